Context: an optimization exercise on an open-source flow, tuned for small area and a short achievable clock period. The choices shown serve that exercise and are no tape-out recipe. RTL that was checked went through simulation tests only; none was proved equivalent to the original. The runs stand in the order in which they began. Some may have run side by side, so a run need not build on the results above it, and the first need not be the original design. The series may have gaps, and a smaller design here may also do less where the tests do not look. No functional check of the RTL was part of runs 3, 6, 8 to 10 and 18. The clock port is modelled as an ideal driver; clocking choices that lean on that would not hold on a real chip. No activity file was given, so power comes from the tool's default toggle rates.

==> flow/design.v <==
module decoder(
input [1:0]alu_fn,
output reg arith_enable,cmp_enable,logic_enable,shift_enable
);
always @(*) begin
        arith_enable=0;
        logic_enable=0;
        cmp_enable=0;
        shift_enable=0;
    case (alu_fn)
       2'b00: arith_enable=1;
       2'b01: logic_enable=1;
       2'b10: cmp_enable=1;
       2'b11: shift_enable=1;
    endcase
end
endmodule
module arith_unit#(parameter in_data_width=16,out_data_width=32)(
input signed [in_data_width-1:0]A,B,
input clk,rst,arith_enable,
input [1:0]alu_fn,
output  carry_out,
output reg arith_flag,
output reg signed[out_data_width-1:0]arith_out
);
assign carry_out=arith_out[in_data_width];
always @(posedge clk , negedge rst) begin
    if(!rst)begin
        arith_flag<=0;
        arith_out<=0;
    end
    else if(arith_enable) begin
        arith_flag<=1;
    case (alu_fn)
        2'b00: arith_out<=A + B;
        2'b01: arith_out<=A - B;
        2'b10: arith_out<=A * B;
        2'b11: arith_out<=(B == 0) ? 0 : A / B;
    endcase
    end
    else begin
        arith_flag<=0;
        arith_out<=0;
    end
end
endmodule
module logic_unit#(parameter in_data_width=16,out_data_width=16)(
input signed[in_data_width-1:0]  A,B,
input clk,rst,logic_enable,
input [1:0]alu_fn,
output reg logic_flag,
output reg [out_data_width-1:0]logic_out
);
reg logic_flag_next;
reg [out_data_width-1:0]logic_out_next;
always @(posedge clk , negedge rst) begin
    if(!rst)begin
        logic_out<=0;
        logic_flag<=0;
    end
    else begin
        logic_out<=logic_out_next;
        logic_flag<=logic_flag_next;
    end    
end
always @(*) begin
    if(logic_enable) begin
        logic_flag_next=1;
    case (alu_fn)
        2'b00: logic_out_next= A & B;
        2'b01: logic_out_next= A | B;
        2'b10: logic_out_next=~(A & B);
        2'b11: logic_out_next=~(A | B);
    endcase
    end
    else begin
        logic_flag_next=0;
        logic_out_next=0;
    end
end
endmodule
module cmp_unit#(parameter in_data_width=16,out_data_width=16)(
input [in_data_width-1:0]A,B,
input clk,rst,cmp_enable,
input [1:0]alu_fn,
output reg cmp_flag,
output reg [out_data_width-1:0]cmp_out
);
always @(posedge clk , negedge rst) begin
    if(!rst)begin
        cmp_out<=0;
        cmp_flag<=0;
    end
    else if(cmp_enable) begin
        cmp_flag<=1;
    case (alu_fn)
        2'b00: cmp_out<=0;
        2'b01: cmp_out<=(A==B)?1:0;
        2'b10: cmp_out<=(A>B)?2:0;
        2'b11: cmp_out<=(A<B)?3:0;
    endcase
    end
    else begin
        cmp_out<=0;
        cmp_flag<=0;
    end
end
endmodule
module shift_unit#(parameter in_data_width=16,out_data_width=16)(
input [in_data_width-1:0]A,B,
input clk,rst,shift_enable,
input [1:0]alu_fn,
output reg shift_flag,
output reg [out_data_width-1:0]shift_out
);
always @(posedge clk , negedge rst) begin
    if(!rst)begin
        shift_flag<=0;
        shift_out<=0;
    end
    else if(shift_enable) begin
        shift_flag<=1;
    case (alu_fn)
        2'b00: shift_out<=A>>1;
        2'b01: shift_out<=A<<1;
        2'b10: shift_out<=B>>1;
        2'b11: shift_out<=B<<1;
    endcase
    end
    else begin
        shift_flag<=0;
        shift_out<=0;
    end
end
endmodule
module parameterized_signed_alu #(parameter in_data_width=16,out_data_width=16,arith_out_data_width=32)(
input signed [in_data_width-1:0]A,B,
input clk,rst,
input [3:0]alu_fn,
output shift_flag,arith_flag,logic_flag,cmp_flag,carry_out,
output [out_data_width-1:0]shift_out,logic_out,cmp_out,
output signed[arith_out_data_width-1:0] arith_out
);
wire arith_enable,shift_enable,logic_enable,cmp_enable;
arith_unit dut0(
.A(A),
.B(B),
.clk(clk),
.rst(rst),
.arith_enable(arith_enable),
.alu_fn(alu_fn[1:0]),
.carry_out(carry_out),
.arith_flag(arith_flag),
.arith_out(arith_out)
);
logic_unit dut1(
.A(A),
.B(B),
.clk(clk),
.rst(rst),
.logic_enable(logic_enable),
.alu_fn(alu_fn[1:0]),
.logic_flag(logic_flag),
.logic_out(logic_out)
);
cmp_unit   dut2(
.A(A),
.B(B),
.clk(clk),
.rst(rst),
.cmp_enable(cmp_enable),
.alu_fn(alu_fn[1:0]),
.cmp_flag(cmp_flag),
.cmp_out(cmp_out)
);
shift_unit dut3(
.A(A),
.B(B),
.clk(clk),
.rst(rst),
.shift_enable(shift_enable),
.alu_fn(alu_fn[1:0]),
.shift_flag(shift_flag),
.shift_out(shift_out)
);
decoder dut4(
.alu_fn(alu_fn[3:2]),
.arith_enable(arith_enable),
.cmp_enable(cmp_enable),
.logic_enable(logic_enable),
.shift_enable(shift_enable)
);
endmodule
==> flow/run.sh <==
#!/bin/bash
# synth_recipe.tcl (not shown) runs the flow's synth.tcl, then flattens the netlist and writes it again
# the make line also repeats each setting of config.mk as NAME=value (left out here)
make -C /OpenROAD-flow-scripts/flow DESIGN_CONFIG=/design/flow/config.mk WORK_HOME=/design/flow/orfs CLKGATE_MAP_FILE= SYNTH_SCRIPT=/design/flow/synth_recipe.tcl finish
==> flow/config.mk <==
export PLATFORM = sky130hd
export DESIGN_NAME = parameterized_signed_alu
export DESIGN_NICKNAME = parameterized_signed_alu
export VERILOG_FILES = /design/flow/design.v
export SDC_FILE = /design/flow/constraint.sdc
export NUM_CORES = 4
export LEC_CHECK = 0
export CAP_MARGIN = 20
export CORE_MARGIN = 2
export CORE_UTILIZATION = 40
export SLEW_MARGIN = 20
==> flow/constraint.sdc <==
create_clock -name core_clock -period 85.0 [get_ports {clk}]
set_input_delay 17.0000 -clock core_clock [delete_from_list [all_inputs] [get_ports {clk}]]
set_output_delay 17.0000 -clock core_clock [all_outputs]
set_load 0.01 [all_outputs]
==> results of run 1 <==
-- metrics by stage --
step	hold slack, ns	utilization	setup TNS [ns]
floorplan	16.70	-	0
global placement	17.24	0.463	-67.21
detailed placement	17.24	0.463	-96.39
CTS	16.80	0.470	0
global route	16.69	0.484	-6.43
finish	16.63	0.484	0
-- cell families (layout without fill, tap and decap cells) --
family | Yosys count | count (layout) | synth area share
and+or+nand+nor | 1973 | 1973 | 0.212
muxes | 121 | 121 | 0.0341
adders and majority gates | 926 | 926 | 0.313
AOI/OAI and AO/OA | 1618 | 1618 | 0.250
DFF | 70 | 70 | 0.0404
other | 2 | 168 | 0.000173
buffers and inverters | 718 | 1162 | 0.0643
xor gates and xnor gates | 429 | 429 | 0.0866
-- cell type report --
cell class / count / area [sq um] / area share
multi-input cells: 5233 / 41000 / 0.789
repair buffers: 652 / 5310 / 0.102
inverters: 494 / 1850 / 0.0357
well taps: 1403 / 1760 / 0.0338
flip-flops and latches: 70 / 1750 / 0.0337
clock buffers: 9 / 225 / 0.00433
clock inverters: 7 / 86.3 / 0.00166
diodes: 2 / 5.00 / 0.0000962
-- flip-flops by register name, summed over array words and instances, names as in the netlist --
| signal | count |
|---|---|
| dut0.arith_flag | 1 |
| dut2.cmp_out | 2 |
| dut3.shift_flag | 1 |
| dut1.logic_flag | 1 |
| dut0.arith_out | 32 |
| dut3.shift_out | 16 |
| dut2.cmp_flag | 1 |
| dut1.logic_out | 16 |
-- layer usage --
| layer | part of all wire | GRT usage | routed length [um] | up-vias |
|---|---|---|---|---|
| met4 | 0.044 | 0.117 | 7730 | 2 |
| met2 | 0.45 | 0.502 | 79700 | 1925 |
| met5 | 0.000063 | 0 | 11 | - |
| met3 | 0.073 | 0.0348 | 12800 | 375 |
| li1 | - | - | - | 21900 |
| met1 | 0.43 | 0.408 | 75700 | 22300 |
-- final timing paths --
kind | startpoint | to | slack, ns | cells after the start
hold / removal | rst | dut0.arith_out[18] | 16.63 | 1
setup / recovery | B[2] | dut0.arith_out[11] | 3.04 | 315
min in group core_clock | alu_fn[2] | dut2.cmp_flag | 17.28 | 2
max in group asynchronous | rst | dut0.arith_out[2] | 67.78 | 1
-- worst max-delay path, delay by kind of cell --
family | cells | cell delay (ns)
AOI/OAI and AO/OA | 144 | 29.52
muxes | 5 | 1.80
buffers and inverters | 38 | 6.52
adders and majority gates | 30 | 9.02
and+or+nand+nor | 95 | 17.71
xor gates and xnor gates | 3 | 0.45
-- cells in the final DEF (no fill, tap or decap), types with 27 or more instances in the layout --
cell type          n
ha_1             653
nand2_1          597
nor2_1           577
buf_4            522
inv_1            476
a21oi_1          362
xnor2_1          285
fa_1             264
o21ai_0          243
conb_1           166
a21o_1           163
nor3_1           140
xor2_1           133
o21a_1           132
nand3_1          114
clkdlybuf4s50_1  105
nor2b_1           79
mux2_2            74
dfrtp_1           70
or3_1             69
nand2b_1          60
nand4_1           56
o211ai_1          54
a31oi_1           50
o21bai_1          48
or2_2             43
and3_1            41
o31ai_1           39
a21oi_2           38
and2_1            36
a211oi_1          34
a221oi_1          31
o22ai_1           30
o21ai_1           28
mux2i_1           27
-- repair_timing --
item,4_1_cts,5_1_grt
setup endpoints to repair,32,32
setup buffers,8,57
pin swaps,10,82
hold buffers,0,0
gates resized for setup,83,258
==> results.json, run 1 <==
{
  "outcome": "no timing/DRC/antenna violations",
  "worst_slew_pin_slew_ns": 1.03,
  "slew_violations": 0,
  "synth_top_area_cell": "ha_1",
  "worstPathArrival_ns": 82.24,
  "portBuffers": 108,
  "synth_top_area_share": 0.191,
  "cts-root-buf": "clkbuf_16",
  "grt_max_degree": 71,
  "grt_first_pass_wirelength_um": 265000,
  "layout_setup_ws_ns": 3.04,
  "die-area_sq_um": 111000,
  "finalCritPeriodShare": 0.964,
  "h-tree-depth": 3,
  "synthesis.area_sq_um": 43400,
  "critPathKind": "in -> reg",
  "cp_common_cell": "buf_4",
  "antenna_found_initial": 4,
  "async_reset_ff_frac": 1.00,
  "nNetsFinal": 7424,
  "pre_cts_ws_ns": -3.54,
  "min_path_type": "in -> async",
  "synth_edf_count": 0,
  "drt-total-wl_um": 176000,
  "synthCells": 5857,
  "slew_headroom": 0.314,
  "core-area_sq_um": 107000,
  "syn_area_per_cell_sq_um": 7.40,
  "yosysWarningCount": 5,
  "grt_pass1_vias": 44400,
  "fin_crit_ns": 81.96,
  "crit_path_max_incr_delay_ns": 0.59,
  "synth_most_common_cell": "ha_1",
  "synth_cell_types": 107,
  "synth_top_cells_by_area": "ha_1 19%, fa_1 12%, xnor2_1 6.0%",
  "fin_cells": 7870,
  "cpMaxStageDelayCell": "or4_4",
  "cts_tree": "built",
  "drt_iter0_markers": 4126,
  "start_util": 0.404,
  "die_height_um": 333,
  "clock_path_buffers": 2,
  "max_freq_mhz": 12.2,
  "io-pin-count": 123,
  "synth_ff_type": "dfrtp_1",
  "placed_area_sq_um": 49700,
  "setup_viol": 0,
  "synth.yosys.seq_area_share": 0.0404,
  "rows": 120,
  "final_area_sq_um": 52000,
  "grt_overflow": 0,
  "fill_cells": 10800,
  "start_kind": "input port",
  "placed_cells": 7787,
  "die_w_um": 333,
  "wire_per_inst_um": 22.4,
  "synth_common_cells": "662 x ha_1, 610 x nand2_1, 597 x nor2_1",
  "layout-drive-gt1-share": 0.159,
  "grt_usage": 0.305,
  "finalHoldViolCount": 0,
  "synthToLayoutAreaGrowth_pct": 19.9,
  "via_per_inst": 5.91,
  "end_kind": "register",
  "ys_ff_latch": 70,
  "required_ns": 85.28,
  "drt_first_pass_iters": 6,
  "drc": 0,
  "dr_total_vias": 46500,
  "numClockSinks": 70,
  "place_congestion": 0.997,
  "cts.reportedPaths.clkPinSlew_ns": 0.09,
  "numCtsBuffers": 9,
  "detail-route-antenna-nets": 0,
  "drv_cap": 0,
  "hpwl_um": 141000,
  "cp_max_fo": 23
}
Power of run 1 is not shown: default switching activity piles up to over one toggle a cycle in this logic, so the estimate is an artifact.
==> run 2: changes to the inputs <==
==> flow/design.v (replaced) <==
module decoder(
input [1:0]alu_fn,
output arith_enable,cmp_enable,logic_enable,shift_enable
);
assign arith_enable = (alu_fn == 2'b00);
assign logic_enable = (alu_fn == 2'b01);
assign cmp_enable   = (alu_fn == 2'b10);
assign shift_enable = (alu_fn == 2'b11);
endmodule
module alu_fa (input a, input b, input c, output s, output co);
  assign s  = a ^ b ^ c;
  assign co = (a & b) | (a & c) | (b & c);
endmodule
module alu_ha (input a, input b, output s, output co);
  assign s  = a ^ b;
  assign co = a & b;
endmodule
module alu_addsub (
  input  [15:0] a,
  input  [15:0] b,
  input         sub,
  output [16:0] y,
  output        co
);
  wire [16:0] c;
  wire [15:0] bb = b ^ {16{sub}};
  assign c[0] = sub;
  genvar i;
  generate for (i = 0; i < 16; i = i + 1) begin : bt
    alu_fa u_fa (.a(a[i]), .b(bb[i]), .c(c[i]), .s(y[i]), .co(c[i+1]));
  end endgenerate
  assign y[16] = a[15] ^ bb[15] ^ c[16];
  assign co = c[16];
endmodule
module alu_abs (input [15:0] x, output [15:0] y);
  wire [15:0] lo;
  assign lo[0] = 1'b0;
  genvar i;
  generate for (i = 1; i < 16; i = i + 1) begin : pre
    assign lo[i] = lo[i-1] | x[i-1];
  end endgenerate
  assign y = x ^ ({16{x[15]}} & lo);
endmodule
module alu_udiv_rows #(parameter KHI = 15, parameter KLO = 0) (
  input  [15:0] rin,
  input  [15:0] a,
  input  [15:0] d,
  input  [16:0] nzab,
  output [15:0] q,
  output [15:0] rout
);
  wire [16*17-1:0] rr;
  assign rr[(KHI+1)*16 +: 16] = rin;
  genvar k, i;
  generate for (k = KHI; k >= KLO; k = k - 1) begin : row
    localparam W = 16 - k;
    wire [W:0] xx = {rr[(k+1)*16 +: W], a[k]};
    wire [W-1:0] x = xx[W-1:0];
    wire [W:0] c;
    wire [W-1:0] s;
    assign c[0] = 1'b1;
    for (i = 0; i < W; i = i + 1) begin : col
      alu_fa u_fa (.a(x[i]), .b(~d[i]), .c(c[i]), .s(s[i]), .co(c[i+1]));
    end
    assign q[k] = c[W] & ~nzab[W];
    wire [W-1:0] r = q[k] ? s : x;
    if (W < 16) begin : ext
      assign rr[k*16 +: 16] = {{(16-W){1'b0}}, r};
    end else begin : noext
      assign rr[k*16 +: 16] = r;
    end
  end endgenerate
  generate if (KHI < 15) begin : qh
    assign q[15:KHI+1] = 0;
  end endgenerate
  generate if (KLO > 0) begin : ql
    assign q[KLO-1:0] = 0;
  end endgenerate
  assign rout = rr[KLO*16 +: 16];
endmodule
module alu_nzab (input [15:0] d, output [16:0] nzab);
  assign nzab[16] = 1'b0;
  genvar w;
  generate for (w = 15; w >= 0; w = w - 1) begin : orw
    assign nzab[w] = nzab[w+1] | d[w];
  end endgenerate
endmodule
module alu_mul (
  input  [15:0] a,
  input  [15:0] b,
  output [31:0] p
);
  wire [16:0] bx = {b, 1'b0};
  wire [7:0] one, two, neg;
  wire [16:0] pp0;
  wire [16:0] pp1;
  wire [16:0] pp2;
  wire [16:0] pp3;
  wire [16:0] pp4;
  wire [16:0] pp5;
  wire [16:0] pp6;
  wire [16:0] pp7;
  genvar i, j;
  generate for (i = 0; i < 8; i = i + 1) begin : enc
    assign one[i] = bx[2*i+1] ^ bx[2*i];
    assign two[i] = (bx[2*i+2] & ~bx[2*i+1] & ~bx[2*i]) | (~bx[2*i+2] & bx[2*i+1] & bx[2*i]);
    assign neg[i] = bx[2*i+2];
  end endgenerate
  wire [16:0] ax = {a[15], a};
  wire [17:0] ax2 = {a[15], a, 1'b0};
  assign pp0 = ({17{one[0]}} & ax | {17{two[0]}} & ax2[16:0]) ^ {17{neg[0]}};
  assign pp1 = ({17{one[1]}} & ax | {17{two[1]}} & ax2[16:0]) ^ {17{neg[1]}};
  assign pp2 = ({17{one[2]}} & ax | {17{two[2]}} & ax2[16:0]) ^ {17{neg[2]}};
  assign pp3 = ({17{one[3]}} & ax | {17{two[3]}} & ax2[16:0]) ^ {17{neg[3]}};
  assign pp4 = ({17{one[4]}} & ax | {17{two[4]}} & ax2[16:0]) ^ {17{neg[4]}};
  assign pp5 = ({17{one[5]}} & ax | {17{two[5]}} & ax2[16:0]) ^ {17{neg[5]}};
  assign pp6 = ({17{one[6]}} & ax | {17{two[6]}} & ax2[16:0]) ^ {17{neg[6]}};
  assign pp7 = ({17{one[7]}} & ax | {17{two[7]}} & ax2[16:0]) ^ {17{neg[7]}};
  wire s1, c2;
  alu_ha u_s1 (.a(pp0[10]), .b(pp1[8]), .s(s1), .co(c2));
  wire s3, c4;
  alu_ha u_s3 (.a(pp0[11]), .b(pp1[9]), .s(s3), .co(c4));
  wire s5, c6;
  alu_fa u_s5 (.a(pp0[12]), .b(pp1[10]), .c(pp2[8]), .s(s5), .co(c6));
  wire s7, c8;
  alu_ha u_s7 (.a(pp3[6]), .b(pp4[4]), .s(s7), .co(c8));
  wire s9, c10;
  alu_fa u_s9 (.a(pp0[13]), .b(pp1[11]), .c(pp2[9]), .s(s9), .co(c10));
  wire s11, c12;
  alu_ha u_s11 (.a(pp3[7]), .b(pp4[5]), .s(s11), .co(c12));
  wire s13, c14;
  alu_fa u_s13 (.a(pp0[14]), .b(pp1[12]), .c(pp2[10]), .s(s13), .co(c14));
  wire s15, c16;
  alu_fa u_s15 (.a(pp3[8]), .b(pp4[6]), .c(pp5[4]), .s(s15), .co(c16));
  wire s17, c18;
  alu_ha u_s17 (.a(pp6[2]), .b(pp7[0]), .s(s17), .co(c18));
  wire s19, c20;
  alu_fa u_s19 (.a(pp0[15]), .b(pp1[13]), .c(pp2[11]), .s(s19), .co(c20));
  wire s21, c22;
  alu_fa u_s21 (.a(pp3[9]), .b(pp4[7]), .c(pp5[5]), .s(s21), .co(c22));
  wire s23, c24;
  alu_ha u_s23 (.a(pp6[3]), .b(pp7[1]), .s(s23), .co(c24));
  wire s25, c26;
  alu_fa u_s25 (.a(~pp0[16]), .b(pp1[14]), .c(pp2[12]), .s(s25), .co(c26));
  wire s27, c28;
  alu_fa u_s27 (.a(pp3[10]), .b(pp4[8]), .c(pp5[6]), .s(s27), .co(c28));
  wire s29, c30;
  alu_ha u_s29 (.a(pp6[4]), .b(~pp7[2]), .s(s29), .co(c30));
  wire s31, c32;
  alu_fa u_s31 (.a(pp1[15]), .b(pp2[13]), .c(pp3[11]), .s(s31), .co(c32));
  wire s33, c34;
  alu_fa u_s33 (.a(pp4[9]), .b(pp5[7]), .c(pp6[5]), .s(s33), .co(c34));
  wire s35, c36;
  alu_ha u_s35 (.a(pp7[3]), .b(~pp7[2]), .s(s35), .co(c36));
  wire s37, c38;
  alu_fa u_s37 (.a(~pp1[16]), .b(pp2[14]), .c(pp3[12]), .s(s37), .co(c38));
  wire s39, c40;
  alu_fa u_s39 (.a(pp4[10]), .b(pp5[8]), .c(pp6[6]), .s(s39), .co(c40));
  wire s41, c42;
  alu_ha u_s41 (.a(pp7[4]), .b(pp7[2]), .s(s41), .co(c42));
  wire s43, c44;
  alu_fa u_s43 (.a(pp2[15]), .b(pp3[13]), .c(pp4[11]), .s(s43), .co(c44));
  wire s45, c46;
  alu_ha u_s45 (.a(pp5[9]), .b(pp6[7]), .s(s45), .co(c46));
  wire s47, c48;
  alu_fa u_s47 (.a(~pp2[16]), .b(pp3[14]), .c(pp4[12]), .s(s47), .co(c48));
  wire s49, c50;
  alu_ha u_s49 (.a(pp5[10]), .b(pp6[8]), .s(s49), .co(c50));
  wire s51, c52;
  alu_ha u_s51 (.a(pp3[15]), .b(pp4[13]), .s(s51), .co(c52));
  wire s53, c54;
  alu_ha u_s53 (.a(~pp3[16]), .b(pp4[14]), .s(s53), .co(c54));
  wire s55, c56;
  alu_ha u_s55 (.a(pp0[6]), .b(pp1[4]), .s(s55), .co(c56));
  wire s57, c58;
  alu_ha u_s57 (.a(pp0[7]), .b(pp1[5]), .s(s57), .co(c58));
  wire s59, c60;
  alu_fa u_s59 (.a(pp0[8]), .b(pp1[6]), .c(pp2[4]), .s(s59), .co(c60));
  wire s61, c62;
  alu_ha u_s61 (.a(pp3[2]), .b(pp4[0]), .s(s61), .co(c62));
  wire s63, c64;
  alu_fa u_s63 (.a(pp0[9]), .b(pp1[7]), .c(pp2[5]), .s(s63), .co(c64));
  wire s65, c66;
  alu_ha u_s65 (.a(pp3[3]), .b(pp4[1]), .s(s65), .co(c66));
  wire s67, c68;
  alu_fa u_s67 (.a(s1), .b(pp2[6]), .c(pp3[4]), .s(s67), .co(c68));
  wire s69, c70;
  alu_fa u_s69 (.a(pp4[2]), .b(pp5[0]), .c(neg[5]), .s(s69), .co(c70));
  wire s71, c72;
  alu_fa u_s71 (.a(s3), .b(pp2[7]), .c(pp3[5]), .s(s71), .co(c72));
  wire s73, c74;
  alu_fa u_s73 (.a(pp4[3]), .b(pp5[1]), .c(c2), .s(s73), .co(c74));
  wire s75, c76;
  alu_fa u_s75 (.a(s5), .b(s7), .c(pp5[2]), .s(s75), .co(c76));
  wire s77, c78;
  alu_fa u_s77 (.a(pp6[0]), .b(neg[6]), .c(c4), .s(s77), .co(c78));
  wire s79, c80;
  alu_fa u_s79 (.a(s9), .b(s11), .c(pp5[3]), .s(s79), .co(c80));
  wire s81, c82;
  alu_fa u_s81 (.a(pp6[1]), .b(c6), .c(c8), .s(s81), .co(c82));
  wire s83, c84;
  alu_fa u_s83 (.a(s13), .b(s15), .c(s17), .s(s83), .co(c84));
  wire s85, c86;
  alu_fa u_s85 (.a(neg[7]), .b(c10), .c(c12), .s(s85), .co(c86));
  wire s87, c88;
  alu_fa u_s87 (.a(s19), .b(s21), .c(s23), .s(s87), .co(c88));
  wire s89, c90;
  alu_fa u_s89 (.a(c14), .b(c16), .c(c18), .s(s89), .co(c90));
  wire s91, c92;
  alu_fa u_s91 (.a(s25), .b(s27), .c(s29), .s(s91), .co(c92));
  wire s93, c94;
  alu_fa u_s93 (.a(c20), .b(c22), .c(c24), .s(s93), .co(c94));
  wire s95, c96;
  alu_fa u_s95 (.a(s31), .b(s33), .c(s35), .s(s95), .co(c96));
  wire s97, c98;
  alu_fa u_s97 (.a(c26), .b(c28), .c(c30), .s(s97), .co(c98));
  wire s99, c100;
  alu_fa u_s99 (.a(s37), .b(s39), .c(s41), .s(s99), .co(c100));
  wire s101, c102;
  alu_fa u_s101 (.a(c32), .b(c34), .c(c36), .s(s101), .co(c102));
  wire s103, c104;
  alu_fa u_s103 (.a(s43), .b(s45), .c(~pp7[5]), .s(s103), .co(c104));
  wire s105, c106;
  alu_fa u_s105 (.a(c38), .b(c40), .c(c42), .s(s105), .co(c106));
  wire s107, c108;
  alu_fa u_s107 (.a(s47), .b(s49), .c(pp7[6]), .s(s107), .co(c108));
  wire s109, c110;
  alu_fa u_s109 (.a(pp7[5]), .b(c44), .c(c46), .s(s109), .co(c110));
  wire s111, c112;
  alu_fa u_s111 (.a(s51), .b(pp5[11]), .c(pp6[9]), .s(s111), .co(c112));
  wire s113, c114;
  alu_fa u_s113 (.a(~pp7[7]), .b(c48), .c(c50), .s(s113), .co(c114));
  wire s115, c116;
  alu_fa u_s115 (.a(s53), .b(pp5[12]), .c(pp6[10]), .s(s115), .co(c116));
  wire s117, c118;
  alu_fa u_s117 (.a(pp7[8]), .b(pp7[7]), .c(c52), .s(s117), .co(c118));
  wire s119, c120;
  alu_fa u_s119 (.a(pp4[15]), .b(pp5[13]), .c(pp6[11]), .s(s119), .co(c120));
  wire s121, c122;
  alu_ha u_s121 (.a(~pp7[9]), .b(c54), .s(s121), .co(c122));
  wire s123, c124;
  alu_fa u_s123 (.a(~pp4[16]), .b(pp5[14]), .c(pp6[12]), .s(s123), .co(c124));
  wire s125, c126;
  alu_ha u_s125 (.a(pp7[10]), .b(pp7[9]), .s(s125), .co(c126));
  wire s127, c128;
  alu_ha u_s127 (.a(pp5[15]), .b(pp6[13]), .s(s127), .co(c128));
  wire s129, c130;
  alu_ha u_s129 (.a(~pp5[16]), .b(pp6[14]), .s(s129), .co(c130));
  wire s131, c132;
  alu_ha u_s131 (.a(pp0[4]), .b(pp1[2]), .s(s131), .co(c132));
  wire s133, c134;
  alu_ha u_s133 (.a(pp0[5]), .b(pp1[3]), .s(s133), .co(c134));
  wire s135, c136;
  alu_fa u_s135 (.a(s55), .b(pp2[2]), .c(pp3[0]), .s(s135), .co(c136));
  wire s137, c138;
  alu_fa u_s137 (.a(s57), .b(pp2[3]), .c(pp3[1]), .s(s137), .co(c138));
  wire s139, c140;
  alu_fa u_s139 (.a(s59), .b(s61), .c(neg[4]), .s(s139), .co(c140));
  wire s141, c142;
  alu_fa u_s141 (.a(s63), .b(s65), .c(c60), .s(s141), .co(c142));
  wire s143, c144;
  alu_fa u_s143 (.a(s67), .b(s69), .c(c64), .s(s143), .co(c144));
  wire s145, c146;
  alu_fa u_s145 (.a(s71), .b(s73), .c(c68), .s(s145), .co(c146));
  wire s147, c148;
  alu_fa u_s147 (.a(s75), .b(s77), .c(c72), .s(s147), .co(c148));
  wire s149, c150;
  alu_fa u_s149 (.a(s79), .b(s81), .c(c76), .s(s149), .co(c150));
  wire s151, c152;
  alu_fa u_s151 (.a(s83), .b(s85), .c(c80), .s(s151), .co(c152));
  wire s153, c154;
  alu_fa u_s153 (.a(s87), .b(s89), .c(c84), .s(s153), .co(c154));
  wire s155, c156;
  alu_fa u_s155 (.a(s91), .b(s93), .c(c88), .s(s155), .co(c156));
  wire s157, c158;
  alu_fa u_s157 (.a(s95), .b(s97), .c(c92), .s(s157), .co(c158));
  wire s159, c160;
  alu_fa u_s159 (.a(s99), .b(s101), .c(c96), .s(s159), .co(c160));
  wire s161, c162;
  alu_fa u_s161 (.a(s103), .b(s105), .c(c100), .s(s161), .co(c162));
  wire s163, c164;
  alu_fa u_s163 (.a(s107), .b(s109), .c(c104), .s(s163), .co(c164));
  wire s165, c166;
  alu_fa u_s165 (.a(s111), .b(s113), .c(c108), .s(s165), .co(c166));
  wire s167, c168;
  alu_fa u_s167 (.a(s115), .b(s117), .c(c112), .s(s167), .co(c168));
  wire s169, c170;
  alu_fa u_s169 (.a(s119), .b(s121), .c(c116), .s(s169), .co(c170));
  wire s171, c172;
  alu_fa u_s171 (.a(s123), .b(s125), .c(c120), .s(s171), .co(c172));
  wire s173, c174;
  alu_fa u_s173 (.a(s127), .b(~pp7[11]), .c(c124), .s(s173), .co(c174));
  wire s175, c176;
  alu_fa u_s175 (.a(s129), .b(pp7[12]), .c(pp7[11]), .s(s175), .co(c176));
  wire s177, c178;
  alu_ha u_s177 (.a(pp6[15]), .b(~pp7[13]), .s(s177), .co(c178));
  wire s179, c180;
  alu_ha u_s179 (.a(~pp6[16]), .b(pp7[14]), .s(s179), .co(c180));
  wire s181, c182;
  alu_ha u_s181 (.a(pp0[2]), .b(pp1[0]), .s(s181), .co(c182));
  wire s183, c184;
  alu_ha u_s183 (.a(pp0[3]), .b(pp1[1]), .s(s183), .co(c184));
  wire s185, c186;
  alu_fa u_s185 (.a(s131), .b(pp2[0]), .c(neg[2]), .s(s185), .co(c186));
  wire s187, c188;
  alu_fa u_s187 (.a(s133), .b(pp2[1]), .c(c132), .s(s187), .co(c188));
  wire s189, c190;
  alu_fa u_s189 (.a(s135), .b(neg[3]), .c(c134), .s(s189), .co(c190));
  wire s191, c192;
  alu_fa u_s191 (.a(s137), .b(c56), .c(c136), .s(s191), .co(c192));
  wire s193, c194;
  alu_fa u_s193 (.a(s139), .b(c58), .c(c138), .s(s193), .co(c194));
  wire s195, c196;
  alu_fa u_s195 (.a(s141), .b(c62), .c(c140), .s(s195), .co(c196));
  wire s197, c198;
  alu_fa u_s197 (.a(s143), .b(c66), .c(c142), .s(s197), .co(c198));
  wire s199, c200;
  alu_fa u_s199 (.a(s145), .b(c70), .c(c144), .s(s199), .co(c200));
  wire s201, c202;
  alu_fa u_s201 (.a(s147), .b(c74), .c(c146), .s(s201), .co(c202));
  wire s203, c204;
  alu_fa u_s203 (.a(s149), .b(c78), .c(c148), .s(s203), .co(c204));
  wire s205, c206;
  alu_fa u_s205 (.a(s151), .b(c82), .c(c150), .s(s205), .co(c206));
  wire s207, c208;
  alu_fa u_s207 (.a(s153), .b(c86), .c(c152), .s(s207), .co(c208));
  wire s209, c210;
  alu_fa u_s209 (.a(s155), .b(c90), .c(c154), .s(s209), .co(c210));
  wire s211, c212;
  alu_fa u_s211 (.a(s157), .b(c94), .c(c156), .s(s211), .co(c212));
  wire s213, c214;
  alu_fa u_s213 (.a(s159), .b(c98), .c(c158), .s(s213), .co(c214));
  wire s215, c216;
  alu_fa u_s215 (.a(s161), .b(c102), .c(c160), .s(s215), .co(c216));
  wire s217, c218;
  alu_fa u_s217 (.a(s163), .b(c106), .c(c162), .s(s217), .co(c218));
  wire s219, c220;
  alu_fa u_s219 (.a(s165), .b(c110), .c(c164), .s(s219), .co(c220));
  wire s221, c222;
  alu_fa u_s221 (.a(s167), .b(c114), .c(c166), .s(s221), .co(c222));
  wire s223, c224;
  alu_fa u_s223 (.a(s169), .b(c118), .c(c168), .s(s223), .co(c224));
  wire s225, c226;
  alu_fa u_s225 (.a(s171), .b(c122), .c(c170), .s(s225), .co(c226));
  wire s227, c228;
  alu_fa u_s227 (.a(s173), .b(c126), .c(c172), .s(s227), .co(c228));
  wire s229, c230;
  alu_fa u_s229 (.a(s175), .b(c128), .c(c174), .s(s229), .co(c230));
  wire s231, c232;
  alu_fa u_s231 (.a(s177), .b(c130), .c(c176), .s(s231), .co(c232));
  wire s233, c234;
  alu_fa u_s233 (.a(s179), .b(pp7[13]), .c(c178), .s(s233), .co(c234));
  wire s235, c236;
  alu_ha u_s235 (.a(~pp7[15]), .b(c180), .s(s235), .co(c236));
  wire s237, c238;
  alu_ha u_s237 (.a(~pp7[16]), .b(pp7[15]), .s(s237), .co(c238));
  wire s239, c240;
  alu_ha u_s239 (.a(pp0[0]), .b(neg[0]), .s(s239), .co(c240));
  wire s241, c242;
  alu_ha u_s241 (.a(pp0[1]), .b(c240), .s(s241), .co(c242));
  wire s243, c244;
  alu_fa u_s243 (.a(s181), .b(neg[1]), .c(c242), .s(s243), .co(c244));
  wire s245, c246;
  alu_fa u_s245 (.a(s183), .b(c182), .c(c244), .s(s245), .co(c246));
  wire s247, c248;
  alu_fa u_s247 (.a(s185), .b(c184), .c(c246), .s(s247), .co(c248));
  wire s249, c250;
  alu_fa u_s249 (.a(s187), .b(c186), .c(c248), .s(s249), .co(c250));
  wire s251, c252;
  alu_fa u_s251 (.a(s189), .b(c188), .c(c250), .s(s251), .co(c252));
  wire s253, c254;
  alu_fa u_s253 (.a(s191), .b(c190), .c(c252), .s(s253), .co(c254));
  wire s255, c256;
  alu_fa u_s255 (.a(s193), .b(c192), .c(c254), .s(s255), .co(c256));
  wire s257, c258;
  alu_fa u_s257 (.a(s195), .b(c194), .c(c256), .s(s257), .co(c258));
  wire s259, c260;
  alu_fa u_s259 (.a(s197), .b(c196), .c(c258), .s(s259), .co(c260));
  wire s261, c262;
  alu_fa u_s261 (.a(s199), .b(c198), .c(c260), .s(s261), .co(c262));
  wire s263, c264;
  alu_fa u_s263 (.a(s201), .b(c200), .c(c262), .s(s263), .co(c264));
  wire s265, c266;
  alu_fa u_s265 (.a(s203), .b(c202), .c(c264), .s(s265), .co(c266));
  wire s267, c268;
  alu_fa u_s267 (.a(s205), .b(c204), .c(c266), .s(s267), .co(c268));
  wire s269, c270;
  alu_fa u_s269 (.a(s207), .b(c206), .c(c268), .s(s269), .co(c270));
  wire s271, c272;
  alu_fa u_s271 (.a(s209), .b(c208), .c(c270), .s(s271), .co(c272));
  wire s273, c274;
  alu_fa u_s273 (.a(s211), .b(c210), .c(c272), .s(s273), .co(c274));
  wire s275, c276;
  alu_fa u_s275 (.a(s213), .b(c212), .c(c274), .s(s275), .co(c276));
  wire s277, c278;
  alu_fa u_s277 (.a(s215), .b(c214), .c(c276), .s(s277), .co(c278));
  wire s279, c280;
  alu_fa u_s279 (.a(s217), .b(c216), .c(c278), .s(s279), .co(c280));
  wire s281, c282;
  alu_fa u_s281 (.a(s219), .b(c218), .c(c280), .s(s281), .co(c282));
  wire s283, c284;
  alu_fa u_s283 (.a(s221), .b(c220), .c(c282), .s(s283), .co(c284));
  wire s285, c286;
  alu_fa u_s285 (.a(s223), .b(c222), .c(c284), .s(s285), .co(c286));
  wire s287, c288;
  alu_fa u_s287 (.a(s225), .b(c224), .c(c286), .s(s287), .co(c288));
  wire s289, c290;
  alu_fa u_s289 (.a(s227), .b(c226), .c(c288), .s(s289), .co(c290));
  wire s291, c292;
  alu_fa u_s291 (.a(s229), .b(c228), .c(c290), .s(s291), .co(c292));
  wire s293, c294;
  alu_fa u_s293 (.a(s231), .b(c230), .c(c292), .s(s293), .co(c294));
  wire s295, c296;
  alu_fa u_s295 (.a(s233), .b(c232), .c(c294), .s(s295), .co(c296));
  wire s297, c298;
  alu_fa u_s297 (.a(s235), .b(c234), .c(c296), .s(s297), .co(c298));
  wire s299, c300;
  alu_fa u_s299 (.a(s237), .b(c236), .c(c298), .s(s299), .co(c300));
  assign p = {(1'b1 ^ c238 ^ c300), s299, s297, s295, s293, s291, s289, s287, s285, s283, s281, s279, s277, s275, s273, s271, s269, s267, s265, s263, s261, s259, s257, s255, s253, s251, s249, s247, s245, s243, s241, s239};
endmodule
module logic_unit(
input [15:0] A,B,
input [1:0] alu_fn,
output [15:0] y
);
wire [15:0] t = alu_fn[0] ? (A | B) : (A & B);
assign y = t ^ {16{alu_fn[1]}};
endmodule
module cmp_unit(
input ge, diff_zero,
input [1:0] alu_fn,
output [1:0] y
);
wire eq = diff_zero;
wire gt = ge & ~diff_zero;
wire lt = ~ge;
assign y = (alu_fn == 2'b01) ? {1'b0, eq} :
           (alu_fn == 2'b10) ? {gt, 1'b0} :
           (alu_fn == 2'b11) ? {lt, lt}   : 2'b00;
endmodule
module shift_unit(
input [15:0] A,B,
input [1:0] alu_fn,
output [15:0] y
);
wire [15:0] x = alu_fn[1] ? B : A;
assign y = alu_fn[0] ? {x[14:0], 1'b0} : {1'b0, x[15:1]};
endmodule
module parameterized_signed_alu #(parameter in_data_width=16,out_data_width=16,arith_out_data_width=32)(
input signed [in_data_width-1:0]A,B,
input clk,rst,
input [3:0]alu_fn,
output shift_flag,arith_flag,logic_flag,cmp_flag,carry_out,
output [out_data_width-1:0]shift_out,logic_out,cmp_out,
output signed[arith_out_data_width-1:0] arith_out
);
localparam K0 = 5;               
localparam RW = 16 - K0;         
localparam DSW = 1 + 16 + RW + RW + K0;    
localparam WW = (DSW > 32) ? DSW : 32;
wire arith_en, logic_en, cmp_en, shift_en;
decoder dut4(.alu_fn(alu_fn[3:2]), .arith_enable(arith_en), .cmp_enable(cmp_en),
             .logic_enable(logic_en), .shift_enable(shift_en));
wire [16:0] sum;
wire ge;
alu_addsub u_add(.a(A), .b(B), .sub(alu_fn[0] | alu_fn[3]), .y(sum), .co(ge));
wire [31:0] prod;
alu_mul u_mul(.a(A), .b(B), .p(prod));
wire [15:0] ua, ub;
alu_abs u_absa(.x(A), .y(ua));
alu_abs u_absb(.x(B), .y(ub));
wire [16:0] nzab1;
alu_nzab u_nz1(.d(ub), .nzab(nzab1));
wire b_nz = nzab1[0];
wire [15:0] q1, r1;
alu_udiv_rows #(.KHI(15), .KLO(K0)) u_div1(.rin(16'd0), .a(ua), .d(ub), .nzab(nzab1),
                                          .q(q1), .rout(r1));
wire [DSW-1:0] ds = {A[15] ^ B[15], ub, r1[RW-1:0], q1[15:K0], ua[K0-1:0]};
wire [15:0] lres, sres;
wire [1:0]  cres;
logic_unit dut1(.A(A), .B(B), .alu_fn(alu_fn[1:0]), .y(lres));
shift_unit dut3(.A(A), .B(B), .alu_fn(alu_fn[1:0]), .y(sres));
cmp_unit   dut2(.ge(ge), .diff_zero(sum[15:0] == 16'd0), .alu_fn(alu_fn[1:0]), .y(cres));
reg [31:0] aval;
always @(*) begin
    case (alu_fn[1:0])
        2'b00, 2'b01: aval = {{15{sum[16]}}, sum};
        2'b10:        aval = prod;
        default:      aval = ds[31:0] & {32{b_nz}};
    endcase
end
wire [15:0] olo = alu_fn[3] ? {sres[15:2], (alu_fn[2] ? sres[1:0] : cres)}
                            : (alu_fn[2] ? lres : aval[15:0]);
wire [WW-1:0] w_d;
generate if (WW > 32) begin : wx
    assign w_d = {ds[WW-1:32], aval[31:16], olo};
end else begin : wn
    assign w_d = {aval[31:16], olo};
end endgenerate
wire div_sel = arith_en & (alu_fn[1:0] == 2'b11) & b_nz;
reg [WW-1:0] w;
reg f_an, f_div, f_logic, f_cmp, f_shift;
always @(posedge clk) w <= w_d;
always @(posedge clk, negedge rst) begin
    if (!rst) begin
        f_an <= 1'b0; f_div <= 1'b0; f_logic <= 1'b0; f_cmp <= 1'b0; f_shift <= 1'b0;
    end else begin
        f_an    <= arith_en & ~div_sel;
        f_div   <= div_sel;
        f_logic <= logic_en;
        f_cmp   <= cmp_en;
        f_shift <= shift_en;
    end
end
wire [DSW-1:0] dr = w[DSW-1:0];
wire        d_sgn = dr[DSW-1];
wire [15:0] d_d   = dr[DSW-2 -: 16];
wire [RW-1:0] d_r = dr[2*RW+K0-1 -: RW];
wire [RW-1:0] d_q = dr[RW+K0-1 -: RW];
wire [K0-1:0] d_a = dr[K0-1:0];
wire [16:0] nzab2;
alu_nzab u_nz2(.d(d_d), .nzab(nzab2));
wire [15:0] q2, r2;
alu_udiv_rows #(.KHI(K0-1), .KLO(0)) u_div2(.rin({{(16-RW){1'b0}}, d_r}), .a({{(16-K0){1'b0}}, d_a}),
                                           .d(d_d), .nzab(nzab2), .q(q2), .rout(r2));
wire [15:0] quo = {d_q, q2[K0-1:0]};
wire [15:0] qlo;
assign qlo[0] = 1'b0;
genvar gi;
generate for (gi = 1; gi < 16; gi = gi + 1) begin : neg
    assign qlo[gi] = qlo[gi-1] | quo[gi-1];
end endgenerate
wire [15:0] dq = quo ^ ({16{d_sgn}} & qlo);
wire dneg = d_sgn & (qlo[15] | quo[15]);
wire [31:0] divres = {{16{dneg}}, dq};
assign arith_out = ({32{f_an}} & w[31:0]) | ({32{f_div}} & divres);
assign carry_out = arith_out[16];
assign arith_flag = f_an | f_div;
assign logic_flag = f_logic;
assign cmp_flag = f_cmp;
assign shift_flag = f_shift;
assign logic_out = {16{f_logic}} & w[15:0];
assign shift_out = {16{f_shift}} & w[15:0];
assign cmp_out = {14'd0, {2{f_cmp}} & w[1:0]};
endmodule
==> run 2 against run 1 <==
Wire length decreased by 63%. Global-route usage is 2.2 points lower. Clock-buffer cell count fell by 4. Hold slack better by 0.33 ns. Via count shrank 63%. Utilization down 4.6 points. Final area down 64%. Sequential share of layout area increased by 1.9 points. Die area is 59% lower. Synthesized cell count is 61% lower. Area after synthesis down 59%. Largest cell class unchanged. Highest routed layer unchanged.
==> results.json, run 2 <==
{
  "cpMaxStageDelayCell": "or4_1",
  "grt_pass1_vias": 16600,
  "grt_max_degree": 78,
  "tns_ns": 0,
  "ir_drop_v": 0.0000363,
  "start_kind": "input port",
  "finalCritPeriodShare": 0.564,
  "numClockSinks": 49,
  "synth_most_common_cell": "fa_1",
  "fin_crit_ns": 47.95,
  "crit_buf_inv": 4,
  "slew_violations": 0,
  "p_sw_mw": 0.351,
  "cts.reportedPaths.clkPinSlew_ns": 0.07,
  "die_w_um": 214,
  "numCtsBuffers": 5,
  "synth_top_area_share": 0.268,
  "synthCells": 2305,
  "h-tree-depth": 2,
  "min_path_type": "in -> async",
  "wire_per_inst_um": 22.8,
  "largest_reg_flops": 44,
  "drt-total-wl_um": 64300,
  "critPathKind": "in -> reg",
  "required_ns": 85.21,
  "grt_first_pass_wirelength_um": 99700,
  "synthToLayoutAreaGrowth_pct": 7.60,
  "final_cell_mix": "236 x fa_1, 225 x inv_1, 221 x nor2_1, 178 x nand2_1, 158 x a21oi_1",
  "synth.yosys.seq_area_share": 0.0571,
  "dr_total_vias": 17200,
  "power_density_nw_per_um2": 31.7,
  "outcome": "no timing/DRC/antenna violations",
  "end_kind": "register",
  "syn_area_per_cell_sq_um": 7.64,
  "final_common_cell": "fa_1",
  "yosysWarningCount": 1,
  "detail-route-antenna-nets": 0,
  "place_congestion": 0.928,
  "layout-drive-gt1-share": 0.0687,
  "nNetsFinal": 2565,
  "finalHoldViolCount": 0,
  "synth_top_area_cell": "fa_1",
  "rows": 76,
  "fill_cells": 4396,
  "drt_first_pass_iters": 8,
  "crit_path_max_incr_delay_ns": 0.64,
  "cts_hold_buf": 0,
  "fin_util": 0.438,
  "grt_usage": 0.283,
  "worstPathArrival_ns": 48.16,
  "sw_frac_of_total": 0.584,
  "drt_iter0_markers": 1722,
  "cts_tree": "built",
  "pwr-share-comb": 0.896,
  "synth_ff_type": "dfxtp_1",
  "post-cts-setup-buffer-count": 0,
  "cts-root-buf": "clkbuf_16",
  "start_util": 0.407,
  "crit_family": "adder cells",
  "synth_common_cells": "236 x fa_1, 225 x inv_1, 221 x nor2_1",
  "antenna_found_initial": 2,
  "drv_cap": 0,
  "core-area_sq_um": 43300,
  "pwr-share-seq": 0.069,
  "io-pin-count": 123,
  "via_per_inst": 6.10,
  "top_register": "w",
  "synthesis.area_sq_um": 17600,
  "n_antenna_cell": 0,
  "post_cts_resized": 0,
  "cp_common_cell": "fa_1",
  "drc": 0,
  "ys_ff_latch": 49,
  "clock_path_buffers": 2,
  "worst_slew_pin_slew_ns": 0.987,
  "die_height_um": 214,
  "die-area_sq_um": 45700,
  "synth_edf_count": 0,
  "grt_overflow": 0,
  "synth_cell_types": 104,
  "portBuffers": 108,
  "fin_cells": 2826,
  "hpwl_um": 47800,
  "intPower_mw": 0.250,
  "max_freq_mhz": 20.9,
  "synth_top_cells_by_area": "fa_1 27%, dfxtp_1 5.0%, inv_1 4.8%",
  "rsz0062_at_grt": "false",
  "setup_viol": 0,
  "p_leak_nw": 7.70,
  "async_reset_ff_frac": 0.102,
  "cp_max_fo": 45,
  "slew_headroom": 0.341,
  "clkPwrFrac": 0.035,
  "placed_cells": 2818
}
==> run 2: changes by cell type in the layout (fill, tap and decap cells not counted), sizes merged, moves of 152 or more <==
cell   delta
nor2    -378
conb    -152
nand2   -433
xnor2   -234
inv     -260
a21oi   -243
ha      -611
buf     -471
==> run 2: path summary, 6_finish.rpt <==
| check | end | depth (start not counted) | slack, ns | start |
|---|---|---|---|---|
| worst min-delay path | f_cmp | 1 | 16.96 | rst |
| worst max-delay path | w[23] | 94 | 37.05 | B[3] |
| min in group core_clock | w[38] | 2 | 17.16 | B[11] |
| max in group asynchronous | f_div | 1 | 67.80 | rst |
==> run 2: cell type report <==
type                       instances  area, sq um  share of cell area
sequential                        49         1010              0.0531
multi-input combinational       1781        14700               0.776
clock inverter                     3         28.8             0.00152
timing repair buffer             171         1490              0.0785
inverter                         232          871              0.0459
clock buffer                       5          125             0.00660
tap                              585          732              0.0386
==> run 2: through the flow <==
| step | power, mW | setup WS, ns | hold slack, ns | cell area, sq um |
|---|---|---|---|---|
| after floorplan | 0.360 | 39.92 | 16.70 | 17700 |
| after global placement | 0.561 | 37.50 | 17.27 | 18800 |
| after detailed placement | 0.567 | 36.84 | 17.27 | 18800 |
| after CTS | 0.590 | 37.15 | 16.96 | 19000 |
| after global routing | 0.649 | 35.37 | 16.95 | 19000 |
| final | 0.601 | 37.05 | 16.96 | 19000 |
==> run 2: cells by family (layout without fill, tap and decap cells) <==
family                     after synthesis  after routing  share of synthesized area
xor gates and xnor gates                92             92                     0.0468
adders and majority gates              307            307                      0.316
other                                    1             14                   0.000213
and+or+nand+nor                        605            605                      0.161
buffers and inverters                  488            411                      0.112
AOI/OAI and AO/OA                      702            702                      0.264
muxes                                   61             61                     0.0425
DFF                                     49             49                     0.0571
==> run 2: routing by layer <==
layer,global-route usage,part of all wire
met5,0,0.00020
met4,0.118,0.047
met3,0.0305,0.072
met2,0.477,0.48
met1,0.371,0.40
==> run 2: power groups by stage <==
stage | clock network (mW) | logic [mW] | registers, mW
final | 0.0209 | 0.538 | 0.0416
after global routing | 0.0220 | 0.584 | 0.0425
after CTS | 0.0210 | 0.528 | 0.0414
after detailed placement | 0 | 0.525 | 0.0420
after global placement | 0 | 0.519 | 0.0420
after floorplan | 0 | 0.323 | 0.0364
==> run 3: changes to the inputs <==
--- a/flow/design.v
+++ b/flow/design.v
@@ -15,13 +15,45 @@
   assign s  = a ^ b;
   assign co = a & b;
 endmodule
-module alu_addsub (
-  input  [15:0] a,
-  input  [15:0] b,
-  input         sub,
-  output [16:0] y,
-  output        co
-);
+module alu_benc (input b2, input b1, input b0, output one, output two, output neg);
+  assign one = b1 ^ b0;
+  assign two = (b2 & ~b1 & ~b0) | (~b2 & b1 & b0);
+  assign neg = b2;
+endmodule
+module alu_bsel (input one, input two, input neg, input a, input ap, output p);
+  assign p = ((one & a) | (two & ap)) ^ neg;
+endmodule
+module alu_dpe (input x, input d, output h, output g);
+  assign h = ~(x ^ d);
+  assign g = x & ~d;
+endmodule
+module alu_dpo (input x, input d, output t, output gn);
+  assign t  = x ^ d;
+  assign gn = ~x | d;
+endmodule
+module alu_dce (input h, input c, input g, output cn);
+  assign cn = ~((h & c) | g);
+endmodule
+module alu_dco (input t, input cn, input gn, output c);
+  assign c = ~((t | cn) & gn);
+endmodule
+module alu_dsm (input p, input c, input x, input q, output r);
+  assign r = q ? (p ^ c) : x;
+endmodule
+module alu_db0 (input x, input d, input q, output cn, output r);
+  assign cn = ~x & d;
+  assign r  = x ^ (q & d);
+endmodule
+module alu_db0c (input x, input d, output cn);
+  assign cn = ~x & d;
+endmodule
+module alu_dqt (input c, input nz, output q);
+  assign q = c & ~nz;
+endmodule
+module alu_dqn (input cn, input nz, output q);
+  assign q = ~(cn | nz);
+endmodule
+module alu_addsub (input [15:0] a, input [15:0] b, input sub, output [16:0] y, output co);
   wire [16:0] c;
   wire [15:0] bb = b ^ {16{sub}};
   assign c[0] = sub;
@@ -41,43 +73,6 @@
   end endgenerate
   assign y = x ^ ({16{x[15]}} & lo);
 endmodule
-module alu_udiv_rows #(parameter KHI = 15, parameter KLO = 0) (
-  input  [15:0] rin,
-  input  [15:0] a,
-  input  [15:0] d,
-  input  [16:0] nzab,
-  output [15:0] q,
-  output [15:0] rout
-);
-  wire [16*17-1:0] rr;
-  assign rr[(KHI+1)*16 +: 16] = rin;
-  genvar k, i;
-  generate for (k = KHI; k >= KLO; k = k - 1) begin : row
-    localparam W = 16 - k;
-    wire [W:0] xx = {rr[(k+1)*16 +: W], a[k]};
-    wire [W-1:0] x = xx[W-1:0];
-    wire [W:0] c;
-    wire [W-1:0] s;
-    assign c[0] = 1'b1;
-    for (i = 0; i < W; i = i + 1) begin : col
-      alu_fa u_fa (.a(x[i]), .b(~d[i]), .c(c[i]), .s(s[i]), .co(c[i+1]));
-    end
-    assign q[k] = c[W] & ~nzab[W];
-    wire [W-1:0] r = q[k] ? s : x;
-    if (W < 16) begin : ext
-      assign rr[k*16 +: 16] = {{(16-W){1'b0}}, r};
-    end else begin : noext
-      assign rr[k*16 +: 16] = r;
-    end
-  end endgenerate
-  generate if (KHI < 15) begin : qh
-    assign q[15:KHI+1] = 0;
-  end endgenerate
-  generate if (KLO > 0) begin : ql
-    assign q[KLO-1:0] = 0;
-  end endgenerate
-  assign rout = rr[KLO*16 +: 16];
-endmodule
 module alu_nzab (input [15:0] d, output [16:0] nzab);
   assign nzab[16] = 1'b0;
   genvar w;
@@ -85,37 +80,72 @@
     assign nzab[w] = nzab[w+1] | d[w];
   end endgenerate
 endmodule
-module alu_mul (
-  input  [15:0] a,
-  input  [15:0] b,
-  output [31:0] p
-);
+module alu_qfix (input [15:0] q, input neg, output [31:0] y);
+  wire [16:0] lo;
+  assign lo[1] = 1'b0;
+  genvar i;
+  generate for (i = 2; i < 17; i = i + 1) begin : pre
+    assign lo[i] = lo[i-1] | q[i-1];
+  end endgenerate
+  assign y[0] = q[0];
+  generate for (i = 1; i < 16; i = i + 1) begin : fx
+    alu_qbit u_b (.q(q[i]), .q0(q[0]), .lo(lo[i]), .neg(neg), .y(y[i]));
+  end endgenerate
+  wire hi = neg & (q[0] | lo[16]);
+  assign y[31:16] = {16{hi}};
+endmodule
+module alu_qbit (input q, input q0, input lo, input neg, output y);
+  assign y = q ^ (neg & (q0 | lo));
+endmodule
+module alu_mul (input [15:0] a, input [15:0] b, output [31:0] p);
   wire [16:0] bx = {b, 1'b0};
   wire [7:0] one, two, neg;
   wire [16:0] pp0;
+  wire ppn0 = ~pp0[16];
   wire [16:0] pp1;
+  wire ppn1 = ~pp1[16];
   wire [16:0] pp2;
+  wire ppn2 = ~pp2[16];
   wire [16:0] pp3;
+  wire ppn3 = ~pp3[16];
   wire [16:0] pp4;
+  wire ppn4 = ~pp4[16];
   wire [16:0] pp5;
+  wire ppn5 = ~pp5[16];
   wire [16:0] pp6;
+  wire ppn6 = ~pp6[16];
   wire [16:0] pp7;
-  genvar i, j;
-  generate for (i = 0; i < 8; i = i + 1) begin : enc
-    assign one[i] = bx[2*i+1] ^ bx[2*i];
-    assign two[i] = (bx[2*i+2] & ~bx[2*i+1] & ~bx[2*i]) | (~bx[2*i+2] & bx[2*i+1] & bx[2*i]);
-    assign neg[i] = bx[2*i+2];
-  end endgenerate
+  wire ppn7 = ~pp7[16];
   wire [16:0] ax = {a[15], a};
   wire [17:0] ax2 = {a[15], a, 1'b0};
-  assign pp0 = ({17{one[0]}} & ax | {17{two[0]}} & ax2[16:0]) ^ {17{neg[0]}};
-  assign pp1 = ({17{one[1]}} & ax | {17{two[1]}} & ax2[16:0]) ^ {17{neg[1]}};
-  assign pp2 = ({17{one[2]}} & ax | {17{two[2]}} & ax2[16:0]) ^ {17{neg[2]}};
-  assign pp3 = ({17{one[3]}} & ax | {17{two[3]}} & ax2[16:0]) ^ {17{neg[3]}};
-  assign pp4 = ({17{one[4]}} & ax | {17{two[4]}} & ax2[16:0]) ^ {17{neg[4]}};
-  assign pp5 = ({17{one[5]}} & ax | {17{two[5]}} & ax2[16:0]) ^ {17{neg[5]}};
-  assign pp6 = ({17{one[6]}} & ax | {17{two[6]}} & ax2[16:0]) ^ {17{neg[6]}};
-  assign pp7 = ({17{one[7]}} & ax | {17{two[7]}} & ax2[16:0]) ^ {17{neg[7]}};
+  genvar i, j;
+  generate for (i = 0; i < 8; i = i + 1) begin : row
+    alu_benc u_enc (.b2(bx[2*i+2]), .b1(bx[2*i+1]), .b0(bx[2*i]), .one(one[i]), .two(two[i]), .neg(neg[i]));
+  end endgenerate
+  generate for (j = 0; j < 17; j = j + 1) begin : sel0
+    alu_bsel u_sel (.one(one[0]), .two(two[0]), .neg(neg[0]), .a(ax[j]), .ap(ax2[j]), .p(pp0[j]));
+  end endgenerate
+  generate for (j = 0; j < 17; j = j + 1) begin : sel1
+    alu_bsel u_sel (.one(one[1]), .two(two[1]), .neg(neg[1]), .a(ax[j]), .ap(ax2[j]), .p(pp1[j]));
+  end endgenerate
+  generate for (j = 0; j < 17; j = j + 1) begin : sel2
+    alu_bsel u_sel (.one(one[2]), .two(two[2]), .neg(neg[2]), .a(ax[j]), .ap(ax2[j]), .p(pp2[j]));
+  end endgenerate
+  generate for (j = 0; j < 17; j = j + 1) begin : sel3
+    alu_bsel u_sel (.one(one[3]), .two(two[3]), .neg(neg[3]), .a(ax[j]), .ap(ax2[j]), .p(pp3[j]));
+  end endgenerate
+  generate for (j = 0; j < 17; j = j + 1) begin : sel4
+    alu_bsel u_sel (.one(one[4]), .two(two[4]), .neg(neg[4]), .a(ax[j]), .ap(ax2[j]), .p(pp4[j]));
+  end endgenerate
+  generate for (j = 0; j < 17; j = j + 1) begin : sel5
+    alu_bsel u_sel (.one(one[5]), .two(two[5]), .neg(neg[5]), .a(ax[j]), .ap(ax2[j]), .p(pp5[j]));
+  end endgenerate
+  generate for (j = 0; j < 17; j = j + 1) begin : sel6
+    alu_bsel u_sel (.one(one[6]), .two(two[6]), .neg(neg[6]), .a(ax[j]), .ap(ax2[j]), .p(pp6[j]));
+  end endgenerate
+  generate for (j = 0; j < 17; j = j + 1) begin : sel7
+    alu_bsel u_sel (.one(one[7]), .two(two[7]), .neg(neg[7]), .a(ax[j]), .ap(ax2[j]), .p(pp7[j]));
+  end endgenerate
   wire s1, c2;
   alu_ha u_s1 (.a(pp0[10]), .b(pp1[8]), .s(s1), .co(c2));
   wire s3, c4;
@@ -141,7 +171,7 @@
   wire s23, c24;
   alu_ha u_s23 (.a(pp6[3]), .b(pp7[1]), .s(s23), .co(c24));
   wire s25, c26;
-  alu_fa u_s25 (.a(~pp0[16]), .b(pp1[14]), .c(pp2[12]), .s(s25), .co(c26));
+  alu_fa u_s25 (.a(ppn0), .b(pp1[14]), .c(pp2[12]), .s(s25), .co(c26));
   wire s27, c28;
   alu_fa u_s27 (.a(pp3[10]), .b(pp4[8]), .c(pp5[6]), .s(s27), .co(c28));
   wire s29, c30;
@@ -153,7 +183,7 @@
   wire s35, c36;
   alu_ha u_s35 (.a(pp7[3]), .b(~pp7[2]), .s(s35), .co(c36));
   wire s37, c38;
-  alu_fa u_s37 (.a(~pp1[16]), .b(pp2[14]), .c(pp3[12]), .s(s37), .co(c38));
+  alu_fa u_s37 (.a(ppn1), .b(pp2[14]), .c(pp3[12]), .s(s37), .co(c38));
   wire s39, c40;
   alu_fa u_s39 (.a(pp4[10]), .b(pp5[8]), .c(pp6[6]), .s(s39), .co(c40));
   wire s41, c42;
@@ -163,13 +193,13 @@
   wire s45, c46;
   alu_ha u_s45 (.a(pp5[9]), .b(pp6[7]), .s(s45), .co(c46));
   wire s47, c48;
-  alu_fa u_s47 (.a(~pp2[16]), .b(pp3[14]), .c(pp4[12]), .s(s47), .co(c48));
+  alu_fa u_s47 (.a(ppn2), .b(pp3[14]), .c(pp4[12]), .s(s47), .co(c48));
   wire s49, c50;
   alu_ha u_s49 (.a(pp5[10]), .b(pp6[8]), .s(s49), .co(c50));
   wire s51, c52;
   alu_ha u_s51 (.a(pp3[15]), .b(pp4[13]), .s(s51), .co(c52));
   wire s53, c54;
-  alu_ha u_s53 (.a(~pp3[16]), .b(pp4[14]), .s(s53), .co(c54));
+  alu_ha u_s53 (.a(ppn3), .b(pp4[14]), .s(s53), .co(c54));
   wire s55, c56;
   alu_ha u_s55 (.a(pp0[6]), .b(pp1[4]), .s(s55), .co(c56));
   wire s57, c58;
@@ -239,13 +269,13 @@
   wire s121, c122;
   alu_ha u_s121 (.a(~pp7[9]), .b(c54), .s(s121), .co(c122));
   wire s123, c124;
-  alu_fa u_s123 (.a(~pp4[16]), .b(pp5[14]), .c(pp6[12]), .s(s123), .co(c124));
+  alu_fa u_s123 (.a(ppn4), .b(pp5[14]), .c(pp6[12]), .s(s123), .co(c124));
   wire s125, c126;
   alu_ha u_s125 (.a(pp7[10]), .b(pp7[9]), .s(s125), .co(c126));
   wire s127, c128;
   alu_ha u_s127 (.a(pp5[15]), .b(pp6[13]), .s(s127), .co(c128));
   wire s129, c130;
-  alu_ha u_s129 (.a(~pp5[16]), .b(pp6[14]), .s(s129), .co(c130));
+  alu_ha u_s129 (.a(ppn5), .b(pp6[14]), .s(s129), .co(c130));
   wire s131, c132;
   alu_ha u_s131 (.a(pp0[4]), .b(pp1[2]), .s(s131), .co(c132));
   wire s133, c134;
@@ -295,7 +325,7 @@
   wire s177, c178;
   alu_ha u_s177 (.a(pp6[15]), .b(~pp7[13]), .s(s177), .co(c178));
   wire s179, c180;
-  alu_ha u_s179 (.a(~pp6[16]), .b(pp7[14]), .s(s179), .co(c180));
+  alu_ha u_s179 (.a(ppn6), .b(pp7[14]), .s(s179), .co(c180));
   wire s181, c182;
   alu_ha u_s181 (.a(pp0[2]), .b(pp1[0]), .s(s181), .co(c182));
   wire s183, c184;
@@ -353,7 +383,7 @@
   wire s235, c236;
   alu_ha u_s235 (.a(~pp7[15]), .b(c180), .s(s235), .co(c236));
   wire s237, c238;
-  alu_ha u_s237 (.a(~pp7[16]), .b(pp7[15]), .s(s237), .co(c238));
+  alu_ha u_s237 (.a(ppn7), .b(pp7[15]), .s(s237), .co(c238));
   wire s239, c240;
   alu_ha u_s239 (.a(pp0[0]), .b(neg[0]), .s(s239), .co(c240));
   wire s241, c242;
@@ -418,6 +448,567 @@
   alu_fa u_s299 (.a(s237), .b(c236), .c(c298), .s(s299), .co(c300));
   assign p = {(1'b1 ^ c238 ^ c300), s299, s297, s295, s293, s291, s289, s287, s285, s283, s281, s279, s277, s275, s273, s271, s269, s267, s265, s263, s261, s259, s257, s255, s253, s251, s249, s247, s245, s243, s241, s239};
 endmodule
+module alu_div_hi (
+  input  [15:0] a,
+  input  [15:0] d,
+  input  [16:0] nzab,
+  output [15:6] q,
+  output [9:0] rout
+);
+  wire [0:0] rr15;
+  wire r15_q;
+  wire r15_c1; alu_db0 u_r15_b0 (.x(a[15]), .d(d[0]), .q(r15_q), .cn(r15_c1), .r(rr15[0]));
+  alu_dqn u_r15_q (.cn(r15_c1), .nz(nzab[1]), .q(r15_q));
+  assign q[15] = r15_q;
+  wire [1:0] rr14;
+  wire r14_q;
+  wire r14_c1; alu_db0 u_r14_b0 (.x(a[14]), .d(d[0]), .q(r14_q), .cn(r14_c1), .r(rr14[0]));
+  wire r14_t1, r14_g1, r14_c2;
+  alu_dpo u_r14_p1 (.x(rr15[0]), .d(d[1]), .t(r14_t1), .gn(r14_g1));
+  alu_dco u_r14_k1 (.t(r14_t1), .cn(r14_c1), .gn(r14_g1), .c(r14_c2));
+  alu_dsm u_r14_m1 (.p(r14_t1), .c(r14_c1), .x(rr15[0]), .q(r14_q), .r(rr14[1]));
+  alu_dqt u_r14_q (.c(r14_c2), .nz(nzab[2]), .q(r14_q));
+  assign q[14] = r14_q;
+  wire [2:0] rr13;
+  wire r13_q;
+  wire r13_c1; alu_db0 u_r13_b0 (.x(a[13]), .d(d[0]), .q(r13_q), .cn(r13_c1), .r(rr13[0]));
+  wire r13_t1, r13_g1, r13_c2;
+  alu_dpo u_r13_p1 (.x(rr14[0]), .d(d[1]), .t(r13_t1), .gn(r13_g1));
+  alu_dco u_r13_k1 (.t(r13_t1), .cn(r13_c1), .gn(r13_g1), .c(r13_c2));
+  alu_dsm u_r13_m1 (.p(r13_t1), .c(r13_c1), .x(rr14[0]), .q(r13_q), .r(rr13[1]));
+  wire r13_t2, r13_g2, r13_c3;
+  alu_dpe u_r13_p2 (.x(rr14[1]), .d(d[2]), .h(r13_t2), .g(r13_g2));
+  alu_dce u_r13_k2 (.h(r13_t2), .c(r13_c2), .g(r13_g2), .cn(r13_c3));
+  alu_dsm u_r13_m2 (.p(r13_t2), .c(r13_c2), .x(rr14[1]), .q(r13_q), .r(rr13[2]));
+  alu_dqn u_r13_q (.cn(r13_c3), .nz(nzab[3]), .q(r13_q));
+  assign q[13] = r13_q;
+  wire [3:0] rr12;
+  wire r12_q;
+  wire r12_c1; alu_db0 u_r12_b0 (.x(a[12]), .d(d[0]), .q(r12_q), .cn(r12_c1), .r(rr12[0]));
+  wire r12_t1, r12_g1, r12_c2;
+  alu_dpo u_r12_p1 (.x(rr13[0]), .d(d[1]), .t(r12_t1), .gn(r12_g1));
+  alu_dco u_r12_k1 (.t(r12_t1), .cn(r12_c1), .gn(r12_g1), .c(r12_c2));
+  alu_dsm u_r12_m1 (.p(r12_t1), .c(r12_c1), .x(rr13[0]), .q(r12_q), .r(rr12[1]));
+  wire r12_t2, r12_g2, r12_c3;
+  alu_dpe u_r12_p2 (.x(rr13[1]), .d(d[2]), .h(r12_t2), .g(r12_g2));
+  alu_dce u_r12_k2 (.h(r12_t2), .c(r12_c2), .g(r12_g2), .cn(r12_c3));
+  alu_dsm u_r12_m2 (.p(r12_t2), .c(r12_c2), .x(rr13[1]), .q(r12_q), .r(rr12[2]));
+  wire r12_t3, r12_g3, r12_c4;
+  alu_dpo u_r12_p3 (.x(rr13[2]), .d(d[3]), .t(r12_t3), .gn(r12_g3));
+  alu_dco u_r12_k3 (.t(r12_t3), .cn(r12_c3), .gn(r12_g3), .c(r12_c4));
+  alu_dsm u_r12_m3 (.p(r12_t3), .c(r12_c3), .x(rr13[2]), .q(r12_q), .r(rr12[3]));
+  alu_dqt u_r12_q (.c(r12_c4), .nz(nzab[4]), .q(r12_q));
+  assign q[12] = r12_q;
+  wire [4:0] rr11;
+  wire r11_q;
+  wire r11_c1; alu_db0 u_r11_b0 (.x(a[11]), .d(d[0]), .q(r11_q), .cn(r11_c1), .r(rr11[0]));
+  wire r11_t1, r11_g1, r11_c2;
+  alu_dpo u_r11_p1 (.x(rr12[0]), .d(d[1]), .t(r11_t1), .gn(r11_g1));
+  alu_dco u_r11_k1 (.t(r11_t1), .cn(r11_c1), .gn(r11_g1), .c(r11_c2));
+  alu_dsm u_r11_m1 (.p(r11_t1), .c(r11_c1), .x(rr12[0]), .q(r11_q), .r(rr11[1]));
+  wire r11_t2, r11_g2, r11_c3;
+  alu_dpe u_r11_p2 (.x(rr12[1]), .d(d[2]), .h(r11_t2), .g(r11_g2));
+  alu_dce u_r11_k2 (.h(r11_t2), .c(r11_c2), .g(r11_g2), .cn(r11_c3));
+  alu_dsm u_r11_m2 (.p(r11_t2), .c(r11_c2), .x(rr12[1]), .q(r11_q), .r(rr11[2]));
+  wire r11_t3, r11_g3, r11_c4;
+  alu_dpo u_r11_p3 (.x(rr12[2]), .d(d[3]), .t(r11_t3), .gn(r11_g3));
+  alu_dco u_r11_k3 (.t(r11_t3), .cn(r11_c3), .gn(r11_g3), .c(r11_c4));
+  alu_dsm u_r11_m3 (.p(r11_t3), .c(r11_c3), .x(rr12[2]), .q(r11_q), .r(rr11[3]));
+  wire r11_t4, r11_g4, r11_c5;
+  alu_dpe u_r11_p4 (.x(rr12[3]), .d(d[4]), .h(r11_t4), .g(r11_g4));
+  alu_dce u_r11_k4 (.h(r11_t4), .c(r11_c4), .g(r11_g4), .cn(r11_c5));
+  alu_dsm u_r11_m4 (.p(r11_t4), .c(r11_c4), .x(rr12[3]), .q(r11_q), .r(rr11[4]));
+  alu_dqn u_r11_q (.cn(r11_c5), .nz(nzab[5]), .q(r11_q));
+  assign q[11] = r11_q;
+  wire [5:0] rr10;
+  wire r10_q;
+  wire r10_c1; alu_db0 u_r10_b0 (.x(a[10]), .d(d[0]), .q(r10_q), .cn(r10_c1), .r(rr10[0]));
+  wire r10_t1, r10_g1, r10_c2;
+  alu_dpo u_r10_p1 (.x(rr11[0]), .d(d[1]), .t(r10_t1), .gn(r10_g1));
+  alu_dco u_r10_k1 (.t(r10_t1), .cn(r10_c1), .gn(r10_g1), .c(r10_c2));
+  alu_dsm u_r10_m1 (.p(r10_t1), .c(r10_c1), .x(rr11[0]), .q(r10_q), .r(rr10[1]));
+  wire r10_t2, r10_g2, r10_c3;
+  alu_dpe u_r10_p2 (.x(rr11[1]), .d(d[2]), .h(r10_t2), .g(r10_g2));
+  alu_dce u_r10_k2 (.h(r10_t2), .c(r10_c2), .g(r10_g2), .cn(r10_c3));
+  alu_dsm u_r10_m2 (.p(r10_t2), .c(r10_c2), .x(rr11[1]), .q(r10_q), .r(rr10[2]));
+  wire r10_t3, r10_g3, r10_c4;
+  alu_dpo u_r10_p3 (.x(rr11[2]), .d(d[3]), .t(r10_t3), .gn(r10_g3));
+  alu_dco u_r10_k3 (.t(r10_t3), .cn(r10_c3), .gn(r10_g3), .c(r10_c4));
+  alu_dsm u_r10_m3 (.p(r10_t3), .c(r10_c3), .x(rr11[2]), .q(r10_q), .r(rr10[3]));
+  wire r10_t4, r10_g4, r10_c5;
+  alu_dpe u_r10_p4 (.x(rr11[3]), .d(d[4]), .h(r10_t4), .g(r10_g4));
+  alu_dce u_r10_k4 (.h(r10_t4), .c(r10_c4), .g(r10_g4), .cn(r10_c5));
+  alu_dsm u_r10_m4 (.p(r10_t4), .c(r10_c4), .x(rr11[3]), .q(r10_q), .r(rr10[4]));
+  wire r10_t5, r10_g5, r10_c6;
+  alu_dpo u_r10_p5 (.x(rr11[4]), .d(d[5]), .t(r10_t5), .gn(r10_g5));
+  alu_dco u_r10_k5 (.t(r10_t5), .cn(r10_c5), .gn(r10_g5), .c(r10_c6));
+  alu_dsm u_r10_m5 (.p(r10_t5), .c(r10_c5), .x(rr11[4]), .q(r10_q), .r(rr10[5]));
+  alu_dqt u_r10_q (.c(r10_c6), .nz(nzab[6]), .q(r10_q));
+  assign q[10] = r10_q;
+  wire [6:0] rr9;
+  wire r9_q;
+  wire r9_c1; alu_db0 u_r9_b0 (.x(a[9]), .d(d[0]), .q(r9_q), .cn(r9_c1), .r(rr9[0]));
+  wire r9_t1, r9_g1, r9_c2;
+  alu_dpo u_r9_p1 (.x(rr10[0]), .d(d[1]), .t(r9_t1), .gn(r9_g1));
+  alu_dco u_r9_k1 (.t(r9_t1), .cn(r9_c1), .gn(r9_g1), .c(r9_c2));
+  alu_dsm u_r9_m1 (.p(r9_t1), .c(r9_c1), .x(rr10[0]), .q(r9_q), .r(rr9[1]));
+  wire r9_t2, r9_g2, r9_c3;
+  alu_dpe u_r9_p2 (.x(rr10[1]), .d(d[2]), .h(r9_t2), .g(r9_g2));
+  alu_dce u_r9_k2 (.h(r9_t2), .c(r9_c2), .g(r9_g2), .cn(r9_c3));
+  alu_dsm u_r9_m2 (.p(r9_t2), .c(r9_c2), .x(rr10[1]), .q(r9_q), .r(rr9[2]));
+  wire r9_t3, r9_g3, r9_c4;
+  alu_dpo u_r9_p3 (.x(rr10[2]), .d(d[3]), .t(r9_t3), .gn(r9_g3));
+  alu_dco u_r9_k3 (.t(r9_t3), .cn(r9_c3), .gn(r9_g3), .c(r9_c4));
+  alu_dsm u_r9_m3 (.p(r9_t3), .c(r9_c3), .x(rr10[2]), .q(r9_q), .r(rr9[3]));
+  wire r9_t4, r9_g4, r9_c5;
+  alu_dpe u_r9_p4 (.x(rr10[3]), .d(d[4]), .h(r9_t4), .g(r9_g4));
+  alu_dce u_r9_k4 (.h(r9_t4), .c(r9_c4), .g(r9_g4), .cn(r9_c5));
+  alu_dsm u_r9_m4 (.p(r9_t4), .c(r9_c4), .x(rr10[3]), .q(r9_q), .r(rr9[4]));
+  wire r9_t5, r9_g5, r9_c6;
+  alu_dpo u_r9_p5 (.x(rr10[4]), .d(d[5]), .t(r9_t5), .gn(r9_g5));
+  alu_dco u_r9_k5 (.t(r9_t5), .cn(r9_c5), .gn(r9_g5), .c(r9_c6));
+  alu_dsm u_r9_m5 (.p(r9_t5), .c(r9_c5), .x(rr10[4]), .q(r9_q), .r(rr9[5]));
+  wire r9_t6, r9_g6, r9_c7;
+  alu_dpe u_r9_p6 (.x(rr10[5]), .d(d[6]), .h(r9_t6), .g(r9_g6));
+  alu_dce u_r9_k6 (.h(r9_t6), .c(r9_c6), .g(r9_g6), .cn(r9_c7));
+  alu_dsm u_r9_m6 (.p(r9_t6), .c(r9_c6), .x(rr10[5]), .q(r9_q), .r(rr9[6]));
+  alu_dqn u_r9_q (.cn(r9_c7), .nz(nzab[7]), .q(r9_q));
+  assign q[9] = r9_q;
+  wire [7:0] rr8;
+  wire r8_q;
+  wire r8_c1; alu_db0 u_r8_b0 (.x(a[8]), .d(d[0]), .q(r8_q), .cn(r8_c1), .r(rr8[0]));
+  wire r8_t1, r8_g1, r8_c2;
+  alu_dpo u_r8_p1 (.x(rr9[0]), .d(d[1]), .t(r8_t1), .gn(r8_g1));
+  alu_dco u_r8_k1 (.t(r8_t1), .cn(r8_c1), .gn(r8_g1), .c(r8_c2));
+  alu_dsm u_r8_m1 (.p(r8_t1), .c(r8_c1), .x(rr9[0]), .q(r8_q), .r(rr8[1]));
+  wire r8_t2, r8_g2, r8_c3;
+  alu_dpe u_r8_p2 (.x(rr9[1]), .d(d[2]), .h(r8_t2), .g(r8_g2));
+  alu_dce u_r8_k2 (.h(r8_t2), .c(r8_c2), .g(r8_g2), .cn(r8_c3));
+  alu_dsm u_r8_m2 (.p(r8_t2), .c(r8_c2), .x(rr9[1]), .q(r8_q), .r(rr8[2]));
+  wire r8_t3, r8_g3, r8_c4;
+  alu_dpo u_r8_p3 (.x(rr9[2]), .d(d[3]), .t(r8_t3), .gn(r8_g3));
+  alu_dco u_r8_k3 (.t(r8_t3), .cn(r8_c3), .gn(r8_g3), .c(r8_c4));
+  alu_dsm u_r8_m3 (.p(r8_t3), .c(r8_c3), .x(rr9[2]), .q(r8_q), .r(rr8[3]));
+  wire r8_t4, r8_g4, r8_c5;
+  alu_dpe u_r8_p4 (.x(rr9[3]), .d(d[4]), .h(r8_t4), .g(r8_g4));
+  alu_dce u_r8_k4 (.h(r8_t4), .c(r8_c4), .g(r8_g4), .cn(r8_c5));
+  alu_dsm u_r8_m4 (.p(r8_t4), .c(r8_c4), .x(rr9[3]), .q(r8_q), .r(rr8[4]));
+  wire r8_t5, r8_g5, r8_c6;
+  alu_dpo u_r8_p5 (.x(rr9[4]), .d(d[5]), .t(r8_t5), .gn(r8_g5));
+  alu_dco u_r8_k5 (.t(r8_t5), .cn(r8_c5), .gn(r8_g5), .c(r8_c6));
+  alu_dsm u_r8_m5 (.p(r8_t5), .c(r8_c5), .x(rr9[4]), .q(r8_q), .r(rr8[5]));
+  wire r8_t6, r8_g6, r8_c7;
+  alu_dpe u_r8_p6 (.x(rr9[5]), .d(d[6]), .h(r8_t6), .g(r8_g6));
+  alu_dce u_r8_k6 (.h(r8_t6), .c(r8_c6), .g(r8_g6), .cn(r8_c7));
+  alu_dsm u_r8_m6 (.p(r8_t6), .c(r8_c6), .x(rr9[5]), .q(r8_q), .r(rr8[6]));
+  wire r8_t7, r8_g7, r8_c8;
+  alu_dpo u_r8_p7 (.x(rr9[6]), .d(d[7]), .t(r8_t7), .gn(r8_g7));
+  alu_dco u_r8_k7 (.t(r8_t7), .cn(r8_c7), .gn(r8_g7), .c(r8_c8));
+  alu_dsm u_r8_m7 (.p(r8_t7), .c(r8_c7), .x(rr9[6]), .q(r8_q), .r(rr8[7]));
+  alu_dqt u_r8_q (.c(r8_c8), .nz(nzab[8]), .q(r8_q));
+  assign q[8] = r8_q;
+  wire [8:0] rr7;
+  wire r7_q;
+  wire r7_c1; alu_db0 u_r7_b0 (.x(a[7]), .d(d[0]), .q(r7_q), .cn(r7_c1), .r(rr7[0]));
+  wire r7_t1, r7_g1, r7_c2;
+  alu_dpo u_r7_p1 (.x(rr8[0]), .d(d[1]), .t(r7_t1), .gn(r7_g1));
+  alu_dco u_r7_k1 (.t(r7_t1), .cn(r7_c1), .gn(r7_g1), .c(r7_c2));
+  alu_dsm u_r7_m1 (.p(r7_t1), .c(r7_c1), .x(rr8[0]), .q(r7_q), .r(rr7[1]));
+  wire r7_t2, r7_g2, r7_c3;
+  alu_dpe u_r7_p2 (.x(rr8[1]), .d(d[2]), .h(r7_t2), .g(r7_g2));
+  alu_dce u_r7_k2 (.h(r7_t2), .c(r7_c2), .g(r7_g2), .cn(r7_c3));
+  alu_dsm u_r7_m2 (.p(r7_t2), .c(r7_c2), .x(rr8[1]), .q(r7_q), .r(rr7[2]));
+  wire r7_t3, r7_g3, r7_c4;
+  alu_dpo u_r7_p3 (.x(rr8[2]), .d(d[3]), .t(r7_t3), .gn(r7_g3));
+  alu_dco u_r7_k3 (.t(r7_t3), .cn(r7_c3), .gn(r7_g3), .c(r7_c4));
+  alu_dsm u_r7_m3 (.p(r7_t3), .c(r7_c3), .x(rr8[2]), .q(r7_q), .r(rr7[3]));
+  wire r7_t4, r7_g4, r7_c5;
+  alu_dpe u_r7_p4 (.x(rr8[3]), .d(d[4]), .h(r7_t4), .g(r7_g4));
+  alu_dce u_r7_k4 (.h(r7_t4), .c(r7_c4), .g(r7_g4), .cn(r7_c5));
+  alu_dsm u_r7_m4 (.p(r7_t4), .c(r7_c4), .x(rr8[3]), .q(r7_q), .r(rr7[4]));
+  wire r7_t5, r7_g5, r7_c6;
+  alu_dpo u_r7_p5 (.x(rr8[4]), .d(d[5]), .t(r7_t5), .gn(r7_g5));
+  alu_dco u_r7_k5 (.t(r7_t5), .cn(r7_c5), .gn(r7_g5), .c(r7_c6));
+  alu_dsm u_r7_m5 (.p(r7_t5), .c(r7_c5), .x(rr8[4]), .q(r7_q), .r(rr7[5]));
+  wire r7_t6, r7_g6, r7_c7;
+  alu_dpe u_r7_p6 (.x(rr8[5]), .d(d[6]), .h(r7_t6), .g(r7_g6));
+  alu_dce u_r7_k6 (.h(r7_t6), .c(r7_c6), .g(r7_g6), .cn(r7_c7));
+  alu_dsm u_r7_m6 (.p(r7_t6), .c(r7_c6), .x(rr8[5]), .q(r7_q), .r(rr7[6]));
+  wire r7_t7, r7_g7, r7_c8;
+  alu_dpo u_r7_p7 (.x(rr8[6]), .d(d[7]), .t(r7_t7), .gn(r7_g7));
+  alu_dco u_r7_k7 (.t(r7_t7), .cn(r7_c7), .gn(r7_g7), .c(r7_c8));
+  alu_dsm u_r7_m7 (.p(r7_t7), .c(r7_c7), .x(rr8[6]), .q(r7_q), .r(rr7[7]));
+  wire r7_t8, r7_g8, r7_c9;
+  alu_dpe u_r7_p8 (.x(rr8[7]), .d(d[8]), .h(r7_t8), .g(r7_g8));
+  alu_dce u_r7_k8 (.h(r7_t8), .c(r7_c8), .g(r7_g8), .cn(r7_c9));
+  alu_dsm u_r7_m8 (.p(r7_t8), .c(r7_c8), .x(rr8[7]), .q(r7_q), .r(rr7[8]));
+  alu_dqn u_r7_q (.cn(r7_c9), .nz(nzab[9]), .q(r7_q));
+  assign q[7] = r7_q;
+  wire [9:0] rr6;
+  wire r6_q;
+  wire r6_c1; alu_db0 u_r6_b0 (.x(a[6]), .d(d[0]), .q(r6_q), .cn(r6_c1), .r(rr6[0]));
+  wire r6_t1, r6_g1, r6_c2;
+  alu_dpo u_r6_p1 (.x(rr7[0]), .d(d[1]), .t(r6_t1), .gn(r6_g1));
+  alu_dco u_r6_k1 (.t(r6_t1), .cn(r6_c1), .gn(r6_g1), .c(r6_c2));
+  alu_dsm u_r6_m1 (.p(r6_t1), .c(r6_c1), .x(rr7[0]), .q(r6_q), .r(rr6[1]));
+  wire r6_t2, r6_g2, r6_c3;
+  alu_dpe u_r6_p2 (.x(rr7[1]), .d(d[2]), .h(r6_t2), .g(r6_g2));
+  alu_dce u_r6_k2 (.h(r6_t2), .c(r6_c2), .g(r6_g2), .cn(r6_c3));
+  alu_dsm u_r6_m2 (.p(r6_t2), .c(r6_c2), .x(rr7[1]), .q(r6_q), .r(rr6[2]));
+  wire r6_t3, r6_g3, r6_c4;
+  alu_dpo u_r6_p3 (.x(rr7[2]), .d(d[3]), .t(r6_t3), .gn(r6_g3));
+  alu_dco u_r6_k3 (.t(r6_t3), .cn(r6_c3), .gn(r6_g3), .c(r6_c4));
+  alu_dsm u_r6_m3 (.p(r6_t3), .c(r6_c3), .x(rr7[2]), .q(r6_q), .r(rr6[3]));
+  wire r6_t4, r6_g4, r6_c5;
+  alu_dpe u_r6_p4 (.x(rr7[3]), .d(d[4]), .h(r6_t4), .g(r6_g4));
+  alu_dce u_r6_k4 (.h(r6_t4), .c(r6_c4), .g(r6_g4), .cn(r6_c5));
+  alu_dsm u_r6_m4 (.p(r6_t4), .c(r6_c4), .x(rr7[3]), .q(r6_q), .r(rr6[4]));
+  wire r6_t5, r6_g5, r6_c6;
+  alu_dpo u_r6_p5 (.x(rr7[4]), .d(d[5]), .t(r6_t5), .gn(r6_g5));
+  alu_dco u_r6_k5 (.t(r6_t5), .cn(r6_c5), .gn(r6_g5), .c(r6_c6));
+  alu_dsm u_r6_m5 (.p(r6_t5), .c(r6_c5), .x(rr7[4]), .q(r6_q), .r(rr6[5]));
+  wire r6_t6, r6_g6, r6_c7;
+  alu_dpe u_r6_p6 (.x(rr7[5]), .d(d[6]), .h(r6_t6), .g(r6_g6));
+  alu_dce u_r6_k6 (.h(r6_t6), .c(r6_c6), .g(r6_g6), .cn(r6_c7));
+  alu_dsm u_r6_m6 (.p(r6_t6), .c(r6_c6), .x(rr7[5]), .q(r6_q), .r(rr6[6]));
+  wire r6_t7, r6_g7, r6_c8;
+  alu_dpo u_r6_p7 (.x(rr7[6]), .d(d[7]), .t(r6_t7), .gn(r6_g7));
+  alu_dco u_r6_k7 (.t(r6_t7), .cn(r6_c7), .gn(r6_g7), .c(r6_c8));
+  alu_dsm u_r6_m7 (.p(r6_t7), .c(r6_c7), .x(rr7[6]), .q(r6_q), .r(rr6[7]));
+  wire r6_t8, r6_g8, r6_c9;
+  alu_dpe u_r6_p8 (.x(rr7[7]), .d(d[8]), .h(r6_t8), .g(r6_g8));
+  alu_dce u_r6_k8 (.h(r6_t8), .c(r6_c8), .g(r6_g8), .cn(r6_c9));
+  alu_dsm u_r6_m8 (.p(r6_t8), .c(r6_c8), .x(rr7[7]), .q(r6_q), .r(rr6[8]));
+  wire r6_t9, r6_g9, r6_c10;
+  alu_dpo u_r6_p9 (.x(rr7[8]), .d(d[9]), .t(r6_t9), .gn(r6_g9));
+  alu_dco u_r6_k9 (.t(r6_t9), .cn(r6_c9), .gn(r6_g9), .c(r6_c10));
+  alu_dsm u_r6_m9 (.p(r6_t9), .c(r6_c9), .x(rr7[8]), .q(r6_q), .r(rr6[9]));
+  alu_dqt u_r6_q (.c(r6_c10), .nz(nzab[10]), .q(r6_q));
+  assign q[6] = r6_q;
+  assign rout = rr6;
+endmodule
+module alu_div_lo (
+  input  [9:0] rin,
+  input  [15:0] a,
+  input  [15:0] d,
+  input  [16:0] nzab,
+  output [5:0] q
+);
+  wire [10:0] rr5;
+  wire r5_q;
+  wire r5_c1; alu_db0 u_r5_b0 (.x(a[5]), .d(d[0]), .q(r5_q), .cn(r5_c1), .r(rr5[0]));
+  wire r5_t1, r5_g1, r5_c2;
+  alu_dpo u_r5_p1 (.x(rin[0]), .d(d[1]), .t(r5_t1), .gn(r5_g1));
+  alu_dco u_r5_k1 (.t(r5_t1), .cn(r5_c1), .gn(r5_g1), .c(r5_c2));
+  alu_dsm u_r5_m1 (.p(r5_t1), .c(r5_c1), .x(rin[0]), .q(r5_q), .r(rr5[1]));
+  wire r5_t2, r5_g2, r5_c3;
+  alu_dpe u_r5_p2 (.x(rin[1]), .d(d[2]), .h(r5_t2), .g(r5_g2));
+  alu_dce u_r5_k2 (.h(r5_t2), .c(r5_c2), .g(r5_g2), .cn(r5_c3));
+  alu_dsm u_r5_m2 (.p(r5_t2), .c(r5_c2), .x(rin[1]), .q(r5_q), .r(rr5[2]));
+  wire r5_t3, r5_g3, r5_c4;
+  alu_dpo u_r5_p3 (.x(rin[2]), .d(d[3]), .t(r5_t3), .gn(r5_g3));
+  alu_dco u_r5_k3 (.t(r5_t3), .cn(r5_c3), .gn(r5_g3), .c(r5_c4));
+  alu_dsm u_r5_m3 (.p(r5_t3), .c(r5_c3), .x(rin[2]), .q(r5_q), .r(rr5[3]));
+  wire r5_t4, r5_g4, r5_c5;
+  alu_dpe u_r5_p4 (.x(rin[3]), .d(d[4]), .h(r5_t4), .g(r5_g4));
+  alu_dce u_r5_k4 (.h(r5_t4), .c(r5_c4), .g(r5_g4), .cn(r5_c5));
+  alu_dsm u_r5_m4 (.p(r5_t4), .c(r5_c4), .x(rin[3]), .q(r5_q), .r(rr5[4]));
+  wire r5_t5, r5_g5, r5_c6;
+  alu_dpo u_r5_p5 (.x(rin[4]), .d(d[5]), .t(r5_t5), .gn(r5_g5));
+  alu_dco u_r5_k5 (.t(r5_t5), .cn(r5_c5), .gn(r5_g5), .c(r5_c6));
+  alu_dsm u_r5_m5 (.p(r5_t5), .c(r5_c5), .x(rin[4]), .q(r5_q), .r(rr5[5]));
+  wire r5_t6, r5_g6, r5_c7;
+  alu_dpe u_r5_p6 (.x(rin[5]), .d(d[6]), .h(r5_t6), .g(r5_g6));
+  alu_dce u_r5_k6 (.h(r5_t6), .c(r5_c6), .g(r5_g6), .cn(r5_c7));
+  alu_dsm u_r5_m6 (.p(r5_t6), .c(r5_c6), .x(rin[5]), .q(r5_q), .r(rr5[6]));
+  wire r5_t7, r5_g7, r5_c8;
+  alu_dpo u_r5_p7 (.x(rin[6]), .d(d[7]), .t(r5_t7), .gn(r5_g7));
+  alu_dco u_r5_k7 (.t(r5_t7), .cn(r5_c7), .gn(r5_g7), .c(r5_c8));
+  alu_dsm u_r5_m7 (.p(r5_t7), .c(r5_c7), .x(rin[6]), .q(r5_q), .r(rr5[7]));
+  wire r5_t8, r5_g8, r5_c9;
+  alu_dpe u_r5_p8 (.x(rin[7]), .d(d[8]), .h(r5_t8), .g(r5_g8));
+  alu_dce u_r5_k8 (.h(r5_t8), .c(r5_c8), .g(r5_g8), .cn(r5_c9));
+  alu_dsm u_r5_m8 (.p(r5_t8), .c(r5_c8), .x(rin[7]), .q(r5_q), .r(rr5[8]));
+  wire r5_t9, r5_g9, r5_c10;
+  alu_dpo u_r5_p9 (.x(rin[8]), .d(d[9]), .t(r5_t9), .gn(r5_g9));
+  alu_dco u_r5_k9 (.t(r5_t9), .cn(r5_c9), .gn(r5_g9), .c(r5_c10));
+  alu_dsm u_r5_m9 (.p(r5_t9), .c(r5_c9), .x(rin[8]), .q(r5_q), .r(rr5[9]));
+  wire r5_t10, r5_g10, r5_c11;
+  alu_dpe u_r5_p10 (.x(rin[9]), .d(d[10]), .h(r5_t10), .g(r5_g10));
+  alu_dce u_r5_k10 (.h(r5_t10), .c(r5_c10), .g(r5_g10), .cn(r5_c11));
+  alu_dsm u_r5_m10 (.p(r5_t10), .c(r5_c10), .x(rin[9]), .q(r5_q), .r(rr5[10]));
+  alu_dqn u_r5_q (.cn(r5_c11), .nz(nzab[11]), .q(r5_q));
+  assign q[5] = r5_q;
+  wire [11:0] rr4;
+  wire r4_q;
+  wire r4_c1; alu_db0 u_r4_b0 (.x(a[4]), .d(d[0]), .q(r4_q), .cn(r4_c1), .r(rr4[0]));
+  wire r4_t1, r4_g1, r4_c2;
+  alu_dpo u_r4_p1 (.x(rr5[0]), .d(d[1]), .t(r4_t1), .gn(r4_g1));
+  alu_dco u_r4_k1 (.t(r4_t1), .cn(r4_c1), .gn(r4_g1), .c(r4_c2));
+  alu_dsm u_r4_m1 (.p(r4_t1), .c(r4_c1), .x(rr5[0]), .q(r4_q), .r(rr4[1]));
+  wire r4_t2, r4_g2, r4_c3;
+  alu_dpe u_r4_p2 (.x(rr5[1]), .d(d[2]), .h(r4_t2), .g(r4_g2));
+  alu_dce u_r4_k2 (.h(r4_t2), .c(r4_c2), .g(r4_g2), .cn(r4_c3));
+  alu_dsm u_r4_m2 (.p(r4_t2), .c(r4_c2), .x(rr5[1]), .q(r4_q), .r(rr4[2]));
+  wire r4_t3, r4_g3, r4_c4;
+  alu_dpo u_r4_p3 (.x(rr5[2]), .d(d[3]), .t(r4_t3), .gn(r4_g3));
+  alu_dco u_r4_k3 (.t(r4_t3), .cn(r4_c3), .gn(r4_g3), .c(r4_c4));
+  alu_dsm u_r4_m3 (.p(r4_t3), .c(r4_c3), .x(rr5[2]), .q(r4_q), .r(rr4[3]));
+  wire r4_t4, r4_g4, r4_c5;
+  alu_dpe u_r4_p4 (.x(rr5[3]), .d(d[4]), .h(r4_t4), .g(r4_g4));
+  alu_dce u_r4_k4 (.h(r4_t4), .c(r4_c4), .g(r4_g4), .cn(r4_c5));
+  alu_dsm u_r4_m4 (.p(r4_t4), .c(r4_c4), .x(rr5[3]), .q(r4_q), .r(rr4[4]));
+  wire r4_t5, r4_g5, r4_c6;
+  alu_dpo u_r4_p5 (.x(rr5[4]), .d(d[5]), .t(r4_t5), .gn(r4_g5));
+  alu_dco u_r4_k5 (.t(r4_t5), .cn(r4_c5), .gn(r4_g5), .c(r4_c6));
+  alu_dsm u_r4_m5 (.p(r4_t5), .c(r4_c5), .x(rr5[4]), .q(r4_q), .r(rr4[5]));
+  wire r4_t6, r4_g6, r4_c7;
+  alu_dpe u_r4_p6 (.x(rr5[5]), .d(d[6]), .h(r4_t6), .g(r4_g6));
+  alu_dce u_r4_k6 (.h(r4_t6), .c(r4_c6), .g(r4_g6), .cn(r4_c7));
+  alu_dsm u_r4_m6 (.p(r4_t6), .c(r4_c6), .x(rr5[5]), .q(r4_q), .r(rr4[6]));
+  wire r4_t7, r4_g7, r4_c8;
+  alu_dpo u_r4_p7 (.x(rr5[6]), .d(d[7]), .t(r4_t7), .gn(r4_g7));
+  alu_dco u_r4_k7 (.t(r4_t7), .cn(r4_c7), .gn(r4_g7), .c(r4_c8));
+  alu_dsm u_r4_m7 (.p(r4_t7), .c(r4_c7), .x(rr5[6]), .q(r4_q), .r(rr4[7]));
+  wire r4_t8, r4_g8, r4_c9;
+  alu_dpe u_r4_p8 (.x(rr5[7]), .d(d[8]), .h(r4_t8), .g(r4_g8));
+  alu_dce u_r4_k8 (.h(r4_t8), .c(r4_c8), .g(r4_g8), .cn(r4_c9));
+  alu_dsm u_r4_m8 (.p(r4_t8), .c(r4_c8), .x(rr5[7]), .q(r4_q), .r(rr4[8]));
+  wire r4_t9, r4_g9, r4_c10;
+  alu_dpo u_r4_p9 (.x(rr5[8]), .d(d[9]), .t(r4_t9), .gn(r4_g9));
+  alu_dco u_r4_k9 (.t(r4_t9), .cn(r4_c9), .gn(r4_g9), .c(r4_c10));
+  alu_dsm u_r4_m9 (.p(r4_t9), .c(r4_c9), .x(rr5[8]), .q(r4_q), .r(rr4[9]));
+  wire r4_t10, r4_g10, r4_c11;
+  alu_dpe u_r4_p10 (.x(rr5[9]), .d(d[10]), .h(r4_t10), .g(r4_g10));
+  alu_dce u_r4_k10 (.h(r4_t10), .c(r4_c10), .g(r4_g10), .cn(r4_c11));
+  alu_dsm u_r4_m10 (.p(r4_t10), .c(r4_c10), .x(rr5[9]), .q(r4_q), .r(rr4[10]));
+  wire r4_t11, r4_g11, r4_c12;
+  alu_dpo u_r4_p11 (.x(rr5[10]), .d(d[11]), .t(r4_t11), .gn(r4_g11));
+  alu_dco u_r4_k11 (.t(r4_t11), .cn(r4_c11), .gn(r4_g11), .c(r4_c12));
+  alu_dsm u_r4_m11 (.p(r4_t11), .c(r4_c11), .x(rr5[10]), .q(r4_q), .r(rr4[11]));
+  alu_dqt u_r4_q (.c(r4_c12), .nz(nzab[12]), .q(r4_q));
+  assign q[4] = r4_q;
+  wire [12:0] rr3;
+  wire r3_q;
+  wire r3_c1; alu_db0 u_r3_b0 (.x(a[3]), .d(d[0]), .q(r3_q), .cn(r3_c1), .r(rr3[0]));
+  wire r3_t1, r3_g1, r3_c2;
+  alu_dpo u_r3_p1 (.x(rr4[0]), .d(d[1]), .t(r3_t1), .gn(r3_g1));
+  alu_dco u_r3_k1 (.t(r3_t1), .cn(r3_c1), .gn(r3_g1), .c(r3_c2));
+  alu_dsm u_r3_m1 (.p(r3_t1), .c(r3_c1), .x(rr4[0]), .q(r3_q), .r(rr3[1]));
+  wire r3_t2, r3_g2, r3_c3;
+  alu_dpe u_r3_p2 (.x(rr4[1]), .d(d[2]), .h(r3_t2), .g(r3_g2));
+  alu_dce u_r3_k2 (.h(r3_t2), .c(r3_c2), .g(r3_g2), .cn(r3_c3));
+  alu_dsm u_r3_m2 (.p(r3_t2), .c(r3_c2), .x(rr4[1]), .q(r3_q), .r(rr3[2]));
+  wire r3_t3, r3_g3, r3_c4;
+  alu_dpo u_r3_p3 (.x(rr4[2]), .d(d[3]), .t(r3_t3), .gn(r3_g3));
+  alu_dco u_r3_k3 (.t(r3_t3), .cn(r3_c3), .gn(r3_g3), .c(r3_c4));
+  alu_dsm u_r3_m3 (.p(r3_t3), .c(r3_c3), .x(rr4[2]), .q(r3_q), .r(rr3[3]));
+  wire r3_t4, r3_g4, r3_c5;
+  alu_dpe u_r3_p4 (.x(rr4[3]), .d(d[4]), .h(r3_t4), .g(r3_g4));
+  alu_dce u_r3_k4 (.h(r3_t4), .c(r3_c4), .g(r3_g4), .cn(r3_c5));
+  alu_dsm u_r3_m4 (.p(r3_t4), .c(r3_c4), .x(rr4[3]), .q(r3_q), .r(rr3[4]));
+  wire r3_t5, r3_g5, r3_c6;
+  alu_dpo u_r3_p5 (.x(rr4[4]), .d(d[5]), .t(r3_t5), .gn(r3_g5));
+  alu_dco u_r3_k5 (.t(r3_t5), .cn(r3_c5), .gn(r3_g5), .c(r3_c6));
+  alu_dsm u_r3_m5 (.p(r3_t5), .c(r3_c5), .x(rr4[4]), .q(r3_q), .r(rr3[5]));
+  wire r3_t6, r3_g6, r3_c7;
+  alu_dpe u_r3_p6 (.x(rr4[5]), .d(d[6]), .h(r3_t6), .g(r3_g6));
+  alu_dce u_r3_k6 (.h(r3_t6), .c(r3_c6), .g(r3_g6), .cn(r3_c7));
+  alu_dsm u_r3_m6 (.p(r3_t6), .c(r3_c6), .x(rr4[5]), .q(r3_q), .r(rr3[6]));
+  wire r3_t7, r3_g7, r3_c8;
+  alu_dpo u_r3_p7 (.x(rr4[6]), .d(d[7]), .t(r3_t7), .gn(r3_g7));
+  alu_dco u_r3_k7 (.t(r3_t7), .cn(r3_c7), .gn(r3_g7), .c(r3_c8));
+  alu_dsm u_r3_m7 (.p(r3_t7), .c(r3_c7), .x(rr4[6]), .q(r3_q), .r(rr3[7]));
+  wire r3_t8, r3_g8, r3_c9;
+  alu_dpe u_r3_p8 (.x(rr4[7]), .d(d[8]), .h(r3_t8), .g(r3_g8));
+  alu_dce u_r3_k8 (.h(r3_t8), .c(r3_c8), .g(r3_g8), .cn(r3_c9));
+  alu_dsm u_r3_m8 (.p(r3_t8), .c(r3_c8), .x(rr4[7]), .q(r3_q), .r(rr3[8]));
+  wire r3_t9, r3_g9, r3_c10;
+  alu_dpo u_r3_p9 (.x(rr4[8]), .d(d[9]), .t(r3_t9), .gn(r3_g9));
+  alu_dco u_r3_k9 (.t(r3_t9), .cn(r3_c9), .gn(r3_g9), .c(r3_c10));
+  alu_dsm u_r3_m9 (.p(r3_t9), .c(r3_c9), .x(rr4[8]), .q(r3_q), .r(rr3[9]));
+  wire r3_t10, r3_g10, r3_c11;
+  alu_dpe u_r3_p10 (.x(rr4[9]), .d(d[10]), .h(r3_t10), .g(r3_g10));
+  alu_dce u_r3_k10 (.h(r3_t10), .c(r3_c10), .g(r3_g10), .cn(r3_c11));
+  alu_dsm u_r3_m10 (.p(r3_t10), .c(r3_c10), .x(rr4[9]), .q(r3_q), .r(rr3[10]));
+  wire r3_t11, r3_g11, r3_c12;
+  alu_dpo u_r3_p11 (.x(rr4[10]), .d(d[11]), .t(r3_t11), .gn(r3_g11));
+  alu_dco u_r3_k11 (.t(r3_t11), .cn(r3_c11), .gn(r3_g11), .c(r3_c12));
+  alu_dsm u_r3_m11 (.p(r3_t11), .c(r3_c11), .x(rr4[10]), .q(r3_q), .r(rr3[11]));
+  wire r3_t12, r3_g12, r3_c13;
+  alu_dpe u_r3_p12 (.x(rr4[11]), .d(d[12]), .h(r3_t12), .g(r3_g12));
+  alu_dce u_r3_k12 (.h(r3_t12), .c(r3_c12), .g(r3_g12), .cn(r3_c13));
+  alu_dsm u_r3_m12 (.p(r3_t12), .c(r3_c12), .x(rr4[11]), .q(r3_q), .r(rr3[12]));
+  alu_dqn u_r3_q (.cn(r3_c13), .nz(nzab[13]), .q(r3_q));
+  assign q[3] = r3_q;
+  wire [13:0] rr2;
+  wire r2_q;
+  wire r2_c1; alu_db0 u_r2_b0 (.x(a[2]), .d(d[0]), .q(r2_q), .cn(r2_c1), .r(rr2[0]));
+  wire r2_t1, r2_g1, r2_c2;
+  alu_dpo u_r2_p1 (.x(rr3[0]), .d(d[1]), .t(r2_t1), .gn(r2_g1));
+  alu_dco u_r2_k1 (.t(r2_t1), .cn(r2_c1), .gn(r2_g1), .c(r2_c2));
+  alu_dsm u_r2_m1 (.p(r2_t1), .c(r2_c1), .x(rr3[0]), .q(r2_q), .r(rr2[1]));
+  wire r2_t2, r2_g2, r2_c3;
+  alu_dpe u_r2_p2 (.x(rr3[1]), .d(d[2]), .h(r2_t2), .g(r2_g2));
+  alu_dce u_r2_k2 (.h(r2_t2), .c(r2_c2), .g(r2_g2), .cn(r2_c3));
+  alu_dsm u_r2_m2 (.p(r2_t2), .c(r2_c2), .x(rr3[1]), .q(r2_q), .r(rr2[2]));
+  wire r2_t3, r2_g3, r2_c4;
+  alu_dpo u_r2_p3 (.x(rr3[2]), .d(d[3]), .t(r2_t3), .gn(r2_g3));
+  alu_dco u_r2_k3 (.t(r2_t3), .cn(r2_c3), .gn(r2_g3), .c(r2_c4));
+  alu_dsm u_r2_m3 (.p(r2_t3), .c(r2_c3), .x(rr3[2]), .q(r2_q), .r(rr2[3]));
+  wire r2_t4, r2_g4, r2_c5;
+  alu_dpe u_r2_p4 (.x(rr3[3]), .d(d[4]), .h(r2_t4), .g(r2_g4));
+  alu_dce u_r2_k4 (.h(r2_t4), .c(r2_c4), .g(r2_g4), .cn(r2_c5));
+  alu_dsm u_r2_m4 (.p(r2_t4), .c(r2_c4), .x(rr3[3]), .q(r2_q), .r(rr2[4]));
+  wire r2_t5, r2_g5, r2_c6;
+  alu_dpo u_r2_p5 (.x(rr3[4]), .d(d[5]), .t(r2_t5), .gn(r2_g5));
+  alu_dco u_r2_k5 (.t(r2_t5), .cn(r2_c5), .gn(r2_g5), .c(r2_c6));
+  alu_dsm u_r2_m5 (.p(r2_t5), .c(r2_c5), .x(rr3[4]), .q(r2_q), .r(rr2[5]));
+  wire r2_t6, r2_g6, r2_c7;
+  alu_dpe u_r2_p6 (.x(rr3[5]), .d(d[6]), .h(r2_t6), .g(r2_g6));
+  alu_dce u_r2_k6 (.h(r2_t6), .c(r2_c6), .g(r2_g6), .cn(r2_c7));
+  alu_dsm u_r2_m6 (.p(r2_t6), .c(r2_c6), .x(rr3[5]), .q(r2_q), .r(rr2[6]));
+  wire r2_t7, r2_g7, r2_c8;
+  alu_dpo u_r2_p7 (.x(rr3[6]), .d(d[7]), .t(r2_t7), .gn(r2_g7));
+  alu_dco u_r2_k7 (.t(r2_t7), .cn(r2_c7), .gn(r2_g7), .c(r2_c8));
+  alu_dsm u_r2_m7 (.p(r2_t7), .c(r2_c7), .x(rr3[6]), .q(r2_q), .r(rr2[7]));
+  wire r2_t8, r2_g8, r2_c9;
+  alu_dpe u_r2_p8 (.x(rr3[7]), .d(d[8]), .h(r2_t8), .g(r2_g8));
+  alu_dce u_r2_k8 (.h(r2_t8), .c(r2_c8), .g(r2_g8), .cn(r2_c9));
+  alu_dsm u_r2_m8 (.p(r2_t8), .c(r2_c8), .x(rr3[7]), .q(r2_q), .r(rr2[8]));
+  wire r2_t9, r2_g9, r2_c10;
+  alu_dpo u_r2_p9 (.x(rr3[8]), .d(d[9]), .t(r2_t9), .gn(r2_g9));
+  alu_dco u_r2_k9 (.t(r2_t9), .cn(r2_c9), .gn(r2_g9), .c(r2_c10));
+  alu_dsm u_r2_m9 (.p(r2_t9), .c(r2_c9), .x(rr3[8]), .q(r2_q), .r(rr2[9]));
+  wire r2_t10, r2_g10, r2_c11;
+  alu_dpe u_r2_p10 (.x(rr3[9]), .d(d[10]), .h(r2_t10), .g(r2_g10));
+  alu_dce u_r2_k10 (.h(r2_t10), .c(r2_c10), .g(r2_g10), .cn(r2_c11));
+  alu_dsm u_r2_m10 (.p(r2_t10), .c(r2_c10), .x(rr3[9]), .q(r2_q), .r(rr2[10]));
+  wire r2_t11, r2_g11, r2_c12;
+  alu_dpo u_r2_p11 (.x(rr3[10]), .d(d[11]), .t(r2_t11), .gn(r2_g11));
+  alu_dco u_r2_k11 (.t(r2_t11), .cn(r2_c11), .gn(r2_g11), .c(r2_c12));
+  alu_dsm u_r2_m11 (.p(r2_t11), .c(r2_c11), .x(rr3[10]), .q(r2_q), .r(rr2[11]));
+  wire r2_t12, r2_g12, r2_c13;
+  alu_dpe u_r2_p12 (.x(rr3[11]), .d(d[12]), .h(r2_t12), .g(r2_g12));
+  alu_dce u_r2_k12 (.h(r2_t12), .c(r2_c12), .g(r2_g12), .cn(r2_c13));
+  alu_dsm u_r2_m12 (.p(r2_t12), .c(r2_c12), .x(rr3[11]), .q(r2_q), .r(rr2[12]));
+  wire r2_t13, r2_g13, r2_c14;
+  alu_dpo u_r2_p13 (.x(rr3[12]), .d(d[13]), .t(r2_t13), .gn(r2_g13));
+  alu_dco u_r2_k13 (.t(r2_t13), .cn(r2_c13), .gn(r2_g13), .c(r2_c14));
+  alu_dsm u_r2_m13 (.p(r2_t13), .c(r2_c13), .x(rr3[12]), .q(r2_q), .r(rr2[13]));
+  alu_dqt u_r2_q (.c(r2_c14), .nz(nzab[14]), .q(r2_q));
+  assign q[2] = r2_q;
+  wire [14:0] rr1;
+  wire r1_q;
+  wire r1_c1; alu_db0 u_r1_b0 (.x(a[1]), .d(d[0]), .q(r1_q), .cn(r1_c1), .r(rr1[0]));
+  wire r1_t1, r1_g1, r1_c2;
+  alu_dpo u_r1_p1 (.x(rr2[0]), .d(d[1]), .t(r1_t1), .gn(r1_g1));
+  alu_dco u_r1_k1 (.t(r1_t1), .cn(r1_c1), .gn(r1_g1), .c(r1_c2));
+  alu_dsm u_r1_m1 (.p(r1_t1), .c(r1_c1), .x(rr2[0]), .q(r1_q), .r(rr1[1]));
+  wire r1_t2, r1_g2, r1_c3;
+  alu_dpe u_r1_p2 (.x(rr2[1]), .d(d[2]), .h(r1_t2), .g(r1_g2));
+  alu_dce u_r1_k2 (.h(r1_t2), .c(r1_c2), .g(r1_g2), .cn(r1_c3));
+  alu_dsm u_r1_m2 (.p(r1_t2), .c(r1_c2), .x(rr2[1]), .q(r1_q), .r(rr1[2]));
+  wire r1_t3, r1_g3, r1_c4;
+  alu_dpo u_r1_p3 (.x(rr2[2]), .d(d[3]), .t(r1_t3), .gn(r1_g3));
+  alu_dco u_r1_k3 (.t(r1_t3), .cn(r1_c3), .gn(r1_g3), .c(r1_c4));
+  alu_dsm u_r1_m3 (.p(r1_t3), .c(r1_c3), .x(rr2[2]), .q(r1_q), .r(rr1[3]));
+  wire r1_t4, r1_g4, r1_c5;
+  alu_dpe u_r1_p4 (.x(rr2[3]), .d(d[4]), .h(r1_t4), .g(r1_g4));
+  alu_dce u_r1_k4 (.h(r1_t4), .c(r1_c4), .g(r1_g4), .cn(r1_c5));
+  alu_dsm u_r1_m4 (.p(r1_t4), .c(r1_c4), .x(rr2[3]), .q(r1_q), .r(rr1[4]));
+  wire r1_t5, r1_g5, r1_c6;
+  alu_dpo u_r1_p5 (.x(rr2[4]), .d(d[5]), .t(r1_t5), .gn(r1_g5));
+  alu_dco u_r1_k5 (.t(r1_t5), .cn(r1_c5), .gn(r1_g5), .c(r1_c6));
+  alu_dsm u_r1_m5 (.p(r1_t5), .c(r1_c5), .x(rr2[4]), .q(r1_q), .r(rr1[5]));
+  wire r1_t6, r1_g6, r1_c7;
+  alu_dpe u_r1_p6 (.x(rr2[5]), .d(d[6]), .h(r1_t6), .g(r1_g6));
+  alu_dce u_r1_k6 (.h(r1_t6), .c(r1_c6), .g(r1_g6), .cn(r1_c7));
+  alu_dsm u_r1_m6 (.p(r1_t6), .c(r1_c6), .x(rr2[5]), .q(r1_q), .r(rr1[6]));
+  wire r1_t7, r1_g7, r1_c8;
+  alu_dpo u_r1_p7 (.x(rr2[6]), .d(d[7]), .t(r1_t7), .gn(r1_g7));
+  alu_dco u_r1_k7 (.t(r1_t7), .cn(r1_c7), .gn(r1_g7), .c(r1_c8));
+  alu_dsm u_r1_m7 (.p(r1_t7), .c(r1_c7), .x(rr2[6]), .q(r1_q), .r(rr1[7]));
+  wire r1_t8, r1_g8, r1_c9;
+  alu_dpe u_r1_p8 (.x(rr2[7]), .d(d[8]), .h(r1_t8), .g(r1_g8));
+  alu_dce u_r1_k8 (.h(r1_t8), .c(r1_c8), .g(r1_g8), .cn(r1_c9));
+  alu_dsm u_r1_m8 (.p(r1_t8), .c(r1_c8), .x(rr2[7]), .q(r1_q), .r(rr1[8]));
+  wire r1_t9, r1_g9, r1_c10;
+  alu_dpo u_r1_p9 (.x(rr2[8]), .d(d[9]), .t(r1_t9), .gn(r1_g9));
+  alu_dco u_r1_k9 (.t(r1_t9), .cn(r1_c9), .gn(r1_g9), .c(r1_c10));
+  alu_dsm u_r1_m9 (.p(r1_t9), .c(r1_c9), .x(rr2[8]), .q(r1_q), .r(rr1[9]));
+  wire r1_t10, r1_g10, r1_c11;
+  alu_dpe u_r1_p10 (.x(rr2[9]), .d(d[10]), .h(r1_t10), .g(r1_g10));
+  alu_dce u_r1_k10 (.h(r1_t10), .c(r1_c10), .g(r1_g10), .cn(r1_c11));
+  alu_dsm u_r1_m10 (.p(r1_t10), .c(r1_c10), .x(rr2[9]), .q(r1_q), .r(rr1[10]));
+  wire r1_t11, r1_g11, r1_c12;
+  alu_dpo u_r1_p11 (.x(rr2[10]), .d(d[11]), .t(r1_t11), .gn(r1_g11));
+  alu_dco u_r1_k11 (.t(r1_t11), .cn(r1_c11), .gn(r1_g11), .c(r1_c12));
+  alu_dsm u_r1_m11 (.p(r1_t11), .c(r1_c11), .x(rr2[10]), .q(r1_q), .r(rr1[11]));
+  wire r1_t12, r1_g12, r1_c13;
+  alu_dpe u_r1_p12 (.x(rr2[11]), .d(d[12]), .h(r1_t12), .g(r1_g12));
+  alu_dce u_r1_k12 (.h(r1_t12), .c(r1_c12), .g(r1_g12), .cn(r1_c13));
+  alu_dsm u_r1_m12 (.p(r1_t12), .c(r1_c12), .x(rr2[11]), .q(r1_q), .r(rr1[12]));
+  wire r1_t13, r1_g13, r1_c14;
+  alu_dpo u_r1_p13 (.x(rr2[12]), .d(d[13]), .t(r1_t13), .gn(r1_g13));
+  alu_dco u_r1_k13 (.t(r1_t13), .cn(r1_c13), .gn(r1_g13), .c(r1_c14));
+  alu_dsm u_r1_m13 (.p(r1_t13), .c(r1_c13), .x(rr2[12]), .q(r1_q), .r(rr1[13]));
+  wire r1_t14, r1_g14, r1_c15;
+  alu_dpe u_r1_p14 (.x(rr2[13]), .d(d[14]), .h(r1_t14), .g(r1_g14));
+  alu_dce u_r1_k14 (.h(r1_t14), .c(r1_c14), .g(r1_g14), .cn(r1_c15));
+  alu_dsm u_r1_m14 (.p(r1_t14), .c(r1_c14), .x(rr2[13]), .q(r1_q), .r(rr1[14]));
+  alu_dqn u_r1_q (.cn(r1_c15), .nz(nzab[15]), .q(r1_q));
+  assign q[1] = r1_q;
+  wire r0_q;
+  wire r0_c1; alu_db0c u_r0_b0 (.x(a[0]), .d(d[0]), .cn(r0_c1));
+  wire r0_t1, r0_g1, r0_c2;
+  alu_dpo u_r0_p1 (.x(rr1[0]), .d(d[1]), .t(r0_t1), .gn(r0_g1));
+  alu_dco u_r0_k1 (.t(r0_t1), .cn(r0_c1), .gn(r0_g1), .c(r0_c2));
+  wire r0_t2, r0_g2, r0_c3;
+  alu_dpe u_r0_p2 (.x(rr1[1]), .d(d[2]), .h(r0_t2), .g(r0_g2));
+  alu_dce u_r0_k2 (.h(r0_t2), .c(r0_c2), .g(r0_g2), .cn(r0_c3));
+  wire r0_t3, r0_g3, r0_c4;
+  alu_dpo u_r0_p3 (.x(rr1[2]), .d(d[3]), .t(r0_t3), .gn(r0_g3));
+  alu_dco u_r0_k3 (.t(r0_t3), .cn(r0_c3), .gn(r0_g3), .c(r0_c4));
+  wire r0_t4, r0_g4, r0_c5;
+  alu_dpe u_r0_p4 (.x(rr1[3]), .d(d[4]), .h(r0_t4), .g(r0_g4));
+  alu_dce u_r0_k4 (.h(r0_t4), .c(r0_c4), .g(r0_g4), .cn(r0_c5));
+  wire r0_t5, r0_g5, r0_c6;
+  alu_dpo u_r0_p5 (.x(rr1[4]), .d(d[5]), .t(r0_t5), .gn(r0_g5));
+  alu_dco u_r0_k5 (.t(r0_t5), .cn(r0_c5), .gn(r0_g5), .c(r0_c6));
+  wire r0_t6, r0_g6, r0_c7;
+  alu_dpe u_r0_p6 (.x(rr1[5]), .d(d[6]), .h(r0_t6), .g(r0_g6));
+  alu_dce u_r0_k6 (.h(r0_t6), .c(r0_c6), .g(r0_g6), .cn(r0_c7));
+  wire r0_t7, r0_g7, r0_c8;
+  alu_dpo u_r0_p7 (.x(rr1[6]), .d(d[7]), .t(r0_t7), .gn(r0_g7));
+  alu_dco u_r0_k7 (.t(r0_t7), .cn(r0_c7), .gn(r0_g7), .c(r0_c8));
+  wire r0_t8, r0_g8, r0_c9;
+  alu_dpe u_r0_p8 (.x(rr1[7]), .d(d[8]), .h(r0_t8), .g(r0_g8));
+  alu_dce u_r0_k8 (.h(r0_t8), .c(r0_c8), .g(r0_g8), .cn(r0_c9));
+  wire r0_t9, r0_g9, r0_c10;
+  alu_dpo u_r0_p9 (.x(rr1[8]), .d(d[9]), .t(r0_t9), .gn(r0_g9));
+  alu_dco u_r0_k9 (.t(r0_t9), .cn(r0_c9), .gn(r0_g9), .c(r0_c10));
+  wire r0_t10, r0_g10, r0_c11;
+  alu_dpe u_r0_p10 (.x(rr1[9]), .d(d[10]), .h(r0_t10), .g(r0_g10));
+  alu_dce u_r0_k10 (.h(r0_t10), .c(r0_c10), .g(r0_g10), .cn(r0_c11));
+  wire r0_t11, r0_g11, r0_c12;
+  alu_dpo u_r0_p11 (.x(rr1[10]), .d(d[11]), .t(r0_t11), .gn(r0_g11));
+  alu_dco u_r0_k11 (.t(r0_t11), .cn(r0_c11), .gn(r0_g11), .c(r0_c12));
+  wire r0_t12, r0_g12, r0_c13;
+  alu_dpe u_r0_p12 (.x(rr1[11]), .d(d[12]), .h(r0_t12), .g(r0_g12));
+  alu_dce u_r0_k12 (.h(r0_t12), .c(r0_c12), .g(r0_g12), .cn(r0_c13));
+  wire r0_t13, r0_g13, r0_c14;
+  alu_dpo u_r0_p13 (.x(rr1[12]), .d(d[13]), .t(r0_t13), .gn(r0_g13));
+  alu_dco u_r0_k13 (.t(r0_t13), .cn(r0_c13), .gn(r0_g13), .c(r0_c14));
+  wire r0_t14, r0_g14, r0_c15;
+  alu_dpe u_r0_p14 (.x(rr1[13]), .d(d[14]), .h(r0_t14), .g(r0_g14));
+  alu_dce u_r0_k14 (.h(r0_t14), .c(r0_c14), .g(r0_g14), .cn(r0_c15));
+  wire r0_t15, r0_g15, r0_c16;
+  alu_dpo u_r0_p15 (.x(rr1[14]), .d(d[15]), .t(r0_t15), .gn(r0_g15));
+  alu_dco u_r0_k15 (.t(r0_t15), .cn(r0_c15), .gn(r0_g15), .c(r0_c16));
+  alu_dqt u_r0_q (.c(r0_c16), .nz(nzab[16]), .q(r0_q));
+  assign q[0] = r0_q;
+endmodule
 module logic_unit(
 input [15:0] A,B,
 input [1:0] alu_fn,
@@ -454,7 +1045,7 @@
 output [out_data_width-1:0]shift_out,logic_out,cmp_out,
 output signed[arith_out_data_width-1:0] arith_out
 );
-localparam K0 = 5;               
+localparam K0 = 6;               
 localparam RW = 16 - K0;         
 localparam DSW = 1 + 16 + RW + RW + K0;    
 localparam WW = (DSW > 32) ? DSW : 32;
@@ -472,10 +1063,10 @@
 wire [16:0] nzab1;
 alu_nzab u_nz1(.d(ub), .nzab(nzab1));
 wire b_nz = nzab1[0];
-wire [15:0] q1, r1;
-alu_udiv_rows #(.KHI(15), .KLO(K0)) u_div1(.rin(16'd0), .a(ua), .d(ub), .nzab(nzab1),
-                                          .q(q1), .rout(r1));
-wire [DSW-1:0] ds = {A[15] ^ B[15], ub, r1[RW-1:0], q1[15:K0], ua[K0-1:0]};
+wire [15:K0] q1;
+wire [RW-1:0] r1;
+alu_div_hi u_div1(.a(ua), .d(ub), .nzab(nzab1), .q(q1), .rout(r1));
+wire [DSW-1:0] ds = {A[15] ^ B[15], ub, r1, q1, ua[K0-1:0]};
 wire [15:0] lres, sres;
 wire [1:0]  cres;
 logic_unit dut1(.A(A), .B(B), .alu_fn(alu_fn[1:0]), .y(lres));
@@ -520,19 +1111,10 @@
 wire [K0-1:0] d_a = dr[K0-1:0];
 wire [16:0] nzab2;
 alu_nzab u_nz2(.d(d_d), .nzab(nzab2));
-wire [15:0] q2, r2;
-alu_udiv_rows #(.KHI(K0-1), .KLO(0)) u_div2(.rin({{(16-RW){1'b0}}, d_r}), .a({{(16-K0){1'b0}}, d_a}),
-                                           .d(d_d), .nzab(nzab2), .q(q2), .rout(r2));
-wire [15:0] quo = {d_q, q2[K0-1:0]};
-wire [15:0] qlo;
-assign qlo[0] = 1'b0;
-genvar gi;
-generate for (gi = 1; gi < 16; gi = gi + 1) begin : neg
-    assign qlo[gi] = qlo[gi-1] | quo[gi-1];
-end endgenerate
-wire [15:0] dq = quo ^ ({16{d_sgn}} & qlo);
-wire dneg = d_sgn & (qlo[15] | quo[15]);
-wire [31:0] divres = {{16{dneg}}, dq};
+wire [K0-1:0] q2;
+alu_div_lo u_div2(.rin(d_r), .a({{(16-K0){1'b0}}, d_a}), .d(d_d), .nzab(nzab2), .q(q2));
+wire [31:0] divres;
+alu_qfix u_fix(.q({d_q, q2}), .neg(d_sgn), .y(divres));
 assign arith_out = ({32{f_an}} & w[31:0]) | ({32{f_div}} & divres);
 assign carry_out = arith_out[16];
 assign arith_flag = f_an | f_div;
--- a/flow/config.mk
+++ b/flow/config.mk
@@ -5,6 +5,7 @@
 export SDC_FILE = /design/flow/constraint.sdc
 export NUM_CORES = 4
 export LEC_CHECK = 0
+export ABC_AREA = 1
 export CAP_MARGIN = 20
 export CORE_MARGIN = 2
 export CORE_UTILIZATION = 40
==> run 3 against run 2 <==
Maximum frequency down 6.1%. Critical path depth rose by 17. Hold slack gained 0.016 ns. Highest routed layer is now met4. Utilization is 0.89 points higher. Combinational power increased by 3%. Setup slack got worse by 3.1 ns. Flip-flop and latch count decreased by 1. Non-clock buffer count decreased by 21. Synthesized cell count is 11% lower. Area after synthesis shrank 14%. First-iteration DRC count fell by 36%.
==> results.json, run 3 <==
{
  "outcome": "no timing/DRC/antenna violations",
  "required_ns": 68.00,
  "largest_reg_flops": 43,
  "cpMaxStageDelayCell": "nor2_1",
  "layout_setup_ws_ns": 33.93,
  "pre_cts_ws_ns": 34.20,
  "drv_cap": 0,
  "nNetsFinal": 2406,
  "fill_cells": 3838,
  "placed_cells": 2585,
  "top_register": "w",
  "drt_first_pass_iters": 5,
  "core-area_sq_um": 37400,
  "drt_iter0_markers": 1095,
  "via_per_inst": 5.36,
  "hpwl_um": 40700,
  "cp_common_cell": "fa_1",
  "syn_area_per_cell_sq_um": 7.36,
  "cp-startpoint": "w[27]",
  "dr_total_vias": 13900,
  "whs_ns": 16.97,
  "synthToLayoutAreaGrowth_pct": 11.0,
  "die_w_um": 198,
  "grt_first_pass_wirelength_um": 81500,
  "synth_top_cells_by_area": "fa_1 31%, nand2_1 11%, xor2_1 10%",
  "layout-drive-gt1-share": 0.0528,
  "p_leak_nw": 8.00,
  "die_height_um": 198,
  "crit_buf_inv": 7,
  "synth_cell_types": 56,
  "end_kind": "output port",
  "grt_pass1_vias": 13700,
  "die-area_sq_um": 39200,
  "tns_ns": 0,
  "critPathKind": "reg -> out",
  "fin_cells": 2593,
  "rows": 71,
  "synthCells": 2046,
  "crit_path_max_incr_delay_ns": 0.59,
  "start_util": 0.403,
  "ys_ff_latch": 48,
  "final_area_sq_um": 16700,
  "placed_area_sq_um": 16600,
  "grt_usage": 0.271,
  "synth_most_common_cell": "nand2_1",
  "cp_max_fo": 23,
  "finalCritPeriodShare": 0.601,
  "numClockSinks": 48,
  "yosysWarningCount": 1,
  "start_kind": "register",
  "worstPathArrival_ns": 34.07,
  "synth.yosys.seq_area_share": 0.0654,
  "drt-total-wl_um": 51300,
  "synth_top_area_cell": "fa_1",
  "numCtsBuffers": 5,
  "n_antenna_cell": 0,
  "synth_ff_type": "dfxtp_1",
  "cts_hold_buf": 0,
  "final_common_cell": "nand2_1",
  "drc": 0,
  "async_reset_ff_frac": 0.104,
  "min_path_type": "in -> async",
  "synth_common_cells": "435 x nand2_1, 328 x inv_1, 237 x fa_1",
  "synth_top_area_share": 0.315,
  "cts.reportedPaths.clkPinSlew_ns": 0.07,
  "slew_violations": 0,
  "synth_edf_count": 0,
  "rsz0062_at_grt": "false",
  "finalHoldViolCount": 0,
  "place_congestion": 0.944,
  "crit_family": "adder cells",
  "cts-root-buf": "clkbuf_16",
  "ir_drop_v": 0.0000426,
  "fin_crit_ns": 51.07,
  "slew_headroom": 0.328,
  "cts_tree": "built",
  "io-pin-count": 123,
  "h-tree-depth": 2,
  "wire_per_inst_um": 19.8,
  "worst_slew_pin_slew_ns": 1.01,
  "power_density_nw_per_um2": 36.9,
  "detail-route-antenna-nets": 0,
  "final_cell_mix": "435 x nand2_1, 328 x inv_1, 237 x fa_1, 175 x xor2_1, 124 x o22ai_1",
  "clock_path_buffers": 2,
  "portBuffers": 108,
  "setup_viol": 0,
  "max_freq_mhz": 19.6,
  "post-cts-setup-buffer-count": 0,
  "post_cts_resized": 0,
  "grt_max_degree": 59,
  "synthesis.area_sq_um": 15100,
  "grt_overflow": 0,
  "antenna_found_initial": 0
}
[run 3: per-stage QoR]
| step | utilization | total power, mW |
|---|---|---|
| 2_1_floorplan | - | 0.367 |
| 6_report | 0.447 | 0.617 |
| 4_1_cts | 0.447 | 0.623 |
| 3_5_place_dp | 0.443 | 0.598 |
| 5_1_grt | 0.447 | 0.683 |
| 3_3_place_gp | 0.443 | 0.588 |
[run 3: worst paths after layout]
kind	end	cells past startpoint
min in group core_clock	f_shift	4
worst min-delay path	f_shift	1
max in group asynchronous	f_an	1
worst max-delay path	arith_out[29]	111
[run 3: power breakdown]
group          internal [mW]  switching (mW)  total (mW)
sequential            0.0293          0.0119      0.0412
combinational          0.211           0.344       0.555
clock                 0.0117         0.00890      0.0206
[run 3: layout make-up]
cell class / instances / area, sq um / share of cell area
clock buffer: 6 / 139 / 0.00831
clock inverter: 2 / 15.0 / 0.000898
inverter: 348 / 1310 / 0.0781
multi-input combinational: 1528 / 12200 / 0.732
sequential: 48 / 986 / 0.0590
tap: 511 / 639 / 0.0382
timing repair buffer: 150 / 1390 / 0.0832
[run 3: cell families (layout without fill, tap and decap cells)]
family / count (synthesis) / after routing / synth area share
other: 1 / 14 / 0.000249
XOR/XNOR: 181 / 181 / 0.106
AO/OA/AOI/OAI: 324 / 324 / 0.131
multiplexers: 15 / 15 / 0.00997
flip-flops: 48 / 48 / 0.0654
AND/OR/NAND/NOR: 707 / 707 / 0.205
buffers and inverters: 483 / 506 / 0.126
adder cells (fa/ha/maj): 287 / 287 / 0.356
[run 3: routing by layer]
layer / track usage / vias up / wire [um]
li1: - / 6485 / -
met5: 0 / - / 0
met4: 0.0849 / 0 / 1710
met2: 0.455 / 595 / 24400
met3: 0.0220 / 85 / 3450
met1: 0.370 / 6731 / 21800
==> run 4: changes to the inputs <==
==> flow/design.v (replaced) <==
module decoder(
input [1:0]alu_fn,
output arith_enable,cmp_enable,logic_enable,shift_enable
);
assign arith_enable = (alu_fn == 2'b00);
assign logic_enable = (alu_fn == 2'b01);
assign cmp_enable   = (alu_fn == 2'b10);
assign shift_enable = (alu_fn == 2'b11);
endmodule
module alu_fa (input a, input b, input c, output s, output co);
  assign s  = a ^ b ^ c;
  assign co = (a & b) | (a & c) | (b & c);
endmodule
module alu_ha (input a, input b, output s, output co);
  assign s  = a ^ b;
  assign co = a & b;
endmodule
module alu_benc (input b2, input b1, input b0, output one, output two, output neg);
  assign one = b1 ^ b0;
  assign two = (b2 & ~b1 & ~b0) | (~b2 & b1 & b0);
  assign neg = b2;
endmodule
module alu_bsel (input one, input two, input neg, input a, input ap, output p);
  assign p = ((one & a) | (two & ap)) ^ neg;
endmodule
module alu_dpe (input x, input d, output h, output g);
  assign h = ~(x ^ d);
  assign g = x & ~d;
endmodule
module alu_dpo (input x, input d, output t, output gn);
  assign t  = x ^ d;
  assign gn = ~x | d;
endmodule
module alu_dce (input h, input c, input g, output cn);
  assign cn = ~((h & c) | g);
endmodule
module alu_dco (input t, input cn, input gn, output c);
  assign c = ~((t | cn) & gn);
endmodule
module alu_dsm (input p, input c, input x, input q, output r);
  assign r = q ? (p ^ c) : x;
endmodule
module alu_db0 (input x, input d, input q, output cn, output r);
  assign cn = ~x & d;
  assign r  = x ^ (q & d);
endmodule
module alu_db0c (input x, input d, output cn);
  assign cn = ~x & d;
endmodule
module alu_dqt (input c, input nz, output q);
  assign q = c & ~nz;
endmodule
module alu_dqn (input cn, input nz, output q);
  assign q = ~(cn | nz);
endmodule
module alu_addsub (input [15:0] a, input [15:0] b, input sub, output [16:0] y, output co);
  wire [16:0] c;
  wire [15:0] bb = b ^ {16{sub}};
  assign c[0] = sub;
  genvar i;
  generate for (i = 0; i < 16; i = i + 1) begin : bt
    alu_fa u_fa (.a(a[i]), .b(bb[i]), .c(c[i]), .s(y[i]), .co(c[i+1]));
  end endgenerate
  assign y[16] = a[15] ^ bb[15] ^ c[16];
  assign co = c[16];
endmodule
module alu_abs (input [15:0] x, output [15:0] y);
  wire [15:0] lo;
  assign lo[0] = 1'b0;
  genvar i;
  generate for (i = 1; i < 16; i = i + 1) begin : pre
    assign lo[i] = lo[i-1] | x[i-1];
  end endgenerate
  assign y = x ^ ({16{x[15]}} & lo);
endmodule
module alu_nzab (input [15:0] d, output [16:0] nzab);
  assign nzab[16] = 1'b0;
  genvar w;
  generate for (w = 15; w >= 0; w = w - 1) begin : orw
    assign nzab[w] = nzab[w+1] | d[w];
  end endgenerate
endmodule
module alu_qfix (input [15:0] q, input neg, output [31:0] y);
  wire [16:0] lo;
  assign lo[1] = 1'b0;
  genvar i;
  generate for (i = 2; i < 17; i = i + 1) begin : pre
    assign lo[i] = lo[i-1] | q[i-1];
  end endgenerate
  assign y[0] = q[0];
  generate for (i = 1; i < 16; i = i + 1) begin : fx
    alu_qbit u_b (.q(q[i]), .q0(q[0]), .lo(lo[i]), .neg(neg), .y(y[i]));
  end endgenerate
  wire hi = neg & (q[0] | lo[16]);
  assign y[31:16] = {16{hi}};
endmodule
module alu_qbit (input q, input q0, input lo, input neg, output y);
  assign y = q ^ (neg & (q0 | lo));
endmodule
module alu_mul (input [15:0] a, input [15:0] b, output [31:0] p);
  wire [16:0] bx = {b, 1'b0};
  wire [7:0] one, two, neg;
  wire [16:0] pp0;
  wire ppn0 = ~pp0[16];
  wire [16:0] pp1;
  wire ppn1 = ~pp1[16];
  wire [16:0] pp2;
  wire ppn2 = ~pp2[16];
  wire [16:0] pp3;
  wire ppn3 = ~pp3[16];
  wire [16:0] pp4;
  wire ppn4 = ~pp4[16];
  wire [16:0] pp5;
  wire ppn5 = ~pp5[16];
  wire [16:0] pp6;
  wire ppn6 = ~pp6[16];
  wire [16:0] pp7;
  wire ppn7 = ~pp7[16];
  wire [16:0] ax = {a[15], a};
  wire [17:0] ax2 = {a[15], a, 1'b0};
  genvar i, j;
  generate for (i = 0; i < 8; i = i + 1) begin : row
    alu_benc u_enc (.b2(bx[2*i+2]), .b1(bx[2*i+1]), .b0(bx[2*i]), .one(one[i]), .two(two[i]), .neg(neg[i]));
  end endgenerate
  generate for (j = 0; j < 17; j = j + 1) begin : sel0
    alu_bsel u_sel (.one(one[0]), .two(two[0]), .neg(neg[0]), .a(ax[j]), .ap(ax2[j]), .p(pp0[j]));
  end endgenerate
  generate for (j = 0; j < 17; j = j + 1) begin : sel1
    alu_bsel u_sel (.one(one[1]), .two(two[1]), .neg(neg[1]), .a(ax[j]), .ap(ax2[j]), .p(pp1[j]));
  end endgenerate
  generate for (j = 0; j < 17; j = j + 1) begin : sel2
    alu_bsel u_sel (.one(one[2]), .two(two[2]), .neg(neg[2]), .a(ax[j]), .ap(ax2[j]), .p(pp2[j]));
  end endgenerate
  generate for (j = 0; j < 17; j = j + 1) begin : sel3
    alu_bsel u_sel (.one(one[3]), .two(two[3]), .neg(neg[3]), .a(ax[j]), .ap(ax2[j]), .p(pp3[j]));
  end endgenerate
  generate for (j = 0; j < 17; j = j + 1) begin : sel4
    alu_bsel u_sel (.one(one[4]), .two(two[4]), .neg(neg[4]), .a(ax[j]), .ap(ax2[j]), .p(pp4[j]));
  end endgenerate
  generate for (j = 0; j < 17; j = j + 1) begin : sel5
    alu_bsel u_sel (.one(one[5]), .two(two[5]), .neg(neg[5]), .a(ax[j]), .ap(ax2[j]), .p(pp5[j]));
  end endgenerate
  generate for (j = 0; j < 17; j = j + 1) begin : sel6
    alu_bsel u_sel (.one(one[6]), .two(two[6]), .neg(neg[6]), .a(ax[j]), .ap(ax2[j]), .p(pp6[j]));
  end endgenerate
  generate for (j = 0; j < 17; j = j + 1) begin : sel7
    alu_bsel u_sel (.one(one[7]), .two(two[7]), .neg(neg[7]), .a(ax[j]), .ap(ax2[j]), .p(pp7[j]));
  end endgenerate
  wire s1, c2;
  alu_ha u_s1 (.a(pp0[10]), .b(pp1[8]), .s(s1), .co(c2));
  wire s3, c4;
  alu_ha u_s3 (.a(pp0[11]), .b(pp1[9]), .s(s3), .co(c4));
  wire s5, c6;
  alu_fa u_s5 (.a(pp0[12]), .b(pp1[10]), .c(pp2[8]), .s(s5), .co(c6));
  wire s7, c8;
  alu_ha u_s7 (.a(pp3[6]), .b(pp4[4]), .s(s7), .co(c8));
  wire s9, c10;
  alu_fa u_s9 (.a(pp0[13]), .b(pp1[11]), .c(pp2[9]), .s(s9), .co(c10));
  wire s11, c12;
  alu_ha u_s11 (.a(pp3[7]), .b(pp4[5]), .s(s11), .co(c12));
  wire s13, c14;
  alu_fa u_s13 (.a(pp0[14]), .b(pp1[12]), .c(pp2[10]), .s(s13), .co(c14));
  wire s15, c16;
  alu_fa u_s15 (.a(pp3[8]), .b(pp4[6]), .c(pp5[4]), .s(s15), .co(c16));
  wire s17, c18;
  alu_ha u_s17 (.a(pp6[2]), .b(pp7[0]), .s(s17), .co(c18));
  wire s19, c20;
  alu_fa u_s19 (.a(pp0[15]), .b(pp1[13]), .c(pp2[11]), .s(s19), .co(c20));
  wire s21, c22;
  alu_fa u_s21 (.a(pp3[9]), .b(pp4[7]), .c(pp5[5]), .s(s21), .co(c22));
  wire s23, c24;
  alu_ha u_s23 (.a(pp6[3]), .b(pp7[1]), .s(s23), .co(c24));
  wire s25, c26;
  alu_fa u_s25 (.a(ppn0), .b(pp1[14]), .c(pp2[12]), .s(s25), .co(c26));
  wire s27, c28;
  alu_fa u_s27 (.a(pp3[10]), .b(pp4[8]), .c(pp5[6]), .s(s27), .co(c28));
  wire s29, c30;
  alu_ha u_s29 (.a(pp6[4]), .b(~pp7[2]), .s(s29), .co(c30));
  wire s31, c32;
  alu_fa u_s31 (.a(pp1[15]), .b(pp2[13]), .c(pp3[11]), .s(s31), .co(c32));
  wire s33, c34;
  alu_fa u_s33 (.a(pp4[9]), .b(pp5[7]), .c(pp6[5]), .s(s33), .co(c34));
  wire s35, c36;
  alu_ha u_s35 (.a(pp7[3]), .b(~pp7[2]), .s(s35), .co(c36));
  wire s37, c38;
  alu_fa u_s37 (.a(ppn1), .b(pp2[14]), .c(pp3[12]), .s(s37), .co(c38));
  wire s39, c40;
  alu_fa u_s39 (.a(pp4[10]), .b(pp5[8]), .c(pp6[6]), .s(s39), .co(c40));
  wire s41, c42;
  alu_ha u_s41 (.a(pp7[4]), .b(pp7[2]), .s(s41), .co(c42));
  wire s43, c44;
  alu_fa u_s43 (.a(pp2[15]), .b(pp3[13]), .c(pp4[11]), .s(s43), .co(c44));
  wire s45, c46;
  alu_ha u_s45 (.a(pp5[9]), .b(pp6[7]), .s(s45), .co(c46));
  wire s47, c48;
  alu_fa u_s47 (.a(ppn2), .b(pp3[14]), .c(pp4[12]), .s(s47), .co(c48));
  wire s49, c50;
  alu_ha u_s49 (.a(pp5[10]), .b(pp6[8]), .s(s49), .co(c50));
  wire s51, c52;
  alu_ha u_s51 (.a(pp3[15]), .b(pp4[13]), .s(s51), .co(c52));
  wire s53, c54;
  alu_ha u_s53 (.a(ppn3), .b(pp4[14]), .s(s53), .co(c54));
  wire s55, c56;
  alu_ha u_s55 (.a(pp0[6]), .b(pp1[4]), .s(s55), .co(c56));
  wire s57, c58;
  alu_ha u_s57 (.a(pp0[7]), .b(pp1[5]), .s(s57), .co(c58));
  wire s59, c60;
  alu_fa u_s59 (.a(pp0[8]), .b(pp1[6]), .c(pp2[4]), .s(s59), .co(c60));
  wire s61, c62;
  alu_ha u_s61 (.a(pp3[2]), .b(pp4[0]), .s(s61), .co(c62));
  wire s63, c64;
  alu_fa u_s63 (.a(pp0[9]), .b(pp1[7]), .c(pp2[5]), .s(s63), .co(c64));
  wire s65, c66;
  alu_ha u_s65 (.a(pp3[3]), .b(pp4[1]), .s(s65), .co(c66));
  wire s67, c68;
  alu_fa u_s67 (.a(s1), .b(pp2[6]), .c(pp3[4]), .s(s67), .co(c68));
  wire s69, c70;
  alu_fa u_s69 (.a(pp4[2]), .b(pp5[0]), .c(neg[5]), .s(s69), .co(c70));
  wire s71, c72;
  alu_fa u_s71 (.a(s3), .b(pp2[7]), .c(pp3[5]), .s(s71), .co(c72));
  wire s73, c74;
  alu_fa u_s73 (.a(pp4[3]), .b(pp5[1]), .c(c2), .s(s73), .co(c74));
  wire s75, c76;
  alu_fa u_s75 (.a(s5), .b(s7), .c(pp5[2]), .s(s75), .co(c76));
  wire s77, c78;
  alu_fa u_s77 (.a(pp6[0]), .b(neg[6]), .c(c4), .s(s77), .co(c78));
  wire s79, c80;
  alu_fa u_s79 (.a(s9), .b(s11), .c(pp5[3]), .s(s79), .co(c80));
  wire s81, c82;
  alu_fa u_s81 (.a(pp6[1]), .b(c6), .c(c8), .s(s81), .co(c82));
  wire s83, c84;
  alu_fa u_s83 (.a(s13), .b(s15), .c(s17), .s(s83), .co(c84));
  wire s85, c86;
  alu_fa u_s85 (.a(neg[7]), .b(c10), .c(c12), .s(s85), .co(c86));
  wire s87, c88;
  alu_fa u_s87 (.a(s19), .b(s21), .c(s23), .s(s87), .co(c88));
  wire s89, c90;
  alu_fa u_s89 (.a(c14), .b(c16), .c(c18), .s(s89), .co(c90));
  wire s91, c92;
  alu_fa u_s91 (.a(s25), .b(s27), .c(s29), .s(s91), .co(c92));
  wire s93, c94;
  alu_fa u_s93 (.a(c20), .b(c22), .c(c24), .s(s93), .co(c94));
  wire s95, c96;
  alu_fa u_s95 (.a(s31), .b(s33), .c(s35), .s(s95), .co(c96));
  wire s97, c98;
  alu_fa u_s97 (.a(c26), .b(c28), .c(c30), .s(s97), .co(c98));
  wire s99, c100;
  alu_fa u_s99 (.a(s37), .b(s39), .c(s41), .s(s99), .co(c100));
  wire s101, c102;
  alu_fa u_s101 (.a(c32), .b(c34), .c(c36), .s(s101), .co(c102));
  wire s103, c104;
  alu_fa u_s103 (.a(s43), .b(s45), .c(~pp7[5]), .s(s103), .co(c104));
  wire s105, c106;
  alu_fa u_s105 (.a(c38), .b(c40), .c(c42), .s(s105), .co(c106));
  wire s107, c108;
  alu_fa u_s107 (.a(s47), .b(s49), .c(pp7[6]), .s(s107), .co(c108));
  wire s109, c110;
  alu_fa u_s109 (.a(pp7[5]), .b(c44), .c(c46), .s(s109), .co(c110));
  wire s111, c112;
  alu_fa u_s111 (.a(s51), .b(pp5[11]), .c(pp6[9]), .s(s111), .co(c112));
  wire s113, c114;
  alu_fa u_s113 (.a(~pp7[7]), .b(c48), .c(c50), .s(s113), .co(c114));
  wire s115, c116;
  alu_fa u_s115 (.a(s53), .b(pp5[12]), .c(pp6[10]), .s(s115), .co(c116));
  wire s117, c118;
  alu_fa u_s117 (.a(pp7[8]), .b(pp7[7]), .c(c52), .s(s117), .co(c118));
  wire s119, c120;
  alu_fa u_s119 (.a(pp4[15]), .b(pp5[13]), .c(pp6[11]), .s(s119), .co(c120));
  wire s121, c122;
  alu_ha u_s121 (.a(~pp7[9]), .b(c54), .s(s121), .co(c122));
  wire s123, c124;
  alu_fa u_s123 (.a(ppn4), .b(pp5[14]), .c(pp6[12]), .s(s123), .co(c124));
  wire s125, c126;
  alu_ha u_s125 (.a(pp7[10]), .b(pp7[9]), .s(s125), .co(c126));
  wire s127, c128;
  alu_ha u_s127 (.a(pp5[15]), .b(pp6[13]), .s(s127), .co(c128));
  wire s129, c130;
  alu_ha u_s129 (.a(ppn5), .b(pp6[14]), .s(s129), .co(c130));
  wire s131, c132;
  alu_ha u_s131 (.a(pp0[4]), .b(pp1[2]), .s(s131), .co(c132));
  wire s133, c134;
  alu_ha u_s133 (.a(pp0[5]), .b(pp1[3]), .s(s133), .co(c134));
  wire s135, c136;
  alu_fa u_s135 (.a(s55), .b(pp2[2]), .c(pp3[0]), .s(s135), .co(c136));
  wire s137, c138;
  alu_fa u_s137 (.a(s57), .b(pp2[3]), .c(pp3[1]), .s(s137), .co(c138));
  wire s139, c140;
  alu_fa u_s139 (.a(s59), .b(s61), .c(neg[4]), .s(s139), .co(c140));
  wire s141, c142;
  alu_fa u_s141 (.a(s63), .b(s65), .c(c60), .s(s141), .co(c142));
  wire s143, c144;
  alu_fa u_s143 (.a(s67), .b(s69), .c(c64), .s(s143), .co(c144));
  wire s145, c146;
  alu_fa u_s145 (.a(s71), .b(s73), .c(c68), .s(s145), .co(c146));
  wire s147, c148;
  alu_fa u_s147 (.a(s75), .b(s77), .c(c72), .s(s147), .co(c148));
  wire s149, c150;
  alu_fa u_s149 (.a(s79), .b(s81), .c(c76), .s(s149), .co(c150));
  wire s151, c152;
  alu_fa u_s151 (.a(s83), .b(s85), .c(c80), .s(s151), .co(c152));
  wire s153, c154;
  alu_fa u_s153 (.a(s87), .b(s89), .c(c84), .s(s153), .co(c154));
  wire s155, c156;
  alu_fa u_s155 (.a(s91), .b(s93), .c(c88), .s(s155), .co(c156));
  wire s157, c158;
  alu_fa u_s157 (.a(s95), .b(s97), .c(c92), .s(s157), .co(c158));
  wire s159, c160;
  alu_fa u_s159 (.a(s99), .b(s101), .c(c96), .s(s159), .co(c160));
  wire s161, c162;
  alu_fa u_s161 (.a(s103), .b(s105), .c(c100), .s(s161), .co(c162));
  wire s163, c164;
  alu_fa u_s163 (.a(s107), .b(s109), .c(c104), .s(s163), .co(c164));
  wire s165, c166;
  alu_fa u_s165 (.a(s111), .b(s113), .c(c108), .s(s165), .co(c166));
  wire s167, c168;
  alu_fa u_s167 (.a(s115), .b(s117), .c(c112), .s(s167), .co(c168));
  wire s169, c170;
  alu_fa u_s169 (.a(s119), .b(s121), .c(c116), .s(s169), .co(c170));
  wire s171, c172;
  alu_fa u_s171 (.a(s123), .b(s125), .c(c120), .s(s171), .co(c172));
  wire s173, c174;
  alu_fa u_s173 (.a(s127), .b(~pp7[11]), .c(c124), .s(s173), .co(c174));
  wire s175, c176;
  alu_fa u_s175 (.a(s129), .b(pp7[12]), .c(pp7[11]), .s(s175), .co(c176));
  wire s177, c178;
  alu_ha u_s177 (.a(pp6[15]), .b(~pp7[13]), .s(s177), .co(c178));
  wire s179, c180;
  alu_ha u_s179 (.a(ppn6), .b(pp7[14]), .s(s179), .co(c180));
  wire s181, c182;
  alu_ha u_s181 (.a(pp0[2]), .b(pp1[0]), .s(s181), .co(c182));
  wire s183, c184;
  alu_ha u_s183 (.a(pp0[3]), .b(pp1[1]), .s(s183), .co(c184));
  wire s185, c186;
  alu_fa u_s185 (.a(s131), .b(pp2[0]), .c(neg[2]), .s(s185), .co(c186));
  wire s187, c188;
  alu_fa u_s187 (.a(s133), .b(pp2[1]), .c(c132), .s(s187), .co(c188));
  wire s189, c190;
  alu_fa u_s189 (.a(s135), .b(neg[3]), .c(c134), .s(s189), .co(c190));
  wire s191, c192;
  alu_fa u_s191 (.a(s137), .b(c56), .c(c136), .s(s191), .co(c192));
  wire s193, c194;
  alu_fa u_s193 (.a(s139), .b(c58), .c(c138), .s(s193), .co(c194));
  wire s195, c196;
  alu_fa u_s195 (.a(s141), .b(c62), .c(c140), .s(s195), .co(c196));
  wire s197, c198;
  alu_fa u_s197 (.a(s143), .b(c66), .c(c142), .s(s197), .co(c198));
  wire s199, c200;
  alu_fa u_s199 (.a(s145), .b(c70), .c(c144), .s(s199), .co(c200));
  wire s201, c202;
  alu_fa u_s201 (.a(s147), .b(c74), .c(c146), .s(s201), .co(c202));
  wire s203, c204;
  alu_fa u_s203 (.a(s149), .b(c78), .c(c148), .s(s203), .co(c204));
  wire s205, c206;
  alu_fa u_s205 (.a(s151), .b(c82), .c(c150), .s(s205), .co(c206));
  wire s207, c208;
  alu_fa u_s207 (.a(s153), .b(c86), .c(c152), .s(s207), .co(c208));
  wire s209, c210;
  alu_fa u_s209 (.a(s155), .b(c90), .c(c154), .s(s209), .co(c210));
  wire s211, c212;
  alu_fa u_s211 (.a(s157), .b(c94), .c(c156), .s(s211), .co(c212));
  wire s213, c214;
  alu_fa u_s213 (.a(s159), .b(c98), .c(c158), .s(s213), .co(c214));
  wire s215, c216;
  alu_fa u_s215 (.a(s161), .b(c102), .c(c160), .s(s215), .co(c216));
  wire s217, c218;
  alu_fa u_s217 (.a(s163), .b(c106), .c(c162), .s(s217), .co(c218));
  wire s219, c220;
  alu_fa u_s219 (.a(s165), .b(c110), .c(c164), .s(s219), .co(c220));
  wire s221, c222;
  alu_fa u_s221 (.a(s167), .b(c114), .c(c166), .s(s221), .co(c222));
  wire s223, c224;
  alu_fa u_s223 (.a(s169), .b(c118), .c(c168), .s(s223), .co(c224));
  wire s225, c226;
  alu_fa u_s225 (.a(s171), .b(c122), .c(c170), .s(s225), .co(c226));
  wire s227, c228;
  alu_fa u_s227 (.a(s173), .b(c126), .c(c172), .s(s227), .co(c228));
  wire s229, c230;
  alu_fa u_s229 (.a(s175), .b(c128), .c(c174), .s(s229), .co(c230));
  wire s231, c232;
  alu_fa u_s231 (.a(s177), .b(c130), .c(c176), .s(s231), .co(c232));
  wire s233, c234;
  alu_fa u_s233 (.a(s179), .b(pp7[13]), .c(c178), .s(s233), .co(c234));
  wire s235, c236;
  alu_ha u_s235 (.a(~pp7[15]), .b(c180), .s(s235), .co(c236));
  wire s237, c238;
  alu_ha u_s237 (.a(ppn7), .b(pp7[15]), .s(s237), .co(c238));
  wire s239, c240;
  alu_ha u_s239 (.a(pp0[0]), .b(neg[0]), .s(s239), .co(c240));
  wire s241, c242;
  alu_ha u_s241 (.a(pp0[1]), .b(c240), .s(s241), .co(c242));
  wire s243, c244;
  alu_fa u_s243 (.a(s181), .b(neg[1]), .c(c242), .s(s243), .co(c244));
  wire s245, c246;
  alu_fa u_s245 (.a(s183), .b(c182), .c(c244), .s(s245), .co(c246));
  wire s247, c248;
  alu_fa u_s247 (.a(s185), .b(c184), .c(c246), .s(s247), .co(c248));
  wire s249, c250;
  alu_fa u_s249 (.a(s187), .b(c186), .c(c248), .s(s249), .co(c250));
  wire s251, c252;
  alu_fa u_s251 (.a(s189), .b(c188), .c(c250), .s(s251), .co(c252));
  wire s253, c254;
  alu_fa u_s253 (.a(s191), .b(c190), .c(c252), .s(s253), .co(c254));
  wire s255, c256;
  alu_fa u_s255 (.a(s193), .b(c192), .c(c254), .s(s255), .co(c256));
  wire s257, c258;
  alu_fa u_s257 (.a(s195), .b(c194), .c(c256), .s(s257), .co(c258));
  wire s259, c260;
  alu_fa u_s259 (.a(s197), .b(c196), .c(c258), .s(s259), .co(c260));
  wire s261, c262;
  alu_fa u_s261 (.a(s199), .b(c198), .c(c260), .s(s261), .co(c262));
  wire s263, c264;
  alu_fa u_s263 (.a(s201), .b(c200), .c(c262), .s(s263), .co(c264));
  wire s265, c266;
  alu_fa u_s265 (.a(s203), .b(c202), .c(c264), .s(s265), .co(c266));
  wire s267, c268;
  alu_fa u_s267 (.a(s205), .b(c204), .c(c266), .s(s267), .co(c268));
  wire s269, c270;
  alu_fa u_s269 (.a(s207), .b(c206), .c(c268), .s(s269), .co(c270));
  wire s271, c272;
  alu_fa u_s271 (.a(s209), .b(c208), .c(c270), .s(s271), .co(c272));
  wire s273, c274;
  alu_fa u_s273 (.a(s211), .b(c210), .c(c272), .s(s273), .co(c274));
  wire s275, c276;
  alu_fa u_s275 (.a(s213), .b(c212), .c(c274), .s(s275), .co(c276));
  wire s277, c278;
  alu_fa u_s277 (.a(s215), .b(c214), .c(c276), .s(s277), .co(c278));
  wire s279, c280;
  alu_fa u_s279 (.a(s217), .b(c216), .c(c278), .s(s279), .co(c280));
  wire s281, c282;
  alu_fa u_s281 (.a(s219), .b(c218), .c(c280), .s(s281), .co(c282));
  wire s283, c284;
  alu_fa u_s283 (.a(s221), .b(c220), .c(c282), .s(s283), .co(c284));
  wire s285, c286;
  alu_fa u_s285 (.a(s223), .b(c222), .c(c284), .s(s285), .co(c286));
  wire s287, c288;
  alu_fa u_s287 (.a(s225), .b(c224), .c(c286), .s(s287), .co(c288));
  wire s289, c290;
  alu_fa u_s289 (.a(s227), .b(c226), .c(c288), .s(s289), .co(c290));
  wire s291, c292;
  alu_fa u_s291 (.a(s229), .b(c228), .c(c290), .s(s291), .co(c292));
  wire s293, c294;
  alu_fa u_s293 (.a(s231), .b(c230), .c(c292), .s(s293), .co(c294));
  wire s295, c296;
  alu_fa u_s295 (.a(s233), .b(c232), .c(c294), .s(s295), .co(c296));
  wire s297, c298;
  alu_fa u_s297 (.a(s235), .b(c234), .c(c296), .s(s297), .co(c298));
  wire s299, c300;
  alu_fa u_s299 (.a(s237), .b(c236), .c(c298), .s(s299), .co(c300));
  assign p = {(1'b1 ^ c238 ^ c300), s299, s297, s295, s293, s291, s289, s287, s285, s283, s281, s279, s277, s275, s273, s271, s269, s267, s265, s263, s261, s259, s257, s255, s253, s251, s249, s247, s245, s243, s241, s239};
endmodule
module alu_div_hi (
  input  [15:0] a,
  input  [15:0] d,
  input  [16:0] nzab,
  output [15:6] q,
  output [9:0] rout
);
  wire [15:0] nd = ~d;
  wire [0:0] x15 = {a[15]};
  wire [1:0] c15;
  assign c15[0] = 1'b1;
  assign c15[1:1] = (x15 & nd[0:0]) | ((x15 | nd[0:0]) & c15[0:0]);
  assign q[15] = c15[1] & ~nzab[1];
  wire [1:0] x14 = {x15 ^ ({1{q[15]}} & (nd[0:0] ^ c15[0:0])), a[14]};
  wire [2:0] c14;
  assign c14[0] = 1'b1;
  assign c14[2:1] = (x14 & nd[1:0]) | ((x14 | nd[1:0]) & c14[1:0]);
  assign q[14] = c14[2] & ~nzab[2];
  wire [2:0] x13 = {x14 ^ ({2{q[14]}} & (nd[1:0] ^ c14[1:0])), a[13]};
  wire [3:0] c13;
  assign c13[0] = 1'b1;
  assign c13[3:1] = (x13 & nd[2:0]) | ((x13 | nd[2:0]) & c13[2:0]);
  assign q[13] = c13[3] & ~nzab[3];
  wire [3:0] x12 = {x13 ^ ({3{q[13]}} & (nd[2:0] ^ c13[2:0])), a[12]};
  wire [4:0] c12;
  assign c12[0] = 1'b1;
  assign c12[4:1] = (x12 & nd[3:0]) | ((x12 | nd[3:0]) & c12[3:0]);
  assign q[12] = c12[4] & ~nzab[4];
  wire [4:0] x11 = {x12 ^ ({4{q[12]}} & (nd[3:0] ^ c12[3:0])), a[11]};
  wire [5:0] c11;
  assign c11[0] = 1'b1;
  assign c11[5:1] = (x11 & nd[4:0]) | ((x11 | nd[4:0]) & c11[4:0]);
  assign q[11] = c11[5] & ~nzab[5];
  wire [5:0] x10 = {x11 ^ ({5{q[11]}} & (nd[4:0] ^ c11[4:0])), a[10]};
  wire [6:0] c10;
  assign c10[0] = 1'b1;
  assign c10[6:1] = (x10 & nd[5:0]) | ((x10 | nd[5:0]) & c10[5:0]);
  assign q[10] = c10[6] & ~nzab[6];
  wire [6:0] x9 = {x10 ^ ({6{q[10]}} & (nd[5:0] ^ c10[5:0])), a[9]};
  wire [7:0] c9;
  assign c9[0] = 1'b1;
  assign c9[7:1] = (x9 & nd[6:0]) | ((x9 | nd[6:0]) & c9[6:0]);
  assign q[9] = c9[7] & ~nzab[7];
  wire [7:0] x8 = {x9 ^ ({7{q[9]}} & (nd[6:0] ^ c9[6:0])), a[8]};
  wire [8:0] c8;
  assign c8[0] = 1'b1;
  assign c8[8:1] = (x8 & nd[7:0]) | ((x8 | nd[7:0]) & c8[7:0]);
  assign q[8] = c8[8] & ~nzab[8];
  wire [8:0] x7 = {x8 ^ ({8{q[8]}} & (nd[7:0] ^ c8[7:0])), a[7]};
  wire [9:0] c7;
  assign c7[0] = 1'b1;
  assign c7[9:1] = (x7 & nd[8:0]) | ((x7 | nd[8:0]) & c7[8:0]);
  assign q[7] = c7[9] & ~nzab[9];
  wire [9:0] x6 = {x7 ^ ({9{q[7]}} & (nd[8:0] ^ c7[8:0])), a[6]};
  wire [10:0] c6;
  assign c6[0] = 1'b1;
  assign c6[10:1] = (x6 & nd[9:0]) | ((x6 | nd[9:0]) & c6[9:0]);
  assign q[6] = c6[10] & ~nzab[10];
  assign rout = x6 ^ ({10{q[6]}} & (nd[9:0] ^ c6[9:0]));
endmodule
module alu_div_lo (
  input  [9:0] rin,
  input  [15:0] a,
  input  [15:0] d,
  input  [16:0] nzab,
  output [5:0] q
);
  wire [15:0] nd = ~d;
  wire [10:0] x5 = {rin, a[5]};
  wire [11:0] c5;
  assign c5[0] = 1'b1;
  assign c5[11:1] = (x5 & nd[10:0]) | ((x5 | nd[10:0]) & c5[10:0]);
  assign q[5] = c5[11] & ~nzab[11];
  wire [11:0] x4 = {x5 ^ ({11{q[5]}} & (nd[10:0] ^ c5[10:0])), a[4]};
  wire [12:0] c4;
  assign c4[0] = 1'b1;
  assign c4[12:1] = (x4 & nd[11:0]) | ((x4 | nd[11:0]) & c4[11:0]);
  assign q[4] = c4[12] & ~nzab[12];
  wire [12:0] x3 = {x4 ^ ({12{q[4]}} & (nd[11:0] ^ c4[11:0])), a[3]};
  wire [13:0] c3;
  assign c3[0] = 1'b1;
  assign c3[13:1] = (x3 & nd[12:0]) | ((x3 | nd[12:0]) & c3[12:0]);
  assign q[3] = c3[13] & ~nzab[13];
  wire [13:0] x2 = {x3 ^ ({13{q[3]}} & (nd[12:0] ^ c3[12:0])), a[2]};
  wire [14:0] c2;
  assign c2[0] = 1'b1;
  assign c2[14:1] = (x2 & nd[13:0]) | ((x2 | nd[13:0]) & c2[13:0]);
  assign q[2] = c2[14] & ~nzab[14];
  wire [14:0] x1 = {x2 ^ ({14{q[2]}} & (nd[13:0] ^ c2[13:0])), a[1]};
  wire [15:0] c1;
  assign c1[0] = 1'b1;
  assign c1[15:1] = (x1 & nd[14:0]) | ((x1 | nd[14:0]) & c1[14:0]);
  assign q[1] = c1[15] & ~nzab[15];
  wire [15:0] x0 = {x1 ^ ({15{q[1]}} & (nd[14:0] ^ c1[14:0])), a[0]};
  wire [16:0] c0;
  assign c0[0] = 1'b1;
  assign c0[16:1] = (x0 & nd[15:0]) | ((x0 | nd[15:0]) & c0[15:0]);
  assign q[0] = c0[16] & ~nzab[16];
endmodule
module logic_unit(
input [15:0] A,B,
input [1:0] alu_fn,
output [15:0] y
);
wire [15:0] t = alu_fn[0] ? (A | B) : (A & B);
assign y = t ^ {16{alu_fn[1]}};
endmodule
module cmp_unit(
input ge, diff_zero,
input [1:0] alu_fn,
output [1:0] y
);
wire eq = diff_zero;
wire gt = ge & ~diff_zero;
wire lt = ~ge;
assign y = (alu_fn == 2'b01) ? {1'b0, eq} :
           (alu_fn == 2'b10) ? {gt, 1'b0} :
           (alu_fn == 2'b11) ? {lt, lt}   : 2'b00;
endmodule
module shift_unit(
input [15:0] A,B,
input [1:0] alu_fn,
output [15:0] y
);
wire [15:0] x = alu_fn[1] ? B : A;
assign y = alu_fn[0] ? {x[14:0], 1'b0} : {1'b0, x[15:1]};
endmodule
module parameterized_signed_alu #(parameter in_data_width=16,out_data_width=16,arith_out_data_width=32)(
input signed [in_data_width-1:0]A,B,
input clk,rst,
input [3:0]alu_fn,
output shift_flag,arith_flag,logic_flag,cmp_flag,carry_out,
output [out_data_width-1:0]shift_out,logic_out,cmp_out,
output signed[arith_out_data_width-1:0] arith_out
);
localparam K0 = 6;               
localparam RW = 16 - K0;         
localparam DSW = 1 + 16 + RW + RW + K0;    
localparam WW = (DSW > 32) ? DSW : 32;
wire arith_en, logic_en, cmp_en, shift_en;
decoder dut4(.alu_fn(alu_fn[3:2]), .arith_enable(arith_en), .cmp_enable(cmp_en),
             .logic_enable(logic_en), .shift_enable(shift_en));
wire [16:0] sum;
wire ge;
alu_addsub u_add(.a(A), .b(B), .sub(alu_fn[0] | alu_fn[3]), .y(sum), .co(ge));
wire [31:0] prod;
alu_mul u_mul(.a(A), .b(B), .p(prod));
wire [15:0] ua, ub;
alu_abs u_absa(.x(A), .y(ua));
alu_abs u_absb(.x(B), .y(ub));
wire [16:0] nzab1;
alu_nzab u_nz1(.d(ub), .nzab(nzab1));
wire b_nz = nzab1[0];
wire [15:K0] q1;
wire [RW-1:0] r1;
alu_div_hi u_div1(.a(ua), .d(ub), .nzab(nzab1), .q(q1), .rout(r1));
wire [DSW-1:0] ds = {A[15] ^ B[15], ub, r1, q1, ua[K0-1:0]};
wire [15:0] lres, sres;
wire [1:0]  cres;
logic_unit dut1(.A(A), .B(B), .alu_fn(alu_fn[1:0]), .y(lres));
shift_unit dut3(.A(A), .B(B), .alu_fn(alu_fn[1:0]), .y(sres));
cmp_unit   dut2(.ge(ge), .diff_zero(sum[15:0] == 16'd0), .alu_fn(alu_fn[1:0]), .y(cres));
reg [31:0] aval;
always @(*) begin
    case (alu_fn[1:0])
        2'b00, 2'b01: aval = {{15{sum[16]}}, sum};
        2'b10:        aval = prod;
        default:      aval = ds[31:0] & {32{b_nz}};
    endcase
end
wire [15:0] olo = alu_fn[3] ? {sres[15:2], (alu_fn[2] ? sres[1:0] : cres)}
                            : (alu_fn[2] ? lres : aval[15:0]);
wire [WW-1:0] w_d;
generate if (WW > 32) begin : wx
    assign w_d = {ds[WW-1:32], aval[31:16], olo};
end else begin : wn
    assign w_d = {aval[31:16], olo};
end endgenerate
wire div_sel = arith_en & (alu_fn[1:0] == 2'b11) & b_nz;
reg [WW-1:0] w;
reg f_an, f_div, f_logic, f_cmp, f_shift;
always @(posedge clk) w <= w_d;
always @(posedge clk, negedge rst) begin
    if (!rst) begin
        f_an <= 1'b0; f_div <= 1'b0; f_logic <= 1'b0; f_cmp <= 1'b0; f_shift <= 1'b0;
    end else begin
        f_an    <= arith_en & ~div_sel;
        f_div   <= div_sel;
        f_logic <= logic_en;
        f_cmp   <= cmp_en;
        f_shift <= shift_en;
    end
end
wire [DSW-1:0] dr = w[DSW-1:0];
wire        d_sgn = dr[DSW-1];
wire [15:0] d_d   = dr[DSW-2 -: 16];
wire [RW-1:0] d_r = dr[2*RW+K0-1 -: RW];
wire [RW-1:0] d_q = dr[RW+K0-1 -: RW];
wire [K0-1:0] d_a = dr[K0-1:0];
wire [16:0] nzab2;
alu_nzab u_nz2(.d(d_d), .nzab(nzab2));
wire [K0-1:0] q2;
alu_div_lo u_div2(.rin(d_r), .a({{(16-K0){1'b0}}, d_a}), .d(d_d), .nzab(nzab2), .q(q2));
wire [31:0] divres;
alu_qfix u_fix(.q({d_q, q2}), .neg(d_sgn), .y(divres));
assign arith_out = ({32{f_an}} & w[31:0]) | ({32{f_div}} & divres);
assign carry_out = arith_out[16];
assign arith_flag = f_an | f_div;
assign logic_flag = f_logic;
assign cmp_flag = f_cmp;
assign shift_flag = f_shift;
assign logic_out = {16{f_logic}} & w[15:0];
assign shift_out = {16{f_shift}} & w[15:0];
assign cmp_out = {14'd0, {2{f_cmp}} & w[1:0]};
endmodule
==> run 4 against run 3 <==
Cell count rose by 27%. Die area rose by 12%. Setup slack improved by 19 ns. First-iteration DRC count rose by 49%. Critical endpoint is now w[31]. Non-clock buffer count fell by 13. Largest power group unchanged. Sequential power rose by 8.7%. Clock-buffer cell count fell by 1. Largest cell class unchanged. Global-route usage rose by 0.081 points. Clock power rose by 25%.
==> results.json, run 4 <==
{
  "outcome": "no timing/DRC/antenna violations",
  "yosysWarningCount": 1,
  "post_cts_resized": 0,
  "slew_headroom": 0.274,
  "synth_common_cells": "781 x nand2_1, 430 x inv_1, 279 x nand3_1",
  "clock_path_buffers": 2,
  "synth_top_area_cell": "nand2_1",
  "rows": 75,
  "wire_per_inst_um": 18.2,
  "drt_first_pass_iters": 7,
  "post-cts-setup-buffer-count": 0,
  "grt_overflow": 0,
  "setup_viol": 0,
  "final_cell_mix": "781 x nand2_1, 430 x inv_1, 279 x nand3_1, 243 x xor2_1, 132 x fa_1",
  "synth_edf_count": 0,
  "pwr-share-comb": 0.894,
  "drt_iter0_markers": 1637,
  "dr_total_vias": 17700,
  "top_register": "w",
  "fin_crit_ns": 31.71,
  "power_density_nw_per_um2": 36.4,
  "numClockSinks": 48,
  "async_reset_ff_frac": 0.104,
  "synthesis.area_sq_um": 16900,
  "synth_most_common_cell": "nand2_1",
  "syn_area_per_cell_sq_um": 6.13,
  "min_path_type": "in -> async",
  "numCtsBuffers": 5,
  "drt-total-wl_um": 59600,
  "die_w_um": 209,
  "drc": 0,
  "max_freq_mhz": 31.5,
  "grt_max_degree": 68,
  "antenna_found_initial": 1,
  "critPathKind": "in -> reg",
  "pwr-share-seq": 0.067,
  "ys_ff_latch": 48,
  "nNetsFinal": 2951,
  "synth.yosys.seq_area_share": 0.0585,
  "die_height_um": 209,
  "cp_max_fo": 15,
  "required_ns": 85.13,
  "cts-root-buf": "clkbuf_16",
  "fill_cells": 4515,
  "sw_frac_of_total": 0.608,
  "core-area_sq_um": 41800,
  "p_leak_nw": 9.58,
  "finalCritPeriodShare": 0.373,
  "crit_path_max_incr_delay_ns": 1.10,
  "cp_common_cell": "fa_1",
  "synthToLayoutAreaGrowth_pct": 8.35,
  "grt_pass1_vias": 17200,
  "detail-route-antenna-nets": 0,
  "cts_hold_buf": 0,
  "tns_ns": 0,
  "seq_area_sq_um": 987,
  "end_kind": "register",
  "layout-drive-gt1-share": 0.0677,
  "multiInputGateArea_sq_um": 13300,
  "hpwl_um": 45900,
  "p_sw_mw": 0.404,
  "via_per_inst": 5.40,
  "largest_reg_flops": 43,
  "synth_ff_type": "dfxtp_1",
  "synth_top_area_share": 0.174,
  "slew_violations": 0,
  "ir_drop_v": 0.0000949,
  "finalHoldViolCount": 0,
  "worstPathArrival_ns": 31.84,
  "cts_tree": "built",
  "worst_slew_pin_slew_ns": 1.09,
  "synth_top_cells_by_area": "nand2_1 17%, fa_1 16%, xor2_1 13%",
  "fin_util": 0.437,
  "cpMaxStageDelayCell": "clkdlybuf4s50_1",
  "intPower_mw": 0.260,
  "final_common_cell": "nand2_1",
  "die-area_sq_um": 43800,
  "h-tree-depth": 2,
  "rsz0062_at_grt": "false",
  "synth_cell_types": 59,
  "n_antenna_cell": 0,
  "clkPwrFrac": 0.039,
  "cts.reportedPaths.clkPinSlew_ns": 0.07,
  "grt_usage": 0.271,
  "start_util": 0.404,
  "portBuffers": 108,
  "io-pin-count": 123,
  "place_congestion": 1.02,
  "drv_cap": 0,
  "grt_first_pass_wirelength_um": 94800,
  "synthCells": 2751,
  "start_kind": "input port"
}
run 4: cell count changes after synthesis, moves of 19 or more:
cell	delta
nand3_1	+183
xor2_1	+67
nand2_1	+346
inv_1	+102
nand2_2	+41
nand2_4	+23
fa_1	-105
nand4_1	+19
run 4: worst max path at each step:
| stage | startpoint | to | cells past startpoint | slack (ns) |
|---|---|---|---|---|
| 2_1_floorplan | B[0] | w[31] | 46 | 55.21 |
| 3_3_place_gp | B[3] | w[31] | 39 | 53.05 |
| 3_5_place_dp | B[3] | w[31] | 39 | 52.84 |
| 4_1_cts | B[3] | w[31] | 39 | 53.11 |
| 5_1_grt | w[26] | arith_out[4] | 98 | 52.21 |
| 6_report | B[3] | w[31] | 39 | 53.29 |
run 4: critical path: cells and delay by family:
kind                       cells  cell delay [ns]
adders and majority gates     28            11.25
buffers and inverters          6             2.15
AOI/OAI and AO/OA              3             1.05
xor gates and xnor gates       2             0.35
run 4: per-stage QoR:
step                      setup slack, ns  power [mW]  instance area, sq um  instances  hold WS (ns)
after floorplan                     55.21       0.411                 16900       2764         16.70
after global placement              53.05       0.617                 18100       3278         17.25
after detailed placement            52.84       0.621                 18100       3278         17.25
after CTS                           53.11       0.650                 18300       3286         16.93
after global routing                52.21       0.729                 18300       3286         16.95
final                               53.29       0.665                 18300       3286         16.93
run 4: power groups by stage:
| stage | registers [mW] | logic [mW] | clock network [mW] |
|---|---|---|---|
| final | 0.0448 | 0.594 | 0.0257 |
| after global routing | 0.0458 | 0.657 | 0.0270 |
| after CTS | 0.0443 | 0.579 | 0.0263 |
| after detailed placement | 0.0449 | 0.576 | 0 |
| after global placement | 0.0448 | 0.572 | 0 |
| after floorplan | 0.0345 | 0.376 | 0 |
run 4: kinds of logic after synthesis:
logic type | Yosys count | share of synthesized area
simple gates | 1329 | 0.357
buf+inv | 635 | 0.154
compound gates | 310 | 0.110
fa+ha+maj | 167 | 0.183
other cells | 1 | 0.000222
xor+xnor | 259 | 0.136
flops | 48 | 0.0585
mux | 2 | 0.00119
run 4: metal layers:
layer	track usage	vias to the layer above	part of all wire	wire [um]
met4	0.117	2	0.050	3010
met3	0.0266	188	0.060	3590
li1	-	8557	-	-
met2	0.472	683	0.47	28300
met1	0.343	8305	0.42	24800
met5	0	-	0.00023	14
run 4: final cells by class:
cell class,instances,area share
multi-input combinational,2081,0.730
sequential,48,0.0541
clock inverter,3,0.00377
timing repair buffer,137,0.0708
tap,539,0.0369
clock buffer,5,0.00685
inverter,473,0.0974
==> run 5: changes to the inputs <==
==> flow/design.v (replaced) <==
module decoder(
input [1:0]alu_fn,
output arith_enable,cmp_enable,logic_enable,shift_enable
);
assign arith_enable = (alu_fn == 2'b00);
assign logic_enable = (alu_fn == 2'b01);
assign cmp_enable   = (alu_fn == 2'b10);
assign shift_enable = (alu_fn == 2'b11);
endmodule
module alu_fa (input a, input b, input c, output s, output co);
  assign s  = a ^ b ^ c;
  assign co = (a & b) | (a & c) | (b & c);
endmodule
module alu_ha (input a, input b, output s, output co);
  assign s  = a ^ b;
  assign co = a & b;
endmodule
module logic_unit(
input [15:0] A,B,
input [1:0] alu_fn,
output [15:0] y
);
wire [15:0] t = alu_fn[0] ? (A | B) : (A & B);
assign y = t ^ {16{alu_fn[1]}};
endmodule
module cmp_unit(
input ge, diff_zero,
input [1:0] alu_fn,
output [1:0] y
);
wire eq = diff_zero;
wire gt = ge & ~diff_zero;
wire lt = ~ge;
assign y = (alu_fn == 2'b01) ? {1'b0, eq} :
           (alu_fn == 2'b10) ? {gt, 1'b0} :
           (alu_fn == 2'b11) ? {lt, lt}   : 2'b00;
endmodule
module shift_unit(
input [15:0] A,B,
input [1:0] alu_fn,
output [15:0] y
);
wire [15:0] x = alu_fn[1] ? B : A;
assign y = alu_fn[0] ? {x[14:0], 1'b0} : {1'b0, x[15:1]};
endmodule
module parameterized_signed_alu #(parameter in_data_width=16,out_data_width=16,arith_out_data_width=32)(
input signed [in_data_width-1:0]A,B,
input clk,rst,
input [3:0]alu_fn,
output shift_flag,arith_flag,logic_flag,cmp_flag,carry_out,
output [out_data_width-1:0]shift_out,logic_out,cmp_out,
output signed[arith_out_data_width-1:0] arith_out
);
localparam K0 = 6;               
localparam RW = 16 - K0;         
localparam DSW = 1 + 16 + RW + RW + K0;    
localparam WW = (DSW > 32) ? DSW : 32;
wire arith_en = (alu_fn[3:2] == 2'b00);
wire logic_en = (alu_fn[3:2] == 2'b01);
wire cmp_en   = (alu_fn[3:2] == 2'b10);
wire shift_en = (alu_fn[3:2] == 2'b11);
wire [16:0] sum;
wire ge;
wire ad_sub = alu_fn[0] | alu_fn[3];
  wire [16:0] ad_c;
  wire [15:0] ad_bb = B ^ {16{ad_sub}};
  assign ad_c[0] = ad_sub;
  genvar ad_i;
  generate for (ad_i = 0; ad_i < 16; ad_i = ad_i + 1) begin : ad_bt
    alu_fa ad_u_fa (.a(A[ad_i]), .b(ad_bb[ad_i]), .c(ad_c[ad_i]), .s(sum[ad_i]), .co(ad_c[ad_i+1]));
  end endgenerate
  assign sum[16] = A[15] ^ ad_bb[15] ^ ad_c[16];
  assign ge = ad_c[16];
wire [31:0] prod;
  wire [16:0] mu_bx = {B, 1'b0};
  wire [7:0] mu_one, mu_two, mu_neg;
  wire [16:0] mu_pp0;
  wire mu_ppn0 = ~mu_pp0[16];
  wire [16:0] mu_pp1;
  wire mu_ppn1 = ~mu_pp1[16];
  wire [16:0] mu_pp2;
  wire mu_ppn2 = ~mu_pp2[16];
  wire [16:0] mu_pp3;
  wire mu_ppn3 = ~mu_pp3[16];
  wire [16:0] mu_pp4;
  wire mu_ppn4 = ~mu_pp4[16];
  wire [16:0] mu_pp5;
  wire mu_ppn5 = ~mu_pp5[16];
  wire [16:0] mu_pp6;
  wire mu_ppn6 = ~mu_pp6[16];
  wire [16:0] mu_pp7;
  wire mu_ppn7 = ~mu_pp7[16];
  wire [16:0] mu_ax = {A[15], A};
  wire [17:0] mu_ax2 = {A[15], A, 1'b0};
  genvar mu_i;
  generate for (mu_i = 0; mu_i < 8; mu_i = mu_i + 1) begin : mu_enc
    assign mu_one[mu_i] = mu_bx[2*mu_i+1] ^ mu_bx[2*mu_i];
    assign mu_two[mu_i] = (mu_bx[2*mu_i+2] & ~mu_bx[2*mu_i+1] & ~mu_bx[2*mu_i]) | (~mu_bx[2*mu_i+2] & mu_bx[2*mu_i+1] & mu_bx[2*mu_i]);
    assign mu_neg[mu_i] = mu_bx[2*mu_i+2];
  end endgenerate
  assign mu_pp0 = ({17{mu_one[0]}} & mu_ax | {17{mu_two[0]}} & mu_ax2[16:0]) ^ {17{mu_neg[0]}};
  assign mu_pp1 = ({17{mu_one[1]}} & mu_ax | {17{mu_two[1]}} & mu_ax2[16:0]) ^ {17{mu_neg[1]}};
  assign mu_pp2 = ({17{mu_one[2]}} & mu_ax | {17{mu_two[2]}} & mu_ax2[16:0]) ^ {17{mu_neg[2]}};
  assign mu_pp3 = ({17{mu_one[3]}} & mu_ax | {17{mu_two[3]}} & mu_ax2[16:0]) ^ {17{mu_neg[3]}};
  assign mu_pp4 = ({17{mu_one[4]}} & mu_ax | {17{mu_two[4]}} & mu_ax2[16:0]) ^ {17{mu_neg[4]}};
  assign mu_pp5 = ({17{mu_one[5]}} & mu_ax | {17{mu_two[5]}} & mu_ax2[16:0]) ^ {17{mu_neg[5]}};
  assign mu_pp6 = ({17{mu_one[6]}} & mu_ax | {17{mu_two[6]}} & mu_ax2[16:0]) ^ {17{mu_neg[6]}};
  assign mu_pp7 = ({17{mu_one[7]}} & mu_ax | {17{mu_two[7]}} & mu_ax2[16:0]) ^ {17{mu_neg[7]}};
  wire mu_s1, mu_c2;
  alu_ha mu_u_s1 (.a(mu_pp0[10]), .b(mu_pp1[8]), .s(mu_s1), .co(mu_c2));
  wire mu_s3, mu_c4;
  alu_ha mu_u_s3 (.a(mu_pp0[11]), .b(mu_pp1[9]), .s(mu_s3), .co(mu_c4));
  wire mu_s5, mu_c6;
  alu_fa mu_u_s5 (.a(mu_pp0[12]), .b(mu_pp1[10]), .c(mu_pp2[8]), .s(mu_s5), .co(mu_c6));
  wire mu_s7, mu_c8;
  alu_ha mu_u_s7 (.a(mu_pp3[6]), .b(mu_pp4[4]), .s(mu_s7), .co(mu_c8));
  wire mu_s9, mu_c10;
  alu_fa mu_u_s9 (.a(mu_pp0[13]), .b(mu_pp1[11]), .c(mu_pp2[9]), .s(mu_s9), .co(mu_c10));
  wire mu_s11, mu_c12;
  alu_ha mu_u_s11 (.a(mu_pp3[7]), .b(mu_pp4[5]), .s(mu_s11), .co(mu_c12));
  wire mu_s13, mu_c14;
  alu_fa mu_u_s13 (.a(mu_pp0[14]), .b(mu_pp1[12]), .c(mu_pp2[10]), .s(mu_s13), .co(mu_c14));
  wire mu_s15, mu_c16;
  alu_fa mu_u_s15 (.a(mu_pp3[8]), .b(mu_pp4[6]), .c(mu_pp5[4]), .s(mu_s15), .co(mu_c16));
  wire mu_s17, mu_c18;
  alu_ha mu_u_s17 (.a(mu_pp6[2]), .b(mu_pp7[0]), .s(mu_s17), .co(mu_c18));
  wire mu_s19, mu_c20;
  alu_fa mu_u_s19 (.a(mu_pp0[15]), .b(mu_pp1[13]), .c(mu_pp2[11]), .s(mu_s19), .co(mu_c20));
  wire mu_s21, mu_c22;
  alu_fa mu_u_s21 (.a(mu_pp3[9]), .b(mu_pp4[7]), .c(mu_pp5[5]), .s(mu_s21), .co(mu_c22));
  wire mu_s23, mu_c24;
  alu_ha mu_u_s23 (.a(mu_pp6[3]), .b(mu_pp7[1]), .s(mu_s23), .co(mu_c24));
  wire mu_s25, mu_c26;
  alu_fa mu_u_s25 (.a(mu_ppn0), .b(mu_pp1[14]), .c(mu_pp2[12]), .s(mu_s25), .co(mu_c26));
  wire mu_s27, mu_c28;
  alu_fa mu_u_s27 (.a(mu_pp3[10]), .b(mu_pp4[8]), .c(mu_pp5[6]), .s(mu_s27), .co(mu_c28));
  wire mu_s29, mu_c30;
  alu_ha mu_u_s29 (.a(mu_pp6[4]), .b(~mu_pp7[2]), .s(mu_s29), .co(mu_c30));
  wire mu_s31, mu_c32;
  alu_fa mu_u_s31 (.a(mu_pp1[15]), .b(mu_pp2[13]), .c(mu_pp3[11]), .s(mu_s31), .co(mu_c32));
  wire mu_s33, mu_c34;
  alu_fa mu_u_s33 (.a(mu_pp4[9]), .b(mu_pp5[7]), .c(mu_pp6[5]), .s(mu_s33), .co(mu_c34));
  wire mu_s35, mu_c36;
  alu_ha mu_u_s35 (.a(mu_pp7[3]), .b(~mu_pp7[2]), .s(mu_s35), .co(mu_c36));
  wire mu_s37, mu_c38;
  alu_fa mu_u_s37 (.a(mu_ppn1), .b(mu_pp2[14]), .c(mu_pp3[12]), .s(mu_s37), .co(mu_c38));
  wire mu_s39, mu_c40;
  alu_fa mu_u_s39 (.a(mu_pp4[10]), .b(mu_pp5[8]), .c(mu_pp6[6]), .s(mu_s39), .co(mu_c40));
  wire mu_s41, mu_c42;
  alu_ha mu_u_s41 (.a(mu_pp7[4]), .b(mu_pp7[2]), .s(mu_s41), .co(mu_c42));
  wire mu_s43, mu_c44;
  alu_fa mu_u_s43 (.a(mu_pp2[15]), .b(mu_pp3[13]), .c(mu_pp4[11]), .s(mu_s43), .co(mu_c44));
  wire mu_s45, mu_c46;
  alu_ha mu_u_s45 (.a(mu_pp5[9]), .b(mu_pp6[7]), .s(mu_s45), .co(mu_c46));
  wire mu_s47, mu_c48;
  alu_fa mu_u_s47 (.a(mu_ppn2), .b(mu_pp3[14]), .c(mu_pp4[12]), .s(mu_s47), .co(mu_c48));
  wire mu_s49, mu_c50;
  alu_ha mu_u_s49 (.a(mu_pp5[10]), .b(mu_pp6[8]), .s(mu_s49), .co(mu_c50));
  wire mu_s51, mu_c52;
  alu_ha mu_u_s51 (.a(mu_pp3[15]), .b(mu_pp4[13]), .s(mu_s51), .co(mu_c52));
  wire mu_s53, mu_c54;
  alu_ha mu_u_s53 (.a(mu_ppn3), .b(mu_pp4[14]), .s(mu_s53), .co(mu_c54));
  wire mu_s55, mu_c56;
  alu_ha mu_u_s55 (.a(mu_pp0[6]), .b(mu_pp1[4]), .s(mu_s55), .co(mu_c56));
  wire mu_s57, mu_c58;
  alu_ha mu_u_s57 (.a(mu_pp0[7]), .b(mu_pp1[5]), .s(mu_s57), .co(mu_c58));
  wire mu_s59, mu_c60;
  alu_fa mu_u_s59 (.a(mu_pp0[8]), .b(mu_pp1[6]), .c(mu_pp2[4]), .s(mu_s59), .co(mu_c60));
  wire mu_s61, mu_c62;
  alu_ha mu_u_s61 (.a(mu_pp3[2]), .b(mu_pp4[0]), .s(mu_s61), .co(mu_c62));
  wire mu_s63, mu_c64;
  alu_fa mu_u_s63 (.a(mu_pp0[9]), .b(mu_pp1[7]), .c(mu_pp2[5]), .s(mu_s63), .co(mu_c64));
  wire mu_s65, mu_c66;
  alu_ha mu_u_s65 (.a(mu_pp3[3]), .b(mu_pp4[1]), .s(mu_s65), .co(mu_c66));
  wire mu_s67, mu_c68;
  alu_fa mu_u_s67 (.a(mu_s1), .b(mu_pp2[6]), .c(mu_pp3[4]), .s(mu_s67), .co(mu_c68));
  wire mu_s69, mu_c70;
  alu_fa mu_u_s69 (.a(mu_pp4[2]), .b(mu_pp5[0]), .c(mu_neg[5]), .s(mu_s69), .co(mu_c70));
  wire mu_s71, mu_c72;
  alu_fa mu_u_s71 (.a(mu_s3), .b(mu_pp2[7]), .c(mu_pp3[5]), .s(mu_s71), .co(mu_c72));
  wire mu_s73, mu_c74;
  alu_fa mu_u_s73 (.a(mu_pp4[3]), .b(mu_pp5[1]), .c(mu_c2), .s(mu_s73), .co(mu_c74));
  wire mu_s75, mu_c76;
  alu_fa mu_u_s75 (.a(mu_s5), .b(mu_s7), .c(mu_pp5[2]), .s(mu_s75), .co(mu_c76));
  wire mu_s77, mu_c78;
  alu_fa mu_u_s77 (.a(mu_pp6[0]), .b(mu_neg[6]), .c(mu_c4), .s(mu_s77), .co(mu_c78));
  wire mu_s79, mu_c80;
  alu_fa mu_u_s79 (.a(mu_s9), .b(mu_s11), .c(mu_pp5[3]), .s(mu_s79), .co(mu_c80));
  wire mu_s81, mu_c82;
  alu_fa mu_u_s81 (.a(mu_pp6[1]), .b(mu_c6), .c(mu_c8), .s(mu_s81), .co(mu_c82));
  wire mu_s83, mu_c84;
  alu_fa mu_u_s83 (.a(mu_s13), .b(mu_s15), .c(mu_s17), .s(mu_s83), .co(mu_c84));
  wire mu_s85, mu_c86;
  alu_fa mu_u_s85 (.a(mu_neg[7]), .b(mu_c10), .c(mu_c12), .s(mu_s85), .co(mu_c86));
  wire mu_s87, mu_c88;
  alu_fa mu_u_s87 (.a(mu_s19), .b(mu_s21), .c(mu_s23), .s(mu_s87), .co(mu_c88));
  wire mu_s89, mu_c90;
  alu_fa mu_u_s89 (.a(mu_c14), .b(mu_c16), .c(mu_c18), .s(mu_s89), .co(mu_c90));
  wire mu_s91, mu_c92;
  alu_fa mu_u_s91 (.a(mu_s25), .b(mu_s27), .c(mu_s29), .s(mu_s91), .co(mu_c92));
  wire mu_s93, mu_c94;
  alu_fa mu_u_s93 (.a(mu_c20), .b(mu_c22), .c(mu_c24), .s(mu_s93), .co(mu_c94));
  wire mu_s95, mu_c96;
  alu_fa mu_u_s95 (.a(mu_s31), .b(mu_s33), .c(mu_s35), .s(mu_s95), .co(mu_c96));
  wire mu_s97, mu_c98;
  alu_fa mu_u_s97 (.a(mu_c26), .b(mu_c28), .c(mu_c30), .s(mu_s97), .co(mu_c98));
  wire mu_s99, mu_c100;
  alu_fa mu_u_s99 (.a(mu_s37), .b(mu_s39), .c(mu_s41), .s(mu_s99), .co(mu_c100));
  wire mu_s101, mu_c102;
  alu_fa mu_u_s101 (.a(mu_c32), .b(mu_c34), .c(mu_c36), .s(mu_s101), .co(mu_c102));
  wire mu_s103, mu_c104;
  alu_fa mu_u_s103 (.a(mu_s43), .b(mu_s45), .c(~mu_pp7[5]), .s(mu_s103), .co(mu_c104));
  wire mu_s105, mu_c106;
  alu_fa mu_u_s105 (.a(mu_c38), .b(mu_c40), .c(mu_c42), .s(mu_s105), .co(mu_c106));
  wire mu_s107, mu_c108;
  alu_fa mu_u_s107 (.a(mu_s47), .b(mu_s49), .c(mu_pp7[6]), .s(mu_s107), .co(mu_c108));
  wire mu_s109, mu_c110;
  alu_fa mu_u_s109 (.a(mu_pp7[5]), .b(mu_c44), .c(mu_c46), .s(mu_s109), .co(mu_c110));
  wire mu_s111, mu_c112;
  alu_fa mu_u_s111 (.a(mu_s51), .b(mu_pp5[11]), .c(mu_pp6[9]), .s(mu_s111), .co(mu_c112));
  wire mu_s113, mu_c114;
  alu_fa mu_u_s113 (.a(~mu_pp7[7]), .b(mu_c48), .c(mu_c50), .s(mu_s113), .co(mu_c114));
  wire mu_s115, mu_c116;
  alu_fa mu_u_s115 (.a(mu_s53), .b(mu_pp5[12]), .c(mu_pp6[10]), .s(mu_s115), .co(mu_c116));
  wire mu_s117, mu_c118;
  alu_fa mu_u_s117 (.a(mu_pp7[8]), .b(mu_pp7[7]), .c(mu_c52), .s(mu_s117), .co(mu_c118));
  wire mu_s119, mu_c120;
  alu_fa mu_u_s119 (.a(mu_pp4[15]), .b(mu_pp5[13]), .c(mu_pp6[11]), .s(mu_s119), .co(mu_c120));
  wire mu_s121, mu_c122;
  alu_ha mu_u_s121 (.a(~mu_pp7[9]), .b(mu_c54), .s(mu_s121), .co(mu_c122));
  wire mu_s123, mu_c124;
  alu_fa mu_u_s123 (.a(mu_ppn4), .b(mu_pp5[14]), .c(mu_pp6[12]), .s(mu_s123), .co(mu_c124));
  wire mu_s125, mu_c126;
  alu_ha mu_u_s125 (.a(mu_pp7[10]), .b(mu_pp7[9]), .s(mu_s125), .co(mu_c126));
  wire mu_s127, mu_c128;
  alu_ha mu_u_s127 (.a(mu_pp5[15]), .b(mu_pp6[13]), .s(mu_s127), .co(mu_c128));
  wire mu_s129, mu_c130;
  alu_ha mu_u_s129 (.a(mu_ppn5), .b(mu_pp6[14]), .s(mu_s129), .co(mu_c130));
  wire mu_s131, mu_c132;
  alu_ha mu_u_s131 (.a(mu_pp0[4]), .b(mu_pp1[2]), .s(mu_s131), .co(mu_c132));
  wire mu_s133, mu_c134;
  alu_ha mu_u_s133 (.a(mu_pp0[5]), .b(mu_pp1[3]), .s(mu_s133), .co(mu_c134));
  wire mu_s135, mu_c136;
  alu_fa mu_u_s135 (.a(mu_s55), .b(mu_pp2[2]), .c(mu_pp3[0]), .s(mu_s135), .co(mu_c136));
  wire mu_s137, mu_c138;
  alu_fa mu_u_s137 (.a(mu_s57), .b(mu_pp2[3]), .c(mu_pp3[1]), .s(mu_s137), .co(mu_c138));
  wire mu_s139, mu_c140;
  alu_fa mu_u_s139 (.a(mu_s59), .b(mu_s61), .c(mu_neg[4]), .s(mu_s139), .co(mu_c140));
  wire mu_s141, mu_c142;
  alu_fa mu_u_s141 (.a(mu_s63), .b(mu_s65), .c(mu_c60), .s(mu_s141), .co(mu_c142));
  wire mu_s143, mu_c144;
  alu_fa mu_u_s143 (.a(mu_s67), .b(mu_s69), .c(mu_c64), .s(mu_s143), .co(mu_c144));
  wire mu_s145, mu_c146;
  alu_fa mu_u_s145 (.a(mu_s71), .b(mu_s73), .c(mu_c68), .s(mu_s145), .co(mu_c146));
  wire mu_s147, mu_c148;
  alu_fa mu_u_s147 (.a(mu_s75), .b(mu_s77), .c(mu_c72), .s(mu_s147), .co(mu_c148));
  wire mu_s149, mu_c150;
  alu_fa mu_u_s149 (.a(mu_s79), .b(mu_s81), .c(mu_c76), .s(mu_s149), .co(mu_c150));
  wire mu_s151, mu_c152;
  alu_fa mu_u_s151 (.a(mu_s83), .b(mu_s85), .c(mu_c80), .s(mu_s151), .co(mu_c152));
  wire mu_s153, mu_c154;
  alu_fa mu_u_s153 (.a(mu_s87), .b(mu_s89), .c(mu_c84), .s(mu_s153), .co(mu_c154));
  wire mu_s155, mu_c156;
  alu_fa mu_u_s155 (.a(mu_s91), .b(mu_s93), .c(mu_c88), .s(mu_s155), .co(mu_c156));
  wire mu_s157, mu_c158;
  alu_fa mu_u_s157 (.a(mu_s95), .b(mu_s97), .c(mu_c92), .s(mu_s157), .co(mu_c158));
  wire mu_s159, mu_c160;
  alu_fa mu_u_s159 (.a(mu_s99), .b(mu_s101), .c(mu_c96), .s(mu_s159), .co(mu_c160));
  wire mu_s161, mu_c162;
  alu_fa mu_u_s161 (.a(mu_s103), .b(mu_s105), .c(mu_c100), .s(mu_s161), .co(mu_c162));
  wire mu_s163, mu_c164;
  alu_fa mu_u_s163 (.a(mu_s107), .b(mu_s109), .c(mu_c104), .s(mu_s163), .co(mu_c164));
  wire mu_s165, mu_c166;
  alu_fa mu_u_s165 (.a(mu_s111), .b(mu_s113), .c(mu_c108), .s(mu_s165), .co(mu_c166));
  wire mu_s167, mu_c168;
  alu_fa mu_u_s167 (.a(mu_s115), .b(mu_s117), .c(mu_c112), .s(mu_s167), .co(mu_c168));
  wire mu_s169, mu_c170;
  alu_fa mu_u_s169 (.a(mu_s119), .b(mu_s121), .c(mu_c116), .s(mu_s169), .co(mu_c170));
  wire mu_s171, mu_c172;
  alu_fa mu_u_s171 (.a(mu_s123), .b(mu_s125), .c(mu_c120), .s(mu_s171), .co(mu_c172));
  wire mu_s173, mu_c174;
  alu_fa mu_u_s173 (.a(mu_s127), .b(~mu_pp7[11]), .c(mu_c124), .s(mu_s173), .co(mu_c174));
  wire mu_s175, mu_c176;
  alu_fa mu_u_s175 (.a(mu_s129), .b(mu_pp7[12]), .c(mu_pp7[11]), .s(mu_s175), .co(mu_c176));
  wire mu_s177, mu_c178;
  alu_ha mu_u_s177 (.a(mu_pp6[15]), .b(~mu_pp7[13]), .s(mu_s177), .co(mu_c178));
  wire mu_s179, mu_c180;
  alu_ha mu_u_s179 (.a(mu_ppn6), .b(mu_pp7[14]), .s(mu_s179), .co(mu_c180));
  wire mu_s181, mu_c182;
  alu_ha mu_u_s181 (.a(mu_pp0[2]), .b(mu_pp1[0]), .s(mu_s181), .co(mu_c182));
  wire mu_s183, mu_c184;
  alu_ha mu_u_s183 (.a(mu_pp0[3]), .b(mu_pp1[1]), .s(mu_s183), .co(mu_c184));
  wire mu_s185, mu_c186;
  alu_fa mu_u_s185 (.a(mu_s131), .b(mu_pp2[0]), .c(mu_neg[2]), .s(mu_s185), .co(mu_c186));
  wire mu_s187, mu_c188;
  alu_fa mu_u_s187 (.a(mu_s133), .b(mu_pp2[1]), .c(mu_c132), .s(mu_s187), .co(mu_c188));
  wire mu_s189, mu_c190;
  alu_fa mu_u_s189 (.a(mu_s135), .b(mu_neg[3]), .c(mu_c134), .s(mu_s189), .co(mu_c190));
  wire mu_s191, mu_c192;
  alu_fa mu_u_s191 (.a(mu_s137), .b(mu_c56), .c(mu_c136), .s(mu_s191), .co(mu_c192));
  wire mu_s193, mu_c194;
  alu_fa mu_u_s193 (.a(mu_s139), .b(mu_c58), .c(mu_c138), .s(mu_s193), .co(mu_c194));
  wire mu_s195, mu_c196;
  alu_fa mu_u_s195 (.a(mu_s141), .b(mu_c62), .c(mu_c140), .s(mu_s195), .co(mu_c196));
  wire mu_s197, mu_c198;
  alu_fa mu_u_s197 (.a(mu_s143), .b(mu_c66), .c(mu_c142), .s(mu_s197), .co(mu_c198));
  wire mu_s199, mu_c200;
  alu_fa mu_u_s199 (.a(mu_s145), .b(mu_c70), .c(mu_c144), .s(mu_s199), .co(mu_c200));
  wire mu_s201, mu_c202;
  alu_fa mu_u_s201 (.a(mu_s147), .b(mu_c74), .c(mu_c146), .s(mu_s201), .co(mu_c202));
  wire mu_s203, mu_c204;
  alu_fa mu_u_s203 (.a(mu_s149), .b(mu_c78), .c(mu_c148), .s(mu_s203), .co(mu_c204));
  wire mu_s205, mu_c206;
  alu_fa mu_u_s205 (.a(mu_s151), .b(mu_c82), .c(mu_c150), .s(mu_s205), .co(mu_c206));
  wire mu_s207, mu_c208;
  alu_fa mu_u_s207 (.a(mu_s153), .b(mu_c86), .c(mu_c152), .s(mu_s207), .co(mu_c208));
  wire mu_s209, mu_c210;
  alu_fa mu_u_s209 (.a(mu_s155), .b(mu_c90), .c(mu_c154), .s(mu_s209), .co(mu_c210));
  wire mu_s211, mu_c212;
  alu_fa mu_u_s211 (.a(mu_s157), .b(mu_c94), .c(mu_c156), .s(mu_s211), .co(mu_c212));
  wire mu_s213, mu_c214;
  alu_fa mu_u_s213 (.a(mu_s159), .b(mu_c98), .c(mu_c158), .s(mu_s213), .co(mu_c214));
  wire mu_s215, mu_c216;
  alu_fa mu_u_s215 (.a(mu_s161), .b(mu_c102), .c(mu_c160), .s(mu_s215), .co(mu_c216));
  wire mu_s217, mu_c218;
  alu_fa mu_u_s217 (.a(mu_s163), .b(mu_c106), .c(mu_c162), .s(mu_s217), .co(mu_c218));
  wire mu_s219, mu_c220;
  alu_fa mu_u_s219 (.a(mu_s165), .b(mu_c110), .c(mu_c164), .s(mu_s219), .co(mu_c220));
  wire mu_s221, mu_c222;
  alu_fa mu_u_s221 (.a(mu_s167), .b(mu_c114), .c(mu_c166), .s(mu_s221), .co(mu_c222));
  wire mu_s223, mu_c224;
  alu_fa mu_u_s223 (.a(mu_s169), .b(mu_c118), .c(mu_c168), .s(mu_s223), .co(mu_c224));
  wire mu_s225, mu_c226;
  alu_fa mu_u_s225 (.a(mu_s171), .b(mu_c122), .c(mu_c170), .s(mu_s225), .co(mu_c226));
  wire mu_s227, mu_c228;
  alu_fa mu_u_s227 (.a(mu_s173), .b(mu_c126), .c(mu_c172), .s(mu_s227), .co(mu_c228));
  wire mu_s229, mu_c230;
  alu_fa mu_u_s229 (.a(mu_s175), .b(mu_c128), .c(mu_c174), .s(mu_s229), .co(mu_c230));
  wire mu_s231, mu_c232;
  alu_fa mu_u_s231 (.a(mu_s177), .b(mu_c130), .c(mu_c176), .s(mu_s231), .co(mu_c232));
  wire mu_s233, mu_c234;
  alu_fa mu_u_s233 (.a(mu_s179), .b(mu_pp7[13]), .c(mu_c178), .s(mu_s233), .co(mu_c234));
  wire mu_s235, mu_c236;
  alu_ha mu_u_s235 (.a(~mu_pp7[15]), .b(mu_c180), .s(mu_s235), .co(mu_c236));
  wire mu_s237, mu_c238;
  alu_ha mu_u_s237 (.a(mu_ppn7), .b(mu_pp7[15]), .s(mu_s237), .co(mu_c238));
  wire mu_s239, mu_c240;
  alu_ha mu_u_s239 (.a(mu_pp0[0]), .b(mu_neg[0]), .s(mu_s239), .co(mu_c240));
  wire mu_s241, mu_c242;
  alu_ha mu_u_s241 (.a(mu_pp0[1]), .b(mu_c240), .s(mu_s241), .co(mu_c242));
  wire mu_s243, mu_c244;
  alu_fa mu_u_s243 (.a(mu_s181), .b(mu_neg[1]), .c(mu_c242), .s(mu_s243), .co(mu_c244));
  wire mu_s245, mu_c246;
  alu_fa mu_u_s245 (.a(mu_s183), .b(mu_c182), .c(mu_c244), .s(mu_s245), .co(mu_c246));
  wire mu_s247, mu_c248;
  alu_fa mu_u_s247 (.a(mu_s185), .b(mu_c184), .c(mu_c246), .s(mu_s247), .co(mu_c248));
  wire mu_s249, mu_c250;
  alu_fa mu_u_s249 (.a(mu_s187), .b(mu_c186), .c(mu_c248), .s(mu_s249), .co(mu_c250));
  wire mu_s251, mu_c252;
  alu_fa mu_u_s251 (.a(mu_s189), .b(mu_c188), .c(mu_c250), .s(mu_s251), .co(mu_c252));
  wire mu_s253, mu_c254;
  alu_fa mu_u_s253 (.a(mu_s191), .b(mu_c190), .c(mu_c252), .s(mu_s253), .co(mu_c254));
  wire mu_s255, mu_c256;
  alu_fa mu_u_s255 (.a(mu_s193), .b(mu_c192), .c(mu_c254), .s(mu_s255), .co(mu_c256));
  wire mu_s257, mu_c258;
  alu_fa mu_u_s257 (.a(mu_s195), .b(mu_c194), .c(mu_c256), .s(mu_s257), .co(mu_c258));
  wire mu_s259, mu_c260;
  alu_fa mu_u_s259 (.a(mu_s197), .b(mu_c196), .c(mu_c258), .s(mu_s259), .co(mu_c260));
  wire mu_s261, mu_c262;
  alu_fa mu_u_s261 (.a(mu_s199), .b(mu_c198), .c(mu_c260), .s(mu_s261), .co(mu_c262));
  wire mu_s263, mu_c264;
  alu_fa mu_u_s263 (.a(mu_s201), .b(mu_c200), .c(mu_c262), .s(mu_s263), .co(mu_c264));
  wire mu_s265, mu_c266;
  alu_fa mu_u_s265 (.a(mu_s203), .b(mu_c202), .c(mu_c264), .s(mu_s265), .co(mu_c266));
  wire mu_s267, mu_c268;
  alu_fa mu_u_s267 (.a(mu_s205), .b(mu_c204), .c(mu_c266), .s(mu_s267), .co(mu_c268));
  wire mu_s269, mu_c270;
  alu_fa mu_u_s269 (.a(mu_s207), .b(mu_c206), .c(mu_c268), .s(mu_s269), .co(mu_c270));
  wire mu_s271, mu_c272;
  alu_fa mu_u_s271 (.a(mu_s209), .b(mu_c208), .c(mu_c270), .s(mu_s271), .co(mu_c272));
  wire mu_s273, mu_c274;
  alu_fa mu_u_s273 (.a(mu_s211), .b(mu_c210), .c(mu_c272), .s(mu_s273), .co(mu_c274));
  wire mu_s275, mu_c276;
  alu_fa mu_u_s275 (.a(mu_s213), .b(mu_c212), .c(mu_c274), .s(mu_s275), .co(mu_c276));
  wire mu_s277, mu_c278;
  alu_fa mu_u_s277 (.a(mu_s215), .b(mu_c214), .c(mu_c276), .s(mu_s277), .co(mu_c278));
  wire mu_s279, mu_c280;
  alu_fa mu_u_s279 (.a(mu_s217), .b(mu_c216), .c(mu_c278), .s(mu_s279), .co(mu_c280));
  wire mu_s281, mu_c282;
  alu_fa mu_u_s281 (.a(mu_s219), .b(mu_c218), .c(mu_c280), .s(mu_s281), .co(mu_c282));
  wire mu_s283, mu_c284;
  alu_fa mu_u_s283 (.a(mu_s221), .b(mu_c220), .c(mu_c282), .s(mu_s283), .co(mu_c284));
  wire mu_s285, mu_c286;
  alu_fa mu_u_s285 (.a(mu_s223), .b(mu_c222), .c(mu_c284), .s(mu_s285), .co(mu_c286));
  wire mu_s287, mu_c288;
  alu_fa mu_u_s287 (.a(mu_s225), .b(mu_c224), .c(mu_c286), .s(mu_s287), .co(mu_c288));
  wire mu_s289, mu_c290;
  alu_fa mu_u_s289 (.a(mu_s227), .b(mu_c226), .c(mu_c288), .s(mu_s289), .co(mu_c290));
  wire mu_s291, mu_c292;
  alu_fa mu_u_s291 (.a(mu_s229), .b(mu_c228), .c(mu_c290), .s(mu_s291), .co(mu_c292));
  wire mu_s293, mu_c294;
  alu_fa mu_u_s293 (.a(mu_s231), .b(mu_c230), .c(mu_c292), .s(mu_s293), .co(mu_c294));
  wire mu_s295, mu_c296;
  alu_fa mu_u_s295 (.a(mu_s233), .b(mu_c232), .c(mu_c294), .s(mu_s295), .co(mu_c296));
  wire mu_s297, mu_c298;
  alu_fa mu_u_s297 (.a(mu_s235), .b(mu_c234), .c(mu_c296), .s(mu_s297), .co(mu_c298));
  wire mu_s299, mu_c300;
  alu_fa mu_u_s299 (.a(mu_s237), .b(mu_c236), .c(mu_c298), .s(mu_s299), .co(mu_c300));
  assign prod = {(1'b1 ^ mu_c238 ^ mu_c300), mu_s299, mu_s297, mu_s295, mu_s293, mu_s291, mu_s289, mu_s287, mu_s285, mu_s283, mu_s281, mu_s279, mu_s277, mu_s275, mu_s273, mu_s271, mu_s269, mu_s267, mu_s265, mu_s263, mu_s261, mu_s259, mu_s257, mu_s255, mu_s253, mu_s251, mu_s249, mu_s247, mu_s245, mu_s243, mu_s241, mu_s239};
wire [15:0] alo, blo;
assign alo[0] = 1'b0;
assign blo[0] = 1'b0;
genvar gi;
generate for (gi = 1; gi < 16; gi = gi + 1) begin : absg
    assign alo[gi] = alo[gi-1] | A[gi-1];
    assign blo[gi] = blo[gi-1] | B[gi-1];
end endgenerate
wire [15:0] ua = A ^ ({16{A[15]}} & alo);
wire [15:0] ub = B ^ ({16{B[15]}} & blo);
wire [16:0] nzab1;
assign nzab1[16] = 1'b0;
generate for (gi = 15; gi >= 0; gi = gi - 1) begin : nz1g
    assign nzab1[gi] = nzab1[gi+1] | ub[gi];
end endgenerate
wire b_nz = nzab1[0];
wire [15:K0] q1;
wire [RW-1:0] r1;
  wire [15:0] d1_nd = ~ub;
  wire [0:0] d1_x15 = {ua[15]};
  wire [1:0] d1_c15;
  assign d1_c15[0] = 1'b1;
  assign d1_c15[1:1] = (d1_x15 & d1_nd[0:0]) | ((d1_x15 | d1_nd[0:0]) & d1_c15[0:0]);
  assign q1[15] = d1_c15[1] & ~nzab1[1];
  wire [1:0] d1_x14 = {d1_x15 ^ ({1{q1[15]}} & (d1_nd[0:0] ^ d1_c15[0:0])), ua[14]};
  wire [2:0] d1_c14;
  assign d1_c14[0] = 1'b1;
  assign d1_c14[2:1] = (d1_x14 & d1_nd[1:0]) | ((d1_x14 | d1_nd[1:0]) & d1_c14[1:0]);
  assign q1[14] = d1_c14[2] & ~nzab1[2];
  wire [2:0] d1_x13 = {d1_x14 ^ ({2{q1[14]}} & (d1_nd[1:0] ^ d1_c14[1:0])), ua[13]};
  wire [3:0] d1_c13;
  assign d1_c13[0] = 1'b1;
  assign d1_c13[3:1] = (d1_x13 & d1_nd[2:0]) | ((d1_x13 | d1_nd[2:0]) & d1_c13[2:0]);
  assign q1[13] = d1_c13[3] & ~nzab1[3];
  wire [3:0] d1_x12 = {d1_x13 ^ ({3{q1[13]}} & (d1_nd[2:0] ^ d1_c13[2:0])), ua[12]};
  wire [4:0] d1_c12;
  assign d1_c12[0] = 1'b1;
  assign d1_c12[4:1] = (d1_x12 & d1_nd[3:0]) | ((d1_x12 | d1_nd[3:0]) & d1_c12[3:0]);
  assign q1[12] = d1_c12[4] & ~nzab1[4];
  wire [4:0] d1_x11 = {d1_x12 ^ ({4{q1[12]}} & (d1_nd[3:0] ^ d1_c12[3:0])), ua[11]};
  wire [5:0] d1_c11;
  assign d1_c11[0] = 1'b1;
  assign d1_c11[5:1] = (d1_x11 & d1_nd[4:0]) | ((d1_x11 | d1_nd[4:0]) & d1_c11[4:0]);
  assign q1[11] = d1_c11[5] & ~nzab1[5];
  wire [5:0] d1_x10 = {d1_x11 ^ ({5{q1[11]}} & (d1_nd[4:0] ^ d1_c11[4:0])), ua[10]};
  wire [6:0] d1_c10;
  assign d1_c10[0] = 1'b1;
  assign d1_c10[6:1] = (d1_x10 & d1_nd[5:0]) | ((d1_x10 | d1_nd[5:0]) & d1_c10[5:0]);
  assign q1[10] = d1_c10[6] & ~nzab1[6];
  wire [6:0] d1_x9 = {d1_x10 ^ ({6{q1[10]}} & (d1_nd[5:0] ^ d1_c10[5:0])), ua[9]};
  wire [7:0] d1_c9;
  assign d1_c9[0] = 1'b1;
  assign d1_c9[7:1] = (d1_x9 & d1_nd[6:0]) | ((d1_x9 | d1_nd[6:0]) & d1_c9[6:0]);
  assign q1[9] = d1_c9[7] & ~nzab1[7];
  wire [7:0] d1_x8 = {d1_x9 ^ ({7{q1[9]}} & (d1_nd[6:0] ^ d1_c9[6:0])), ua[8]};
  wire [8:0] d1_c8;
  assign d1_c8[0] = 1'b1;
  assign d1_c8[8:1] = (d1_x8 & d1_nd[7:0]) | ((d1_x8 | d1_nd[7:0]) & d1_c8[7:0]);
  assign q1[8] = d1_c8[8] & ~nzab1[8];
  wire [8:0] d1_x7 = {d1_x8 ^ ({8{q1[8]}} & (d1_nd[7:0] ^ d1_c8[7:0])), ua[7]};
  wire [9:0] d1_c7;
  assign d1_c7[0] = 1'b1;
  assign d1_c7[9:1] = (d1_x7 & d1_nd[8:0]) | ((d1_x7 | d1_nd[8:0]) & d1_c7[8:0]);
  assign q1[7] = d1_c7[9] & ~nzab1[9];
  wire [9:0] d1_x6 = {d1_x7 ^ ({9{q1[7]}} & (d1_nd[8:0] ^ d1_c7[8:0])), ua[6]};
  wire [10:0] d1_c6;
  assign d1_c6[0] = 1'b1;
  assign d1_c6[10:1] = (d1_x6 & d1_nd[9:0]) | ((d1_x6 | d1_nd[9:0]) & d1_c6[9:0]);
  assign q1[6] = d1_c6[10] & ~nzab1[10];
  assign r1 = d1_x6 ^ ({10{q1[6]}} & (d1_nd[9:0] ^ d1_c6[9:0]));
wire [DSW-1:0] ds = {A[15] ^ B[15], ub, r1, q1, ua[K0-1:0]};
wire [15:0] lres = (alu_fn[0] ? (A | B) : (A & B)) ^ {16{alu_fn[1]}};
wire [15:0] sx = alu_fn[1] ? B : A;
wire [15:0] sres = alu_fn[0] ? {sx[14:0], 1'b0} : {1'b0, sx[15:1]};
wire eq = (sum[15:0] == 16'd0);
wire [1:0] cres = (alu_fn[1:0] == 2'b01) ? {1'b0, eq} :
                  (alu_fn[1:0] == 2'b10) ? {ge & ~eq, 1'b0} :
                  (alu_fn[1:0] == 2'b11) ? {~ge, ~ge} : 2'b00;
reg [31:0] aval;
always @(*) begin
    case (alu_fn[1:0])
        2'b00, 2'b01: aval = {{15{sum[16]}}, sum};
        2'b10:        aval = prod;
        default:      aval = ds[31:0] & {32{b_nz}};
    endcase
end
wire [15:0] olo = alu_fn[3] ? {sres[15:2], (alu_fn[2] ? sres[1:0] : cres)}
                            : (alu_fn[2] ? lres : aval[15:0]);
wire [WW-1:0] w_d;
generate if (WW > 32) begin : wx
    assign w_d = {ds[WW-1:32], aval[31:16], olo};
end else begin : wn
    assign w_d = {aval[31:16], olo};
end endgenerate
wire div_sel = arith_en & (alu_fn[1:0] == 2'b11) & b_nz;
reg [WW-1:0] w;
reg f_an, f_div, f_logic, f_cmp, f_shift;
always @(posedge clk) w <= w_d;
always @(posedge clk, negedge rst) begin
    if (!rst) begin
        f_an <= 1'b0; f_div <= 1'b0; f_logic <= 1'b0; f_cmp <= 1'b0; f_shift <= 1'b0;
    end else begin
        f_an    <= arith_en & ~div_sel;
        f_div   <= div_sel;
        f_logic <= logic_en;
        f_cmp   <= cmp_en;
        f_shift <= shift_en;
    end
end
wire [DSW-1:0] dr = w[DSW-1:0];
wire        d_sgn = dr[DSW-1];
wire [15:0] d_d   = dr[DSW-2 -: 16];
wire [RW-1:0] d_r = dr[2*RW+K0-1 -: RW];
wire [RW-1:0] d_q = dr[RW+K0-1 -: RW];
wire [K0-1:0] d_a = dr[K0-1:0];
wire [16:0] nzab2;
assign nzab2[16] = 1'b0;
generate for (gi = 15; gi >= 0; gi = gi - 1) begin : nz2g
    assign nzab2[gi] = nzab2[gi+1] | d_d[gi];
end endgenerate
wire [K0-1:0] q2;
wire [15:0] d_ax = {{(16-K0){1'b0}}, d_a};
  wire [15:0] d2_nd = ~d_d;
  wire [10:0] d2_x5 = {d_r, d_ax[5]};
  wire [11:0] d2_c5;
  assign d2_c5[0] = 1'b1;
  assign d2_c5[11:1] = (d2_x5 & d2_nd[10:0]) | ((d2_x5 | d2_nd[10:0]) & d2_c5[10:0]);
  assign q2[5] = d2_c5[11] & ~nzab2[11];
  wire [11:0] d2_x4 = {d2_x5 ^ ({11{q2[5]}} & (d2_nd[10:0] ^ d2_c5[10:0])), d_ax[4]};
  wire [12:0] d2_c4;
  assign d2_c4[0] = 1'b1;
  assign d2_c4[12:1] = (d2_x4 & d2_nd[11:0]) | ((d2_x4 | d2_nd[11:0]) & d2_c4[11:0]);
  assign q2[4] = d2_c4[12] & ~nzab2[12];
  wire [12:0] d2_x3 = {d2_x4 ^ ({12{q2[4]}} & (d2_nd[11:0] ^ d2_c4[11:0])), d_ax[3]};
  wire [13:0] d2_c3;
  assign d2_c3[0] = 1'b1;
  assign d2_c3[13:1] = (d2_x3 & d2_nd[12:0]) | ((d2_x3 | d2_nd[12:0]) & d2_c3[12:0]);
  assign q2[3] = d2_c3[13] & ~nzab2[13];
  wire [13:0] d2_x2 = {d2_x3 ^ ({13{q2[3]}} & (d2_nd[12:0] ^ d2_c3[12:0])), d_ax[2]};
  wire [14:0] d2_c2;
  assign d2_c2[0] = 1'b1;
  assign d2_c2[14:1] = (d2_x2 & d2_nd[13:0]) | ((d2_x2 | d2_nd[13:0]) & d2_c2[13:0]);
  assign q2[2] = d2_c2[14] & ~nzab2[14];
  wire [14:0] d2_x1 = {d2_x2 ^ ({14{q2[2]}} & (d2_nd[13:0] ^ d2_c2[13:0])), d_ax[1]};
  wire [15:0] d2_c1;
  assign d2_c1[0] = 1'b1;
  assign d2_c1[15:1] = (d2_x1 & d2_nd[14:0]) | ((d2_x1 | d2_nd[14:0]) & d2_c1[14:0]);
  assign q2[1] = d2_c1[15] & ~nzab2[15];
  wire [15:0] d2_x0 = {d2_x1 ^ ({15{q2[1]}} & (d2_nd[14:0] ^ d2_c1[14:0])), d_ax[0]};
  wire [16:0] d2_c0;
  assign d2_c0[0] = 1'b1;
  assign d2_c0[16:1] = (d2_x0 & d2_nd[15:0]) | ((d2_x0 | d2_nd[15:0]) & d2_c0[15:0]);
  assign q2[0] = d2_c0[16] & ~nzab2[16];
wire [15:0] quo = {d_q, q2};
wire [16:0] qlo;
assign qlo[1] = 1'b0;
generate for (gi = 2; gi < 17; gi = gi + 1) begin : qlog
    assign qlo[gi] = qlo[gi-1] | quo[gi-1];
end endgenerate
wire [31:0] divres;
assign divres[0] = quo[0];
generate for (gi = 1; gi < 16; gi = gi + 1) begin : qfxg
    assign divres[gi] = quo[gi] ^ (d_sgn & (quo[0] | qlo[gi]));
end endgenerate
assign divres[31:16] = {16{d_sgn & (quo[0] | qlo[16])}};
assign arith_out = ({32{f_an}} & w[31:0]) | ({32{f_div}} & divres);
assign carry_out = arith_out[16];
assign arith_flag = f_an | f_div;
assign logic_flag = f_logic;
assign cmp_flag = f_cmp;
assign shift_flag = f_shift;
assign logic_out = {16{f_logic}} & w[15:0];
assign shift_out = {16{f_shift}} & w[15:0];
assign cmp_out = {14'd0, {2{f_cmp}} & w[1:0]};
endmodule
--- a/flow/config.mk
+++ b/flow/config.mk
@@ -10,3 +10,5 @@
 export CORE_MARGIN = 2
 export CORE_UTILIZATION = 40
 export SLEW_MARGIN = 20
+export SYNTH_HIERARCHICAL = 1
+export SYNTH_MINIMUM_KEEP_SIZE = 0
==> run 5 against run 4 <==
Sequential power grew 2%. Hold slack gained 0.056 ns. Critical path depth grew 58. Critical path type is now reg -> out. Largest power group unchanged. Flip-flop and latch count is the same. Utilization grew 0.61 points. Power shrank 1.9%. Still clean on timing, DRC and antenna. Largest cell class unchanged.
==> results.json, run 5 <==
{
  "placed_cells": 3105,
  "top_register": "w",
  "start_kind": "register",
  "worstPathArrival_ns": 14.32,
  "die_w_um": 204,
  "place_congestion": 0.951,
  "nNetsFinal": 2793,
  "async_reset_ff_frac": 0.104,
  "fin_crit_ns": 31.32,
  "final_common_cell": "nand2_1",
  "grt_usage": 0.275,
  "ys_ff_latch": 48,
  "cts_hold_buf": 0,
  "drt_iter0_markers": 1297,
  "synth_common_cells": "780 x nand2_1, 284 x nand3_1, 278 x inv_1",
  "n_antenna_cell": 0,
  "die_height_um": 204,
  "final_cell_mix": "780 x nand2_1, 284 x nand3_1, 278 x inv_1, 261 x xor2_1, 135 x fa_1",
  "portBuffers": 108,
  "fill_cells": 4254,
  "cts-root-buf": "clkbuf_16",
  "core-area_sq_um": 39600,
  "synth_ff_type": "dfxtp_1",
  "met2_usage": 0.471,
  "grt_busiest_layer": "met2",
  "synth_top_area_cell": "nand2_1",
  "detail-route-antenna-nets": 0,
  "ir_drop_v": 0.0000772,
  "synthCells": 2580,
  "slew_violations": 0,
  "numCtsBuffers": 5,
  "worst_slew_pin_slew_ns": 1.08,
  "synthToLayoutAreaGrowth_pct": 9.63,
  "die-area_sq_um": 41700,
  "setup_viol": 0,
  "yosysWarningCount": 7,
  "rows": 73,
  "grtUsageMet3": 0.0271,
  "post_cts_resized": 0,
  "use_met1": 0.351,
  "rsz0062_at_grt": "false",
  "crit_path_max_incr_delay_ns": 0.85,
  "numClockSinks": 48,
  "cp_common_cell": "nand3_1",
  "cts.reportedPaths.clkPinSlew_ns": 0.07,
  "largest_reg_flops": 43,
  "min_path_type": "in -> async",
  "power_density_nw_per_um2": 37.1,
  "syn_area_per_cell_sq_um": 6.22,
  "post-cts-setup-buffer-count": 0,
  "grt_max_degree": 59,
  "wire_per_inst_um": 18.4,
  "synth_cell_types": 51,
  "io-pin-count": 123,
  "slew_headroom": 0.278,
  "p_leak_nw": 8.74,
  "synth.yosys.seq_area_share": 0.0615,
  "antenna_found_initial": 0,
  "dr_total_vias": 17100,
  "grt_pass1_vias": 16400,
  "finalHoldViolCount": 0,
  "synthesis.area_sq_um": 16000,
  "synth_edf_count": 0,
  "grt_overflow": 0,
  "cts_tree": "built",
  "drc": 0,
  "fin_util": 0.443,
  "seq_area_sq_um": 987,
  "synth_top_cells_by_area": "nand2_1 18%, fa_1 17%, xor2_1 14%",
  "hpwl_um": 44200,
  "drt_first_pass_iters": 6,
  "h-tree-depth": 2,
  "via_per_inst": 5.49,
  "finalCritPeriodShare": 0.369,
  "outcome": "no timing/DRC/antenna violations",
  "clock_path_buffers": 2,
  "drt-total-wl_um": 57300,
  "layout-drive-gt1-share": 0.0638,
  "grt_first_pass_wirelength_um": 90400,
  "tns_ns": 0,
  "start_util": 0.405,
  "cp_max_fo": 22,
  "synth_top_area_share": 0.183,
  "drv_cap": 0,
  "multiInputGateArea_sq_um": 13200,
  "end_kind": "output port",
  "fin_cells": 3113,
  "required_ns": 68.00,
  "synth_most_common_cell": "nand2_1",
  "cp-startpoint": "w[26]",
  "critPathKind": "reg -> out",
  "max_freq_mhz": 31.9,
  "cpMaxStageDelayCell": "dfxtp_1"
}
run 5: changes by cell type after synthesis, moves of 7 or more:
cell      previous run  this run
nand3_2             24        14
buf_6                9         2
nand2_4             23        16
inv_1              430       278
clkbuf_1            82        90
buf_2               22        12
o221ai_1            10         2
o21ai_0             73        62
xor2_1             243       262
run 5: worst max path at each step:
stage | end | slack [ns] | depth (start not counted)
2_1_floorplan | w[31] | 54.71 | 41
3_3_place_gp | w[31] | 53.92 | 38
3_5_place_dp | w[31] | 53.75 | 38
4_1_cts | arith_out[6] | 53.88 | 98
5_1_grt | arith_out[11] | 52.11 | 101
6_report | arith_out[1] | 53.68 | 97
run 5: cells by family (layout without fill, tap and decap cells):
family,count (synthesis),in the layout,synth area share
flip-flops,48,48,0.0615
adder cells (fa/ha/maj),168,168,0.194
AO/OA/AOI/OAI,302,302,0.112
XOR/XNOR,274,274,0.150
other,1,14,0.000234
buffers and inverters,474,469,0.118
AND/OR/NAND/NOR,1313,1313,0.365
run 5: cell type report:
class,instances,area share
multi-input combinational,2071,0.752
sequential,48,0.0562
clock buffer,5,0.00712
clock inverter,3,0.00391
timing repair buffer,138,0.0740
inverter,323,0.0690
tap,525,0.0374
run 5: worst max-delay path: cells and delay by family (launching register included):
| family | cells | cell delay (ns) |
|---|---|---|
| and+or+nand+nor | 81 | 9.64 |
| AOI/OAI and AO/OA | 2 | 0.37 |
| DFF | 1 | 0.85 |
| xor gates and xnor gates | 4 | 0.80 |
| buffers and inverters | 10 | 2.30 |
run 5: modules after synthesis (local to each module, per instance):
| module | flops+latches | cells | cell area [sq um] |
|---|---|---|---|
| alu_ha | 0 | 1 | 12.5 |
| parameterized_signed_alu | 48 | 2414 | 12900 |
| alu_fa | 0 | 1 | 20.0 |
run 5: power breakdown:
group          leakage, nW  switching [mW]  internal [mW]
combinational         8.22           0.360          0.221
clock               0.0944         0.00880         0.0169
sequential           0.426          0.0162         0.0294
run 5: per-layer routing:
layer,routed length (um),up-vias
met5,0,-
met4,2510,0
met3,3470,135
met2,27300,625
met1,24000,8130
li1,-,8200
run 5: per-stage QoR:
step | power (mW) | instance area [sq um] | setup slack (ns) | hold slack (ns)
after global routing | 0.717 | 17600 | 52.11 | 17.00
after detailed placement | 0.611 | 17400 | 53.75 | 17.32
final | 0.652 | 17600 | 53.68 | 16.99
after floorplan | 0.415 | 16100 | 54.71 | 16.70
after CTS | 0.639 | 17600 | 53.88 | 17.00
after global placement | 0.608 | 17400 | 53.92 | 17.31
==> run 6: changes to the inputs <==
--- a/flow/design.v
+++ b/flow/design.v
@@ -426,57 +426,98 @@
 wire [15:K0] q1;
 wire [RW-1:0] r1;
   wire [15:0] d1_nd = ~ub;
+  genvar d1_i;
   wire [0:0] d1_x15 = {ua[15]};
+  wire [0:0] d1_h15, d1_g15;
+  generate for (d1_i = 0; d1_i < 1; d1_i = d1_i + 1) begin : d1_hr15
+    alu_ha d1_u_ha (.a(d1_x15[d1_i]), .b(d1_nd[d1_i]), .s(d1_h15[d1_i]), .co(d1_g15[d1_i]));
+  end endgenerate
   wire [1:0] d1_c15;
   assign d1_c15[0] = 1'b1;
-  assign d1_c15[1:1] = (d1_x15 & d1_nd[0:0]) | ((d1_x15 | d1_nd[0:0]) & d1_c15[0:0]);
+  assign d1_c15[1:1] = d1_g15 | (d1_h15 & d1_c15[0:0]);
   assign q1[15] = d1_c15[1] & ~nzab1[1];
-  wire [1:0] d1_x14 = {d1_x15 ^ ({1{q1[15]}} & (d1_nd[0:0] ^ d1_c15[0:0])), ua[14]};
+  wire [1:0] d1_x14 = {(q1[15] ? (d1_h15 ^ d1_c15[0:0]) : d1_x15), ua[14]};
+  wire [1:0] d1_h14, d1_g14;
+  generate for (d1_i = 0; d1_i < 2; d1_i = d1_i + 1) begin : d1_hr14
+    alu_ha d1_u_ha (.a(d1_x14[d1_i]), .b(d1_nd[d1_i]), .s(d1_h14[d1_i]), .co(d1_g14[d1_i]));
+  end endgenerate
   wire [2:0] d1_c14;
   assign d1_c14[0] = 1'b1;
-  assign d1_c14[2:1] = (d1_x14 & d1_nd[1:0]) | ((d1_x14 | d1_nd[1:0]) & d1_c14[1:0]);
+  assign d1_c14[2:1] = d1_g14 | (d1_h14 & d1_c14[1:0]);
   assign q1[14] = d1_c14[2] & ~nzab1[2];
-  wire [2:0] d1_x13 = {d1_x14 ^ ({2{q1[14]}} & (d1_nd[1:0] ^ d1_c14[1:0])), ua[13]};
+  wire [2:0] d1_x13 = {(q1[14] ? (d1_h14 ^ d1_c14[1:0]) : d1_x14), ua[13]};
+  wire [2:0] d1_h13, d1_g13;
+  generate for (d1_i = 0; d1_i < 3; d1_i = d1_i + 1) begin : d1_hr13
+    alu_ha d1_u_ha (.a(d1_x13[d1_i]), .b(d1_nd[d1_i]), .s(d1_h13[d1_i]), .co(d1_g13[d1_i]));
+  end endgenerate
   wire [3:0] d1_c13;
   assign d1_c13[0] = 1'b1;
-  assign d1_c13[3:1] = (d1_x13 & d1_nd[2:0]) | ((d1_x13 | d1_nd[2:0]) & d1_c13[2:0]);
+  assign d1_c13[3:1] = d1_g13 | (d1_h13 & d1_c13[2:0]);
   assign q1[13] = d1_c13[3] & ~nzab1[3];
-  wire [3:0] d1_x12 = {d1_x13 ^ ({3{q1[13]}} & (d1_nd[2:0] ^ d1_c13[2:0])), ua[12]};
+  wire [3:0] d1_x12 = {(q1[13] ? (d1_h13 ^ d1_c13[2:0]) : d1_x13), ua[12]};
+  wire [3:0] d1_h12, d1_g12;
+  generate for (d1_i = 0; d1_i < 4; d1_i = d1_i + 1) begin : d1_hr12
+    alu_ha d1_u_ha (.a(d1_x12[d1_i]), .b(d1_nd[d1_i]), .s(d1_h12[d1_i]), .co(d1_g12[d1_i]));
+  end endgenerate
   wire [4:0] d1_c12;
   assign d1_c12[0] = 1'b1;
-  assign d1_c12[4:1] = (d1_x12 & d1_nd[3:0]) | ((d1_x12 | d1_nd[3:0]) & d1_c12[3:0]);
+  assign d1_c12[4:1] = d1_g12 | (d1_h12 & d1_c12[3:0]);
   assign q1[12] = d1_c12[4] & ~nzab1[4];
-  wire [4:0] d1_x11 = {d1_x12 ^ ({4{q1[12]}} & (d1_nd[3:0] ^ d1_c12[3:0])), ua[11]};
+  wire [4:0] d1_x11 = {(q1[12] ? (d1_h12 ^ d1_c12[3:0]) : d1_x12), ua[11]};
+  wire [4:0] d1_h11, d1_g11;
+  generate for (d1_i = 0; d1_i < 5; d1_i = d1_i + 1) begin : d1_hr11
+    alu_ha d1_u_ha (.a(d1_x11[d1_i]), .b(d1_nd[d1_i]), .s(d1_h11[d1_i]), .co(d1_g11[d1_i]));
+  end endgenerate
   wire [5:0] d1_c11;
   assign d1_c11[0] = 1'b1;
-  assign d1_c11[5:1] = (d1_x11 & d1_nd[4:0]) | ((d1_x11 | d1_nd[4:0]) & d1_c11[4:0]);
+  assign d1_c11[5:1] = d1_g11 | (d1_h11 & d1_c11[4:0]);
   assign q1[11] = d1_c11[5] & ~nzab1[5];
-  wire [5:0] d1_x10 = {d1_x11 ^ ({5{q1[11]}} & (d1_nd[4:0] ^ d1_c11[4:0])), ua[10]};
+  wire [5:0] d1_x10 = {(q1[11] ? (d1_h11 ^ d1_c11[4:0]) : d1_x11), ua[10]};
+  wire [5:0] d1_h10, d1_g10;
+  generate for (d1_i = 0; d1_i < 6; d1_i = d1_i + 1) begin : d1_hr10
+    alu_ha d1_u_ha (.a(d1_x10[d1_i]), .b(d1_nd[d1_i]), .s(d1_h10[d1_i]), .co(d1_g10[d1_i]));
+  end endgenerate
   wire [6:0] d1_c10;
   assign d1_c10[0] = 1'b1;
-  assign d1_c10[6:1] = (d1_x10 & d1_nd[5:0]) | ((d1_x10 | d1_nd[5:0]) & d1_c10[5:0]);
+  assign d1_c10[6:1] = d1_g10 | (d1_h10 & d1_c10[5:0]);
   assign q1[10] = d1_c10[6] & ~nzab1[6];
-  wire [6:0] d1_x9 = {d1_x10 ^ ({6{q1[10]}} & (d1_nd[5:0] ^ d1_c10[5:0])), ua[9]};
+  wire [6:0] d1_x9 = {(q1[10] ? (d1_h10 ^ d1_c10[5:0]) : d1_x10), ua[9]};
+  wire [6:0] d1_h9, d1_g9;
+  generate for (d1_i = 0; d1_i < 7; d1_i = d1_i + 1) begin : d1_hr9
+    alu_ha d1_u_ha (.a(d1_x9[d1_i]), .b(d1_nd[d1_i]), .s(d1_h9[d1_i]), .co(d1_g9[d1_i]));
+  end endgenerate
   wire [7:0] d1_c9;
   assign d1_c9[0] = 1'b1;
-  assign d1_c9[7:1] = (d1_x9 & d1_nd[6:0]) | ((d1_x9 | d1_nd[6:0]) & d1_c9[6:0]);
+  assign d1_c9[7:1] = d1_g9 | (d1_h9 & d1_c9[6:0]);
   assign q1[9] = d1_c9[7] & ~nzab1[7];
-  wire [7:0] d1_x8 = {d1_x9 ^ ({7{q1[9]}} & (d1_nd[6:0] ^ d1_c9[6:0])), ua[8]};
+  wire [7:0] d1_x8 = {(q1[9] ? (d1_h9 ^ d1_c9[6:0]) : d1_x9), ua[8]};
+  wire [7:0] d1_h8, d1_g8;
+  generate for (d1_i = 0; d1_i < 8; d1_i = d1_i + 1) begin : d1_hr8
+    alu_ha d1_u_ha (.a(d1_x8[d1_i]), .b(d1_nd[d1_i]), .s(d1_h8[d1_i]), .co(d1_g8[d1_i]));
+  end endgenerate
   wire [8:0] d1_c8;
   assign d1_c8[0] = 1'b1;
-  assign d1_c8[8:1] = (d1_x8 & d1_nd[7:0]) | ((d1_x8 | d1_nd[7:0]) & d1_c8[7:0]);
+  assign d1_c8[8:1] = d1_g8 | (d1_h8 & d1_c8[7:0]);
   assign q1[8] = d1_c8[8] & ~nzab1[8];
-  wire [8:0] d1_x7 = {d1_x8 ^ ({8{q1[8]}} & (d1_nd[7:0] ^ d1_c8[7:0])), ua[7]};
+  wire [8:0] d1_x7 = {(q1[8] ? (d1_h8 ^ d1_c8[7:0]) : d1_x8), ua[7]};
+  wire [8:0] d1_h7, d1_g7;
+  generate for (d1_i = 0; d1_i < 9; d1_i = d1_i + 1) begin : d1_hr7
+    alu_ha d1_u_ha (.a(d1_x7[d1_i]), .b(d1_nd[d1_i]), .s(d1_h7[d1_i]), .co(d1_g7[d1_i]));
+  end endgenerate
   wire [9:0] d1_c7;
   assign d1_c7[0] = 1'b1;
-  assign d1_c7[9:1] = (d1_x7 & d1_nd[8:0]) | ((d1_x7 | d1_nd[8:0]) & d1_c7[8:0]);
+  assign d1_c7[9:1] = d1_g7 | (d1_h7 & d1_c7[8:0]);
   assign q1[7] = d1_c7[9] & ~nzab1[9];
-  wire [9:0] d1_x6 = {d1_x7 ^ ({9{q1[7]}} & (d1_nd[8:0] ^ d1_c7[8:0])), ua[6]};
+  wire [9:0] d1_x6 = {(q1[7] ? (d1_h7 ^ d1_c7[8:0]) : d1_x7), ua[6]};
+  wire [9:0] d1_h6, d1_g6;
+  generate for (d1_i = 0; d1_i < 10; d1_i = d1_i + 1) begin : d1_hr6
+    alu_ha d1_u_ha (.a(d1_x6[d1_i]), .b(d1_nd[d1_i]), .s(d1_h6[d1_i]), .co(d1_g6[d1_i]));
+  end endgenerate
   wire [10:0] d1_c6;
   assign d1_c6[0] = 1'b1;
-  assign d1_c6[10:1] = (d1_x6 & d1_nd[9:0]) | ((d1_x6 | d1_nd[9:0]) & d1_c6[9:0]);
+  assign d1_c6[10:1] = d1_g6 | (d1_h6 & d1_c6[9:0]);
   assign q1[6] = d1_c6[10] & ~nzab1[10];
-  assign r1 = d1_x6 ^ ({10{q1[6]}} & (d1_nd[9:0] ^ d1_c6[9:0]));
+  assign r1 = q1[6] ? (d1_h6 ^ d1_c6[9:0]) : d1_x6;
 wire [DSW-1:0] ds = {A[15] ^ B[15], ub, r1, q1, ua[K0-1:0]};
 wire [15:0] lres = (alu_fn[0] ? (A | B) : (A & B)) ^ {16{alu_fn[1]}};
 wire [15:0] sx = alu_fn[1] ? B : A;
@@ -530,35 +571,60 @@
 wire [K0-1:0] q2;
 wire [15:0] d_ax = {{(16-K0){1'b0}}, d_a};
   wire [15:0] d2_nd = ~d_d;
+  genvar d2_i;
   wire [10:0] d2_x5 = {d_r, d_ax[5]};
+  wire [10:0] d2_h5, d2_g5;
+  generate for (d2_i = 0; d2_i < 11; d2_i = d2_i + 1) begin : d2_hr5
+    alu_ha d2_u_ha (.a(d2_x5[d2_i]), .b(d2_nd[d2_i]), .s(d2_h5[d2_i]), .co(d2_g5[d2_i]));
+  end endgenerate
   wire [11:0] d2_c5;
   assign d2_c5[0] = 1'b1;
-  assign d2_c5[11:1] = (d2_x5 & d2_nd[10:0]) | ((d2_x5 | d2_nd[10:0]) & d2_c5[10:0]);
+  assign d2_c5[11:1] = d2_g5 | (d2_h5 & d2_c5[10:0]);
   assign q2[5] = d2_c5[11] & ~nzab2[11];
-  wire [11:0] d2_x4 = {d2_x5 ^ ({11{q2[5]}} & (d2_nd[10:0] ^ d2_c5[10:0])), d_ax[4]};
+  wire [11:0] d2_x4 = {(q2[5] ? (d2_h5 ^ d2_c5[10:0]) : d2_x5), d_ax[4]};
+  wire [11:0] d2_h4, d2_g4;
+  generate for (d2_i = 0; d2_i < 12; d2_i = d2_i + 1) begin : d2_hr4
+    alu_ha d2_u_ha (.a(d2_x4[d2_i]), .b(d2_nd[d2_i]), .s(d2_h4[d2_i]), .co(d2_g4[d2_i]));
+  end endgenerate
   wire [12:0] d2_c4;
   assign d2_c4[0] = 1'b1;
-  assign d2_c4[12:1] = (d2_x4 & d2_nd[11:0]) | ((d2_x4 | d2_nd[11:0]) & d2_c4[11:0]);
+  assign d2_c4[12:1] = d2_g4 | (d2_h4 & d2_c4[11:0]);
   assign q2[4] = d2_c4[12] & ~nzab2[12];
-  wire [12:0] d2_x3 = {d2_x4 ^ ({12{q2[4]}} & (d2_nd[11:0] ^ d2_c4[11:0])), d_ax[3]};
+  wire [12:0] d2_x3 = {(q2[4] ? (d2_h4 ^ d2_c4[11:0]) : d2_x4), d_ax[3]};
+  wire [12:0] d2_h3, d2_g3;
+  generate for (d2_i = 0; d2_i < 13; d2_i = d2_i + 1) begin : d2_hr3
+    alu_ha d2_u_ha (.a(d2_x3[d2_i]), .b(d2_nd[d2_i]), .s(d2_h3[d2_i]), .co(d2_g3[d2_i]));
+  end endgenerate
   wire [13:0] d2_c3;
   assign d2_c3[0] = 1'b1;
-  assign d2_c3[13:1] = (d2_x3 & d2_nd[12:0]) | ((d2_x3 | d2_nd[12:0]) & d2_c3[12:0]);
+  assign d2_c3[13:1] = d2_g3 | (d2_h3 & d2_c3[12:0]);
   assign q2[3] = d2_c3[13] & ~nzab2[13];
-  wire [13:0] d2_x2 = {d2_x3 ^ ({13{q2[3]}} & (d2_nd[12:0] ^ d2_c3[12:0])), d_ax[2]};
+  wire [13:0] d2_x2 = {(q2[3] ? (d2_h3 ^ d2_c3[12:0]) : d2_x3), d_ax[2]};
+  wire [13:0] d2_h2, d2_g2;
+  generate for (d2_i = 0; d2_i < 14; d2_i = d2_i + 1) begin : d2_hr2
+    alu_ha d2_u_ha (.a(d2_x2[d2_i]), .b(d2_nd[d2_i]), .s(d2_h2[d2_i]), .co(d2_g2[d2_i]));
+  end endgenerate
   wire [14:0] d2_c2;
   assign d2_c2[0] = 1'b1;
-  assign d2_c2[14:1] = (d2_x2 & d2_nd[13:0]) | ((d2_x2 | d2_nd[13:0]) & d2_c2[13:0]);
+  assign d2_c2[14:1] = d2_g2 | (d2_h2 & d2_c2[13:0]);
   assign q2[2] = d2_c2[14] & ~nzab2[14];
-  wire [14:0] d2_x1 = {d2_x2 ^ ({14{q2[2]}} & (d2_nd[13:0] ^ d2_c2[13:0])), d_ax[1]};
+  wire [14:0] d2_x1 = {(q2[2] ? (d2_h2 ^ d2_c2[13:0]) : d2_x2), d_ax[1]};
+  wire [14:0] d2_h1, d2_g1;
+  generate for (d2_i = 0; d2_i < 15; d2_i = d2_i + 1) begin : d2_hr1
+    alu_ha d2_u_ha (.a(d2_x1[d2_i]), .b(d2_nd[d2_i]), .s(d2_h1[d2_i]), .co(d2_g1[d2_i]));
+  end endgenerate
   wire [15:0] d2_c1;
   assign d2_c1[0] = 1'b1;
-  assign d2_c1[15:1] = (d2_x1 & d2_nd[14:0]) | ((d2_x1 | d2_nd[14:0]) & d2_c1[14:0]);
+  assign d2_c1[15:1] = d2_g1 | (d2_h1 & d2_c1[14:0]);
   assign q2[1] = d2_c1[15] & ~nzab2[15];
-  wire [15:0] d2_x0 = {d2_x1 ^ ({15{q2[1]}} & (d2_nd[14:0] ^ d2_c1[14:0])), d_ax[0]};
+  wire [15:0] d2_x0 = {(q2[1] ? (d2_h1 ^ d2_c1[14:0]) : d2_x1), d_ax[0]};
+  wire [15:0] d2_h0, d2_g0;
+  generate for (d2_i = 0; d2_i < 16; d2_i = d2_i + 1) begin : d2_hr0
+    alu_ha d2_u_ha (.a(d2_x0[d2_i]), .b(d2_nd[d2_i]), .s(d2_h0[d2_i]), .co(d2_g0[d2_i]));
+  end endgenerate
   wire [16:0] d2_c0;
   assign d2_c0[0] = 1'b1;
-  assign d2_c0[16:1] = (d2_x0 & d2_nd[15:0]) | ((d2_x0 | d2_nd[15:0]) & d2_c0[15:0]);
+  assign d2_c0[16:1] = d2_g0 | (d2_h0 & d2_c0[15:0]);
   assign q2[0] = d2_c0[16] & ~nzab2[16];
 wire [15:0] quo = {d_q, q2};
 wire [16:0] qlo;
==> run 6 against run 5 <==
Still clean on timing, DRC and antenna. Maximum frequency down 41%. Combinational power down 2%. Sequential power down 23%. Utilization up 0.69 points. Wire length down 11%. Setup slack worse by 22 ns. Clock-buffer cell count unchanged. Die area down 2.3%. Critical path type unchanged. Largest power group unchanged.
==> results.json, run 6 <==
{
  "synthToLayoutAreaGrowth_pct": 11.2,
  "post-cts-setup-buffer-count": 0,
  "synth_top_area_cell": "ha_1",
  "crit_path_max_incr_delay_ns": 0.62,
  "min_path_type": "in -> async",
  "die-area_sq_um": 40700,
  "post_cts_resized": 0,
  "dr_total_vias": 14700,
  "antenna_found_initial": 1,
  "crit_family": "simple AND/OR/NAND/NOR gates",
  "required_ns": 68.00,
  "finalCritPeriodShare": 0.624,
  "place_congestion": 0.948,
  "cts.reportedPaths.clkPinSlew_ns": 0.07,
  "synth_ff_type": "dfxtp_1",
  "die_height_um": 202,
  "cpMaxStageDelayCell": "o21ai_4",
  "p_leak_nw": 8.71,
  "portBuffers": 108,
  "finalHoldViolCount": 0,
  "drv_cap": 0,
  "grt_overflow": 0,
  "synth_edf_count": 0,
  "synth_cell_types": 53,
  "final_area_sq_um": 17400,
  "fin_cells": 2656,
  "synth.yosys.seq_area_share": 0.0630,
  "start_kind": "register",
  "synthesis.area_sq_um": 15700,
  "cp_max_fo": 32,
  "cp_common_cell": "ha_1",
  "synth_top_area_share": 0.219,
  "detail-route-antenna-nets": 0,
  "numClockSinks": 48,
  "critPathKind": "reg -> out",
  "placed_cells": 2647,
  "grt_usage": 0.252,
  "crit_buf_inv": 9,
  "slew_violations": 0,
  "core-area_sq_um": 38600,
  "cts_tree": "built",
  "tns_ns": 0,
  "placed_area_sq_um": 17200,
  "slew_headroom": 0.415,
  "synthCells": 2096,
  "wire_per_inst_um": 19.3,
  "power_density_nw_per_um2": 36.2,
  "rsz0062_at_grt": "false",
  "nNetsFinal": 2584,
  "worst_slew_pin_slew_ns": 0.875,
  "cts_hold_buf": 0,
  "synth_most_common_cell": "nand2_1",
  "via_per_inst": 5.53,
  "cts-root-buf": "clkbuf_16",
  "fin_crit_ns": 53.05,
  "clock_path_buffers": 2,
  "outcome": "no timing/DRC/antenna violations",
  "numCtsBuffers": 5,
  "ir_drop_v": 0.0000791,
  "synth_top_cells_by_area": "ha_1 22%, fa_1 17%, nand2_1 11%",
  "grt_pass1_vias": 14700,
  "layout-drive-gt1-share": 0.104,
  "syn_area_per_cell_sq_um": 7.47,
  "drt_first_pass_iters": 6,
  "end_kind": "output port",
  "grt_max_degree": 68,
  "n_antenna_cell": 0,
  "yosysWarningCount": 7,
  "hpwl_um": 39700,
  "max_freq_mhz": 18.8,
  "top_register": "w",
  "h-tree-depth": 2,
  "drt_iter0_markers": 1113,
  "largest_reg_flops": 43,
  "start_util": 0.405,
  "final_common_cell": "nand2_1",
  "worstPathArrival_ns": 36.05,
  "drt-total-wl_um": 51200,
  "async_reset_ff_frac": 0.104,
  "drc": 0,
  "final_cell_mix": "468 x nand2_1, 274 x ha_1, 171 x xor2_1, 162 x inv_1, 135 x fa_1",
  "setup_viol": 0,
  "io-pin-count": 123,
  "die_w_um": 202,
  "rows": 72,
  "ys_ff_latch": 48,
  "grt_first_pass_wirelength_um": 82000,
  "synth_common_cells": "468 x nand2_1, 274 x ha_1, 171 x xor2_1"
}
-- run 6: cell count changes after synthesis, moves of 91 or more --
cell     change
ha_1       +241
nand2_1    -312
nand3_1    -228
or2_2      +108
inv_1      -116
xor2_1      -91
-- run 6: final cells by class --
type / count / area [sq um]
tap: 518 / 648
inverter: 187 / 702
clock buffer: 5 / 125
clock inverter: 3 / 90.1
multi-input combinational: 1745 / 13500
fill: 3897 / 21200
sequential: 48 / 986
timing repair buffer: 150 / 1390
-- run 6: path summary, 6_finish.rpt --
path | from | endpoint | slack (ns) | cells after the start
setup / recovery | w[26] | arith_out[16] | 31.95 | 174
max in group asynchronous | rst | f_div | 67.88 | 1
hold / removal | rst | f_an | 16.92 | 1
min in group core_clock | alu_fn[3] | f_logic | 17.49 | 2
-- run 6: layer usage --
metal,routed length (um),global-route usage
met5,0,0
met4,1650,0.0832
met3,3360,0.0224
met2,23800,0.419
met1,22400,0.344
-- run 6: Yosys stat by module (local to each module, per instance) --
module / flops+latches / times used / area, sq um / cells inside
parameterized_signed_alu: 48 / 1 / 10900 / 1794
alu_fa: 0 / 135 / 20.0 / 1
alu_ha: 0 / 167 / 12.5 / 1
-- run 6: through the flow --
| step | total power, mW | hold WS [ns] | setup WS [ns] | utilization |
|---|---|---|---|---|
| global route | 0.709 | 16.95 | 29.90 | 0.450 |
| global placement | 0.578 | 17.24 | 32.13 | 0.444 |
| floorplan | 0.401 | 16.70 | 34.91 | - |
| detailed placement | 0.591 | 17.25 | 31.42 | 0.444 |
| finish | 0.630 | 16.92 | 31.95 | 0.450 |
| CTS | 0.624 | 16.92 | 31.01 | 0.450 |
-- run 6: report_power, final --
group / total, mW / internal (mW) / switching, mW
Clock: 0.0285 / 0.0198 / 0.00865
Sequential: 0.0353 / 0.0293 / 0.00606
Combinational: 0.566 / 0.243 / 0.323
Total: 0.630 / 0.292 / 0.338
-- run 6: logic make-up after synthesis --
logic type | share of synthesized area
AO/OA/AOI/OAI | 0.139
XOR/XNOR | 0.0983
adder cells (fa/ha/maj) | 0.392
buffers and inverters | 0.0811
flip-flops | 0.0630
multiplexers | 0.000719
other | 0.000240
AND/OR/NAND/NOR | 0.226
==> run 7: changes to the inputs <==
==> flow/design.v: back to that of run 5 <==
--- a/flow/config.mk
+++ b/flow/config.mk
@@ -8,7 +8,7 @@
 export ABC_AREA = 1
 export CAP_MARGIN = 20
 export CORE_MARGIN = 2
-export CORE_UTILIZATION = 40
+export CORE_UTILIZATION = 70
 export SLEW_MARGIN = 20
 export SYNTH_HIERARCHICAL = 1
 export SYNTH_MINIMUM_KEEP_SIZE = 0
==> run 7 against run 6 <==
Flip-flop and latch count is the same. Wire length is 5.6% higher. Critical path depth is 136 lower. Largest cell class unchanged. Still clean on timing, DRC and antenna. Global-route usage increased by 20 points. Largest power group unchanged. Final area fell by 1.0%. Area after synthesis up 2.4%. Critical path type is now in -> reg.
==> results.json, run 7 <==
{
  "cts_hold_buf": 0,
  "n_antenna_cell": 0,
  "portBuffers": 108,
  "sw_frac_of_total": 0.601,
  "pwr-share-seq": 0.066,
  "final_area_sq_um": 17200,
  "drt-total-wl_um": 54000,
  "dr_total_vias": 17800,
  "ir_drop_v": 0.000129,
  "placed_area_sq_um": 17100,
  "cp_max_fo": 26,
  "io-pin-count": 123,
  "clock_path_buffers": 2,
  "drc": 0,
  "crit_path_max_incr_delay_ns": 0.85,
  "slew_violations": 0,
  "synth_cell_types": 51,
  "yosysWarningCount": 7,
  "multiInputGateArea_sq_um": 13200,
  "cpMaxStageDelayCell": "o21ai_1",
  "synth_most_common_cell": "nand2_1",
  "fill_cells": 1885,
  "synthesis.area_sq_um": 16000,
  "tns_ns": 0,
  "cts_tree": "built",
  "h-tree-depth": 2,
  "die-area_sq_um": 24100,
  "drt_first_pass_iters": 6,
  "grt_usage": 0.447,
  "finalCritPeriodShare": 0.367,
  "cts.reportedPaths.clkPinSlew_ns": 0.07,
  "synth_top_cells_by_area": "nand2_1 18%, fa_1 17%, xor2_1 14%",
  "synth_common_cells": "780 x nand2_1, 284 x nand3_1, 278 x inv_1",
  "grt_pass1_vias": 16800,
  "die_height_um": 155,
  "max_freq_mhz": 32.1,
  "syn_area_per_cell_sq_um": 6.22,
  "report.power.total_mw": 0.669,
  "post_cts_resized": 0,
  "critPathKind": "in -> reg",
  "min_path_type": "in -> async",
  "synth.yosys.seq_area_share": 0.0615,
  "hpwl_um": 41500,
  "ys_ff_latch": 48,
  "start_kind": "input port",
  "cts-root-buf": "clkbuf_16",
  "final_common_cell": "nand2_1",
  "required_ns": 85.13,
  "clkPwrFrac": 0.030,
  "grt_first_pass_wirelength_um": 86300,
  "slew_headroom": 0.295,
  "finalHoldViolCount": 0,
  "antenna_found_initial": 0,
  "numClockSinks": 48,
  "nNetsFinal": 2793,
  "worstPathArrival_ns": 31.32,
  "synth_edf_count": 0,
  "synth_top_area_cell": "nand2_1",
  "drt_iter0_markers": 1832,
  "top_register": "w",
  "synth_top_area_share": 0.183,
  "seq_area_sq_um": 988,
  "outcome": "no timing/DRC/antenna violations",
  "fin_crit_ns": 31.19,
  "power_density_nw_per_um2": 38.8,
  "cp_common_cell": "fa_1",
  "post-cts-setup-buffer-count": 0,
  "via_per_inst": 6.18,
  "end_kind": "register",
  "rows": 55,
  "start_util": 0.710,
  "detail-route-antenna-nets": 0,
  "async_reset_ff_frac": 0.104,
  "final_cell_mix": "780 x nand2_1, 284 x nand3_1, 278 x inv_1, 262 x xor2_1, 135 x fa_1",
  "wire_per_inst_um": 18.8,
  "grt_max_degree": 59,
  "setup_viol": 0,
  "place_congestion": 1.04,
  "p_sw_mw": 0.402,
  "intPower_mw": 0.267,
  "synthCells": 2580,
  "synth_ff_type": "dfxtp_1",
  "synthToLayoutAreaGrowth_pct": 7.44,
  "numCtsBuffers": 5,
  "layout-drive-gt1-share": 0.0641,
  "drv_cap": 0,
  "grt_overflow": 0,
  "core-area_sq_um": 22600,
  "pwr-share-comb": 0.905,
  "largest_reg_flops": 43,
  "fin_util": 0.763,
  "worst_slew_pin_slew_ns": 1.05,
  "rsz0062_at_grt": "false",
  "p_leak_nw": 8.72,
  "die_w_um": 155
}
==> run 7: cell count changes after synthesis, sizes merged, moves of 11 or more <==
cell   delta
nand2   +360
ha      -241
nand3   +240
inv     +129
or2     -102
xor2     +89
o21ai    -37
a31oi    -28
nor2     +23
buf      +13
xnor2    +11
==> run 7: kinds of logic (layout without fill, tap and decap cells) <==
| group | Yosys count | count (layout) | share of synthesized area |
|---|---|---|---|
| AND/OR/NAND/NOR | 1313 | 1313 | 0.365 |
| buffers and inverters | 474 | 469 | 0.118 |
| AO/OA/AOI/OAI | 302 | 302 | 0.112 |
| XOR/XNOR | 274 | 274 | 0.150 |
| adder cells (fa/ha/maj) | 168 | 168 | 0.194 |
| flip-flops | 48 | 48 | 0.0615 |
| other | 1 | 14 | 0.000234 |
==> run 7: area by class of cell <==
class | instances | share of cell area
clock buffer | 5 | 0.00726
sequential | 48 | 0.0574
inverter | 323 | 0.0704
timing repair buffer | 138 | 0.0755
tap | 285 | 0.0207
clock inverter | 3 | 0.00123
multi-input combinational | 2071 | 0.768
==> run 7: worst max-delay path: cells and delay by family <==
| family | cells | cell delay (ns) |
|---|---|---|
| XOR/XNOR | 2 | 0.35 |
| adder cells (fa/ha/maj) | 29 | 11.76 |
| AND/OR/NAND/NOR | 1 | 0.08 |
| buffers and inverters | 3 | 0.98 |
| AO/OA/AOI/OAI | 3 | 1.12 |
==> run 7: modules after synthesis (local to each module, per instance) <==
module	cells	copies in the design
alu_fa	1	135
parameterized_signed_alu	2414	1
alu_ha	1	31
==> run 7: metrics by stage <==
| step | cells | hold WS (ns) | setup slack [ns] |
|---|---|---|---|
| finish | 2873 | 16.92 | 53.81 |
| global route | 2873 | 16.93 | 52.53 |
| CTS | 2873 | 16.92 | 54.00 |
| detailed placement | 2865 | 17.24 | 53.75 |
| global placement | 2865 | 17.24 | 53.97 |
| floorplan | 2593 | 16.70 | 54.71 |
==> run 7: worst max path at each step <==
stage	start	to	slack (ns)	cells after the start
3_3_place_gp	B[3]	w[31]	53.97	38
6_report	B[3]	w[31]	53.81	38
4_1_cts	B[3]	w[31]	54.00	38
3_5_place_dp	B[3]	w[31]	53.75	38
2_1_floorplan	B[0]	w[31]	54.71	41
5_1_grt	w[26]	arith_out[8]	52.53	101
==> run 7: power by group through the flow <==
| stage | combinational, mW | clock [mW] | sequential (mW) |
|---|---|---|---|
| finish | 0.605 | 0.0198 | 0.0439 |
| global placement | 0.552 | 0 | 0.0435 |
| global route | 0.649 | 0.0208 | 0.0450 |
| detailed placement | 0.571 | 0 | 0.0438 |
| CTS | 0.574 | 0.0197 | 0.0433 |
| floorplan | 0.380 | 0 | 0.0348 |
==> run 7: layer usage <==
metal  GRT usage  share of wire  up-vias
li1            -              -     8196
met2       0.712           0.44     1185
met4       0.252          0.070        0
met3       0.104           0.12      312
met1       0.560           0.37     8074
met5           0              0        -
==> run 8: changes to the inputs <==
--- a/flow/design.v
+++ b/flow/design.v
@@ -426,55 +426,96 @@
 wire [15:K0] q1;
 wire [RW-1:0] r1;
   wire [15:0] d1_nd = ~ub;
+  genvar d1_i;
   wire [0:0] d1_x15 = {ua[15]};
+  wire [0:0] d1_h15, d1_g15;
+  generate for (d1_i = 0; d1_i < 1; d1_i = d1_i + 1) begin : d1_hr15
+    alu_ha d1_u_ha (.a(d1_x15[d1_i]), .b(d1_nd[d1_i]), .s(d1_h15[d1_i]), .co(d1_g15[d1_i]));
+  end endgenerate
   wire [1:0] d1_c15;
   assign d1_c15[0] = 1'b1;
-  assign d1_c15[1:1] = (d1_x15 & d1_nd[0:0]) | ((d1_x15 | d1_nd[0:0]) & d1_c15[0:0]);
+  assign d1_c15[1:1] = d1_g15 | (d1_h15 & d1_c15[0:0]);
   assign q1[15] = d1_c15[1] & ~nzab1[1];
-  wire [1:0] d1_x14 = {d1_x15 ^ ({1{q1[15]}} & (d1_nd[0:0] ^ d1_c15[0:0])), ua[14]};
+  wire [1:0] d1_x14 = {(d1_x15 ^ ({1{q1[15]}} & (d1_nd[0:0] ^ d1_c15[0:0]))), ua[14]};
+  wire [1:0] d1_h14, d1_g14;
+  generate for (d1_i = 0; d1_i < 2; d1_i = d1_i + 1) begin : d1_hr14
+    alu_ha d1_u_ha (.a(d1_x14[d1_i]), .b(d1_nd[d1_i]), .s(d1_h14[d1_i]), .co(d1_g14[d1_i]));
+  end endgenerate
   wire [2:0] d1_c14;
   assign d1_c14[0] = 1'b1;
-  assign d1_c14[2:1] = (d1_x14 & d1_nd[1:0]) | ((d1_x14 | d1_nd[1:0]) & d1_c14[1:0]);
+  assign d1_c14[2:1] = d1_g14 | (d1_h14 & d1_c14[1:0]);
   assign q1[14] = d1_c14[2] & ~nzab1[2];
-  wire [2:0] d1_x13 = {d1_x14 ^ ({2{q1[14]}} & (d1_nd[1:0] ^ d1_c14[1:0])), ua[13]};
+  wire [2:0] d1_x13 = {(d1_x14 ^ ({2{q1[14]}} & (d1_nd[1:0] ^ d1_c14[1:0]))), ua[13]};
+  wire [2:0] d1_h13, d1_g13;
+  generate for (d1_i = 0; d1_i < 3; d1_i = d1_i + 1) begin : d1_hr13
+    alu_ha d1_u_ha (.a(d1_x13[d1_i]), .b(d1_nd[d1_i]), .s(d1_h13[d1_i]), .co(d1_g13[d1_i]));
+  end endgenerate
   wire [3:0] d1_c13;
   assign d1_c13[0] = 1'b1;
-  assign d1_c13[3:1] = (d1_x13 & d1_nd[2:0]) | ((d1_x13 | d1_nd[2:0]) & d1_c13[2:0]);
+  assign d1_c13[3:1] = d1_g13 | (d1_h13 & d1_c13[2:0]);
   assign q1[13] = d1_c13[3] & ~nzab1[3];
-  wire [3:0] d1_x12 = {d1_x13 ^ ({3{q1[13]}} & (d1_nd[2:0] ^ d1_c13[2:0])), ua[12]};
+  wire [3:0] d1_x12 = {(d1_x13 ^ ({3{q1[13]}} & (d1_nd[2:0] ^ d1_c13[2:0]))), ua[12]};
+  wire [3:0] d1_h12, d1_g12;
+  generate for (d1_i = 0; d1_i < 4; d1_i = d1_i + 1) begin : d1_hr12
+    alu_ha d1_u_ha (.a(d1_x12[d1_i]), .b(d1_nd[d1_i]), .s(d1_h12[d1_i]), .co(d1_g12[d1_i]));
+  end endgenerate
   wire [4:0] d1_c12;
   assign d1_c12[0] = 1'b1;
-  assign d1_c12[4:1] = (d1_x12 & d1_nd[3:0]) | ((d1_x12 | d1_nd[3:0]) & d1_c12[3:0]);
+  assign d1_c12[4:1] = d1_g12 | (d1_h12 & d1_c12[3:0]);
   assign q1[12] = d1_c12[4] & ~nzab1[4];
-  wire [4:0] d1_x11 = {d1_x12 ^ ({4{q1[12]}} & (d1_nd[3:0] ^ d1_c12[3:0])), ua[11]};
+  wire [4:0] d1_x11 = {(d1_x12 ^ ({4{q1[12]}} & (d1_nd[3:0] ^ d1_c12[3:0]))), ua[11]};
+  wire [4:0] d1_h11, d1_g11;
+  generate for (d1_i = 0; d1_i < 5; d1_i = d1_i + 1) begin : d1_hr11
+    alu_ha d1_u_ha (.a(d1_x11[d1_i]), .b(d1_nd[d1_i]), .s(d1_h11[d1_i]), .co(d1_g11[d1_i]));
+  end endgenerate
   wire [5:0] d1_c11;
   assign d1_c11[0] = 1'b1;
-  assign d1_c11[5:1] = (d1_x11 & d1_nd[4:0]) | ((d1_x11 | d1_nd[4:0]) & d1_c11[4:0]);
+  assign d1_c11[5:1] = d1_g11 | (d1_h11 & d1_c11[4:0]);
   assign q1[11] = d1_c11[5] & ~nzab1[5];
-  wire [5:0] d1_x10 = {d1_x11 ^ ({5{q1[11]}} & (d1_nd[4:0] ^ d1_c11[4:0])), ua[10]};
+  wire [5:0] d1_x10 = {(d1_x11 ^ ({5{q1[11]}} & (d1_nd[4:0] ^ d1_c11[4:0]))), ua[10]};
+  wire [5:0] d1_h10, d1_g10;
+  generate for (d1_i = 0; d1_i < 6; d1_i = d1_i + 1) begin : d1_hr10
+    alu_ha d1_u_ha (.a(d1_x10[d1_i]), .b(d1_nd[d1_i]), .s(d1_h10[d1_i]), .co(d1_g10[d1_i]));
+  end endgenerate
   wire [6:0] d1_c10;
   assign d1_c10[0] = 1'b1;
-  assign d1_c10[6:1] = (d1_x10 & d1_nd[5:0]) | ((d1_x10 | d1_nd[5:0]) & d1_c10[5:0]);
+  assign d1_c10[6:1] = d1_g10 | (d1_h10 & d1_c10[5:0]);
   assign q1[10] = d1_c10[6] & ~nzab1[6];
-  wire [6:0] d1_x9 = {d1_x10 ^ ({6{q1[10]}} & (d1_nd[5:0] ^ d1_c10[5:0])), ua[9]};
+  wire [6:0] d1_x9 = {(d1_x10 ^ ({6{q1[10]}} & (d1_nd[5:0] ^ d1_c10[5:0]))), ua[9]};
+  wire [6:0] d1_h9, d1_g9;
+  generate for (d1_i = 0; d1_i < 7; d1_i = d1_i + 1) begin : d1_hr9
+    alu_ha d1_u_ha (.a(d1_x9[d1_i]), .b(d1_nd[d1_i]), .s(d1_h9[d1_i]), .co(d1_g9[d1_i]));
+  end endgenerate
   wire [7:0] d1_c9;
   assign d1_c9[0] = 1'b1;
-  assign d1_c9[7:1] = (d1_x9 & d1_nd[6:0]) | ((d1_x9 | d1_nd[6:0]) & d1_c9[6:0]);
+  assign d1_c9[7:1] = d1_g9 | (d1_h9 & d1_c9[6:0]);
   assign q1[9] = d1_c9[7] & ~nzab1[7];
-  wire [7:0] d1_x8 = {d1_x9 ^ ({7{q1[9]}} & (d1_nd[6:0] ^ d1_c9[6:0])), ua[8]};
+  wire [7:0] d1_x8 = {(d1_x9 ^ ({7{q1[9]}} & (d1_nd[6:0] ^ d1_c9[6:0]))), ua[8]};
+  wire [7:0] d1_h8, d1_g8;
+  generate for (d1_i = 0; d1_i < 8; d1_i = d1_i + 1) begin : d1_hr8
+    alu_ha d1_u_ha (.a(d1_x8[d1_i]), .b(d1_nd[d1_i]), .s(d1_h8[d1_i]), .co(d1_g8[d1_i]));
+  end endgenerate
   wire [8:0] d1_c8;
   assign d1_c8[0] = 1'b1;
-  assign d1_c8[8:1] = (d1_x8 & d1_nd[7:0]) | ((d1_x8 | d1_nd[7:0]) & d1_c8[7:0]);
+  assign d1_c8[8:1] = d1_g8 | (d1_h8 & d1_c8[7:0]);
   assign q1[8] = d1_c8[8] & ~nzab1[8];
-  wire [8:0] d1_x7 = {d1_x8 ^ ({8{q1[8]}} & (d1_nd[7:0] ^ d1_c8[7:0])), ua[7]};
+  wire [8:0] d1_x7 = {(d1_x8 ^ ({8{q1[8]}} & (d1_nd[7:0] ^ d1_c8[7:0]))), ua[7]};
+  wire [8:0] d1_h7, d1_g7;
+  generate for (d1_i = 0; d1_i < 9; d1_i = d1_i + 1) begin : d1_hr7
+    alu_ha d1_u_ha (.a(d1_x7[d1_i]), .b(d1_nd[d1_i]), .s(d1_h7[d1_i]), .co(d1_g7[d1_i]));
+  end endgenerate
   wire [9:0] d1_c7;
   assign d1_c7[0] = 1'b1;
-  assign d1_c7[9:1] = (d1_x7 & d1_nd[8:0]) | ((d1_x7 | d1_nd[8:0]) & d1_c7[8:0]);
+  assign d1_c7[9:1] = d1_g7 | (d1_h7 & d1_c7[8:0]);
   assign q1[7] = d1_c7[9] & ~nzab1[9];
-  wire [9:0] d1_x6 = {d1_x7 ^ ({9{q1[7]}} & (d1_nd[8:0] ^ d1_c7[8:0])), ua[6]};
+  wire [9:0] d1_x6 = {(d1_x7 ^ ({9{q1[7]}} & (d1_nd[8:0] ^ d1_c7[8:0]))), ua[6]};
+  wire [9:0] d1_h6, d1_g6;
+  generate for (d1_i = 0; d1_i < 10; d1_i = d1_i + 1) begin : d1_hr6
+    alu_ha d1_u_ha (.a(d1_x6[d1_i]), .b(d1_nd[d1_i]), .s(d1_h6[d1_i]), .co(d1_g6[d1_i]));
+  end endgenerate
   wire [10:0] d1_c6;
   assign d1_c6[0] = 1'b1;
-  assign d1_c6[10:1] = (d1_x6 & d1_nd[9:0]) | ((d1_x6 | d1_nd[9:0]) & d1_c6[9:0]);
+  assign d1_c6[10:1] = d1_g6 | (d1_h6 & d1_c6[9:0]);
   assign q1[6] = d1_c6[10] & ~nzab1[10];
   assign r1 = d1_x6 ^ ({10{q1[6]}} & (d1_nd[9:0] ^ d1_c6[9:0]));
 wire [DSW-1:0] ds = {A[15] ^ B[15], ub, r1, q1, ua[K0-1:0]};
@@ -530,35 +571,60 @@
 wire [K0-1:0] q2;
 wire [15:0] d_ax = {{(16-K0){1'b0}}, d_a};
   wire [15:0] d2_nd = ~d_d;
+  genvar d2_i;
   wire [10:0] d2_x5 = {d_r, d_ax[5]};
+  wire [10:0] d2_h5, d2_g5;
+  generate for (d2_i = 0; d2_i < 11; d2_i = d2_i + 1) begin : d2_hr5
+    alu_ha d2_u_ha (.a(d2_x5[d2_i]), .b(d2_nd[d2_i]), .s(d2_h5[d2_i]), .co(d2_g5[d2_i]));
+  end endgenerate
   wire [11:0] d2_c5;
   assign d2_c5[0] = 1'b1;
-  assign d2_c5[11:1] = (d2_x5 & d2_nd[10:0]) | ((d2_x5 | d2_nd[10:0]) & d2_c5[10:0]);
+  assign d2_c5[11:1] = d2_g5 | (d2_h5 & d2_c5[10:0]);
   assign q2[5] = d2_c5[11] & ~nzab2[11];
-  wire [11:0] d2_x4 = {d2_x5 ^ ({11{q2[5]}} & (d2_nd[10:0] ^ d2_c5[10:0])), d_ax[4]};
+  wire [11:0] d2_x4 = {(d2_x5 ^ ({11{q2[5]}} & (d2_nd[10:0] ^ d2_c5[10:0]))), d_ax[4]};
+  wire [11:0] d2_h4, d2_g4;
+  generate for (d2_i = 0; d2_i < 12; d2_i = d2_i + 1) begin : d2_hr4
+    alu_ha d2_u_ha (.a(d2_x4[d2_i]), .b(d2_nd[d2_i]), .s(d2_h4[d2_i]), .co(d2_g4[d2_i]));
+  end endgenerate
   wire [12:0] d2_c4;
   assign d2_c4[0] = 1'b1;
-  assign d2_c4[12:1] = (d2_x4 & d2_nd[11:0]) | ((d2_x4 | d2_nd[11:0]) & d2_c4[11:0]);
+  assign d2_c4[12:1] = d2_g4 | (d2_h4 & d2_c4[11:0]);
   assign q2[4] = d2_c4[12] & ~nzab2[12];
-  wire [12:0] d2_x3 = {d2_x4 ^ ({12{q2[4]}} & (d2_nd[11:0] ^ d2_c4[11:0])), d_ax[3]};
+  wire [12:0] d2_x3 = {(d2_x4 ^ ({12{q2[4]}} & (d2_nd[11:0] ^ d2_c4[11:0]))), d_ax[3]};
+  wire [12:0] d2_h3, d2_g3;
+  generate for (d2_i = 0; d2_i < 13; d2_i = d2_i + 1) begin : d2_hr3
+    alu_ha d2_u_ha (.a(d2_x3[d2_i]), .b(d2_nd[d2_i]), .s(d2_h3[d2_i]), .co(d2_g3[d2_i]));
+  end endgenerate
   wire [13:0] d2_c3;
   assign d2_c3[0] = 1'b1;
-  assign d2_c3[13:1] = (d2_x3 & d2_nd[12:0]) | ((d2_x3 | d2_nd[12:0]) & d2_c3[12:0]);
+  assign d2_c3[13:1] = d2_g3 | (d2_h3 & d2_c3[12:0]);
   assign q2[3] = d2_c3[13] & ~nzab2[13];
-  wire [13:0] d2_x2 = {d2_x3 ^ ({13{q2[3]}} & (d2_nd[12:0] ^ d2_c3[12:0])), d_ax[2]};
+  wire [13:0] d2_x2 = {(d2_x3 ^ ({13{q2[3]}} & (d2_nd[12:0] ^ d2_c3[12:0]))), d_ax[2]};
+  wire [13:0] d2_h2, d2_g2;
+  generate for (d2_i = 0; d2_i < 14; d2_i = d2_i + 1) begin : d2_hr2
+    alu_ha d2_u_ha (.a(d2_x2[d2_i]), .b(d2_nd[d2_i]), .s(d2_h2[d2_i]), .co(d2_g2[d2_i]));
+  end endgenerate
   wire [14:0] d2_c2;
   assign d2_c2[0] = 1'b1;
-  assign d2_c2[14:1] = (d2_x2 & d2_nd[13:0]) | ((d2_x2 | d2_nd[13:0]) & d2_c2[13:0]);
+  assign d2_c2[14:1] = d2_g2 | (d2_h2 & d2_c2[13:0]);
   assign q2[2] = d2_c2[14] & ~nzab2[14];
-  wire [14:0] d2_x1 = {d2_x2 ^ ({14{q2[2]}} & (d2_nd[13:0] ^ d2_c2[13:0])), d_ax[1]};
+  wire [14:0] d2_x1 = {(d2_x2 ^ ({14{q2[2]}} & (d2_nd[13:0] ^ d2_c2[13:0]))), d_ax[1]};
+  wire [14:0] d2_h1, d2_g1;
+  generate for (d2_i = 0; d2_i < 15; d2_i = d2_i + 1) begin : d2_hr1
+    alu_ha d2_u_ha (.a(d2_x1[d2_i]), .b(d2_nd[d2_i]), .s(d2_h1[d2_i]), .co(d2_g1[d2_i]));
+  end endgenerate
   wire [15:0] d2_c1;
   assign d2_c1[0] = 1'b1;
-  assign d2_c1[15:1] = (d2_x1 & d2_nd[14:0]) | ((d2_x1 | d2_nd[14:0]) & d2_c1[14:0]);
+  assign d2_c1[15:1] = d2_g1 | (d2_h1 & d2_c1[14:0]);
   assign q2[1] = d2_c1[15] & ~nzab2[15];
-  wire [15:0] d2_x0 = {d2_x1 ^ ({15{q2[1]}} & (d2_nd[14:0] ^ d2_c1[14:0])), d_ax[0]};
+  wire [15:0] d2_x0 = {(d2_x1 ^ ({15{q2[1]}} & (d2_nd[14:0] ^ d2_c1[14:0]))), d_ax[0]};
+  wire [15:0] d2_h0, d2_g0;
+  generate for (d2_i = 0; d2_i < 16; d2_i = d2_i + 1) begin : d2_hr0
+    alu_ha d2_u_ha (.a(d2_x0[d2_i]), .b(d2_nd[d2_i]), .s(d2_h0[d2_i]), .co(d2_g0[d2_i]));
+  end endgenerate
   wire [16:0] d2_c0;
   assign d2_c0[0] = 1'b1;
-  assign d2_c0[16:1] = (d2_x0 & d2_nd[15:0]) | ((d2_x0 | d2_nd[15:0]) & d2_c0[15:0]);
+  assign d2_c0[16:1] = d2_g0 | (d2_h0 & d2_c0[15:0]);
   assign q2[0] = d2_c0[16] & ~nzab2[16];
 wire [15:0] quo = {d_q, q2};
 wire [16:0] qlo;
==> run 8 against run 7 <==
First-iteration DRC count decreased by 9.8%. Setup slack worse by 8.0 ns. Area after synthesis shrank 0.95%. Critical path depth up 94. Largest cell class unchanged. Hold slack worse by 0.0047 ns. Final area up 0.22%. Clock-buffer cell count is the same. Sequential share of layout area about the same. Wire length is 4.2% lower. Global-route usage shrank 0.97 points. Critical endpoint is now w[24]. Synthesized cell count decreased by 12%.
==> results.json, run 8 <==
{
  "outcome": "no timing/DRC/antenna violations",
  "start_kind": "input port",
  "post_cts_resized": 0,
  "grt_max_degree": 68,
  "seq_area_sq_um": 986,
  "end_kind": "register",
  "max_freq_mhz": 25.5,
  "cts.reportedPaths.clkPinSlew_ns": 0.07,
  "cp_max_fo": 13,
  "placed_area_sq_um": 17100,
  "clock_path_buffers": 2,
  "synth_top_cells_by_area": "xor2_1 19%, fa_1 17%, ha_1 13%",
  "rsz0062_at_grt": "false",
  "crit_path_max_incr_delay_ns": 0.70,
  "drt-total-wl_um": 51800,
  "grt_usage": 0.438,
  "die-area_sq_um": 23900,
  "cts_hold_buf": 0,
  "synth.yosys.seq_area_share": 0.0621,
  "cpMaxStageDelayCell": "clkdlybuf4s50_1",
  "worstPathArrival_ns": 39.40,
  "async_reset_ff_frac": 0.104,
  "final_area_sq_um": 17300,
  "final_common_cell": "nand2_1",
  "cp_common_cell": "a21oi_1",
  "slew_headroom": 0.277,
  "die_height_um": 155,
  "grt_first_pass_wirelength_um": 83500,
  "dr_total_vias": 15900,
  "crit_path_end": "w[24]",
  "cp-startpoint": "A[0]",
  "finalCritPeriodShare": 0.461,
  "synthesis.area_sq_um": 15900,
  "antenna_found_initial": 1,
  "final_cell_mix": "446 x nand2_1, 336 x xor2_1, 275 x inv_1, 197 x nor2_1, 169 x ha_1",
  "grt_overflow": 0,
  "wire_per_inst_um": 20.0,
  "synthCells": 2265,
  "drt_iter0_markers": 1652,
  "critPathKind": "in -> reg",
  "die_w_um": 155,
  "nNetsFinal": 2641,
  "layout-drive-gt1-share": 0.0330,
  "syn_area_per_cell_sq_um": 7.01,
  "drt_first_pass_iters": 6,
  "slew_violations": 0,
  "start_util": 0.708,
  "synth_common_cells": "446 x nand2_1, 336 x xor2_1, 275 x inv_1",
  "io-pin-count": 123,
  "cts_tree": "built",
  "synthToLayoutAreaGrowth_pct": 8.71,
  "worst_slew_pin_slew_ns": 1.08,
  "synth_cell_types": 48,
  "rows": 55,
  "post-cts-setup-buffer-count": 0,
  "fin_crit_ns": 39.22,
  "tns_ns": 0,
  "drv_cap": 0,
  "synth_most_common_cell": "nand2_1",
  "ys_ff_latch": 48,
  "yosysWarningCount": 7,
  "hpwl_um": 40000,
  "numClockSinks": 48,
  "synth_top_area_cell": "xor2_1",
  "synth_edf_count": 0,
  "via_per_inst": 6.15,
  "numCtsBuffers": 5,
  "largest_reg_flops": 43,
  "synth_ff_type": "dfxtp_1",
  "multiInputGateArea_sq_um": 13300,
  "fill_cells": 1720,
  "cts-root-buf": "clkbuf_16",
  "h-tree-depth": 2,
  "top_register": "w",
  "portBuffers": 108,
  "min_path_type": "in -> async",
  "setup_viol": 0,
  "detail-route-antenna-nets": 0,
  "required_ns": 85.18,
  "drc": 0,
  "finalHoldViolCount": 0,
  "synth_top_area_share": 0.185,
  "place_congestion": 1.03,
  "grt_pass1_vias": 16100,
  "core-area_sq_um": 22400
}
## run 8: how the worst min path moves through the flow
stage,end,depth (start not counted),slack (ns)
CTS,f_logic,1,16.91
detailed placement,f_logic,1,17.23
global placement,f_div,1,17.24
floorplan,f_an,0,16.70
global route,f_logic,1,16.93
finish,f_logic,1,16.91
## run 8: cells by family after synthesis
family / synth area share
other: 0.000236
AND/OR/NAND/NOR: 0.196
XOR/XNOR: 0.194
AO/OA/AOI/OAI: 0.139
adder cells (fa/ha/maj): 0.303
flip-flops: 0.0621
buffers and inverters: 0.105
## run 8: modules after synthesis (local to each module, per instance)
module | cells inside | flip-flops and latches
alu_fa | 1 | 0
alu_ha | 1 | 0
parameterized_signed_alu | 1963 | 48
## run 8: area by class of cell
class / instances / share of cell area
diodes: 1 / 0.000145
clock buffers: 5 / 0.00725
clock inverters: 3 / 0.00399
inverters: 299 / 0.0650
multi-input cells: 1805 / 0.770
flip-flops and latches: 48 / 0.0571
well taps: 285 / 0.0207
repair buffers: 140 / 0.0762
## run 8: stage by stage
stage          setup WS (ns)  instances  hold WS [ns]   util
2_1_floorplan          50.00       2278         16.70      -
3_3_place_gp           47.21       2577         17.24  0.761
3_5_place_dp           45.90       2577         17.23  0.761
4_1_cts                46.09       2585         16.91  0.769
5_1_grt                43.06       2585         16.93  0.770
6_report               45.78       2586         16.91  0.770
## run 8: critical path, delay by kind of cell
family	cells	cell delay, ns
AOI/OAI and AO/OA	46	10.47
xor gates and xnor gates	7	1.68
adders and majority gates	10	2.60
and+or+nand+nor	36	4.00
buffers and inverters	33	3.64
## run 8: per-layer routing
layer	wire [um]	vias up	global-route usage
met4	3360	0	0.241
met3	5100	271	0.0782
met5	0	-	0
met1	19100	7373	0.527
li1	-	7285	-
met2	24100	973	0.744
Power of run 8 is not shown: the default activity estimate is doubtful for this run.
==> run 9: changes to the inputs <==
--- a/flow/design.v
+++ b/flow/design.v
@@ -417,107 +417,116 @@
 end endgenerate
 wire [15:0] ua = A ^ ({16{A[15]}} & alo);
 wire [15:0] ub = B ^ ({16{B[15]}} & blo);
-wire [16:0] nzab1;
-assign nzab1[16] = 1'b0;
-generate for (gi = 15; gi >= 0; gi = gi - 1) begin : nz1g
-    assign nzab1[gi] = nzab1[gi+1] | ub[gi];
-end endgenerate
-wire b_nz = nzab1[0];
+wire b_nz = |B;
 wire [15:K0] q1;
 wire [RW-1:0] r1;
-  wire [15:0] d1_nd = ~ub;
+  wire [17:0] d1_m1 = {2'b00, ub};
+  wire [17:0] d1_m2 = {1'b0, ub, 1'b0};
+  wire [17:0] d1_m3 = d1_m1 + d1_m2;
+  wire [17:0] d1_n1 = ~d1_m1, d1_n2 = ~d1_m2, d1_n3 = ~d1_m3;
+  wire [18:0] d1_z1, d1_z2, d1_z3;
+  assign d1_z1[18] = 1'b0; assign d1_z2[18] = 1'b0; assign d1_z3[18] = 1'b0;
   genvar d1_i;
-  wire [0:0] d1_x15 = {ua[15]};
-  wire [0:0] d1_h15, d1_g15;
-  generate for (d1_i = 0; d1_i < 1; d1_i = d1_i + 1) begin : d1_hr15
-    alu_ha d1_u_ha (.a(d1_x15[d1_i]), .b(d1_nd[d1_i]), .s(d1_h15[d1_i]), .co(d1_g15[d1_i]));
-  end endgenerate
-  wire [1:0] d1_c15;
-  assign d1_c15[0] = 1'b1;
-  assign d1_c15[1:1] = d1_g15 | (d1_h15 & d1_c15[0:0]);
-  assign q1[15] = d1_c15[1] & ~nzab1[1];
-  wire [1:0] d1_x14 = {(d1_x15 ^ ({1{q1[15]}} & (d1_nd[0:0] ^ d1_c15[0:0]))), ua[14]};
-  wire [1:0] d1_h14, d1_g14;
-  generate for (d1_i = 0; d1_i < 2; d1_i = d1_i + 1) begin : d1_hr14
-    alu_ha d1_u_ha (.a(d1_x14[d1_i]), .b(d1_nd[d1_i]), .s(d1_h14[d1_i]), .co(d1_g14[d1_i]));
-  end endgenerate
-  wire [2:0] d1_c14;
-  assign d1_c14[0] = 1'b1;
-  assign d1_c14[2:1] = d1_g14 | (d1_h14 & d1_c14[1:0]);
-  assign q1[14] = d1_c14[2] & ~nzab1[2];
-  wire [2:0] d1_x13 = {(d1_x14 ^ ({2{q1[14]}} & (d1_nd[1:0] ^ d1_c14[1:0]))), ua[13]};
-  wire [2:0] d1_h13, d1_g13;
-  generate for (d1_i = 0; d1_i < 3; d1_i = d1_i + 1) begin : d1_hr13
-    alu_ha d1_u_ha (.a(d1_x13[d1_i]), .b(d1_nd[d1_i]), .s(d1_h13[d1_i]), .co(d1_g13[d1_i]));
-  end endgenerate
-  wire [3:0] d1_c13;
-  assign d1_c13[0] = 1'b1;
-  assign d1_c13[3:1] = d1_g13 | (d1_h13 & d1_c13[2:0]);
-  assign q1[13] = d1_c13[3] & ~nzab1[3];
-  wire [3:0] d1_x12 = {(d1_x13 ^ ({3{q1[13]}} & (d1_nd[2:0] ^ d1_c13[2:0]))), ua[12]};
-  wire [3:0] d1_h12, d1_g12;
-  generate for (d1_i = 0; d1_i < 4; d1_i = d1_i + 1) begin : d1_hr12
-    alu_ha d1_u_ha (.a(d1_x12[d1_i]), .b(d1_nd[d1_i]), .s(d1_h12[d1_i]), .co(d1_g12[d1_i]));
-  end endgenerate
-  wire [4:0] d1_c12;
-  assign d1_c12[0] = 1'b1;
-  assign d1_c12[4:1] = d1_g12 | (d1_h12 & d1_c12[3:0]);
-  assign q1[12] = d1_c12[4] & ~nzab1[4];
-  wire [4:0] d1_x11 = {(d1_x12 ^ ({4{q1[12]}} & (d1_nd[3:0] ^ d1_c12[3:0]))), ua[11]};
-  wire [4:0] d1_h11, d1_g11;
-  generate for (d1_i = 0; d1_i < 5; d1_i = d1_i + 1) begin : d1_hr11
-    alu_ha d1_u_ha (.a(d1_x11[d1_i]), .b(d1_nd[d1_i]), .s(d1_h11[d1_i]), .co(d1_g11[d1_i]));
-  end endgenerate
-  wire [5:0] d1_c11;
-  assign d1_c11[0] = 1'b1;
-  assign d1_c11[5:1] = d1_g11 | (d1_h11 & d1_c11[4:0]);
-  assign q1[11] = d1_c11[5] & ~nzab1[5];
-  wire [5:0] d1_x10 = {(d1_x11 ^ ({5{q1[11]}} & (d1_nd[4:0] ^ d1_c11[4:0]))), ua[10]};
-  wire [5:0] d1_h10, d1_g10;
-  generate for (d1_i = 0; d1_i < 6; d1_i = d1_i + 1) begin : d1_hr10
-    alu_ha d1_u_ha (.a(d1_x10[d1_i]), .b(d1_nd[d1_i]), .s(d1_h10[d1_i]), .co(d1_g10[d1_i]));
-  end endgenerate
-  wire [6:0] d1_c10;
-  assign d1_c10[0] = 1'b1;
-  assign d1_c10[6:1] = d1_g10 | (d1_h10 & d1_c10[5:0]);
-  assign q1[10] = d1_c10[6] & ~nzab1[6];
-  wire [6:0] d1_x9 = {(d1_x10 ^ ({6{q1[10]}} & (d1_nd[5:0] ^ d1_c10[5:0]))), ua[9]};
-  wire [6:0] d1_h9, d1_g9;
-  generate for (d1_i = 0; d1_i < 7; d1_i = d1_i + 1) begin : d1_hr9
-    alu_ha d1_u_ha (.a(d1_x9[d1_i]), .b(d1_nd[d1_i]), .s(d1_h9[d1_i]), .co(d1_g9[d1_i]));
-  end endgenerate
-  wire [7:0] d1_c9;
-  assign d1_c9[0] = 1'b1;
-  assign d1_c9[7:1] = d1_g9 | (d1_h9 & d1_c9[6:0]);
-  assign q1[9] = d1_c9[7] & ~nzab1[7];
-  wire [7:0] d1_x8 = {(d1_x9 ^ ({7{q1[9]}} & (d1_nd[6:0] ^ d1_c9[6:0]))), ua[8]};
-  wire [7:0] d1_h8, d1_g8;
-  generate for (d1_i = 0; d1_i < 8; d1_i = d1_i + 1) begin : d1_hr8
-    alu_ha d1_u_ha (.a(d1_x8[d1_i]), .b(d1_nd[d1_i]), .s(d1_h8[d1_i]), .co(d1_g8[d1_i]));
-  end endgenerate
-  wire [8:0] d1_c8;
-  assign d1_c8[0] = 1'b1;
-  assign d1_c8[8:1] = d1_g8 | (d1_h8 & d1_c8[7:0]);
-  assign q1[8] = d1_c8[8] & ~nzab1[8];
-  wire [8:0] d1_x7 = {(d1_x8 ^ ({8{q1[8]}} & (d1_nd[7:0] ^ d1_c8[7:0]))), ua[7]};
-  wire [8:0] d1_h7, d1_g7;
-  generate for (d1_i = 0; d1_i < 9; d1_i = d1_i + 1) begin : d1_hr7
-    alu_ha d1_u_ha (.a(d1_x7[d1_i]), .b(d1_nd[d1_i]), .s(d1_h7[d1_i]), .co(d1_g7[d1_i]));
-  end endgenerate
-  wire [9:0] d1_c7;
-  assign d1_c7[0] = 1'b1;
-  assign d1_c7[9:1] = d1_g7 | (d1_h7 & d1_c7[8:0]);
-  assign q1[7] = d1_c7[9] & ~nzab1[9];
-  wire [9:0] d1_x6 = {(d1_x7 ^ ({9{q1[7]}} & (d1_nd[8:0] ^ d1_c7[8:0]))), ua[6]};
-  wire [9:0] d1_h6, d1_g6;
-  generate for (d1_i = 0; d1_i < 10; d1_i = d1_i + 1) begin : d1_hr6
-    alu_ha d1_u_ha (.a(d1_x6[d1_i]), .b(d1_nd[d1_i]), .s(d1_h6[d1_i]), .co(d1_g6[d1_i]));
-  end endgenerate
-  wire [10:0] d1_c6;
-  assign d1_c6[0] = 1'b1;
-  assign d1_c6[10:1] = d1_g6 | (d1_h6 & d1_c6[9:0]);
-  assign q1[6] = d1_c6[10] & ~nzab1[10];
-  assign r1 = d1_x6 ^ ({10{q1[6]}} & (d1_nd[9:0] ^ d1_c6[9:0]));
+  generate for (d1_i = 17; d1_i >= 0; d1_i = d1_i - 1) begin : d1_nz
+    assign d1_z1[d1_i] = d1_z1[d1_i+1] | d1_m1[d1_i];
+    assign d1_z2[d1_i] = d1_z2[d1_i+1] | d1_m2[d1_i];
+    assign d1_z3[d1_i] = d1_z3[d1_i+1] | d1_m3[d1_i];
+  end endgenerate
+  wire [1:0] d1_y14 = {ua[15], ua[14]};
+  wire [2:0] d1_c1_14;
+  assign d1_c1_14[0] = 1'b1;
+  assign d1_c1_14[2:1] = (d1_y14 & d1_n1[1:0]) | ((d1_y14 | d1_n1[1:0]) & d1_c1_14[1:0]);
+  wire d1_ge1_14 = d1_c1_14[2] & ~d1_z1[2];
+  wire [2:0] d1_c2_14;
+  assign d1_c2_14[0] = 1'b1;
+  assign d1_c2_14[2:1] = (d1_y14 & d1_n2[1:0]) | ((d1_y14 | d1_n2[1:0]) & d1_c2_14[1:0]);
+  wire d1_ge2_14 = d1_c2_14[2] & ~d1_z2[2];
+  wire [2:0] d1_c3_14;
+  assign d1_c3_14[0] = 1'b1;
+  assign d1_c3_14[2:1] = (d1_y14 & d1_n3[1:0]) | ((d1_y14 | d1_n3[1:0]) & d1_c3_14[1:0]);
+  wire d1_ge3_14 = d1_c3_14[2] & ~d1_z3[2];
+  assign q1[15] = d1_ge2_14;
+  assign q1[14] = d1_ge3_14 | (d1_ge1_14 & ~d1_ge2_14);
+  wire [1:0] d1_t1_14 = d1_n1[1:0] ^ d1_c1_14[1:0];
+  wire [1:0] d1_t2_14 = d1_n2[1:0] ^ d1_c2_14[1:0];
+  wire [1:0] d1_t3_14 = d1_n3[1:0] ^ d1_c3_14[1:0];
+  wire [1:0] d1_r14 = d1_y14 ^ (d1_ge3_14 ? d1_t3_14 : d1_ge2_14 ? d1_t2_14 : d1_ge1_14 ? d1_t1_14 : 2'd0);
+  wire [3:0] d1_y12 = {d1_r14, ua[13], ua[12]};
+  wire [4:0] d1_c1_12;
+  assign d1_c1_12[0] = 1'b1;
+  assign d1_c1_12[4:1] = (d1_y12 & d1_n1[3:0]) | ((d1_y12 | d1_n1[3:0]) & d1_c1_12[3:0]);
+  wire d1_ge1_12 = d1_c1_12[4] & ~d1_z1[4];
+  wire [4:0] d1_c2_12;
+  assign d1_c2_12[0] = 1'b1;
+  assign d1_c2_12[4:1] = (d1_y12 & d1_n2[3:0]) | ((d1_y12 | d1_n2[3:0]) & d1_c2_12[3:0]);
+  wire d1_ge2_12 = d1_c2_12[4] & ~d1_z2[4];
+  wire [4:0] d1_c3_12;
+  assign d1_c3_12[0] = 1'b1;
+  assign d1_c3_12[4:1] = (d1_y12 & d1_n3[3:0]) | ((d1_y12 | d1_n3[3:0]) & d1_c3_12[3:0]);
+  wire d1_ge3_12 = d1_c3_12[4] & ~d1_z3[4];
+  assign q1[13] = d1_ge2_12;
+  assign q1[12] = d1_ge3_12 | (d1_ge1_12 & ~d1_ge2_12);
+  wire [3:0] d1_t1_12 = d1_n1[3:0] ^ d1_c1_12[3:0];
+  wire [3:0] d1_t2_12 = d1_n2[3:0] ^ d1_c2_12[3:0];
+  wire [3:0] d1_t3_12 = d1_n3[3:0] ^ d1_c3_12[3:0];
+  wire [3:0] d1_r12 = d1_y12 ^ (d1_ge3_12 ? d1_t3_12 : d1_ge2_12 ? d1_t2_12 : d1_ge1_12 ? d1_t1_12 : 4'd0);
+  wire [5:0] d1_y10 = {d1_r12, ua[11], ua[10]};
+  wire [6:0] d1_c1_10;
+  assign d1_c1_10[0] = 1'b1;
+  assign d1_c1_10[6:1] = (d1_y10 & d1_n1[5:0]) | ((d1_y10 | d1_n1[5:0]) & d1_c1_10[5:0]);
+  wire d1_ge1_10 = d1_c1_10[6] & ~d1_z1[6];
+  wire [6:0] d1_c2_10;
+  assign d1_c2_10[0] = 1'b1;
+  assign d1_c2_10[6:1] = (d1_y10 & d1_n2[5:0]) | ((d1_y10 | d1_n2[5:0]) & d1_c2_10[5:0]);
+  wire d1_ge2_10 = d1_c2_10[6] & ~d1_z2[6];
+  wire [6:0] d1_c3_10;
+  assign d1_c3_10[0] = 1'b1;
+  assign d1_c3_10[6:1] = (d1_y10 & d1_n3[5:0]) | ((d1_y10 | d1_n3[5:0]) & d1_c3_10[5:0]);
+  wire d1_ge3_10 = d1_c3_10[6] & ~d1_z3[6];
+  assign q1[11] = d1_ge2_10;
+  assign q1[10] = d1_ge3_10 | (d1_ge1_10 & ~d1_ge2_10);
+  wire [5:0] d1_t1_10 = d1_n1[5:0] ^ d1_c1_10[5:0];
+  wire [5:0] d1_t2_10 = d1_n2[5:0] ^ d1_c2_10[5:0];
+  wire [5:0] d1_t3_10 = d1_n3[5:0] ^ d1_c3_10[5:0];
+  wire [5:0] d1_r10 = d1_y10 ^ (d1_ge3_10 ? d1_t3_10 : d1_ge2_10 ? d1_t2_10 : d1_ge1_10 ? d1_t1_10 : 6'd0);
+  wire [7:0] d1_y8 = {d1_r10, ua[9], ua[8]};
+  wire [8:0] d1_c1_8;
+  assign d1_c1_8[0] = 1'b1;
+  assign d1_c1_8[8:1] = (d1_y8 & d1_n1[7:0]) | ((d1_y8 | d1_n1[7:0]) & d1_c1_8[7:0]);
+  wire d1_ge1_8 = d1_c1_8[8] & ~d1_z1[8];
+  wire [8:0] d1_c2_8;
+  assign d1_c2_8[0] = 1'b1;
+  assign d1_c2_8[8:1] = (d1_y8 & d1_n2[7:0]) | ((d1_y8 | d1_n2[7:0]) & d1_c2_8[7:0]);
+  wire d1_ge2_8 = d1_c2_8[8] & ~d1_z2[8];
+  wire [8:0] d1_c3_8;
+  assign d1_c3_8[0] = 1'b1;
+  assign d1_c3_8[8:1] = (d1_y8 & d1_n3[7:0]) | ((d1_y8 | d1_n3[7:0]) & d1_c3_8[7:0]);
+  wire d1_ge3_8 = d1_c3_8[8] & ~d1_z3[8];
+  assign q1[9] = d1_ge2_8;
+  assign q1[8] = d1_ge3_8 | (d1_ge1_8 & ~d1_ge2_8);
+  wire [7:0] d1_t1_8 = d1_n1[7:0] ^ d1_c1_8[7:0];
+  wire [7:0] d1_t2_8 = d1_n2[7:0] ^ d1_c2_8[7:0];
+  wire [7:0] d1_t3_8 = d1_n3[7:0] ^ d1_c3_8[7:0];
+  wire [7:0] d1_r8 = d1_y8 ^ (d1_ge3_8 ? d1_t3_8 : d1_ge2_8 ? d1_t2_8 : d1_ge1_8 ? d1_t1_8 : 8'd0);
+  wire [9:0] d1_y6 = {d1_r8, ua[7], ua[6]};
+  wire [10:0] d1_c1_6;
+  assign d1_c1_6[0] = 1'b1;
+  assign d1_c1_6[10:1] = (d1_y6 & d1_n1[9:0]) | ((d1_y6 | d1_n1[9:0]) & d1_c1_6[9:0]);
+  wire d1_ge1_6 = d1_c1_6[10] & ~d1_z1[10];
+  wire [10:0] d1_c2_6;
+  assign d1_c2_6[0] = 1'b1;
+  assign d1_c2_6[10:1] = (d1_y6 & d1_n2[9:0]) | ((d1_y6 | d1_n2[9:0]) & d1_c2_6[9:0]);
+  wire d1_ge2_6 = d1_c2_6[10] & ~d1_z2[10];
+  wire [10:0] d1_c3_6;
+  assign d1_c3_6[0] = 1'b1;
+  assign d1_c3_6[10:1] = (d1_y6 & d1_n3[9:0]) | ((d1_y6 | d1_n3[9:0]) & d1_c3_6[9:0]);
+  wire d1_ge3_6 = d1_c3_6[10] & ~d1_z3[10];
+  assign q1[7] = d1_ge2_6;
+  assign q1[6] = d1_ge3_6 | (d1_ge1_6 & ~d1_ge2_6);
+  wire [9:0] d1_t1_6 = d1_n1[9:0] ^ d1_c1_6[9:0];
+  wire [9:0] d1_t2_6 = d1_n2[9:0] ^ d1_c2_6[9:0];
+  wire [9:0] d1_t3_6 = d1_n3[9:0] ^ d1_c3_6[9:0];
+  assign r1 = d1_y6 ^ (d1_ge3_6 ? d1_t3_6 : d1_ge2_6 ? d1_t2_6 : d1_ge1_6 ? d1_t1_6 : 10'd0);
 wire [DSW-1:0] ds = {A[15] ^ B[15], ub, r1, q1, ua[K0-1:0]};
 wire [15:0] lres = (alu_fn[0] ? (A | B) : (A & B)) ^ {16{alu_fn[1]}};
 wire [15:0] sx = alu_fn[1] ? B : A;
@@ -563,69 +572,76 @@
 wire [RW-1:0] d_r = dr[2*RW+K0-1 -: RW];
 wire [RW-1:0] d_q = dr[RW+K0-1 -: RW];
 wire [K0-1:0] d_a = dr[K0-1:0];
-wire [16:0] nzab2;
-assign nzab2[16] = 1'b0;
-generate for (gi = 15; gi >= 0; gi = gi - 1) begin : nz2g
-    assign nzab2[gi] = nzab2[gi+1] | d_d[gi];
-end endgenerate
 wire [K0-1:0] q2;
 wire [15:0] d_ax = {{(16-K0){1'b0}}, d_a};
-  wire [15:0] d2_nd = ~d_d;
+  wire [17:0] d2_m1 = {2'b00, d_d};
+  wire [17:0] d2_m2 = {1'b0, d_d, 1'b0};
+  wire [17:0] d2_m3 = d2_m1 + d2_m2;
+  wire [17:0] d2_n1 = ~d2_m1, d2_n2 = ~d2_m2, d2_n3 = ~d2_m3;
+  wire [18:0] d2_z1, d2_z2, d2_z3;
+  assign d2_z1[18] = 1'b0; assign d2_z2[18] = 1'b0; assign d2_z3[18] = 1'b0;
   genvar d2_i;
-  wire [10:0] d2_x5 = {d_r, d_ax[5]};
-  wire [10:0] d2_h5, d2_g5;
-  generate for (d2_i = 0; d2_i < 11; d2_i = d2_i + 1) begin : d2_hr5
-    alu_ha d2_u_ha (.a(d2_x5[d2_i]), .b(d2_nd[d2_i]), .s(d2_h5[d2_i]), .co(d2_g5[d2_i]));
-  end endgenerate
-  wire [11:0] d2_c5;
-  assign d2_c5[0] = 1'b1;
-  assign d2_c5[11:1] = d2_g5 | (d2_h5 & d2_c5[10:0]);
-  assign q2[5] = d2_c5[11] & ~nzab2[11];
-  wire [11:0] d2_x4 = {(d2_x5 ^ ({11{q2[5]}} & (d2_nd[10:0] ^ d2_c5[10:0]))), d_ax[4]};
-  wire [11:0] d2_h4, d2_g4;
-  generate for (d2_i = 0; d2_i < 12; d2_i = d2_i + 1) begin : d2_hr4
-    alu_ha d2_u_ha (.a(d2_x4[d2_i]), .b(d2_nd[d2_i]), .s(d2_h4[d2_i]), .co(d2_g4[d2_i]));
-  end endgenerate
-  wire [12:0] d2_c4;
-  assign d2_c4[0] = 1'b1;
-  assign d2_c4[12:1] = d2_g4 | (d2_h4 & d2_c4[11:0]);
-  assign q2[4] = d2_c4[12] & ~nzab2[12];
-  wire [12:0] d2_x3 = {(d2_x4 ^ ({12{q2[4]}} & (d2_nd[11:0] ^ d2_c4[11:0]))), d_ax[3]};
-  wire [12:0] d2_h3, d2_g3;
-  generate for (d2_i = 0; d2_i < 13; d2_i = d2_i + 1) begin : d2_hr3
-    alu_ha d2_u_ha (.a(d2_x3[d2_i]), .b(d2_nd[d2_i]), .s(d2_h3[d2_i]), .co(d2_g3[d2_i]));
-  end endgenerate
-  wire [13:0] d2_c3;
-  assign d2_c3[0] = 1'b1;
-  assign d2_c3[13:1] = d2_g3 | (d2_h3 & d2_c3[12:0]);
-  assign q2[3] = d2_c3[13] & ~nzab2[13];
-  wire [13:0] d2_x2 = {(d2_x3 ^ ({13{q2[3]}} & (d2_nd[12:0] ^ d2_c3[12:0]))), d_ax[2]};
-  wire [13:0] d2_h2, d2_g2;
-  generate for (d2_i = 0; d2_i < 14; d2_i = d2_i + 1) begin : d2_hr2
-    alu_ha d2_u_ha (.a(d2_x2[d2_i]), .b(d2_nd[d2_i]), .s(d2_h2[d2_i]), .co(d2_g2[d2_i]));
-  end endgenerate
-  wire [14:0] d2_c2;
-  assign d2_c2[0] = 1'b1;
-  assign d2_c2[14:1] = d2_g2 | (d2_h2 & d2_c2[13:0]);
-  assign q2[2] = d2_c2[14] & ~nzab2[14];
-  wire [14:0] d2_x1 = {(d2_x2 ^ ({14{q2[2]}} & (d2_nd[13:0] ^ d2_c2[13:0]))), d_ax[1]};
-  wire [14:0] d2_h1, d2_g1;
-  generate for (d2_i = 0; d2_i < 15; d2_i = d2_i + 1) begin : d2_hr1
-    alu_ha d2_u_ha (.a(d2_x1[d2_i]), .b(d2_nd[d2_i]), .s(d2_h1[d2_i]), .co(d2_g1[d2_i]));
-  end endgenerate
-  wire [15:0] d2_c1;
-  assign d2_c1[0] = 1'b1;
-  assign d2_c1[15:1] = d2_g1 | (d2_h1 & d2_c1[14:0]);
-  assign q2[1] = d2_c1[15] & ~nzab2[15];
-  wire [15:0] d2_x0 = {(d2_x1 ^ ({15{q2[1]}} & (d2_nd[14:0] ^ d2_c1[14:0]))), d_ax[0]};
-  wire [15:0] d2_h0, d2_g0;
-  generate for (d2_i = 0; d2_i < 16; d2_i = d2_i + 1) begin : d2_hr0
-    alu_ha d2_u_ha (.a(d2_x0[d2_i]), .b(d2_nd[d2_i]), .s(d2_h0[d2_i]), .co(d2_g0[d2_i]));
-  end endgenerate
-  wire [16:0] d2_c0;
-  assign d2_c0[0] = 1'b1;
-  assign d2_c0[16:1] = d2_g0 | (d2_h0 & d2_c0[15:0]);
-  assign q2[0] = d2_c0[16] & ~nzab2[16];
+  generate for (d2_i = 17; d2_i >= 0; d2_i = d2_i - 1) begin : d2_nz
+    assign d2_z1[d2_i] = d2_z1[d2_i+1] | d2_m1[d2_i];
+    assign d2_z2[d2_i] = d2_z2[d2_i+1] | d2_m2[d2_i];
+    assign d2_z3[d2_i] = d2_z3[d2_i+1] | d2_m3[d2_i];
+  end endgenerate
+  wire [11:0] d2_y4 = {d_r, d_ax[5], d_ax[4]};
+  wire [12:0] d2_c1_4;
+  assign d2_c1_4[0] = 1'b1;
+  assign d2_c1_4[12:1] = (d2_y4 & d2_n1[11:0]) | ((d2_y4 | d2_n1[11:0]) & d2_c1_4[11:0]);
+  wire d2_ge1_4 = d2_c1_4[12] & ~d2_z1[12];
+  wire [12:0] d2_c2_4;
+  assign d2_c2_4[0] = 1'b1;
+  assign d2_c2_4[12:1] = (d2_y4 & d2_n2[11:0]) | ((d2_y4 | d2_n2[11:0]) & d2_c2_4[11:0]);
+  wire d2_ge2_4 = d2_c2_4[12] & ~d2_z2[12];
+  wire [12:0] d2_c3_4;
+  assign d2_c3_4[0] = 1'b1;
+  assign d2_c3_4[12:1] = (d2_y4 & d2_n3[11:0]) | ((d2_y4 | d2_n3[11:0]) & d2_c3_4[11:0]);
+  wire d2_ge3_4 = d2_c3_4[12] & ~d2_z3[12];
+  assign q2[5] = d2_ge2_4;
+  assign q2[4] = d2_ge3_4 | (d2_ge1_4 & ~d2_ge2_4);
+  wire [11:0] d2_t1_4 = d2_n1[11:0] ^ d2_c1_4[11:0];
+  wire [11:0] d2_t2_4 = d2_n2[11:0] ^ d2_c2_4[11:0];
+  wire [11:0] d2_t3_4 = d2_n3[11:0] ^ d2_c3_4[11:0];
+  wire [11:0] d2_r4 = d2_y4 ^ (d2_ge3_4 ? d2_t3_4 : d2_ge2_4 ? d2_t2_4 : d2_ge1_4 ? d2_t1_4 : 12'd0);
+  wire [13:0] d2_y2 = {d2_r4, d_ax[3], d_ax[2]};
+  wire [14:0] d2_c1_2;
+  assign d2_c1_2[0] = 1'b1;
+  assign d2_c1_2[14:1] = (d2_y2 & d2_n1[13:0]) | ((d2_y2 | d2_n1[13:0]) & d2_c1_2[13:0]);
+  wire d2_ge1_2 = d2_c1_2[14] & ~d2_z1[14];
+  wire [14:0] d2_c2_2;
+  assign d2_c2_2[0] = 1'b1;
+  assign d2_c2_2[14:1] = (d2_y2 & d2_n2[13:0]) | ((d2_y2 | d2_n2[13:0]) & d2_c2_2[13:0]);
+  wire d2_ge2_2 = d2_c2_2[14] & ~d2_z2[14];
+  wire [14:0] d2_c3_2;
+  assign d2_c3_2[0] = 1'b1;
+  assign d2_c3_2[14:1] = (d2_y2 & d2_n3[13:0]) | ((d2_y2 | d2_n3[13:0]) & d2_c3_2[13:0]);
+  wire d2_ge3_2 = d2_c3_2[14] & ~d2_z3[14];
+  assign q2[3] = d2_ge2_2;
+  assign q2[2] = d2_ge3_2 | (d2_ge1_2 & ~d2_ge2_2);
+  wire [13:0] d2_t1_2 = d2_n1[13:0] ^ d2_c1_2[13:0];
+  wire [13:0] d2_t2_2 = d2_n2[13:0] ^ d2_c2_2[13:0];
+  wire [13:0] d2_t3_2 = d2_n3[13:0] ^ d2_c3_2[13:0];
+  wire [13:0] d2_r2 = d2_y2 ^ (d2_ge3_2 ? d2_t3_2 : d2_ge2_2 ? d2_t2_2 : d2_ge1_2 ? d2_t1_2 : 14'd0);
+  wire [15:0] d2_y0 = {d2_r2, d_ax[1], d_ax[0]};
+  wire [16:0] d2_c1_0;
+  assign d2_c1_0[0] = 1'b1;
+  assign d2_c1_0[16:1] = (d2_y0 & d2_n1[15:0]) | ((d2_y0 | d2_n1[15:0]) & d2_c1_0[15:0]);
+  wire d2_ge1_0 = d2_c1_0[16] & ~d2_z1[16];
+  wire [16:0] d2_c2_0;
+  assign d2_c2_0[0] = 1'b1;
+  assign d2_c2_0[16:1] = (d2_y0 & d2_n2[15:0]) | ((d2_y0 | d2_n2[15:0]) & d2_c2_0[15:0]);
+  wire d2_ge2_0 = d2_c2_0[16] & ~d2_z2[16];
+  wire [16:0] d2_c3_0;
+  assign d2_c3_0[0] = 1'b1;
+  assign d2_c3_0[16:1] = (d2_y0 & d2_n3[15:0]) | ((d2_y0 | d2_n3[15:0]) & d2_c3_0[15:0]);
+  wire d2_ge3_0 = d2_c3_0[16] & ~d2_z3[16];
+  assign q2[1] = d2_ge2_0;
+  assign q2[0] = d2_ge3_0 | (d2_ge1_0 & ~d2_ge2_0);
+  wire [15:0] d2_t1_0 = d2_n1[15:0] ^ d2_c1_0[15:0];
+  wire [15:0] d2_t2_0 = d2_n2[15:0] ^ d2_c2_0[15:0];
+  wire [15:0] d2_t3_0 = d2_n3[15:0] ^ d2_c3_0[15:0];
 wire [15:0] quo = {d_q, q2};
 wire [16:0] qlo;
 assign qlo[1] = 1'b0;
==> run 9 against run 8 <==
Flip-flop and latch count unchanged. Via count up 33%. Synthesized cell count up 32%. Utilization down 0.65 points. Maximum frequency up 25%. Area after synthesis up 17%. Final area up 15%. Die area up 16%. Still clean. Cell count up 30%. Non-clock buffer count up 3.
==> results.json, run 9 <==
{
  "numClockSinks": 48,
  "p_leak_nw": 10.1,
  "crit_family": "adder cells",
  "finalCritPeriodShare": 0.369,
  "synth_top_area_cell": "nand2_1",
  "synth_ff_type": "dfxtp_1",
  "synth_top_cells_by_area": "nand2_1 19%, fa_1 15%, xor2_1 13%",
  "crit_buf_inv": 4,
  "hpwl_um": 49300,
  "p_sw_mw": 0.426,
  "cts_tree": "built",
  "final_cell_mix": "960 x nand2_1, 321 x inv_1, 280 x xor2_1, 212 x nand3_1, 138 x o22ai_1",
  "outcome": "no timing/DRC/antenna violations",
  "synthCells": 3000,
  "placed_cells": 3348,
  "place_congestion": 0.991,
  "yosysWarningCount": 7,
  "cts-root-buf": "clkbuf_16",
  "sw_frac_of_total": 0.602,
  "synthMuxAreaShare": 0,
  "synth_cell_types": 67,
  "grt_pass1_vias": 20000,
  "synth_top_family_by_area": "simple AND/OR/NAND/NOR gates",
  "wire_per_inst_um": 18.8,
  "tns_ns": 0,
  "nNetsFinal": 3264,
  "start_kind": "input port",
  "fin_util": 0.763,
  "intPower_mw": 0.282,
  "core-area_sq_um": 26000,
  "portBuffers": 108,
  "die_w_um": 167,
  "ys_ff_latch": 48,
  "synth_compound_area_frac": 0.154,
  "layout-drive-gt1-share": 0.0712,
  "clkPwrFrac": 0.033,
  "power_density_nw_per_um2": 35.8,
  "post-cts-setup-buffer-count": 0,
  "clock_path_buffers": 2,
  "grt_max_degree": 53,
  "pre_cts_ws_ns": 53.53,
  "pwr-share-comb": 0.904,
  "worstPathArrival_ns": 31.53,
  "synth_edf_count": 0,
  "grt_overflow": 0,
  "numCtsBuffers": 5,
  "drc": 0,
  "slew_headroom": 0.334,
  "cts_hold_buf": 0,
  "cp_common_cell": "fa_1",
  "crit_path_max_incr_delay_ns": 0.45,
  "synthXorXnorAreaFrac": 0.137,
  "drv_cap": 0,
  "min_path_type": "in -> async",
  "fin_cells": 3357,
  "final_common_cell": "nand2_1",
  "cts.reportedPaths.clkPinSlew_ns": 0.07,
  "largest_reg_flops": 43,
  "synth_most_common_cell": "nand2_1",
  "required_ns": 85.14,
  "slew_violations": 0,
  "via_per_inst": 6.29,
  "critPathKind": "in -> reg",
  "synthToLayoutAreaGrowth_pct": 7.14,
  "antenna_found_initial": 2,
  "synthesis.area_sq_um": 18500,
  "rsz0062_at_grt": "false",
  "ir_drop_v": 0.000113,
  "dr_total_vias": 21100,
  "die-area_sq_um": 27800,
  "die_height_um": 167,
  "syn_area_per_cell_sq_um": 6.17,
  "cpMaxStageDelayCell": "clkdlybuf4s50_1",
  "rows": 59,
  "end_kind": "register",
  "top_register": "w",
  "pwr-share-seq": 0.063,
  "drt_first_pass_iters": 7,
  "drt_iter0_markers": 3111,
  "start_util": 0.712,
  "max_freq_mhz": 31.9,
  "post_cts_resized": 0,
  "layout_setup_ws_ns": 53.61,
  "yosys.area_share.simple": 0.349,
  "synth_top_area_share": 0.195,
  "synth_common_cells": "960 x nand2_1, 321 x inv_1, 280 x xor2_1",
  "async_reset_ff_frac": 0.104,
  "grt_first_pass_wirelength_um": 103000,
  "finalHoldViolCount": 0,
  "yosys.area_share.adder": 0.195,
  "drt-total-wl_um": 63000,
  "cp_max_fo": 29,
  "grt_usage": 0.451,
  "setup_viol": 0,
  "synth.yosys.seq_area_share": 0.0533,
  "worst_slew_pin_slew_ns": 0.995,
  "io-pin-count": 123,
  "detail-route-antenna-nets": 0,
  "h-tree-depth": 2,
  "fin_crit_ns": 31.39
}
## run 9: changes by cell type after synthesis, sizes merged, moves of 21 or more
cell   before   now
nand2     453  1035
nand3      54   231
buf        40    62
ha        169    69
o21ai     103   142
xor2      341   283
nor2      206   146
inv       280   345
a21oi      95   116
## run 9: per-stage QoR
step / instance area, sq um / power (mW) / hold WS (ns)
finish: 19800 / 0.709 / 16.92
global route: 19800 / 0.768 / 16.95
CTS: 19800 / 0.681 / 16.93
detailed placement: 19600 / 0.655 / 17.24
global placement: 19600 / 0.634 / 17.24
floorplan: 18600 / 0.466 / 16.70
## run 9: logic make-up after synthesis
kind of cell / Yosys count
other: 1
AO/OA/AOI/OAI: 477
buffers and inverters: 511
AND/OR/NAND/NOR: 1471
flip-flops: 48
XOR/XNOR: 286
adder cells (fa/ha/maj): 206
## run 9: power groups by stage
stage,sequential [mW],combinational [mW],clock [mW]
after detailed placement,0.0446,0.611,0
after floorplan,0.0361,0.429,0
after global placement,0.0440,0.590,0
final,0.0449,0.641,0.0234
after CTS,0.0440,0.614,0.0234
after global routing,0.0459,0.698,0.0244
## run 9: final cells by class
class / instances / area, sq um
Antenna cell: 1 / 2.50
Tap cell: 335 / 419
Fill cell: 2139 / 6150
Inverter: 368 / 1390
Clock inverter: 2 / 38.8
Multi-Input combinational cell: 2454 / 15500
Timing Repair Buffer: 143 / 1340
Clock buffer: 6 / 139
Sequential cell: 48 / 986
## run 9: path summary, 6_finish.rpt
kind	depth (start not counted)	slack [ns]	start	end
setup / recovery	40	53.61	B[0]	w[31]
hold / removal	1	16.92	rst	f_an
max in group asynchronous	1	67.88	rst	f_cmp
min in group core_clock	2	17.54	alu_fn[3]	f_logic
## run 9: routing by layer
metal / global-route usage / vias up / wire length (um)
li1: - / 9657 / -
met1: 0.581 / 9618 / 23400
met2: 0.736 / 1516 / 28200
met3: 0.0853 / 308 / 7930
met4: 0.204 / 2 / 3490
met5: 0 / - / 9
## run 9: modules after synthesis, one instance, submodules excluded
module	flops+latches	cell area, sq um	copies in the design	cells inside
alu_fa	0	20.0	135	1
alu_ha	0	12.5	31	1
parameterized_signed_alu	48	15400	1	2834
==> run 10: changes to the inputs <==
--- a/flow/design.v
+++ b/flow/design.v
@@ -417,116 +417,66 @@
 end endgenerate
 wire [15:0] ua = A ^ ({16{A[15]}} & alo);
 wire [15:0] ub = B ^ ({16{B[15]}} & blo);
-wire b_nz = |B;
+wire [16:0] nzab1;
+assign nzab1[16] = 1'b0;
+generate for (gi = 15; gi >= 0; gi = gi - 1) begin : nz1g
+    assign nzab1[gi] = nzab1[gi+1] | ub[gi];
+end endgenerate
+wire b_nz = nzab1[0];
 wire [15:K0] q1;
 wire [RW-1:0] r1;
-  wire [17:0] d1_m1 = {2'b00, ub};
-  wire [17:0] d1_m2 = {1'b0, ub, 1'b0};
-  wire [17:0] d1_m3 = d1_m1 + d1_m2;
-  wire [17:0] d1_n1 = ~d1_m1, d1_n2 = ~d1_m2, d1_n3 = ~d1_m3;
-  wire [18:0] d1_z1, d1_z2, d1_z3;
-  assign d1_z1[18] = 1'b0; assign d1_z2[18] = 1'b0; assign d1_z3[18] = 1'b0;
-  genvar d1_i;
-  generate for (d1_i = 17; d1_i >= 0; d1_i = d1_i - 1) begin : d1_nz
-    assign d1_z1[d1_i] = d1_z1[d1_i+1] | d1_m1[d1_i];
-    assign d1_z2[d1_i] = d1_z2[d1_i+1] | d1_m2[d1_i];
-    assign d1_z3[d1_i] = d1_z3[d1_i+1] | d1_m3[d1_i];
-  end endgenerate
-  wire [1:0] d1_y14 = {ua[15], ua[14]};
-  wire [2:0] d1_c1_14;
-  assign d1_c1_14[0] = 1'b1;
-  assign d1_c1_14[2:1] = (d1_y14 & d1_n1[1:0]) | ((d1_y14 | d1_n1[1:0]) & d1_c1_14[1:0]);
-  wire d1_ge1_14 = d1_c1_14[2] & ~d1_z1[2];
-  wire [2:0] d1_c2_14;
-  assign d1_c2_14[0] = 1'b1;
-  assign d1_c2_14[2:1] = (d1_y14 & d1_n2[1:0]) | ((d1_y14 | d1_n2[1:0]) & d1_c2_14[1:0]);
-  wire d1_ge2_14 = d1_c2_14[2] & ~d1_z2[2];
-  wire [2:0] d1_c3_14;
-  assign d1_c3_14[0] = 1'b1;
-  assign d1_c3_14[2:1] = (d1_y14 & d1_n3[1:0]) | ((d1_y14 | d1_n3[1:0]) & d1_c3_14[1:0]);
-  wire d1_ge3_14 = d1_c3_14[2] & ~d1_z3[2];
-  assign q1[15] = d1_ge2_14;
-  assign q1[14] = d1_ge3_14 | (d1_ge1_14 & ~d1_ge2_14);
-  wire [1:0] d1_t1_14 = d1_n1[1:0] ^ d1_c1_14[1:0];
-  wire [1:0] d1_t2_14 = d1_n2[1:0] ^ d1_c2_14[1:0];
-  wire [1:0] d1_t3_14 = d1_n3[1:0] ^ d1_c3_14[1:0];
-  wire [1:0] d1_r14 = d1_y14 ^ (d1_ge3_14 ? d1_t3_14 : d1_ge2_14 ? d1_t2_14 : d1_ge1_14 ? d1_t1_14 : 2'd0);
-  wire [3:0] d1_y12 = {d1_r14, ua[13], ua[12]};
-  wire [4:0] d1_c1_12;
-  assign d1_c1_12[0] = 1'b1;
-  assign d1_c1_12[4:1] = (d1_y12 & d1_n1[3:0]) | ((d1_y12 | d1_n1[3:0]) & d1_c1_12[3:0]);
-  wire d1_ge1_12 = d1_c1_12[4] & ~d1_z1[4];
-  wire [4:0] d1_c2_12;
-  assign d1_c2_12[0] = 1'b1;
-  assign d1_c2_12[4:1] = (d1_y12 & d1_n2[3:0]) | ((d1_y12 | d1_n2[3:0]) & d1_c2_12[3:0]);
-  wire d1_ge2_12 = d1_c2_12[4] & ~d1_z2[4];
-  wire [4:0] d1_c3_12;
-  assign d1_c3_12[0] = 1'b1;
-  assign d1_c3_12[4:1] = (d1_y12 & d1_n3[3:0]) | ((d1_y12 | d1_n3[3:0]) & d1_c3_12[3:0]);
-  wire d1_ge3_12 = d1_c3_12[4] & ~d1_z3[4];
-  assign q1[13] = d1_ge2_12;
-  assign q1[12] = d1_ge3_12 | (d1_ge1_12 & ~d1_ge2_12);
-  wire [3:0] d1_t1_12 = d1_n1[3:0] ^ d1_c1_12[3:0];
-  wire [3:0] d1_t2_12 = d1_n2[3:0] ^ d1_c2_12[3:0];
-  wire [3:0] d1_t3_12 = d1_n3[3:0] ^ d1_c3_12[3:0];
-  wire [3:0] d1_r12 = d1_y12 ^ (d1_ge3_12 ? d1_t3_12 : d1_ge2_12 ? d1_t2_12 : d1_ge1_12 ? d1_t1_12 : 4'd0);
-  wire [5:0] d1_y10 = {d1_r12, ua[11], ua[10]};
-  wire [6:0] d1_c1_10;
-  assign d1_c1_10[0] = 1'b1;
-  assign d1_c1_10[6:1] = (d1_y10 & d1_n1[5:0]) | ((d1_y10 | d1_n1[5:0]) & d1_c1_10[5:0]);
-  wire d1_ge1_10 = d1_c1_10[6] & ~d1_z1[6];
-  wire [6:0] d1_c2_10;
-  assign d1_c2_10[0] = 1'b1;
-  assign d1_c2_10[6:1] = (d1_y10 & d1_n2[5:0]) | ((d1_y10 | d1_n2[5:0]) & d1_c2_10[5:0]);
-  wire d1_ge2_10 = d1_c2_10[6] & ~d1_z2[6];
-  wire [6:0] d1_c3_10;
-  assign d1_c3_10[0] = 1'b1;
-  assign d1_c3_10[6:1] = (d1_y10 & d1_n3[5:0]) | ((d1_y10 | d1_n3[5:0]) & d1_c3_10[5:0]);
-  wire d1_ge3_10 = d1_c3_10[6] & ~d1_z3[6];
-  assign q1[11] = d1_ge2_10;
-  assign q1[10] = d1_ge3_10 | (d1_ge1_10 & ~d1_ge2_10);
-  wire [5:0] d1_t1_10 = d1_n1[5:0] ^ d1_c1_10[5:0];
-  wire [5:0] d1_t2_10 = d1_n2[5:0] ^ d1_c2_10[5:0];
-  wire [5:0] d1_t3_10 = d1_n3[5:0] ^ d1_c3_10[5:0];
-  wire [5:0] d1_r10 = d1_y10 ^ (d1_ge3_10 ? d1_t3_10 : d1_ge2_10 ? d1_t2_10 : d1_ge1_10 ? d1_t1_10 : 6'd0);
-  wire [7:0] d1_y8 = {d1_r10, ua[9], ua[8]};
-  wire [8:0] d1_c1_8;
-  assign d1_c1_8[0] = 1'b1;
-  assign d1_c1_8[8:1] = (d1_y8 & d1_n1[7:0]) | ((d1_y8 | d1_n1[7:0]) & d1_c1_8[7:0]);
-  wire d1_ge1_8 = d1_c1_8[8] & ~d1_z1[8];
-  wire [8:0] d1_c2_8;
-  assign d1_c2_8[0] = 1'b1;
-  assign d1_c2_8[8:1] = (d1_y8 & d1_n2[7:0]) | ((d1_y8 | d1_n2[7:0]) & d1_c2_8[7:0]);
-  wire d1_ge2_8 = d1_c2_8[8] & ~d1_z2[8];
-  wire [8:0] d1_c3_8;
-  assign d1_c3_8[0] = 1'b1;
-  assign d1_c3_8[8:1] = (d1_y8 & d1_n3[7:0]) | ((d1_y8 | d1_n3[7:0]) & d1_c3_8[7:0]);
-  wire d1_ge3_8 = d1_c3_8[8] & ~d1_z3[8];
-  assign q1[9] = d1_ge2_8;
-  assign q1[8] = d1_ge3_8 | (d1_ge1_8 & ~d1_ge2_8);
-  wire [7:0] d1_t1_8 = d1_n1[7:0] ^ d1_c1_8[7:0];
-  wire [7:0] d1_t2_8 = d1_n2[7:0] ^ d1_c2_8[7:0];
-  wire [7:0] d1_t3_8 = d1_n3[7:0] ^ d1_c3_8[7:0];
-  wire [7:0] d1_r8 = d1_y8 ^ (d1_ge3_8 ? d1_t3_8 : d1_ge2_8 ? d1_t2_8 : d1_ge1_8 ? d1_t1_8 : 8'd0);
-  wire [9:0] d1_y6 = {d1_r8, ua[7], ua[6]};
-  wire [10:0] d1_c1_6;
-  assign d1_c1_6[0] = 1'b1;
-  assign d1_c1_6[10:1] = (d1_y6 & d1_n1[9:0]) | ((d1_y6 | d1_n1[9:0]) & d1_c1_6[9:0]);
-  wire d1_ge1_6 = d1_c1_6[10] & ~d1_z1[10];
-  wire [10:0] d1_c2_6;
-  assign d1_c2_6[0] = 1'b1;
-  assign d1_c2_6[10:1] = (d1_y6 & d1_n2[9:0]) | ((d1_y6 | d1_n2[9:0]) & d1_c2_6[9:0]);
-  wire d1_ge2_6 = d1_c2_6[10] & ~d1_z2[10];
-  wire [10:0] d1_c3_6;
-  assign d1_c3_6[0] = 1'b1;
-  assign d1_c3_6[10:1] = (d1_y6 & d1_n3[9:0]) | ((d1_y6 | d1_n3[9:0]) & d1_c3_6[9:0]);
-  wire d1_ge3_6 = d1_c3_6[10] & ~d1_z3[10];
-  assign q1[7] = d1_ge2_6;
-  assign q1[6] = d1_ge3_6 | (d1_ge1_6 & ~d1_ge2_6);
-  wire [9:0] d1_t1_6 = d1_n1[9:0] ^ d1_c1_6[9:0];
-  wire [9:0] d1_t2_6 = d1_n2[9:0] ^ d1_c2_6[9:0];
-  wire [9:0] d1_t3_6 = d1_n3[9:0] ^ d1_c3_6[9:0];
-  assign r1 = d1_y6 ^ (d1_ge3_6 ? d1_t3_6 : d1_ge2_6 ? d1_t2_6 : d1_ge1_6 ? d1_t1_6 : 10'd0);
+  wire [15:0] d1_nd = ~ub;
+  wire [0:0] d1_x15 = {ua[15]};
+  wire [1:0] d1_c15;
+  assign d1_c15[0] = 1'b1;
+  assign d1_c15[1:1] = (d1_x15 & d1_nd[0:0]) | ((d1_x15 ^ d1_nd[0:0]) & d1_c15[0:0]);
+  assign q1[15] = d1_c15[1] & ~nzab1[1];
+  wire [1:0] d1_x14 = {d1_x15 ^ ({1{q1[15]}} & (d1_nd[0:0] ^ d1_c15[0:0])), ua[14]};
+  wire [2:0] d1_c14;
+  assign d1_c14[0] = 1'b1;
+  assign d1_c14[2:1] = (d1_x14 & d1_nd[1:0]) | ((d1_x14 ^ d1_nd[1:0]) & d1_c14[1:0]);
+  assign q1[14] = d1_c14[2] & ~nzab1[2];
+  wire [2:0] d1_x13 = {d1_x14 ^ ({2{q1[14]}} & (d1_nd[1:0] ^ d1_c14[1:0])), ua[13]};
+  wire [3:0] d1_c13;
+  assign d1_c13[0] = 1'b1;
+  assign d1_c13[3:1] = (d1_x13 & d1_nd[2:0]) | ((d1_x13 ^ d1_nd[2:0]) & d1_c13[2:0]);
+  assign q1[13] = d1_c13[3] & ~nzab1[3];
+  wire [3:0] d1_x12 = {d1_x13 ^ ({3{q1[13]}} & (d1_nd[2:0] ^ d1_c13[2:0])), ua[12]};
+  wire [4:0] d1_c12;
+  assign d1_c12[0] = 1'b1;
+  assign d1_c12[4:1] = (d1_x12 & d1_nd[3:0]) | ((d1_x12 ^ d1_nd[3:0]) & d1_c12[3:0]);
+  assign q1[12] = d1_c12[4] & ~nzab1[4];
+  wire [4:0] d1_x11 = {d1_x12 ^ ({4{q1[12]}} & (d1_nd[3:0] ^ d1_c12[3:0])), ua[11]};
+  wire [5:0] d1_c11;
+  assign d1_c11[0] = 1'b1;
+  assign d1_c11[5:1] = (d1_x11 & d1_nd[4:0]) | ((d1_x11 ^ d1_nd[4:0]) & d1_c11[4:0]);
+  assign q1[11] = d1_c11[5] & ~nzab1[5];
+  wire [5:0] d1_x10 = {d1_x11 ^ ({5{q1[11]}} & (d1_nd[4:0] ^ d1_c11[4:0])), ua[10]};
+  wire [6:0] d1_c10;
+  assign d1_c10[0] = 1'b1;
+  assign d1_c10[6:1] = (d1_x10 & d1_nd[5:0]) | ((d1_x10 ^ d1_nd[5:0]) & d1_c10[5:0]);
+  assign q1[10] = d1_c10[6] & ~nzab1[6];
+  wire [6:0] d1_x9 = {d1_x10 ^ ({6{q1[10]}} & (d1_nd[5:0] ^ d1_c10[5:0])), ua[9]};
+  wire [7:0] d1_c9;
+  assign d1_c9[0] = 1'b1;
+  assign d1_c9[7:1] = (d1_x9 & d1_nd[6:0]) | ((d1_x9 ^ d1_nd[6:0]) & d1_c9[6:0]);
+  assign q1[9] = d1_c9[7] & ~nzab1[7];
+  wire [7:0] d1_x8 = {d1_x9 ^ ({7{q1[9]}} & (d1_nd[6:0] ^ d1_c9[6:0])), ua[8]};
+  wire [8:0] d1_c8;
+  assign d1_c8[0] = 1'b1;
+  assign d1_c8[8:1] = (d1_x8 & d1_nd[7:0]) | ((d1_x8 ^ d1_nd[7:0]) & d1_c8[7:0]);
+  assign q1[8] = d1_c8[8] & ~nzab1[8];
+  wire [8:0] d1_x7 = {d1_x8 ^ ({8{q1[8]}} & (d1_nd[7:0] ^ d1_c8[7:0])), ua[7]};
+  wire [9:0] d1_c7;
+  assign d1_c7[0] = 1'b1;
+  assign d1_c7[9:1] = (d1_x7 & d1_nd[8:0]) | ((d1_x7 ^ d1_nd[8:0]) & d1_c7[8:0]);
+  assign q1[7] = d1_c7[9] & ~nzab1[9];
+  wire [9:0] d1_x6 = {d1_x7 ^ ({9{q1[7]}} & (d1_nd[8:0] ^ d1_c7[8:0])), ua[6]};
+  wire [10:0] d1_c6;
+  assign d1_c6[0] = 1'b1;
+  assign d1_c6[10:1] = (d1_x6 & d1_nd[9:0]) | ((d1_x6 ^ d1_nd[9:0]) & d1_c6[9:0]);
+  assign q1[6] = d1_c6[10] & ~nzab1[10];
+  assign r1 = d1_x6 ^ ({10{q1[6]}} & (d1_nd[9:0] ^ d1_c6[9:0]));
 wire [DSW-1:0] ds = {A[15] ^ B[15], ub, r1, q1, ua[K0-1:0]};
 wire [15:0] lres = (alu_fn[0] ? (A | B) : (A & B)) ^ {16{alu_fn[1]}};
 wire [15:0] sx = alu_fn[1] ? B : A;
@@ -572,76 +522,44 @@
 wire [RW-1:0] d_r = dr[2*RW+K0-1 -: RW];
 wire [RW-1:0] d_q = dr[RW+K0-1 -: RW];
 wire [K0-1:0] d_a = dr[K0-1:0];
+wire [16:0] nzab2;
+assign nzab2[16] = 1'b0;
+generate for (gi = 15; gi >= 0; gi = gi - 1) begin : nz2g
+    assign nzab2[gi] = nzab2[gi+1] | d_d[gi];
+end endgenerate
 wire [K0-1:0] q2;
 wire [15:0] d_ax = {{(16-K0){1'b0}}, d_a};
-  wire [17:0] d2_m1 = {2'b00, d_d};
-  wire [17:0] d2_m2 = {1'b0, d_d, 1'b0};
-  wire [17:0] d2_m3 = d2_m1 + d2_m2;
-  wire [17:0] d2_n1 = ~d2_m1, d2_n2 = ~d2_m2, d2_n3 = ~d2_m3;
-  wire [18:0] d2_z1, d2_z2, d2_z3;
-  assign d2_z1[18] = 1'b0; assign d2_z2[18] = 1'b0; assign d2_z3[18] = 1'b0;
-  genvar d2_i;
-  generate for (d2_i = 17; d2_i >= 0; d2_i = d2_i - 1) begin : d2_nz
-    assign d2_z1[d2_i] = d2_z1[d2_i+1] | d2_m1[d2_i];
-    assign d2_z2[d2_i] = d2_z2[d2_i+1] | d2_m2[d2_i];
-    assign d2_z3[d2_i] = d2_z3[d2_i+1] | d2_m3[d2_i];
-  end endgenerate
-  wire [11:0] d2_y4 = {d_r, d_ax[5], d_ax[4]};
-  wire [12:0] d2_c1_4;
-  assign d2_c1_4[0] = 1'b1;
-  assign d2_c1_4[12:1] = (d2_y4 & d2_n1[11:0]) | ((d2_y4 | d2_n1[11:0]) & d2_c1_4[11:0]);
-  wire d2_ge1_4 = d2_c1_4[12] & ~d2_z1[12];
-  wire [12:0] d2_c2_4;
-  assign d2_c2_4[0] = 1'b1;
-  assign d2_c2_4[12:1] = (d2_y4 & d2_n2[11:0]) | ((d2_y4 | d2_n2[11:0]) & d2_c2_4[11:0]);
-  wire d2_ge2_4 = d2_c2_4[12] & ~d2_z2[12];
-  wire [12:0] d2_c3_4;
-  assign d2_c3_4[0] = 1'b1;
-  assign d2_c3_4[12:1] = (d2_y4 & d2_n3[11:0]) | ((d2_y4 | d2_n3[11:0]) & d2_c3_4[11:0]);
-  wire d2_ge3_4 = d2_c3_4[12] & ~d2_z3[12];
-  assign q2[5] = d2_ge2_4;
-  assign q2[4] = d2_ge3_4 | (d2_ge1_4 & ~d2_ge2_4);
-  wire [11:0] d2_t1_4 = d2_n1[11:0] ^ d2_c1_4[11:0];
-  wire [11:0] d2_t2_4 = d2_n2[11:0] ^ d2_c2_4[11:0];
-  wire [11:0] d2_t3_4 = d2_n3[11:0] ^ d2_c3_4[11:0];
-  wire [11:0] d2_r4 = d2_y4 ^ (d2_ge3_4 ? d2_t3_4 : d2_ge2_4 ? d2_t2_4 : d2_ge1_4 ? d2_t1_4 : 12'd0);
-  wire [13:0] d2_y2 = {d2_r4, d_ax[3], d_ax[2]};
-  wire [14:0] d2_c1_2;
-  assign d2_c1_2[0] = 1'b1;
-  assign d2_c1_2[14:1] = (d2_y2 & d2_n1[13:0]) | ((d2_y2 | d2_n1[13:0]) & d2_c1_2[13:0]);
-  wire d2_ge1_2 = d2_c1_2[14] & ~d2_z1[14];
-  wire [14:0] d2_c2_2;
-  assign d2_c2_2[0] = 1'b1;
-  assign d2_c2_2[14:1] = (d2_y2 & d2_n2[13:0]) | ((d2_y2 | d2_n2[13:0]) & d2_c2_2[13:0]);
-  wire d2_ge2_2 = d2_c2_2[14] & ~d2_z2[14];
-  wire [14:0] d2_c3_2;
-  assign d2_c3_2[0] = 1'b1;
-  assign d2_c3_2[14:1] = (d2_y2 & d2_n3[13:0]) | ((d2_y2 | d2_n3[13:0]) & d2_c3_2[13:0]);
-  wire d2_ge3_2 = d2_c3_2[14] & ~d2_z3[14];
-  assign q2[3] = d2_ge2_2;
-  assign q2[2] = d2_ge3_2 | (d2_ge1_2 & ~d2_ge2_2);
-  wire [13:0] d2_t1_2 = d2_n1[13:0] ^ d2_c1_2[13:0];
-  wire [13:0] d2_t2_2 = d2_n2[13:0] ^ d2_c2_2[13:0];
-  wire [13:0] d2_t3_2 = d2_n3[13:0] ^ d2_c3_2[13:0];
-  wire [13:0] d2_r2 = d2_y2 ^ (d2_ge3_2 ? d2_t3_2 : d2_ge2_2 ? d2_t2_2 : d2_ge1_2 ? d2_t1_2 : 14'd0);
-  wire [15:0] d2_y0 = {d2_r2, d_ax[1], d_ax[0]};
-  wire [16:0] d2_c1_0;
-  assign d2_c1_0[0] = 1'b1;
-  assign d2_c1_0[16:1] = (d2_y0 & d2_n1[15:0]) | ((d2_y0 | d2_n1[15:0]) & d2_c1_0[15:0]);
-  wire d2_ge1_0 = d2_c1_0[16] & ~d2_z1[16];
-  wire [16:0] d2_c2_0;
-  assign d2_c2_0[0] = 1'b1;
-  assign d2_c2_0[16:1] = (d2_y0 & d2_n2[15:0]) | ((d2_y0 | d2_n2[15:0]) & d2_c2_0[15:0]);
-  wire d2_ge2_0 = d2_c2_0[16] & ~d2_z2[16];
-  wire [16:0] d2_c3_0;
-  assign d2_c3_0[0] = 1'b1;
-  assign d2_c3_0[16:1] = (d2_y0 & d2_n3[15:0]) | ((d2_y0 | d2_n3[15:0]) & d2_c3_0[15:0]);
-  wire d2_ge3_0 = d2_c3_0[16] & ~d2_z3[16];
-  assign q2[1] = d2_ge2_0;
-  assign q2[0] = d2_ge3_0 | (d2_ge1_0 & ~d2_ge2_0);
-  wire [15:0] d2_t1_0 = d2_n1[15:0] ^ d2_c1_0[15:0];
-  wire [15:0] d2_t2_0 = d2_n2[15:0] ^ d2_c2_0[15:0];
-  wire [15:0] d2_t3_0 = d2_n3[15:0] ^ d2_c3_0[15:0];
+  wire [15:0] d2_nd = ~d_d;
+  wire [10:0] d2_x5 = {d_r, d_ax[5]};
+  wire [11:0] d2_c5;
+  assign d2_c5[0] = 1'b1;
+  assign d2_c5[11:1] = (d2_x5 & d2_nd[10:0]) | ((d2_x5 ^ d2_nd[10:0]) & d2_c5[10:0]);
+  assign q2[5] = d2_c5[11] & ~nzab2[11];
+  wire [11:0] d2_x4 = {d2_x5 ^ ({11{q2[5]}} & (d2_nd[10:0] ^ d2_c5[10:0])), d_ax[4]};
+  wire [12:0] d2_c4;
+  assign d2_c4[0] = 1'b1;
+  assign d2_c4[12:1] = (d2_x4 & d2_nd[11:0]) | ((d2_x4 ^ d2_nd[11:0]) & d2_c4[11:0]);
+  assign q2[4] = d2_c4[12] & ~nzab2[12];
+  wire [12:0] d2_x3 = {d2_x4 ^ ({12{q2[4]}} & (d2_nd[11:0] ^ d2_c4[11:0])), d_ax[3]};
+  wire [13:0] d2_c3;
+  assign d2_c3[0] = 1'b1;
+  assign d2_c3[13:1] = (d2_x3 & d2_nd[12:0]) | ((d2_x3 ^ d2_nd[12:0]) & d2_c3[12:0]);
+  assign q2[3] = d2_c3[13] & ~nzab2[13];
+  wire [13:0] d2_x2 = {d2_x3 ^ ({13{q2[3]}} & (d2_nd[12:0] ^ d2_c3[12:0])), d_ax[2]};
+  wire [14:0] d2_c2;
+  assign d2_c2[0] = 1'b1;
+  assign d2_c2[14:1] = (d2_x2 & d2_nd[13:0]) | ((d2_x2 ^ d2_nd[13:0]) & d2_c2[13:0]);
+  assign q2[2] = d2_c2[14] & ~nzab2[14];
+  wire [14:0] d2_x1 = {d2_x2 ^ ({14{q2[2]}} & (d2_nd[13:0] ^ d2_c2[13:0])), d_ax[1]};
+  wire [15:0] d2_c1;
+  assign d2_c1[0] = 1'b1;
+  assign d2_c1[15:1] = (d2_x1 & d2_nd[14:0]) | ((d2_x1 ^ d2_nd[14:0]) & d2_c1[14:0]);
+  assign q2[1] = d2_c1[15] & ~nzab2[15];
+  wire [15:0] d2_x0 = {d2_x1 ^ ({15{q2[1]}} & (d2_nd[14:0] ^ d2_c1[14:0])), d_ax[0]};
+  wire [16:0] d2_c0;
+  assign d2_c0[0] = 1'b1;
+  assign d2_c0[16:1] = (d2_x0 & d2_nd[15:0]) | ((d2_x0 ^ d2_nd[15:0]) & d2_c0[15:0]);
+  assign q2[0] = d2_c0[16] & ~nzab2[16];
 wire [15:0] quo = {d_q, q2};
 wire [16:0] qlo;
 assign qlo[1] = 1'b0;
==> run 10 against run 9 <==
Die area decreased by 14%. First-iteration DRC count decreased by 44%. Clock-buffer cell count decreased by 1. Utilization is 0.16 points lower. Critical path depth grew 74. Sequential power shrank 7.1%. Clock power fell by 15%. Combinational power down 13%. Via count shrank 25%. Maximum frequency fell by 18%.
==> results.json, run 10 <==
{
  "cts_tree": "built",
  "cpMaxStageDelayCell": "clkinv_1",
  "cts.reportedPaths.clkPinSlew_ns": 0.07,
  "rsz0062_at_grt": "false",
  "synth_top_area_share": 0.178,
  "max_freq_mhz": 26.1,
  "die_w_um": 154,
  "detail-route-antenna-nets": 0,
  "core-area_sq_um": 22400,
  "hpwl_um": 39200,
  "top_register": "w",
  "die-area_sq_um": 23800,
  "ys_ff_latch": 48,
  "portBuffers": 108,
  "end_kind": "register",
  "start_kind": "input port",
  "n_antenna_cell": 0,
  "nNetsFinal": 2594,
  "synth_most_common_cell": "nand2_1",
  "die_height_um": 154,
  "drc": 0,
  "final_cell_mix": "474 x nand2_1, 322 x xor2_1, 250 x inv_1, 179 x nor2_1, 153 x ha_1",
  "synth_edf_count": 0,
  "drt_iter0_markers": 1741,
  "synthCells": 2242,
  "rows": 55,
  "via_per_inst": 6.21,
  "outcome": "no timing/DRC/antenna violations",
  "cp_common_cell": "a21oi_1",
  "drv_cap": 0,
  "synth_top_cells_by_area": "xor2_1 18%, fa_1 17%, ha_1 12%",
  "drt-total-wl_um": 51500,
  "grt_usage": 0.431,
  "finalHoldViolCount": 0,
  "grt_pass1_vias": 15800,
  "finalCritPeriodShare": 0.451,
  "synth_common_cells": "474 x nand2_1, 322 x xor2_1, 250 x inv_1",
  "post_cts_resized": 0,
  "io-pin-count": 123,
  "worstPathArrival_ns": 38.53,
  "tns_ns": 0,
  "synth_top_area_cell": "xor2_1",
  "start_util": 0.705,
  "dr_total_vias": 15800,
  "drt_first_pass_iters": 6,
  "setup_viol": 0,
  "async_reset_ff_frac": 0.104,
  "synth_ff_type": "dfxtp_1",
  "grt_overflow": 0,
  "ir_drop_v": 0.0000866,
  "layout_setup_ws_ns": 46.63,
  "syn_area_per_cell_sq_um": 7.06,
  "required_ns": 85.16,
  "final_area_sq_um": 17100,
  "largest_reg_flops": 43,
  "synth.yosys.seq_area_share": 0.0623,
  "synthesis.area_sq_um": 15800,
  "grt_max_degree": 67,
  "place_congestion": 0.993,
  "fin_crit_ns": 38.37,
  "numClockSinks": 48,
  "antenna_found_initial": 0,
  "h-tree-depth": 2,
  "grt_first_pass_wirelength_um": 81800,
  "synthToLayoutAreaGrowth_pct": 8.01,
  "critPathKind": "in -> reg",
  "synth_cell_types": 54,
  "layout-drive-gt1-share": 0.0423,
  "cts-root-buf": "clkbuf_16",
  "power_density_nw_per_um2": 36.2,
  "final_common_cell": "nand2_1",
  "clock_path_buffers": 2,
  "cp_max_fo": 26,
  "p_leak_nw": 8.60,
  "placed_area_sq_um": 16900,
  "cts_hold_buf": 0,
  "crit_path_max_incr_delay_ns": 0.77,
  "yosysWarningCount": 7,
  "slew_headroom": 0.242,
  "min_path_type": "in -> async",
  "slew_violations": 0,
  "numCtsBuffers": 5,
  "pre_cts_ws_ns": 46.90,
  "worst_slew_pin_slew_ns": 1.14,
  "post-cts-setup-buffer-count": 0,
  "wire_per_inst_um": 20.2,
  "fill_cells": 1764
}
-- run 10: cell count changes after synthesis, sizes merged, moves of 10 or more --
cell	delta
nand2	-555
nand3	-164
inv	-86
ha	+84
o21ai	-56
nor2	+50
xor2	+46
a21oi	-20
buf	-19
o22ai	-16
nand4	-15
xnor2	+13
o21bai	+10
-- run 10: metal layers --
layer  global-route usage  up-vias  wire [um]
met5                    0        -          0
li1                     -     7220          -
met2                0.717     1039      23700
met1                0.526     7327      19000
met4                0.251        0       3180
met3               0.0768      262       5580
-- run 10: path summary, 6_finish.rpt --
kind / start / to / slack [ns] / cells past startpoint
max: B[15] / w[6] / 46.63 / 114
max in group asynchronous: rst / f_an / 67.79 / 1
min: rst / f_cmp / 16.95 / 1
min in group core_clock: alu_fn[1] / w[14] / 17.51 / 5
-- run 10: Yosys stat by module (local to each module, per instance) --
| module | area [sq um] | cells inside | flops+latches | copies in the design |
|---|---|---|---|---|
| alu_ha | 12.5 | 1 | 0 | 31 |
| alu_fa | 20.0 | 1 | 0 | 135 |
| parameterized_signed_alu | 12700 | 2076 | 48 | 1 |
-- run 10: cells by family (layout without fill, tap and decap cells) --
logic type                 count (synthesis)  count (layout)  share of synthesized area
other                                      1              14                   0.000237
AOI/OAI and AO/OA                        374             374                      0.143
DFF                                       48              48                     0.0623
adders and majority gates                288             288                      0.292
and+or+nand+nor                          778             778                      0.204
buffers and inverters                    408             422                      0.103
xor gates and xnor gates                 345             345                      0.196
-- run 10: stage by stage --
| stage | std cells | hold WS, ns | utilization | power, mW |
|---|---|---|---|---|
| 4_1_cts | 2554 | 16.94 | 0.762 | 0.603 |
| 3_5_place_dp | 2546 | 17.26 | 0.755 | 0.580 |
| 5_1_grt | 2554 | 16.96 | 0.762 | 0.675 |
| 6_report | 2554 | 16.95 | 0.762 | 0.618 |
| 3_3_place_gp | 2546 | 17.26 | 0.755 | 0.561 |
| 2_1_floorplan | 2255 | 16.70 | - | 0.409 |
-- run 10: where the power goes --
part	switching (mW)	internal, mW
sequential	0.0123	0.0293
combinational	0.331	0.225
clock	0.00901	0.0110
-- run 10: cell type report --
type	instances	area, sq um	area share
multi-input cells	1799	13300	0.776
repair buffers	136	1290	0.0753
inverters	278	1050	0.0612
flip-flops and latches	48	986	0.0577
well taps	285	357	0.0209
clock buffers	5	125	0.00732
clock inverters	3	21.3	0.00124
-- run 10: critical path, delay by kind of cell --
kind | cells | cell delay [ns]
xor+xnor | 7 | 1.62
compound gates | 49 | 10.56
buf+inv | 23 | 3.55
fa+ha+maj | 9 | 2.55
simple gates | 26 | 3.15
==> run 11: changes to the inputs <==
==> flow/design.v: back to that of run 5 <==
--- a/flow/config.mk
+++ b/flow/config.mk
@@ -8,7 +8,7 @@
 export ABC_AREA = 1
 export CAP_MARGIN = 20
 export CORE_MARGIN = 2
-export CORE_UTILIZATION = 70
+export CORE_UTILIZATION = 85
 export SLEW_MARGIN = 20
 export SYNTH_HIERARCHICAL = 1
 export SYNTH_MINIMUM_KEEP_SIZE = 0
==> run 11 against run 10 <==
The flow now stops in 3_3_place_gp. Area after synthesis rose by 1.4%. Synthesized cell count rose by 15%.
==> results.json, run 11 <==
{
  "synth_top_area_share": 0.183,
  "io-pin-count": 123,
  "synthesis.area_sq_um": 16000,
  "stop_stage": "3_3_place_gp",
  "ys_ff_latch": 48,
  "start_util": 0.863,
  "portBuffers": 108,
  "yosysWarningCount": 7,
  "syn_area_per_cell_sq_um": 6.22,
  "die_height_um": 141,
  "outcome": "stopped before the end",
  "synth_common_cells": "780 x nand2_1, 284 x nand3_1, 278 x inv_1",
  "async_reset_ff_frac": 0.104,
  "rows": 50,
  "synth_top_area_cell": "nand2_1",
  "synthCells": 2580,
  "die_w_um": 141,
  "synth_top_cells_by_area": "nand2_1 18%, fa_1 17%, xor2_1 14%",
  "synth_cell_types": 51,
  "synth.yosys.seq_area_share": 0.0615,
  "synth_ff_type": "dfxtp_1",
  "synth_edf_count": 0,
  "error_line": "[ERROR GPL-0301] Utilization 102.293 % exceeds 100%.",
  "synth_most_common_cell": "nand2_1"
}
run 11: changes by cell type after synthesis, moves of 41 or more:
cell,delta
nand2_1,+306
nand3_1,+222
ha_1,-120
nor2_1,-73
xor2_1,-60
a21oi_1,-41
run 11: cells by family after synthesis:
family	share of synthesized area
and+or+nand+nor	0.365
buffers and inverters	0.118
AOI/OAI and AO/OA	0.112
xor gates and xnor gates	0.150
adders and majority gates	0.194
DFF	0.0615
other	0.000234
run 11: modules after synthesis (local to each module, per instance):
module | cells | times used | area [sq um]
parameterized_signed_alu | 2414 | 1 | 12900
alu_ha | 1 | 31 | 12.5
alu_fa | 1 | 135 | 20.0
==> run 12: changes to the inputs <==
==> flow/flow/run.sh (new file) <==
#!/bin/bash
export BUFFER_PORTS_ARGS="-buffer_cell sky130_fd_sc_hd__buf_2"
export PRE_CTS_TCL="$PWD/flow/tighten.tcl"
export TIGHT_PERIOD=29.0
bash standard.sh > standard.log 2>&1
==> flow/flow/tighten.tcl (new file) <==
# Runs at the start of the CTS step (PRE_CTS_TCL), on the placed design.
# Repair setup timing against a clock of TIGHT_PERIOD ns (same input/output delays),
# legalize, then restore the step's own constraints (the design's clock period).
set sdc_in $::env(RESULTS_DIR)/3_place.sdc
set f [open $sdc_in r]
set txt [read $f]
close $f
regsub -all -- {-period\s+[0-9.]+} $txt "-period $::env(TIGHT_PERIOD)" tight
set tight_sdc $::env(OBJECTS_DIR)/tight_clock.sdc
set f [open $tight_sdc w]
puts $f $tight
close $f

set_dont_use $::env(DONT_USE_CELLS)
read_sdc $tight_sdc
estimate_parasitics -placement
puts "tighten: worst slack at $::env(TIGHT_PERIOD) ns before repair: [sta::worst_slack_cmd max]"
repair_timing -setup -repair_tns 100 -verbose
detailed_placement
estimate_parasitics -placement
puts "tighten: worst slack at $::env(TIGHT_PERIOD) ns after repair: [sta::worst_slack_cmd max]"
read_sdc $sdc_in
puts "tighten: constraints restored from $sdc_in, worst slack [sta::worst_slack_cmd max]"
==> flow/standard.sh (new file) <==
#!/bin/bash
# synth_recipe.tcl (not shown) runs the flow's synth.tcl, then flattens the netlist and writes it again
# the make line also repeats each setting of config.mk as NAME=value (left out here)
make -C /OpenROAD-flow-scripts/flow DESIGN_CONFIG=/design/flow/config.mk WORK_HOME=/design/flow/orfs CLKGATE_MAP_FILE= SYNTH_SCRIPT=/design/flow/synth_recipe.tcl "${@:-finish}"
--- a/flow/config.mk
+++ b/flow/config.mk
@@ -8,7 +8,7 @@
 export ABC_AREA = 1
 export CAP_MARGIN = 20
 export CORE_MARGIN = 2
-export CORE_UTILIZATION = 85
+export CORE_UTILIZATION = 70
 export SLEW_MARGIN = 20
 export SYNTH_HIERARCHICAL = 1
 export SYNTH_MINIMUM_KEEP_SIZE = 0
removed: flow/run.sh
==> run 12 against run 11 <==
The run now finishes clean. Area after synthesis unchanged. Synthesized cell count unchanged.
==> results.json, run 12 <==
{
  "outcome": "no timing/DRC/antenna violations",
  "place_congestion": 1.06,
  "numClockSinks": 48,
  "required_ns": 68.00,
  "slew_violations": 0,
  "nNetsFinal": 2865,
  "grt_usage": 0.471,
  "synth_ff_type": "dfxtp_1",
  "start_kind": "register",
  "synth_most_common_cell": "nand2_1",
  "drt-total-wl_um": 57000,
  "hpwl_um": 40700,
  "pre_cts_ws_ns": 54.11,
  "sw_frac_of_total": 0.584,
  "critPathKind": "reg -> out",
  "crit_buf_inv": 11,
  "cpMaxStageDelayCell": "dfxtp_2",
  "rsz0062_at_grt": "false",
  "wire_per_inst_um": 19.3,
  "die_height_um": 155,
  "numCtsBuffers": 5,
  "clkPwrFrac": 0.035,
  "finalCritPeriodShare": 0.349,
  "start_util": 0.710,
  "ys_ff_latch": 48,
  "antenna_found_initial": 3,
  "die-area_sq_um": 24100,
  "rows": 55,
  "final_cell_mix": "772 x nand2_1, 278 x nand3_1, 272 x inv_1, 257 x xor2_1, 122 x o22ai_1",
  "power_density_nw_per_um2": 40.1,
  "fin_cells": 2946,
  "die_w_um": 155,
  "dr_total_vias": 18300,
  "cp_common_cell": "nand3_1",
  "grt_pass1_vias": 17600,
  "async_reset_ff_frac": 0.104,
  "layout-drive-gt1-share": 0.157,
  "synth_common_cells": "780 x nand2_1, 284 x nand3_1, 278 x inv_1",
  "via_per_inst": 6.20,
  "synth_top_area_cell": "nand2_1",
  "min_path_type": "in -> async",
  "cts.reportedPaths.clkPinSlew_ns": 0.07,
  "intPower_mw": 0.296,
  "drt_first_pass_iters": 6,
  "io-pin-count": 123,
  "ir_drop_v": 0.000147,
  "portBuffers": 108,
  "drc": 0,
  "end_kind": "output port",
  "crit_family": "simple AND/OR/NAND/NOR gates",
  "slew_headroom": 0.396,
  "final_common_cell": "nand2_1",
  "pwr-share-comb": 0.902,
  "layout_setup_ws_ns": 55.37,
  "synth_edf_count": 0,
  "synthToLayoutAreaGrowth_pct": 10.5,
  "placed_cells": 2856,
  "fin_crit_ns": 29.63,
  "grt_overflow": 0,
  "synth_cell_types": 51,
  "tns_ns": 0,
  "finalHoldViolCount": 0,
  "core-area_sq_um": 22600,
  "synthesis.area_sq_um": 16000,
  "p_sw_mw": 0.416,
  "drv_cap": 0,
  "cts_tree": "built",
  "pwr-share-seq": 0.063,
  "crit_path_max_incr_delay_ns": 0.44,
  "drt_iter0_markers": 2373,
  "detail-route-antenna-nets": 0,
  "setup_viol": 0,
  "cp_max_fo": 14,
  "top_register": "w",
  "worst_slew_pin_slew_ns": 0.906,
  "synth_top_cells_by_area": "nand2_1 18%, fa_1 17%, xor2_1 14%",
  "largest_reg_flops": 43,
  "grt_max_degree": 59,
  "synth_top_area_share": 0.183,
  "syn_area_per_cell_sq_um": 6.22,
  "grt_first_pass_wirelength_um": 90600,
  "synthCells": 2580,
  "p_leak_nw": 9.25,
  "fin_util": 0.785,
  "synth.yosys.seq_area_share": 0.0615,
  "worstPathArrival_ns": 12.63,
  "yosysWarningCount": 7,
  "max_freq_mhz": 33.8
}
-- run 12: cell counts after synthesis --
Identical to the previous run, type by type.
-- run 12: cell type report --
| cell class | instances | area [sq um] |
|---|---|---|
| multi-input combinational | 2072 | 13500 |
| sequential | 48 | 1000 |
| inverter | 323 | 1270 |
| clock inverter | 2 | 38.8 |
| timing repair buffer | 209 | 1430 |
| antenna | 1 | 2.50 |
| tap | 285 | 357 |
| fill | 1791 | 4850 |
| clock buffer | 6 | 150 |
-- run 12: Yosys stat by module, one instance, submodules excluded --
| module | cell area (sq um) | cells inside |
|---|---|---|
| alu_fa | 20.0 | 1 |
| alu_ha | 12.5 | 1 |
| parameterized_signed_alu | 12900 | 2414 |
-- run 12: final timing paths --
check                      startpoint   endpoint  slack [ns]  depth (start not counted)
max                              w[5]  carry_out       55.37                         97
min                               rst    f_shift       16.51                          1
max in group asynchronous         rst       f_an       68.33                          1
min in group core_clock     alu_fn[3]       f_an       17.04                          2
-- run 12: repair_timing --
item                                    in CTS  in global routing
endpoints found under the setup margin      39                  0
hold buffers                                 0                  0
gates resized for setup                    114                  0
setup buffers                               76                  0
-- run 12: stage by stage --
stage | instance area (sq um) | power [mW] | hold WS [ns]
2_1_floorplan | 16100 | 0.415 | 16.70
3_3_place_gp | 16500 | 0.601 | 16.82
3_5_place_dp | 16500 | 0.610 | 16.82
4_1_cts | 17700 | 0.677 | 16.52
5_1_grt | 17700 | 0.756 | 16.51
6_report | 17700 | 0.711 | 16.51
-- run 12: logic make-up (layout without fill, tap and decap cells) --
family,Yosys count,in the layout,share of synthesized area
DFF,48,48,0.0615
AOI/OAI and AO/OA,302,302,0.112
and+or+nand+nor,1313,1314,0.365
xor gates and xnor gates,274,274,0.150
other,1,15,0.000234
adders and majority gates,168,168,0.194
buffers and inverters,474,540,0.118
-- run 12: power by group through the flow --
stage,clock (mW),sequential (mW),combinational (mW)
2_1_floorplan,0,0.0348,0.380
3_3_place_gp,0,0.0435,0.557
3_5_place_dp,0,0.0436,0.567
4_1_cts,0.0246,0.0441,0.608
5_1_grt,0.0256,0.0461,0.685
6_report,0.0246,0.0450,0.642
-- run 12: layer usage --
metal  vias up  global-route usage  part of all wire
li1       8367                   -                 -
met1      8288               0.581              0.36
met2      1277               0.748              0.44
met3       331               0.128              0.13
met4         2               0.265             0.071
met5         -                   0           0.00023
==> run 13: changes to the inputs <==
==> flow/flow/run.sh (replaced) <==
#!/bin/bash
cp standard.sh standard.sh.txt
export BUFFER_PORTS_ARGS="-buffer_cell sky130_fd_sc_hd__buf_2"
bash standard.sh > standard.log 2>&1
removed: flow/flow/tighten.tcl
==> run 13 against run 12 <==
Global-route usage down 3.2 points. Non-clock buffer count down 79. Wire length down 7.3%. Flip-flop and latch count unchanged. First-iteration DRC count down 12%. Utilization down 4.6 points. Still clean on timing, DRC and antenna. Cell count down 2.7%. Highest routed layer unchanged.
==> results.json, run 13 <==
{
  "critPathKind": "in -> reg",
  "syn_area_per_cell_sq_um": 6.22,
  "cpMaxStageDelayCell": "buf_2",
  "max_freq_mhz": 32.6,
  "pwr-share-comb": 0.895,
  "grt_first_pass_wirelength_um": 85100,
  "crit_family": "adder cells",
  "numCtsBuffers": 5,
  "whs_ns": 16.51,
  "worstPathArrival_ns": 30.85,
  "core-area_sq_um": 22600,
  "die_height_um": 155,
  "crit_path_max_incr_delay_ns": 0.51,
  "detail-route-antenna-nets": 0,
  "power_density_nw_per_um2": 39.8,
  "cts_hold_buf": 0,
  "post_cts_resized": 0,
  "die_w_um": 155,
  "cts-root-buf": "clkbuf_16",
  "crit_buf_inv": 2,
  "synth_cell_types": 51,
  "h-tree-depth": 2,
  "finalHoldViolCount": 0,
  "dr_total_vias": 17600,
  "antenna_found_initial": 1,
  "pwr-share-seq": 0.066,
  "top_register": "w",
  "place_congestion": 1.06,
  "clock_path_buffers": 2,
  "async_reset_ff_frac": 0.104,
  "p_sw_mw": 0.397,
  "synth.yosys.seq_area_share": 0.0615,
  "drt_iter0_markers": 2100,
  "outcome": "no timing/DRC/antenna violations",
  "rsz0062_at_grt": "false",
  "synth_ff_type": "dfxtp_1",
  "grt_max_degree": 59,
  "grt_pass1_vias": 16500,
  "synth_top_area_cell": "nand2_1",
  "synthCells": 2580,
  "cts.reportedPaths.clkPinSlew_ns": 0.07,
  "start_util": 0.710,
  "synth_edf_count": 0,
  "portBuffers": 108,
  "sw_frac_of_total": 0.598,
  "synth_top_area_share": 0.183,
  "yosysWarningCount": 7,
  "final_cell_mix": "780 x nand2_1, 284 x nand3_1, 278 x inv_1, 262 x xor2_1, 135 x fa_1",
  "n_antenna_cell": 0,
  "slew_violations": 0,
  "synth_common_cells": "780 x nand2_1, 284 x nand3_1, 278 x inv_1",
  "grt_overflow": 0,
  "fill_cells": 1956,
  "nNetsFinal": 2785,
  "largest_reg_flops": 43,
  "ys_ff_latch": 48,
  "drc": 0,
  "clkPwrFrac": 0.039,
  "min_path_type": "in -> async",
  "setup_viol": 0,
  "finalCritPeriodShare": 0.361,
  "synth_top_cells_by_area": "nand2_1 18%, fa_1 17%, xor2_1 14%",
  "die-area_sq_um": 24100,
  "end_kind": "register",
  "cts_tree": "built",
  "cp_common_cell": "fa_1",
  "numClockSinks": 48,
  "synth_most_common_cell": "nand2_1",
  "start_kind": "input port",
  "drt_first_pass_iters": 7,
  "drt-total-wl_um": 52800,
  "cp_max_fo": 23,
  "intPower_mw": 0.267,
  "via_per_inst": 6.14,
  "slew_headroom": 0.293,
  "layout-drive-gt1-share": 0.102,
  "fin_crit_ns": 30.70,
  "grt_usage": 0.439,
  "final_common_cell": "nand2_1",
  "hpwl_um": 40700,
  "p_leak_nw": 8.83,
  "drv_cap": 0,
  "tns_ns": 0,
  "post-cts-setup-buffer-count": 0,
  "synthesis.area_sq_um": 16000,
  "io-pin-count": 123,
  "required_ns": 85.15,
  "synthToLayoutAreaGrowth_pct": 4.00,
  "rows": 55,
  "worst_slew_pin_slew_ns": 1.05,
  "ir_drop_v": 0.000124,
  "wire_per_inst_um": 18.4
}
==> run 13: cell counts after synthesis <==
Identical to the previous run, type by type.
==> run 13: Yosys stat by module, one instance, submodules excluded <==
module,cells inside,cell area (sq um),flip-flops and latches,copies in the design
alu_fa,1,20.0,0,135
parameterized_signed_alu,2414,12900,48,1
alu_ha,1,12.5,0,31
==> run 13: kinds of logic after synthesis <==
| family | count (synthesis) | share of synthesized area |
|---|---|---|
| buffers and inverters | 474 | 0.118 |
| AND/OR/NAND/NOR | 1313 | 0.365 |
| other | 1 | 0.000234 |
| XOR/XNOR | 274 | 0.150 |
| adder cells (fa/ha/maj) | 168 | 0.194 |
| flip-flops | 48 | 0.0615 |
| AO/OA/AOI/OAI | 302 | 0.112 |
==> run 13: worst max-delay path by stage <==
stage / start / to / slack [ns] / cells past startpoint
after CTS: B[1] / w[31] / 54.39 / 39
after global routing: w[26] / arith_out[16] / 52.77 / 99
final: B[1] / w[31] / 54.30 / 39
after global placement: B[1] / w[31] / 54.22 / 39
after floorplan: B[0] / w[31] / 54.71 / 41
after detailed placement: B[1] / w[31] / 54.11 / 39
==> run 13: power groups by stage <==
| stage | Combinational [mW] | Sequential [mW] | Clock (mW) |
|---|---|---|---|
| after floorplan | 0.380 | 0.0348 | 0 |
| after global placement | 0.557 | 0.0435 | 0 |
| after detailed placement | 0.567 | 0.0436 | 0 |
| after CTS | 0.570 | 0.0432 | 0.0259 |
| after global routing | 0.646 | 0.0450 | 0.0270 |
| final | 0.594 | 0.0439 | 0.0259 |
==> run 13: area by class of cell <==
type                    count  area [sq um]  share of cell area
flip-flops and latches     48           987              0.0592
well taps                 285           357              0.0214
clock inverters             3          68.8             0.00413
repair buffers            130           706              0.0423
clock buffers               5           125             0.00750
multi-input cells        2071         13200               0.793
inverters                 323          1210              0.0727
==> run 13: routing by layer <==
metal,vias to the layer above,wire (um),share of wire,track usage
li1,8193,-,-,-
met1,7994,20500,0.39,0.570
met2,1129,23600,0.45,0.707
met3,266,5650,0.11,0.0841
met4,2,3070,0.058,0.210
met5,-,13,0.00025,0
==> run 13: stage by stage <==
stage	cell area, sq um	setup WS (ns)	power, mW	cells	util
5_1_grt	16700	52.77	0.718	2865	0.739
6_report	16700	54.30	0.664	2865	0.739
3_3_place_gp	16500	54.22	0.601	2856	0.729
4_1_cts	16700	54.39	0.639	2864	0.738
2_1_floorplan	16100	54.71	0.415	2593	-
3_5_place_dp	16500	54.11	0.610	2856	0.729
==> run 14: changes to the inputs <==
==> flow/flow/run.sh (replaced) <==
#!/bin/bash
export BUFFER_PORTS_ARGS="-buffer_cell sky130_fd_sc_hd__buf_2"
export PRE_CTS_TCL="$PWD/flow/tighten.tcl"
export TIGHT_PERIOD=30.5
bash standard.sh > standard.log 2>&1
==> flow/flow/tighten.tcl (new file) <==
# Runs at the start of the CTS step (PRE_CTS_TCL), on the placed design.
# Repair setup timing against a clock of TIGHT_PERIOD ns (same input/output delays),
# legalize, then restore the step's own constraints (the design's clock period).
set sdc_in $::env(RESULTS_DIR)/3_place.sdc
set f [open $sdc_in r]
set txt [read $f]
close $f
regsub -all -- {-period\s+[0-9.]+} $txt "-period $::env(TIGHT_PERIOD)" tight
set tight_sdc $::env(OBJECTS_DIR)/tight_clock.sdc
set f [open $tight_sdc w]
puts $f $tight
close $f

set_dont_use $::env(DONT_USE_CELLS)
read_sdc $tight_sdc
estimate_parasitics -placement
puts "tighten: worst slack at $::env(TIGHT_PERIOD) ns before repair: [sta::worst_slack_cmd max]"
repair_timing -setup -repair_tns 100 -verbose
detailed_placement
estimate_parasitics -placement
puts "tighten: worst slack at $::env(TIGHT_PERIOD) ns after repair: [sta::worst_slack_cmd max]"
read_sdc $sdc_in
puts "tighten: constraints restored from $sdc_in, worst slack [sta::worst_slack_cmd max]"
==> run 14 against run 13 <==
Still clean on timing, DRC and antenna. Clock power about the same. Clock-buffer cell count unchanged. Non-clock buffer count down 1. Synthesized cell count unchanged. Largest cell class unchanged.
==> results.json, run 14 <==
{
  "fill_cells": 1963,
  "drc": 0,
  "synthCells": 2580,
  "cts_tree": "built",
  "start_kind": "register",
  "grt_max_degree": 59,
  "worstPathArrival_ns": 13.68,
  "rows": 55,
  "core-area_sq_um": 22600,
  "synth_edf_count": 0,
  "hpwl_um": 40700,
  "detail-route-antenna-nets": 0,
  "top_register": "w",
  "critPathKind": "reg -> out",
  "synth.yosys.seq_area_share": 0.0615,
  "final_common_cell": "nand2_1",
  "whs_ns": 16.51,
  "crit_family": "simple AND/OR/NAND/NOR gates",
  "post-cts-setup-buffer-count": 0,
  "report.power.total_mw": 0.664,
  "setup_viol": 0,
  "n_antenna_cell": 0,
  "grt_pass1_vias": 16500,
  "die-area_sq_um": 24100,
  "numCtsBuffers": 5,
  "use_met1": 0.567,
  "place_congestion": 1.06,
  "synthesis.area_sq_um": 16000,
  "ir_drop_v": 0.000127,
  "worst_slew_pin_slew_ns": 1.06,
  "syn_area_per_cell_sq_um": 6.22,
  "grt_first_pass_wirelength_um": 85200,
  "crit_buf_inv": 9,
  "yosysWarningCount": 7,
  "async_reset_ff_frac": 0.104,
  "outcome": "no timing/DRC/antenna violations",
  "grt_busiest_layer": "met2",
  "nNetsFinal": 2784,
  "max_freq_mhz": 32.6,
  "final_cell_mix": "778 x nand2_1, 284 x nand3_1, 278 x inv_1, 262 x xor2_1, 135 x fa_1",
  "synthToLayoutAreaGrowth_pct": 4.08,
  "min_path_type": "in -> async",
  "slew_violations": 0,
  "largest_reg_flops": 43,
  "tns_ns": 0,
  "synth_top_area_share": 0.183,
  "cp_max_fo": 22,
  "power_density_nw_per_um2": 39.8,
  "cpMaxStageDelayCell": "dfxtp_1",
  "end_kind": "output port",
  "cts.reportedPaths.clkPinSlew_ns": 0.07,
  "die_height_um": 155,
  "fin_crit_ns": 30.68,
  "fin_util": 0.739,
  "synth_cell_types": 51,
  "drt-total-wl_um": 52700,
  "wire_per_inst_um": 18.4,
  "synth_ff_type": "dfxtp_1",
  "die_w_um": 155,
  "seq_area_sq_um": 987,
  "synth_top_area_cell": "nand2_1",
  "drt_iter0_markers": 2334,
  "numClockSinks": 48,
  "synth_common_cells": "780 x nand2_1, 284 x nand3_1, 278 x inv_1",
  "required_ns": 68.00,
  "grt_overflow": 0,
  "drt_first_pass_iters": 7,
  "antenna_found_initial": 3,
  "layout-drive-gt1-share": 0.104,
  "portBuffers": 108,
  "finalHoldViolCount": 0,
  "crit_path_max_incr_delay_ns": 0.79,
  "p_leak_nw": 8.82,
  "met2_usage": 0.704,
  "dr_total_vias": 17500,
  "ys_ff_latch": 48,
  "grtUsageMet3": 0.0950,
  "grt_usage": 0.439,
  "finalCritPeriodShare": 0.361,
  "cp.depth": 93,
  "start_util": 0.710,
  "io-pin-count": 123,
  "multiInputGateArea_sq_um": 13200,
  "cp_common_cell": "nand3_1",
  "synth_most_common_cell": "nand2_1",
  "slew_headroom": 0.291,
  "synth_top_cells_by_area": "nand2_1 18%, fa_1 17%, xor2_1 14%",
  "via_per_inst": 6.12,
  "rsz0062_at_grt": "false",
  "drv_cap": 0,
  "cts_hold_buf": 0
}
## run 14: cell counts after synthesis
No cell type changed its count.
## run 14: report_power, final
group,leakage [nW],total (mW),internal [mW],switching [mW]
sequential,0.426,0.0439,0.0294,0.0145
clock,0.0944,0.0259,0.0170,0.00896
combinational,8.30,0.594,0.220,0.374
total,8.82,0.664,0.266,0.397
## run 14: what timing repair did
action / 4_1_cts / 5_1_grt
hold endpoints to repair: 0 / 0
setup endpoints to repair: 2 / 0
gates resized for setup: 7 / 0
## run 14: cell families after synthesis
group,synth area share
AOI/OAI and AO/OA,0.112
xor gates and xnor gates,0.150
adders and majority gates,0.194
buffers and inverters,0.118
DFF,0.0615
other,0.000234
and+or+nand+nor,0.365
## run 14: per-layer routing
layer	wire length, um	vias to the layer above
li1	-	8195
met2	23400	1115
met5	26	-
met4	3070	4
met1	20000	7954
met3	6180	256
## run 14: per-stage QoR
| stage | setup WS [ns] | area, sq um | std cells |
|---|---|---|---|
| 2_1_floorplan | 54.71 | 16100 | 2593 |
| 3_3_place_gp | 54.22 | 16500 | 2856 |
| 3_5_place_dp | 54.11 | 16500 | 2856 |
| 4_1_cts | 54.68 | 16700 | 2864 |
| 5_1_grt | 52.75 | 16700 | 2864 |
| 6_report | 54.32 | 16700 | 2864 |
## run 14: worst max path at each step
| stage | from | to | slack, ns |
|---|---|---|---|
| 4_1_cts | w[26] | carry_out | 54.68 |
| 2_1_floorplan | B[0] | w[31] | 54.71 |
| 3_3_place_gp | B[1] | w[31] | 54.22 |
| 3_5_place_dp | B[1] | w[31] | 54.11 |
| 5_1_grt | w[26] | arith_out[16] | 52.75 |
| 6_report | w[26] | carry_out | 54.32 |
## run 14: layout make-up
type	count	area share
Multi-Input combinational cell	2071	0.793
Inverter	323	0.0731
Sequential cell	48	0.0591
Timing Repair Buffer	129	0.0421
Tap cell	285	0.0214
Clock buffer	5	0.00750
Clock inverter	3	0.00412
## run 14: modules after synthesis (local to each module, per instance)
module,flops+latches,area [sq um],cells
parameterized_signed_alu,48,12900,2414
alu_ha,0,12.5,1
alu_fa,0,20.0,1
==> run 15: changes to the inputs <==
--- a/flow/design.v
+++ b/flow/design.v
@@ -397,16 +397,26 @@
   wire mu_s289, mu_c290;
   alu_fa mu_u_s289 (.a(mu_s227), .b(mu_c226), .c(mu_c288), .s(mu_s289), .co(mu_c290));
   wire mu_s291, mu_c292;
-  alu_fa mu_u_s291 (.a(mu_s229), .b(mu_c228), .c(mu_c290), .s(mu_s291), .co(mu_c292));
-  wire mu_s293, mu_c294;
-  alu_fa mu_u_s293 (.a(mu_s231), .b(mu_c230), .c(mu_c292), .s(mu_s293), .co(mu_c294));
+  alu_ha mu_u_s291 (.a(mu_s229), .b(mu_c228), .s(mu_s291), .co(mu_c292));
+  wire mu_s293 = ~(mu_s229 ^ mu_c228);
+  wire mu_c294 = mu_s229 | mu_c228;
   wire mu_s295, mu_c296;
-  alu_fa mu_u_s295 (.a(mu_s233), .b(mu_c232), .c(mu_c294), .s(mu_s295), .co(mu_c296));
+  alu_fa mu_u_s295 (.a(mu_s231), .b(mu_c230), .c(mu_c292), .s(mu_s295), .co(mu_c296));
   wire mu_s297, mu_c298;
-  alu_fa mu_u_s297 (.a(mu_s235), .b(mu_c234), .c(mu_c296), .s(mu_s297), .co(mu_c298));
+  alu_fa mu_u_s297 (.a(mu_s231), .b(mu_c230), .c(mu_c294), .s(mu_s297), .co(mu_c298));
   wire mu_s299, mu_c300;
-  alu_fa mu_u_s299 (.a(mu_s237), .b(mu_c236), .c(mu_c298), .s(mu_s299), .co(mu_c300));
-  assign prod = {(1'b1 ^ mu_c238 ^ mu_c300), mu_s299, mu_s297, mu_s295, mu_s293, mu_s291, mu_s289, mu_s287, mu_s285, mu_s283, mu_s281, mu_s279, mu_s277, mu_s275, mu_s273, mu_s271, mu_s269, mu_s267, mu_s265, mu_s263, mu_s261, mu_s259, mu_s257, mu_s255, mu_s253, mu_s251, mu_s249, mu_s247, mu_s245, mu_s243, mu_s241, mu_s239};
+  alu_fa mu_u_s299 (.a(mu_s233), .b(mu_c232), .c(mu_c296), .s(mu_s299), .co(mu_c300));
+  wire mu_s301, mu_c302;
+  alu_fa mu_u_s301 (.a(mu_s233), .b(mu_c232), .c(mu_c298), .s(mu_s301), .co(mu_c302));
+  wire mu_s303, mu_c304;
+  alu_fa mu_u_s303 (.a(mu_s235), .b(mu_c234), .c(mu_c300), .s(mu_s303), .co(mu_c304));
+  wire mu_s305, mu_c306;
+  alu_fa mu_u_s305 (.a(mu_s235), .b(mu_c234), .c(mu_c302), .s(mu_s305), .co(mu_c306));
+  wire mu_s307, mu_c308;
+  alu_fa mu_u_s307 (.a(mu_s237), .b(mu_c236), .c(mu_c304), .s(mu_s307), .co(mu_c308));
+  wire mu_s309, mu_c310;
+  alu_fa mu_u_s309 (.a(mu_s237), .b(mu_c236), .c(mu_c306), .s(mu_s309), .co(mu_c310));
+  assign prod = {(mu_c290 ? (1'b1 ^ mu_c238 ^ mu_c310) : (1'b1 ^ mu_c238 ^ mu_c308)), (mu_c290 ? mu_s309 : mu_s307), (mu_c290 ? mu_s305 : mu_s303), (mu_c290 ? mu_s301 : mu_s299), (mu_c290 ? mu_s297 : mu_s295), (mu_c290 ? mu_s293 : mu_s291), mu_s289, mu_s287, mu_s285, mu_s283, mu_s281, mu_s279, mu_s277, mu_s275, mu_s273, mu_s271, mu_s269, mu_s267, mu_s265, mu_s263, mu_s261, mu_s259, mu_s257, mu_s255, mu_s253, mu_s251, mu_s249, mu_s247, mu_s245, mu_s243, mu_s241, mu_s239};
 wire [15:0] alo, blo;
 assign alo[0] = 1'b0;
 assign blo[0] = 1'b0;
==> flow/flow/run.sh (replaced) <==
#!/bin/bash
cp standard.sh standard.sh.txt
export BUFFER_PORTS_ARGS="-buffer_cell sky130_fd_sc_hd__buf_2"
bash standard.sh > standard.log 2>&1
removed: flow/flow/tighten.tcl
==> run 15 against run 14 <==
Area after synthesis grew 2.3%. Cell count up 1.6%. Critical endpoint is now arith_out[5]. Still clean. Final area grew 1.3%. Sequential share of layout area fell by 0.085 points.
==> results.json, run 15 <==
{
  "drv_cap": 0,
  "crit_path_max_incr_delay_ns": 0.83,
  "synth.yosys.seq_area_share": 0.0601,
  "final_common_cell": "nand2_1",
  "setup_viol": 0,
  "critPathKind": "reg -> out",
  "rsz0062_at_grt": "false",
  "rows": 56,
  "h-tree-depth": 2,
  "required_ns": 68.00,
  "layout-drive-gt1-share": 0.108,
  "io-pin-count": 123,
  "final_cell_mix": "770 x nand2_1, 286 x inv_1, 262 x nand3_1, 257 x xor2_1, 138 x fa_1",
  "syn_area_per_cell_sq_um": 6.32,
  "worst_slew_pin_slew_ns": 1.16,
  "numClockSinks": 48,
  "ir_drop_v": 0.0000547,
  "start_util": 0.705,
  "nNetsFinal": 2801,
  "antenna_found_initial": 0,
  "largest_reg_flops": 43,
  "fin_crit_ns": 29.82,
  "layout_setup_ws_ns": 55.18,
  "via_per_inst": 6.07,
  "top_register": "w",
  "synth_cell_types": 55,
  "cp_max_fo": 22,
  "place_congestion": 0.992,
  "start_kind": "register",
  "end_kind": "output port",
  "synth_ff_type": "dfxtp_1",
  "numCtsBuffers": 5,
  "synthCells": 2595,
  "post_cts_resized": 0,
  "synthesis.area_sq_um": 16400,
  "clock_path_buffers": 2,
  "drt_first_pass_iters": 6,
  "tns_ns": 0,
  "synth_top_area_share": 0.176,
  "dr_total_vias": 17700,
  "cts_tree": "built",
  "synth_edf_count": 0,
  "slew_violations": 0,
  "grt_usage": 0.437,
  "worstPathArrival_ns": 12.82,
  "cpMaxStageDelayCell": "dfxtp_1",
  "pre_cts_ws_ns": 55.24,
  "ys_ff_latch": 48,
  "finalHoldViolCount": 0,
  "synth_common_cells": "770 x nand2_1, 286 x inv_1, 262 x nand3_1",
  "wire_per_inst_um": 18.6,
  "post-cts-setup-buffer-count": 0,
  "max_freq_mhz": 33.5,
  "grt_first_pass_wirelength_um": 85200,
  "finalCritPeriodShare": 0.351,
  "core-area_sq_um": 23300,
  "report.power.total_mw": 0.651,
  "synthToLayoutAreaGrowth_pct": 3.13,
  "drc": 0,
  "async_reset_ff_frac": 0.104,
  "grt_pass1_vias": 16600,
  "detail-route-antenna-nets": 0,
  "synth_top_cells_by_area": "nand2_1 18%, fa_1 17%, xor2_1 14%",
  "power_density_nw_per_um2": 38.5,
  "outcome": "no timing/DRC/antenna violations",
  "slew_headroom": 0.228,
  "cts.reportedPaths.clkPinSlew_ns": 0.07,
  "drt_iter0_markers": 2102,
  "hpwl_um": 41000,
  "die_height_um": 157,
  "synth_top_area_cell": "nand2_1",
  "grt_max_degree": 63,
  "cts-root-buf": "clkbuf_16",
  "p_leak_nw": 8.89,
  "cts_hold_buf": 0,
  "die_w_um": 157,
  "die-area_sq_um": 24700,
  "yosysWarningCount": 7,
  "min_path_type": "in -> async",
  "drt-total-wl_um": 54100,
  "grt_overflow": 0,
  "synth_most_common_cell": "nand2_1",
  "portBuffers": 108
}
==> run 15: modules after synthesis (local to each module, per instance) <==
module | area (sq um) | times used
alu_fa | 20.0 | 138
alu_ha | 12.5 | 32
parameterized_signed_alu | 13200 | 1
==> run 15: power breakdown <==
group	internal [mW]	switching [mW]	leakage [nW]
sequential	0.0296	0.0169	0.427
clock	0.0147	0.00866	0.0871
combinational	0.220	0.361	8.38
==> run 15: cell type report <==
cell class / instances / area, sq um
clock inverters: 2 / 38.8
flip-flops and latches: 48 / 986
multi-input cells: 2082 / 13400
diodes: 1 / 2.50
fillers: 2080 / 6350
repair buffers: 128 / 691
inverters: 325 / 1220
well taps: 319 / 399
clock buffers: 6 / 139
==> run 15: critical path, delay by kind of cell, from the launching register on <==
kind            cells  cell delay (ns)
buf+inv            10             1.52
simple gates       87             9.38
compound gates      1             0.16
flops               1             0.83
xor+xnor            3             0.59
==> run 15: metal layers <==
metal,up-vias,track usage,wire [um]
li1,8246,-,-
met2,1074,0.718,24300
met3,263,0.0680,5590
met5,-,0,0
met4,0,0.263,3880
met1,8081,0.544,20300
==> run 15: cells by family (layout without fill, tap and decap cells) <==
logic type | after synthesis | after routing | share of synthesized area
flops | 48 | 48 | 0.0601
buf+inv | 478 | 461 | 0.124
simple gates | 1316 | 1316 | 0.363
xor+xnor | 270 | 270 | 0.145
other cells | 1 | 15 | 0.000229
fa+ha+maj | 173 | 173 | 0.195
compound gates | 308 | 308 | 0.112
mux | 1 | 1 | 0.000610
==> run 15: path summary, 6_finish.rpt <==
kind | start | to | slack (ns) | cells after the start
worst max-delay path | w[26] | arith_out[5] | 55.18 | 101
worst min-delay path | rst | f_div | 16.52 | 1
max in group asynchronous | rst | f_shift | 68.35 | 1
min in group core_clock | alu_fn[3] | f_logic | 17.08 | 2
==> run 15: metrics by stage <==
step,instances,hold slack [ns],util,instance area (sq um)
finish,2911,16.52,0.727,16900
global route,2910,16.52,0.727,16900
CTS,2910,16.52,0.727,16900
detailed placement,2902,16.82,0.719,16700
global placement,2902,16.82,0.719,16700
floorplan,2608,16.70,-,16400
==> run 16: changes to the inputs <==
==> flow/flow/run.sh (replaced) <==
#!/bin/bash
# The standard layout (standard.sh), with two changes:
#  - the port buffers are sky130_fd_sc_hd__buf_2 instead of the buffer the
#    port-buffering step picks by default (every port still gets one);
#  - before clock-tree synthesis, flip-flops with 8 or more loads get drive
#    strength 4 (flow/upsize_ff.tcl); their cell type is unchanged.
# Each tool's output goes to the ORFS logs under orfs/logs; make's output to standard.log.
export BUFFER_PORTS_ARGS="-buffer_cell sky130_fd_sc_hd__buf_2"
export PRE_CTS_TCL="$PWD/flow/upsize_ff.tcl"
bash standard.sh > standard.log 2>&1
==> flow/flow/upsize_ff.tcl (new file) <==
# Upsize flip-flops that drive many loads (drive strength only; the cell type stays the same).
proc upsize_ff { min_fo size } {
  set n 0
  set block [[[ord::get_db] getChip] getBlock]
  foreach inst [$block getInsts] {
    set m [[$inst getMaster] getName]
    if { ![regexp {^(sky130_fd_sc_hd__(dfxtp|dfrtp))_1$} $m -> base] } { continue }
    set fo 0
    foreach it [$inst getITerms] {
      if { [$it isOutputSignal] } {
        set net [$it getNet]
        if { $net == "NULL" } { continue }
        foreach lt [$net getITerms] { if { [$lt isInputSignal] } { incr fo } }
      }
    }
    if { $fo < $min_fo } { continue }
    set lc [get_lib_cells -quiet ${base}_$size]
    if { $lc != "" } { replace_cell [get_cells [$inst getName]] $lc; incr n }
  }
  puts "upsize_ff: resized $n flip-flops (fanout >= $min_fo) to size $size"
}

# Runs at the start of the CTS step (PRE_CTS_TCL): stronger drive for the result
# register's high-fanout bits, which start the paths after the register.
upsize_ff 8 4
detailed_placement
==> run 16 against run 15 <==
Still clean. Sequential power increased by 2%. Global-route usage rose by 0.074 points. Via count about the same. Hold slack better by 0.0022 ns. Utilization is 0.25 points higher. First-iteration DRC count down 5.9%. Flip-flop and latch count stayed put. Final area up 0.34%. Clock-buffer cell count is 1 lower. Critical endpoint is now w[29]. Largest power group unchanged.
==> results.json, run 16 <==
{
  "outcome": "no timing/DRC/antenna violations",
  "drt_first_pass_iters": 6,
  "synth_top_cells_by_area": "nand2_1 18%, fa_1 17%, xor2_1 14%",
  "synthCells": 2595,
  "yosysWarningCount": 7,
  "core-area_sq_um": 23300,
  "grt_pass1_vias": 16600,
  "synth.yosys.seq_area_share": 0.0601,
  "intPower_mw": 0.264,
  "top_register": "w",
  "async_reset_ff_frac": 0.104,
  "nNetsFinal": 2801,
  "final_area_sq_um": 17000,
  "synth_ff_type": "dfxtp_1",
  "drc": 0,
  "ir_drop_v": 0.0000543,
  "cp_common_cell": "fa_1",
  "pwr-share-seq": 0.073,
  "portBuffers": 108,
  "max_freq_mhz": 33.8,
  "rsz0062_at_grt": "false",
  "io-pin-count": 123,
  "slew_headroom": 0.364,
  "rows": 56,
  "synth_edf_count": 0,
  "fin_util": 0.730,
  "final_common_cell": "nand2_1",
  "via_per_inst": 6.07,
  "post-cts-setup-buffer-count": 0,
  "start_util": 0.705,
  "detail-route-antenna-nets": 0,
  "finalCritPeriodShare": 0.348,
  "die_height_um": 157,
  "antenna_found_initial": 0,
  "hpwl_um": 41000,
  "syn_area_per_cell_sq_um": 6.32,
  "cts_tree": "built",
  "start_kind": "input port",
  "fin_crit_ns": 29.60,
  "grt_overflow": 0,
  "wire_per_inst_um": 18.6,
  "largest_reg_flops": 43,
  "drv_cap": 0,
  "die-area_sq_um": 24700,
  "min_path_type": "in -> async",
  "grt_usage": 0.438,
  "layout-drive-gt1-share": 0.115,
  "tns_ns": 0,
  "p_leak_nw": 8.88,
  "cpMaxStageDelayCell": "inv_2",
  "place_congestion": 0.992,
  "synth_top_area_share": 0.176,
  "synth_cell_types": 55,
  "pwr-share-comb": 0.893,
  "numCtsBuffers": 5,
  "final_cell_mix": "770 x nand2_1, 286 x inv_1, 262 x nand3_1, 257 x xor2_1, 138 x fa_1",
  "finalHoldViolCount": 0,
  "required_ns": 85.15,
  "grt_max_degree": 63,
  "critPathKind": "in -> reg",
  "cts_hold_buf": 0,
  "worstPathArrival_ns": 29.74,
  "end_kind": "register",
  "dr_total_vias": 17700,
  "synth_common_cells": "770 x nand2_1, 286 x inv_1, 262 x nand3_1",
  "numClockSinks": 48,
  "cts.reportedPaths.clkPinSlew_ns": 0.07,
  "drt_iter0_markers": 1978,
  "power_density_nw_per_um2": 38.4,
  "clkPwrFrac": 0.034,
  "synth_most_common_cell": "nand2_1",
  "synth_top_area_cell": "nand2_1",
  "crit_path_max_incr_delay_ns": 0.57,
  "fill_cells": 2075,
  "p_sw_mw": 0.387,
  "grt_first_pass_wirelength_um": 85300,
  "synthToLayoutAreaGrowth_pct": 3.48,
  "synthesis.area_sq_um": 16400,
  "post_cts_resized": 0,
  "die_w_um": 157,
  "slew_violations": 0,
  "sw_frac_of_total": 0.594,
  "drt-total-wl_um": 54200,
  "setup_viol": 0,
  "layout_setup_ws_ns": 55.40,
  "worst_slew_pin_slew_ns": 0.953,
  "placed_area_sq_um": 16700,
  "cp_max_fo": 39,
  "pre_cts_ws_ns": 55.24,
  "ys_ff_latch": 48
}
run 16: cell counts after synthesis:
No cell type changed its count.
run 16: layout make-up:
cell class / count / area, sq um / area share
repair buffers: 128 / 691 / 0.0407
diodes: 1 / 2.50 / 0.000147
clock buffers: 5 / 125 / 0.00737
flip-flops and latches: 48 / 1050 / 0.0621
well taps: 319 / 399 / 0.0235
inverters: 325 / 1220 / 0.0719
clock inverters: 3 / 42.5 / 0.00251
multi-input cells: 2082 / 13400 / 0.792
run 16: power groups by stage:
stage	sequential, mW	clock [mW]	combinational (mW)
finish	0.0476	0.0224	0.581
global placement	0.0457	0	0.552
CTS	0.0467	0.0223	0.563
detailed placement	0.0460	0	0.560
global route	0.0483	0.0233	0.632
floorplan	0.0353	0	0.398
run 16: final timing paths:
| check | start | endpoint | slack (ns) | cells after the start |
|---|---|---|---|---|
| setup / recovery | B[0] | w[29] | 55.40 | 33 |
| hold / removal | rst | f_an | 16.52 | 1 |
| min in group core_clock | alu_fn[3] | f_an | 17.08 | 2 |
| max in group asynchronous | rst | f_div | 68.32 | 1 |
run 16: stage by stage:
stage | power [mW] | hold slack [ns] | instances
after floorplan | 0.433 | 16.70 | 2608
after global placement | 0.598 | 16.82 | 2902
after detailed placement | 0.606 | 16.82 | 2902
after CTS | 0.632 | 16.52 | 2910
after global routing | 0.703 | 16.52 | 2910
final | 0.651 | 16.52 | 2911
run 16: Yosys stat by module, one instance, submodules excluded:
| module | copies in the design | flops+latches | cells inside |
|---|---|---|---|
| alu_ha | 32 | 0 | 1 |
| alu_fa | 138 | 0 | 1 |
| parameterized_signed_alu | 1 | 48 | 2425 |
run 16: logic make-up after synthesis:
family                     count (synthesis)  share of synthesized area
xor gates and xnor gates                 270                      0.145
buffers and inverters                    478                      0.124
and+or+nand+nor                         1316                      0.363
other                                      1                   0.000229
adders and majority gates                173                      0.195
DFF                                       48                     0.0601
muxes                                      1                   0.000610
AOI/OAI and AO/OA                        308                      0.112
run 16: critical path, delay by kind of cell:
| kind | cells | cell delay (ns) |
|---|---|---|
| simple gates | 1 | 0.56 |
| buf+inv | 3 | 0.97 |
| xor+xnor | 1 | 0.11 |
| compound gates | 3 | 0.78 |
| fa+ha+maj | 25 | 10.25 |
run 16: layer usage:
metal / up-vias / wire [um] / share of wire / track usage
met4: 0 / 3990 / 0.074 / 0.269
met1: 8078 / 20200 / 0.37 / 0.547
met3: 276 / 5620 / 0.10 / 0.0631
met2: 1077 / 24400 / 0.45 / 0.718
met5: - / 0 / 0 / 0
li1: 8238 / - / - / -
==> run 17: changes to the inputs <==
--- a/flow/config.mk
+++ b/flow/config.mk
@@ -8,7 +8,7 @@
 export ABC_AREA = 1
 export CAP_MARGIN = 20
 export CORE_MARGIN = 2
-export CORE_UTILIZATION = 70
+export CORE_UTILIZATION = 78
 export SLEW_MARGIN = 20
 export SYNTH_HIERARCHICAL = 1
 export SYNTH_MINIMUM_KEEP_SIZE = 0
==> run 17 against run 16 <==
Area after synthesis did not move. Critical path depth grew 65. Sequential power fell by 1%. Flip-flop and latch count stayed put. Non-clock buffer count decreased by 1. Power up 4.7%. Hold slack got worse by 0.016 ns. Sequential share of layout area about the same. Wire length up 2.2%. Maximum frequency decreased by 0.79%. Clock-buffer cell count increased by 1. Synthesized cell count unchanged. Critical endpoint is now arith_out[14]. Highest routed layer is now met5.
==> results.json, run 17 <==
{
  "nNetsFinal": 2800,
  "worstPathArrival_ns": 12.83,
  "met2_usage": 0.790,
  "pwr-share-comb": 0.898,
  "crit_path_max_incr_delay_ns": 0.39,
  "fin_crit_ns": 29.83,
  "yosysWarningCount": 7,
  "hpwl_um": 41400,
  "drt_first_pass_iters": 6,
  "cts.reportedPaths.clkPinSlew_ns": 0.07,
  "antenna_found_initial": 3,
  "fill_cells": 1563,
  "portBuffers": 108,
  "finalHoldViolCount": 0,
  "grt_overflow": 0,
  "grt_usage": 0.495,
  "synth_top_cells_by_area": "nand2_1 18%, fa_1 17%, xor2_1 14%",
  "synthMuxAreaShare": 0.000610,
  "cts_tree": "built",
  "rows": 53,
  "top_register": "w",
  "setup_viol": 0,
  "yosys.area_share.adder": 0.195,
  "synth_compound_area_frac": 0.112,
  "async_reset_ff_frac": 0.104,
  "synth.yosys.seq_area_share": 0.0601,
  "grt_max_degree": 63,
  "dr_total_vias": 18300,
  "rsz0062_at_grt": "false",
  "cts_hold_buf": 0,
  "synthesis.area_sq_um": 16400,
  "synth_edf_count": 0,
  "synth_most_common_cell": "nand2_1",
  "drc": 0,
  "end_kind": "output port",
  "die_w_um": 149,
  "p_sw_mw": 0.411,
  "placed_cells": 2857,
  "synthCells": 2595,
  "die-area_sq_um": 22200,
  "power_density_nw_per_um2": 40.3,
  "synth_ff_type": "dfxtp_1",
  "slew_violations": 0,
  "wire_per_inst_um": 19.3,
  "max_freq_mhz": 33.5,
  "layout-drive-gt1-share": 0.114,
  "ir_drop_v": 0.0000853,
  "slew_headroom": 0.337,
  "synth_top_area_share": 0.176,
  "p_leak_nw": 8.88,
  "detail-route-antenna-nets": 0,
  "start_kind": "register",
  "post_cts_resized": 0,
  "grt_pass1_vias": 17400,
  "io-pin-count": 123,
  "via_per_inst": 6.37,
  "synthXorXnorAreaFrac": 0.145,
  "synth_top_area_cell": "nand2_1",
  "place_congestion": 1.02,
  "start_util": 0.788,
  "clkPwrFrac": 0.033,
  "cp_max_fo": 15,
  "outcome": "no timing/DRC/antenna violations",
  "drt_iter0_markers": 2176,
  "sw_frac_of_total": 0.603,
  "final_common_cell": "nand2_1",
  "synth_cell_types": 55,
  "tns_ns": 0,
  "syn_area_per_cell_sq_um": 6.32,
  "numCtsBuffers": 5,
  "fin_cells": 2866,
  "numClockSinks": 48,
  "cp_common_cell": "nand3_1",
  "yosys.area_share.simple": 0.363,
  "required_ns": 68.00,
  "ys_ff_latch": 48,
  "worst_slew_pin_slew_ns": 0.994,
  "grt_busiest_layer": "met2",
  "intPower_mw": 0.270,
  "drt-total-wl_um": 55400,
  "min_path_type": "in -> async",
  "drv_cap": 0,
  "die_height_um": 149,
  "final_cell_mix": "770 x nand2_1, 286 x inv_1, 262 x nand3_1, 257 x xor2_1, 138 x fa_1",
  "synthToLayoutAreaGrowth_pct": 3.06,
  "grtUsageMet3": 0.119,
  "critPathKind": "reg -> out",
  "use_met1": 0.581,
  "cpMaxStageDelayCell": "dfxtp_4",
  "synth_common_cells": "770 x nand2_1, 286 x inv_1, 262 x nand3_1",
  "finalCritPeriodShare": 0.351,
  "grt_first_pass_wirelength_um": 87000,
  "post-cts-setup-buffer-count": 0,
  "largest_reg_flops": 43,
  "synth_top_family_by_area": "simple AND/OR/NAND/NOR gates",
  "core-area_sq_um": 20800,
  "pwr-share-seq": 0.069
}
-- run 17: final cells by class --
cell class	count	area, sq um	area share
clock inverters	2	15.0	0.000888
clock buffers	6	150	0.00888
well taps	275	344	0.0204
multi-input cells	2082	13400	0.795
inverters	325	1220	0.0722
repair buffers	127	683	0.0404
flip-flops and latches	48	1050	0.0623
diodes	1	2.50	0.000148
-- run 17: how the worst max path moves through the flow --
stage                      from             to  slack [ns]
after floorplan            B[0]          w[31]       56.55
after global placement     B[0]          w[31]       55.92
after detailed placement  w[29]  arith_out[11]       55.59
after CTS                 w[28]   arith_out[7]       55.47
after global routing      w[28]   arith_out[7]       53.91
final                     w[28]  arith_out[14]       55.17
-- run 17: cells by family after synthesis --
kind of cell	after synthesis
adder cells (fa/ha/maj)	173
other	1
AND/OR/NAND/NOR	1316
XOR/XNOR	270
AO/OA/AOI/OAI	308
flip-flops	48
multiplexers	1
buffers and inverters	478
-- run 17: Yosys stat by module, one instance, submodules excluded --
module / times used / cells / flops+latches / cell area, sq um
alu_fa: 138 / 1 / 0 / 20.0
parameterized_signed_alu: 1 / 2425 / 48 / 13200
alu_ha: 32 / 1 / 0 / 12.5
-- run 17: power by group through the flow --
stage	clock (mW)	sequential, mW	combinational, mW
after CTS	0.0220	0.0462	0.577
after floorplan	0	0.0353	0.398
after detailed placement	0	0.0454	0.571
final	0.0223	0.0471	0.612
after global placement	0	0.0451	0.550
after global routing	0.0231	0.0479	0.653
-- run 17: metrics by stage --
| stage | util | power, mW | hold WS (ns) | area (sq um) | setup slack, ns |
|---|---|---|---|---|---|
| finish | 0.812 | 0.682 | 16.50 | 16900 | 55.17 |
| global route | 0.812 | 0.724 | 16.51 | 16900 | 53.91 |
| CTS | 0.811 | 0.645 | 16.51 | 16900 | 55.47 |
| detailed placement | 0.800 | 0.616 | 16.82 | 16700 | 55.59 |
| global placement | 0.800 | 0.595 | 16.82 | 16700 | 55.92 |
| floorplan | - | 0.433 | 16.70 | 16400 | 56.55 |
-- run 17: critical path, delay by kind of cell (launching register included) --
kind	cells	cell delay, ns
xor+xnor	5	0.97
buf+inv	11	2.10
simple gates	81	8.89
compound gates	1	0.11
flops	1	0.39
-- run 17: per-layer routing --
metal / up-vias / part of all wire
li1: 8242 / -
met1: 8286 / 0.35
met2: 1319 / 0.45
met3: 413 / 0.12
met4: 4 / 0.087
met5: - / 0.0011
==> run 18: changes to the inputs <==
--- a/flow/design.v
+++ b/flow/design.v
@@ -389,34 +389,42 @@
   wire mu_s281, mu_c282;
   alu_fa mu_u_s281 (.a(mu_s219), .b(mu_c218), .c(mu_c280), .s(mu_s281), .co(mu_c282));
   wire mu_s283, mu_c284;
-  alu_fa mu_u_s283 (.a(mu_s221), .b(mu_c220), .c(mu_c282), .s(mu_s283), .co(mu_c284));
-  wire mu_s285, mu_c286;
-  alu_fa mu_u_s285 (.a(mu_s223), .b(mu_c222), .c(mu_c284), .s(mu_s285), .co(mu_c286));
+  alu_ha mu_u_s283 (.a(mu_s221), .b(mu_c220), .s(mu_s283), .co(mu_c284));
+  wire mu_s285 = ~(mu_s221 ^ mu_c220);
+  wire mu_c286 = mu_s221 | mu_c220;
   wire mu_s287, mu_c288;
-  alu_fa mu_u_s287 (.a(mu_s225), .b(mu_c224), .c(mu_c286), .s(mu_s287), .co(mu_c288));
+  alu_fa mu_u_s287 (.a(mu_s223), .b(mu_c222), .c(mu_c284), .s(mu_s287), .co(mu_c288));
   wire mu_s289, mu_c290;
-  alu_fa mu_u_s289 (.a(mu_s227), .b(mu_c226), .c(mu_c288), .s(mu_s289), .co(mu_c290));
+  alu_fa mu_u_s289 (.a(mu_s223), .b(mu_c222), .c(mu_c286), .s(mu_s289), .co(mu_c290));
   wire mu_s291, mu_c292;
-  alu_ha mu_u_s291 (.a(mu_s229), .b(mu_c228), .s(mu_s291), .co(mu_c292));
-  wire mu_s293 = ~(mu_s229 ^ mu_c228);
-  wire mu_c294 = mu_s229 | mu_c228;
+  alu_fa mu_u_s291 (.a(mu_s225), .b(mu_c224), .c(mu_c288), .s(mu_s291), .co(mu_c292));
+  wire mu_s293, mu_c294;
+  alu_fa mu_u_s293 (.a(mu_s225), .b(mu_c224), .c(mu_c290), .s(mu_s293), .co(mu_c294));
   wire mu_s295, mu_c296;
-  alu_fa mu_u_s295 (.a(mu_s231), .b(mu_c230), .c(mu_c292), .s(mu_s295), .co(mu_c296));
+  alu_fa mu_u_s295 (.a(mu_s227), .b(mu_c226), .c(mu_c292), .s(mu_s295), .co(mu_c296));
   wire mu_s297, mu_c298;
-  alu_fa mu_u_s297 (.a(mu_s231), .b(mu_c230), .c(mu_c294), .s(mu_s297), .co(mu_c298));
+  alu_fa mu_u_s297 (.a(mu_s227), .b(mu_c226), .c(mu_c294), .s(mu_s297), .co(mu_c298));
   wire mu_s299, mu_c300;
-  alu_fa mu_u_s299 (.a(mu_s233), .b(mu_c232), .c(mu_c296), .s(mu_s299), .co(mu_c300));
+  alu_fa mu_u_s299 (.a(mu_s229), .b(mu_c228), .c(mu_c296), .s(mu_s299), .co(mu_c300));
   wire mu_s301, mu_c302;
-  alu_fa mu_u_s301 (.a(mu_s233), .b(mu_c232), .c(mu_c298), .s(mu_s301), .co(mu_c302));
+  alu_fa mu_u_s301 (.a(mu_s229), .b(mu_c228), .c(mu_c298), .s(mu_s301), .co(mu_c302));
   wire mu_s303, mu_c304;
-  alu_fa mu_u_s303 (.a(mu_s235), .b(mu_c234), .c(mu_c300), .s(mu_s303), .co(mu_c304));
+  alu_fa mu_u_s303 (.a(mu_s231), .b(mu_c230), .c(mu_c300), .s(mu_s303), .co(mu_c304));
   wire mu_s305, mu_c306;
-  alu_fa mu_u_s305 (.a(mu_s235), .b(mu_c234), .c(mu_c302), .s(mu_s305), .co(mu_c306));
+  alu_fa mu_u_s305 (.a(mu_s231), .b(mu_c230), .c(mu_c302), .s(mu_s305), .co(mu_c306));
   wire mu_s307, mu_c308;
-  alu_fa mu_u_s307 (.a(mu_s237), .b(mu_c236), .c(mu_c304), .s(mu_s307), .co(mu_c308));
+  alu_fa mu_u_s307 (.a(mu_s233), .b(mu_c232), .c(mu_c304), .s(mu_s307), .co(mu_c308));
   wire mu_s309, mu_c310;
-  alu_fa mu_u_s309 (.a(mu_s237), .b(mu_c236), .c(mu_c306), .s(mu_s309), .co(mu_c310));
-  assign prod = {(mu_c290 ? (1'b1 ^ mu_c238 ^ mu_c310) : (1'b1 ^ mu_c238 ^ mu_c308)), (mu_c290 ? mu_s309 : mu_s307), (mu_c290 ? mu_s305 : mu_s303), (mu_c290 ? mu_s301 : mu_s299), (mu_c290 ? mu_s297 : mu_s295), (mu_c290 ? mu_s293 : mu_s291), mu_s289, mu_s287, mu_s285, mu_s283, mu_s281, mu_s279, mu_s277, mu_s275, mu_s273, mu_s271, mu_s269, mu_s267, mu_s265, mu_s263, mu_s261, mu_s259, mu_s257, mu_s255, mu_s253, mu_s251, mu_s249, mu_s247, mu_s245, mu_s243, mu_s241, mu_s239};
+  alu_fa mu_u_s309 (.a(mu_s233), .b(mu_c232), .c(mu_c306), .s(mu_s309), .co(mu_c310));
+  wire mu_s311, mu_c312;
+  alu_fa mu_u_s311 (.a(mu_s235), .b(mu_c234), .c(mu_c308), .s(mu_s311), .co(mu_c312));
+  wire mu_s313, mu_c314;
+  alu_fa mu_u_s313 (.a(mu_s235), .b(mu_c234), .c(mu_c310), .s(mu_s313), .co(mu_c314));
+  wire mu_s315, mu_c316;
+  alu_fa mu_u_s315 (.a(mu_s237), .b(mu_c236), .c(mu_c312), .s(mu_s315), .co(mu_c316));
+  wire mu_s317, mu_c318;
+  alu_fa mu_u_s317 (.a(mu_s237), .b(mu_c236), .c(mu_c314), .s(mu_s317), .co(mu_c318));
+  assign prod = {(mu_c282 ? (1'b1 ^ mu_c238 ^ mu_c318) : (1'b1 ^ mu_c238 ^ mu_c316)), (mu_c282 ? mu_s317 : mu_s315), (mu_c282 ? mu_s313 : mu_s311), (mu_c282 ? mu_s309 : mu_s307), (mu_c282 ? mu_s305 : mu_s303), (mu_c282 ? mu_s301 : mu_s299), (mu_c282 ? mu_s297 : mu_s295), (mu_c282 ? mu_s293 : mu_s291), (mu_c282 ? mu_s289 : mu_s287), (mu_c282 ? mu_s285 : mu_s283), mu_s281, mu_s279, mu_s277, mu_s275, mu_s273, mu_s271, mu_s269, mu_s267, mu_s265, mu_s263, mu_s261, mu_s259, mu_s257, mu_s255, mu_s253, mu_s251, mu_s249, mu_s247, mu_s245, mu_s243, mu_s241, mu_s239};
 wire [15:0] alo, blo;
 assign alo[0] = 1'b0;
 assign blo[0] = 1'b0;
--- a/flow/config.mk
+++ b/flow/config.mk
@@ -8,7 +8,7 @@
 export ABC_AREA = 1
 export CAP_MARGIN = 20
 export CORE_MARGIN = 2
-export CORE_UTILIZATION = 78
+export CORE_UTILIZATION = 70
 export SLEW_MARGIN = 20
 export SYNTH_HIERARCHICAL = 1
 export SYNTH_MINIMUM_KEEP_SIZE = 0
==> run 18 against run 17 <==
Non-clock buffer count grew 2. Clock power is essentially flat. Combinational power shrank 3.9%. Cell count grew 1.4%. Sequential share of layout area shrank 0.090 points. Flip-flop and latch count is the same. Largest power group unchanged. Highest routed layer is now met4.
==> results.json, run 18 <==
{
  "multiInputGateArea_sq_um": 13500,
  "placed_cells": 2897,
  "grt_max_degree": 63,
  "drv_cap": 0,
  "cts.reportedPaths.clkPinSlew_ns": 0.07,
  "numClockSinks": 48,
  "drc": 0,
  "routed-wl-met3_um": 5920,
  "sw_frac_of_total": 0.592,
  "yosys.area_share.simple": 0.357,
  "setup_viol": 0,
  "power_density_nw_per_um2": 38.5,
  "synth_top_family_by_area": "simple AND/OR/NAND/NOR gates",
  "ir_drop_v": 0.0000412,
  "grt_first_pass_wirelength_um": 85300,
  "die_w_um": 158,
  "final_common_cell": "nand2_1",
  "required_ns": 68.00,
  "start_util": 0.707,
  "synthToLayoutAreaGrowth_pct": 3.55,
  "yosysWarningCount": 7,
  "cp_max_fo": 16,
  "finalHoldViolCount": 0,
  "rsz0062_at_grt": "false",
  "p_sw_mw": 0.389,
  "max_freq_mhz": 34.1,
  "worstPathArrival_ns": 12.32,
  "critPathKind": "reg -> out",
  "numCtsBuffers": 5,
  "cts_tree": "built",
  "placed_area_sq_um": 16900,
  "nNetsFinal": 2800,
  "layout-drive-gt1-share": 0.114,
  "final_cell_mix": "740 x nand2_1, 285 x inv_1, 266 x nand3_1, 261 x xor2_1, 142 x fa_1",
  "n_antenna_cell": 0,
  "grt_overflow": 0,
  "async_reset_ff_frac": 0.104,
  "synth_most_common_cell": "nand2_1",
  "post_cts_resized": 0,
  "top_layer_used": "met4",
  "grt_pass1_vias": 16700,
  "synth_compound_area_frac": 0.114,
  "die_height_um": 158,
  "synth_ff_type": "dfxtp_1",
  "synth_top_cells_by_area": "fa_1 17%, nand2_1 17%, xor2_1 14%",
  "slew_headroom": 0.327,
  "syn_area_per_cell_sq_um": 6.38,
  "wire_per_inst_um": 18.9,
  "final_area_sq_um": 17100,
  "finalCritPeriodShare": 0.345,
  "grt_usage": 0.438,
  "cpMaxStageDelayCell": "dfxtp_4",
  "p_leak_nw": 8.95,
  "place_congestion": 1.03,
  "antenna_found_initial": 0,
  "cts_hold_buf": 0,
  "synth_cell_types": 57,
  "clkPwrFrac": 0.034,
  "min_path_type": "in -> async",
  "synthCells": 2588,
  "fin_crit_ns": 29.32,
  "synthMuxAreaShare": 0.000607,
  "tns_ns": 0,
  "ys_ff_latch": 48,
  "largest_reg_flops": 43,
  "drt_first_pass_iters": 6,
  "yosys.area_share.adder": 0.199,
  "cp_common_cell": "nand3_1",
  "start_kind": "register",
  "end_kind": "output port",
  "detail-route-antenna-nets": 0,
  "pwr-share-comb": 0.895,
  "rows": 56,
  "post-cts-setup-buffer-count": 0,
  "synthXorXnorAreaFrac": 0.146,
  "outcome": "no timing/DRC/antenna violations",
  "via_per_inst": 6.13,
  "fill_cells": 2026,
  "die-area_sq_um": 24800,
  "pwr-share-seq": 0.072,
  "synth.yosys.seq_area_share": 0.0597,
  "wl_met1_um": 20200,
  "synthesis.area_sq_um": 16500,
  "core-area_sq_um": 23300,
  "synth_common_cells": "740 x nand2_1, 285 x inv_1, 266 x nand3_1",
  "slew_violations": 0,
  "fin_cells": 2905,
  "crit_path_max_incr_delay_ns": 0.40,
  "top_register": "w",
  "synth_top_area_share": 0.172,
  "synth_top_area_cell": "fa_1",
  "intPower_mw": 0.268,
  "met2_length_um": 25400,
  "whs_ns": 16.53,
  "drt_iter0_markers": 1957,
  "hpwl_um": 41800,
  "io-pin-count": 123,
  "worst_slew_pin_slew_ns": 1.01,
  "portBuffers": 108,
  "drt-total-wl_um": 54800,
  "dr_total_vias": 17800,
  "seq_area_sq_um": 1050,
  "synth_edf_count": 0
}
==> run 18: changes by cell type after synthesis, moves of 6 or more <==
cell | previous run | this run
nand2_1 | 770 | 740
nand4_1 | 35 | 29
clkbuf_1 | 80 | 73
nor2_2 | 11 | 3
nand2_4 | 17 | 23
nor2_1 | 113 | 122
buf_2 | 10 | 16
==> run 18: power groups by stage <==
stage | Clock (mW) | Combinational [mW] | Sequential [mW]
after floorplan | 0 | 0.423 | 0.0354
after global placement | 0 | 0.548 | 0.0456
after detailed placement | 0 | 0.570 | 0.0456
after CTS | 0.0220 | 0.572 | 0.0462
after global routing | 0.0229 | 0.647 | 0.0478
final | 0.0222 | 0.588 | 0.0471
==> run 18: final cells by class <==
class	instances	area share
clock inverter	2	0.000879
inverter	325	0.0725
sequential	48	0.0614
clock buffer	6	0.00879
tap	319	0.0234
multi-input combinational	2076	0.792
timing repair buffer	129	0.0409
==> run 18: logic make-up after synthesis <==
logic type	Yosys count
compound gates	319
xor+xnor	275
fa+ha+maj	177
buf+inv	477
flops	48
mux	1
other cells	1
simple gates	1290
==> run 18: metrics by stage <==
step                utilization  power, mW  setup slack (ns)
CTS                       0.732      0.641             55.82
finish                    0.732      0.657             55.68
global route              0.732      0.718             54.14
detailed placement        0.722      0.616             55.90
global placement          0.722      0.593             56.11
floorplan                     -      0.459             58.02
==> run 18: final timing paths <==
check | to | from | slack (ns)
max | arith_out[16] | w[28] | 55.68
min | f_cmp | rst | 16.53
max in group asynchronous | f_logic | rst | 68.30
min in group core_clock | f_logic | alu_fn[3] | 17.06
==> run 18: Yosys stat by module, one instance, submodules excluded <==
| module | times used | flip-flops and latches | area (sq um) | cells inside |
|---|---|---|---|---|
| parameterized_signed_alu | 1 | 48 | 13300 | 2414 |
| alu_fa | 142 | 0 | 20.0 | 1 |
| alu_ha | 32 | 0 | 12.5 | 1 |
==> run 18: layer usage <==
layer  GRT usage  up-vias
li1            -     8230
met5           0        -
met4       0.251        0
met2       0.723     1133
met1       0.533     8173
met3      0.0887      277
==> run 18: critical path, delay by kind of cell, from the launching register on <==
family        cells  cell delay (ns)
simple gates     79             8.86
buf+inv          10             1.90
xor+xnor          4             0.85
flops             1             0.40

-- re-timing with driven ports --
The results above use ideal ports. As a check the final layouts listed here were re-extracted and re-timed, cells and wires unchanged.
Step 1 (the two cells are an assumption about what drives the block):
set clk [get_ports {clk}]
set_driving_cell -lib_cell sky130_fd_sc_hd__clkbuf_16 $clk
set_driving_cell -lib_cell sky130_fd_sc_hd__buf_2 [delete_from_list [all_inputs] $clk]
Step 2 times the ports against the registers' clock, not the clock port: input delays grow and output delays shrink by t, the midpoint of the rising clock arrivals with the driver on.
Slacks: ideal ports / drivers / drivers and shift; pairs: ideal ports / drivers.
run	t (ns)	slack for setup (ns)	worst setup path at the end	worst data-port slew with drivers (ns)
run 1	0.449	3.041 / 3.057 / 2.609	input to register	0.05
run 2	0.339	37.052 / 37.074 / 36.735	input to register	0.04
run 3	0.333	33.928 / 33.886 / 34.219	register to output	0.06
run 4	0.332	53.289 / 53.308 / 52.976	input to register	0.06
run 5	0.340	53.677 / 53.635 / 53.638	input to register	0.09
run 6	0.333	31.947 / 31.908 / 32.241	register to output	0.05
run 7	0.335	53.812 / 53.835 / 53.500	input to register	0.04
run 8	0.333	45.782 / 45.794 / 45.462	input to register	0.06
run 9	0.332	53.615 / 53.636 / 53.304	input to register	0.11
run 10	0.331	46.628 / 46.650 / 46.319	input to register	0.04
run 12	0.326	55.374 / 55.335 / 55.120	input to register	0.15
run 13	0.328	54.298 / 54.301 / 53.987	input to register	0.08
run 14	0.334	54.321 / 54.278 / 54.399	input to register	0.08
run 15	0.328	55.179 / 55.134 / 55.104	input to register	0.08
run 16	0.333	55.404 / 55.392 / 55.099	input to register	0.08
run 17	0.336	55.170 / 55.130 / 55.360	input to register	0.08
run 18	0.334	55.685 / 55.647 / 55.981	register to output	0.06
After both steps setup and hold are still met in every run listed. For run 1, which loses most, drivers alone change the setup slack by +0.016 ns; drivers and shift together by -0.432 ns.
